Source: an optimization exercise on an open RTL-to-GDS flow (aim: small area). Production flows keep margins and buffers that such runs may drop.
Where RTL was checked, it was by simulation tests only, not by an equivalence proof against the original.
The runs stand in the order in which they began. Some may have run side by side, so a run need not build on the results above it, and the first need not be the original design.
The series may have gaps, and a smaller design here may also do less where the tests do not look.
For runs 8 to 13, 17, 19, 20 and 28, only the layout was checked, not whether the RTL still works.
Power figures rest on the tool's default switching activity, not on a simulated workload.

## config.mk

```make
export PLATFORM = sky130hd
export DESIGN_NAME = vlt
export DESIGN_NICKNAME = vlt
export VERILOG_FILES = /design/flow/design.v
export SDC_FILE = /design/flow/constraint.sdc
export NUM_CORES = 4
export LEC_CHECK = 0
export CAP_MARGIN = 20
export CORE_MARGIN = 2
export CORE_UTILIZATION = 40
export PLACE_DENSITY = 0.6
export SLEW_MARGIN = 20
```

## constraint.sdc

```tcl
create_clock -name core_clock -period 9.0 [get_ports {clock}]
set_input_delay 1.8000 -clock core_clock [delete_from_list [all_inputs] [get_ports {clock}]]
set_output_delay 1.8000 -clock core_clock [all_outputs]
set_load 0.01 [all_outputs]
```

## design.v

```verilog
module vlt_IQ (
    input important_i
  , input [8:0] opcode_i
  , input [9:0] start_ts_i
  , input [9:0] end_ts_i
  , output reg [3:0] shift1_o
  , output reg [3:0] shift2_o
  , output reg shift1_v_o
  , output reg shift2_v_o
  , output reg [9:0] duration_o
  );
always @(*)
begin
  shift1_o = 0;
  shift1_v_o = 0;
  shift2_o = 0;
  shift2_v_o = 0;
  duration_o = end_ts_i - start_ts_i;
  case (opcode_i)
    46: begin
      if (important_i) begin  
        shift1_o = 5;
        shift1_v_o = 1;
        shift2_o = 4;
        shift2_v_o = 1;
      end
      else begin  
        shift1_o = 5;
        shift1_v_o = 1;
        shift2_o = 1;
        shift2_v_o = 1;
      end
    end
    98: begin
      if (important_i) begin  
        shift1_o = 7;
        shift1_v_o = 1;
        shift2_o = 5;
        shift2_v_o = 1;
      end
      else begin  
        shift1_o = 5;
        shift1_v_o = 1;
        shift2_o = 0;
        shift2_v_o = 0;
      end
    end
    137: begin
      if (important_i) begin  
        shift1_o = 6;
        shift1_v_o = 1;
        shift2_o = 0;
        shift2_v_o = 0;
      end
      else begin  
        shift1_o = 5;
        shift1_v_o = 1;
        shift2_o = 0;
        shift2_v_o = 1;
      end
    end
    67: begin
      if (important_i) begin  
        shift1_o = 5;
        shift1_v_o = 1;
        shift2_o = 4;
        shift2_v_o = 1;
      end
      else begin  
        shift1_o = 5;
        shift1_v_o = 1;
        shift2_o = 1;
        shift2_v_o = 1;
      end
    end
    139: begin
      if (important_i) begin  
        shift1_o = 6;
        shift1_v_o = 1;
        shift2_o = 0;
        shift2_v_o = 0;
      end
      else begin  
        shift1_o = 5;
        shift1_v_o = 1;
        shift2_o = 0;
        shift2_v_o = 1;
      end
    end
    47: begin
      if (important_i) begin  
        shift1_o = 5;
        shift1_v_o = 1;
        shift2_o = 4;
        shift2_v_o = 1;
      end
      else begin  
        shift1_o = 5;
        shift1_v_o = 1;
        shift2_o = 1;
        shift2_v_o = 1;
      end
    end
    115: begin
      if (important_i) begin  
        shift1_o = 7;
        shift1_v_o = 1;
        shift2_o = 6;
        shift2_v_o = 1;
      end
      else begin  
        shift1_o = 5;
        shift1_v_o = 1;
        shift2_o = 0;
        shift2_v_o = 0;
      end
    end
    81: begin
      if (important_i) begin  
        shift1_o = 5;
        shift1_v_o = 1;
        shift2_o = 3;
        shift2_v_o = 1;
      end
      else begin  
        shift1_o = 4;
        shift1_v_o = 1;
        shift2_o = 3;
        shift2_v_o = 1;
      end
    end
    1: begin
      if (important_i) begin  
        shift1_o = 6;
        shift1_v_o = 1;
        shift2_o = 0;
        shift2_v_o = 1;
      end
      else begin  
        shift1_o = 5;
        shift1_v_o = 1;
        shift2_o = 3;
        shift2_v_o = 1;
      end
    end
    14: begin
      if (important_i) begin  
        shift1_o = 6;
        shift1_v_o = 1;
        shift2_o = 3;
        shift2_v_o = 1;
      end
      else begin  
        shift1_o = 5;
        shift1_v_o = 1;
        shift2_o = 3;
        shift2_v_o = 1;
      end
    end
    119: begin
      if (important_i) begin  
        shift1_o = 4;
        shift1_v_o = 1;
        shift2_o = 3;
        shift2_v_o = 1;
      end
      else begin  
        shift1_o = 4;
        shift1_v_o = 1;
        shift2_o = 3;
        shift2_v_o = 1;
      end
    end
    89: begin
      if (important_i) begin  
        shift1_o = 5;
        shift1_v_o = 1;
        shift2_o = 4;
        shift2_v_o = 1;
      end
      else begin  
        shift1_o = 5;
        shift1_v_o = 1;
        shift2_o = 1;
        shift2_v_o = 1;
      end
    end
    92: begin
      if (important_i) begin  
        shift1_o = 5;
        shift1_v_o = 1;
        shift2_o = 4;
        shift2_v_o = 1;
      end
      else begin  
        shift1_o = 5;
        shift1_v_o = 1;
        shift2_o = 1;
        shift2_v_o = 1;
      end
    end
    86: begin
      if (important_i) begin  
        shift1_o = 5;
        shift1_v_o = 1;
        shift2_o = 4;
        shift2_v_o = 1;
      end
      else begin  
        shift1_o = 5;
        shift1_v_o = 1;
        shift2_o = 1;
        shift2_v_o = 1;
      end
    end
    73: begin
      if (important_i) begin  
        shift1_o = 5;
        shift1_v_o = 1;
        shift2_o = 4;
        shift2_v_o = 1;
      end
      else begin  
        shift1_o = 5;
        shift1_v_o = 1;
        shift2_o = 1;
        shift2_v_o = 1;
      end
    end
    122: begin
      if (important_i) begin  
        shift1_o = 5;
        shift1_v_o = 1;
        shift2_o = 3;
        shift2_v_o = 1;
      end
      else begin  
        shift1_o = 4;
        shift1_v_o = 1;
        shift2_o = 3;
        shift2_v_o = 1;
      end
    end
    133: begin
      if (important_i) begin  
        shift1_o = 6;
        shift1_v_o = 1;
        shift2_o = 1;
        shift2_v_o = 1;
      end
      else begin  
        shift1_o = 5;
        shift1_v_o = 1;
        shift2_o = 1;
        shift2_v_o = 1;
      end
    end
    127: begin
      if (important_i) begin  
        shift1_o = 5;
        shift1_v_o = 1;
        shift2_o = 4;
        shift2_v_o = 1;
      end
      else begin  
        shift1_o = 4;
        shift1_v_o = 1;
        shift2_o = 3;
        shift2_v_o = 1;
      end
    end
    3: begin
      if (important_i) begin  
        shift1_o = 6;
        shift1_v_o = 1;
        shift2_o = 0;
        shift2_v_o = 1;
      end
      else begin  
        shift1_o = 5;
        shift1_v_o = 1;
        shift2_o = 3;
        shift2_v_o = 1;
      end
    end
    136: begin
      if (important_i) begin  
        shift1_o = 4;
        shift1_v_o = 1;
        shift2_o = 3;
        shift2_v_o = 1;
      end
      else begin  
        shift1_o = 4;
        shift1_v_o = 1;
        shift2_o = 3;
        shift2_v_o = 1;
      end
    end
    68: begin
      if (important_i) begin  
        shift1_o = 5;
        shift1_v_o = 1;
        shift2_o = 4;
        shift2_v_o = 1;
      end
      else begin  
        shift1_o = 5;
        shift1_v_o = 1;
        shift2_o = 1;
        shift2_v_o = 1;
      end
    end
    71: begin
      if (important_i) begin  
        shift1_o = 5;
        shift1_v_o = 1;
        shift2_o = 4;
        shift2_v_o = 1;
      end
      else begin  
        shift1_o = 5;
        shift1_v_o = 1;
        shift2_o = 1;
        shift2_v_o = 1;
      end
    end
    101: begin
      if (important_i) begin  
        shift1_o = 7;
        shift1_v_o = 1;
        shift2_o = 6;
        shift2_v_o = 1;
      end
      else begin  
        shift1_o = 5;
        shift1_v_o = 1;
        shift2_o = 0;
        shift2_v_o = 0;
      end
    end
    36: begin
      if (important_i) begin  
        shift1_o = 5;
        shift1_v_o = 1;
        shift2_o = 4;
        shift2_v_o = 1;
      end
      else begin  
        shift1_o = 5;
        shift1_v_o = 1;
        shift2_o = 1;
        shift2_v_o = 1;
      end
    end
    126: begin
      if (important_i) begin  
        shift1_o = 5;
        shift1_v_o = 1;
        shift2_o = 4;
        shift2_v_o = 1;
      end
      else begin  
        shift1_o = 4;
        shift1_v_o = 1;
        shift2_o = 3;
        shift2_v_o = 1;
      end
    end
    62: begin
      if (important_i) begin  
        shift1_o = 6;
        shift1_v_o = 1;
        shift2_o = 0;
        shift2_v_o = 0;
      end
      else begin  
        shift1_o = 5;
        shift1_v_o = 1;
        shift2_o = 0;
        shift2_v_o = 1;
      end
    end
    22: begin
      if (important_i) begin  
        shift1_o = 5;
        shift1_v_o = 1;
        shift2_o = 3;
        shift2_v_o = 1;
      end
      else begin  
        shift1_o = 5;
        shift1_v_o = 1;
        shift2_o = 0;
        shift2_v_o = 1;
      end
    end
    21: begin
      if (important_i) begin  
        shift1_o = 6;
        shift1_v_o = 1;
        shift2_o = 1;
        shift2_v_o = 1;
      end
      else begin  
        shift1_o = 5;
        shift1_v_o = 1;
        shift2_o = 1;
        shift2_v_o = 1;
      end
    end
    65: begin
      if (important_i) begin  
        shift1_o = 6;
        shift1_v_o = 1;
        shift2_o = 0;
        shift2_v_o = 0;
      end
      else begin  
        shift1_o = 5;
        shift1_v_o = 1;
        shift2_o = 0;
        shift2_v_o = 1;
      end
    end
    54: begin
      if (important_i) begin  
        shift1_o = 5;
        shift1_v_o = 1;
        shift2_o = 4;
        shift2_v_o = 1;
      end
      else begin  
        shift1_o = 5;
        shift1_v_o = 1;
        shift2_o = 1;
        shift2_v_o = 1;
      end
    end
    30: begin
      if (important_i) begin  
        shift1_o = 6;
        shift1_v_o = 1;
        shift2_o = 0;
        shift2_v_o = 0;
      end
      else begin  
        shift1_o = 5;
        shift1_v_o = 1;
        shift2_o = 0;
        shift2_v_o = 1;
      end
    end
    128: begin
      if (important_i) begin  
        shift1_o = 5;
        shift1_v_o = 1;
        shift2_o = 4;
        shift2_v_o = 1;
      end
      else begin  
        shift1_o = 4;
        shift1_v_o = 1;
        shift2_o = 3;
        shift2_v_o = 1;
      end
    end
    41: begin
      if (important_i) begin  
        shift1_o = 5;
        shift1_v_o = 1;
        shift2_o = 4;
        shift2_v_o = 1;
      end
      else begin  
        shift1_o = 5;
        shift1_v_o = 1;
        shift2_o = 1;
        shift2_v_o = 1;
      end
    end
    131: begin
      if (important_i) begin  
        shift1_o = 5;
        shift1_v_o = 1;
        shift2_o = 4;
        shift2_v_o = 1;
      end
      else begin  
        shift1_o = 4;
        shift1_v_o = 1;
        shift2_o = 3;
        shift2_v_o = 1;
      end
    end
    39: begin
      if (important_i) begin  
        shift1_o = 5;
        shift1_v_o = 1;
        shift2_o = 4;
        shift2_v_o = 1;
      end
      else begin  
        shift1_o = 5;
        shift1_v_o = 1;
        shift2_o = 1;
        shift2_v_o = 1;
      end
    end
    25: begin
      if (important_i) begin  
        shift1_o = 6;
        shift1_v_o = 1;
        shift2_o = 0;
        shift2_v_o = 0;
      end
      else begin  
        shift1_o = 5;
        shift1_v_o = 1;
        shift2_o = 0;
        shift2_v_o = 1;
      end
    end
    106: begin
      if (important_i) begin  
        shift1_o = 7;
        shift1_v_o = 1;
        shift2_o = 6;
        shift2_v_o = 1;
      end
      else begin  
        shift1_o = 5;
        shift1_v_o = 1;
        shift2_o = 0;
        shift2_v_o = 0;
      end
    end
    129: begin
      if (important_i) begin  
        shift1_o = 5;
        shift1_v_o = 1;
        shift2_o = 4;
        shift2_v_o = 1;
      end
      else begin  
        shift1_o = 4;
        shift1_v_o = 1;
        shift2_o = 3;
        shift2_v_o = 1;
      end
    end
    78: begin
      if (important_i) begin  
        shift1_o = 5;
        shift1_v_o = 1;
        shift2_o = 3;
        shift2_v_o = 1;
      end
      else begin  
        shift1_o = 5;
        shift1_v_o = 1;
        shift2_o = 0;
        shift2_v_o = 1;
      end
    end
    116: begin
      if (important_i) begin  
        shift1_o = 4;
        shift1_v_o = 1;
        shift2_o = 3;
        shift2_v_o = 1;
      end
      else begin  
        shift1_o = 4;
        shift1_v_o = 1;
        shift2_o = 3;
        shift2_v_o = 1;
      end
    end
    361: begin
      if (important_i) begin  
        shift1_o = 5;
        shift1_v_o = 1;
        shift2_o = 4;
        shift2_v_o = 1;
      end
      else begin  
        shift1_o = 5;
        shift1_v_o = 1;
        shift2_o = 1;
        shift2_v_o = 1;
      end
    end
    360: begin
      if (important_i) begin  
        shift1_o = 5;
        shift1_v_o = 1;
        shift2_o = 4;
        shift2_v_o = 1;
      end
      else begin  
        shift1_o = 5;
        shift1_v_o = 1;
        shift2_o = 1;
        shift2_v_o = 1;
      end
    end
    111: begin
      if (important_i) begin  
        shift1_o = 7;
        shift1_v_o = 1;
        shift2_o = 6;
        shift2_v_o = 1;
      end
      else begin  
        shift1_o = 5;
        shift1_v_o = 1;
        shift2_o = 0;
        shift2_v_o = 0;
      end
    end
    23: begin
      if (important_i) begin  
        shift1_o = 6;
        shift1_v_o = 1;
        shift2_o = 1;
        shift2_v_o = 1;
      end
      else begin  
        shift1_o = 5;
        shift1_v_o = 1;
        shift2_o = 1;
        shift2_v_o = 1;
      end
    end
    24: begin
      if (important_i) begin  
        shift1_o = 5;
        shift1_v_o = 1;
        shift2_o = 3;
        shift2_v_o = 1;
      end
      else begin  
        shift1_o = 5;
        shift1_v_o = 1;
        shift2_o = 0;
        shift2_v_o = 1;
      end
    end
    63: begin
      if (important_i) begin  
        shift1_o = 6;
        shift1_v_o = 1;
        shift2_o = 0;
        shift2_v_o = 0;
      end
      else begin  
        shift1_o = 5;
        shift1_v_o = 1;
        shift2_o = 0;
        shift2_v_o = 1;
      end
    end
    74: begin
      if (important_i) begin  
        shift1_o = 5;
        shift1_v_o = 1;
        shift2_o = 4;
        shift2_v_o = 1;
      end
      else begin  
        shift1_o = 5;
        shift1_v_o = 1;
        shift2_o = 1;
        shift2_v_o = 1;
      end
    end
    100: begin
      if (important_i) begin  
        shift1_o = 7;
        shift1_v_o = 1;
        shift2_o = 6;
        shift2_v_o = 1;
      end
      else begin  
        shift1_o = 5;
        shift1_v_o = 1;
        shift2_o = 0;
        shift2_v_o = 0;
      end
    end
    80: begin
      if (important_i) begin  
        shift1_o = 5;
        shift1_v_o = 1;
        shift2_o = 3;
        shift2_v_o = 1;
      end
      else begin  
        shift1_o = 4;
        shift1_v_o = 1;
        shift2_o = 3;
        shift2_v_o = 1;
      end
    end
    48: begin
      if (important_i) begin  
        shift1_o = 5;
        shift1_v_o = 1;
        shift2_o = 4;
        shift2_v_o = 1;
      end
      else begin  
        shift1_o = 5;
        shift1_v_o = 1;
        shift2_o = 1;
        shift2_v_o = 1;
      end
    end
    130: begin
      if (important_i) begin  
        shift1_o = 5;
        shift1_v_o = 1;
        shift2_o = 4;
        shift2_v_o = 1;
      end
      else begin  
        shift1_o = 4;
        shift1_v_o = 1;
        shift2_o = 3;
        shift2_v_o = 1;
      end
    end
    76: begin
      if (important_i) begin  
        shift1_o = 5;
        shift1_v_o = 1;
        shift2_o = 3;
        shift2_v_o = 1;
      end
      else begin  
        shift1_o = 4;
        shift1_v_o = 1;
        shift2_o = 3;
        shift2_v_o = 1;
      end
    end
    88: begin
      if (important_i) begin  
        shift1_o = 5;
        shift1_v_o = 1;
        shift2_o = 4;
        shift2_v_o = 1;
      end
      else begin  
        shift1_o = 5;
        shift1_v_o = 1;
        shift2_o = 1;
        shift2_v_o = 1;
      end
    end
    40: begin
      if (important_i) begin  
        shift1_o = 5;
        shift1_v_o = 1;
        shift2_o = 4;
        shift2_v_o = 1;
      end
      else begin  
        shift1_o = 5;
        shift1_v_o = 1;
        shift2_o = 1;
        shift2_v_o = 1;
      end
    end
    13: begin
      if (important_i) begin  
        shift1_o = 6;
        shift1_v_o = 1;
        shift2_o = 3;
        shift2_v_o = 1;
      end
      else begin  
        shift1_o = 5;
        shift1_v_o = 1;
        shift2_o = 3;
        shift2_v_o = 1;
      end
    end
    97: begin
      if (important_i) begin  
        shift1_o = 7;
        shift1_v_o = 1;
        shift2_o = 5;
        shift2_v_o = 1;
      end
      else begin  
        shift1_o = 5;
        shift1_v_o = 1;
        shift2_o = 3;
        shift2_v_o = 1;
      end
    end
    52: begin
      if (important_i) begin  
        shift1_o = 5;
        shift1_v_o = 1;
        shift2_o = 4;
        shift2_v_o = 1;
      end
      else begin  
        shift1_o = 5;
        shift1_v_o = 1;
        shift2_o = 1;
        shift2_v_o = 1;
      end
    end
    20: begin
      if (important_i) begin  
        shift1_o = 6;
        shift1_v_o = 1;
        shift2_o = 0;
        shift2_v_o = 1;
      end
      else begin  
        shift1_o = 5;
        shift1_v_o = 1;
        shift2_o = 3;
        shift2_v_o = 1;
      end
    end
    43: begin
      if (important_i) begin  
        shift1_o = 5;
        shift1_v_o = 1;
        shift2_o = 4;
        shift2_v_o = 1;
      end
      else begin  
        shift1_o = 5;
        shift1_v_o = 1;
        shift2_o = 1;
        shift2_v_o = 1;
      end
    end
    114: begin
      if (important_i) begin  
        shift1_o = 7;
        shift1_v_o = 1;
        shift2_o = 6;
        shift2_v_o = 1;
      end
      else begin  
        shift1_o = 5;
        shift1_v_o = 1;
        shift2_o = 0;
        shift2_v_o = 0;
      end
    end
    113: begin
      if (important_i) begin  
        shift1_o = 7;
        shift1_v_o = 1;
        shift2_o = 6;
        shift2_v_o = 1;
      end
      else begin  
        shift1_o = 5;
        shift1_v_o = 1;
        shift2_o = 3;
        shift2_v_o = 1;
      end
    end
    147: begin
      if (important_i) begin  
        shift1_o = 5;
        shift1_v_o = 1;
        shift2_o = 3;
        shift2_v_o = 1;
      end
      else begin  
        shift1_o = 5;
        shift1_v_o = 1;
        shift2_o = 0;
        shift2_v_o = 1;
      end
    end
    37: begin
      if (important_i) begin  
        shift1_o = 5;
        shift1_v_o = 1;
        shift2_o = 4;
        shift2_v_o = 1;
      end
      else begin  
        shift1_o = 5;
        shift1_v_o = 1;
        shift2_o = 1;
        shift2_v_o = 1;
      end
    end
    53: begin
      if (important_i) begin  
        shift1_o = 6;
        shift1_v_o = 1;
        shift2_o = 0;
        shift2_v_o = 0;
      end
      else begin  
        shift1_o = 5;
        shift1_v_o = 1;
        shift2_o = 0;
        shift2_v_o = 1;
      end
    end
    99: begin
      if (important_i) begin  
        shift1_o = 7;
        shift1_v_o = 1;
        shift2_o = 5;
        shift2_v_o = 1;
      end
      else begin  
        shift1_o = 5;
        shift1_v_o = 1;
        shift2_o = 0;
        shift2_v_o = 0;
      end
    end
    61: begin
      if (important_i) begin  
        shift1_o = 5;
        shift1_v_o = 1;
        shift2_o = 4;
        shift2_v_o = 1;
      end
      else begin  
        shift1_o = 5;
        shift1_v_o = 1;
        shift2_o = 1;
        shift2_v_o = 1;
      end
    end
    138: begin
      if (important_i) begin  
        shift1_o = 6;
        shift1_v_o = 1;
        shift2_o = 1;
        shift2_v_o = 1;
      end
      else begin  
        shift1_o = 5;
        shift1_v_o = 1;
        shift2_o = 1;
        shift2_v_o = 1;
      end
    end
    153: begin
      if (important_i) begin  
        shift1_o = 5;
        shift1_v_o = 1;
        shift2_o = 4;
        shift2_v_o = 1;
      end
      else begin  
        shift1_o = 5;
        shift1_v_o = 1;
        shift2_o = 0;
        shift2_v_o = 0;
      end
    end
    83: begin
      if (important_i) begin  
        shift1_o = 5;
        shift1_v_o = 1;
        shift2_o = 3;
        shift2_v_o = 1;
      end
      else begin  
        shift1_o = 5;
        shift1_v_o = 1;
        shift2_o = 0;
        shift2_v_o = 1;
      end
    end
    59: begin
      if (important_i) begin  
        shift1_o = 6;
        shift1_v_o = 1;
        shift2_o = 0;
        shift2_v_o = 0;
      end
      else begin  
        shift1_o = 5;
        shift1_v_o = 1;
        shift2_o = 0;
        shift2_v_o = 1;
      end
    end
    134: begin
      if (important_i) begin  
        shift1_o = 4;
        shift1_v_o = 1;
        shift2_o = 3;
        shift2_v_o = 1;
      end
      else begin  
        shift1_o = 4;
        shift1_v_o = 1;
        shift2_o = 3;
        shift2_v_o = 1;
      end
    end
    38: begin
      if (important_i) begin  
        shift1_o = 5;
        shift1_v_o = 1;
        shift2_o = 4;
        shift2_v_o = 1;
      end
      else begin  
        shift1_o = 5;
        shift1_v_o = 1;
        shift2_o = 1;
        shift2_v_o = 1;
      end
    end
    42: begin
      if (important_i) begin  
        shift1_o = 5;
        shift1_v_o = 1;
        shift2_o = 4;
        shift2_v_o = 1;
      end
      else begin  
        shift1_o = 5;
        shift1_v_o = 1;
        shift2_o = 1;
        shift2_v_o = 1;
      end
    end
    105: begin
      if (important_i) begin  
        shift1_o = 7;
        shift1_v_o = 1;
        shift2_o = 6;
        shift2_v_o = 1;
      end
      else begin  
        shift1_o = 5;
        shift1_v_o = 1;
        shift2_o = 0;
        shift2_v_o = 0;
      end
    end
    110: begin
      if (important_i) begin  
        shift1_o = 7;
        shift1_v_o = 1;
        shift2_o = 6;
        shift2_v_o = 1;
      end
      else begin  
        shift1_o = 5;
        shift1_v_o = 1;
        shift2_o = 0;
        shift2_v_o = 0;
      end
    end
    84: begin
      if (important_i) begin  
        shift1_o = 5;
        shift1_v_o = 1;
        shift2_o = 4;
        shift2_v_o = 1;
      end
      else begin  
        shift1_o = 5;
        shift1_v_o = 1;
        shift2_o = 1;
        shift2_v_o = 1;
      end
    end
    60: begin
      if (important_i) begin  
        shift1_o = 6;
        shift1_v_o = 1;
        shift2_o = 0;
        shift2_v_o = 0;
      end
      else begin  
        shift1_o = 5;
        shift1_v_o = 1;
        shift2_o = 0;
        shift2_v_o = 1;
      end
    end
    77: begin
      if (important_i) begin  
        shift1_o = 5;
        shift1_v_o = 1;
        shift2_o = 3;
        shift2_v_o = 1;
      end
      else begin  
        shift1_o = 4;
        shift1_v_o = 1;
        shift2_o = 3;
        shift2_v_o = 1;
      end
    end
    27: begin
      if (important_i) begin  
        shift1_o = 6;
        shift1_v_o = 1;
        shift2_o = 0;
        shift2_v_o = 0;
      end
      else begin  
        shift1_o = 5;
        shift1_v_o = 1;
        shift2_o = 0;
        shift2_v_o = 1;
      end
    end
    91: begin
      if (important_i) begin  
        shift1_o = 5;
        shift1_v_o = 1;
        shift2_o = 4;
        shift2_v_o = 1;
      end
      else begin  
        shift1_o = 5;
        shift1_v_o = 1;
        shift2_o = 1;
        shift2_v_o = 1;
      end
    end
    64: begin
      if (important_i) begin  
        shift1_o = 5;
        shift1_v_o = 1;
        shift2_o = 4;
        shift2_v_o = 1;
      end
      else begin  
        shift1_o = 5;
        shift1_v_o = 1;
        shift2_o = 1;
        shift2_v_o = 1;
      end
    end
    90: begin
      if (important_i) begin  
        shift1_o = 5;
        shift1_v_o = 1;
        shift2_o = 4;
        shift2_v_o = 1;
      end
      else begin  
        shift1_o = 5;
        shift1_v_o = 1;
        shift2_o = 1;
        shift2_v_o = 1;
      end
    end
    85: begin
      if (important_i) begin  
        shift1_o = 5;
        shift1_v_o = 1;
        shift2_o = 4;
        shift2_v_o = 1;
      end
      else begin  
        shift1_o = 5;
        shift1_v_o = 1;
        shift2_o = 1;
        shift2_v_o = 1;
      end
    end
    120: begin
      if (important_i) begin  
        shift1_o = 5;
        shift1_v_o = 1;
        shift2_o = 3;
        shift2_v_o = 1;
      end
      else begin  
        shift1_o = 4;
        shift1_v_o = 1;
        shift2_o = 3;
        shift2_v_o = 1;
      end
    end
    368: begin
      if (important_i) begin  
        shift1_o = 5;
        shift1_v_o = 1;
        shift2_o = 4;
        shift2_v_o = 1;
      end
      else begin  
        shift1_o = 5;
        shift1_v_o = 1;
        shift2_o = 1;
        shift2_v_o = 1;
      end
    end
    367: begin
      if (important_i) begin  
        shift1_o = 5;
        shift1_v_o = 1;
        shift2_o = 4;
        shift2_v_o = 1;
      end
      else begin  
        shift1_o = 5;
        shift1_v_o = 1;
        shift2_o = 1;
        shift2_v_o = 1;
      end
    end
    145: begin
      if (important_i) begin  
        shift1_o = 5;
        shift1_v_o = 1;
        shift2_o = 3;
        shift2_v_o = 1;
      end
      else begin  
        shift1_o = 5;
        shift1_v_o = 1;
        shift2_o = 0;
        shift2_v_o = 1;
      end
    end
    70: begin
      if (important_i) begin  
        shift1_o = 5;
        shift1_v_o = 1;
        shift2_o = 4;
        shift2_v_o = 1;
      end
      else begin  
        shift1_o = 5;
        shift1_v_o = 1;
        shift2_o = 1;
        shift2_v_o = 1;
      end
    end
    55: begin
      if (important_i) begin  
        shift1_o = 6;
        shift1_v_o = 1;
        shift2_o = 0;
        shift2_v_o = 0;
      end
      else begin  
        shift1_o = 5;
        shift1_v_o = 1;
        shift2_o = 0;
        shift2_v_o = 1;
      end
    end
    123: begin
      if (important_i) begin  
        shift1_o = 5;
        shift1_v_o = 1;
        shift2_o = 3;
        shift2_v_o = 1;
      end
      else begin  
        shift1_o = 4;
        shift1_v_o = 1;
        shift2_o = 3;
        shift2_v_o = 1;
      end
    end
    33: begin
      if (important_i) begin  
        shift1_o = 6;
        shift1_v_o = 1;
        shift2_o = 0;
        shift2_v_o = 0;
      end
      else begin  
        shift1_o = 5;
        shift1_v_o = 1;
        shift2_o = 0;
        shift2_v_o = 1;
      end
    end
    57: begin
      if (important_i) begin  
        shift1_o = 6;
        shift1_v_o = 1;
        shift2_o = 0;
        shift2_v_o = 0;
      end
      else begin  
        shift1_o = 5;
        shift1_v_o = 1;
        shift2_o = 0;
        shift2_v_o = 1;
      end
    end
    35: begin
      if (important_i) begin  
        shift1_o = 5;
        shift1_v_o = 1;
        shift2_o = 4;
        shift2_v_o = 1;
      end
      else begin  
        shift1_o = 5;
        shift1_v_o = 1;
        shift2_o = 1;
        shift2_v_o = 1;
      end
    end
    69: begin
      if (important_i) begin  
        shift1_o = 5;
        shift1_v_o = 1;
        shift2_o = 4;
        shift2_v_o = 1;
      end
      else begin  
        shift1_o = 5;
        shift1_v_o = 1;
        shift2_o = 1;
        shift2_v_o = 1;
      end
    end
    50: begin
      if (important_i) begin  
        shift1_o = 5;
        shift1_v_o = 1;
        shift2_o = 3;
        shift2_v_o = 1;
      end
      else begin  
        shift1_o = 5;
        shift1_v_o = 1;
        shift2_o = 0;
        shift2_v_o = 1;
      end
    end
    34: begin
      if (important_i) begin  
        shift1_o = 6;
        shift1_v_o = 1;
        shift2_o = 0;
        shift2_v_o = 0;
      end
      else begin  
        shift1_o = 5;
        shift1_v_o = 1;
        shift2_o = 0;
        shift2_v_o = 1;
      end
    end
    32: begin
      if (important_i) begin  
        shift1_o = 6;
        shift1_v_o = 1;
        shift2_o = 0;
        shift2_v_o = 0;
      end
      else begin  
        shift1_o = 5;
        shift1_v_o = 1;
        shift2_o = 0;
        shift2_v_o = 1;
      end
    end
    72: begin
      if (important_i) begin  
        shift1_o = 5;
        shift1_v_o = 1;
        shift2_o = 4;
        shift2_v_o = 1;
      end
      else begin  
        shift1_o = 5;
        shift1_v_o = 1;
        shift2_o = 1;
        shift2_v_o = 1;
      end
    end
    109: begin
      if (important_i) begin  
        shift1_o = 7;
        shift1_v_o = 1;
        shift2_o = 6;
        shift2_v_o = 1;
      end
      else begin  
        shift1_o = 5;
        shift1_v_o = 1;
        shift2_o = 3;
        shift2_v_o = 1;
      end
    end
    96: begin
      if (important_i) begin  
        shift1_o = 7;
        shift1_v_o = 1;
        shift2_o = 5;
        shift2_v_o = 1;
      end
      else begin  
        shift1_o = 5;
        shift1_v_o = 1;
        shift2_o = 3;
        shift2_v_o = 1;
      end
    end
    31: begin
      if (important_i) begin  
        shift1_o = 6;
        shift1_v_o = 1;
        shift2_o = 0;
        shift2_v_o = 0;
      end
      else begin  
        shift1_o = 5;
        shift1_v_o = 1;
        shift2_o = 0;
        shift2_v_o = 1;
      end
    end
    132: begin
      if (important_i) begin  
        shift1_o = 6;
        shift1_v_o = 1;
        shift2_o = 1;
        shift2_v_o = 1;
      end
      else begin  
        shift1_o = 5;
        shift1_v_o = 1;
        shift2_o = 1;
        shift2_v_o = 1;
      end
    end
    8: begin
      if (important_i) begin  
        shift1_o = 6;
        shift1_v_o = 1;
        shift2_o = 1;
        shift2_v_o = 1;
      end
      else begin  
        shift1_o = 5;
        shift1_v_o = 1;
        shift2_o = 1;
        shift2_v_o = 1;
      end
    end
    95: begin
      if (important_i) begin  
        shift1_o = 6;
        shift1_v_o = 1;
        shift2_o = 5;
        shift2_v_o = 1;
      end
      else begin  
        shift1_o = 5;
        shift1_v_o = 1;
        shift2_o = 2;
        shift2_v_o = 1;
      end
    end
    118: begin
      if (important_i) begin  
        shift1_o = 4;
        shift1_v_o = 1;
        shift2_o = 3;
        shift2_v_o = 1;
      end
      else begin  
        shift1_o = 4;
        shift1_v_o = 1;
        shift2_o = 3;
        shift2_v_o = 1;
      end
    end
    7: begin
      if (important_i) begin  
        shift1_o = 6;
        shift1_v_o = 1;
        shift2_o = 1;
        shift2_v_o = 1;
      end
      else begin  
        shift1_o = 5;
        shift1_v_o = 1;
        shift2_o = 1;
        shift2_v_o = 1;
      end
    end
    58: begin
      if (important_i) begin  
        shift1_o = 5;
        shift1_v_o = 1;
        shift2_o = 4;
        shift2_v_o = 1;
      end
      else begin  
        shift1_o = 5;
        shift1_v_o = 1;
        shift2_o = 1;
        shift2_v_o = 1;
      end
    end
    29: begin
      if (important_i) begin  
        shift1_o = 6;
        shift1_v_o = 1;
        shift2_o = 0;
        shift2_v_o = 0;
      end
      else begin  
        shift1_o = 5;
        shift1_v_o = 1;
        shift2_o = 0;
        shift2_v_o = 1;
      end
    end
    6: begin
      if (important_i) begin  
        shift1_o = 6;
        shift1_v_o = 1;
        shift2_o = 1;
        shift2_v_o = 1;
      end
      else begin  
        shift1_o = 5;
        shift1_v_o = 1;
        shift2_o = 1;
        shift2_v_o = 1;
      end
    end
    146: begin
      if (important_i) begin  
        shift1_o = 5;
        shift1_v_o = 1;
        shift2_o = 3;
        shift2_v_o = 1;
      end
      else begin  
        shift1_o = 5;
        shift1_v_o = 1;
        shift2_o = 0;
        shift2_v_o = 1;
      end
    end
    10: begin
      if (important_i) begin  
        shift1_o = 6;
        shift1_v_o = 1;
        shift2_o = 1;
        shift2_v_o = 1;
      end
      else begin  
        shift1_o = 5;
        shift1_v_o = 1;
        shift2_o = 1;
        shift2_v_o = 1;
      end
    end
    108: begin
      if (important_i) begin  
        shift1_o = 7;
        shift1_v_o = 1;
        shift2_o = 6;
        shift2_v_o = 1;
      end
      else begin  
        shift1_o = 5;
        shift1_v_o = 1;
        shift2_o = 0;
        shift2_v_o = 0;
      end
    end
    15: begin
      if (important_i) begin  
        shift1_o = 6;
        shift1_v_o = 1;
        shift2_o = 1;
        shift2_v_o = 1;
      end
      else begin  
        shift1_o = 5;
        shift1_v_o = 1;
        shift2_o = 1;
        shift2_v_o = 1;
      end
    end
    79: begin
      if (important_i) begin  
        shift1_o = 5;
        shift1_v_o = 1;
        shift2_o = 3;
        shift2_v_o = 1;
      end
      else begin  
        shift1_o = 5;
        shift1_v_o = 1;
        shift2_o = 0;
        shift2_v_o = 1;
      end
    end
    12: begin
      if (important_i) begin  
        shift1_o = 6;
        shift1_v_o = 1;
        shift2_o = 3;
        shift2_v_o = 1;
      end
      else begin  
        shift1_o = 5;
        shift1_v_o = 1;
        shift2_o = 3;
        shift2_v_o = 1;
      end
    end
    28: begin
      if (important_i) begin  
        shift1_o = 5;
        shift1_v_o = 1;
        shift2_o = 4;
        shift2_v_o = 1;
      end
      else begin  
        shift1_o = 5;
        shift1_v_o = 1;
        shift2_o = 0;
        shift2_v_o = 0;
      end
    end
    5: begin
      if (important_i) begin  
        shift1_o = 6;
        shift1_v_o = 1;
        shift2_o = 0;
        shift2_v_o = 1;
      end
      else begin  
        shift1_o = 5;
        shift1_v_o = 1;
        shift2_o = 3;
        shift2_v_o = 1;
      end
    end
    75: begin
      if (important_i) begin  
        shift1_o = 5;
        shift1_v_o = 1;
        shift2_o = 4;
        shift2_v_o = 1;
      end
      else begin  
        shift1_o = 5;
        shift1_v_o = 1;
        shift2_o = 1;
        shift2_v_o = 1;
      end
    end
    56: begin
      if (important_i) begin  
        shift1_o = 5;
        shift1_v_o = 1;
        shift2_o = 4;
        shift2_v_o = 1;
      end
      else begin  
        shift1_o = 5;
        shift1_v_o = 1;
        shift2_o = 1;
        shift2_v_o = 1;
      end
    end
    49: begin
      if (important_i) begin  
        shift1_o = 5;
        shift1_v_o = 1;
        shift2_o = 3;
        shift2_v_o = 1;
      end
      else begin  
        shift1_o = 5;
        shift1_v_o = 1;
        shift2_o = 0;
        shift2_v_o = 1;
      end
    end
    11: begin
      if (important_i) begin  
        shift1_o = 6;
        shift1_v_o = 1;
        shift2_o = 3;
        shift2_v_o = 1;
      end
      else begin  
        shift1_o = 5;
        shift1_v_o = 1;
        shift2_o = 3;
        shift2_v_o = 1;
      end
    end
    117: begin
      if (important_i) begin  
        shift1_o = 5;
        shift1_v_o = 1;
        shift2_o = 4;
        shift2_v_o = 1;
      end
      else begin  
        shift1_o = 4;
        shift1_v_o = 1;
        shift2_o = 3;
        shift2_v_o = 1;
      end
    end
    16: begin
      if (important_i) begin  
        shift1_o = 6;
        shift1_v_o = 1;
        shift2_o = 1;
        shift2_v_o = 1;
      end
      else begin  
        shift1_o = 5;
        shift1_v_o = 1;
        shift2_o = 1;
        shift2_v_o = 1;
      end
    end
    9: begin
      if (important_i) begin  
        shift1_o = 6;
        shift1_v_o = 1;
        shift2_o = 0;
        shift2_v_o = 1;
      end
      else begin  
        shift1_o = 5;
        shift1_v_o = 1;
        shift2_o = 3;
        shift2_v_o = 1;
      end
    end
    0: begin
      if (important_i) begin  
        shift1_o = 6;
        shift1_v_o = 1;
        shift2_o = 0;
        shift2_v_o = 1;
      end
      else begin  
        shift1_o = 5;
        shift1_v_o = 1;
        shift2_o = 3;
        shift2_v_o = 1;
      end
    end
    112: begin
      if (important_i) begin  
        shift1_o = 7;
        shift1_v_o = 1;
        shift2_o = 6;
        shift2_v_o = 1;
      end
      else begin  
        shift1_o = 5;
        shift1_v_o = 1;
        shift2_o = 0;
        shift2_v_o = 0;
      end
    end
    19: begin
      if (important_i) begin  
        shift1_o = 6;
        shift1_v_o = 1;
        shift2_o = 0;
        shift2_v_o = 1;
      end
      else begin  
        shift1_o = 5;
        shift1_v_o = 1;
        shift2_o = 3;
        shift2_v_o = 1;
      end
    end
    51: begin
      if (important_i) begin  
        shift1_o = 6;
        shift1_v_o = 1;
        shift2_o = 0;
        shift2_v_o = 0;
      end
      else begin  
        shift1_o = 5;
        shift1_v_o = 1;
        shift2_o = 0;
        shift2_v_o = 1;
      end
    end
    66: begin
      if (important_i) begin  
        shift1_o = 6;
        shift1_v_o = 1;
        shift2_o = 0;
        shift2_v_o = 0;
      end
      else begin  
        shift1_o = 5;
        shift1_v_o = 1;
        shift2_o = 0;
        shift2_v_o = 1;
      end
    end
    2: begin
      if (important_i) begin  
        shift1_o = 6;
        shift1_v_o = 1;
        shift2_o = 0;
        shift2_v_o = 1;
      end
      else begin  
        shift1_o = 5;
        shift1_v_o = 1;
        shift2_o = 3;
        shift2_v_o = 1;
      end
    end
    124: begin
      if (important_i) begin  
        shift1_o = 5;
        shift1_v_o = 1;
        shift2_o = 3;
        shift2_v_o = 1;
      end
      else begin  
        shift1_o = 4;
        shift1_v_o = 1;
        shift2_o = 3;
        shift2_v_o = 1;
      end
    end
    4: begin
      if (important_i) begin  
        shift1_o = 6;
        shift1_v_o = 1;
        shift2_o = 0;
        shift2_v_o = 1;
      end
      else begin  
        shift1_o = 5;
        shift1_v_o = 1;
        shift2_o = 3;
        shift2_v_o = 1;
      end
    end
    142: begin
      if (important_i) begin  
        shift1_o = 6;
        shift1_v_o = 1;
        shift2_o = 1;
        shift2_v_o = 1;
      end
      else begin  
        shift1_o = 5;
        shift1_v_o = 1;
        shift2_o = 1;
        shift2_v_o = 1;
      end
    end
    87: begin
      if (important_i) begin  
        shift1_o = 5;
        shift1_v_o = 1;
        shift2_o = 4;
        shift2_v_o = 1;
      end
      else begin  
        shift1_o = 5;
        shift1_v_o = 1;
        shift2_o = 1;
        shift2_v_o = 1;
      end
    end
    121: begin
      if (important_i) begin  
        shift1_o = 5;
        shift1_v_o = 1;
        shift2_o = 3;
        shift2_v_o = 1;
      end
      else begin  
        shift1_o = 4;
        shift1_v_o = 1;
        shift2_o = 3;
        shift2_v_o = 1;
      end
    end
    26: begin
      if (important_i) begin  
        shift1_o = 6;
        shift1_v_o = 1;
        shift2_o = 0;
        shift2_v_o = 0;
      end
      else begin  
        shift1_o = 5;
        shift1_v_o = 1;
        shift2_o = 0;
        shift2_v_o = 1;
      end
    end
    103: begin
      if (important_i) begin  
        shift1_o = 7;
        shift1_v_o = 1;
        shift2_o = 6;
        shift2_v_o = 1;
      end
      else begin  
        shift1_o = 5;
        shift1_v_o = 1;
        shift2_o = 3;
        shift2_v_o = 1;
      end
    end
    93: begin
      if (important_i) begin  
        shift1_o = 6;
        shift1_v_o = 1;
        shift2_o = 5;
        shift2_v_o = 1;
      end
      else begin  
        shift1_o = 5;
        shift1_v_o = 1;
        shift2_o = 0;
        shift2_v_o = 0;
      end
    end
    44: begin
      if (important_i) begin  
        shift1_o = 5;
        shift1_v_o = 1;
        shift2_o = 4;
        shift2_v_o = 1;
      end
      else begin  
        shift1_o = 5;
        shift1_v_o = 1;
        shift2_o = 1;
        shift2_v_o = 1;
      end
    end
    141: begin
      if (important_i) begin  
        shift1_o = 6;
        shift1_v_o = 1;
        shift2_o = 0;
        shift2_v_o = 0;
      end
      else begin  
        shift1_o = 5;
        shift1_v_o = 1;
        shift2_o = 0;
        shift2_v_o = 1;
      end
    end
    135: begin
      if (important_i) begin  
        shift1_o = 4;
        shift1_v_o = 1;
        shift2_o = 3;
        shift2_v_o = 1;
      end
      else begin  
        shift1_o = 4;
        shift1_v_o = 1;
        shift2_o = 3;
        shift2_v_o = 1;
      end
    end
    102: begin
      if (important_i) begin  
        shift1_o = 7;
        shift1_v_o = 1;
        shift2_o = 6;
        shift2_v_o = 1;
      end
      else begin  
        shift1_o = 5;
        shift1_v_o = 1;
        shift2_o = 0;
        shift2_v_o = 0;
      end
    end
    125: begin
      if (important_i) begin  
        shift1_o = 5;
        shift1_v_o = 1;
        shift2_o = 3;
        shift2_v_o = 1;
      end
      else begin  
        shift1_o = 4;
        shift1_v_o = 1;
        shift2_o = 3;
        shift2_v_o = 1;
      end
    end
    17: begin
      if (important_i) begin  
        shift1_o = 6;
        shift1_v_o = 1;
        shift2_o = 1;
        shift2_v_o = 1;
      end
      else begin  
        shift1_o = 5;
        shift1_v_o = 1;
        shift2_o = 1;
        shift2_v_o = 1;
      end
    end
    140: begin
      if (important_i) begin  
        shift1_o = 6;
        shift1_v_o = 1;
        shift2_o = 0;
        shift2_v_o = 0;
      end
      else begin  
        shift1_o = 5;
        shift1_v_o = 1;
        shift2_o = 0;
        shift2_v_o = 1;
      end
    end
    144: begin
      if (important_i) begin  
        shift1_o = 6;
        shift1_v_o = 1;
        shift2_o = 1;
        shift2_v_o = 1;
      end
      else begin  
        shift1_o = 5;
        shift1_v_o = 1;
        shift2_o = 1;
        shift2_v_o = 1;
      end
    end
    18: begin
      if (important_i) begin  
        shift1_o = 6;
        shift1_v_o = 1;
        shift2_o = 1;
        shift2_v_o = 1;
      end
      else begin  
        shift1_o = 5;
        shift1_v_o = 1;
        shift2_o = 1;
        shift2_v_o = 1;
      end
    end
    45: begin
      if (important_i) begin  
        shift1_o = 5;
        shift1_v_o = 1;
        shift2_o = 4;
        shift2_v_o = 1;
      end
      else begin  
        shift1_o = 5;
        shift1_v_o = 1;
        shift2_o = 1;
        shift2_v_o = 1;
      end
    end
    94: begin
      if (important_i) begin  
        shift1_o = 6;
        shift1_v_o = 1;
        shift2_o = 5;
        shift2_v_o = 1;
      end
      else begin  
        shift1_o = 5;
        shift1_v_o = 1;
        shift2_o = 2;
        shift2_v_o = 1;
      end
    end
    104: begin
      if (important_i) begin  
        shift1_o = 7;
        shift1_v_o = 1;
        shift2_o = 6;
        shift2_v_o = 1;
      end
      else begin  
        shift1_o = 5;
        shift1_v_o = 1;
        shift2_o = 0;
        shift2_v_o = 0;
      end
    end
    143: begin
      if (important_i) begin  
        shift1_o = 6;
        shift1_v_o = 1;
        shift2_o = 1;
        shift2_v_o = 1;
      end
      else begin  
        shift1_o = 5;
        shift1_v_o = 1;
        shift2_o = 1;
        shift2_v_o = 1;
      end
    end
    107: begin
      if (important_i) begin  
        shift1_o = 7;
        shift1_v_o = 1;
        shift2_o = 6;
        shift2_v_o = 1;
      end
      else begin  
        shift1_o = 5;
        shift1_v_o = 1;
        shift2_o = 3;
        shift2_v_o = 1;
      end
    end
    82: begin
      if (important_i) begin  
        shift1_o = 5;
        shift1_v_o = 1;
        shift2_o = 3;
        shift2_v_o = 1;
      end
      else begin  
        shift1_o = 5;
        shift1_v_o = 1;
        shift2_o = 0;
        shift2_v_o = 1;
      end
    end
  endcase
end
endmodule
module vlt_ROB (
    input important_i
  , input [8:0] opcode_i
  , input [9:0] start_ts_i
  , input [9:0] end_ts_i
  , output reg [3:0] shift1_o
  , output reg [3:0] shift2_o
  , output reg shift1_v_o
  , output reg shift2_v_o
  , output reg [9:0] duration_o
  );
always @(*)
begin
  shift1_o = 0;
  shift1_v_o = 0;
  shift2_o = 0;
  shift2_v_o = 0;
  duration_o = end_ts_i - start_ts_i;
  case (opcode_i)
    46: begin
      if (important_i) begin  
        shift1_o = 5;
        shift1_v_o = 1;
        shift2_o = 0;
        shift2_v_o = 0;
      end
      else begin  
        shift1_o = 5;
        shift1_v_o = 1;
        shift2_o = 0;
        shift2_v_o = 0;
      end
    end
    98: begin
      if (important_i) begin  
        shift1_o = 6;
        shift1_v_o = 1;
        shift2_o = 4;
        shift2_v_o = 1;
      end
      else begin  
        shift1_o = 6;
        shift1_v_o = 1;
        shift2_o = 4;
        shift2_v_o = 1;
      end
    end
    137: begin
      if (important_i) begin  
        shift1_o = 5;
        shift1_v_o = 1;
        shift2_o = 0;
        shift2_v_o = 0;
      end
      else begin  
        shift1_o = 5;
        shift1_v_o = 1;
        shift2_o = 0;
        shift2_v_o = 0;
      end
    end
    67: begin
      if (important_i) begin  
        shift1_o = 5;
        shift1_v_o = 1;
        shift2_o = 0;
        shift2_v_o = 0;
      end
      else begin  
        shift1_o = 5;
        shift1_v_o = 1;
        shift2_o = 0;
        shift2_v_o = 0;
      end
    end
    139: begin
      if (important_i) begin  
        shift1_o = 5;
        shift1_v_o = 1;
        shift2_o = 0;
        shift2_v_o = 0;
      end
      else begin  
        shift1_o = 5;
        shift1_v_o = 1;
        shift2_o = 0;
        shift2_v_o = 0;
      end
    end
    47: begin
      if (important_i) begin  
        shift1_o = 5;
        shift1_v_o = 1;
        shift2_o = 0;
        shift2_v_o = 0;
      end
      else begin  
        shift1_o = 5;
        shift1_v_o = 1;
        shift2_o = 0;
        shift2_v_o = 0;
      end
    end
    115: begin
      if (important_i) begin  
        shift1_o = 6;
        shift1_v_o = 1;
        shift2_o = 4;
        shift2_v_o = 1;
      end
      else begin  
        shift1_o = 6;
        shift1_v_o = 1;
        shift2_o = 4;
        shift2_v_o = 1;
      end
    end
    81: begin
      if (important_i) begin  
        shift1_o = 4;
        shift1_v_o = 1;
        shift2_o = 0;
        shift2_v_o = 0;
      end
      else begin  
        shift1_o = 4;
        shift1_v_o = 1;
        shift2_o = 0;
        shift2_v_o = 0;
      end
    end
    1: begin
      if (important_i) begin  
        shift1_o = 6;
        shift1_v_o = 1;
        shift2_o = 5;
        shift2_v_o = 1;
      end
      else begin  
        shift1_o = 6;
        shift1_v_o = 1;
        shift2_o = 5;
        shift2_v_o = 1;
      end
    end
    14: begin
      if (important_i) begin  
        shift1_o = 6;
        shift1_v_o = 1;
        shift2_o = 5;
        shift2_v_o = 1;
      end
      else begin  
        shift1_o = 6;
        shift1_v_o = 1;
        shift2_o = 5;
        shift2_v_o = 1;
      end
    end
    119: begin
      if (important_i) begin  
        shift1_o = 6;
        shift1_v_o = 1;
        shift2_o = 4;
        shift2_v_o = 1;
      end
      else begin  
        shift1_o = 6;
        shift1_v_o = 1;
        shift2_o = 4;
        shift2_v_o = 1;
      end
    end
    89: begin
      if (important_i) begin  
        shift1_o = 5;
        shift1_v_o = 1;
        shift2_o = 0;
        shift2_v_o = 0;
      end
      else begin  
        shift1_o = 5;
        shift1_v_o = 1;
        shift2_o = 0;
        shift2_v_o = 0;
      end
    end
    92: begin
      if (important_i) begin  
        shift1_o = 5;
        shift1_v_o = 1;
        shift2_o = 0;
        shift2_v_o = 0;
      end
      else begin  
        shift1_o = 5;
        shift1_v_o = 1;
        shift2_o = 0;
        shift2_v_o = 0;
      end
    end
    86: begin
      if (important_i) begin  
        shift1_o = 5;
        shift1_v_o = 1;
        shift2_o = 0;
        shift2_v_o = 0;
      end
      else begin  
        shift1_o = 5;
        shift1_v_o = 1;
        shift2_o = 0;
        shift2_v_o = 0;
      end
    end
    73: begin
      if (important_i) begin  
        shift1_o = 5;
        shift1_v_o = 1;
        shift2_o = 0;
        shift2_v_o = 0;
      end
      else begin  
        shift1_o = 5;
        shift1_v_o = 1;
        shift2_o = 0;
        shift2_v_o = 0;
      end
    end
    122: begin
      if (important_i) begin  
        shift1_o = 6;
        shift1_v_o = 1;
        shift2_o = 4;
        shift2_v_o = 1;
      end
      else begin  
        shift1_o = 6;
        shift1_v_o = 1;
        shift2_o = 4;
        shift2_v_o = 1;
      end
    end
    133: begin
      if (important_i) begin  
        shift1_o = 4;
        shift1_v_o = 1;
        shift2_o = 0;
        shift2_v_o = 0;
      end
      else begin  
        shift1_o = 4;
        shift1_v_o = 1;
        shift2_o = 0;
        shift2_v_o = 0;
      end
    end
    127: begin
      if (important_i) begin  
        shift1_o = 6;
        shift1_v_o = 1;
        shift2_o = 4;
        shift2_v_o = 1;
      end
      else begin  
        shift1_o = 6;
        shift1_v_o = 1;
        shift2_o = 4;
        shift2_v_o = 1;
      end
    end
    3: begin
      if (important_i) begin  
        shift1_o = 6;
        shift1_v_o = 1;
        shift2_o = 5;
        shift2_v_o = 1;
      end
      else begin  
        shift1_o = 6;
        shift1_v_o = 1;
        shift2_o = 5;
        shift2_v_o = 1;
      end
    end
    136: begin
      if (important_i) begin  
        shift1_o = 5;
        shift1_v_o = 1;
        shift2_o = 0;
        shift2_v_o = 0;
      end
      else begin  
        shift1_o = 5;
        shift1_v_o = 1;
        shift2_o = 0;
        shift2_v_o = 0;
      end
    end
    68: begin
      if (important_i) begin  
        shift1_o = 5;
        shift1_v_o = 1;
        shift2_o = 0;
        shift2_v_o = 0;
      end
      else begin  
        shift1_o = 5;
        shift1_v_o = 1;
        shift2_o = 0;
        shift2_v_o = 0;
      end
    end
    71: begin
      if (important_i) begin  
        shift1_o = 5;
        shift1_v_o = 1;
        shift2_o = 0;
        shift2_v_o = 0;
      end
      else begin  
        shift1_o = 5;
        shift1_v_o = 1;
        shift2_o = 0;
        shift2_v_o = 0;
      end
    end
    101: begin
      if (important_i) begin  
        shift1_o = 6;
        shift1_v_o = 1;
        shift2_o = 4;
        shift2_v_o = 1;
      end
      else begin  
        shift1_o = 6;
        shift1_v_o = 1;
        shift2_o = 4;
        shift2_v_o = 1;
      end
    end
    36: begin
      if (important_i) begin  
        shift1_o = 5;
        shift1_v_o = 1;
        shift2_o = 0;
        shift2_v_o = 0;
      end
      else begin  
        shift1_o = 5;
        shift1_v_o = 1;
        shift2_o = 0;
        shift2_v_o = 0;
      end
    end
    126: begin
      if (important_i) begin  
        shift1_o = 6;
        shift1_v_o = 1;
        shift2_o = 4;
        shift2_v_o = 1;
      end
      else begin  
        shift1_o = 6;
        shift1_v_o = 1;
        shift2_o = 4;
        shift2_v_o = 1;
      end
    end
    62: begin
      if (important_i) begin  
        shift1_o = 5;
        shift1_v_o = 1;
        shift2_o = 0;
        shift2_v_o = 0;
      end
      else begin  
        shift1_o = 5;
        shift1_v_o = 1;
        shift2_o = 0;
        shift2_v_o = 0;
      end
    end
    22: begin
      if (important_i) begin  
        shift1_o = 6;
        shift1_v_o = 1;
        shift2_o = 5;
        shift2_v_o = 1;
      end
      else begin  
        shift1_o = 6;
        shift1_v_o = 1;
        shift2_o = 5;
        shift2_v_o = 1;
      end
    end
    21: begin
      if (important_i) begin  
        shift1_o = 6;
        shift1_v_o = 1;
        shift2_o = 4;
        shift2_v_o = 1;
      end
      else begin  
        shift1_o = 6;
        shift1_v_o = 1;
        shift2_o = 4;
        shift2_v_o = 1;
      end
    end
    65: begin
      if (important_i) begin  
        shift1_o = 5;
        shift1_v_o = 1;
        shift2_o = 0;
        shift2_v_o = 0;
      end
      else begin  
        shift1_o = 5;
        shift1_v_o = 1;
        shift2_o = 0;
        shift2_v_o = 0;
      end
    end
    54: begin
      if (important_i) begin  
        shift1_o = 5;
        shift1_v_o = 1;
        shift2_o = 0;
        shift2_v_o = 0;
      end
      else begin  
        shift1_o = 5;
        shift1_v_o = 1;
        shift2_o = 0;
        shift2_v_o = 0;
      end
    end
    30: begin
      if (important_i) begin  
        shift1_o = 5;
        shift1_v_o = 1;
        shift2_o = 0;
        shift2_v_o = 0;
      end
      else begin  
        shift1_o = 5;
        shift1_v_o = 1;
        shift2_o = 0;
        shift2_v_o = 0;
      end
    end
    128: begin
      if (important_i) begin  
        shift1_o = 6;
        shift1_v_o = 1;
        shift2_o = 4;
        shift2_v_o = 1;
      end
      else begin  
        shift1_o = 6;
        shift1_v_o = 1;
        shift2_o = 4;
        shift2_v_o = 1;
      end
    end
    41: begin
      if (important_i) begin  
        shift1_o = 5;
        shift1_v_o = 1;
        shift2_o = 0;
        shift2_v_o = 0;
      end
      else begin  
        shift1_o = 5;
        shift1_v_o = 1;
        shift2_o = 0;
        shift2_v_o = 0;
      end
    end
    131: begin
      if (important_i) begin  
        shift1_o = 6;
        shift1_v_o = 1;
        shift2_o = 4;
        shift2_v_o = 1;
      end
      else begin  
        shift1_o = 6;
        shift1_v_o = 1;
        shift2_o = 4;
        shift2_v_o = 1;
      end
    end
    39: begin
      if (important_i) begin  
        shift1_o = 5;
        shift1_v_o = 1;
        shift2_o = 0;
        shift2_v_o = 0;
      end
      else begin  
        shift1_o = 5;
        shift1_v_o = 1;
        shift2_o = 0;
        shift2_v_o = 0;
      end
    end
    25: begin
      if (important_i) begin  
        shift1_o = 6;
        shift1_v_o = 1;
        shift2_o = 5;
        shift2_v_o = 1;
      end
      else begin  
        shift1_o = 6;
        shift1_v_o = 1;
        shift2_o = 5;
        shift2_v_o = 1;
      end
    end
    106: begin
      if (important_i) begin  
        shift1_o = 6;
        shift1_v_o = 1;
        shift2_o = 4;
        shift2_v_o = 1;
      end
      else begin  
        shift1_o = 6;
        shift1_v_o = 1;
        shift2_o = 4;
        shift2_v_o = 1;
      end
    end
    129: begin
      if (important_i) begin  
        shift1_o = 6;
        shift1_v_o = 1;
        shift2_o = 4;
        shift2_v_o = 1;
      end
      else begin  
        shift1_o = 6;
        shift1_v_o = 1;
        shift2_o = 4;
        shift2_v_o = 1;
      end
    end
    78: begin
      if (important_i) begin  
        shift1_o = 5;
        shift1_v_o = 1;
        shift2_o = 0;
        shift2_v_o = 0;
      end
      else begin  
        shift1_o = 5;
        shift1_v_o = 1;
        shift2_o = 0;
        shift2_v_o = 0;
      end
    end
    116: begin
      if (important_i) begin  
        shift1_o = 4;
        shift1_v_o = 1;
        shift2_o = 0;
        shift2_v_o = 0;
      end
      else begin  
        shift1_o = 4;
        shift1_v_o = 1;
        shift2_o = 0;
        shift2_v_o = 0;
      end
    end
    361: begin
      if (important_i) begin  
        shift1_o = 5;
        shift1_v_o = 1;
        shift2_o = 0;
        shift2_v_o = 0;
      end
      else begin  
        shift1_o = 5;
        shift1_v_o = 1;
        shift2_o = 0;
        shift2_v_o = 0;
      end
    end
    360: begin
      if (important_i) begin  
        shift1_o = 5;
        shift1_v_o = 1;
        shift2_o = 0;
        shift2_v_o = 0;
      end
      else begin  
        shift1_o = 5;
        shift1_v_o = 1;
        shift2_o = 0;
        shift2_v_o = 0;
      end
    end
    111: begin
      if (important_i) begin  
        shift1_o = 6;
        shift1_v_o = 1;
        shift2_o = 4;
        shift2_v_o = 1;
      end
      else begin  
        shift1_o = 6;
        shift1_v_o = 1;
        shift2_o = 4;
        shift2_v_o = 1;
      end
    end
    23: begin
      if (important_i) begin  
        shift1_o = 6;
        shift1_v_o = 1;
        shift2_o = 4;
        shift2_v_o = 1;
      end
      else begin  
        shift1_o = 6;
        shift1_v_o = 1;
        shift2_o = 4;
        shift2_v_o = 1;
      end
    end
    24: begin
      if (important_i) begin  
        shift1_o = 6;
        shift1_v_o = 1;
        shift2_o = 5;
        shift2_v_o = 1;
      end
      else begin  
        shift1_o = 6;
        shift1_v_o = 1;
        shift2_o = 5;
        shift2_v_o = 1;
      end
    end
    63: begin
      if (important_i) begin  
        shift1_o = 5;
        shift1_v_o = 1;
        shift2_o = 0;
        shift2_v_o = 0;
      end
      else begin  
        shift1_o = 5;
        shift1_v_o = 1;
        shift2_o = 0;
        shift2_v_o = 0;
      end
    end
    74: begin
      if (important_i) begin  
        shift1_o = 5;
        shift1_v_o = 1;
        shift2_o = 0;
        shift2_v_o = 0;
      end
      else begin  
        shift1_o = 5;
        shift1_v_o = 1;
        shift2_o = 0;
        shift2_v_o = 0;
      end
    end
    100: begin
      if (important_i) begin  
        shift1_o = 6;
        shift1_v_o = 1;
        shift2_o = 4;
        shift2_v_o = 1;
      end
      else begin  
        shift1_o = 6;
        shift1_v_o = 1;
        shift2_o = 4;
        shift2_v_o = 1;
      end
    end
    80: begin
      if (important_i) begin  
        shift1_o = 4;
        shift1_v_o = 1;
        shift2_o = 0;
        shift2_v_o = 0;
      end
      else begin  
        shift1_o = 4;
        shift1_v_o = 1;
        shift2_o = 0;
        shift2_v_o = 0;
      end
    end
    48: begin
      if (important_i) begin  
        shift1_o = 5;
        shift1_v_o = 1;
        shift2_o = 0;
        shift2_v_o = 0;
      end
      else begin  
        shift1_o = 5;
        shift1_v_o = 1;
        shift2_o = 0;
        shift2_v_o = 0;
      end
    end
    130: begin
      if (important_i) begin  
        shift1_o = 6;
        shift1_v_o = 1;
        shift2_o = 4;
        shift2_v_o = 1;
      end
      else begin  
        shift1_o = 6;
        shift1_v_o = 1;
        shift2_o = 4;
        shift2_v_o = 1;
      end
    end
    76: begin
      if (important_i) begin  
        shift1_o = 4;
        shift1_v_o = 1;
        shift2_o = 0;
        shift2_v_o = 0;
      end
      else begin  
        shift1_o = 4;
        shift1_v_o = 1;
        shift2_o = 0;
        shift2_v_o = 0;
      end
    end
    88: begin
      if (important_i) begin  
        shift1_o = 5;
        shift1_v_o = 1;
        shift2_o = 0;
        shift2_v_o = 0;
      end
      else begin  
        shift1_o = 5;
        shift1_v_o = 1;
        shift2_o = 0;
        shift2_v_o = 0;
      end
    end
    40: begin
      if (important_i) begin  
        shift1_o = 5;
        shift1_v_o = 1;
        shift2_o = 0;
        shift2_v_o = 0;
      end
      else begin  
        shift1_o = 5;
        shift1_v_o = 1;
        shift2_o = 0;
        shift2_v_o = 0;
      end
    end
    13: begin
      if (important_i) begin  
        shift1_o = 6;
        shift1_v_o = 1;
        shift2_o = 5;
        shift2_v_o = 1;
      end
      else begin  
        shift1_o = 6;
        shift1_v_o = 1;
        shift2_o = 5;
        shift2_v_o = 1;
      end
    end
    97: begin
      if (important_i) begin  
        shift1_o = 6;
        shift1_v_o = 1;
        shift2_o = 5;
        shift2_v_o = 1;
      end
      else begin  
        shift1_o = 6;
        shift1_v_o = 1;
        shift2_o = 5;
        shift2_v_o = 1;
      end
    end
    52: begin
      if (important_i) begin  
        shift1_o = 5;
        shift1_v_o = 1;
        shift2_o = 0;
        shift2_v_o = 0;
      end
      else begin  
        shift1_o = 5;
        shift1_v_o = 1;
        shift2_o = 0;
        shift2_v_o = 0;
      end
    end
    20: begin
      if (important_i) begin  
        shift1_o = 6;
        shift1_v_o = 1;
        shift2_o = 5;
        shift2_v_o = 1;
      end
      else begin  
        shift1_o = 6;
        shift1_v_o = 1;
        shift2_o = 5;
        shift2_v_o = 1;
      end
    end
    43: begin
      if (important_i) begin  
        shift1_o = 5;
        shift1_v_o = 1;
        shift2_o = 0;
        shift2_v_o = 0;
      end
      else begin  
        shift1_o = 5;
        shift1_v_o = 1;
        shift2_o = 0;
        shift2_v_o = 0;
      end
    end
    114: begin
      if (important_i) begin  
        shift1_o = 6;
        shift1_v_o = 1;
        shift2_o = 4;
        shift2_v_o = 1;
      end
      else begin  
        shift1_o = 6;
        shift1_v_o = 1;
        shift2_o = 4;
        shift2_v_o = 1;
      end
    end
    113: begin
      if (important_i) begin  
        shift1_o = 6;
        shift1_v_o = 1;
        shift2_o = 5;
        shift2_v_o = 1;
      end
      else begin  
        shift1_o = 6;
        shift1_v_o = 1;
        shift2_o = 5;
        shift2_v_o = 1;
      end
    end
    147: begin
      if (important_i) begin  
        shift1_o = 5;
        shift1_v_o = 1;
        shift2_o = 0;
        shift2_v_o = 0;
      end
      else begin  
        shift1_o = 5;
        shift1_v_o = 1;
        shift2_o = 0;
        shift2_v_o = 0;
      end
    end
    37: begin
      if (important_i) begin  
        shift1_o = 5;
        shift1_v_o = 1;
        shift2_o = 0;
        shift2_v_o = 0;
      end
      else begin  
        shift1_o = 5;
        shift1_v_o = 1;
        shift2_o = 0;
        shift2_v_o = 0;
      end
    end
    53: begin
      if (important_i) begin  
        shift1_o = 5;
        shift1_v_o = 1;
        shift2_o = 0;
        shift2_v_o = 0;
      end
      else begin  
        shift1_o = 5;
        shift1_v_o = 1;
        shift2_o = 0;
        shift2_v_o = 0;
      end
    end
    99: begin
      if (important_i) begin  
        shift1_o = 6;
        shift1_v_o = 1;
        shift2_o = 4;
        shift2_v_o = 1;
      end
      else begin  
        shift1_o = 6;
        shift1_v_o = 1;
        shift2_o = 4;
        shift2_v_o = 1;
      end
    end
    61: begin
      if (important_i) begin  
        shift1_o = 5;
        shift1_v_o = 1;
        shift2_o = 0;
        shift2_v_o = 0;
      end
      else begin  
        shift1_o = 5;
        shift1_v_o = 1;
        shift2_o = 0;
        shift2_v_o = 0;
      end
    end
    138: begin
      if (important_i) begin  
        shift1_o = 5;
        shift1_v_o = 1;
        shift2_o = 0;
        shift2_v_o = 0;
      end
      else begin  
        shift1_o = 5;
        shift1_v_o = 1;
        shift2_o = 0;
        shift2_v_o = 0;
      end
    end
    153: begin
      if (important_i) begin  
        shift1_o = 5;
        shift1_v_o = 1;
        shift2_o = 0;
        shift2_v_o = 0;
      end
      else begin  
        shift1_o = 5;
        shift1_v_o = 1;
        shift2_o = 0;
        shift2_v_o = 0;
      end
    end
    83: begin
      if (important_i) begin  
        shift1_o = 5;
        shift1_v_o = 1;
        shift2_o = 0;
        shift2_v_o = 0;
      end
      else begin  
        shift1_o = 5;
        shift1_v_o = 1;
        shift2_o = 0;
        shift2_v_o = 0;
      end
    end
    59: begin
      if (important_i) begin  
        shift1_o = 5;
        shift1_v_o = 1;
        shift2_o = 0;
        shift2_v_o = 0;
      end
      else begin  
        shift1_o = 5;
        shift1_v_o = 1;
        shift2_o = 0;
        shift2_v_o = 0;
      end
    end
    134: begin
      if (important_i) begin  
        shift1_o = 4;
        shift1_v_o = 1;
        shift2_o = 0;
        shift2_v_o = 0;
      end
      else begin  
        shift1_o = 4;
        shift1_v_o = 1;
        shift2_o = 0;
        shift2_v_o = 0;
      end
    end
    38: begin
      if (important_i) begin  
        shift1_o = 5;
        shift1_v_o = 1;
        shift2_o = 0;
        shift2_v_o = 0;
      end
      else begin  
        shift1_o = 5;
        shift1_v_o = 1;
        shift2_o = 0;
        shift2_v_o = 0;
      end
    end
    42: begin
      if (important_i) begin  
        shift1_o = 6;
        shift1_v_o = 1;
        shift2_o = 5;
        shift2_v_o = 1;
      end
      else begin  
        shift1_o = 6;
        shift1_v_o = 1;
        shift2_o = 5;
        shift2_v_o = 1;
      end
    end
    105: begin
      if (important_i) begin  
        shift1_o = 6;
        shift1_v_o = 1;
        shift2_o = 4;
        shift2_v_o = 1;
      end
      else begin  
        shift1_o = 6;
        shift1_v_o = 1;
        shift2_o = 4;
        shift2_v_o = 1;
      end
    end
    110: begin
      if (important_i) begin  
        shift1_o = 6;
        shift1_v_o = 1;
        shift2_o = 4;
        shift2_v_o = 1;
      end
      else begin  
        shift1_o = 6;
        shift1_v_o = 1;
        shift2_o = 4;
        shift2_v_o = 1;
      end
    end
    84: begin
      if (important_i) begin  
        shift1_o = 5;
        shift1_v_o = 1;
        shift2_o = 0;
        shift2_v_o = 0;
      end
      else begin  
        shift1_o = 5;
        shift1_v_o = 1;
        shift2_o = 0;
        shift2_v_o = 0;
      end
    end
    60: begin
      if (important_i) begin  
        shift1_o = 5;
        shift1_v_o = 1;
        shift2_o = 0;
        shift2_v_o = 0;
      end
      else begin  
        shift1_o = 5;
        shift1_v_o = 1;
        shift2_o = 0;
        shift2_v_o = 0;
      end
    end
    77: begin
      if (important_i) begin  
        shift1_o = 4;
        shift1_v_o = 1;
        shift2_o = 0;
        shift2_v_o = 0;
      end
      else begin  
        shift1_o = 4;
        shift1_v_o = 1;
        shift2_o = 0;
        shift2_v_o = 0;
      end
    end
    27: begin
      if (important_i) begin  
        shift1_o = 5;
        shift1_v_o = 1;
        shift2_o = 0;
        shift2_v_o = 0;
      end
      else begin  
        shift1_o = 5;
        shift1_v_o = 1;
        shift2_o = 0;
        shift2_v_o = 0;
      end
    end
    91: begin
      if (important_i) begin  
        shift1_o = 5;
        shift1_v_o = 1;
        shift2_o = 0;
        shift2_v_o = 0;
      end
      else begin  
        shift1_o = 5;
        shift1_v_o = 1;
        shift2_o = 0;
        shift2_v_o = 0;
      end
    end
    64: begin
      if (important_i) begin  
        shift1_o = 5;
        shift1_v_o = 1;
        shift2_o = 0;
        shift2_v_o = 0;
      end
      else begin  
        shift1_o = 5;
        shift1_v_o = 1;
        shift2_o = 0;
        shift2_v_o = 0;
      end
    end
    90: begin
      if (important_i) begin  
        shift1_o = 5;
        shift1_v_o = 1;
        shift2_o = 0;
        shift2_v_o = 0;
      end
      else begin  
        shift1_o = 5;
        shift1_v_o = 1;
        shift2_o = 0;
        shift2_v_o = 0;
      end
    end
    85: begin
      if (important_i) begin  
        shift1_o = 5;
        shift1_v_o = 1;
        shift2_o = 0;
        shift2_v_o = 0;
      end
      else begin  
        shift1_o = 5;
        shift1_v_o = 1;
        shift2_o = 0;
        shift2_v_o = 0;
      end
    end
    120: begin
      if (important_i) begin  
        shift1_o = 6;
        shift1_v_o = 1;
        shift2_o = 4;
        shift2_v_o = 1;
      end
      else begin  
        shift1_o = 6;
        shift1_v_o = 1;
        shift2_o = 4;
        shift2_v_o = 1;
      end
    end
    368: begin
      if (important_i) begin  
        shift1_o = 5;
        shift1_v_o = 1;
        shift2_o = 0;
        shift2_v_o = 0;
      end
      else begin  
        shift1_o = 5;
        shift1_v_o = 1;
        shift2_o = 0;
        shift2_v_o = 0;
      end
    end
    367: begin
      if (important_i) begin  
        shift1_o = 5;
        shift1_v_o = 1;
        shift2_o = 0;
        shift2_v_o = 0;
      end
      else begin  
        shift1_o = 5;
        shift1_v_o = 1;
        shift2_o = 0;
        shift2_v_o = 0;
      end
    end
    145: begin
      if (important_i) begin  
        shift1_o = 5;
        shift1_v_o = 1;
        shift2_o = 0;
        shift2_v_o = 0;
      end
      else begin  
        shift1_o = 5;
        shift1_v_o = 1;
        shift2_o = 0;
        shift2_v_o = 0;
      end
    end
    70: begin
      if (important_i) begin  
        shift1_o = 5;
        shift1_v_o = 1;
        shift2_o = 0;
        shift2_v_o = 0;
      end
      else begin  
        shift1_o = 5;
        shift1_v_o = 1;
        shift2_o = 0;
        shift2_v_o = 0;
      end
    end
    55: begin
      if (important_i) begin  
        shift1_o = 5;
        shift1_v_o = 1;
        shift2_o = 0;
        shift2_v_o = 0;
      end
      else begin  
        shift1_o = 5;
        shift1_v_o = 1;
        shift2_o = 0;
        shift2_v_o = 0;
      end
    end
    123: begin
      if (important_i) begin  
        shift1_o = 6;
        shift1_v_o = 1;
        shift2_o = 4;
        shift2_v_o = 1;
      end
      else begin  
        shift1_o = 6;
        shift1_v_o = 1;
        shift2_o = 4;
        shift2_v_o = 1;
      end
    end
    33: begin
      if (important_i) begin  
        shift1_o = 6;
        shift1_v_o = 1;
        shift2_o = 5;
        shift2_v_o = 1;
      end
      else begin  
        shift1_o = 6;
        shift1_v_o = 1;
        shift2_o = 5;
        shift2_v_o = 1;
      end
    end
    57: begin
      if (important_i) begin  
        shift1_o = 5;
        shift1_v_o = 1;
        shift2_o = 0;
        shift2_v_o = 0;
      end
      else begin  
        shift1_o = 5;
        shift1_v_o = 1;
        shift2_o = 0;
        shift2_v_o = 0;
      end
    end
    35: begin
      if (important_i) begin  
        shift1_o = 6;
        shift1_v_o = 1;
        shift2_o = 5;
        shift2_v_o = 1;
      end
      else begin  
        shift1_o = 6;
        shift1_v_o = 1;
        shift2_o = 5;
        shift2_v_o = 1;
      end
    end
    69: begin
      if (important_i) begin  
        shift1_o = 5;
        shift1_v_o = 1;
        shift2_o = 0;
        shift2_v_o = 0;
      end
      else begin  
        shift1_o = 5;
        shift1_v_o = 1;
        shift2_o = 0;
        shift2_v_o = 0;
      end
    end
    50: begin
      if (important_i) begin  
        shift1_o = 5;
        shift1_v_o = 1;
        shift2_o = 0;
        shift2_v_o = 0;
      end
      else begin  
        shift1_o = 5;
        shift1_v_o = 1;
        shift2_o = 0;
        shift2_v_o = 0;
      end
    end
    34: begin
      if (important_i) begin  
        shift1_o = 5;
        shift1_v_o = 1;
        shift2_o = 0;
        shift2_v_o = 0;
      end
      else begin  
        shift1_o = 5;
        shift1_v_o = 1;
        shift2_o = 0;
        shift2_v_o = 0;
      end
    end
    32: begin
      if (important_i) begin  
        shift1_o = 5;
        shift1_v_o = 1;
        shift2_o = 0;
        shift2_v_o = 0;
      end
      else begin  
        shift1_o = 5;
        shift1_v_o = 1;
        shift2_o = 0;
        shift2_v_o = 0;
      end
    end
    72: begin
      if (important_i) begin  
        shift1_o = 5;
        shift1_v_o = 1;
        shift2_o = 0;
        shift2_v_o = 0;
      end
      else begin  
        shift1_o = 5;
        shift1_v_o = 1;
        shift2_o = 0;
        shift2_v_o = 0;
      end
    end
    109: begin
      if (important_i) begin  
        shift1_o = 6;
        shift1_v_o = 1;
        shift2_o = 5;
        shift2_v_o = 1;
      end
      else begin  
        shift1_o = 6;
        shift1_v_o = 1;
        shift2_o = 5;
        shift2_v_o = 1;
      end
    end
    96: begin
      if (important_i) begin  
        shift1_o = 6;
        shift1_v_o = 1;
        shift2_o = 5;
        shift2_v_o = 1;
      end
      else begin  
        shift1_o = 6;
        shift1_v_o = 1;
        shift2_o = 5;
        shift2_v_o = 1;
      end
    end
    31: begin
      if (important_i) begin  
        shift1_o = 5;
        shift1_v_o = 1;
        shift2_o = 0;
        shift2_v_o = 0;
      end
      else begin  
        shift1_o = 5;
        shift1_v_o = 1;
        shift2_o = 0;
        shift2_v_o = 0;
      end
    end
    132: begin
      if (important_i) begin  
        shift1_o = 4;
        shift1_v_o = 1;
        shift2_o = 0;
        shift2_v_o = 0;
      end
      else begin  
        shift1_o = 4;
        shift1_v_o = 1;
        shift2_o = 0;
        shift2_v_o = 0;
      end
    end
    8: begin
      if (important_i) begin  
        shift1_o = 6;
        shift1_v_o = 1;
        shift2_o = 4;
        shift2_v_o = 1;
      end
      else begin  
        shift1_o = 6;
        shift1_v_o = 1;
        shift2_o = 4;
        shift2_v_o = 1;
      end
    end
    95: begin
      if (important_i) begin  
        shift1_o = 5;
        shift1_v_o = 1;
        shift2_o = 0;
        shift2_v_o = 0;
      end
      else begin  
        shift1_o = 5;
        shift1_v_o = 1;
        shift2_o = 0;
        shift2_v_o = 0;
      end
    end
    118: begin
      if (important_i) begin  
        shift1_o = 6;
        shift1_v_o = 1;
        shift2_o = 4;
        shift2_v_o = 1;
      end
      else begin  
        shift1_o = 6;
        shift1_v_o = 1;
        shift2_o = 4;
        shift2_v_o = 1;
      end
    end
    7: begin
      if (important_i) begin  
        shift1_o = 6;
        shift1_v_o = 1;
        shift2_o = 4;
        shift2_v_o = 1;
      end
      else begin  
        shift1_o = 6;
        shift1_v_o = 1;
        shift2_o = 4;
        shift2_v_o = 1;
      end
    end
    58: begin
      if (important_i) begin  
        shift1_o = 5;
        shift1_v_o = 1;
        shift2_o = 0;
        shift2_v_o = 0;
      end
      else begin  
        shift1_o = 5;
        shift1_v_o = 1;
        shift2_o = 0;
        shift2_v_o = 0;
      end
    end
    29: begin
      if (important_i) begin  
        shift1_o = 5;
        shift1_v_o = 1;
        shift2_o = 0;
        shift2_v_o = 0;
      end
      else begin  
        shift1_o = 5;
        shift1_v_o = 1;
        shift2_o = 0;
        shift2_v_o = 0;
      end
    end
    6: begin
      if (important_i) begin  
        shift1_o = 6;
        shift1_v_o = 1;
        shift2_o = 4;
        shift2_v_o = 1;
      end
      else begin  
        shift1_o = 6;
        shift1_v_o = 1;
        shift2_o = 4;
        shift2_v_o = 1;
      end
    end
    146: begin
      if (important_i) begin  
        shift1_o = 5;
        shift1_v_o = 1;
        shift2_o = 0;
        shift2_v_o = 0;
      end
      else begin  
        shift1_o = 5;
        shift1_v_o = 1;
        shift2_o = 0;
        shift2_v_o = 0;
      end
    end
    10: begin
      if (important_i) begin  
        shift1_o = 6;
        shift1_v_o = 1;
        shift2_o = 4;
        shift2_v_o = 1;
      end
      else begin  
        shift1_o = 6;
        shift1_v_o = 1;
        shift2_o = 4;
        shift2_v_o = 1;
      end
    end
    108: begin
      if (important_i) begin  
        shift1_o = 6;
        shift1_v_o = 1;
        shift2_o = 4;
        shift2_v_o = 1;
      end
      else begin  
        shift1_o = 6;
        shift1_v_o = 1;
        shift2_o = 4;
        shift2_v_o = 1;
      end
    end
    15: begin
      if (important_i) begin  
        shift1_o = 6;
        shift1_v_o = 1;
        shift2_o = 4;
        shift2_v_o = 1;
      end
      else begin  
        shift1_o = 6;
        shift1_v_o = 1;
        shift2_o = 4;
        shift2_v_o = 1;
      end
    end
    79: begin
      if (important_i) begin  
        shift1_o = 5;
        shift1_v_o = 1;
        shift2_o = 0;
        shift2_v_o = 0;
      end
      else begin  
        shift1_o = 5;
        shift1_v_o = 1;
        shift2_o = 0;
        shift2_v_o = 0;
      end
    end
    12: begin
      if (important_i) begin  
        shift1_o = 6;
        shift1_v_o = 1;
        shift2_o = 5;
        shift2_v_o = 1;
      end
      else begin  
        shift1_o = 6;
        shift1_v_o = 1;
        shift2_o = 5;
        shift2_v_o = 1;
      end
    end
    28: begin
      if (important_i) begin  
        shift1_o = 5;
        shift1_v_o = 1;
        shift2_o = 0;
        shift2_v_o = 0;
      end
      else begin  
        shift1_o = 5;
        shift1_v_o = 1;
        shift2_o = 0;
        shift2_v_o = 0;
      end
    end
    5: begin
      if (important_i) begin  
        shift1_o = 6;
        shift1_v_o = 1;
        shift2_o = 5;
        shift2_v_o = 1;
      end
      else begin  
        shift1_o = 6;
        shift1_v_o = 1;
        shift2_o = 5;
        shift2_v_o = 1;
      end
    end
    75: begin
      if (important_i) begin  
        shift1_o = 5;
        shift1_v_o = 1;
        shift2_o = 0;
        shift2_v_o = 0;
      end
      else begin  
        shift1_o = 5;
        shift1_v_o = 1;
        shift2_o = 0;
        shift2_v_o = 0;
      end
    end
    56: begin
      if (important_i) begin  
        shift1_o = 5;
        shift1_v_o = 1;
        shift2_o = 0;
        shift2_v_o = 0;
      end
      else begin  
        shift1_o = 5;
        shift1_v_o = 1;
        shift2_o = 0;
        shift2_v_o = 0;
      end
    end
    49: begin
      if (important_i) begin  
        shift1_o = 5;
        shift1_v_o = 1;
        shift2_o = 0;
        shift2_v_o = 0;
      end
      else begin  
        shift1_o = 5;
        shift1_v_o = 1;
        shift2_o = 0;
        shift2_v_o = 0;
      end
    end
    11: begin
      if (important_i) begin  
        shift1_o = 6;
        shift1_v_o = 1;
        shift2_o = 5;
        shift2_v_o = 1;
      end
      else begin  
        shift1_o = 6;
        shift1_v_o = 1;
        shift2_o = 5;
        shift2_v_o = 1;
      end
    end
    117: begin
      if (important_i) begin  
        shift1_o = 4;
        shift1_v_o = 1;
        shift2_o = 0;
        shift2_v_o = 0;
      end
      else begin  
        shift1_o = 4;
        shift1_v_o = 1;
        shift2_o = 0;
        shift2_v_o = 0;
      end
    end
    16: begin
      if (important_i) begin  
        shift1_o = 6;
        shift1_v_o = 1;
        shift2_o = 4;
        shift2_v_o = 1;
      end
      else begin  
        shift1_o = 6;
        shift1_v_o = 1;
        shift2_o = 4;
        shift2_v_o = 1;
      end
    end
    9: begin
      if (important_i) begin  
        shift1_o = 6;
        shift1_v_o = 1;
        shift2_o = 5;
        shift2_v_o = 1;
      end
      else begin  
        shift1_o = 6;
        shift1_v_o = 1;
        shift2_o = 5;
        shift2_v_o = 1;
      end
    end
    0: begin
      if (important_i) begin  
        shift1_o = 6;
        shift1_v_o = 1;
        shift2_o = 5;
        shift2_v_o = 1;
      end
      else begin  
        shift1_o = 6;
        shift1_v_o = 1;
        shift2_o = 5;
        shift2_v_o = 1;
      end
    end
    112: begin
      if (important_i) begin  
        shift1_o = 6;
        shift1_v_o = 1;
        shift2_o = 4;
        shift2_v_o = 1;
      end
      else begin  
        shift1_o = 6;
        shift1_v_o = 1;
        shift2_o = 4;
        shift2_v_o = 1;
      end
    end
    19: begin
      if (important_i) begin  
        shift1_o = 6;
        shift1_v_o = 1;
        shift2_o = 5;
        shift2_v_o = 1;
      end
      else begin  
        shift1_o = 6;
        shift1_v_o = 1;
        shift2_o = 5;
        shift2_v_o = 1;
      end
    end
    51: begin
      if (important_i) begin  
        shift1_o = 5;
        shift1_v_o = 1;
        shift2_o = 0;
        shift2_v_o = 0;
      end
      else begin  
        shift1_o = 5;
        shift1_v_o = 1;
        shift2_o = 0;
        shift2_v_o = 0;
      end
    end
    66: begin
      if (important_i) begin  
        shift1_o = 5;
        shift1_v_o = 1;
        shift2_o = 0;
        shift2_v_o = 0;
      end
      else begin  
        shift1_o = 5;
        shift1_v_o = 1;
        shift2_o = 0;
        shift2_v_o = 0;
      end
    end
    2: begin
      if (important_i) begin  
        shift1_o = 6;
        shift1_v_o = 1;
        shift2_o = 5;
        shift2_v_o = 1;
      end
      else begin  
        shift1_o = 6;
        shift1_v_o = 1;
        shift2_o = 5;
        shift2_v_o = 1;
      end
    end
    124: begin
      if (important_i) begin  
        shift1_o = 6;
        shift1_v_o = 1;
        shift2_o = 4;
        shift2_v_o = 1;
      end
      else begin  
        shift1_o = 6;
        shift1_v_o = 1;
        shift2_o = 4;
        shift2_v_o = 1;
      end
    end
    4: begin
      if (important_i) begin  
        shift1_o = 6;
        shift1_v_o = 1;
        shift2_o = 5;
        shift2_v_o = 1;
      end
      else begin  
        shift1_o = 6;
        shift1_v_o = 1;
        shift2_o = 5;
        shift2_v_o = 1;
      end
    end
    142: begin
      if (important_i) begin  
        shift1_o = 5;
        shift1_v_o = 1;
        shift2_o = 0;
        shift2_v_o = 0;
      end
      else begin  
        shift1_o = 5;
        shift1_v_o = 1;
        shift2_o = 0;
        shift2_v_o = 0;
      end
    end
    87: begin
      if (important_i) begin  
        shift1_o = 5;
        shift1_v_o = 1;
        shift2_o = 0;
        shift2_v_o = 0;
      end
      else begin  
        shift1_o = 5;
        shift1_v_o = 1;
        shift2_o = 0;
        shift2_v_o = 0;
      end
    end
    121: begin
      if (important_i) begin  
        shift1_o = 6;
        shift1_v_o = 1;
        shift2_o = 4;
        shift2_v_o = 1;
      end
      else begin  
        shift1_o = 6;
        shift1_v_o = 1;
        shift2_o = 4;
        shift2_v_o = 1;
      end
    end
    26: begin
      if (important_i) begin  
        shift1_o = 5;
        shift1_v_o = 1;
        shift2_o = 0;
        shift2_v_o = 0;
      end
      else begin  
        shift1_o = 5;
        shift1_v_o = 1;
        shift2_o = 0;
        shift2_v_o = 0;
      end
    end
    103: begin
      if (important_i) begin  
        shift1_o = 6;
        shift1_v_o = 1;
        shift2_o = 5;
        shift2_v_o = 1;
      end
      else begin  
        shift1_o = 6;
        shift1_v_o = 1;
        shift2_o = 5;
        shift2_v_o = 1;
      end
    end
    93: begin
      if (important_i) begin  
        shift1_o = 4;
        shift1_v_o = 1;
        shift2_o = 0;
        shift2_v_o = 0;
      end
      else begin  
        shift1_o = 4;
        shift1_v_o = 1;
        shift2_o = 0;
        shift2_v_o = 0;
      end
    end
    44: begin
      if (important_i) begin  
        shift1_o = 5;
        shift1_v_o = 1;
        shift2_o = 0;
        shift2_v_o = 0;
      end
      else begin  
        shift1_o = 5;
        shift1_v_o = 1;
        shift2_o = 0;
        shift2_v_o = 0;
      end
    end
    141: begin
      if (important_i) begin  
        shift1_o = 5;
        shift1_v_o = 1;
        shift2_o = 0;
        shift2_v_o = 0;
      end
      else begin  
        shift1_o = 5;
        shift1_v_o = 1;
        shift2_o = 0;
        shift2_v_o = 0;
      end
    end
    135: begin
      if (important_i) begin  
        shift1_o = 4;
        shift1_v_o = 1;
        shift2_o = 0;
        shift2_v_o = 0;
      end
      else begin  
        shift1_o = 4;
        shift1_v_o = 1;
        shift2_o = 0;
        shift2_v_o = 0;
      end
    end
    102: begin
      if (important_i) begin  
        shift1_o = 6;
        shift1_v_o = 1;
        shift2_o = 4;
        shift2_v_o = 1;
      end
      else begin  
        shift1_o = 6;
        shift1_v_o = 1;
        shift2_o = 4;
        shift2_v_o = 1;
      end
    end
    125: begin
      if (important_i) begin  
        shift1_o = 6;
        shift1_v_o = 1;
        shift2_o = 4;
        shift2_v_o = 1;
      end
      else begin  
        shift1_o = 6;
        shift1_v_o = 1;
        shift2_o = 4;
        shift2_v_o = 1;
      end
    end
    17: begin
      if (important_i) begin  
        shift1_o = 6;
        shift1_v_o = 1;
        shift2_o = 4;
        shift2_v_o = 1;
      end
      else begin  
        shift1_o = 6;
        shift1_v_o = 1;
        shift2_o = 4;
        shift2_v_o = 1;
      end
    end
    140: begin
      if (important_i) begin  
        shift1_o = 5;
        shift1_v_o = 1;
        shift2_o = 0;
        shift2_v_o = 0;
      end
      else begin  
        shift1_o = 5;
        shift1_v_o = 1;
        shift2_o = 0;
        shift2_v_o = 0;
      end
    end
    144: begin
      if (important_i) begin  
        shift1_o = 5;
        shift1_v_o = 1;
        shift2_o = 0;
        shift2_v_o = 0;
      end
      else begin  
        shift1_o = 5;
        shift1_v_o = 1;
        shift2_o = 0;
        shift2_v_o = 0;
      end
    end
    18: begin
      if (important_i) begin  
        shift1_o = 6;
        shift1_v_o = 1;
        shift2_o = 4;
        shift2_v_o = 1;
      end
      else begin  
        shift1_o = 6;
        shift1_v_o = 1;
        shift2_o = 4;
        shift2_v_o = 1;
      end
    end
    45: begin
      if (important_i) begin  
        shift1_o = 5;
        shift1_v_o = 1;
        shift2_o = 0;
        shift2_v_o = 0;
      end
      else begin  
        shift1_o = 5;
        shift1_v_o = 1;
        shift2_o = 0;
        shift2_v_o = 0;
      end
    end
    94: begin
      if (important_i) begin  
        shift1_o = 5;
        shift1_v_o = 1;
        shift2_o = 0;
        shift2_v_o = 0;
      end
      else begin  
        shift1_o = 5;
        shift1_v_o = 1;
        shift2_o = 0;
        shift2_v_o = 0;
      end
    end
    104: begin
      if (important_i) begin  
        shift1_o = 6;
        shift1_v_o = 1;
        shift2_o = 4;
        shift2_v_o = 1;
      end
      else begin  
        shift1_o = 6;
        shift1_v_o = 1;
        shift2_o = 4;
        shift2_v_o = 1;
      end
    end
    143: begin
      if (important_i) begin  
        shift1_o = 5;
        shift1_v_o = 1;
        shift2_o = 0;
        shift2_v_o = 0;
      end
      else begin  
        shift1_o = 5;
        shift1_v_o = 1;
        shift2_o = 0;
        shift2_v_o = 0;
      end
    end
    107: begin
      if (important_i) begin  
        shift1_o = 6;
        shift1_v_o = 1;
        shift2_o = 5;
        shift2_v_o = 1;
      end
      else begin  
        shift1_o = 6;
        shift1_v_o = 1;
        shift2_o = 5;
        shift2_v_o = 1;
      end
    end
    82: begin
      if (important_i) begin  
        shift1_o = 5;
        shift1_v_o = 1;
        shift2_o = 0;
        shift2_v_o = 0;
      end
      else begin  
        shift1_o = 5;
        shift1_v_o = 1;
        shift2_o = 0;
        shift2_v_o = 0;
      end
    end
  endcase
end
endmodule
module vlt_LQ (
    input important_i
  , input [8:0] opcode_i
  , input [9:0] start_ts_i
  , input [9:0] end_ts_i
  , output reg [3:0] shift1_o
  , output reg [3:0] shift2_o
  , output reg shift1_v_o
  , output reg shift2_v_o
  , output reg [9:0] duration_o
  );
always @(*)
begin
  shift1_o = 0;
  shift1_v_o = 0;
  shift2_o = 0;
  shift2_v_o = 0;
  duration_o = end_ts_i - start_ts_i;
  case (opcode_i)
    9: begin
      if (important_i) begin  
        shift1_o = 6;
        shift1_v_o = 1;
        shift2_o = 5;
        shift2_v_o = 1;
      end
      else begin  
        shift1_o = 6;
        shift1_v_o = 1;
        shift2_o = 5;
        shift2_v_o = 1;
      end
    end
    1: begin
      if (important_i) begin  
        shift1_o = 6;
        shift1_v_o = 1;
        shift2_o = 5;
        shift2_v_o = 1;
      end
      else begin  
        shift1_o = 6;
        shift1_v_o = 1;
        shift2_o = 5;
        shift2_v_o = 1;
      end
    end
    4: begin
      if (important_i) begin  
        shift1_o = 6;
        shift1_v_o = 1;
        shift2_o = 5;
        shift2_v_o = 1;
      end
      else begin  
        shift1_o = 6;
        shift1_v_o = 1;
        shift2_o = 5;
        shift2_v_o = 1;
      end
    end
    12: begin
      if (important_i) begin  
        shift1_o = 7;
        shift1_v_o = 1;
        shift2_o = 5;
        shift2_v_o = 1;
      end
      else begin  
        shift1_o = 6;
        shift1_v_o = 1;
        shift2_o = 5;
        shift2_v_o = 1;
      end
    end
    19: begin
      if (important_i) begin  
        shift1_o = 6;
        shift1_v_o = 1;
        shift2_o = 5;
        shift2_v_o = 1;
      end
      else begin  
        shift1_o = 6;
        shift1_v_o = 1;
        shift2_o = 5;
        shift2_v_o = 1;
      end
    end
    132: begin
      if (important_i) begin  
        shift1_o = 4;
        shift1_v_o = 1;
        shift2_o = 2;
        shift2_v_o = 1;
      end
      else begin  
        shift1_o = 4;
        shift1_v_o = 1;
        shift2_o = 2;
        shift2_v_o = 1;
      end
    end
    2: begin
      if (important_i) begin  
        shift1_o = 6;
        shift1_v_o = 1;
        shift2_o = 5;
        shift2_v_o = 1;
      end
      else begin  
        shift1_o = 6;
        shift1_v_o = 1;
        shift2_o = 5;
        shift2_v_o = 1;
      end
    end
    5: begin
      if (important_i) begin  
        shift1_o = 6;
        shift1_v_o = 1;
        shift2_o = 5;
        shift2_v_o = 1;
      end
      else begin  
        shift1_o = 6;
        shift1_v_o = 1;
        shift2_o = 5;
        shift2_v_o = 1;
      end
    end
    133: begin
      if (important_i) begin  
        shift1_o = 4;
        shift1_v_o = 1;
        shift2_o = 2;
        shift2_v_o = 1;
      end
      else begin  
        shift1_o = 4;
        shift1_v_o = 1;
        shift2_o = 2;
        shift2_v_o = 1;
      end
    end
    14: begin
      if (important_i) begin  
        shift1_o = 7;
        shift1_v_o = 1;
        shift2_o = 5;
        shift2_v_o = 1;
      end
      else begin  
        shift1_o = 6;
        shift1_v_o = 1;
        shift2_o = 5;
        shift2_v_o = 1;
      end
    end
    3: begin
      if (important_i) begin  
        shift1_o = 6;
        shift1_v_o = 1;
        shift2_o = 5;
        shift2_v_o = 1;
      end
      else begin  
        shift1_o = 6;
        shift1_v_o = 1;
        shift2_o = 5;
        shift2_v_o = 1;
      end
    end
    11: begin
      if (important_i) begin  
        shift1_o = 7;
        shift1_v_o = 1;
        shift2_o = 5;
        shift2_v_o = 1;
      end
      else begin  
        shift1_o = 6;
        shift1_v_o = 1;
        shift2_o = 5;
        shift2_v_o = 1;
      end
    end
    0: begin
      if (important_i) begin  
        shift1_o = 6;
        shift1_v_o = 1;
        shift2_o = 5;
        shift2_v_o = 1;
      end
      else begin  
        shift1_o = 6;
        shift1_v_o = 1;
        shift2_o = 5;
        shift2_v_o = 1;
      end
    end
    13: begin
      if (important_i) begin  
        shift1_o = 7;
        shift1_v_o = 1;
        shift2_o = 5;
        shift2_v_o = 1;
      end
      else begin  
        shift1_o = 6;
        shift1_v_o = 1;
        shift2_o = 5;
        shift2_v_o = 1;
      end
    end
    20: begin
      if (important_i) begin  
        shift1_o = 6;
        shift1_v_o = 1;
        shift2_o = 5;
        shift2_v_o = 1;
      end
      else begin  
        shift1_o = 6;
        shift1_v_o = 1;
        shift2_o = 5;
        shift2_v_o = 1;
      end
    end
  endcase
end
endmodule
module vlt_SQ (
    input important_i
  , input [8:0] opcode_i
  , input [9:0] start_ts_i
  , input [9:0] end_ts_i
  , output reg [3:0] shift1_o
  , output reg [3:0] shift2_o
  , output reg shift1_v_o
  , output reg shift2_v_o
  , output reg [9:0] duration_o
  );
always @(*)
begin
  shift1_o = 0;
  shift1_v_o = 0;
  shift2_o = 0;
  shift2_v_o = 0;
  duration_o = end_ts_i - start_ts_i;
  case (opcode_i)
    15: begin
      if (important_i) begin  
        shift1_o = 6;
        shift1_v_o = 1;
        shift2_o = 5;
        shift2_v_o = 1;
      end
      else begin  
        shift1_o = 6;
        shift1_v_o = 1;
        shift2_o = 3;
        shift2_v_o = 1;
      end
    end
    18: begin
      if (important_i) begin  
        shift1_o = 7;
        shift1_v_o = 1;
        shift2_o = 4;
        shift2_v_o = 1;
      end
      else begin  
        shift1_o = 6;
        shift1_v_o = 1;
        shift2_o = 3;
        shift2_v_o = 1;
      end
    end
    21: begin
      if (important_i) begin  
        shift1_o = 7;
        shift1_v_o = 1;
        shift2_o = 4;
        shift2_v_o = 1;
      end
      else begin  
        shift1_o = 6;
        shift1_v_o = 1;
        shift2_o = 3;
        shift2_v_o = 1;
      end
    end
    8: begin
      if (important_i) begin  
        shift1_o = 6;
        shift1_v_o = 1;
        shift2_o = 5;
        shift2_v_o = 1;
      end
      else begin  
        shift1_o = 6;
        shift1_v_o = 1;
        shift2_o = 3;
        shift2_v_o = 1;
      end
    end
    7: begin
      if (important_i) begin  
        shift1_o = 6;
        shift1_v_o = 1;
        shift2_o = 5;
        shift2_v_o = 1;
      end
      else begin  
        shift1_o = 6;
        shift1_v_o = 1;
        shift2_o = 3;
        shift2_v_o = 1;
      end
    end
    23: begin
      if (important_i) begin  
        shift1_o = 7;
        shift1_v_o = 1;
        shift2_o = 4;
        shift2_v_o = 1;
      end
      else begin  
        shift1_o = 6;
        shift1_v_o = 1;
        shift2_o = 3;
        shift2_v_o = 1;
      end
    end
    17: begin
      if (important_i) begin  
        shift1_o = 7;
        shift1_v_o = 1;
        shift2_o = 4;
        shift2_v_o = 1;
      end
      else begin  
        shift1_o = 6;
        shift1_v_o = 1;
        shift2_o = 3;
        shift2_v_o = 1;
      end
    end
    6: begin
      if (important_i) begin  
        shift1_o = 6;
        shift1_v_o = 1;
        shift2_o = 4;
        shift2_v_o = 1;
      end
      else begin  
        shift1_o = 6;
        shift1_v_o = 1;
        shift2_o = 3;
        shift2_v_o = 1;
      end
    end
    16: begin
      if (important_i) begin  
        shift1_o = 6;
        shift1_v_o = 1;
        shift2_o = 5;
        shift2_v_o = 1;
      end
      else begin  
        shift1_o = 6;
        shift1_v_o = 1;
        shift2_o = 3;
        shift2_v_o = 1;
      end
    end
    10: begin
      if (important_i) begin  
        shift1_o = 7;
        shift1_v_o = 1;
        shift2_o = 4;
        shift2_v_o = 1;
      end
      else begin  
        shift1_o = 6;
        shift1_v_o = 1;
        shift2_o = 3;
        shift2_v_o = 1;
      end
    end
  endcase
end
endmodule
module vlt_InstBuff (
    input important_i
  , input [8:0] opcode_i
  , input [9:0] start_ts_i
  , input [9:0] end_ts_i
  , output reg [3:0] shift1_o
  , output reg [3:0] shift2_o
  , output reg shift1_v_o
  , output reg shift2_v_o
  , output reg [9:0] duration_o
  );
always @(*)
begin
  shift1_o = 0;
  shift1_v_o = 0;
  shift2_o = 0;
  shift2_v_o = 0;
  duration_o = end_ts_i - start_ts_i;
  case (opcode_i)
    46: begin
      if (important_i) begin  
        shift1_o = 5;
        shift1_v_o = 1;
        shift2_o = 3;
        shift2_v_o = 1;
      end
      else begin  
        shift1_o = 4;
        shift1_v_o = 1;
        shift2_o = 3;
        shift2_v_o = 1;
      end
    end
    98: begin
      if (important_i) begin  
        shift1_o = 6;
        shift1_v_o = 1;
        shift2_o = 5;
        shift2_v_o = 1;
      end
      else begin  
        shift1_o = 4;
        shift1_v_o = 1;
        shift2_o = 3;
        shift2_v_o = 1;
      end
    end
    137: begin
      if (important_i) begin  
        shift1_o = 5;
        shift1_v_o = 1;
        shift2_o = 4;
        shift2_v_o = 1;
      end
      else begin  
        shift1_o = 4;
        shift1_v_o = 1;
        shift2_o = 3;
        shift2_v_o = 1;
      end
    end
    67: begin
      if (important_i) begin  
        shift1_o = 5;
        shift1_v_o = 1;
        shift2_o = 3;
        shift2_v_o = 1;
      end
      else begin  
        shift1_o = 4;
        shift1_v_o = 1;
        shift2_o = 3;
        shift2_v_o = 1;
      end
    end
    139: begin
      if (important_i) begin  
        shift1_o = 5;
        shift1_v_o = 1;
        shift2_o = 4;
        shift2_v_o = 1;
      end
      else begin  
        shift1_o = 4;
        shift1_v_o = 1;
        shift2_o = 3;
        shift2_v_o = 1;
      end
    end
    47: begin
      if (important_i) begin  
        shift1_o = 5;
        shift1_v_o = 1;
        shift2_o = 3;
        shift2_v_o = 1;
      end
      else begin  
        shift1_o = 4;
        shift1_v_o = 1;
        shift2_o = 3;
        shift2_v_o = 1;
      end
    end
    115: begin
      if (important_i) begin  
        shift1_o = 7;
        shift1_v_o = 1;
        shift2_o = 0;
        shift2_v_o = 0;
      end
      else begin  
        shift1_o = 4;
        shift1_v_o = 1;
        shift2_o = 3;
        shift2_v_o = 1;
      end
    end
    81: begin
      if (important_i) begin  
        shift1_o = 5;
        shift1_v_o = 1;
        shift2_o = 0;
        shift2_v_o = 1;
      end
      else begin  
        shift1_o = 4;
        shift1_v_o = 1;
        shift2_o = 2;
        shift2_v_o = 1;
      end
    end
    1: begin
      if (important_i) begin  
        shift1_o = 7;
        shift1_v_o = 1;
        shift2_o = 0;
        shift2_v_o = 0;
      end
      else begin  
        shift1_o = 4;
        shift1_v_o = 1;
        shift2_o = 3;
        shift2_v_o = 1;
      end
    end
    14: begin
      if (important_i) begin  
        shift1_o = 7;
        shift1_v_o = 1;
        shift2_o = 0;
        shift2_v_o = 0;
      end
      else begin  
        shift1_o = 4;
        shift1_v_o = 1;
        shift2_o = 3;
        shift2_v_o = 1;
      end
    end
    119: begin
      if (important_i) begin  
        shift1_o = 6;
        shift1_v_o = 1;
        shift2_o = 4;
        shift2_v_o = 1;
      end
      else begin  
        shift1_o = 4;
        shift1_v_o = 1;
        shift2_o = 2;
        shift2_v_o = 1;
      end
    end
    89: begin
      if (important_i) begin  
        shift1_o = 5;
        shift1_v_o = 1;
        shift2_o = 3;
        shift2_v_o = 1;
      end
      else begin  
        shift1_o = 4;
        shift1_v_o = 1;
        shift2_o = 3;
        shift2_v_o = 1;
      end
    end
    92: begin
      if (important_i) begin  
        shift1_o = 5;
        shift1_v_o = 1;
        shift2_o = 3;
        shift2_v_o = 1;
      end
      else begin  
        shift1_o = 4;
        shift1_v_o = 1;
        shift2_o = 3;
        shift2_v_o = 1;
      end
    end
    86: begin
      if (important_i) begin  
        shift1_o = 5;
        shift1_v_o = 1;
        shift2_o = 3;
        shift2_v_o = 1;
      end
      else begin  
        shift1_o = 4;
        shift1_v_o = 1;
        shift2_o = 3;
        shift2_v_o = 1;
      end
    end
    73: begin
      if (important_i) begin  
        shift1_o = 5;
        shift1_v_o = 1;
        shift2_o = 3;
        shift2_v_o = 1;
      end
      else begin  
        shift1_o = 4;
        shift1_v_o = 1;
        shift2_o = 3;
        shift2_v_o = 1;
      end
    end
    122: begin
      if (important_i) begin  
        shift1_o = 6;
        shift1_v_o = 1;
        shift2_o = 5;
        shift2_v_o = 1;
      end
      else begin  
        shift1_o = 4;
        shift1_v_o = 1;
        shift2_o = 2;
        shift2_v_o = 1;
      end
    end
    133: begin
      if (important_i) begin  
        shift1_o = 5;
        shift1_v_o = 1;
        shift2_o = 4;
        shift2_v_o = 1;
      end
      else begin  
        shift1_o = 4;
        shift1_v_o = 1;
        shift2_o = 2;
        shift2_v_o = 1;
      end
    end
    127: begin
      if (important_i) begin  
        shift1_o = 6;
        shift1_v_o = 1;
        shift2_o = 5;
        shift2_v_o = 1;
      end
      else begin  
        shift1_o = 4;
        shift1_v_o = 1;
        shift2_o = 2;
        shift2_v_o = 1;
      end
    end
    3: begin
      if (important_i) begin  
        shift1_o = 7;
        shift1_v_o = 1;
        shift2_o = 0;
        shift2_v_o = 0;
      end
      else begin  
        shift1_o = 4;
        shift1_v_o = 1;
        shift2_o = 3;
        shift2_v_o = 1;
      end
    end
    136: begin
      if (important_i) begin  
        shift1_o = 4;
        shift1_v_o = 1;
        shift2_o = 2;
        shift2_v_o = 1;
      end
      else begin  
        shift1_o = 4;
        shift1_v_o = 1;
        shift2_o = 2;
        shift2_v_o = 1;
      end
    end
    68: begin
      if (important_i) begin  
        shift1_o = 5;
        shift1_v_o = 1;
        shift2_o = 3;
        shift2_v_o = 1;
      end
      else begin  
        shift1_o = 4;
        shift1_v_o = 1;
        shift2_o = 3;
        shift2_v_o = 1;
      end
    end
    71: begin
      if (important_i) begin  
        shift1_o = 5;
        shift1_v_o = 1;
        shift2_o = 3;
        shift2_v_o = 1;
      end
      else begin  
        shift1_o = 4;
        shift1_v_o = 1;
        shift2_o = 3;
        shift2_v_o = 1;
      end
    end
    101: begin
      if (important_i) begin  
        shift1_o = 7;
        shift1_v_o = 1;
        shift2_o = 0;
        shift2_v_o = 0;
      end
      else begin  
        shift1_o = 4;
        shift1_v_o = 1;
        shift2_o = 3;
        shift2_v_o = 1;
      end
    end
    36: begin
      if (important_i) begin  
        shift1_o = 5;
        shift1_v_o = 1;
        shift2_o = 3;
        shift2_v_o = 1;
      end
      else begin  
        shift1_o = 4;
        shift1_v_o = 1;
        shift2_o = 3;
        shift2_v_o = 1;
      end
    end
    126: begin
      if (important_i) begin  
        shift1_o = 6;
        shift1_v_o = 1;
        shift2_o = 5;
        shift2_v_o = 1;
      end
      else begin  
        shift1_o = 4;
        shift1_v_o = 1;
        shift2_o = 2;
        shift2_v_o = 1;
      end
    end
    62: begin
      if (important_i) begin  
        shift1_o = 5;
        shift1_v_o = 1;
        shift2_o = 4;
        shift2_v_o = 1;
      end
      else begin  
        shift1_o = 4;
        shift1_v_o = 1;
        shift2_o = 3;
        shift2_v_o = 1;
      end
    end
    22: begin
      if (important_i) begin  
        shift1_o = 6;
        shift1_v_o = 1;
        shift2_o = 5;
        shift2_v_o = 1;
      end
      else begin  
        shift1_o = 4;
        shift1_v_o = 1;
        shift2_o = 3;
        shift2_v_o = 1;
      end
    end
    21: begin
      if (important_i) begin  
        shift1_o = 7;
        shift1_v_o = 1;
        shift2_o = 0;
        shift2_v_o = 0;
      end
      else begin  
        shift1_o = 4;
        shift1_v_o = 1;
        shift2_o = 2;
        shift2_v_o = 1;
      end
    end
    65: begin
      if (important_i) begin  
        shift1_o = 5;
        shift1_v_o = 1;
        shift2_o = 4;
        shift2_v_o = 1;
      end
      else begin  
        shift1_o = 4;
        shift1_v_o = 1;
        shift2_o = 3;
        shift2_v_o = 1;
      end
    end
    54: begin
      if (important_i) begin  
        shift1_o = 5;
        shift1_v_o = 1;
        shift2_o = 3;
        shift2_v_o = 1;
      end
      else begin  
        shift1_o = 4;
        shift1_v_o = 1;
        shift2_o = 3;
        shift2_v_o = 1;
      end
    end
    30: begin
      if (important_i) begin  
        shift1_o = 5;
        shift1_v_o = 1;
        shift2_o = 4;
        shift2_v_o = 1;
      end
      else begin  
        shift1_o = 4;
        shift1_v_o = 1;
        shift2_o = 3;
        shift2_v_o = 1;
      end
    end
    128: begin
      if (important_i) begin  
        shift1_o = 6;
        shift1_v_o = 1;
        shift2_o = 5;
        shift2_v_o = 1;
      end
      else begin  
        shift1_o = 4;
        shift1_v_o = 1;
        shift2_o = 2;
        shift2_v_o = 1;
      end
    end
    41: begin
      if (important_i) begin  
        shift1_o = 5;
        shift1_v_o = 1;
        shift2_o = 3;
        shift2_v_o = 1;
      end
      else begin  
        shift1_o = 4;
        shift1_v_o = 1;
        shift2_o = 3;
        shift2_v_o = 1;
      end
    end
    131: begin
      if (important_i) begin  
        shift1_o = 6;
        shift1_v_o = 1;
        shift2_o = 5;
        shift2_v_o = 1;
      end
      else begin  
        shift1_o = 4;
        shift1_v_o = 1;
        shift2_o = 2;
        shift2_v_o = 1;
      end
    end
    39: begin
      if (important_i) begin  
        shift1_o = 5;
        shift1_v_o = 1;
        shift2_o = 3;
        shift2_v_o = 1;
      end
      else begin  
        shift1_o = 4;
        shift1_v_o = 1;
        shift2_o = 3;
        shift2_v_o = 1;
      end
    end
    25: begin
      if (important_i) begin  
        shift1_o = 7;
        shift1_v_o = 1;
        shift2_o = 0;
        shift2_v_o = 0;
      end
      else begin  
        shift1_o = 4;
        shift1_v_o = 1;
        shift2_o = 3;
        shift2_v_o = 1;
      end
    end
    106: begin
      if (important_i) begin  
        shift1_o = 7;
        shift1_v_o = 1;
        shift2_o = 0;
        shift2_v_o = 0;
      end
      else begin  
        shift1_o = 4;
        shift1_v_o = 1;
        shift2_o = 3;
        shift2_v_o = 1;
      end
    end
    129: begin
      if (important_i) begin  
        shift1_o = 6;
        shift1_v_o = 1;
        shift2_o = 5;
        shift2_v_o = 1;
      end
      else begin  
        shift1_o = 4;
        shift1_v_o = 1;
        shift2_o = 2;
        shift2_v_o = 1;
      end
    end
    78: begin
      if (important_i) begin  
        shift1_o = 5;
        shift1_v_o = 1;
        shift2_o = 0;
        shift2_v_o = 1;
      end
      else begin  
        shift1_o = 4;
        shift1_v_o = 1;
        shift2_o = 3;
        shift2_v_o = 1;
      end
    end
    116: begin
      if (important_i) begin  
        shift1_o = 4;
        shift1_v_o = 1;
        shift2_o = 2;
        shift2_v_o = 1;
      end
      else begin  
        shift1_o = 4;
        shift1_v_o = 1;
        shift2_o = 2;
        shift2_v_o = 1;
      end
    end
    361: begin
      if (important_i) begin  
        shift1_o = 5;
        shift1_v_o = 1;
        shift2_o = 3;
        shift2_v_o = 1;
      end
      else begin  
        shift1_o = 4;
        shift1_v_o = 1;
        shift2_o = 3;
        shift2_v_o = 1;
      end
    end
    360: begin
      if (important_i) begin  
        shift1_o = 5;
        shift1_v_o = 1;
        shift2_o = 3;
        shift2_v_o = 1;
      end
      else begin  
        shift1_o = 4;
        shift1_v_o = 1;
        shift2_o = 3;
        shift2_v_o = 1;
      end
    end
    111: begin
      if (important_i) begin  
        shift1_o = 7;
        shift1_v_o = 1;
        shift2_o = 0;
        shift2_v_o = 0;
      end
      else begin  
        shift1_o = 4;
        shift1_v_o = 1;
        shift2_o = 3;
        shift2_v_o = 1;
      end
    end
    23: begin
      if (important_i) begin  
        shift1_o = 7;
        shift1_v_o = 1;
        shift2_o = 0;
        shift2_v_o = 0;
      end
      else begin  
        shift1_o = 4;
        shift1_v_o = 1;
        shift2_o = 2;
        shift2_v_o = 1;
      end
    end
    24: begin
      if (important_i) begin  
        shift1_o = 6;
        shift1_v_o = 1;
        shift2_o = 5;
        shift2_v_o = 1;
      end
      else begin  
        shift1_o = 4;
        shift1_v_o = 1;
        shift2_o = 3;
        shift2_v_o = 1;
      end
    end
    63: begin
      if (important_i) begin  
        shift1_o = 5;
        shift1_v_o = 1;
        shift2_o = 4;
        shift2_v_o = 1;
      end
      else begin  
        shift1_o = 4;
        shift1_v_o = 1;
        shift2_o = 3;
        shift2_v_o = 1;
      end
    end
    74: begin
      if (important_i) begin  
        shift1_o = 5;
        shift1_v_o = 1;
        shift2_o = 3;
        shift2_v_o = 1;
      end
      else begin  
        shift1_o = 4;
        shift1_v_o = 1;
        shift2_o = 3;
        shift2_v_o = 1;
      end
    end
    100: begin
      if (important_i) begin  
        shift1_o = 7;
        shift1_v_o = 1;
        shift2_o = 0;
        shift2_v_o = 0;
      end
      else begin  
        shift1_o = 4;
        shift1_v_o = 1;
        shift2_o = 3;
        shift2_v_o = 1;
      end
    end
    80: begin
      if (important_i) begin  
        shift1_o = 5;
        shift1_v_o = 1;
        shift2_o = 0;
        shift2_v_o = 1;
      end
      else begin  
        shift1_o = 4;
        shift1_v_o = 1;
        shift2_o = 2;
        shift2_v_o = 1;
      end
    end
    48: begin
      if (important_i) begin  
        shift1_o = 5;
        shift1_v_o = 1;
        shift2_o = 3;
        shift2_v_o = 1;
      end
      else begin  
        shift1_o = 4;
        shift1_v_o = 1;
        shift2_o = 3;
        shift2_v_o = 1;
      end
    end
    130: begin
      if (important_i) begin  
        shift1_o = 6;
        shift1_v_o = 1;
        shift2_o = 5;
        shift2_v_o = 1;
      end
      else begin  
        shift1_o = 4;
        shift1_v_o = 1;
        shift2_o = 2;
        shift2_v_o = 1;
      end
    end
    76: begin
      if (important_i) begin  
        shift1_o = 5;
        shift1_v_o = 1;
        shift2_o = 0;
        shift2_v_o = 1;
      end
      else begin  
        shift1_o = 4;
        shift1_v_o = 1;
        shift2_o = 2;
        shift2_v_o = 1;
      end
    end
    88: begin
      if (important_i) begin  
        shift1_o = 5;
        shift1_v_o = 1;
        shift2_o = 3;
        shift2_v_o = 1;
      end
      else begin  
        shift1_o = 4;
        shift1_v_o = 1;
        shift2_o = 3;
        shift2_v_o = 1;
      end
    end
    40: begin
      if (important_i) begin  
        shift1_o = 5;
        shift1_v_o = 1;
        shift2_o = 3;
        shift2_v_o = 1;
      end
      else begin  
        shift1_o = 4;
        shift1_v_o = 1;
        shift2_o = 3;
        shift2_v_o = 1;
      end
    end
    13: begin
      if (important_i) begin  
        shift1_o = 7;
        shift1_v_o = 1;
        shift2_o = 0;
        shift2_v_o = 0;
      end
      else begin  
        shift1_o = 4;
        shift1_v_o = 1;
        shift2_o = 3;
        shift2_v_o = 1;
      end
    end
    97: begin
      if (important_i) begin  
        shift1_o = 6;
        shift1_v_o = 1;
        shift2_o = 5;
        shift2_v_o = 1;
      end
      else begin  
        shift1_o = 5;
        shift1_v_o = 1;
        shift2_o = 0;
        shift2_v_o = 1;
      end
    end
    52: begin
      if (important_i) begin  
        shift1_o = 5;
        shift1_v_o = 1;
        shift2_o = 3;
        shift2_v_o = 1;
      end
      else begin  
        shift1_o = 4;
        shift1_v_o = 1;
        shift2_o = 3;
        shift2_v_o = 1;
      end
    end
    20: begin
      if (important_i) begin  
        shift1_o = 7;
        shift1_v_o = 1;
        shift2_o = 0;
        shift2_v_o = 0;
      end
      else begin  
        shift1_o = 4;
        shift1_v_o = 1;
        shift2_o = 3;
        shift2_v_o = 1;
      end
    end
    43: begin
      if (important_i) begin  
        shift1_o = 5;
        shift1_v_o = 1;
        shift2_o = 3;
        shift2_v_o = 1;
      end
      else begin  
        shift1_o = 4;
        shift1_v_o = 1;
        shift2_o = 3;
        shift2_v_o = 1;
      end
    end
    114: begin
      if (important_i) begin  
        shift1_o = 7;
        shift1_v_o = 1;
        shift2_o = 0;
        shift2_v_o = 0;
      end
      else begin  
        shift1_o = 4;
        shift1_v_o = 1;
        shift2_o = 3;
        shift2_v_o = 1;
      end
    end
    113: begin
      if (important_i) begin  
        shift1_o = 7;
        shift1_v_o = 1;
        shift2_o = 0;
        shift2_v_o = 0;
      end
      else begin  
        shift1_o = 5;
        shift1_v_o = 1;
        shift2_o = 0;
        shift2_v_o = 1;
      end
    end
    147: begin
      if (important_i) begin  
        shift1_o = 5;
        shift1_v_o = 1;
        shift2_o = 0;
        shift2_v_o = 1;
      end
      else begin  
        shift1_o = 4;
        shift1_v_o = 1;
        shift2_o = 3;
        shift2_v_o = 1;
      end
    end
    37: begin
      if (important_i) begin  
        shift1_o = 5;
        shift1_v_o = 1;
        shift2_o = 3;
        shift2_v_o = 1;
      end
      else begin  
        shift1_o = 4;
        shift1_v_o = 1;
        shift2_o = 3;
        shift2_v_o = 1;
      end
    end
    53: begin
      if (important_i) begin  
        shift1_o = 5;
        shift1_v_o = 1;
        shift2_o = 4;
        shift2_v_o = 1;
      end
      else begin  
        shift1_o = 4;
        shift1_v_o = 1;
        shift2_o = 3;
        shift2_v_o = 1;
      end
    end
    99: begin
      if (important_i) begin  
        shift1_o = 6;
        shift1_v_o = 1;
        shift2_o = 5;
        shift2_v_o = 1;
      end
      else begin  
        shift1_o = 4;
        shift1_v_o = 1;
        shift2_o = 3;
        shift2_v_o = 1;
      end
    end
    61: begin
      if (important_i) begin  
        shift1_o = 5;
        shift1_v_o = 1;
        shift2_o = 3;
        shift2_v_o = 1;
      end
      else begin  
        shift1_o = 4;
        shift1_v_o = 1;
        shift2_o = 3;
        shift2_v_o = 1;
      end
    end
    138: begin
      if (important_i) begin  
        shift1_o = 5;
        shift1_v_o = 1;
        shift2_o = 4;
        shift2_v_o = 1;
      end
      else begin  
        shift1_o = 4;
        shift1_v_o = 1;
        shift2_o = 3;
        shift2_v_o = 1;
      end
    end
    153: begin
      if (important_i) begin  
        shift1_o = 5;
        shift1_v_o = 1;
        shift2_o = 3;
        shift2_v_o = 1;
      end
      else begin  
        shift1_o = 4;
        shift1_v_o = 1;
        shift2_o = 3;
        shift2_v_o = 1;
      end
    end
    83: begin
      if (important_i) begin  
        shift1_o = 5;
        shift1_v_o = 1;
        shift2_o = 0;
        shift2_v_o = 1;
      end
      else begin  
        shift1_o = 4;
        shift1_v_o = 1;
        shift2_o = 3;
        shift2_v_o = 1;
      end
    end
    59: begin
      if (important_i) begin  
        shift1_o = 5;
        shift1_v_o = 1;
        shift2_o = 4;
        shift2_v_o = 1;
      end
      else begin  
        shift1_o = 4;
        shift1_v_o = 1;
        shift2_o = 3;
        shift2_v_o = 1;
      end
    end
    134: begin
      if (important_i) begin  
        shift1_o = 4;
        shift1_v_o = 1;
        shift2_o = 2;
        shift2_v_o = 1;
      end
      else begin  
        shift1_o = 4;
        shift1_v_o = 1;
        shift2_o = 2;
        shift2_v_o = 1;
      end
    end
    38: begin
      if (important_i) begin  
        shift1_o = 5;
        shift1_v_o = 1;
        shift2_o = 3;
        shift2_v_o = 1;
      end
      else begin  
        shift1_o = 4;
        shift1_v_o = 1;
        shift2_o = 3;
        shift2_v_o = 1;
      end
    end
    42: begin
      if (important_i) begin  
        shift1_o = 6;
        shift1_v_o = 1;
        shift2_o = 5;
        shift2_v_o = 1;
      end
      else begin  
        shift1_o = 4;
        shift1_v_o = 1;
        shift2_o = 3;
        shift2_v_o = 1;
      end
    end
    105: begin
      if (important_i) begin  
        shift1_o = 7;
        shift1_v_o = 1;
        shift2_o = 0;
        shift2_v_o = 0;
      end
      else begin  
        shift1_o = 4;
        shift1_v_o = 1;
        shift2_o = 3;
        shift2_v_o = 1;
      end
    end
    110: begin
      if (important_i) begin  
        shift1_o = 7;
        shift1_v_o = 1;
        shift2_o = 0;
        shift2_v_o = 0;
      end
      else begin  
        shift1_o = 4;
        shift1_v_o = 1;
        shift2_o = 3;
        shift2_v_o = 1;
      end
    end
    84: begin
      if (important_i) begin  
        shift1_o = 5;
        shift1_v_o = 1;
        shift2_o = 3;
        shift2_v_o = 1;
      end
      else begin  
        shift1_o = 4;
        shift1_v_o = 1;
        shift2_o = 3;
        shift2_v_o = 1;
      end
    end
    60: begin
      if (important_i) begin  
        shift1_o = 5;
        shift1_v_o = 1;
        shift2_o = 4;
        shift2_v_o = 1;
      end
      else begin  
        shift1_o = 4;
        shift1_v_o = 1;
        shift2_o = 3;
        shift2_v_o = 1;
      end
    end
    77: begin
      if (important_i) begin  
        shift1_o = 5;
        shift1_v_o = 1;
        shift2_o = 0;
        shift2_v_o = 1;
      end
      else begin  
        shift1_o = 4;
        shift1_v_o = 1;
        shift2_o = 2;
        shift2_v_o = 1;
      end
    end
    27: begin
      if (important_i) begin  
        shift1_o = 5;
        shift1_v_o = 1;
        shift2_o = 4;
        shift2_v_o = 1;
      end
      else begin  
        shift1_o = 4;
        shift1_v_o = 1;
        shift2_o = 3;
        shift2_v_o = 1;
      end
    end
    91: begin
      if (important_i) begin  
        shift1_o = 5;
        shift1_v_o = 1;
        shift2_o = 3;
        shift2_v_o = 1;
      end
      else begin  
        shift1_o = 4;
        shift1_v_o = 1;
        shift2_o = 3;
        shift2_v_o = 1;
      end
    end
    64: begin
      if (important_i) begin  
        shift1_o = 5;
        shift1_v_o = 1;
        shift2_o = 3;
        shift2_v_o = 1;
      end
      else begin  
        shift1_o = 4;
        shift1_v_o = 1;
        shift2_o = 3;
        shift2_v_o = 1;
      end
    end
    90: begin
      if (important_i) begin  
        shift1_o = 5;
        shift1_v_o = 1;
        shift2_o = 3;
        shift2_v_o = 1;
      end
      else begin  
        shift1_o = 4;
        shift1_v_o = 1;
        shift2_o = 3;
        shift2_v_o = 1;
      end
    end
    85: begin
      if (important_i) begin  
        shift1_o = 5;
        shift1_v_o = 1;
        shift2_o = 3;
        shift2_v_o = 1;
      end
      else begin  
        shift1_o = 4;
        shift1_v_o = 1;
        shift2_o = 3;
        shift2_v_o = 1;
      end
    end
    120: begin
      if (important_i) begin  
        shift1_o = 6;
        shift1_v_o = 1;
        shift2_o = 5;
        shift2_v_o = 1;
      end
      else begin  
        shift1_o = 4;
        shift1_v_o = 1;
        shift2_o = 2;
        shift2_v_o = 1;
      end
    end
    368: begin
      if (important_i) begin  
        shift1_o = 5;
        shift1_v_o = 1;
        shift2_o = 3;
        shift2_v_o = 1;
      end
      else begin  
        shift1_o = 4;
        shift1_v_o = 1;
        shift2_o = 3;
        shift2_v_o = 1;
      end
    end
    367: begin
      if (important_i) begin  
        shift1_o = 5;
        shift1_v_o = 1;
        shift2_o = 3;
        shift2_v_o = 1;
      end
      else begin  
        shift1_o = 4;
        shift1_v_o = 1;
        shift2_o = 3;
        shift2_v_o = 1;
      end
    end
    145: begin
      if (important_i) begin  
        shift1_o = 5;
        shift1_v_o = 1;
        shift2_o = 0;
        shift2_v_o = 1;
      end
      else begin  
        shift1_o = 4;
        shift1_v_o = 1;
        shift2_o = 3;
        shift2_v_o = 1;
      end
    end
    70: begin
      if (important_i) begin  
        shift1_o = 5;
        shift1_v_o = 1;
        shift2_o = 3;
        shift2_v_o = 1;
      end
      else begin  
        shift1_o = 4;
        shift1_v_o = 1;
        shift2_o = 3;
        shift2_v_o = 1;
      end
    end
    55: begin
      if (important_i) begin  
        shift1_o = 5;
        shift1_v_o = 1;
        shift2_o = 4;
        shift2_v_o = 1;
      end
      else begin  
        shift1_o = 4;
        shift1_v_o = 1;
        shift2_o = 3;
        shift2_v_o = 1;
      end
    end
    123: begin
      if (important_i) begin  
        shift1_o = 6;
        shift1_v_o = 1;
        shift2_o = 5;
        shift2_v_o = 1;
      end
      else begin  
        shift1_o = 4;
        shift1_v_o = 1;
        shift2_o = 2;
        shift2_v_o = 1;
      end
    end
    33: begin
      if (important_i) begin  
        shift1_o = 7;
        shift1_v_o = 1;
        shift2_o = 0;
        shift2_v_o = 0;
      end
      else begin  
        shift1_o = 4;
        shift1_v_o = 1;
        shift2_o = 3;
        shift2_v_o = 1;
      end
    end
    57: begin
      if (important_i) begin  
        shift1_o = 5;
        shift1_v_o = 1;
        shift2_o = 4;
        shift2_v_o = 1;
      end
      else begin  
        shift1_o = 4;
        shift1_v_o = 1;
        shift2_o = 3;
        shift2_v_o = 1;
      end
    end
    35: begin
      if (important_i) begin  
        shift1_o = 6;
        shift1_v_o = 1;
        shift2_o = 5;
        shift2_v_o = 1;
      end
      else begin  
        shift1_o = 4;
        shift1_v_o = 1;
        shift2_o = 3;
        shift2_v_o = 1;
      end
    end
    69: begin
      if (important_i) begin  
        shift1_o = 5;
        shift1_v_o = 1;
        shift2_o = 3;
        shift2_v_o = 1;
      end
      else begin  
        shift1_o = 4;
        shift1_v_o = 1;
        shift2_o = 3;
        shift2_v_o = 1;
      end
    end
    50: begin
      if (important_i) begin  
        shift1_o = 5;
        shift1_v_o = 1;
        shift2_o = 0;
        shift2_v_o = 1;
      end
      else begin  
        shift1_o = 4;
        shift1_v_o = 1;
        shift2_o = 3;
        shift2_v_o = 1;
      end
    end
    34: begin
      if (important_i) begin  
        shift1_o = 5;
        shift1_v_o = 1;
        shift2_o = 4;
        shift2_v_o = 1;
      end
      else begin  
        shift1_o = 4;
        shift1_v_o = 1;
        shift2_o = 3;
        shift2_v_o = 1;
      end
    end
    32: begin
      if (important_i) begin  
        shift1_o = 5;
        shift1_v_o = 1;
        shift2_o = 4;
        shift2_v_o = 1;
      end
      else begin  
        shift1_o = 4;
        shift1_v_o = 1;
        shift2_o = 3;
        shift2_v_o = 1;
      end
    end
    72: begin
      if (important_i) begin  
        shift1_o = 5;
        shift1_v_o = 1;
        shift2_o = 3;
        shift2_v_o = 1;
      end
      else begin  
        shift1_o = 4;
        shift1_v_o = 1;
        shift2_o = 3;
        shift2_v_o = 1;
      end
    end
    109: begin
      if (important_i) begin  
        shift1_o = 7;
        shift1_v_o = 1;
        shift2_o = 0;
        shift2_v_o = 0;
      end
      else begin  
        shift1_o = 5;
        shift1_v_o = 1;
        shift2_o = 0;
        shift2_v_o = 1;
      end
    end
    96: begin
      if (important_i) begin  
        shift1_o = 6;
        shift1_v_o = 1;
        shift2_o = 5;
        shift2_v_o = 1;
      end
      else begin  
        shift1_o = 5;
        shift1_v_o = 1;
        shift2_o = 0;
        shift2_v_o = 1;
      end
    end
    31: begin
      if (important_i) begin  
        shift1_o = 5;
        shift1_v_o = 1;
        shift2_o = 4;
        shift2_v_o = 1;
      end
      else begin  
        shift1_o = 4;
        shift1_v_o = 1;
        shift2_o = 3;
        shift2_v_o = 1;
      end
    end
    132: begin
      if (important_i) begin  
        shift1_o = 5;
        shift1_v_o = 1;
        shift2_o = 4;
        shift2_v_o = 1;
      end
      else begin  
        shift1_o = 4;
        shift1_v_o = 1;
        shift2_o = 2;
        shift2_v_o = 1;
      end
    end
    8: begin
      if (important_i) begin  
        shift1_o = 7;
        shift1_v_o = 1;
        shift2_o = 0;
        shift2_v_o = 0;
      end
      else begin  
        shift1_o = 4;
        shift1_v_o = 1;
        shift2_o = 2;
        shift2_v_o = 1;
      end
    end
    95: begin
      if (important_i) begin  
        shift1_o = 5;
        shift1_v_o = 1;
        shift2_o = 0;
        shift2_v_o = 1;
      end
      else begin  
        shift1_o = 5;
        shift1_v_o = 1;
        shift2_o = 0;
        shift2_v_o = 1;
      end
    end
    118: begin
      if (important_i) begin  
        shift1_o = 6;
        shift1_v_o = 1;
        shift2_o = 4;
        shift2_v_o = 1;
      end
      else begin  
        shift1_o = 4;
        shift1_v_o = 1;
        shift2_o = 2;
        shift2_v_o = 1;
      end
    end
    7: begin
      if (important_i) begin  
        shift1_o = 7;
        shift1_v_o = 1;
        shift2_o = 0;
        shift2_v_o = 0;
      end
      else begin  
        shift1_o = 4;
        shift1_v_o = 1;
        shift2_o = 2;
        shift2_v_o = 1;
      end
    end
    58: begin
      if (important_i) begin  
        shift1_o = 5;
        shift1_v_o = 1;
        shift2_o = 3;
        shift2_v_o = 1;
      end
      else begin  
        shift1_o = 4;
        shift1_v_o = 1;
        shift2_o = 3;
        shift2_v_o = 1;
      end
    end
    29: begin
      if (important_i) begin  
        shift1_o = 5;
        shift1_v_o = 1;
        shift2_o = 4;
        shift2_v_o = 1;
      end
      else begin  
        shift1_o = 4;
        shift1_v_o = 1;
        shift2_o = 3;
        shift2_v_o = 1;
      end
    end
    6: begin
      if (important_i) begin  
        shift1_o = 7;
        shift1_v_o = 1;
        shift2_o = 0;
        shift2_v_o = 0;
      end
      else begin  
        shift1_o = 4;
        shift1_v_o = 1;
        shift2_o = 2;
        shift2_v_o = 1;
      end
    end
    146: begin
      if (important_i) begin  
        shift1_o = 5;
        shift1_v_o = 1;
        shift2_o = 0;
        shift2_v_o = 1;
      end
      else begin  
        shift1_o = 4;
        shift1_v_o = 1;
        shift2_o = 3;
        shift2_v_o = 1;
      end
    end
    10: begin
      if (important_i) begin  
        shift1_o = 7;
        shift1_v_o = 1;
        shift2_o = 0;
        shift2_v_o = 0;
      end
      else begin  
        shift1_o = 4;
        shift1_v_o = 1;
        shift2_o = 2;
        shift2_v_o = 1;
      end
    end
    108: begin
      if (important_i) begin  
        shift1_o = 7;
        shift1_v_o = 1;
        shift2_o = 0;
        shift2_v_o = 0;
      end
      else begin  
        shift1_o = 4;
        shift1_v_o = 1;
        shift2_o = 3;
        shift2_v_o = 1;
      end
    end
    15: begin
      if (important_i) begin  
        shift1_o = 7;
        shift1_v_o = 1;
        shift2_o = 0;
        shift2_v_o = 0;
      end
      else begin  
        shift1_o = 4;
        shift1_v_o = 1;
        shift2_o = 2;
        shift2_v_o = 1;
      end
    end
    79: begin
      if (important_i) begin  
        shift1_o = 5;
        shift1_v_o = 1;
        shift2_o = 0;
        shift2_v_o = 1;
      end
      else begin  
        shift1_o = 4;
        shift1_v_o = 1;
        shift2_o = 3;
        shift2_v_o = 1;
      end
    end
    12: begin
      if (important_i) begin  
        shift1_o = 7;
        shift1_v_o = 1;
        shift2_o = 0;
        shift2_v_o = 0;
      end
      else begin  
        shift1_o = 4;
        shift1_v_o = 1;
        shift2_o = 3;
        shift2_v_o = 1;
      end
    end
    28: begin
      if (important_i) begin  
        shift1_o = 5;
        shift1_v_o = 1;
        shift2_o = 3;
        shift2_v_o = 1;
      end
      else begin  
        shift1_o = 4;
        shift1_v_o = 1;
        shift2_o = 3;
        shift2_v_o = 1;
      end
    end
    5: begin
      if (important_i) begin  
        shift1_o = 7;
        shift1_v_o = 1;
        shift2_o = 0;
        shift2_v_o = 0;
      end
      else begin  
        shift1_o = 4;
        shift1_v_o = 1;
        shift2_o = 3;
        shift2_v_o = 1;
      end
    end
    75: begin
      if (important_i) begin  
        shift1_o = 5;
        shift1_v_o = 1;
        shift2_o = 3;
        shift2_v_o = 1;
      end
      else begin  
        shift1_o = 4;
        shift1_v_o = 1;
        shift2_o = 3;
        shift2_v_o = 1;
      end
    end
    56: begin
      if (important_i) begin  
        shift1_o = 5;
        shift1_v_o = 1;
        shift2_o = 3;
        shift2_v_o = 1;
      end
      else begin  
        shift1_o = 4;
        shift1_v_o = 1;
        shift2_o = 3;
        shift2_v_o = 1;
      end
    end
    49: begin
      if (important_i) begin  
        shift1_o = 5;
        shift1_v_o = 1;
        shift2_o = 0;
        shift2_v_o = 1;
      end
      else begin  
        shift1_o = 4;
        shift1_v_o = 1;
        shift2_o = 3;
        shift2_v_o = 1;
      end
    end
    11: begin
      if (important_i) begin  
        shift1_o = 7;
        shift1_v_o = 1;
        shift2_o = 0;
        shift2_v_o = 0;
      end
      else begin  
        shift1_o = 4;
        shift1_v_o = 1;
        shift2_o = 3;
        shift2_v_o = 1;
      end
    end
    117: begin
      if (important_i) begin  
        shift1_o = 5;
        shift1_v_o = 1;
        shift2_o = 3;
        shift2_v_o = 1;
      end
      else begin  
        shift1_o = 4;
        shift1_v_o = 1;
        shift2_o = 2;
        shift2_v_o = 1;
      end
    end
    16: begin
      if (important_i) begin  
        shift1_o = 7;
        shift1_v_o = 1;
        shift2_o = 0;
        shift2_v_o = 0;
      end
      else begin  
        shift1_o = 4;
        shift1_v_o = 1;
        shift2_o = 2;
        shift2_v_o = 1;
      end
    end
    9: begin
      if (important_i) begin  
        shift1_o = 7;
        shift1_v_o = 1;
        shift2_o = 0;
        shift2_v_o = 0;
      end
      else begin  
        shift1_o = 4;
        shift1_v_o = 1;
        shift2_o = 3;
        shift2_v_o = 1;
      end
    end
    0: begin
      if (important_i) begin  
        shift1_o = 7;
        shift1_v_o = 1;
        shift2_o = 0;
        shift2_v_o = 0;
      end
      else begin  
        shift1_o = 4;
        shift1_v_o = 1;
        shift2_o = 3;
        shift2_v_o = 1;
      end
    end
    112: begin
      if (important_i) begin  
        shift1_o = 7;
        shift1_v_o = 1;
        shift2_o = 0;
        shift2_v_o = 0;
      end
      else begin  
        shift1_o = 4;
        shift1_v_o = 1;
        shift2_o = 3;
        shift2_v_o = 1;
      end
    end
    19: begin
      if (important_i) begin  
        shift1_o = 7;
        shift1_v_o = 1;
        shift2_o = 0;
        shift2_v_o = 0;
      end
      else begin  
        shift1_o = 4;
        shift1_v_o = 1;
        shift2_o = 3;
        shift2_v_o = 1;
      end
    end
    51: begin
      if (important_i) begin  
        shift1_o = 5;
        shift1_v_o = 1;
        shift2_o = 4;
        shift2_v_o = 1;
      end
      else begin  
        shift1_o = 4;
        shift1_v_o = 1;
        shift2_o = 3;
        shift2_v_o = 1;
      end
    end
    66: begin
      if (important_i) begin  
        shift1_o = 5;
        shift1_v_o = 1;
        shift2_o = 4;
        shift2_v_o = 1;
      end
      else begin  
        shift1_o = 4;
        shift1_v_o = 1;
        shift2_o = 3;
        shift2_v_o = 1;
      end
    end
    2: begin
      if (important_i) begin  
        shift1_o = 7;
        shift1_v_o = 1;
        shift2_o = 0;
        shift2_v_o = 0;
      end
      else begin  
        shift1_o = 4;
        shift1_v_o = 1;
        shift2_o = 3;
        shift2_v_o = 1;
      end
    end
    124: begin
      if (important_i) begin  
        shift1_o = 6;
        shift1_v_o = 1;
        shift2_o = 5;
        shift2_v_o = 1;
      end
      else begin  
        shift1_o = 4;
        shift1_v_o = 1;
        shift2_o = 2;
        shift2_v_o = 1;
      end
    end
    4: begin
      if (important_i) begin  
        shift1_o = 7;
        shift1_v_o = 1;
        shift2_o = 0;
        shift2_v_o = 0;
      end
      else begin  
        shift1_o = 4;
        shift1_v_o = 1;
        shift2_o = 3;
        shift2_v_o = 1;
      end
    end
    142: begin
      if (important_i) begin  
        shift1_o = 5;
        shift1_v_o = 1;
        shift2_o = 4;
        shift2_v_o = 1;
      end
      else begin  
        shift1_o = 4;
        shift1_v_o = 1;
        shift2_o = 3;
        shift2_v_o = 1;
      end
    end
    87: begin
      if (important_i) begin  
        shift1_o = 5;
        shift1_v_o = 1;
        shift2_o = 3;
        shift2_v_o = 1;
      end
      else begin  
        shift1_o = 4;
        shift1_v_o = 1;
        shift2_o = 3;
        shift2_v_o = 1;
      end
    end
    121: begin
      if (important_i) begin  
        shift1_o = 6;
        shift1_v_o = 1;
        shift2_o = 5;
        shift2_v_o = 1;
      end
      else begin  
        shift1_o = 4;
        shift1_v_o = 1;
        shift2_o = 2;
        shift2_v_o = 1;
      end
    end
    26: begin
      if (important_i) begin  
        shift1_o = 5;
        shift1_v_o = 1;
        shift2_o = 4;
        shift2_v_o = 1;
      end
      else begin  
        shift1_o = 4;
        shift1_v_o = 1;
        shift2_o = 3;
        shift2_v_o = 1;
      end
    end
    103: begin
      if (important_i) begin  
        shift1_o = 7;
        shift1_v_o = 1;
        shift2_o = 0;
        shift2_v_o = 0;
      end
      else begin  
        shift1_o = 5;
        shift1_v_o = 1;
        shift2_o = 0;
        shift2_v_o = 1;
      end
    end
    93: begin
      if (important_i) begin  
        shift1_o = 4;
        shift1_v_o = 1;
        shift2_o = 3;
        shift2_v_o = 1;
      end
      else begin  
        shift1_o = 4;
        shift1_v_o = 1;
        shift2_o = 3;
        shift2_v_o = 1;
      end
    end
    44: begin
      if (important_i) begin  
        shift1_o = 5;
        shift1_v_o = 1;
        shift2_o = 3;
        shift2_v_o = 1;
      end
      else begin  
        shift1_o = 4;
        shift1_v_o = 1;
        shift2_o = 3;
        shift2_v_o = 1;
      end
    end
    141: begin
      if (important_i) begin  
        shift1_o = 5;
        shift1_v_o = 1;
        shift2_o = 4;
        shift2_v_o = 1;
      end
      else begin  
        shift1_o = 4;
        shift1_v_o = 1;
        shift2_o = 3;
        shift2_v_o = 1;
      end
    end
    135: begin
      if (important_i) begin  
        shift1_o = 4;
        shift1_v_o = 1;
        shift2_o = 2;
        shift2_v_o = 1;
      end
      else begin  
        shift1_o = 4;
        shift1_v_o = 1;
        shift2_o = 2;
        shift2_v_o = 1;
      end
    end
    102: begin
      if (important_i) begin  
        shift1_o = 7;
        shift1_v_o = 1;
        shift2_o = 0;
        shift2_v_o = 0;
      end
      else begin  
        shift1_o = 4;
        shift1_v_o = 1;
        shift2_o = 3;
        shift2_v_o = 1;
      end
    end
    125: begin
      if (important_i) begin  
        shift1_o = 6;
        shift1_v_o = 1;
        shift2_o = 5;
        shift2_v_o = 1;
      end
      else begin  
        shift1_o = 4;
        shift1_v_o = 1;
        shift2_o = 2;
        shift2_v_o = 1;
      end
    end
    17: begin
      if (important_i) begin  
        shift1_o = 7;
        shift1_v_o = 1;
        shift2_o = 0;
        shift2_v_o = 0;
      end
      else begin  
        shift1_o = 4;
        shift1_v_o = 1;
        shift2_o = 2;
        shift2_v_o = 1;
      end
    end
    140: begin
      if (important_i) begin  
        shift1_o = 5;
        shift1_v_o = 1;
        shift2_o = 4;
        shift2_v_o = 1;
      end
      else begin  
        shift1_o = 4;
        shift1_v_o = 1;
        shift2_o = 3;
        shift2_v_o = 1;
      end
    end
    144: begin
      if (important_i) begin  
        shift1_o = 5;
        shift1_v_o = 1;
        shift2_o = 4;
        shift2_v_o = 1;
      end
      else begin  
        shift1_o = 4;
        shift1_v_o = 1;
        shift2_o = 3;
        shift2_v_o = 1;
      end
    end
    18: begin
      if (important_i) begin  
        shift1_o = 7;
        shift1_v_o = 1;
        shift2_o = 0;
        shift2_v_o = 0;
      end
      else begin  
        shift1_o = 4;
        shift1_v_o = 1;
        shift2_o = 2;
        shift2_v_o = 1;
      end
    end
    45: begin
      if (important_i) begin  
        shift1_o = 5;
        shift1_v_o = 1;
        shift2_o = 3;
        shift2_v_o = 1;
      end
      else begin  
        shift1_o = 4;
        shift1_v_o = 1;
        shift2_o = 3;
        shift2_v_o = 1;
      end
    end
    94: begin
      if (important_i) begin  
        shift1_o = 5;
        shift1_v_o = 1;
        shift2_o = 0;
        shift2_v_o = 1;
      end
      else begin  
        shift1_o = 5;
        shift1_v_o = 1;
        shift2_o = 0;
        shift2_v_o = 1;
      end
    end
    104: begin
      if (important_i) begin  
        shift1_o = 7;
        shift1_v_o = 1;
        shift2_o = 0;
        shift2_v_o = 0;
      end
      else begin  
        shift1_o = 4;
        shift1_v_o = 1;
        shift2_o = 3;
        shift2_v_o = 1;
      end
    end
    143: begin
      if (important_i) begin  
        shift1_o = 5;
        shift1_v_o = 1;
        shift2_o = 4;
        shift2_v_o = 1;
      end
      else begin  
        shift1_o = 4;
        shift1_v_o = 1;
        shift2_o = 3;
        shift2_v_o = 1;
      end
    end
    107: begin
      if (important_i) begin  
        shift1_o = 7;
        shift1_v_o = 1;
        shift2_o = 0;
        shift2_v_o = 0;
      end
      else begin  
        shift1_o = 5;
        shift1_v_o = 1;
        shift2_o = 0;
        shift2_v_o = 1;
      end
    end
    82: begin
      if (important_i) begin  
        shift1_o = 5;
        shift1_v_o = 1;
        shift2_o = 0;
        shift2_v_o = 1;
      end
      else begin  
        shift1_o = 4;
        shift1_v_o = 1;
        shift2_o = 3;
        shift2_v_o = 1;
      end
    end
  endcase
end
endmodule
module addshift8x10 (
    input                                clk,
    input                                reset,
    input [11:0]                         in12_i,
    input  [9:0]                         in10_i,
    input  [3:0]                         shift1_i,
    input                                shift1_v_i,
    input  [3:0]                         shift2_i,
    input                                shift2_v_i,
    output reg [17:0]                    mul_o
    );
always @(posedge clk) begin
    if (reset)
        mul_o <= 0;
    else
        mul_o <= (shift1_v_i ? (in10_i << shift1_i) : 0) +
                 (shift2_v_i ? (in10_i << shift2_i) : 0) + in12_i;
end
endmodule
module counter10 (
    input clk,
    input reset,
    output reg [9:0] counter
    );
always @(posedge clk) begin
    if (reset)
        counter <= 0;
    else
        counter <= counter + 1;
end
endmodule  
module spu (
    input               clk,
    input               reset,
    input [11:0]        total_qvbits0_i,
    input [11:0]        total_qvbits1_i,
    input [11:0]        total_qvbits2_i,
    input [11:0]        total_qvbits3_i,
    input [9:0]         rf_vbits_adj_i,
    input               rf_vbits_adj_mode_i,
    input [11:0]        total_sq_vbits_i,
    input [31:0]        rf_live_vector_i,
    input [31:0]        rf_kill_vector_i,
    output reg [19:0]   total_svf_o
);
reg [31:0] reg_live_vector;
reg [12:0] reg_vbits;
always @(posedge clk) begin
    if (reset) begin
        total_svf_o <= 0;
    end
    else begin
        total_svf_o <= total_svf_o + total_qvbits0_i + total_qvbits1_i +
                       total_qvbits2_i + total_qvbits3_i + reg_vbits +
                       (rf_vbits_adj_mode_i ? rf_vbits_adj_i : (-rf_vbits_adj_i)) +
                       total_sq_vbits_i;
    end
end
always @(posedge clk) begin
    if (reset) begin
        reg_live_vector <= 31'h00000000;
    end
    else begin
        reg_live_vector <= (reg_live_vector & (~rf_kill_vector_i)) | rf_live_vector_i;
    end
end
always @(*) begin: REG_VBITS
    integer n;
    reg_vbits = 0;
    for (n=0; n<32; n=n+1) begin
        reg_vbits = reg_vbits + reg_live_vector[n];
    end
    reg_vbits = reg_vbits << 6;
end
endmodule
module vlt (
    input clock
  , input reset
  , input important
  , input [8:0] opcode
  , input [9:0] start_ts
  , input [9:0] end_ts
  , input [11:0] prev_vbits
  , output [3:0] iq_shift1
  , output [3:0] iq_shift2
  , output iq_shift1_v
  , output iq_shift2_v
  , output [17:0] iq_vbits
  , output [3:0] rob_shift1
  , output [3:0] rob_shift2
  , output rob_shift1_v
  , output rob_shift2_v
  , output [17:0] rob_vbits
  , output [3:0] lq_shift1
  , output [3:0] lq_shift2
  , output lq_shift1_v
  , output lq_shift2_v
  , output [17:0] lq_vbits
  , output [3:0] sq_shift1
  , output [3:0] sq_shift2
  , output sq_shift1_v
  , output sq_shift2_v
  , output [17:0] sq_vbits
  , output [3:0] instbuff_shift1
  , output [3:0] instbuff_shift2
  , output instbuff_shift1_v
  , output instbuff_shift2_v
  , output [17:0] instbuff_vbits
  , input [11:0] total_qvbits0
  , input [11:0] total_qvbits1
  , input [11:0] total_qvbits2
  , input [11:0] total_qvbits3
  , input [9:0] rf_vbits_adj
  , input rf_vbits_adj_mode
  , input [11:0] total_sq_vbits
  , input [31:0] rf_live_vector
  , input [31:0] rf_kill_vector
  , output [19:0] total_svf
  , output [9:0] counter_iq
  , output [9:0] counter_rob
  , output [9:0] counter_lq
  , output [9:0] counter_sq
  , output [9:0] counter_instbuff
  );
wire [9:0] iq_duration;
vlt_IQ u_vlt_iq (
  .important_i  (important),
  .opcode_i     (opcode),
  .start_ts_i   (start_ts),
  .end_ts_i     (end_ts),
  .shift1_o     (iq_shift1),
  .shift2_o     (iq_shift2),
  .shift1_v_o   (iq_shift1_v),
  .shift2_v_o   (iq_shift2_v),
  .duration_o   (iq_duration)
);
addshift8x10 u_mul_iq (
    .clk        (clock),
    .reset      (reset),
    .in12_i     (prev_vbits),
    .in10_i     (iq_duration),
    .shift1_i   (iq_shift1),
    .shift1_v_i (iq_shift1_v),
    .shift2_i   (iq_shift2),
    .shift2_v_i (iq_shift2_v),
    .mul_o      (iq_vbits)
);
counter10 u_ctr_iq (
  .clk    (clock),
  .reset  (reset),
  .counter(counter_iq)
);
wire [9:0] rob_duration;
vlt_ROB u_vlt_rob (
  .important_i  (important),
  .opcode_i     (opcode),
  .start_ts_i   (start_ts),
  .end_ts_i     (end_ts),
  .shift1_o     (rob_shift1),
  .shift2_o     (rob_shift2),
  .shift1_v_o   (rob_shift1_v),
  .shift2_v_o   (rob_shift2_v),
  .duration_o   (rob_duration)
);
addshift8x10 u_mul_rob (
    .clk        (clock),
    .reset      (reset),
    .in12_i     (prev_vbits),
    .in10_i     (rob_duration),
    .shift1_i   (rob_shift1),
    .shift1_v_i (rob_shift1_v),
    .shift2_i   (rob_shift2),
    .shift2_v_i (rob_shift2_v),
    .mul_o      (rob_vbits)
);
counter10 u_ctr_rob (
  .clk    (clock),
  .reset  (reset),
  .counter(counter_rob)
);
wire [9:0] lq_duration;
vlt_LQ u_vlt_lq (
  .important_i  (important),
  .opcode_i     (opcode),
  .start_ts_i   (start_ts),
  .end_ts_i     (end_ts),
  .shift1_o     (lq_shift1),
  .shift2_o     (lq_shift2),
  .shift1_v_o   (lq_shift1_v),
  .shift2_v_o   (lq_shift2_v),
  .duration_o   (lq_duration)
);
addshift8x10 u_mul_lq (
    .clk        (clock),
    .reset      (reset),
    .in12_i     (prev_vbits),
    .in10_i     (lq_duration),
    .shift1_i   (lq_shift1),
    .shift1_v_i (lq_shift1_v),
    .shift2_i   (lq_shift2),
    .shift2_v_i (lq_shift2_v),
    .mul_o      (lq_vbits)
);
counter10 u_ctr_lq (
  .clk    (clock),
  .reset  (reset),
  .counter(counter_lq)
);
wire [9:0] sq_duration;
vlt_SQ u_vlt_sq (
  .important_i  (important),
  .opcode_i     (opcode),
  .start_ts_i   (start_ts),
  .end_ts_i     (end_ts),
  .shift1_o     (sq_shift1),
  .shift2_o     (sq_shift2),
  .shift1_v_o   (sq_shift1_v),
  .shift2_v_o   (sq_shift2_v),
  .duration_o   (sq_duration)
);
addshift8x10 u_mul_sq (
    .clk        (clock),
    .reset      (reset),
    .in12_i     (prev_vbits),
    .in10_i     (sq_duration),
    .shift1_i   (sq_shift1),
    .shift1_v_i (sq_shift1_v),
    .shift2_i   (sq_shift2),
    .shift2_v_i (sq_shift2_v),
    .mul_o      (sq_vbits)
);
counter10 u_ctr_sq (
  .clk    (clock),
  .reset  (reset),
  .counter(counter_sq)
);
wire [9:0] instbuff_duration;
vlt_InstBuff u_vlt_instbuff (
  .important_i  (important),
  .opcode_i     (opcode),
  .start_ts_i   (start_ts),
  .end_ts_i     (end_ts),
  .shift1_o     (instbuff_shift1),
  .shift2_o     (instbuff_shift2),
  .shift1_v_o   (instbuff_shift1_v),
  .shift2_v_o   (instbuff_shift2_v),
  .duration_o   (instbuff_duration)
);
addshift8x10 u_mul_instbuff (
    .clk        (clock),
    .reset      (reset),
    .in12_i     (12'b0),
    .in10_i     (instbuff_duration),
    .shift1_i   (instbuff_shift1),
    .shift1_v_i (instbuff_shift1_v),
    .shift2_i   (instbuff_shift2),
    .shift2_v_i (instbuff_shift2_v),
    .mul_o      (instbuff_vbits)
);
counter10 u_ctr_instbuff (
  .clk    (clock),
  .reset  (reset),
  .counter(counter_instbuff)
);
spu u_spu (
    .clk                   (clock),
    .reset                 (reset),
    .total_qvbits0_i       (total_qvbits0),
    .total_qvbits1_i       (total_qvbits1),
    .total_qvbits2_i       (total_qvbits2),
    .total_qvbits3_i       (total_qvbits3),
    .rf_vbits_adj_i        (rf_vbits_adj),
    .rf_vbits_adj_mode_i   (rf_vbits_adj_mode),
    .total_sq_vbits_i      (total_sq_vbits),
    .rf_live_vector_i      (rf_live_vector),
    .rf_kill_vector_i      (rf_kill_vector),
    .total_svf_o           (total_svf)
);
endmodule
```

## run.sh

```bash
#!/bin/bash
# synth_recipe.tcl (not shown) runs the flow's synth.tcl, then flattens the netlist and writes it again
# the make line also repeats each setting of config.mk as NAME=value (left out here)
make -C /OpenROAD-flow-scripts/flow DESIGN_CONFIG=/design/flow/config.mk WORK_HOME=/design/flow/orfs CLKGATE_MAP_FILE= SYNTH_SCRIPT=/design/flow/synth_recipe.tcl finish
```

==> summary.txt, run 1 <==
outcome no timing/DRC/antenna violations; Post-Route WL 72,500 um; CTS tree done; Post-synth EDFFs 0; Final Non-Filler Cells 3,608; DRT antenna net count 0; Mapped Area 19,900 sq um; P_int 4070 uW; setup TNS 0 ps; WS Path Type flop to flop; worst hold path class flop to flop; unrepaired setup endpoints after global routing no; Final period util 94.0%; Largest delay share family, worst path adder cells; PortBufs 377; total gr overflow 0; DP Wirelength 59,300 um; worst clock skew 11.8 ps; first-pass GRT wire length 110,000 um; # DRC 0; clk root buf clkbuf_16; Total GRT Usage 28.1%; Die Area 51,400 sq um; IO Pins 389; Synth Area per Inst 8.00 sq um; Sink Count 192; Sw Pwr 3780 uW; synth unique cells 94; WP data required 9330 ps; minimum clock period 8460 ps; Seq/Total Area, Yosys 19.4%; width of the die 227 um; Post-Synth Adder-Cell Area 25.3%; Worst slew margin 23.5%; Core Util, Final 52.5%; CP endpoint kind flop; row count 81; Area Growth Syn to Fin 29.4%; initial antenna violation count 0; CP most frequent cell fa_1; core region area 49,000 sq um; DRT Pass-1 Iters 6; Via Count 19,300; ys async rst share 0%; multiplexer share of the synthesized area 2.71%; fmax 0.118 GHz; CTS max path bufs 2; CP max stage cell fa_1; XOR/XNOR Fraction of Synth Area 6.62%; Final Hold Fails 0; sw frac 48.2%; power share of the sequential group 13.7%; Fillers 4,759; Nets 3,425; pre-CTS setup slack 279 ps; Startpoint Class flop; CP Launch Point u_spu.reg_live_vector[0]$_SDFF_PP0_; number of global-route vias before repair 19,400; pwr dens 306 nW/um^2; reg2reg setup slack 540 ps; clock transition at the registers of the reported paths 90 ps; Critical R2R Capture u_spu.total_svf_o[19]$_SDFF_PP0_; Least-Margin Pin Slew 1130 ps; slowest stage delay, CP 590 ps; Crit path depth 27; Synth Area in Simple Gates 20.3%; Final Wtd Congestion 0.975; hold path cells 1; worst-skew pair later-pin latency 480 ps; hold_buf cts 0; Mapped Cells 2,482; Die H 227 um; Fin Hold WS 466 ps; placed cells 3,576; Initial Util 40.6%; CTS H-Tree Depth 4; largest family of logic cells by synthesized area adder cells; Routed wire per std cell 20.1 um; Inserted Diodes 0; Slew Viols, Final 0; compound-cell area share of the yosys netlist 15.9%; CP arrival 8790 ps; Worst Slack Setup Final 542 ps; Critical path buffers and inverters 3; clock buffer count from CTS 17; Iteration-0 DRC Markers 1,333; combinational power share 76.0%; layout cells sized above 1 7.57%; worst-path fanout max 4; # setup viols final 0; r2r startpoint u_spu.reg_live_vector[0]$_SDFF_PP0_; max cap viols 0; Clk network pwr share 10.4%; end of the critical path u_spu.total_svf_o[19]$_SDFF_PP0_; worst r2r path cells 27; vias per cell 5.34; Synth warnings 8; P_leak 0.0119 uW; largest net degree at the start of global routing 128; maximum VDD drop 0.000720 V; Top FF cell, synth dfxtp_1; Yosys reg bits 192
## layout by cell type (no fill, tap or decap), types with 105 or more instances in the layout
cell	synthesis	layout
buf_4	25	142
clkdlybuf4s50_1	0	376
a21oi_1	158	158
inv_1	324	324
ha_1	172	172
o21ai_0	106	105
nand2_1	150	150
nor2_1	270	270
fa_1	143	143
dfxtp_1	192	192
## flip-flops by register name (all words and copies together), names as in the netlist
name	count
u_spu.reg_live_vector	32
u_spu.total_svf_o	20
u_mul_instbuff.mul_o	18
u_mul_iq.mul_o	18
u_mul_lq.mul_o	18
u_mul_rob.mul_o	18
u_mul_sq.mul_o	18
u_ctr_instbuff.counter	10
u_ctr_iq.counter	10
u_ctr_lq.counter	10
u_ctr_rob.counter	10
u_ctr_sq.counter	10
## routing by layer
layer  GRT usage [%]  vias to the layer above  share of wire, %
li1                -                     9230                 -
met1            34.5                     9217                41
met5               0                        -                 0
met2            47.7                      675                48
met3            6.53                      149               7.3
met4            10.3                        0               3.6
## cells by family after synthesis
family / Yosys count
AOI/OAI and AO/OA: 497
xor gates and xnor gates: 150
adders and majority gates: 315
buffers and inverters: 470
DFF: 192
muxes: 53
other: 2
and+or+nand+nor: 803
## Yosys cell counts, drive strengths merged (12+ instances only)
library cell / count / area [sq um]
nand4: 12 / 75.1
buf: 73 / 458
a31oi: 21 / 131
or3: 19 / 119
inv: 328 / 1230
a21o: 28 / 210
ha: 172 / 2150
dfxtp: 192 / 3840
o21ai: 108 / 544
nand2: 151 / 569
nor3b: 15 / 113
nor2: 270 / 1010
mux2i: 50 / 500
nand2b: 19 / 119
a21oi: 158 / 791
fa: 143 / 2860
and2: 17 / 106
o211ai: 19 / 143
and3: 39 / 244
o22ai: 20 / 125
nand3: 85 / 425
xnor2: 81 / 709
nor3: 54 / 287
a211oi: 21 / 163
xor2: 69 / 604
nor4: 20 / 140
clkbuf: 66 / 248
a22oi: 12 / 90.1
o21a: 12 / 90.1
nor2b: 41 / 257
## per-stage QoR
stage	area [sq um]	total power [uW]
2_1_floorplan	20000	5480
4_1_cts	25700	7920
3_5_place_dp	25100	7010
3_3_place_gp	25100	6950
6_report	25700	7860
5_1_grt	25700	8780
## timing repair
action | CTS | global route
setup buffers | 0 | 0
gates resized for setup | 0 | 1
endpoints found under the setup margin | 0 | 1
## power by group through the flow
stage / Combinational, uW / Clock (uW) / Sequential (uW)
final: 5970 / 814 / 1080
after global routing: 6820 / 876 / 1090
after CTS: 6000 / 842 / 1080
after detailed placement: 5920 / 0 / 1100
after global placement: 5860 / 0 / 1090
after floorplan: 4330 / 0 / 1140
## final cells by class
class / count / area [sq um] / area share [%]
clock buffers: 17 / 425 / 1.66
clock inverters: 15 / 215 / 0.837
inverters: 331 / 1240 / 4.83
multi-input cells: 1869 / 14300 / 55.6
flip-flops and latches: 192 / 3840 / 15.0
well taps: 664 / 831 / 3.23
repair buffers: 520 / 4860 / 18.9
## worst min path at each step
| stage | startpoint | endpoint | slack (ps) |
|---|---|---|---|
| floorplan | u_spu.reg_live_vector[11]$_SDFF_PP0_ | u_spu.reg_live_vector[11]$_SDFF_PP0_ | 450 |
| global placement | u_ctr_iq.counter[0]$_SDFF_PP0_ | u_ctr_iq.counter[0]$_SDFF_PP0_ | 440 |
| detailed placement | u_ctr_iq.counter[0]$_SDFF_PP0_ | u_ctr_iq.counter[0]$_SDFF_PP0_ | 450 |
| CTS | u_ctr_iq.counter[0]$_SDFF_PP0_ | u_ctr_iq.counter[0]$_SDFF_PP0_ | 470 |
| global route | u_ctr_iq.counter[0]$_SDFF_PP0_ | u_ctr_iq.counter[0]$_SDFF_PP0_ | 490 |
| finish | u_ctr_iq.counter[0]$_SDFF_PP0_ | u_ctr_iq.counter[0]$_SDFF_PP0_ | 470 |
==> run 2, diff against run 1 <==
==> design.v (replaced) <==
module vlt (
    input clock
  , input reset
  , input important
  , input [8:0] opcode
  , input [9:0] start_ts
  , input [9:0] end_ts
  , input [11:0] prev_vbits
  , output [3:0] iq_shift1
  , output [3:0] iq_shift2
  , output iq_shift1_v
  , output iq_shift2_v
  , output [17:0] iq_vbits
  , output [3:0] rob_shift1
  , output [3:0] rob_shift2
  , output rob_shift1_v
  , output rob_shift2_v
  , output [17:0] rob_vbits
  , output [3:0] lq_shift1
  , output [3:0] lq_shift2
  , output lq_shift1_v
  , output lq_shift2_v
  , output [17:0] lq_vbits
  , output [3:0] sq_shift1
  , output [3:0] sq_shift2
  , output sq_shift1_v
  , output sq_shift2_v
  , output [17:0] sq_vbits
  , output [3:0] instbuff_shift1
  , output [3:0] instbuff_shift2
  , output instbuff_shift1_v
  , output instbuff_shift2_v
  , output [17:0] instbuff_vbits
  , input [11:0] total_qvbits0
  , input [11:0] total_qvbits1
  , input [11:0] total_qvbits2
  , input [11:0] total_qvbits3
  , input [9:0] rf_vbits_adj
  , input rf_vbits_adj_mode
  , input [11:0] total_sq_vbits
  , input [31:0] rf_live_vector
  , input [31:0] rf_kill_vector
  , output [19:0] total_svf
  , output [9:0] counter_iq
  , output [9:0] counter_rob
  , output [9:0] counter_lq
  , output [9:0] counter_sq
  , output [9:0] counter_instbuff
  );
reg [3:0] iq_c;
always @(*) begin
  case ({important, opcode})
    10'd0: iq_c = 4'd3;
    10'd1: iq_c = 4'd3;
    10'd2: iq_c = 4'd3;
    10'd3: iq_c = 4'd3;
    10'd4: iq_c = 4'd3;
    10'd5: iq_c = 4'd3;
    10'd6: iq_c = 4'd1;
    10'd7: iq_c = 4'd1;
    10'd8: iq_c = 4'd1;
    10'd9: iq_c = 4'd3;
    10'd10: iq_c = 4'd1;
    10'd11: iq_c = 4'd3;
    10'd12: iq_c = 4'd3;
    10'd13: iq_c = 4'd3;
    10'd14: iq_c = 4'd3;
    10'd15: iq_c = 4'd1;
    10'd16: iq_c = 4'd1;
    10'd17: iq_c = 4'd1;
    10'd18: iq_c = 4'd1;
    10'd19: iq_c = 4'd3;
    10'd20: iq_c = 4'd3;
    10'd21: iq_c = 4'd1;
    10'd22: iq_c = 4'd4;
    10'd23: iq_c = 4'd1;
    10'd24: iq_c = 4'd4;
    10'd25: iq_c = 4'd4;
    10'd26: iq_c = 4'd4;
    10'd27: iq_c = 4'd4;
    10'd28: iq_c = 4'd7;
    10'd29: iq_c = 4'd4;
    10'd30: iq_c = 4'd4;
    10'd31: iq_c = 4'd4;
    10'd32: iq_c = 4'd4;
    10'd33: iq_c = 4'd4;
    10'd34: iq_c = 4'd4;
    10'd35: iq_c = 4'd1;
    10'd36: iq_c = 4'd1;
    10'd37: iq_c = 4'd1;
    10'd38: iq_c = 4'd1;
    10'd39: iq_c = 4'd1;
    10'd40: iq_c = 4'd1;
    10'd41: iq_c = 4'd1;
    10'd42: iq_c = 4'd1;
    10'd43: iq_c = 4'd1;
    10'd44: iq_c = 4'd1;
    10'd45: iq_c = 4'd1;
    10'd46: iq_c = 4'd1;
    10'd47: iq_c = 4'd1;
    10'd48: iq_c = 4'd1;
    10'd49: iq_c = 4'd4;
    10'd50: iq_c = 4'd4;
    10'd51: iq_c = 4'd4;
    10'd52: iq_c = 4'd1;
    10'd53: iq_c = 4'd4;
    10'd54: iq_c = 4'd1;
    10'd55: iq_c = 4'd4;
    10'd56: iq_c = 4'd1;
    10'd57: iq_c = 4'd4;
    10'd58: iq_c = 4'd1;
    10'd59: iq_c = 4'd4;
    10'd60: iq_c = 4'd4;
    10'd61: iq_c = 4'd1;
    10'd62: iq_c = 4'd4;
    10'd63: iq_c = 4'd4;
    10'd64: iq_c = 4'd1;
    10'd65: iq_c = 4'd4;
    10'd66: iq_c = 4'd4;
    10'd67: iq_c = 4'd1;
    10'd68: iq_c = 4'd1;
    10'd69: iq_c = 4'd1;
    10'd70: iq_c = 4'd1;
    10'd71: iq_c = 4'd1;
    10'd72: iq_c = 4'd1;
    10'd73: iq_c = 4'd1;
    10'd74: iq_c = 4'd1;
    10'd75: iq_c = 4'd1;
    10'd76: iq_c = 4'd5;
    10'd77: iq_c = 4'd5;
    10'd78: iq_c = 4'd4;
    10'd79: iq_c = 4'd4;
    10'd80: iq_c = 4'd5;
    10'd81: iq_c = 4'd5;
    10'd82: iq_c = 4'd4;
    10'd83: iq_c = 4'd4;
    10'd84: iq_c = 4'd1;
    10'd85: iq_c = 4'd1;
    10'd86: iq_c = 4'd1;
    10'd87: iq_c = 4'd1;
    10'd88: iq_c = 4'd1;
    10'd89: iq_c = 4'd1;
    10'd90: iq_c = 4'd1;
    10'd91: iq_c = 4'd1;
    10'd92: iq_c = 4'd1;
    10'd93: iq_c = 4'd7;
    10'd94: iq_c = 4'd14;
    10'd95: iq_c = 4'd14;
    10'd96: iq_c = 4'd3;
    10'd97: iq_c = 4'd3;
    10'd98: iq_c = 4'd7;
    10'd99: iq_c = 4'd7;
    10'd100: iq_c = 4'd7;
    10'd101: iq_c = 4'd7;
    10'd102: iq_c = 4'd7;
    10'd103: iq_c = 4'd3;
    10'd104: iq_c = 4'd7;
    10'd105: iq_c = 4'd7;
    10'd106: iq_c = 4'd7;
    10'd107: iq_c = 4'd3;
    10'd108: iq_c = 4'd7;
    10'd109: iq_c = 4'd3;
    10'd110: iq_c = 4'd7;
    10'd111: iq_c = 4'd7;
    10'd112: iq_c = 4'd7;
    10'd113: iq_c = 4'd3;
    10'd114: iq_c = 4'd7;
    10'd115: iq_c = 4'd7;
    10'd116: iq_c = 4'd5;
    10'd117: iq_c = 4'd5;
    10'd118: iq_c = 4'd5;
    10'd119: iq_c = 4'd5;
    10'd120: iq_c = 4'd5;
    10'd121: iq_c = 4'd5;
    10'd122: iq_c = 4'd5;
    10'd123: iq_c = 4'd5;
    10'd124: iq_c = 4'd5;
    10'd125: iq_c = 4'd5;
    10'd126: iq_c = 4'd5;
    10'd127: iq_c = 4'd5;
    10'd128: iq_c = 4'd5;
    10'd129: iq_c = 4'd5;
    10'd130: iq_c = 4'd5;
    10'd131: iq_c = 4'd5;
    10'd132: iq_c = 4'd1;
    10'd133: iq_c = 4'd1;
    10'd134: iq_c = 4'd5;
    10'd135: iq_c = 4'd5;
    10'd136: iq_c = 4'd5;
    10'd137: iq_c = 4'd4;
    10'd138: iq_c = 4'd1;
    10'd139: iq_c = 4'd4;
    10'd140: iq_c = 4'd4;
    10'd141: iq_c = 4'd4;
    10'd142: iq_c = 4'd1;
    10'd143: iq_c = 4'd1;
    10'd144: iq_c = 4'd1;
    10'd145: iq_c = 4'd4;
    10'd146: iq_c = 4'd4;
    10'd147: iq_c = 4'd4;
    10'd153: iq_c = 4'd7;
    10'd360: iq_c = 4'd1;
    10'd361: iq_c = 4'd1;
    10'd367: iq_c = 4'd1;
    10'd368: iq_c = 4'd1;
    10'd512: iq_c = 4'd10;
    10'd513: iq_c = 4'd10;
    10'd514: iq_c = 4'd10;
    10'd515: iq_c = 4'd10;
    10'd516: iq_c = 4'd10;
    10'd517: iq_c = 4'd10;
    10'd518: iq_c = 4'd8;
    10'd519: iq_c = 4'd8;
    10'd520: iq_c = 4'd8;
    10'd521: iq_c = 4'd10;
    10'd522: iq_c = 4'd8;
    10'd523: iq_c = 4'd11;
    10'd524: iq_c = 4'd11;
    10'd525: iq_c = 4'd11;
    10'd526: iq_c = 4'd11;
    10'd527: iq_c = 4'd8;
    10'd528: iq_c = 4'd8;
    10'd529: iq_c = 4'd8;
    10'd530: iq_c = 4'd8;
    10'd531: iq_c = 4'd10;
    10'd532: iq_c = 4'd10;
    10'd533: iq_c = 4'd8;
    10'd534: iq_c = 4'd3;
    10'd535: iq_c = 4'd8;
    10'd536: iq_c = 4'd3;
    10'd537: iq_c = 4'd6;
    10'd538: iq_c = 4'd6;
    10'd539: iq_c = 4'd6;
    10'd540: iq_c = 4'd2;
    10'd541: iq_c = 4'd6;
    10'd542: iq_c = 4'd6;
    10'd543: iq_c = 4'd6;
    10'd544: iq_c = 4'd6;
    10'd545: iq_c = 4'd6;
    10'd546: iq_c = 4'd6;
    10'd547: iq_c = 4'd2;
    10'd548: iq_c = 4'd2;
    10'd549: iq_c = 4'd2;
    10'd550: iq_c = 4'd2;
    10'd551: iq_c = 4'd2;
    10'd552: iq_c = 4'd2;
    10'd553: iq_c = 4'd2;
    10'd554: iq_c = 4'd2;
    10'd555: iq_c = 4'd2;
    10'd556: iq_c = 4'd2;
    10'd557: iq_c = 4'd2;
    10'd558: iq_c = 4'd2;
    10'd559: iq_c = 4'd2;
    10'd560: iq_c = 4'd2;
    10'd561: iq_c = 4'd3;
    10'd562: iq_c = 4'd3;
    10'd563: iq_c = 4'd6;
    10'd564: iq_c = 4'd2;
    10'd565: iq_c = 4'd6;
    10'd566: iq_c = 4'd2;
    10'd567: iq_c = 4'd6;
    10'd568: iq_c = 4'd2;
    10'd569: iq_c = 4'd6;
    10'd570: iq_c = 4'd2;
    10'd571: iq_c = 4'd6;
    10'd572: iq_c = 4'd6;
    10'd573: iq_c = 4'd2;
    10'd574: iq_c = 4'd6;
    10'd575: iq_c = 4'd6;
    10'd576: iq_c = 4'd2;
    10'd577: iq_c = 4'd6;
    10'd578: iq_c = 4'd6;
    10'd579: iq_c = 4'd2;
    10'd580: iq_c = 4'd2;
    10'd581: iq_c = 4'd2;
    10'd582: iq_c = 4'd2;
    10'd583: iq_c = 4'd2;
    10'd584: iq_c = 4'd2;
    10'd585: iq_c = 4'd2;
    10'd586: iq_c = 4'd2;
    10'd587: iq_c = 4'd2;
    10'd588: iq_c = 4'd3;
    10'd589: iq_c = 4'd3;
    10'd590: iq_c = 4'd3;
    10'd591: iq_c = 4'd3;
    10'd592: iq_c = 4'd3;
    10'd593: iq_c = 4'd3;
    10'd594: iq_c = 4'd3;
    10'd595: iq_c = 4'd3;
    10'd596: iq_c = 4'd2;
    10'd597: iq_c = 4'd2;
    10'd598: iq_c = 4'd2;
    10'd599: iq_c = 4'd2;
    10'd600: iq_c = 4'd2;
    10'd601: iq_c = 4'd2;
    10'd602: iq_c = 4'd2;
    10'd603: iq_c = 4'd2;
    10'd604: iq_c = 4'd2;
    10'd605: iq_c = 4'd13;
    10'd606: iq_c = 4'd13;
    10'd607: iq_c = 4'd13;
    10'd608: iq_c = 4'd12;
    10'd609: iq_c = 4'd12;
    10'd610: iq_c = 4'd12;
    10'd611: iq_c = 4'd12;
    10'd612: iq_c = 4'd9;
    10'd613: iq_c = 4'd9;
    10'd614: iq_c = 4'd9;
    10'd615: iq_c = 4'd9;
    10'd616: iq_c = 4'd9;
    10'd617: iq_c = 4'd9;
    10'd618: iq_c = 4'd9;
    10'd619: iq_c = 4'd9;
    10'd620: iq_c = 4'd9;
    10'd621: iq_c = 4'd9;
    10'd622: iq_c = 4'd9;
    10'd623: iq_c = 4'd9;
    10'd624: iq_c = 4'd9;
    10'd625: iq_c = 4'd9;
    10'd626: iq_c = 4'd9;
    10'd627: iq_c = 4'd9;
    10'd628: iq_c = 4'd5;
    10'd629: iq_c = 4'd2;
    10'd630: iq_c = 4'd5;
    10'd631: iq_c = 4'd5;
    10'd632: iq_c = 4'd3;
    10'd633: iq_c = 4'd3;
    10'd634: iq_c = 4'd3;
    10'd635: iq_c = 4'd3;
    10'd636: iq_c = 4'd3;
    10'd637: iq_c = 4'd3;
    10'd638: iq_c = 4'd2;
    10'd639: iq_c = 4'd2;
    10'd640: iq_c = 4'd2;
    10'd641: iq_c = 4'd2;
    10'd642: iq_c = 4'd2;
    10'd643: iq_c = 4'd2;
    10'd644: iq_c = 4'd8;
    10'd645: iq_c = 4'd8;
    10'd646: iq_c = 4'd5;
    10'd647: iq_c = 4'd5;
    10'd648: iq_c = 4'd5;
    10'd649: iq_c = 4'd6;
    10'd650: iq_c = 4'd8;
    10'd651: iq_c = 4'd6;
    10'd652: iq_c = 4'd6;
    10'd653: iq_c = 4'd6;
    10'd654: iq_c = 4'd8;
    10'd655: iq_c = 4'd8;
    10'd656: iq_c = 4'd8;
    10'd657: iq_c = 4'd3;
    10'd658: iq_c = 4'd3;
    10'd659: iq_c = 4'd3;
    10'd665: iq_c = 4'd2;
    10'd872: iq_c = 4'd2;
    10'd873: iq_c = 4'd2;
    10'd879: iq_c = 4'd2;
    10'd880: iq_c = 4'd2;
    default: iq_c = 4'd0;
  endcase
end
reg [3:0] iq_cr;
reg [2:0] rob_c;
always @(*) begin
  case ({important, opcode})
    10'd0: rob_c = 3'd3;
    10'd1: rob_c = 3'd3;
    10'd2: rob_c = 3'd3;
    10'd3: rob_c = 3'd3;
    10'd4: rob_c = 3'd3;
    10'd5: rob_c = 3'd3;
    10'd6: rob_c = 3'd2;
    10'd7: rob_c = 3'd2;
    10'd8: rob_c = 3'd2;
    10'd9: rob_c = 3'd3;
    10'd10: rob_c = 3'd2;
    10'd11: rob_c = 3'd3;
    10'd12: rob_c = 3'd3;
    10'd13: rob_c = 3'd3;
    10'd14: rob_c = 3'd3;
    10'd15: rob_c = 3'd2;
    10'd16: rob_c = 3'd2;
    10'd17: rob_c = 3'd2;
    10'd18: rob_c = 3'd2;
    10'd19: rob_c = 3'd3;
    10'd20: rob_c = 3'd3;
    10'd21: rob_c = 3'd2;
    10'd22: rob_c = 3'd3;
    10'd23: rob_c = 3'd2;
    10'd24: rob_c = 3'd3;
    10'd25: rob_c = 3'd3;
    10'd26: rob_c = 3'd1;
    10'd27: rob_c = 3'd1;
    10'd28: rob_c = 3'd1;
    10'd29: rob_c = 3'd1;
    10'd30: rob_c = 3'd1;
    10'd31: rob_c = 3'd1;
    10'd32: rob_c = 3'd1;
    10'd33: rob_c = 3'd3;
    10'd34: rob_c = 3'd1;
    10'd35: rob_c = 3'd3;
    10'd36: rob_c = 3'd1;
    10'd37: rob_c = 3'd1;
    10'd38: rob_c = 3'd1;
    10'd39: rob_c = 3'd1;
    10'd40: rob_c = 3'd1;
    10'd41: rob_c = 3'd1;
    10'd42: rob_c = 3'd3;
    10'd43: rob_c = 3'd1;
    10'd44: rob_c = 3'd1;
    10'd45: rob_c = 3'd1;
    10'd46: rob_c = 3'd1;
    10'd47: rob_c = 3'd1;
    10'd48: rob_c = 3'd1;
    10'd49: rob_c = 3'd1;
    10'd50: rob_c = 3'd1;
    10'd51: rob_c = 3'd1;
    10'd52: rob_c = 3'd1;
    10'd53: rob_c = 3'd1;
    10'd54: rob_c = 3'd1;
    10'd55: rob_c = 3'd1;
    10'd56: rob_c = 3'd1;
    10'd57: rob_c = 3'd1;
    10'd58: rob_c = 3'd1;
    10'd59: rob_c = 3'd1;
    10'd60: rob_c = 3'd1;
    10'd61: rob_c = 3'd1;
    10'd62: rob_c = 3'd1;
    10'd63: rob_c = 3'd1;
    10'd64: rob_c = 3'd1;
    10'd65: rob_c = 3'd1;
    10'd66: rob_c = 3'd1;
    10'd67: rob_c = 3'd1;
    10'd68: rob_c = 3'd1;
    10'd69: rob_c = 3'd1;
    10'd70: rob_c = 3'd1;
    10'd71: rob_c = 3'd1;
    10'd72: rob_c = 3'd1;
    10'd73: rob_c = 3'd1;
    10'd74: rob_c = 3'd1;
    10'd75: rob_c = 3'd1;
    10'd76: rob_c = 3'd4;
    10'd77: rob_c = 3'd4;
    10'd78: rob_c = 3'd1;
    10'd79: rob_c = 3'd1;
    10'd80: rob_c = 3'd4;
    10'd81: rob_c = 3'd4;
    10'd82: rob_c = 3'd1;
    10'd83: rob_c = 3'd1;
    10'd84: rob_c = 3'd1;
    10'd85: rob_c = 3'd1;
    10'd86: rob_c = 3'd1;
    10'd87: rob_c = 3'd1;
    10'd88: rob_c = 3'd1;
    10'd89: rob_c = 3'd1;
    10'd90: rob_c = 3'd1;
    10'd91: rob_c = 3'd1;
    10'd92: rob_c = 3'd1;
    10'd93: rob_c = 3'd4;
    10'd94: rob_c = 3'd1;
    10'd95: rob_c = 3'd1;
    10'd96: rob_c = 3'd3;
    10'd97: rob_c = 3'd3;
    10'd98: rob_c = 3'd2;
    10'd99: rob_c = 3'd2;
    10'd100: rob_c = 3'd2;
    10'd101: rob_c = 3'd2;
    10'd102: rob_c = 3'd2;
    10'd103: rob_c = 3'd3;
    10'd104: rob_c = 3'd2;
    10'd105: rob_c = 3'd2;
    10'd106: rob_c = 3'd2;
    10'd107: rob_c = 3'd3;
    10'd108: rob_c = 3'd2;
    10'd109: rob_c = 3'd3;
    10'd110: rob_c = 3'd2;
    10'd111: rob_c = 3'd2;
    10'd112: rob_c = 3'd2;
    10'd113: rob_c = 3'd3;
    10'd114: rob_c = 3'd2;
    10'd115: rob_c = 3'd2;
    10'd116: rob_c = 3'd4;
    10'd117: rob_c = 3'd4;
    10'd118: rob_c = 3'd2;
    10'd119: rob_c = 3'd2;
    10'd120: rob_c = 3'd2;
    10'd121: rob_c = 3'd2;
    10'd122: rob_c = 3'd2;
    10'd123: rob_c = 3'd2;
    10'd124: rob_c = 3'd2;
    10'd125: rob_c = 3'd2;
    10'd126: rob_c = 3'd2;
    10'd127: rob_c = 3'd2;
    10'd128: rob_c = 3'd2;
    10'd129: rob_c = 3'd2;
    10'd130: rob_c = 3'd2;
    10'd131: rob_c = 3'd2;
    10'd132: rob_c = 3'd4;
    10'd133: rob_c = 3'd4;
    10'd134: rob_c = 3'd4;
    10'd135: rob_c = 3'd4;
    10'd136: rob_c = 3'd1;
    10'd137: rob_c = 3'd1;
    10'd138: rob_c = 3'd1;
    10'd139: rob_c = 3'd1;
    10'd140: rob_c = 3'd1;
    10'd141: rob_c = 3'd1;
    10'd142: rob_c = 3'd1;
    10'd143: rob_c = 3'd1;
    10'd144: rob_c = 3'd1;
    10'd145: rob_c = 3'd1;
    10'd146: rob_c = 3'd1;
    10'd147: rob_c = 3'd1;
    10'd153: rob_c = 3'd1;
    10'd360: rob_c = 3'd1;
    10'd361: rob_c = 3'd1;
    10'd367: rob_c = 3'd1;
    10'd368: rob_c = 3'd1;
    10'd512: rob_c = 3'd3;
    10'd513: rob_c = 3'd3;
    10'd514: rob_c = 3'd3;
    10'd515: rob_c = 3'd3;
    10'd516: rob_c = 3'd3;
    10'd517: rob_c = 3'd3;
    10'd518: rob_c = 3'd2;
    10'd519: rob_c = 3'd2;
    10'd520: rob_c = 3'd2;
    10'd521: rob_c = 3'd3;
    10'd522: rob_c = 3'd2;
    10'd523: rob_c = 3'd3;
    10'd524: rob_c = 3'd3;
    10'd525: rob_c = 3'd3;
    10'd526: rob_c = 3'd3;
    10'd527: rob_c = 3'd2;
    10'd528: rob_c = 3'd2;
    10'd529: rob_c = 3'd2;
    10'd530: rob_c = 3'd2;
    10'd531: rob_c = 3'd3;
    10'd532: rob_c = 3'd3;
    10'd533: rob_c = 3'd2;
    10'd534: rob_c = 3'd3;
    10'd535: rob_c = 3'd2;
    10'd536: rob_c = 3'd3;
    10'd537: rob_c = 3'd3;
    10'd538: rob_c = 3'd1;
    10'd539: rob_c = 3'd1;
    10'd540: rob_c = 3'd1;
    10'd541: rob_c = 3'd1;
    10'd542: rob_c = 3'd1;
    10'd543: rob_c = 3'd1;
    10'd544: rob_c = 3'd1;
    10'd545: rob_c = 3'd3;
    10'd546: rob_c = 3'd1;
    10'd547: rob_c = 3'd3;
    10'd548: rob_c = 3'd1;
    10'd549: rob_c = 3'd1;
    10'd550: rob_c = 3'd1;
    10'd551: rob_c = 3'd1;
    10'd552: rob_c = 3'd1;
    10'd553: rob_c = 3'd1;
    10'd554: rob_c = 3'd3;
    10'd555: rob_c = 3'd1;
    10'd556: rob_c = 3'd1;
    10'd557: rob_c = 3'd1;
    10'd558: rob_c = 3'd1;
    10'd559: rob_c = 3'd1;
    10'd560: rob_c = 3'd1;
    10'd561: rob_c = 3'd1;
    10'd562: rob_c = 3'd1;
    10'd563: rob_c = 3'd1;
    10'd564: rob_c = 3'd1;
    10'd565: rob_c = 3'd1;
    10'd566: rob_c = 3'd1;
    10'd567: rob_c = 3'd1;
    10'd568: rob_c = 3'd1;
    10'd569: rob_c = 3'd1;
    10'd570: rob_c = 3'd1;
    10'd571: rob_c = 3'd1;
    10'd572: rob_c = 3'd1;
    10'd573: rob_c = 3'd1;
    10'd574: rob_c = 3'd1;
    10'd575: rob_c = 3'd1;
    10'd576: rob_c = 3'd1;
    10'd577: rob_c = 3'd1;
    10'd578: rob_c = 3'd1;
    10'd579: rob_c = 3'd1;
    10'd580: rob_c = 3'd1;
    10'd581: rob_c = 3'd1;
    10'd582: rob_c = 3'd1;
    10'd583: rob_c = 3'd1;
    10'd584: rob_c = 3'd1;
    10'd585: rob_c = 3'd1;
    10'd586: rob_c = 3'd1;
    10'd587: rob_c = 3'd1;
    10'd588: rob_c = 3'd4;
    10'd589: rob_c = 3'd4;
    10'd590: rob_c = 3'd1;
    10'd591: rob_c = 3'd1;
    10'd592: rob_c = 3'd4;
    10'd593: rob_c = 3'd4;
    10'd594: rob_c = 3'd1;
    10'd595: rob_c = 3'd1;
    10'd596: rob_c = 3'd1;
    10'd597: rob_c = 3'd1;
    10'd598: rob_c = 3'd1;
    10'd599: rob_c = 3'd1;
    10'd600: rob_c = 3'd1;
    10'd601: rob_c = 3'd1;
    10'd602: rob_c = 3'd1;
    10'd603: rob_c = 3'd1;
    10'd604: rob_c = 3'd1;
    10'd605: rob_c = 3'd4;
    10'd606: rob_c = 3'd1;
    10'd607: rob_c = 3'd1;
    10'd608: rob_c = 3'd3;
    10'd609: rob_c = 3'd3;
    10'd610: rob_c = 3'd2;
    10'd611: rob_c = 3'd2;
    10'd612: rob_c = 3'd2;
    10'd613: rob_c = 3'd2;
    10'd614: rob_c = 3'd2;
    10'd615: rob_c = 3'd3;
    10'd616: rob_c = 3'd2;
    10'd617: rob_c = 3'd2;
    10'd618: rob_c = 3'd2;
    10'd619: rob_c = 3'd3;
    10'd620: rob_c = 3'd2;
    10'd621: rob_c = 3'd3;
    10'd622: rob_c = 3'd2;
    10'd623: rob_c = 3'd2;
    10'd624: rob_c = 3'd2;
    10'd625: rob_c = 3'd3;
    10'd626: rob_c = 3'd2;
    10'd627: rob_c = 3'd2;
    10'd628: rob_c = 3'd4;
    10'd629: rob_c = 3'd4;
    10'd630: rob_c = 3'd2;
    10'd631: rob_c = 3'd2;
    10'd632: rob_c = 3'd2;
    10'd633: rob_c = 3'd2;
    10'd634: rob_c = 3'd2;
    10'd635: rob_c = 3'd2;
    10'd636: rob_c = 3'd2;
    10'd637: rob_c = 3'd2;
    10'd638: rob_c = 3'd2;
    10'd639: rob_c = 3'd2;
    10'd640: rob_c = 3'd2;
    10'd641: rob_c = 3'd2;
    10'd642: rob_c = 3'd2;
    10'd643: rob_c = 3'd2;
    10'd644: rob_c = 3'd4;
    10'd645: rob_c = 3'd4;
    10'd646: rob_c = 3'd4;
    10'd647: rob_c = 3'd4;
    10'd648: rob_c = 3'd1;
    10'd649: rob_c = 3'd1;
    10'd650: rob_c = 3'd1;
    10'd651: rob_c = 3'd1;
    10'd652: rob_c = 3'd1;
    10'd653: rob_c = 3'd1;
    10'd654: rob_c = 3'd1;
    10'd655: rob_c = 3'd1;
    10'd656: rob_c = 3'd1;
    10'd657: rob_c = 3'd1;
    10'd658: rob_c = 3'd1;
    10'd659: rob_c = 3'd1;
    10'd665: rob_c = 3'd1;
    10'd872: rob_c = 3'd1;
    10'd873: rob_c = 3'd1;
    10'd879: rob_c = 3'd1;
    10'd880: rob_c = 3'd1;
    default: rob_c = 3'd0;
  endcase
end
reg [2:0] rob_cr;
reg [1:0] lq_c;
always @(*) begin
  case ({important, opcode})
    10'd0: lq_c = 2'd1;
    10'd1: lq_c = 2'd1;
    10'd2: lq_c = 2'd1;
    10'd3: lq_c = 2'd1;
    10'd4: lq_c = 2'd1;
    10'd5: lq_c = 2'd1;
    10'd9: lq_c = 2'd1;
    10'd11: lq_c = 2'd1;
    10'd12: lq_c = 2'd1;
    10'd13: lq_c = 2'd1;
    10'd14: lq_c = 2'd1;
    10'd19: lq_c = 2'd1;
    10'd20: lq_c = 2'd1;
    10'd132: lq_c = 2'd2;
    10'd133: lq_c = 2'd2;
    10'd512: lq_c = 2'd1;
    10'd513: lq_c = 2'd1;
    10'd514: lq_c = 2'd1;
    10'd515: lq_c = 2'd1;
    10'd516: lq_c = 2'd1;
    10'd517: lq_c = 2'd1;
    10'd521: lq_c = 2'd1;
    10'd523: lq_c = 2'd3;
    10'd524: lq_c = 2'd3;
    10'd525: lq_c = 2'd3;
    10'd526: lq_c = 2'd3;
    10'd531: lq_c = 2'd1;
    10'd532: lq_c = 2'd1;
    10'd644: lq_c = 2'd2;
    10'd645: lq_c = 2'd2;
    default: lq_c = 2'd0;
  endcase
end
reg [1:0] lq_cr;
reg [2:0] sq_c;
always @(*) begin
  case ({important, opcode})
    10'd6: sq_c = 3'd1;
    10'd7: sq_c = 3'd1;
    10'd8: sq_c = 3'd1;
    10'd10: sq_c = 3'd1;
    10'd15: sq_c = 3'd1;
    10'd16: sq_c = 3'd1;
    10'd17: sq_c = 3'd1;
    10'd18: sq_c = 3'd1;
    10'd21: sq_c = 3'd1;
    10'd23: sq_c = 3'd1;
    10'd518: sq_c = 3'd4;
    10'd519: sq_c = 3'd3;
    10'd520: sq_c = 3'd3;
    10'd522: sq_c = 3'd2;
    10'd527: sq_c = 3'd3;
    10'd528: sq_c = 3'd3;
    10'd529: sq_c = 3'd2;
    10'd530: sq_c = 3'd2;
    10'd533: sq_c = 3'd2;
    10'd535: sq_c = 3'd2;
    default: sq_c = 3'd0;
  endcase
end
reg [2:0] sq_cr;
reg [3:0] instbuff_c;
always @(*) begin
  case ({important, opcode})
    10'd0: instbuff_c = 4'd1;
    10'd1: instbuff_c = 4'd1;
    10'd2: instbuff_c = 4'd1;
    10'd3: instbuff_c = 4'd1;
    10'd4: instbuff_c = 4'd1;
    10'd5: instbuff_c = 4'd1;
    10'd6: instbuff_c = 4'd4;
    10'd7: instbuff_c = 4'd4;
    10'd8: instbuff_c = 4'd4;
    10'd9: instbuff_c = 4'd1;
    10'd10: instbuff_c = 4'd4;
    10'd11: instbuff_c = 4'd1;
    10'd12: instbuff_c = 4'd1;
    10'd13: instbuff_c = 4'd1;
    10'd14: instbuff_c = 4'd1;
    10'd15: instbuff_c = 4'd4;
    10'd16: instbuff_c = 4'd4;
    10'd17: instbuff_c = 4'd4;
    10'd18: instbuff_c = 4'd4;
    10'd19: instbuff_c = 4'd1;
    10'd20: instbuff_c = 4'd1;
    10'd21: instbuff_c = 4'd4;
    10'd22: instbuff_c = 4'd1;
    10'd23: instbuff_c = 4'd4;
    10'd24: instbuff_c = 4'd1;
    10'd25: instbuff_c = 4'd1;
    10'd26: instbuff_c = 4'd1;
    10'd27: instbuff_c = 4'd1;
    10'd28: instbuff_c = 4'd1;
    10'd29: instbuff_c = 4'd1;
    10'd30: instbuff_c = 4'd1;
    10'd31: instbuff_c = 4'd1;
    10'd32: instbuff_c = 4'd1;
    10'd33: instbuff_c = 4'd1;
    10'd34: instbuff_c = 4'd1;
    10'd35: instbuff_c = 4'd1;
    10'd36: instbuff_c = 4'd1;
    10'd37: instbuff_c = 4'd1;
    10'd38: instbuff_c = 4'd1;
    10'd39: instbuff_c = 4'd1;
    10'd40: instbuff_c = 4'd1;
    10'd41: instbuff_c = 4'd1;
    10'd42: instbuff_c = 4'd1;
    10'd43: instbuff_c = 4'd1;
    10'd44: instbuff_c = 4'd1;
    10'd45: instbuff_c = 4'd1;
    10'd46: instbuff_c = 4'd1;
    10'd47: instbuff_c = 4'd1;
    10'd48: instbuff_c = 4'd1;
    10'd49: instbuff_c = 4'd1;
    10'd50: instbuff_c = 4'd1;
    10'd51: instbuff_c = 4'd1;
    10'd52: instbuff_c = 4'd1;
    10'd53: instbuff_c = 4'd1;
    10'd54: instbuff_c = 4'd1;
    10'd55: instbuff_c = 4'd1;
    10'd56: instbuff_c = 4'd1;
    10'd57: instbuff_c = 4'd1;
    10'd58: instbuff_c = 4'd1;
    10'd59: instbuff_c = 4'd1;
    10'd60: instbuff_c = 4'd1;
    10'd61: instbuff_c = 4'd1;
    10'd62: instbuff_c = 4'd1;
    10'd63: instbuff_c = 4'd1;
    10'd64: instbuff_c = 4'd1;
    10'd65: instbuff_c = 4'd1;
    10'd66: instbuff_c = 4'd1;
    10'd67: instbuff_c = 4'd1;
    10'd68: instbuff_c = 4'd1;
    10'd69: instbuff_c = 4'd1;
    10'd70: instbuff_c = 4'd1;
    10'd71: instbuff_c = 4'd1;
    10'd72: instbuff_c = 4'd1;
    10'd73: instbuff_c = 4'd1;
    10'd74: instbuff_c = 4'd1;
    10'd75: instbuff_c = 4'd1;
    10'd76: instbuff_c = 4'd4;
    10'd77: instbuff_c = 4'd4;
    10'd78: instbuff_c = 4'd1;
    10'd79: instbuff_c = 4'd1;
    10'd80: instbuff_c = 4'd4;
    10'd81: instbuff_c = 4'd4;
    10'd82: instbuff_c = 4'd1;
    10'd83: instbuff_c = 4'd1;
    10'd84: instbuff_c = 4'd1;
    10'd85: instbuff_c = 4'd1;
    10'd86: instbuff_c = 4'd1;
    10'd87: instbuff_c = 4'd1;
    10'd88: instbuff_c = 4'd1;
    10'd89: instbuff_c = 4'd1;
    10'd90: instbuff_c = 4'd1;
    10'd91: instbuff_c = 4'd1;
    10'd92: instbuff_c = 4'd1;
    10'd93: instbuff_c = 4'd1;
    10'd94: instbuff_c = 4'd6;
    10'd95: instbuff_c = 4'd6;
    10'd96: instbuff_c = 4'd6;
    10'd97: instbuff_c = 4'd6;
    10'd98: instbuff_c = 4'd1;
    10'd99: instbuff_c = 4'd1;
    10'd100: instbuff_c = 4'd1;
    10'd101: instbuff_c = 4'd1;
    10'd102: instbuff_c = 4'd1;
    10'd103: instbuff_c = 4'd6;
    10'd104: instbuff_c = 4'd1;
    10'd105: instbuff_c = 4'd1;
    10'd106: instbuff_c = 4'd1;
    10'd107: instbuff_c = 4'd6;
    10'd108: instbuff_c = 4'd1;
    10'd109: instbuff_c = 4'd6;
    10'd110: instbuff_c = 4'd1;
    10'd111: instbuff_c = 4'd1;
    10'd112: instbuff_c = 4'd1;
    10'd113: instbuff_c = 4'd6;
    10'd114: instbuff_c = 4'd1;
    10'd115: instbuff_c = 4'd1;
    10'd116: instbuff_c = 4'd4;
    10'd117: instbuff_c = 4'd4;
    10'd118: instbuff_c = 4'd4;
    10'd119: instbuff_c = 4'd4;
    10'd120: instbuff_c = 4'd4;
    10'd121: instbuff_c = 4'd4;
    10'd122: instbuff_c = 4'd4;
    10'd123: instbuff_c = 4'd4;
    10'd124: instbuff_c = 4'd4;
    10'd125: instbuff_c = 4'd4;
    10'd126: instbuff_c = 4'd4;
    10'd127: instbuff_c = 4'd4;
    10'd128: instbuff_c = 4'd4;
    10'd129: instbuff_c = 4'd4;
    10'd130: instbuff_c = 4'd4;
    10'd131: instbuff_c = 4'd4;
    10'd132: instbuff_c = 4'd4;
    10'd133: instbuff_c = 4'd4;
    10'd134: instbuff_c = 4'd4;
    10'd135: instbuff_c = 4'd4;
    10'd136: instbuff_c = 4'd4;
    10'd137: instbuff_c = 4'd1;
    10'd138: instbuff_c = 4'd1;
    10'd139: instbuff_c = 4'd1;
    10'd140: instbuff_c = 4'd1;
    10'd141: instbuff_c = 4'd1;
    10'd142: instbuff_c = 4'd1;
    10'd143: instbuff_c = 4'd1;
    10'd144: instbuff_c = 4'd1;
    10'd145: instbuff_c = 4'd1;
    10'd146: instbuff_c = 4'd1;
    10'd147: instbuff_c = 4'd1;
    10'd153: instbuff_c = 4'd1;
    10'd360: instbuff_c = 4'd1;
    10'd361: instbuff_c = 4'd1;
    10'd367: instbuff_c = 4'd1;
    10'd368: instbuff_c = 4'd1;
    10'd512: instbuff_c = 4'd3;
    10'd513: instbuff_c = 4'd3;
    10'd514: instbuff_c = 4'd3;
    10'd515: instbuff_c = 4'd3;
    10'd516: instbuff_c = 4'd3;
    10'd517: instbuff_c = 4'd3;
    10'd518: instbuff_c = 4'd3;
    10'd519: instbuff_c = 4'd3;
    10'd520: instbuff_c = 4'd3;
    10'd521: instbuff_c = 4'd3;
    10'd522: instbuff_c = 4'd3;
    10'd523: instbuff_c = 4'd3;
    10'd524: instbuff_c = 4'd3;
    10'd525: instbuff_c = 4'd3;
    10'd526: instbuff_c = 4'd3;
    10'd527: instbuff_c = 4'd3;
    10'd528: instbuff_c = 4'd3;
    10'd529: instbuff_c = 4'd3;
    10'd530: instbuff_c = 4'd3;
    10'd531: instbuff_c = 4'd3;
    10'd532: instbuff_c = 4'd3;
    10'd533: instbuff_c = 4'd3;
    10'd534: instbuff_c = 4'd7;
    10'd535: instbuff_c = 4'd3;
    10'd536: instbuff_c = 4'd7;
    10'd537: instbuff_c = 4'd3;
    10'd538: instbuff_c = 4'd5;
    10'd539: instbuff_c = 4'd5;
    10'd540: instbuff_c = 4'd2;
    10'd541: instbuff_c = 4'd5;
    10'd542: instbuff_c = 4'd5;
    10'd543: instbuff_c = 4'd5;
    10'd544: instbuff_c = 4'd5;
    10'd545: instbuff_c = 4'd3;
    10'd546: instbuff_c = 4'd5;
    10'd547: instbuff_c = 4'd7;
    10'd548: instbuff_c = 4'd2;
    10'd549: instbuff_c = 4'd2;
    10'd550: instbuff_c = 4'd2;
    10'd551: instbuff_c = 4'd2;
    10'd552: instbuff_c = 4'd2;
    10'd553: instbuff_c = 4'd2;
    10'd554: instbuff_c = 4'd7;
    10'd555: instbuff_c = 4'd2;
    10'd556: instbuff_c = 4'd2;
    10'd557: instbuff_c = 4'd2;
    10'd558: instbuff_c = 4'd2;
    10'd559: instbuff_c = 4'd2;
    10'd560: instbuff_c = 4'd2;
    10'd561: instbuff_c = 4'd6;
    10'd562: instbuff_c = 4'd6;
    10'd563: instbuff_c = 4'd5;
    10'd564: instbuff_c = 4'd2;
    10'd565: instbuff_c = 4'd5;
    10'd566: instbuff_c = 4'd2;
    10'd567: instbuff_c = 4'd5;
    10'd568: instbuff_c = 4'd2;
    10'd569: instbuff_c = 4'd5;
    10'd570: instbuff_c = 4'd2;
    10'd571: instbuff_c = 4'd5;
    10'd572: instbuff_c = 4'd5;
    10'd573: instbuff_c = 4'd2;
    10'd574: instbuff_c = 4'd5;
    10'd575: instbuff_c = 4'd5;
    10'd576: instbuff_c = 4'd2;
    10'd577: instbuff_c = 4'd5;
    10'd578: instbuff_c = 4'd5;
    10'd579: instbuff_c = 4'd2;
    10'd580: instbuff_c = 4'd2;
    10'd581: instbuff_c = 4'd2;
    10'd582: instbuff_c = 4'd2;
    10'd583: instbuff_c = 4'd2;
    10'd584: instbuff_c = 4'd2;
    10'd585: instbuff_c = 4'd2;
    10'd586: instbuff_c = 4'd2;
    10'd587: instbuff_c = 4'd2;
    10'd588: instbuff_c = 4'd6;
    10'd589: instbuff_c = 4'd6;
    10'd590: instbuff_c = 4'd6;
    10'd591: instbuff_c = 4'd6;
    10'd592: instbuff_c = 4'd6;
    10'd593: instbuff_c = 4'd6;
    10'd594: instbuff_c = 4'd6;
    10'd595: instbuff_c = 4'd6;
    10'd596: instbuff_c = 4'd2;
    10'd597: instbuff_c = 4'd2;
    10'd598: instbuff_c = 4'd2;
    10'd599: instbuff_c = 4'd2;
    10'd600: instbuff_c = 4'd2;
    10'd601: instbuff_c = 4'd2;
    10'd602: instbuff_c = 4'd2;
    10'd603: instbuff_c = 4'd2;
    10'd604: instbuff_c = 4'd2;
    10'd605: instbuff_c = 4'd1;
    10'd606: instbuff_c = 4'd6;
    10'd607: instbuff_c = 4'd6;
    10'd608: instbuff_c = 4'd7;
    10'd609: instbuff_c = 4'd7;
    10'd610: instbuff_c = 4'd7;
    10'd611: instbuff_c = 4'd7;
    10'd612: instbuff_c = 4'd3;
    10'd613: instbuff_c = 4'd3;
    10'd614: instbuff_c = 4'd3;
    10'd615: instbuff_c = 4'd3;
    10'd616: instbuff_c = 4'd3;
    10'd617: instbuff_c = 4'd3;
    10'd618: instbuff_c = 4'd3;
    10'd619: instbuff_c = 4'd3;
    10'd620: instbuff_c = 4'd3;
    10'd621: instbuff_c = 4'd3;
    10'd622: instbuff_c = 4'd3;
    10'd623: instbuff_c = 4'd3;
    10'd624: instbuff_c = 4'd3;
    10'd625: instbuff_c = 4'd3;
    10'd626: instbuff_c = 4'd3;
    10'd627: instbuff_c = 4'd3;
    10'd628: instbuff_c = 4'd4;
    10'd629: instbuff_c = 4'd2;
    10'd630: instbuff_c = 4'd8;
    10'd631: instbuff_c = 4'd8;
    10'd632: instbuff_c = 4'd7;
    10'd633: instbuff_c = 4'd7;
    10'd634: instbuff_c = 4'd7;
    10'd635: instbuff_c = 4'd7;
    10'd636: instbuff_c = 4'd7;
    10'd637: instbuff_c = 4'd7;
    10'd638: instbuff_c = 4'd7;
    10'd639: instbuff_c = 4'd7;
    10'd640: instbuff_c = 4'd7;
    10'd641: instbuff_c = 4'd7;
    10'd642: instbuff_c = 4'd7;
    10'd643: instbuff_c = 4'd7;
    10'd644: instbuff_c = 4'd5;
    10'd645: instbuff_c = 4'd5;
    10'd646: instbuff_c = 4'd4;
    10'd647: instbuff_c = 4'd4;
    10'd648: instbuff_c = 4'd4;
    10'd649: instbuff_c = 4'd5;
    10'd650: instbuff_c = 4'd5;
    10'd651: instbuff_c = 4'd5;
    10'd652: instbuff_c = 4'd5;
    10'd653: instbuff_c = 4'd5;
    10'd654: instbuff_c = 4'd5;
    10'd655: instbuff_c = 4'd5;
    10'd656: instbuff_c = 4'd5;
    10'd657: instbuff_c = 4'd6;
    10'd658: instbuff_c = 4'd6;
    10'd659: instbuff_c = 4'd6;
    10'd665: instbuff_c = 4'd2;
    10'd872: instbuff_c = 4'd2;
    10'd873: instbuff_c = 4'd2;
    10'd879: instbuff_c = 4'd2;
    10'd880: instbuff_c = 4'd2;
    default: instbuff_c = 4'd0;
  endcase
end
reg [3:0] instbuff_cr;
reg [3:0] iq_s1, iq_s2; reg iq_v1, iq_v2;
always @(*) begin
  case (iq_c)
    4'd1: begin iq_s1 = 4'd5; iq_v1 = 1'b1; iq_s2 = 4'd1; iq_v2 = 1'b1; end
    4'd2: begin iq_s1 = 4'd5; iq_v1 = 1'b1; iq_s2 = 4'd4; iq_v2 = 1'b1; end
    4'd3: begin iq_s1 = 4'd5; iq_v1 = 1'b1; iq_s2 = 4'd3; iq_v2 = 1'b1; end
    4'd4: begin iq_s1 = 4'd5; iq_v1 = 1'b1; iq_s2 = 4'd0; iq_v2 = 1'b1; end
    4'd5: begin iq_s1 = 4'd4; iq_v1 = 1'b1; iq_s2 = 4'd3; iq_v2 = 1'b1; end
    4'd6: begin iq_s1 = 4'd6; iq_v1 = 1'b1; iq_s2 = 4'd0; iq_v2 = 1'b0; end
    4'd7: begin iq_s1 = 4'd5; iq_v1 = 1'b1; iq_s2 = 4'd0; iq_v2 = 1'b0; end
    4'd8: begin iq_s1 = 4'd6; iq_v1 = 1'b1; iq_s2 = 4'd1; iq_v2 = 1'b1; end
    4'd9: begin iq_s1 = 4'd7; iq_v1 = 1'b1; iq_s2 = 4'd6; iq_v2 = 1'b1; end
    4'd10: begin iq_s1 = 4'd6; iq_v1 = 1'b1; iq_s2 = 4'd0; iq_v2 = 1'b1; end
    4'd11: begin iq_s1 = 4'd6; iq_v1 = 1'b1; iq_s2 = 4'd3; iq_v2 = 1'b1; end
    4'd12: begin iq_s1 = 4'd7; iq_v1 = 1'b1; iq_s2 = 4'd5; iq_v2 = 1'b1; end
    4'd13: begin iq_s1 = 4'd6; iq_v1 = 1'b1; iq_s2 = 4'd5; iq_v2 = 1'b1; end
    4'd14: begin iq_s1 = 4'd5; iq_v1 = 1'b1; iq_s2 = 4'd2; iq_v2 = 1'b1; end
    default: begin iq_s1 = 4'd0; iq_v1 = 1'b0; iq_s2 = 4'd0; iq_v2 = 1'b0; end
  endcase
end
assign iq_shift1 = iq_s1; assign iq_shift1_v = iq_v1; assign iq_shift2 = iq_s2; assign iq_shift2_v = iq_v2;
reg [3:0] rob_s1, rob_s2; reg rob_v1, rob_v2;
always @(*) begin
  case (rob_c)
    3'd1: begin rob_s1 = 4'd5; rob_v1 = 1'b1; rob_s2 = 4'd0; rob_v2 = 1'b0; end
    3'd2: begin rob_s1 = 4'd6; rob_v1 = 1'b1; rob_s2 = 4'd4; rob_v2 = 1'b1; end
    3'd3: begin rob_s1 = 4'd6; rob_v1 = 1'b1; rob_s2 = 4'd5; rob_v2 = 1'b1; end
    3'd4: begin rob_s1 = 4'd4; rob_v1 = 1'b1; rob_s2 = 4'd0; rob_v2 = 1'b0; end
    default: begin rob_s1 = 4'd0; rob_v1 = 1'b0; rob_s2 = 4'd0; rob_v2 = 1'b0; end
  endcase
end
assign rob_shift1 = rob_s1; assign rob_shift1_v = rob_v1; assign rob_shift2 = rob_s2; assign rob_shift2_v = rob_v2;
reg [3:0] lq_s1, lq_s2; reg lq_v1, lq_v2;
always @(*) begin
  case (lq_c)
    2'd1: begin lq_s1 = 4'd6; lq_v1 = 1'b1; lq_s2 = 4'd5; lq_v2 = 1'b1; end
    2'd2: begin lq_s1 = 4'd4; lq_v1 = 1'b1; lq_s2 = 4'd2; lq_v2 = 1'b1; end
    2'd3: begin lq_s1 = 4'd7; lq_v1 = 1'b1; lq_s2 = 4'd5; lq_v2 = 1'b1; end
    default: begin lq_s1 = 4'd0; lq_v1 = 1'b0; lq_s2 = 4'd0; lq_v2 = 1'b0; end
  endcase
end
assign lq_shift1 = lq_s1; assign lq_shift1_v = lq_v1; assign lq_shift2 = lq_s2; assign lq_shift2_v = lq_v2;
reg [3:0] sq_s1, sq_s2; reg sq_v1, sq_v2;
always @(*) begin
  case (sq_c)
    3'd1: begin sq_s1 = 4'd6; sq_v1 = 1'b1; sq_s2 = 4'd3; sq_v2 = 1'b1; end
    3'd2: begin sq_s1 = 4'd7; sq_v1 = 1'b1; sq_s2 = 4'd4; sq_v2 = 1'b1; end
    3'd3: begin sq_s1 = 4'd6; sq_v1 = 1'b1; sq_s2 = 4'd5; sq_v2 = 1'b1; end
    3'd4: begin sq_s1 = 4'd6; sq_v1 = 1'b1; sq_s2 = 4'd4; sq_v2 = 1'b1; end
    default: begin sq_s1 = 4'd0; sq_v1 = 1'b0; sq_s2 = 4'd0; sq_v2 = 1'b0; end
  endcase
end
assign sq_shift1 = sq_s1; assign sq_shift1_v = sq_v1; assign sq_shift2 = sq_s2; assign sq_shift2_v = sq_v2;
reg [3:0] instbuff_s1, instbuff_s2; reg instbuff_v1, instbuff_v2;
always @(*) begin
  case (instbuff_c)
    4'd1: begin instbuff_s1 = 4'd4; instbuff_v1 = 1'b1; instbuff_s2 = 4'd3; instbuff_v2 = 1'b1; end
    4'd2: begin instbuff_s1 = 4'd5; instbuff_v1 = 1'b1; instbuff_s2 = 4'd3; instbuff_v2 = 1'b1; end
    4'd3: begin instbuff_s1 = 4'd7; instbuff_v1 = 1'b1; instbuff_s2 = 4'd0; instbuff_v2 = 1'b0; end
    4'd4: begin instbuff_s1 = 4'd4; instbuff_v1 = 1'b1; instbuff_s2 = 4'd2; instbuff_v2 = 1'b1; end
    4'd5: begin instbuff_s1 = 4'd5; instbuff_v1 = 1'b1; instbuff_s2 = 4'd4; instbuff_v2 = 1'b1; end
    4'd6: begin instbuff_s1 = 4'd5; instbuff_v1 = 1'b1; instbuff_s2 = 4'd0; instbuff_v2 = 1'b1; end
    4'd7: begin instbuff_s1 = 4'd6; instbuff_v1 = 1'b1; instbuff_s2 = 4'd5; instbuff_v2 = 1'b1; end
    4'd8: begin instbuff_s1 = 4'd6; instbuff_v1 = 1'b1; instbuff_s2 = 4'd4; instbuff_v2 = 1'b1; end
    default: begin instbuff_s1 = 4'd0; instbuff_v1 = 1'b0; instbuff_s2 = 4'd0; instbuff_v2 = 1'b0; end
  endcase
end
assign instbuff_shift1 = instbuff_s1; assign instbuff_shift1_v = instbuff_v1; assign instbuff_shift2 = instbuff_s2; assign instbuff_shift2_v = instbuff_v2;
reg [9:0] dur_r; reg [11:0] prev_r; reg [9:0] cnt;
always @(posedge clock) begin
  if (reset) begin
    dur_r <= 10'd0; prev_r <= 12'd0; cnt <= 10'd0;
    iq_cr <= 0;
    rob_cr <= 0;
    lq_cr <= 0;
    sq_cr <= 0;
    instbuff_cr <= 0;
  end else begin
    dur_r <= end_ts - start_ts; prev_r <= prev_vbits; cnt <= cnt + 10'd1;
    iq_cr <= iq_c;
    rob_cr <= rob_c;
    lq_cr <= lq_c;
    sq_cr <= sq_c;
    instbuff_cr <= instbuff_c;
  end
end
assign counter_iq = cnt;
assign counter_rob = cnt;
assign counter_lq = cnt;
assign counter_sq = cnt;
assign counter_instbuff = cnt;
reg iq_a16;
reg iq_a32;
reg iq_a64;
reg iq_a128;
reg iq_b1;
reg iq_b2;
reg iq_b4;
reg iq_b8;
reg iq_b16;
reg iq_b32;
reg iq_b64;
always @(*) begin
  iq_a16 = 1'b0;
  iq_a32 = 1'b0;
  iq_a64 = 1'b0;
  iq_a128 = 1'b0;
  iq_b1 = 1'b0;
  iq_b2 = 1'b0;
  iq_b4 = 1'b0;
  iq_b8 = 1'b0;
  iq_b16 = 1'b0;
  iq_b32 = 1'b0;
  iq_b64 = 1'b0;
  case (iq_cr)
    4'd1: begin iq_a32 = 1'b1; iq_b2 = 1'b1; end
    4'd2: begin iq_a32 = 1'b1; iq_b16 = 1'b1; end
    4'd3: begin iq_a32 = 1'b1; iq_b8 = 1'b1; end
    4'd4: begin iq_a32 = 1'b1; iq_b1 = 1'b1; end
    4'd5: begin iq_a16 = 1'b1; iq_b8 = 1'b1; end
    4'd6: begin iq_a32 = 1'b1; iq_b32 = 1'b1; end
    4'd7: begin iq_a16 = 1'b1; iq_b16 = 1'b1; end
    4'd8: begin iq_a64 = 1'b1; iq_b2 = 1'b1; end
    4'd9: begin iq_a128 = 1'b1; iq_b64 = 1'b1; end
    4'd10: begin iq_a64 = 1'b1; iq_b1 = 1'b1; end
    4'd11: begin iq_a64 = 1'b1; iq_b8 = 1'b1; end
    4'd12: begin iq_a128 = 1'b1; iq_b32 = 1'b1; end
    4'd13: begin iq_a64 = 1'b1; iq_b32 = 1'b1; end
    4'd14: begin iq_a32 = 1'b1; iq_b4 = 1'b1; end
    default: ;
  endcase
end
wire [17:0] iq_ta = ({18{iq_a16}} & ({8'd0, dur_r} << 4)) | ({18{iq_a32}} & ({8'd0, dur_r} << 5)) | ({18{iq_a64}} & ({8'd0, dur_r} << 6)) | ({18{iq_a128}} & ({8'd0, dur_r} << 7));
wire [17:0] iq_tb = ({18{iq_b1}} & ({8'd0, dur_r} << 0)) | ({18{iq_b2}} & ({8'd0, dur_r} << 1)) | ({18{iq_b4}} & ({8'd0, dur_r} << 2)) | ({18{iq_b8}} & ({8'd0, dur_r} << 3)) | ({18{iq_b16}} & ({8'd0, dur_r} << 4)) | ({18{iq_b32}} & ({8'd0, dur_r} << 5)) | ({18{iq_b64}} & ({8'd0, dur_r} << 6));
assign iq_vbits = iq_ta + iq_tb + {6'd0, prev_r};
reg rob_a16;
reg rob_a64;
reg rob_b16;
reg rob_b32;
always @(*) begin
  rob_a16 = 1'b0;
  rob_a64 = 1'b0;
  rob_b16 = 1'b0;
  rob_b32 = 1'b0;
  case (rob_cr)
    3'd1: begin rob_a16 = 1'b1; rob_b16 = 1'b1; end
    3'd2: begin rob_a64 = 1'b1; rob_b16 = 1'b1; end
    3'd3: begin rob_a64 = 1'b1; rob_b32 = 1'b1; end
    3'd4: begin rob_a16 = 1'b1; end
    default: ;
  endcase
end
wire [17:0] rob_ta = ({18{rob_a16}} & ({8'd0, dur_r} << 4)) | ({18{rob_a64}} & ({8'd0, dur_r} << 6));
wire [17:0] rob_tb = ({18{rob_b16}} & ({8'd0, dur_r} << 4)) | ({18{rob_b32}} & ({8'd0, dur_r} << 5));
assign rob_vbits = rob_ta + rob_tb + {6'd0, prev_r};
reg lq_a16;
reg lq_a64;
reg lq_a128;
reg lq_b4;
reg lq_b32;
always @(*) begin
  lq_a16 = 1'b0;
  lq_a64 = 1'b0;
  lq_a128 = 1'b0;
  lq_b4 = 1'b0;
  lq_b32 = 1'b0;
  case (lq_cr)
    2'd1: begin lq_a64 = 1'b1; lq_b32 = 1'b1; end
    2'd2: begin lq_a16 = 1'b1; lq_b4 = 1'b1; end
    2'd3: begin lq_a128 = 1'b1; lq_b32 = 1'b1; end
    default: ;
  endcase
end
wire [17:0] lq_ta = ({18{lq_a16}} & ({8'd0, dur_r} << 4)) | ({18{lq_a64}} & ({8'd0, dur_r} << 6)) | ({18{lq_a128}} & ({8'd0, dur_r} << 7));
wire [17:0] lq_tb = ({18{lq_b4}} & ({8'd0, dur_r} << 2)) | ({18{lq_b32}} & ({8'd0, dur_r} << 5));
assign lq_vbits = lq_ta + lq_tb + {6'd0, prev_r};
reg sq_a64;
reg sq_a128;
reg sq_b8;
reg sq_b16;
reg sq_b32;
always @(*) begin
  sq_a64 = 1'b0;
  sq_a128 = 1'b0;
  sq_b8 = 1'b0;
  sq_b16 = 1'b0;
  sq_b32 = 1'b0;
  case (sq_cr)
    3'd1: begin sq_a64 = 1'b1; sq_b8 = 1'b1; end
    3'd2: begin sq_a128 = 1'b1; sq_b16 = 1'b1; end
    3'd3: begin sq_a64 = 1'b1; sq_b32 = 1'b1; end
    3'd4: begin sq_a64 = 1'b1; sq_b16 = 1'b1; end
    default: ;
  endcase
end
wire [17:0] sq_ta = ({18{sq_a64}} & ({8'd0, dur_r} << 6)) | ({18{sq_a128}} & ({8'd0, dur_r} << 7));
wire [17:0] sq_tb = ({18{sq_b8}} & ({8'd0, dur_r} << 3)) | ({18{sq_b16}} & ({8'd0, dur_r} << 4)) | ({18{sq_b32}} & ({8'd0, dur_r} << 5));
assign sq_vbits = sq_ta + sq_tb + {6'd0, prev_r};
reg instbuff_a16;
reg instbuff_a32;
reg instbuff_a64;
reg instbuff_b1;
reg instbuff_b4;
reg instbuff_b8;
reg instbuff_b16;
reg instbuff_b32;
reg instbuff_b64;
always @(*) begin
  instbuff_a16 = 1'b0;
  instbuff_a32 = 1'b0;
  instbuff_a64 = 1'b0;
  instbuff_b1 = 1'b0;
  instbuff_b4 = 1'b0;
  instbuff_b8 = 1'b0;
  instbuff_b16 = 1'b0;
  instbuff_b32 = 1'b0;
  instbuff_b64 = 1'b0;
  case (instbuff_cr)
    4'd1: begin instbuff_a16 = 1'b1; instbuff_b8 = 1'b1; end
    4'd2: begin instbuff_a32 = 1'b1; instbuff_b8 = 1'b1; end
    4'd3: begin instbuff_a64 = 1'b1; instbuff_b64 = 1'b1; end
    4'd4: begin instbuff_a16 = 1'b1; instbuff_b4 = 1'b1; end
    4'd5: begin instbuff_a32 = 1'b1; instbuff_b16 = 1'b1; end
    4'd6: begin instbuff_a32 = 1'b1; instbuff_b1 = 1'b1; end
    4'd7: begin instbuff_a64 = 1'b1; instbuff_b32 = 1'b1; end
    4'd8: begin instbuff_a64 = 1'b1; instbuff_b16 = 1'b1; end
    default: ;
  endcase
end
wire [17:0] instbuff_ta = ({18{instbuff_a16}} & ({8'd0, dur_r} << 4)) | ({18{instbuff_a32}} & ({8'd0, dur_r} << 5)) | ({18{instbuff_a64}} & ({8'd0, dur_r} << 6));
wire [17:0] instbuff_tb = ({18{instbuff_b1}} & ({8'd0, dur_r} << 0)) | ({18{instbuff_b4}} & ({8'd0, dur_r} << 2)) | ({18{instbuff_b8}} & ({8'd0, dur_r} << 3)) | ({18{instbuff_b16}} & ({8'd0, dur_r} << 4)) | ({18{instbuff_b32}} & ({8'd0, dur_r} << 5)) | ({18{instbuff_b64}} & ({8'd0, dur_r} << 6));
assign instbuff_vbits = instbuff_ta + instbuff_tb;
reg [31:0] live; reg [19:0] svf;
wire [1:0] p1 [0:15]; wire [2:0] p2 [0:7]; wire [3:0] p3 [0:3]; wire [4:0] p4 [0:1]; wire [5:0] pop;
genvar gi;
generate for (gi=0; gi<16; gi=gi+1) begin : g1 assign p1[gi] = live[2*gi] + live[2*gi+1]; end endgenerate
generate for (gi=0; gi<8; gi=gi+1) begin : g2 assign p2[gi] = p1[2*gi] + p1[2*gi+1]; end endgenerate
generate for (gi=0; gi<4; gi=gi+1) begin : g3 assign p3[gi] = p2[2*gi] + p2[2*gi+1]; end endgenerate
generate for (gi=0; gi<2; gi=gi+1) begin : g4 assign p4[gi] = p3[2*gi] + p3[2*gi+1]; end endgenerate
assign pop = p4[0] + p4[1];
always @(posedge clock) begin
  if (reset) begin live <= 32'd0; svf <= 20'd0; end
  else begin
    live <= (live & ~rf_kill_vector) | rf_live_vector;
    svf <= svf + total_qvbits0 + total_qvbits1 + total_qvbits2 + total_qvbits3 + total_sq_vbits + {pop, 6'd0} + (rf_vbits_adj_mode ? {10'd0, rf_vbits_adj} : -{10'd0, rf_vbits_adj});
  end
end
assign total_svf = svf;
endmodule
==> summary.txt, run 2 <==
Synth Area per Inst 8.06 sq um; post-CTS sizing 0; CP most frequent cell fa_1; outcome no timing/DRC/antenna violations; CP arrival 8290 ps; CP max stage cell fa_1; core region area 39,500 sq um; Initial Util 40.3%; Setup Fix Bufs, Post-CTS 0; vias per cell 5.46; Top Usage Layer GRT met2; Mapped Cells 1,973; DRT antenna net count 0; CTS max path bufs 2; dominant cell type by area after synthesis fa_1; Final period util 89.1%; Largest delay share family, worst path adder cells; CP endpoint kind flop; P_leak 0.00912 uW; Inserted Diodes 0; GRT met2 Usage 39.1%; IO Pins 389; Startpoint Class flop; Seq/Total Area, Yosys 14.1%; worst hold path class flop to flop; DRT Pass-1 Iters 6; largest net degree at the start of global routing 78; ranking of synthesized cells by area fa_1 16%, dfxtp_1 14%, ha_1 13%, inv_1 5.9%, a21oi_1 4.4%; Die Area 41,400 sq um; CTS H-Tree Depth 3; Final Non-Filler Cells 2,735; placed cells 2,719; slowest stage delay, CP 600 ps; synth unique cells 86; Fillers 3,862; Clk network pwr share 6.4%; clk root buf clkbuf_16; Crit path depth 24; worst-skew pair later-pin latency 390 ps; most frequent cell after synthesis inv_1; ys async rst share 0%; Post-synth EDFFs 0; total gr overflow 0; Via Count 14,900; Routed wire per std cell 18.7 um; Sw Pwr 3720 uW; # setup viols final 0; Final Wtd Congestion 0.913; Mapped Area 15,900 sq um; WP data required 9270 ps; combinational power share 83.9%; clock transition at the registers of the reported paths 100 ps; commonest non-fill, non-tap cell in the layout clkdlybuf4s50_1; PortBufs 375; row count 73; Final Hold Fails 0; worst r2r path cells 24; initial antenna violation count 1; Largest register FFs 32; Top FF cell, synth dfxtp_1; Die H 203 um; unrepaired setup endpoints after global routing no; Total GRT Usage 24.2%; P_int 3300 uW; max cap viols 0; clock buffer count from CTS 9; layout cells sized above 1 4.21%; most instantiated cells after synthesis 250 x inv_1, 171 x ha_1, 146 x nor2_1; GR Layer Usage met3 3.24%; CTS tree done; setup TNS 0 ps; Least-Margin Pin Slew 874 ps; worst clock skew 11.5 ps; Synth warnings 1; Sink Count 112; DP Wirelength 41,000 um; WS Path Type flop to flop; hold path cells 2; Area Growth Syn to Fin 24.7%; Critical path buffers and inverters 3; width of the die 203 um; Top reg by flops live; # DRC 0; sw frac 53.0%; Post-Route WL 51,100 um; Slew Viols, Final 0; Iteration-0 DRC Markers 1,239; CP Cell Sequence inv_1, fa_1, fa_1, fa_1, fa_1, fa_1, fa_1, inv_1, ha_1, fa_1, a21o_1, a21oi_1, xor2_1, fa_1, fa_1, fa_1, inv_1, ha_1, nand3_1, a211oi_1, nor3_1, o31ai_1, a21oi_1, o311ai_0; commonest non-fill, non-tap cells in the layout 374 x clkdlybuf4s50_1, 250 x inv_1, 171 x ha_1, 146 x nor2_1, 140 x a21oi_1; hold_buf cts 0; number of global-route vias before repair 14,400; pwr dens 354 nW/um^2; maximum VDD drop 0.000892 V; first-pass GRT wire length 79,500 um; Nets 2,680; largest registers live: 32 flops, svf: 20 flops, prev_r: 12 flops; Yosys reg bits 112; share of the synthesized area in the top cell type 15.7%; minimum clock period 8020 ps; power share of the sequential group 9.7%; Worst slew margin 41.7%; GR Layer Usage met1 33.9%; fmax 0.125 GHz; worst-path fanout max 7
==> run 2: power groups by stage <==
stage / logic [uW] / registers (uW) / clock network, uW
5_1_grt: 6600 / 691 / 476
3_3_place_gp: 5750 / 694 / 0
6_report: 5890 / 682 / 447
4_1_cts: 5840 / 682 / 463
3_5_place_dp: 5770 / 690 / 0
2_1_floorplan: 4250 / 665 / 0
==> run 2: cell type report <==
cell class | count | area [sq um] | area share [%]
repair buffers | 405 | 3980 | 20.1
well taps | 525 | 657 | 3.31
clock buffers | 9 | 225 | 1.14
multi-input cells | 1426 | 11700 | 59.0
clock inverters | 7 | 88.8 | 0.448
flip-flops and latches | 112 | 2240 | 11.3
inverters | 251 | 942 | 4.75
==> run 2: logic make-up (layout without fill, tap and decap cells) <==
logic type / Yosys count / in the layout / share of synthesized area (%)
simple gates: 499 / 499 / 15.6
xor+xnor: 100 / 100 / 5.56
buf+inv: 447 / 672 / 12.6
fa+ha+maj: 296 / 296 / 29.2
flops: 112 / 112 / 14.1
mux: 28 / 28 / 1.87
other cells: 1 / 13 / 0.0236
compound gates: 490 / 490 / 21.0
==> run 2: through the flow <==
stage | instance area [sq um] | total power, uW | worst slack, ps | hold slack (ps) | utilization, %
3_3_place_gp | 19500 | 6450 | 1230 | 467 | 49.4
5_1_grt | 19800 | 7770 | 580 | 508 | 50.2
2_1_floorplan | 15900 | 4910 | 1440 | 451 | -
4_1_cts | 19800 | 6980 | 977 | 494 | 50.2
3_5_place_dp | 19500 | 6460 | 1080 | 472 | 49.4
6_report | 19800 | 7010 | 980 | 493 | 50.2
==> run 2: final timing paths <==
kind	startpoint	to	slack (ps)
min reg2reg	live[16]$_SDFF_PP0_	live[16]$_SDFF_PP0_	490
max reg2reg	live[0]$_SDFF_PP0_	svf[19]$_SDFF_PP0_	980
min	live[16]$_SDFF_PP0_	live[16]$_SDFF_PP0_	490
max	live[0]$_SDFF_PP0_	svf[19]$_SDFF_PP0_	980
==> run 2: worst reg2reg max path, delay by kind of cell, from the launching register on <==
family	cells	cell delay, ps
xor gates and xnor gates	1	220
and+or+nand+nor	2	250
DFF	1	340
buffers and inverters	3	150
AOI/OAI and AO/OA	6	1400
adders and majority gates	12	5540
==> run 2: metal layers <==
| metal | part of all wire [%] | vias to the layer above |
|---|---|---|
| met5 | 0.025 | - |
| met4 | 2.1 | 2 |
| li1 | - | 7137 |
| met3 | 5.6 | 64 |
| met1 | 46 | 7185 |
| met2 | 46 | 548 |
==> run 3, diff against run 2 <==
==> design.v (replaced) <==
module vlt_tab ( 
    x0, x1, x2, x3, x4, x5, x6, x7, x8, x9,
    f0, f1, f2, f3, f4, f5, f6, f7, f8, f9, f10, f11, f12, f13, f14, f15,
    f16, f17, f18, f19, f20, f21, f22, f23, f24, c_iq0, c_iq1, c_iq2,
    c_iq3, c_rob0, c_rob1, c_rob2, c_lq0, c_lq1, c_sq0, c_sq1, c_sq2,
    c_instbuff0, c_instbuff1, c_instbuff2, c_instbuff3  );
  input  x0, x1, x2, x3, x4, x5, x6, x7, x8, x9;
  output f0, f1, f2, f3, f4, f5, f6, f7, f8, f9, f10, f11, f12, f13, f14, f15,
    f16, f17, f18, f19, f20, f21, f22, f23, f24, c_iq0, c_iq1, c_iq2,
    c_iq3, c_rob0, c_rob1, c_rob2, c_lq0, c_lq1, c_sq0, c_sq1, c_sq2,
    c_instbuff0, c_instbuff1, c_instbuff2, c_instbuff3;
  wire new_n52, new_n53, new_n54, new_n55, new_n56, new_n57, new_n58,
    new_n59, new_n60, new_n61, new_n62, new_n63, new_n64, new_n65, new_n66,
    new_n67, new_n68, new_n69, new_n70, new_n71, new_n72, new_n73, new_n74,
    new_n75, new_n76, new_n77, new_n78, new_n79, new_n80, new_n81, new_n82,
    new_n83, new_n84, new_n85, new_n86, new_n87, new_n88, new_n89, new_n90,
    new_n91, new_n92, new_n93, new_n94, new_n95, new_n96, new_n97, new_n98,
    new_n99, new_n100, new_n101, new_n102, new_n103, new_n104, new_n105,
    new_n106, new_n107, new_n108, new_n109, new_n110, new_n111, new_n112,
    new_n113, new_n114, new_n115, new_n116, new_n117, new_n118, new_n119,
    new_n120, new_n122, new_n123, new_n125, new_n126, new_n127, new_n128,
    new_n129, new_n130, new_n132, new_n133, new_n134, new_n135, new_n136,
    new_n137, new_n138, new_n139, new_n140, new_n141, new_n142, new_n143,
    new_n144, new_n145, new_n146, new_n147, new_n148, new_n149, new_n150,
    new_n151, new_n152, new_n153, new_n154, new_n155, new_n156, new_n157,
    new_n158, new_n159, new_n160, new_n161, new_n162, new_n163, new_n164,
    new_n165, new_n166, new_n167, new_n168, new_n169, new_n170, new_n171,
    new_n172, new_n173, new_n174, new_n175, new_n176, new_n177, new_n178,
    new_n179, new_n180, new_n181, new_n182, new_n183, new_n184, new_n185,
    new_n186, new_n187, new_n188, new_n189, new_n190, new_n191, new_n192,
    new_n194, new_n195, new_n196, new_n197, new_n198, new_n199, new_n200,
    new_n201, new_n202, new_n203, new_n204, new_n205, new_n206, new_n207,
    new_n208, new_n209, new_n210, new_n211, new_n212, new_n214, new_n215,
    new_n216, new_n217, new_n218, new_n220, new_n221, new_n222, new_n223,
    new_n224, new_n226, new_n227, new_n228, new_n232, new_n233, new_n234,
    new_n235, new_n236, new_n237, new_n238, new_n239, new_n240, new_n241,
    new_n242, new_n243, new_n244, new_n245, new_n246, new_n247, new_n248,
    new_n249, new_n250, new_n251, new_n252, new_n253, new_n254, new_n255,
    new_n256, new_n257, new_n259, new_n261, new_n262, new_n263, new_n264,
    new_n265, new_n266, new_n267, new_n268, new_n269, new_n270, new_n271,
    new_n272, new_n273, new_n274, new_n275, new_n276, new_n277, new_n278,
    new_n279, new_n280, new_n281, new_n282, new_n284, new_n285, new_n286,
    new_n287, new_n288, new_n289, new_n290, new_n292, new_n294, new_n296,
    new_n297, new_n298, new_n299, new_n300, new_n306, new_n309, new_n310,
    new_n311, new_n312, new_n313, new_n314, new_n316, new_n317, new_n318,
    new_n319, new_n320, new_n322, new_n323, new_n324, new_n326, new_n327,
    new_n330, new_n331, new_n332, new_n333, new_n335, new_n336, new_n337,
    new_n338, new_n343, new_n345, new_n346, new_n347, new_n349, new_n351,
    new_n352, new_n353, new_n354;
  assign new_n52 = ~x3 & ~x4;
  assign new_n53 = ~x1 & new_n52;
  assign new_n54 = ~x7 & x9;
  assign new_n55 = ~x8 & new_n54;
  assign new_n56 = ~x8 & ~x9;
  assign new_n57 = ~x5 & ~new_n56;
  assign new_n58 = ~new_n55 & ~new_n57;
  assign new_n59 = x6 & ~new_n58;
  assign new_n60 = x7 & ~x8;
  assign new_n61 = ~x5 & new_n60;
  assign new_n62 = ~x6 & ~x7;
  assign new_n63 = x5 & new_n62;
  assign new_n64 = ~new_n61 & ~new_n63;
  assign new_n65 = ~new_n59 & new_n64;
  assign new_n66 = new_n53 & ~new_n65;
  assign new_n67 = ~x1 & ~x2;
  assign new_n68 = ~x3 & new_n67;
  assign new_n69 = x4 & ~x9;
  assign new_n70 = ~x7 & new_n69;
  assign new_n71 = new_n59 & new_n70;
  assign new_n72 = ~x5 & x9;
  assign new_n73 = new_n62 & new_n72;
  assign new_n74 = x7 & x8;
  assign new_n75 = x5 & ~x6;
  assign new_n76 = new_n74 & new_n75;
  assign new_n77 = x5 & x6;
  assign new_n78 = ~x8 & new_n77;
  assign new_n79 = ~new_n76 & ~new_n78;
  assign new_n80 = ~x4 & ~new_n79;
  assign new_n81 = x8 & x9;
  assign new_n82 = ~new_n60 & ~new_n81;
  assign new_n83 = new_n80 & new_n82;
  assign new_n84 = ~new_n73 & ~new_n83;
  assign new_n85 = ~new_n71 & new_n84;
  assign new_n86 = new_n68 & ~new_n85;
  assign new_n87 = new_n52 & new_n67;
  assign new_n88 = ~new_n77 & new_n87;
  assign new_n89 = ~new_n86 & ~new_n88;
  assign new_n90 = x5 & ~x8;
  assign new_n91 = x3 & new_n67;
  assign new_n92 = new_n90 & new_n91;
  assign new_n93 = x7 & new_n92;
  assign new_n94 = ~x6 & new_n93;
  assign new_n95 = x3 & x4;
  assign new_n96 = ~x2 & new_n95;
  assign new_n97 = ~x1 & new_n96;
  assign new_n98 = ~new_n94 & new_n97;
  assign new_n99 = new_n89 & ~new_n98;
  assign new_n100 = x6 & x7;
  assign new_n101 = ~new_n62 & ~new_n100;
  assign new_n102 = new_n81 & new_n101;
  assign new_n103 = x7 & ~x9;
  assign new_n104 = ~x8 & ~new_n103;
  assign new_n105 = ~new_n101 & new_n104;
  assign new_n106 = ~new_n102 & ~new_n105;
  assign new_n107 = new_n92 & ~new_n106;
  assign new_n108 = x6 & new_n61;
  assign new_n109 = ~x4 & ~new_n108;
  assign new_n110 = x5 & ~new_n62;
  assign new_n111 = x4 & ~new_n110;
  assign new_n112 = new_n91 & ~new_n111;
  assign new_n113 = ~new_n109 & new_n112;
  assign new_n114 = ~new_n107 & ~new_n113;
  assign new_n115 = new_n99 & ~new_n114;
  assign new_n116 = ~x4 & x6;
  assign new_n117 = x2 & ~x5;
  assign new_n118 = new_n53 & new_n117;
  assign new_n119 = ~new_n116 & new_n118;
  assign new_n120 = x7 & new_n119;
  assign c_rob2 = new_n115 | new_n120;
  assign new_n122 = ~x5 & new_n62;
  assign new_n123 = new_n53 & new_n122;
  assign f8 = ~new_n99 | new_n123;
  assign new_n125 = new_n67 & ~f8;
  assign new_n126 = ~c_rob2 & new_n125;
  assign new_n127 = ~new_n66 & ~new_n126;
  assign new_n128 = ~x0 & ~new_n127;
  assign new_n129 = ~x9 & new_n80;
  assign new_n130 = new_n67 & new_n129;
  assign f20 = x0 & f8;
  assign new_n132 = ~x6 & ~new_n56;
  assign new_n133 = new_n113 & ~new_n132;
  assign new_n134 = ~new_n119 & ~new_n133;
  assign new_n135 = f20 & ~new_n134;
  assign new_n136 = ~new_n130 & ~new_n135;
  assign new_n137 = ~x0 & new_n67;
  assign new_n138 = x4 & ~new_n56;
  assign new_n139 = new_n67 & ~new_n81;
  assign new_n140 = new_n138 & new_n139;
  assign new_n141 = new_n60 & ~new_n75;
  assign new_n142 = new_n140 & new_n141;
  assign new_n143 = ~new_n137 & ~new_n142;
  assign new_n144 = new_n97 & ~new_n110;
  assign new_n145 = ~new_n88 & ~new_n144;
  assign new_n146 = ~new_n129 & ~new_n145;
  assign new_n147 = new_n107 & new_n116;
  assign new_n148 = ~new_n146 & ~new_n147;
  assign new_n149 = x3 & new_n148;
  assign new_n150 = ~new_n143 & ~new_n149;
  assign new_n151 = x2 & x5;
  assign new_n152 = new_n66 & new_n151;
  assign new_n153 = ~new_n56 & new_n152;
  assign new_n154 = ~x3 & ~new_n69;
  assign new_n155 = new_n67 & ~new_n95;
  assign new_n156 = new_n101 & new_n155;
  assign new_n157 = ~new_n154 & new_n156;
  assign new_n158 = new_n63 & new_n140;
  assign new_n159 = x0 & new_n91;
  assign new_n160 = ~new_n110 & ~new_n122;
  assign new_n161 = new_n159 & new_n160;
  assign new_n162 = ~new_n158 & ~new_n161;
  assign new_n163 = ~new_n157 & new_n162;
  assign new_n164 = ~new_n153 & new_n163;
  assign new_n165 = ~new_n150 & new_n164;
  assign new_n166 = new_n136 & new_n165;
  assign new_n167 = ~new_n128 & new_n166;
  assign new_n168 = ~x6 & ~new_n81;
  assign new_n169 = ~x5 & ~new_n168;
  assign new_n170 = x4 & ~new_n75;
  assign new_n171 = new_n56 & ~new_n170;
  assign new_n172 = ~new_n169 & ~new_n171;
  assign new_n173 = x3 & x5;
  assign new_n174 = ~new_n116 & ~new_n173;
  assign new_n175 = new_n155 & new_n174;
  assign new_n176 = ~new_n172 & new_n175;
  assign new_n177 = ~new_n52 & new_n176;
  assign new_n178 = ~x5 & x7;
  assign new_n179 = ~new_n56 & ~new_n178;
  assign new_n180 = new_n60 & new_n179;
  assign new_n181 = ~new_n122 & ~new_n180;
  assign new_n182 = x0 & new_n97;
  assign new_n183 = ~new_n181 & new_n182;
  assign new_n184 = ~new_n177 & ~new_n183;
  assign new_n185 = new_n167 & new_n184;
  assign new_n186 = ~x6 & ~new_n90;
  assign new_n187 = ~new_n110 & ~new_n186;
  assign new_n188 = ~new_n74 & ~new_n82;
  assign new_n189 = ~new_n56 & ~new_n72;
  assign new_n190 = ~new_n188 & ~new_n189;
  assign new_n191 = new_n187 & new_n190;
  assign new_n192 = new_n96 & new_n191;
  assign f0 = ~new_n185 | new_n192;
  assign new_n194 = x0 & ~new_n166;
  assign new_n195 = ~new_n113 & ~new_n194;
  assign new_n196 = new_n74 & new_n77;
  assign new_n197 = ~new_n111 & ~new_n196;
  assign new_n198 = new_n91 & ~new_n197;
  assign new_n199 = x2 & x6;
  assign new_n200 = ~new_n167 & new_n199;
  assign new_n201 = new_n136 & new_n184;
  assign new_n202 = ~new_n93 & ~new_n142;
  assign new_n203 = ~new_n157 & new_n202;
  assign new_n204 = ~new_n192 & new_n203;
  assign new_n205 = ~new_n97 & ~new_n204;
  assign new_n206 = new_n201 & ~new_n205;
  assign new_n207 = ~new_n200 & new_n206;
  assign new_n208 = ~f8 & ~new_n207;
  assign new_n209 = ~new_n198 & ~new_n208;
  assign new_n210 = x0 & ~new_n209;
  assign new_n211 = x0 & ~x5;
  assign new_n212 = ~new_n201 & new_n211;
  assign f5 = new_n210 | new_n212;
  assign new_n214 = ~new_n195 & ~f5;
  assign new_n215 = x6 & new_n118;
  assign new_n216 = x1 & new_n192;
  assign new_n217 = ~new_n152 & ~new_n216;
  assign new_n218 = ~new_n126 & new_n217;
  assign f7 = new_n215 | ~new_n218;
  assign new_n220 = new_n103 & ~new_n132;
  assign new_n221 = ~new_n54 & ~new_n60;
  assign new_n222 = ~new_n122 & new_n221;
  assign new_n223 = ~new_n90 & ~new_n222;
  assign new_n224 = ~new_n220 & ~new_n223;
  assign f11 = new_n88 & ~new_n224;
  assign new_n226 = ~new_n106 & new_n144;
  assign new_n227 = ~new_n191 & new_n226;
  assign new_n228 = ~f11 & ~new_n227;
  assign f9 = new_n86 | ~new_n228;
  assign c_rob0 = f7 | f9;
  assign f15 = new_n68 & ~c_rob0;
  assign new_n232 = ~x7 & new_n115;
  assign new_n233 = new_n74 & new_n116;
  assign new_n234 = new_n159 & new_n233;
  assign new_n235 = ~new_n123 & ~f11;
  assign new_n236 = ~x4 & new_n198;
  assign new_n237 = ~new_n227 & ~new_n236;
  assign new_n238 = new_n235 & new_n237;
  assign new_n239 = ~x0 & ~new_n238;
  assign new_n240 = x4 & new_n239;
  assign new_n241 = ~new_n234 & ~new_n240;
  assign new_n242 = ~new_n232 & new_n241;
  assign new_n243 = ~new_n176 & new_n235;
  assign new_n244 = ~new_n205 & new_n243;
  assign new_n245 = ~x0 & ~new_n244;
  assign new_n246 = ~new_n183 & ~new_n245;
  assign new_n247 = new_n115 & new_n246;
  assign new_n248 = ~new_n115 & ~new_n246;
  assign new_n249 = x2 & ~new_n221;
  assign new_n250 = new_n53 & ~new_n55;
  assign new_n251 = ~new_n249 & new_n250;
  assign new_n252 = new_n187 & new_n251;
  assign new_n253 = ~new_n120 & ~new_n252;
  assign new_n254 = ~new_n248 & new_n253;
  assign new_n255 = ~new_n247 & new_n254;
  assign new_n256 = new_n242 & new_n255;
  assign new_n257 = ~f15 & new_n256;
  assign f3 = new_n214 | ~new_n257;
  assign new_n259 = x0 & f11;
  assign f10 = f3 & new_n259;
  assign new_n261 = x7 & ~new_n172;
  assign new_n262 = ~new_n187 & ~new_n261;
  assign new_n263 = new_n251 & ~new_n262;
  assign new_n264 = x6 & ~new_n151;
  assign new_n265 = ~x6 & new_n151;
  assign new_n266 = ~new_n264 & ~new_n265;
  assign new_n267 = new_n66 & new_n266;
  assign new_n268 = ~new_n263 & ~new_n267;
  assign new_n269 = new_n66 & ~new_n268;
  assign new_n270 = new_n67 & ~new_n146;
  assign new_n271 = ~new_n118 & ~new_n270;
  assign new_n272 = ~new_n269 & ~new_n271;
  assign new_n273 = ~new_n253 & new_n272;
  assign new_n274 = new_n161 & ~new_n205;
  assign new_n275 = ~new_n273 & ~new_n274;
  assign new_n276 = ~new_n214 & new_n275;
  assign new_n277 = ~f10 & new_n276;
  assign new_n278 = ~new_n107 & ~new_n234;
  assign new_n279 = new_n277 & new_n278;
  assign new_n280 = ~new_n97 & new_n268;
  assign new_n281 = ~f3 & new_n280;
  assign new_n282 = ~x0 & ~new_n281;
  assign c_iq0 = ~new_n279 | new_n282;
  assign new_n284 = ~f0 & new_n272;
  assign new_n285 = ~c_iq0 & new_n284;
  assign new_n286 = ~new_n54 & new_n269;
  assign new_n287 = new_n148 & ~new_n286;
  assign new_n288 = x0 & ~new_n287;
  assign new_n289 = ~new_n285 & ~new_n288;
  assign new_n290 = ~f0 & new_n210;
  assign f1 = ~new_n289 | new_n290;
  assign new_n292 = ~new_n118 & new_n218;
  assign f2 = new_n67 | ~new_n292;
  assign new_n294 = ~new_n232 & ~new_n239;
  assign f4 = ~new_n277 | ~new_n294;
  assign new_n296 = new_n89 & ~f0;
  assign new_n297 = ~c_iq0 & ~new_n296;
  assign new_n298 = ~f3 & ~new_n297;
  assign new_n299 = ~new_n285 & ~new_n298;
  assign new_n300 = x0 & ~new_n279;
  assign f6 = new_n299 | new_n300;
  assign f13 = new_n60 & new_n119;
  assign f12 = f11 | f13;
  assign f18 = x0 & f15;
  assign f14 = new_n179 & f18;
  assign new_n306 = x0 & new_n189;
  assign f16 = f15 & ~new_n306;
  assign f17 = ~x0 & f15;
  assign new_n309 = ~x0 & new_n237;
  assign new_n310 = ~new_n99 & ~new_n183;
  assign new_n311 = f1 & new_n310;
  assign new_n312 = ~f20 & f0;
  assign new_n313 = new_n127 & ~new_n312;
  assign new_n314 = ~new_n311 & new_n313;
  assign f19 = ~new_n309 & ~new_n314;
  assign new_n316 = ~c_rob0 & new_n299;
  assign new_n317 = new_n67 & new_n237;
  assign new_n318 = ~new_n316 & new_n317;
  assign new_n319 = ~new_n152 & ~new_n318;
  assign new_n320 = ~x0 & ~new_n319;
  assign f21 = ~new_n207 | new_n320;
  assign new_n322 = f2 & new_n309;
  assign new_n323 = ~new_n94 & ~new_n273;
  assign new_n324 = ~new_n322 & new_n323;
  assign f22 = new_n208 | ~new_n324;
  assign new_n326 = f20 & ~new_n311;
  assign new_n327 = ~new_n289 & ~new_n292;
  assign f23 = new_n326 | new_n327;
  assign f24 = f2 & ~new_n311;
  assign new_n330 = f2 & ~f6;
  assign new_n331 = ~new_n288 & ~new_n309;
  assign new_n332 = f0 & new_n331;
  assign new_n333 = ~f11 & ~new_n332;
  assign c_iq1 = new_n330 | ~new_n333;
  assign new_n335 = f0 & ~f3;
  assign new_n336 = f5 & new_n335;
  assign new_n337 = ~f5 & ~new_n284;
  assign new_n338 = ~new_n335 & new_n337;
  assign c_iq2 = ~new_n336 & ~new_n338;
  assign c_iq3 = new_n236 | new_n288;
  assign c_lq1 = f10 | f13;
  assign c_sq1 = ~new_n103 & f18;
  assign new_n343 = new_n103 & new_n185;
  assign c_sq2 = f15 & new_n343;
  assign new_n345 = ~x0 & f21;
  assign new_n346 = ~new_n201 & new_n326;
  assign new_n347 = new_n289 & ~new_n346;
  assign c_instbuff0 = new_n345 | ~new_n347;
  assign new_n349 = x0 & ~new_n296;
  assign c_instbuff1 = ~new_n237 | new_n349;
  assign new_n351 = ~new_n137 & ~f7;
  assign new_n352 = ~f21 & ~new_n351;
  assign new_n353 = new_n134 & new_n242;
  assign new_n354 = ~new_n346 & new_n353;
  assign c_instbuff2 = new_n352 | ~new_n354;
  assign c_instbuff3 = new_n76 & new_n182;
  assign c_rob1 = f8;
  assign c_lq0 = f11;
  assign c_sq0 = f16;
endmodule
module vlt (
    input clock
  , input reset
  , input important
  , input [8:0] opcode
  , input [9:0] start_ts
  , input [9:0] end_ts
  , input [11:0] prev_vbits
  , output [3:0] iq_shift1
  , output [3:0] iq_shift2
  , output iq_shift1_v
  , output iq_shift2_v
  , output [17:0] iq_vbits
  , output [3:0] rob_shift1
  , output [3:0] rob_shift2
  , output rob_shift1_v
  , output rob_shift2_v
  , output [17:0] rob_vbits
  , output [3:0] lq_shift1
  , output [3:0] lq_shift2
  , output lq_shift1_v
  , output lq_shift2_v
  , output [17:0] lq_vbits
  , output [3:0] sq_shift1
  , output [3:0] sq_shift2
  , output sq_shift1_v
  , output sq_shift2_v
  , output [17:0] sq_vbits
  , output [3:0] instbuff_shift1
  , output [3:0] instbuff_shift2
  , output instbuff_shift1_v
  , output instbuff_shift2_v
  , output [17:0] instbuff_vbits
  , input [11:0] total_qvbits0
  , input [11:0] total_qvbits1
  , input [11:0] total_qvbits2
  , input [11:0] total_qvbits3
  , input [9:0] rf_vbits_adj
  , input rf_vbits_adj_mode
  , input [11:0] total_sq_vbits
  , input [31:0] rf_live_vector
  , input [31:0] rf_kill_vector
  , output [19:0] total_svf
  , output [9:0] counter_iq
  , output [9:0] counter_rob
  , output [9:0] counter_lq
  , output [9:0] counter_sq
  , output [9:0] counter_instbuff
  );
wire [40:0] t;
vlt_tab u_tab (.x0(important), .x1(opcode[8]), .x2(opcode[7]), .x3(opcode[6]), .x4(opcode[5]), .x5(opcode[4]), .x6(opcode[3]), .x7(opcode[2]), .x8(opcode[1]), .x9(opcode[0]), .f0(t[0]), .f1(t[1]), .f2(t[2]), .f3(t[3]), .f4(t[4]), .f5(t[5]), .f6(t[6]), .f7(t[7]), .f8(t[8]), .f9(t[9]), .f10(t[10]), .f11(t[11]), .f12(t[12]), .f13(t[13]), .f14(t[14]), .f15(t[15]), .f16(t[16]), .f17(t[17]), .f18(t[18]), .f19(t[19]), .f20(t[20]), .f21(t[21]), .f22(t[22]), .f23(t[23]), .f24(t[24]), .c_iq0(t[25]), .c_iq1(t[26]), .c_iq2(t[27]), .c_iq3(t[28]), .c_rob0(t[29]), .c_rob1(t[30]), .c_rob2(t[31]), .c_lq0(t[32]), .c_lq1(t[33]), .c_sq0(t[34]), .c_sq1(t[35]), .c_sq2(t[36]), .c_instbuff0(t[37]), .c_instbuff1(t[38]), .c_instbuff2(t[39]), .c_instbuff3(t[40]));
assign iq_shift1 = {1'b0, t[2], t[1], t[0]};
assign iq_shift2 = {1'b0, t[5], t[4], t[3]};
assign iq_shift1_v = t[2];
assign iq_shift2_v = t[6];
assign rob_shift1 = {1'b0, t[2], t[8], t[7]};
assign rob_shift2 = {1'b0, t[8], 1'b0, t[9]};
assign rob_shift1_v = t[2];
assign rob_shift2_v = t[8];
assign lq_shift1 = {1'b0, t[12], t[11], t[10]};
assign lq_shift2 = {1'b0, t[11], t[13], t[11]};
assign lq_shift1_v = t[12];
assign lq_shift2_v = t[12];
assign sq_shift1 = {1'b0, t[15], t[15], t[14]};
assign sq_shift2 = {1'b0, t[18], t[17], t[16]};
assign sq_shift1_v = t[15];
assign sq_shift2_v = t[15];
assign instbuff_shift1 = {1'b0, t[2], t[20], t[19]};
assign instbuff_shift2 = {1'b0, t[23], t[22], t[21]};
assign instbuff_shift1_v = t[2];
assign instbuff_shift2_v = t[24];
wire [3:0] iq_c = t[28:25];
reg [3:0] iq_cr;
wire [2:0] rob_c = t[31:29];
reg [2:0] rob_cr;
wire [1:0] lq_c = t[33:32];
reg [1:0] lq_cr;
wire [2:0] sq_c = t[36:34];
reg [2:0] sq_cr;
wire [3:0] instbuff_c = t[40:37];
reg [3:0] instbuff_cr;
reg [9:0] dur_r; reg [11:0] prev_r; reg [9:0] cnt;
always @(posedge clock) begin
  if (reset) begin
    dur_r <= 10'd0; prev_r <= 12'd0; cnt <= 10'd0;
    iq_cr <= 4'd0;
    rob_cr <= 3'd0;
    lq_cr <= 2'd0;
    sq_cr <= 3'd0;
    instbuff_cr <= 4'd0;
  end else begin
    dur_r <= end_ts - start_ts; prev_r <= prev_vbits; cnt <= cnt + 10'd1;
    iq_cr <= iq_c;
    rob_cr <= rob_c;
    lq_cr <= lq_c;
    sq_cr <= sq_c;
    instbuff_cr <= instbuff_c;
  end
end
assign counter_iq = cnt;
assign counter_rob = cnt;
assign counter_lq = cnt;
assign counter_sq = cnt;
assign counter_instbuff = cnt;
wire iq_a16 = (iq_cr == 4'd5) | (iq_cr == 4'd7);
wire iq_a32 = (iq_cr == 4'd1) | (iq_cr == 4'd2) | (iq_cr == 4'd3) | (iq_cr == 4'd4) | (iq_cr == 4'd6) | (iq_cr == 4'd14);
wire iq_a64 = (iq_cr == 4'd8) | (iq_cr == 4'd10) | (iq_cr == 4'd11) | (iq_cr == 4'd13);
wire iq_a128 = (iq_cr == 4'd9) | (iq_cr == 4'd12);
wire iq_b1 = (iq_cr == 4'd4) | (iq_cr == 4'd10);
wire iq_b2 = (iq_cr == 4'd1) | (iq_cr == 4'd8);
wire iq_b4 = (iq_cr == 4'd14);
wire iq_b8 = (iq_cr == 4'd3) | (iq_cr == 4'd5) | (iq_cr == 4'd11);
wire iq_b16 = (iq_cr == 4'd2) | (iq_cr == 4'd7);
wire iq_b32 = (iq_cr == 4'd6) | (iq_cr == 4'd12) | (iq_cr == 4'd13);
wire iq_b64 = (iq_cr == 4'd9);
wire [17:0] iq_ta = ({18{iq_a16}} & ({8'd0, dur_r} << 4)) | ({18{iq_a32}} & ({8'd0, dur_r} << 5)) | ({18{iq_a64}} & ({8'd0, dur_r} << 6)) | ({18{iq_a128}} & ({8'd0, dur_r} << 7));
wire [17:0] iq_tb = ({18{iq_b1}} & ({8'd0, dur_r} << 0)) | ({18{iq_b2}} & ({8'd0, dur_r} << 1)) | ({18{iq_b4}} & ({8'd0, dur_r} << 2)) | ({18{iq_b8}} & ({8'd0, dur_r} << 3)) | ({18{iq_b16}} & ({8'd0, dur_r} << 4)) | ({18{iq_b32}} & ({8'd0, dur_r} << 5)) | ({18{iq_b64}} & ({8'd0, dur_r} << 6));
assign iq_vbits = iq_ta + iq_tb + {6'd0, prev_r};
wire rob_a16 = (rob_cr == 3'd1) | (rob_cr == 3'd4);
wire rob_a64 = (rob_cr == 3'd2) | (rob_cr == 3'd3);
wire rob_b16 = (rob_cr == 3'd1) | (rob_cr == 3'd2);
wire rob_b32 = (rob_cr == 3'd3);
wire [17:0] rob_ta = ({18{rob_a16}} & ({8'd0, dur_r} << 4)) | ({18{rob_a64}} & ({8'd0, dur_r} << 6));
wire [17:0] rob_tb = ({18{rob_b16}} & ({8'd0, dur_r} << 4)) | ({18{rob_b32}} & ({8'd0, dur_r} << 5));
assign rob_vbits = rob_ta + rob_tb + {6'd0, prev_r};
wire lq_a16 = (lq_cr == 2'd2);
wire lq_a64 = (lq_cr == 2'd1);
wire lq_a128 = (lq_cr == 2'd3);
wire lq_b4 = (lq_cr == 2'd2);
wire lq_b32 = (lq_cr == 2'd1) | (lq_cr == 2'd3);
wire [17:0] lq_ta = ({18{lq_a16}} & ({8'd0, dur_r} << 4)) | ({18{lq_a64}} & ({8'd0, dur_r} << 6)) | ({18{lq_a128}} & ({8'd0, dur_r} << 7));
wire [17:0] lq_tb = ({18{lq_b4}} & ({8'd0, dur_r} << 2)) | ({18{lq_b32}} & ({8'd0, dur_r} << 5));
assign lq_vbits = lq_ta + lq_tb + {6'd0, prev_r};
wire sq_a64 = (sq_cr == 3'd1) | (sq_cr == 3'd3) | (sq_cr == 3'd4);
wire sq_a128 = (sq_cr == 3'd2);
wire sq_b8 = (sq_cr == 3'd1);
wire sq_b16 = (sq_cr == 3'd2) | (sq_cr == 3'd4);
wire sq_b32 = (sq_cr == 3'd3);
wire [17:0] sq_ta = ({18{sq_a64}} & ({8'd0, dur_r} << 6)) | ({18{sq_a128}} & ({8'd0, dur_r} << 7));
wire [17:0] sq_tb = ({18{sq_b8}} & ({8'd0, dur_r} << 3)) | ({18{sq_b16}} & ({8'd0, dur_r} << 4)) | ({18{sq_b32}} & ({8'd0, dur_r} << 5));
assign sq_vbits = sq_ta + sq_tb + {6'd0, prev_r};
wire instbuff_a16 = (instbuff_cr == 4'd1) | (instbuff_cr == 4'd4);
wire instbuff_a32 = (instbuff_cr == 4'd2) | (instbuff_cr == 4'd5) | (instbuff_cr == 4'd6);
wire instbuff_a64 = (instbuff_cr == 4'd3) | (instbuff_cr == 4'd7) | (instbuff_cr == 4'd8);
wire instbuff_b1 = (instbuff_cr == 4'd6);
wire instbuff_b4 = (instbuff_cr == 4'd4);
wire instbuff_b8 = (instbuff_cr == 4'd1) | (instbuff_cr == 4'd2);
wire instbuff_b16 = (instbuff_cr == 4'd5) | (instbuff_cr == 4'd8);
wire instbuff_b32 = (instbuff_cr == 4'd7);
wire instbuff_b64 = (instbuff_cr == 4'd3);
wire [17:0] instbuff_ta = ({18{instbuff_a16}} & ({8'd0, dur_r} << 4)) | ({18{instbuff_a32}} & ({8'd0, dur_r} << 5)) | ({18{instbuff_a64}} & ({8'd0, dur_r} << 6));
wire [17:0] instbuff_tb = ({18{instbuff_b1}} & ({8'd0, dur_r} << 0)) | ({18{instbuff_b4}} & ({8'd0, dur_r} << 2)) | ({18{instbuff_b8}} & ({8'd0, dur_r} << 3)) | ({18{instbuff_b16}} & ({8'd0, dur_r} << 4)) | ({18{instbuff_b32}} & ({8'd0, dur_r} << 5)) | ({18{instbuff_b64}} & ({8'd0, dur_r} << 6));
assign instbuff_vbits = instbuff_ta + instbuff_tb;
reg [31:0] live; reg [19:0] svf;
wire [1:0] p1 [0:15]; wire [2:0] p2 [0:7]; wire [3:0] p3 [0:3]; wire [4:0] p4 [0:1]; wire [5:0] pop;
genvar gi;
generate for (gi=0; gi<16; gi=gi+1) begin : g1 assign p1[gi] = live[2*gi] + live[2*gi+1]; end endgenerate
generate for (gi=0; gi<8; gi=gi+1) begin : g2 assign p2[gi] = p1[2*gi] + p1[2*gi+1]; end endgenerate
generate for (gi=0; gi<4; gi=gi+1) begin : g3 assign p3[gi] = p2[2*gi] + p2[2*gi+1]; end endgenerate
generate for (gi=0; gi<2; gi=gi+1) begin : g4 assign p4[gi] = p3[2*gi] + p3[2*gi+1]; end endgenerate
assign pop = p4[0] + p4[1];
always @(posedge clock) begin
  if (reset) begin live <= 32'd0; svf <= 20'd0; end
  else begin
    live <= (live & ~rf_kill_vector) | rf_live_vector;
    svf <= svf + total_qvbits0 + total_qvbits1 + total_qvbits2 + total_qvbits3 + total_sq_vbits + {pop, 6'd0} + (rf_vbits_adj_mode ? {10'd0, rf_vbits_adj} : -{10'd0, rf_vbits_adj});
  end
end
assign total_svf = svf;
endmodule
--- a/config.mk
+++ b/config.mk
@@ -5,6 +5,7 @@
 export SDC_FILE = /design/flow/constraint.sdc
 export NUM_CORES = 4
 export LEC_CHECK = 0
+export ABC_AREA = 1
 export CAP_MARGIN = 20
 export CORE_MARGIN = 2
 export CORE_UTILIZATION = 40
==> summary.txt, run 3 <==
outcome no timing/DRC/antenna violations; worst clock skew 13.2 ps; minimum clock period 8170 ps; most frequent cell after synthesis inv_1; # setup viols final 0; Iteration-0 DRC Markers 842; clk root buf clkbuf_16; DRT antenna net count 0; dominant cell type by area after synthesis fa_1; worst hold path class flop to flop; most instantiated cells after synthesis 396 x inv_1, 226 x nor2_1, 191 x nand2_1; Yosys reg bits 100; vias per cell 5.11; hold_buf cts 0; IO Pins 389; # DRC 0; row count 69; fmax 0.122 GHz; unrepaired setup endpoints after global routing no; Inserted Diodes 0; width of the die 193 um; commonest non-fill, non-tap cells in the layout 396 x inv_1, 374 x clkdlybuf4s50_1, 226 x nor2_1, 191 x nand2_1, 158 x ha_1; Fillers 3,527; Synth Area per Inst 7.34 sq um; Final Hold Fails 0; largest net degree at the start of global routing 60; Via Count 13,700; Least-Margin Pin Slew 953 ps; WS Path Type flop to flop; Startpoint Class flop; initial antenna violation count 1; ranking of synthesized cells by area fa_1 17%, dfxtp_1 14%, ha_1 14%, inv_1 10%, nor2_1 5.9%; number of global-route vias before repair 14,200; Area Growth Syn to Fin 26.7%; PortBufs 375; clock transition at the registers of the reported paths 80 ps; Total GRT Usage 25.0%; setup TNS 0 ps; Routed wire per std cell 17.5 um; Mapped Cells 1,955; Mapped Area 14,300 sq um; largest registers live: 32 flops, svf: 20 flops, prev_r: 12 flops; DP Wirelength 39,100 um; Initial Util 40.5%; Setup Fix Bufs, Post-CTS 0; CTS tree done; Post-Route WL 46,900 um; Largest register FFs 32; DRT Pass-1 Iters 6; worst-path fanout max 5; synth unique cells 56; CP arrival 8420 ps; slowest stage delay, CP 540 ps; Die H 193 um; Worst Slack Setup Final 830 ps; Post-synth EDFFs 0; Seq/Total Area, Yosys 14.0%; share of the synthesized area in the top cell type 17.4%; Post-Place Cell Area 17,900 sq um; ys async rst share 0%; WP data required 9250 ps; CP max stage cell fa_1; CTS H-Tree Depth 3; Fin Hold WS 523 ps; Synth warnings 1; CTS max path bufs 2; pwr dens 316 nW/um^2; core region area 35,400 sq um; Worst slew margin 36.4%; fin area 18,200 sq um; Final period util 90.8%; Sink Count 100; total gr overflow 0; commonest non-fill, non-tap cell in the layout inv_1; Nets 2,679; CP endpoint kind flop; clock buffer count from CTS 9; first-pass GRT wire length 75,200 um; Top reg by flops live; P_leak 0.00891 uW; layout cells sized above 1 3.29%; Slew Viols, Final 0; Final Wtd Congestion 0.938; worst-skew pair later-pin latency 360 ps; post-CTS sizing 0; Top FF cell, synth dfxtp_1; Die Area 37,400 sq um; max cap viols 0; pre-CTS setup slack 870 ps; maximum VDD drop 0.000713 V
-- run 3: critical path, delay by kind of cell (launching register included) --
family | cells | cell delay [ps]
adder cells (fa/ha/maj) | 12 | 5270
flip-flops | 1 | 340
XOR/XNOR | 1 | 160
buffers and inverters | 10 | 520
AO/OA/AOI/OAI | 6 | 790
AND/OR/NAND/NOR | 13 | 980
-- run 3: worst paths after layout --
| check | from | end | slack, ps | depth (start not counted) |
|---|---|---|---|---|
| max | live[17]$_SDFF_PP0_ | svf[19]$_SDFF_PP0_ | 830 | 42 |
| min | live[31]$_SDFF_PP0_ | live[31]$_SDFF_PP0_ | 520 | 2 |
| max reg2reg | live[17]$_SDFF_PP0_ | svf[19]$_SDFF_PP0_ | 830 | 42 |
| min reg2reg | live[31]$_SDFF_PP0_ | live[31]$_SDFF_PP0_ | 520 | 2 |
-- run 3: kinds of logic (layout without fill, tap and decap cells) --
logic type	Yosys count	count (layout)	synth area share (%)
buffers and inverters	561	816	17.3
and+or+nand+nor	525	525	15.8
AOI/OAI and AO/OA	409	409	17.1
adders and majority gates	283	283	31.2
DFF	100	100	14.0
xor gates and xnor gates	76	76	4.64
other	1	13	0.0261
-- run 3: area by class of cell --
cell class / instances / area [sq um] / share of cell area, %
well taps: 461 / 577 / 3.17
flip-flops and latches: 100 / 2000 / 11.0
repair buffers: 385 / 3820 / 21.0
inverters: 415 / 1560 / 8.59
clock buffers: 10 / 229 / 1.26
clock inverters: 6 / 72.6 / 0.399
multi-input cells: 1306 / 9910 / 54.5
-- run 3: power breakdown --
part | total [uW] | internal, uW | leakage [uW] | switching [uW]
Combinational | 4710 | 1930 | 0.00794 | 2780
Sequential | 617 | 542 | 0.000830 | 75.1
Clock | 412 | 219 | 0.000137 | 193
Total | 5740 | 2690 | 0.00891 | 3050
-- run 3: routing by layer --
layer / GRT usage [%] / vias to the layer above / wire length [um]
met1: 30.5 / 6385 / 19600
met4: 6.90 / 0 / 1110
met2: 45.2 / 542 / 23200
met5: 0 / - / 0
li1: - / 6722 / -
met3: 4.20 / 66 / 3030
-- run 3: stage by stage --
stage               instances  total power, uW  util, %
floorplan                1967             4060        -
global placement         2667             5230     50.5
detailed placement       2667             5290     50.5
CTS                      2683             5740     51.3
global route             2683             6590     51.3
finish                   2683             5740     51.3
## Run 4: large edit since run 3, in outline
design.v: 528 -> 842 lines; modules unchanged: 1
  vlt: edited, 170 -> 482 lines, not shown
  vfa: new, 1 line
  vha: new, 1 line
==> module vfa as of run 4 <==
module vfa(input a, input b, input c, output s, output co); assign {co, s} = a + b + c; endmodule
==> module vha as of run 4 <==
module vha(input a, input b, output s, output co); assign {co, s} = a + b; endmodule
--- a/config.mk
+++ b/config.mk
@@ -11,3 +11,5 @@
 export CORE_UTILIZATION = 40
 export PLACE_DENSITY = 0.6
 export SLEW_MARGIN = 20
+export SYNTH_HIERARCHICAL = 1
+export SYNTH_MINIMUM_KEEP_SIZE = 0
==> summary.txt, run 4 <==
outcome no timing/DRC/antenna violations; Post-Place Cell Area 17,000 sq um; Iteration-0 DRC Markers 838; # setup viols final 0; Final Hold Fails 0; IO Pins 389; WS Path Type flop to output pin; clk root buf clkbuf_16; worst hold path class flop to flop; Top reg by flops live; Synth Area per Inst 7.81 sq um; minimum clock period 8910 ps; largest net degree at the start of global routing 66; fmax 0.112 GHz; hold_buf cts 0; commonest non-fill, non-tap cells in the layout 367 x clkdlybuf4s50_1, 260 x nand2_1, 232 x inv_1, 191 x nor2_1, 162 x fa_1; Least-Margin Pin Slew 848 ps; DRT antenna net count 0; CP most frequent cell fa_2; CP max stage cell fa_1; maximum VDD drop 0.000457 V; CTS tree done; largest registers live: 32 flops, svf: 20 flops, prev_r: 12 flops; setup TNS 0 ps; Largest register FFs 32; CP Cell Sequence inv_2, nand2_2, nor2_2, nor2_4, nor2_2, ha_2, fa_2, fa_2, fa_2, fa_2, fa_2, fa_2, fa_2, fa_2, fa_2, fa_2, fa_2, fa_2, fa_2, fa_2, fa_2, fa_1, buf_2; total power 4890 uW; Yosys reg bits 100; most instantiated cells after synthesis 264 x nand2_1, 234 x inv_1, 193 x nor2_1; Seq/Total Area, Yosys 14.8%; pwr dens 282 nW/um^2; Initial Util 40.6%; Core Util, Final 51.8%; Via Count 12,200; Die Area 35,400 sq um; DP Wirelength 37,500 um; share of the synthesized area in the top cell type 26.4%; CP endpoint kind output pin; Synth warnings 7; initial antenna violation count 4; core region area 33,400 sq um; Routed wire per std cell 18.1 um; fin area 17,300 sq um; clock transition at the registers of the reported paths 70 ps; width of the die 188 um; Slew Viols, Final 0; PortBufs 375; Worst slew margin 43.1%; CTS H-Tree Depth 3; max cap viols 0; WP data required 7200 ps; Top FF cell, synth dfxtp_1; Mapped Area 13,600 sq um; row count 67; most frequent cell after synthesis nand2_1; Post-synth EDFFs 0; synth unique cells 51; worst-skew pair later-pin latency 370 ps; slowest stage delay, CP 480 ps; Final period util 99.0%; CTS max path bufs 2; ranking of synthesized cells by area fa_1 26%, dfxtp_1 15%, buf_4 9.2%, nand2_1 7.3%, ha_1 6.5%; layout cells sized above 1 9.69%; dominant cell type by area after synthesis fa_1; Startpoint Class flop; Mapped Cells 1,736; ys async rst share 0%; number of global-route vias before repair 12,300; pre-CTS setup slack -684 ps; commonest non-fill, non-tap cell in the layout clkdlybuf4s50_1; Sink Count 100; Area Growth Syn to Fin 27.8%; Final Wtd Congestion 0.888; Total GRT Usage 25.0%; first-pass GRT wire length 69,200 um; Nets 2,416; total gr overflow 0; worst clock skew 5.84 ps; P_leak 0.00800 uW; Die H 188 um; CP arrival 7110 ps; Worst Slack Setup Final 93.2 ps; vias per cell 5.01; unrepaired setup endpoints after global routing yes; DRT Pass-1 Iters 5; Post-Route WL 44,200 um; # DRC 0; worst-path fanout max 3; clock buffer count from CTS 9
==> run 4: stage by stage <==
stage | cells | hold slack, ps
floorplan | 1748 | 459
global placement | 2421 | 491
detailed placement | 2421 | 494
CTS | 2438 | 511
global route | 2439 | 544
finish | 2441 | 511
==> run 4: worst max-delay path, delay by kind of cell, from the launching register on <==
family	cells	cell delay, ps
adder cells (fa/ha/maj)	17	5840
flip-flops	1	360
AND/OR/NAND/NOR	4	350
buffers and inverters	2	170
==> run 4: repair_timing <==
action / CTS / global route
setup buffers: 2 / 1
gates resized for setup: 31 / 13
setup endpoints to repair: 6 / 6
pin swaps: 4 / 3
hold endpoints to repair: 0 / 0
==> run 4: kinds of logic (layout without fill, tap and decap cells) <==
logic type / count (synthesis) / count (layout) / synth area share, %
buf+inv: 468 / 711 / 17.7
xor+xnor: 14 / 14 / 0.904
fa+ha+maj: 250 / 250 / 33.0
other cells: 1 / 15 / 0.0276
compound gates: 319 / 319 / 14.6
simple gates: 584 / 584 / 19.0
flops: 100 / 100 / 14.8
==> run 4: cell type report <==
cell class,instances,area [sq um]
fillers,3186,16100
repair buffers,441,4240
inverters,255,960
well taps,448,561
diodes,2,5.00
clock buffers,10,229
flip-flops and latches,100,2010
clock inverters,5,37.5
multi-input cells,1180,9290
==> run 4: per-module statistics from Yosys, one instance, submodules excluded <==
module	cell area, sq um	flops+latches	copies in the design	cells
vfa	20.0	0	177	1
vlt	8080	100	1	1229
vha	12.5	0	33	1
vlt_tab	1530	0	1	297
==> run 4: metal layers <==
metal  vias up  global-route usage, %  part of all wire (%)
met1      5808                   33.9                    45
met4         0                   6.06                   1.9
met2       441                   41.6                    47
met5         -                      0                     0
li1       5928                      -                     -
met3        48                   4.25                   6.2
==> run 4: worst paths after layout <==
kind	to	cells past startpoint	from	slack, ps
max	iq_vbits[16]	23	iq_cr[3]$_SDFF_PP0_	90
min	live[23]$_SDFF_PP0_	2	live[23]$_SDFF_PP0_	510
max reg2reg	svf[14]$_SDFF_PP0_	15	svf[6]$_SDFF_PP0_	4060
min reg2reg	live[23]$_SDFF_PP0_	2	live[23]$_SDFF_PP0_	510
==> run 4: report_power, final <==
group / internal [uW] / switching, uW
sequential: 527 / 68.2
combinational: 1530 / 2390
clock: 187 / 188
total: 2240 / 2640
==> run 5, diff against run 4 <==
==> flow/run.sh (new file) <==
#!/bin/bash
# The standard layout (standard.sh, unchanged synthesis and steps), except that
# buffer_ports puts a sky130_fd_sc_hd__buf_1 on each input and output port instead of the
# cell it would pick itself. Each tool's output goes to the ORFS logs under orfs/logs/ and
# make's own output to standard.log.
set -euo pipefail
export BUFFER_PORTS_ARGS="-buffer_cell sky130_fd_sc_hd__buf_1"
bash standard.sh > standard.log 2>&1
==> standard.sh (new file) <==
#!/bin/bash
# synth_recipe.tcl (not shown) runs the flow's synth.tcl, then flattens the netlist and writes it again
# the make line also repeats each setting of config.mk as NAME=value (left out here)
make -C /OpenROAD-flow-scripts/flow DESIGN_CONFIG=/design/flow/config.mk WORK_HOME=/design/flow/orfs CLKGATE_MAP_FILE= SYNTH_SCRIPT=/design/flow/synth_recipe.tcl "${@:-finish}"
removed: run.sh
==> summary.txt, run 5 <==
CTS tree done; width of the die 188 um; Critical R2R Capture svf[18]$_SDFF_PP0_; setup TNS 0 ps; Sink Count 100; commonest non-fill, non-tap cells in the layout 372 x buf_1, 262 x nand2_1, 232 x inv_1, 190 x nor2_1, 164 x fa_1; Initial Util 40.6%; largest net degree at the start of global routing 73; Synth warnings 7; unrepaired setup endpoints after global routing yes; first-pass GRT wire length 64,600 um; Top reg by flops live; Mapped Cells 1,736; DP Wirelength 34,900 um; Largest register FFs 32; total power 4700 uW; clk root buf clkbuf_16; Final period util 99.2%; worst r2r path cells 16; largest registers live: 32 flops, svf: 20 flops, prev_r: 12 flops; # DRC 0; P_int 2060 uW; Iteration-0 DRC Markers 703; Sw Pwr 2630 uW; CP endpoint kind output pin; worst-skew pair later-pin latency 360 ps; CP most frequent cell fa_2; HP Start live[8]$_SDFF_PP0_; reg2reg setup slack 4060 ps; pwr dens 318 nW/um^2; max cap viols 0; WP data required 7200 ps; Seq/Total Area, Yosys 14.8%; WS Path Type flop to output pin; worst clock skew 9.74 ps; worst hold path class flop to flop; Inserted Diodes 0; most frequent cell after synthesis nand2_1; minimum clock period 8920 ps; synth unique cells 51; power share of the sequential group 12.8%; r2r startpoint svf[6]$_SDFF_PP0_; Die H 188 um; Startpoint Class flop; CTS max path bufs 2; Worst slew margin 43.4%; Via Count 12,200; Post-synth EDFFs 0; sw frac 56.1%; clock buffer count from CTS 9; IO Pins 389; CTS H-Tree Depth 3; Final Wtd Congestion 0.932; fmax 0.112 GHz; Post-Route WL 41,300 um; Nets 2,390; Setup Fix Bufs, Post-CTS 0; layout cells sized above 1 8.39%; commonest non-fill, non-tap cell in the layout buf_1; share of the synthesized area in the top cell type 26.4%; dominant cell type by area after synthesis fa_1; Mapped Area 13,600 sq um; Clk network pwr share 8.7%; Hold Path End live[8]$_SDFF_PP0_; row count 67; outcome no timing/DRC/antenna violations; Least-Margin Pin Slew 844 ps; # setup viols final 0; DRT Pass-1 Iters 5; P_leak 0.00688 uW; core region area 33,400 sq um; Area Growth Syn to Fin 9.08%; Final Hold Fails 0; Slew Viols, Final 0; Die Area 35,400 sq um; vias per cell 5.05; initial antenna violation count 2; CP max stage cell fa_1; Synth Area per Inst 7.81 sq um; combinational power share 78.5%; Yosys reg bits 100; number of global-route vias before repair 11,800; Total GRT Usage 23.2%; clock transition at the registers of the reported paths 70 ps; total gr overflow 0; CP Cell Sequence inv_2, nand2_2, nor2_2, nor2_4, nor2_2, ha_2, fa_2, fa_2, fa_2, fa_2, fa_2, fa_2, fa_2, fa_2, fa_2, fa_2, fa_2, fa_2, fa_2, fa_2, fa_2, fa_1, buf_2; ranking of synthesized cells by area fa_1 26%, dfxtp_1 15%, buf_4 9.2%, nand2_1 7.3%, ha_1 6.5%; most instantiated cells after synthesis 264 x nand2_1, 234 x inv_1, 193 x nor2_1; hold path cells 2; worst-path fanout max 3; Top FF cell, synth dfxtp_1; Routed wire per std cell 17.1 um; CP arrival 7120 ps; ys async rst share 0%; PortBufs 375; slowest stage delay, CP 480 ps; maximum VDD drop 0.000495 V; DRT antenna net count 0
-- run 5: cell counts after synthesis --
Identical to the previous run, type by type.
-- run 5: worst max path at each step --
stage / from / end / slack (ps) / cells after the start
global route: iq_cr[2]$_SDFF_PP0_ / iq_vbits[16] / -140 / 24
global placement: iq_cr[2]$_SDFF_PP0_ / iq_vbits[16] / -250 / 23
detailed placement: iq_cr[3]$_SDFF_PP0_ / iq_vbits[16] / -320 / 23
finish: iq_cr[3]$_SDFF_PP0_ / iq_vbits[16] / 80 / 23
CTS: iq_cr[2]$_SDFF_PP0_ / iq_vbits[16] / -40 / 23
floorplan: iq_cr[0]$_SDFF_PP0_ / iq_vbits[16] / 2 / 23
-- run 5: what timing repair did --
| item | 4_1_cts | 5_1_grt |
|---|---|---|
| pin swaps | 2 | 2 |
| setup endpoints to repair | 3 | 5 |
| gates resized for setup | 17 | 11 |
| hold buffers | 0 | 0 |
-- run 5: critical path: cells and delay by family (launching register included) --
kind	cells	cell delay (ps)
buffers and inverters	2	180
adders and majority gates	17	5840
DFF	1	360
and+or+nand+nor	4	330
-- run 5: cell families (layout without fill, tap and decap cells) --
family	after synthesis	count (layout)	synth area share, %
and+or+nand+nor	584	584	19.0
buffers and inverters	468	686	17.7
AOI/OAI and AO/OA	319	319	14.6
adders and majority gates	250	250	33.0
DFF	100	100	14.8
xor gates and xnor gates	14	14	0.904
other	1	13	0.0276
-- run 5: area by class of cell --
cell class,count,area [sq um]
Timing Repair Buffer,415,1710
Inverter,255,960
Clock inverter,6,65.1
Tap cell,448,561
Sequential cell,100,2010
Multi-Input combinational cell,1180,9260
Fill cell,3490,18700
Clock buffer,10,229
-- run 5: stage by stage --
step	instances	area [sq um]	setup WS [ps]	util [%]	hold slack [ps]
6_report	2414	14800	75.6	44.2	507
4_1_cts	2414	14800	-40.4	44.2	514
3_3_place_gp	2398	14400	-247	43.2	490
3_5_place_dp	2398	14400	-324	43.2	495
5_1_grt	2414	14800	-140	44.2	531
2_1_floorplan	1748	13600	2.37	-	459
-- run 5: per-layer routing --
metal / wire, um / track usage [%] / up-vias
li1: - / - / 5879
met1: 18800 / 32.6 / 5848
met2: 19300 / 37.5 / 418
met3: 2480 / 3.61 / 41
met4: 687 / 5.33 / 2
met5: 13 / 0 / -
-- run 5: per-module statistics from Yosys (local to each module, per instance) --
module / flops+latches / cells inside / area, sq um
vha: 0 / 1 / 12.5
vfa: 0 / 1 / 20.0
vlt: 100 / 1229 / 8080
vlt_tab: 0 / 297 / 1530
-- run 5: power groups by stage --
stage	Sequential, uW	Combinational [uW]	Clock [uW]
4_1_cts	603	3700	423
5_1_grt	611	4260	439
3_3_place_gp	611	3640	0
3_5_place_dp	611	3670	0
6_report	601	3690	410
2_1_floorplan	597	2830	0
==> run 6, diff against run 5 <==
--- a/config.mk
+++ b/config.mk
@@ -9,6 +9,7 @@
 export CAP_MARGIN = 20
 export CORE_MARGIN = 2
 export CORE_UTILIZATION = 40
+export GPL_TIMING_DRIVEN = 0
 export PLACE_DENSITY = 0.6
 export SLEW_MARGIN = 20
 export SYNTH_HIERARCHICAL = 1
==> summary.txt, run 6 <==
outcome complete, but fails checks; Layout Check Fails negative setup slack; Least-Margin Pin Slew 780 ps; Largest register FFs 32; Final Wtd Congestion 0.915; most instantiated cells after synthesis 264 x nand2_1, 234 x inv_1, 193 x nor2_1; width of the die 188 um; Final period util 101%; worst-path fanout max 4; commonest non-fill, non-tap cell in the layout buf_1; slowest stage delay, CP 560 ps; Synth Area per Inst 7.81 sq um; ranking of synthesized cells by area fa_1 26%, dfxtp_1 15%, buf_4 9.2%, nand2_1 7.3%, ha_1 6.5%; worst hold path class flop to flop; Routed wire per std cell 16.7 um; pwr dens 300 nW/um^2; Post-synth EDFFs 0; clock buffer count from CTS 9; vias per cell 4.97; Mapped Area 13,600 sq um; initial antenna violation count 2; total gr overflow 0; CP arrival 7250 ps; Yosys reg bits 100; HP Start live[23]$_SDFF_PP0_; CTS H-Tree Depth 3; Mapped Cells 1,736; largest registers live: 32 flops, svf: 20 flops, prev_r: 12 flops; Critical path buffers and inverters 3; Startpoint Class flop; maximum VDD drop 0.000482 V; core region area 33,400 sq um; Hold Path End live[23]$_SDFF_PP0_; r2r startpoint svf[6]$_SDFF_PP0_; Largest delay share family, worst path adder cells; CTS max path bufs 2; Worst Slack Setup Final -51.5 ps; CP max stage cell fa_2; Critical R2R Capture svf[10]$_SDFF_PP0_; fmax 0.110 GHz; Seq/Total Area, Yosys 14.8%; setup TNS -51.5 ps; Nets 2,565; IO Pins 389; minimum clock period 9050 ps; DRT antenna net count 0; row count 67; Synth warnings 7; Iteration-0 DRC Markers 1,025; Slew Viols, Final 0; layout cells sized above 1 15.0%; ys async rst share 0%; P_leak 0.00771 uW; first-pass GRT wire length 67,000 um; Via Count 12,900; largest net degree at the start of global routing 16; DP Wirelength 36,900 um; # setup viols final 1; worst clock skew 7.77 ps; Initial Util 40.6%; Final Hold Fails 0; Sink Count 100; CP endpoint kind output pin; number of global-route vias before repair 12,300; Die Area 35,400 sq um; Top reg by flops live; WP data required 7200 ps; Core Util, Final 48.0%; CP Cell Sequence inv_2, nand2_4, nor2_2, nor2_4, nor2_2, ha_2, fa_2, fa_2, fa_2, fa_2, fa_2, fa_2, fa_2, fa_2, fa_2, fa_2, fa_2, fa_2, fa_2, fa_2, fa_2, fa_2, buf_6, buf_4; synth unique cells 51; DRT Pass-1 Iters 8; PortBufs 373; CP most frequent cell fa_2; WS Path Type flop to output pin; most frequent cell after synthesis nand2_1; total power 4820 uW; reg2reg setup slack 4050 ps; Total GRT Usage 24.1%; max cap viols 0; CTS tree done; dominant cell type by area after synthesis fa_1; Top FF cell, synth dfxtp_1; Die H 188 um; Area Growth Syn to Fin 18.5%; hold path cells 2; share of the synthesized area in the top cell type 26.4%; Post-Route WL 43,300 um; worst r2r path cells 14; unrepaired setup endpoints after global routing yes; # DRC 0; commonest non-fill, non-tap cells in the layout 378 x buf_1, 261 x nand2_1, 231 x inv_1, 190 x nor2_1, 171 x buf_4; worst-skew pair later-pin latency 360 ps; Fillers 3,437; clock transition at the registers of the reported paths 70 ps; clk root buf clkbuf_16; Worst slew margin 48.0%
==> run 6: cell count changes in the layout (fill, tap and decap cells not counted), moves of 4 or more <==
cell	delta
buf_4	+131
clkbuf_1	+21
buf_2	+11
buf_1	+6
buf_6	+4
clkbuf_8	+4
==> run 6: report_power, final <==
part | internal [uW] | switching (uW) | total, uW
clock | 204 | 186 | 390
sequential | 527 | 69.4 | 597
combinational | 1410 | 2420 | 3830
==> run 6: how the worst max path moves through the flow <==
stage	startpoint	end	slack, ps	cells after the start
after floorplan	iq_cr[0]$_SDFF_PP0_	iq_vbits[16]	2	23
after global placement	dur_r[0]$_SDFF_PP0_	iq_vbits[16]	-650	22
after detailed placement	dur_r[0]$_SDFF_PP0_	iq_vbits[16]	-690	22
after CTS	iq_cr[2]$_SDFF_PP0_	iq_vbits[16]	-130	24
after global routing	iq_cr[2]$_SDFF_PP0_	iq_vbits[16]	-270	25
final	iq_cr[2]$_SDFF_PP0_	iq_vbits[16]	-50	24
==> run 6: per-layer routing <==
metal | global-route usage [%] | wire length (um)
met3 | 3.78 | 3010
met2 | 39.7 | 20400
met5 | 0 | 0
met4 | 6.12 | 901
met1 | 33.0 | 19000
==> run 6: cell families (layout without fill, tap and decap cells) <==
logic type	Yosys count	after routing	synth area share [%]
AOI/OAI and AO/OA	319	319	14.6
xor gates and xnor gates	14	14	0.904
adders and majority gates	250	250	33.0
buffers and inverters	468	861	17.7
DFF	100	100	14.8
other	1	15	0.0276
and+or+nand+nor	584	584	19.0
==> run 6: per-module statistics from Yosys, one instance, submodules excluded <==
module	area, sq um	copies in the design	cells inside	flip-flops and latches
vha	12.5	33	1	0
vlt	8080	1	1229	100
vlt_tab	1530	1	297	0
vfa	20.0	177	1	0
==> run 6: what timing repair did <==
action	in CTS	in global routing
setup endpoints to repair	7	5
setup buffers	5	1
pin swaps	3	3
hold buffers	0	0
gates resized for setup	49	14
==> run 6: layout make-up <==
type,instances,area (sq um),share of cell area (%)
diodes,2,5.00,0.0311
plain buffers,211,1470,9.17
clock buffers,13,260,1.62
clock inverters,3,18.8,0.117
inverters,255,973,6.06
multi-input cells,1180,9300,57.9
flip-flops and latches,100,2020,12.6
well taps,448,561,3.49
repair buffers,379,1460,9.06
==> run 6: per-stage QoR <==
| step | setup WS (ps) | hold WS (ps) | cell area, sq um | cells |
|---|---|---|---|---|
| final | -51.5 | 507 | 16100 | 2591 |
| after global routing | -265 | 527 | 16100 | 2590 |
| after CTS | -132 | 512 | 16000 | 2589 |
| after detailed placement | -688 | 494 | 15600 | 2569 |
| after global placement | -646 | 485 | 15600 | 2569 |
| after floorplan | 2.37 | 459 | 13600 | 1748 |
==> run 6: worst register-to-register path: stages (launching register included) <==
cell and delay, ps:
dfxtp_1 350, fa_1 520, fa_1 430, fa_1 390, fa_1 470, fa_1 430, fa_1 530, fa_1 410
ha_1 360, nand2_1 170, nor2_1 170, nand3_1 100, nand3_1 200, o21ai_0 110, a21oi_1 220
==> run 7, diff against run 6 <==
==> flow/run.sh (replaced) <==
#!/bin/bash
# Own layout flow: the standard synthesis (standard.sh, unchanged), then the
# combinational cells between the standard synthesis's registers and adder cells are
# re-mapped by ABC for area (remap.tcl), then the standard layout steps.
# Port buffers use sky130_fd_sc_hd__buf_1.
# Logs: synth.log (standard synthesis), remap.log (yosys/ABC re-map), standard.log (the
# layout steps); each ORFS step also keeps its own log under orfs/logs/.
set -euo pipefail
HERE=$(pwd)
R=$HERE/orfs/results/sky130hd/vlt/base
export BUFFER_PORTS_ARGS="-buffer_cell sky130_fd_sc_hd__buf_1"
bash standard.sh $R/1_2_yosys.v > synth.log 2>&1
cp $R/1_2_yosys.v std_1_2_yosys.v
YOSYS=$FLOW_HOME/../tools/install/yosys/bin/yosys
[ -x "$YOSYS" ] || YOSYS=yosys
LIB=$FLOW_HOME/platforms/sky130hd/lib/sky130_fd_sc_hd__tt_025C_1v80.lib
DU=$(grep -o -- "-dont_use [^ ]*" $HERE/orfs/logs/sky130hd/vlt/base/1_2_yosys.log | sort -u | tr '\n' ' ')
printf 'strash\ndch -f\nmap -a\namap\ntopo\n' > area.abc
cat > remap.ys <<Y
read_liberty -ignore_miss_func $LIB
read_verilog std_1_2_yosys.v
hierarchy -top $FLOW_TOP
select -module $FLOW_TOP -list
Y
KEEP=$(grep -o "sky130_fd_sc_hd__[a-z0-9_]*" std_1_2_yosys.v | sort -u | grep -E "__(fa|ha|df|sdf|edf|dl|conb)" | tr '\n' ' ')
cat > remap.ys <<Y
read_liberty -ignore_miss_func $LIB
read_verilog std_1_2_yosys.v
hierarchy -top $FLOW_TOP
setattr -mod -set keep_hierarchy 1 $KEEP
flatten
blackbox $KEEP
delete t:\$scopeinfo
opt_clean -purge
tee -o remap_before.txt stat -liberty $LIB
abc -script area.abc -liberty $LIB $DU
opt_clean -purge
splitnets
opt_clean -purge
hilomap -singleton -hicell sky130_fd_sc_hd__conb_1 HI -locell sky130_fd_sc_hd__conb_1 LO
insbuf -buf sky130_fd_sc_hd__buf_4 A X
opt_clean -purge
tee -o remap_after.txt stat -liberty $LIB
write_verilog -noattr -nohex -nodec -noexpr remap_1_2_yosys.v
Y
$YOSYS -l remap.log -q remap.ys > /dev/null 2>&1
grep -q "^module $FLOW_TOP" remap_1_2_yosys.v
cp remap_1_2_yosys.v $R/1_2_yosys.v
touch $R/1_2_yosys.v
bash standard.sh > standard.log 2>&1
--- a/config.mk
+++ b/config.mk
@@ -9,7 +9,6 @@
 export CAP_MARGIN = 20
 export CORE_MARGIN = 2
 export CORE_UTILIZATION = 40
-export GPL_TIMING_DRIVEN = 0
 export PLACE_DENSITY = 0.6
 export SLEW_MARGIN = 20
 export SYNTH_HIERARCHICAL = 1
==> summary.txt, run 7 <==
outcome complete, but fails checks; Layout Check Fails negative setup slack; Worst Slack Setup Final -18.4 ps; initial antenna violation count 0; Final Wtd Congestion 0.933; Synth warnings 7; setup TNS -18.4 ps; clock transition at the registers of the reported paths 80 ps; Inserted Diodes 0; Slew Viols, Final 0; commonest non-fill, non-tap cells in the layout 370 x buf_1, 208 x clkinv_1, 185 x nor2_1, 164 x fa_1, 129 x buf_4; Die Area 32,200 sq um; worst-skew pair later-pin latency 370 ps; CP endpoint kind output pin; CTS max path bufs 2; storage element area 2010 sq um; first-pass GRT wire length 59,800 um; fmax 0.111 GHz; unrepaired setup endpoints after global routing yes; layout cells sized above 1 10.7%; vias per cell 5.21; pwr dens 252 nW/um^2; Final period util 100%; DRT Pass-1 Iters 10; clk root buf clkbuf_16; CP arrival 7220 ps; WP data required 7200 ps; Via Count 11,200; pre-CTS setup slack -320 ps; DRT antenna net count 0; Post-Route WL 37,100 um; Area Growth Syn to Fin 16.3%; worst clock skew 8.51 ps; width of the die 179 um; clock buffer count from CTS 9; total gr overflow 0; Mapped Area 12,300 sq um; Final Hold Fails 0; core region area 30,400 sq um; # DRC 0; Least-Margin Pin Slew 996 ps; minimum clock period 9020 ps; CTS H-Tree Depth 3; Initial Util 40.5%; maximum VDD drop 0.000335 V; Startpoint Class flop; Largest register FFs 32; P_leak 0.00587 uW; commonest non-fill, non-tap cell in the layout buf_1; Fillers 3,060; IO Pins 389; Sink Count 100; worst hold path class flop to flop; Routed wire per std cell 17.3 um; # setup viols final 1; fin area 14,300 sq um; Post-Place Cell Area 13,900 sq um; worst-path fanout max 4; CTS tree done; max cap viols 0; WS Path Type flop to output pin; Mapped Cells 1,397; Nets 2,173; largest registers live: 32 flops, svf: 20 flops, prev_r: 12 flops; DP Wirelength 31,000 um; Synth Area per Inst 8.82 sq um; Total GRT Usage 23.0%; largest net degree at the start of global routing 81; Top reg by flops live; Iteration-0 DRC Markers 959; Worst slew margin 33.6%; Multi-input gate area 8320 sq um; Die H 179 um; number of global-route vias before repair 11,200; PortBufs 375; row count 64
run 7: changes by cell type in the layout (fill, tap and decap cells not counted), moves of 12 or more:
cell,delta
inv_1,-231
nand2_2,-20
nand2_1,-213
a21oi_1,-41
clkinv_1,+202
nand3_1,-38
buf_2,-12
nor2b_1,+20
buf_4,-42
clkbuf_1,-22
a222oi_1,+52
run 7: repair_timing:
item | in CTS | in global routing
hold buffers | 0 | 0
setup endpoints to repair | 4 | 8
setup buffers | 1 | 2
pin swaps | 2 | 4
resized for setup | 17 | 27
run 7: final cells by class:
type                    instances  share of cell area (%)
clock inverters                 7                   0.515
repair buffers                505                    16.7
clock buffers                   9                    1.57
flip-flops and latches        100                    14.0
inverters                     213                    5.64
multi-input cells             915                    58.1
well taps                     396                    3.46
run 7: worst paths after layout:
check | cells after the start | start | to | slack [ps]
max | 22 | iq_cr[2]$_SDFF_PP0_ | iq_vbits[16] | -20
min | 2 | live[22]$_SDFF_PP0_ | live[22]$_SDFF_PP0_ | 520
max reg2reg | 21 | svf[6]$_SDFF_PP0_ | svf[18]$_SDFF_PP0_ | 3160
min reg2reg | 2 | live[22]$_SDFF_PP0_ | live[22]$_SDFF_PP0_ | 520
run 7: where the power goes:
| group | internal [uW] | total, uW | switching, uW |
|---|---|---|---|
| sequential | 526 | 591 | 64.6 |
| combinational | 1100 | 2620 | 1520 |
| clock | 198 | 406 | 208 |
| total | 1820 | 3610 | 1790 |
run 7: through the flow:
step | total power (uW) | utilization (%) | std cells | hold slack, ps
after floorplan | 2640 | - | 1409 | 455
after global placement | 3140 | 45.7 | 2126 | 488
after detailed placement | 3180 | 45.7 | 2126 | 493
after CTS | 3620 | 46.8 | 2143 | 515
after global routing | 4070 | 47.1 | 2145 | 542
final | 3610 | 47.1 | 2145 | 516
run 7: per-layer routing:
layer	vias up	routed length (um)	share of wire [%]	global-route usage, %
met5	-	0	0	0
met4	0	764	2.1	5.76
met3	46	2220	6.0	2.94
met2	506	17600	48	38.4
met1	5294	16500	44	31.6
li1	5337	-	-	-
run 7: worst max-delay path: stages (launching register included):
cell and delay, ps:
dfxtp_4 370, inv_4 60, nor2_4 40, o221ai_4 260, nor2_2 70, ha_2 200, fa_2 330, fa_2 340
fa_2 340, fa_2 340, fa_2 340, fa_2 350, fa_2 350, fa_2 350, fa_2 340, fa_2 350
fa_2 360, fa_2 350, fa_2 350, fa_2 380, fa_2 350, fa_1 490, buf_2 120
==> run 8: too many edits to list; what changed since run 7 <==
design.v: 842 -> 902 lines; modules unchanged: 3
  vlt: edited, 482 -> 542 lines, not shown
==> summary.txt, run 8 <==
Inserted Diodes 0; power share of the sequential group 16.5%; DP Wirelength 32,800 um; Mapped Area 12,300 sq um; # setup viols final 0; Clk network pwr share 12.0%; Synth Area per Inst 9.12 sq um; CTS tree done; Sw Pwr 1840 uW; CTS max path bufs 2; clock transition at the registers of the reported paths 90 ps; initial antenna violation count 0; outcome no timing/DRC/antenna violations; Routed wire per std cell 19.4 um; P_leak 0.00575 uW; Critical R2R Capture svf[19]$_SDFF_PP0_; HP Start live[23]$_SDFF_PP0_; Mapped Cells 1,352; hold path cells 2; layout cells sized above 1 6.48%; Top reg by flops live; clock buffer count from CTS 9; PortBufs 375; worst-path fanout max 10; Largest register FFs 32; Post-Route WL 39,700 um; first-pass GRT wire length 62,200 um; Synth warnings 7; commonest non-fill, non-tap cells in the layout 373 x buf_1, 195 x clkinv_1, 186 x fa_1, 159 x nor2_1, 99 x dfxtp_1; clk root buf clkbuf_16; Slew Viols, Final 0; Iteration-0 DRC Markers 1,167; total gr overflow 0; worst hold path class flop to flop; minimum clock period 8780 ps; fmax 0.114 GHz; largest net degree at the start of global routing 65; r2r startpoint svf[6]$_SDFF_PP0_; # DRC 0; Final period util 97.6%; Startpoint Class flop; worst clock skew 18.5 ps; Final Hold Fails 0; pre-CTS setup slack 56.2 ps; P_int 1840 uW; Hold Path End live[23]$_SDFF_PP0_; Initial Util 40.4%; Die H 180 um; vias per cell 5.38; Via Count 11,000; CP arrival 6980 ps; worst-skew pair later-pin latency 390 ps; WS Path Type flop to output pin; Worst Slack Setup Final 219 ps; fin area 13,900 sq um; Core Util, Final 45.6%; worst r2r path cells 23; Total GRT Usage 24.7%; reg2reg setup slack 3000 ps; pwr dens 264 nW/um^2; total power 3680 uW; hold_buf cts 0; Least-Margin Pin Slew 1040 ps; width of the die 180 um; combinational power share 71.5%; core region area 30,500 sq um; Fillers 3,084; largest registers live: 32 flops, svf: 20 flops, prev_r: 12 flops; CTS H-Tree Depth 3; Die Area 32,300 sq um; Area Growth Syn to Fin 12.8%; Nets 2,099; sw frac 49.9%; IO Pins 389; CP endpoint kind output pin; max cap viols 0; WP data required 7200 ps; Sink Count 100; commonest non-fill, non-tap cell in the layout buf_1; number of global-route vias before repair 11,000; row count 64; maximum VDD drop 0.000317 V; DRT Pass-1 Iters 10; Final Wtd Congestion 1.01; Worst slew margin 30.1%; DRT antenna net count 0; Post-Place Cell Area 13,500 sq um
==> run 8: what timing repair did <==
item                                    4_1_cts  5_1_grt
endpoints found under the setup margin        2       13
gates resized for setup                       2       26
setup buffers                                 0        1
pin swaps                                     0        1
==> run 8: area by class of cell <==
class / count / area [sq um] / share of cell area (%)
Clock buffer: 9 / 225 / 1.62
Clock inverter: 7 / 92.6 / 0.666
Inverter: 199 / 749 / 5.39
Multi-Input combinational cell: 892 / 8420 / 60.5
Sequential cell: 100 / 2000 / 14.4
Tap cell: 396 / 495 / 3.56
Timing Repair Buffer: 444 / 1930 / 13.9
==> run 8: stage by stage <==
stage / TNS, ps / std cells / hold WS, ps
6_report: 0 / 2047 / 500
5_1_grt: -24.7 / 2047 / 534
4_1_cts: 0 / 2046 / 504
3_5_place_dp: 0 / 2030 / 484
3_3_place_gp: 0 / 2030 / 480
2_1_floorplan: 0 / 1364 / 449
==> run 8: metal layers <==
layer | GRT usage [%] | wire (um)
met5 | 0 | 0
met4 | 8.88 | 1390
met3 | 5.06 | 3070
met2 | 40.5 | 18800
met1 | 32.5 | 16500
==> run 8: worst max path at each step <==
| stage | startpoint | endpoint | slack, ps | cells after the start |
|---|---|---|---|---|
| after CTS | opcode[0] | instbuff_shift2[0] | 30 | 32 |
| after floorplan | opcode[8] | instbuff_shift2[0] | 710 | 26 |
| after global routing | rob_cr[0]$_SDFF_PP0_ | rob_vbits[15] | -20 | 17 |
| after global placement | opcode[0] | instbuff_shift2[2] | 250 | 28 |
| final | rob_cr[0]$_SDFF_PP0_ | rob_vbits[15] | 220 | 17 |
| after detailed placement | opcode[0] | instbuff_shift2[0] | 60 | 32 |
==> run 8: power groups by stage <==
| stage | logic (uW) | registers (uW) | clock network (uW) |
|---|---|---|---|
| floorplan | 2050 | 602 | 0 |
| global placement | 2560 | 619 | 0 |
| detailed placement | 2600 | 619 | 0 |
| CTS | 2620 | 610 | 459 |
| global route | 3000 | 618 | 474 |
| finish | 2630 | 607 | 442 |
==> run 8: worst max-delay path, cell delays in order (launching register included) <==
cell and delay [ps]:
dfxtp_1 450, clkinv_1 170, nor3_1 380, a31oi_2 210, nor2_1 230, fa_1 440, fa_1 440, fa_1 410
fa_1 400, fa_1 420, fa_1 430, fa_1 400, fa_1 400, fa_1 400, fa_1 400, fa_1 400
fa_1 480, buf_1 140
## Run 9: large edit since run 8, in outline
design.v: 902 -> 930 lines; modules unchanged: 3
  vlt: edited, 542 -> 570 lines, shown in part
==> module vlt, changes in run 9, first 35 of 518 lines <==
@@ -258,20 +258,27 @@
 assign rob_sum[8] = rob_n156;
 wire rob_n158, rob_n159; vfa u_rob_n158 (rob_n135, rob_n136, rob_n157, rob_n158, rob_n159);
 assign rob_sum[9] = rob_n158;
-wire rob_n160, rob_n161; vfa u_rob_n160 (rob_n137, rob_n138, rob_n159, rob_n160, rob_n161);
-assign rob_sum[10] = rob_n160;
+wire rob_n160, rob_n161; vha u_rob_n160 (rob_n137, rob_n138, rob_n160, rob_n161);
 wire rob_n162, rob_n163; vfa u_rob_n162 (rob_n139, rob_n140, rob_n161, rob_n162, rob_n163);
-assign rob_sum[11] = rob_n162;
 wire rob_n164, rob_n165; vfa u_rob_n164 (rob_n141, rob_n142, rob_n163, rob_n164, rob_n165);
-assign rob_sum[12] = rob_n164;
 wire rob_n166, rob_n167; vfa u_rob_n166 (rob_n143, rob_n144, rob_n165, rob_n166, rob_n167);
-assign rob_sum[13] = rob_n166;
 wire rob_n168, rob_n169; vfa u_rob_n168 (rob_n145, rob_n146, rob_n167, rob_n168, rob_n169);
-assign rob_sum[14] = rob_n168;
 wire rob_n170, rob_n171; vfa u_rob_n170 (rob_ta[15], rob_n147, rob_n169, rob_n170, rob_n171);
-assign rob_sum[15] = rob_n170;
-assign rob_sum[16] = rob_n171;
-assign rob_sum[17] = 1'b0;
+assign rob_sum[10] = rob_n160 ^ rob_n159;
+wire rob_n172 = rob_n159 & rob_n160;
+assign rob_sum[11] = rob_n162 ^ rob_n172;
+wire rob_n173 = rob_n172 & rob_n162;
+assign rob_sum[12] = rob_n164 ^ rob_n173;
+wire rob_n174 = rob_n173 & rob_n164;
+assign rob_sum[13] = rob_n166 ^ rob_n174;
+wire rob_n175 = rob_n174 & rob_n166;
+assign rob_sum[14] = rob_n168 ^ rob_n175;
+wire rob_n176 = rob_n175 & rob_n168;
+assign rob_sum[15] = rob_n170 ^ rob_n176;
+wire rob_n177 = rob_n176 & rob_n170;
+assign rob_sum[16] = rob_n171 ^ rob_n177;
+wire rob_n178 = rob_n177 & rob_n171;
+assign rob_sum[17] = 1'b0 ^ rob_n178;
 assign rob_vbits = rob_sum;
==> summary.txt, run 9 <==
CP arrival 6840 ps; Iteration-0 DRC Markers 986; commonest non-fill, non-tap cell in the layout buf_1; Area Growth Syn to Fin 13.9%; # setup viols final 0; initial antenna violation count 0; worst r2r path cells 22; worst hold path class flop to flop; CP Cell Sequence or2_0, o22ai_1, clkinv_1, o22ai_1, fa_1, fa_1, fa_1, fa_1, fa_1, fa_1, fa_1, fa_1, fa_1, ha_1, ha_1, ha_1, ha_1, ha_1, ha_1, ha_1, xor2_1, buf_1; first-pass GRT wire length 60,300 um; clock transition at the registers of the reported paths 70 ps; largest net degree at the start of global routing 54; # DRC 0; Die Area 32,600 sq um; Inserted Diodes 0; Fillers 3,051; DRT Pass-1 Iters 11; core region area 30,700 sq um; width of the die 181 um; CTS max path bufs 2; clock buffer count from CTS 9; max cap viols 0; WS Path Type flop to output pin; CTS H-Tree Depth 3; worst-path fanout max 6; storage element area 2000 sq um; CTS tree done; P_leak 0.00607 uW; CP most frequent cell fa_1; clk root buf clkbuf_16; Least-Margin Pin Slew 1050 ps; Final Hold Fails 0; Hold Path End cnt[0]$_SDFF_PP0_; Largest delay share family, worst path adder cells; maximum VDD drop 0.000364 V; worst clock skew 9.47 ps; hold_buf cts 0; Sink Count 100; Critical path buffers and inverters 2; Total GRT Usage 23.5%; Critical R2R Capture svf[19]$_SDFF_PP0_; Mapped Cells 1,359; Synth warnings 7; Mapped Area 12,500 sq um; commonest non-fill, non-tap cells in the layout 373 x buf_1, 206 x clkinv_1, 182 x fa_1, 162 x nor2_1, 120 x ha_1; fmax 0.116 GHz; DRT antenna net count 0; HP Start cnt[0]$_SDFF_PP0_; total power 3650 uW; Startpoint Class flop; total gr overflow 0; CP endpoint kind output pin; IO Pins 389; Worst Slack Setup Final 365 ps; largest registers live: 32 flops, svf: 20 flops, prev_r: 12 flops; Core Util, Final 46.4%; PortBufs 377; worst-skew pair later-pin latency 370 ps; number of global-route vias before repair 11,300; Final Wtd Congestion 0.917; minimum clock period 8640 ps; Via Count 11,100; Multi-input gate area 8720 sq um; Die H 181 um; Initial Util 40.7%; hold path cells 1; slowest stage delay, CP 460 ps; Worst slew margin 29.2%; pwr dens 257 nW/um^2; row count 64; Final period util 95.9%; DP Wirelength 31,900 um; Synth Area per Inst 9.18 sq um; vias per cell 5.33; layout cells sized above 1 5.66%; Slew Viols, Final 0; Largest register FFs 32; Nets 2,155; Routed wire per std cell 18.4 um; WP data required 7200 ps; Final Non-Filler Cells 2,075; Top reg by flops live; r2r startpoint live[2]$_SDFF_PP0_; placed cells 2,057; CP max stage cell fa_1; pre-CTS setup slack -35.7 ps; Post-Route WL 38,200 um; reg2reg setup slack 3080 ps; outcome no timing/DRC/antenna violations
-- run 9: cell types whose count changed in the layout (fill, tap and decap cells not counted), sizes merged, moves of 5 or more --
cell,change
ha,+32
clkinv,+12
buf,-9
a21oi,-5
-- run 9: worst max-delay path by stage --
stage                     slack (ps)                 from  cells after the start            endpoint
after floorplan                  590            opcode[7]                     25  instbuff_shift2[0]
after global placement           230            opcode[3]                     21  instbuff_shift2[0]
after detailed placement         -40            opcode[2]                     30  instbuff_shift2[0]
after CTS                         40            opcode[0]                     29  instbuff_shift2[0]
after global routing            -110            opcode[1]                     34  instbuff_shift2[2]
final                            360  iq_cr[1]$_SDFF_PP0_                     22        iq_vbits[17]
-- run 9: timing repair --
| action | CTS | global route |
|---|---|---|
| setup endpoints to repair | 1 | 7 |
| setup buffers | 0 | 2 |
| gates resized for setup | 1 | 26 |
| pin swaps | 1 | 3 |
-- run 9: worst register-to-register path: cells and delay by family (launching register included) --
kind / cells / cell delay [ps]
AOI/OAI and AO/OA: 7 / 1380
adders and majority gates: 7 / 3200
buffers and inverters: 2 / 210
DFF: 1 / 340
and+or+nand+nor: 6 / 700
-- run 9: metal layers --
| metal | vias up | track usage (%) | part of all wire [%] |
|---|---|---|---|
| li1 | 5214 | - | - |
| met1 | 5293 | 29.2 | 41 |
| met2 | 487 | 40.8 | 49 |
| met3 | 62 | 4.93 | 7.0 |
| met4 | 0 | 7.39 | 2.6 |
| met5 | - | 0 | 0 |
-- run 9: layout make-up --
type,count,area share (%)
Clock inverter,7,0.845
Multi-Input combinational cell,917,61.3
Clock buffer,9,1.58
Timing Repair Buffer,437,13.2
Sequential cell,100,14.1
Tap cell,396,3.48
Inverter,209,5.52
-- run 9: where the power goes --
part | switching, uW | internal (uW) | total [uW]
Sequential | 89.0 | 528 | 617
Clock | 207 | 252 | 459
Combinational | 1510 | 1060 | 2570
Total | 1810 | 1840 | 3650
-- run 9: through the flow --
step           area (sq um)  setup TNS (ps)  hold slack (ps)
2_1_floorplan         12500               0              449
3_3_place_gp          13800               0              473
3_5_place_dp          13800           -35.7              491
4_1_cts               14100               0              507
5_1_grt               14200            -165              540
6_report              14200               0              502
==> run 10: too many edits to list; what changed since run 9 <==
design.v: 930 -> 908 lines; modules unchanged: 2
  vlt_tab: edited, 358 -> 359 lines, not shown
  vlt: edited, 570 -> 547 lines, shown in part
==> module vlt as of run 10, first 50 of 547 lines <==
module vlt (
    input clock
  , input reset
  , input important
  , input [8:0] opcode
  , input [9:0] start_ts
  , input [9:0] end_ts
  , input [11:0] prev_vbits
  , output [3:0] iq_shift1
  , output [3:0] iq_shift2
  , output iq_shift1_v
  , output iq_shift2_v
  , output [17:0] iq_vbits
  , output [3:0] rob_shift1
  , output [3:0] rob_shift2
  , output rob_shift1_v
  , output rob_shift2_v
  , output [17:0] rob_vbits
  , output [3:0] lq_shift1
  , output [3:0] lq_shift2
  , output lq_shift1_v
  , output lq_shift2_v
  , output [17:0] lq_vbits
  , output [3:0] sq_shift1
  , output [3:0] sq_shift2
  , output sq_shift1_v
  , output sq_shift2_v
  , output [17:0] sq_vbits
  , output [3:0] instbuff_shift1
  , output [3:0] instbuff_shift2
  , output instbuff_shift1_v
  , output instbuff_shift2_v
  , output [17:0] instbuff_vbits
  , input [11:0] total_qvbits0
  , input [11:0] total_qvbits1
  , input [11:0] total_qvbits2
  , input [11:0] total_qvbits3
  , input [9:0] rf_vbits_adj
  , input rf_vbits_adj_mode
  , input [11:0] total_sq_vbits
  , input [31:0] rf_live_vector
  , input [31:0] rf_kill_vector
  , output [19:0] total_svf
  , output [9:0] counter_iq
  , output [9:0] counter_rob
  , output [9:0] counter_lq
  , output [9:0] counter_sq
  , output [9:0] counter_instbuff
  );
wire [38:0] t;
==> summary.txt, run 10 <==
outcome no timing/DRC/antenna violations; commonest non-fill, non-tap cells in the layout 370 x buf_1, 187 x clkinv_1, 180 x fa_1, 159 x nor2_1, 108 x buf_4; Mapped Cells 1,273; initial antenna violation count 1; Synth Area per Inst 9.25 sq um; row count 62; first-pass GRT wire length 58,200 um; DP Wirelength 32,200 um; Final Non-Filler Cells 2,028; layout cells sized above 1 9.01%; pwr dens 253 nW/um^2; CP arrival 6940 ps; maximum VDD drop 0.000287 V; Final Wtd Congestion 0.960; Via Count 10,600; largest net degree at the start of global routing 52; total gr overflow 0; slowest stage delay, CP 410 ps; Synth warnings 7; Sink Count 98; Total GRT Usage 24.6%; CTS H-Tree Depth 3; P_leak 0.00573 uW; number of global-route vias before repair 10,600; Area Growth Syn to Fin 17.5%; hold_buf cts 0; Worst slew margin 28.1%; clock buffer count from CTS 9; commonest non-fill, non-tap cell in the layout buf_1; r2r startpoint svf[6]$_SDFF_PP0_; DRT antenna net count 0; core region area 28,900 sq um; width of the die 176 um; # setup viols final 0; worst-skew pair later-pin latency 360 ps; worst hold path class flop to flop; clock transition at the registers of the reported paths 80 ps; CP max stage cell fa_1; DRT Pass-1 Iters 7; vias per cell 5.24; Least-Margin Pin Slew 1070 ps; CTS tree done; minimum clock period 8740 ps; Die Area 30,800 sq um; worst clock skew 11.0 ps; Top reg by flops live; placed cells 2,010; Nets 2,087; Largest register FFs 32; HP Start cnt[0]$_SDFF_PP0_; Startpoint Class flop; Critical path buffers and inverters 2; CP most frequent cell fa_1; Iteration-0 DRC Markers 925; Routed wire per std cell 18.7 um; CP endpoint kind output pin; IO Pins 389; fmax 0.114 GHz; PortBufs 375; largest registers live: 32 flops, svf: 20 flops, prev_r: 12 flops; Post-Route WL 37,900 um; clk root buf clkbuf_16; Fillers 2,909; Largest delay share family, worst path adder cells; worst-path fanout max 5; Final Hold Fails 0; Die H 176 um; Final period util 97.1%; Slew Viols, Final 0; CP Launch Point lsq_cr[1]$_SDFF_PP0_; max cap viols 0; CTS max path bufs 2; Initial Util 40.8%; CP Cell Sequence nor2_1, nand2_2, o221ai_1, ha_1, fa_1, fa_1, fa_1, fa_1, fa_1, fa_1, fa_1, fa_1, fa_2, fa_2, fa_2, fa_1, ha_1, clkinv_1, nor2_1, clkbuf_2; Fin Hold WS 503 ps; # DRC 0; Mapped Area 11,800 sq um; WP data required 7200 ps; WS Path Type flop to output pin
-- run 10: cell count changes in the layout (fill, tap and decap cells not counted), sizes merged, moves of 5 or more --
cell	change
buf	+45
o21bai	-5
nor2b	+18
a22o	+11
ha	-35
o22ai	-19
o22a	+10
clkinv	-18
o221ai	+5
-- run 10: final cells by class --
cell class,instances,area (sq um),area share (%)
flip-flops and latches,98,1960,14.2
diodes,1,2.50,0.0181
repair buffers,483,2230,16.1
clock inverters,7,76.3,0.552
clock buffers,9,225,1.63
well taps,384,480,3.47
multi-input cells,857,8150,58.9
inverters,189,709,5.13
-- run 10: stage by stage --
stage | util, % | cell area, sq um | power (uW) | setup TNS, ps | setup WS [ps]
after floorplan | - | 11800 | 2500 | 0 | 293
after global placement | 46.6 | 13500 | 3080 | -508 | -239
after detailed placement | 46.6 | 13500 | 3150 | -803 | -329
after CTS | 47.7 | 13800 | 3560 | 0 | 26.3
after global routing | 47.9 | 13800 | 3940 | -15.1 | -15.1
final | 47.9 | 13800 | 3500 | 0 | 259
-- run 10: per-layer routing --
metal,up-vias,global-route usage (%),part of all wire [%]
met2,499,43.8,51
li1,4941,-,-
met3,74,4.35,7.2
met5,-,0,0
met4,0,8.71,3.3
met1,5111,29.9,39
-- run 10: worst paths after layout --
path         cells past startpoint                 end  slack, ps
max                             20        lq_vbits[16]        260
min reg2reg                      1   cnt[0]$_SDFF_PP0_        500
min                              1   cnt[0]$_SDFF_PP0_        500
max reg2reg                     21  svf[18]$_SDFF_PP0_       1520
-- run 10: timing repair --
item | 4_1_cts | 5_1_grt
setup buffers | 0 | 1
hold endpoints to repair | 0 | 0
endpoints found under the setup margin | 2 | 16
resized for setup | 1 | 28
pin swaps | 0 | 5
-- run 10: worst register-to-register path, stage by stage, from the launching register on --
cell and delay, ps:
dfxtp_1 370, fa_1 520, fa_1 410, fa_1 480, fa_1 570, fa_1 430, fa_1 440, ha_1 200
fa_1 370, fa_1 390, fa_1 390, fa_1 390, fa_1 390, fa_1 440, ha_1 200, or2_0 230
ha_1 190, ha_1 180, ha_1 180, ha_1 180, ha_1 260, nor2b_1 120
-- run 10: power by group --
part / total [uW] / switching [uW] / internal [uW]
Clock: 403 / 205 / 198
Sequential: 611 / 84.2 / 527
Combinational: 2480 / 1270 / 1210
Total: 3500 / 1560 / 1940
==> run 11: too many edits to list; what changed since run 10 <==
design.v: 908 -> 931 lines; modules unchanged: 3
  vlt_tab: edited, 359 -> 382 lines, shown in part
==> module vlt_tab, changes in run 11, first 23 of 707 lines <==
@@ -13,347 +13,370 @@
     new_n57, new_n58, new_n59, new_n60, new_n61, new_n62, new_n63, new_n64,
     new_n65, new_n66, new_n67, new_n68, new_n69, new_n70, new_n71, new_n72,
     new_n73, new_n74, new_n75, new_n76, new_n77, new_n78, new_n79, new_n80,
-    new_n81, new_n82, new_n83, new_n84, new_n85, new_n87, new_n88, new_n89,
-    new_n90, new_n91, new_n92, new_n93, new_n94, new_n95, new_n96, new_n97,
-    new_n98, new_n99, new_n100, new_n101, new_n102, new_n103, new_n104,
-    new_n105, new_n106, new_n107, new_n108, new_n109, new_n110, new_n111,
+    new_n81, new_n82, new_n83, new_n84, new_n85, new_n86, new_n87, new_n88,
+    new_n89, new_n90, new_n91, new_n92, new_n93, new_n94, new_n95, new_n96,
+    new_n97, new_n98, new_n99, new_n100, new_n101, new_n102, new_n103,
+    new_n104, new_n105, new_n106, new_n107, new_n108, new_n109, new_n110,
     new_n112, new_n113, new_n114, new_n115, new_n116, new_n117, new_n118,
     new_n119, new_n120, new_n121, new_n122, new_n123, new_n124, new_n125,
-    new_n126, new_n128, new_n129, new_n130, new_n131, new_n132, new_n133,
+    new_n126, new_n127, new_n129, new_n130, new_n131, new_n132, new_n133,
     new_n134, new_n135, new_n136, new_n137, new_n138, new_n139, new_n140,
-    new_n141, new_n142, new_n143, new_n144, new_n145, new_n146, new_n147,
-    new_n148, new_n149, new_n150, new_n151, new_n152, new_n153, new_n154,
-    new_n155, new_n156, new_n157, new_n158, new_n159, new_n160, new_n161,
-    new_n162, new_n163, new_n164, new_n165, new_n166, new_n167, new_n168,
-    new_n169, new_n170, new_n172, new_n173, new_n174, new_n175, new_n176,
-    new_n177, new_n178, new_n179, new_n180, new_n181, new_n182, new_n183,
==> summary.txt, run 11 <==
outcome complete, but fails checks; Layout Check Fails negative setup slack; DRT antenna net count 0; total power 3530 uW; reg2reg setup slack 1480 ps; worst-path fanout max 3; Least-Margin Pin Slew 995 ps; placed cells 2,033; core region area 28,900 sq um; worst r2r path cells 21; HP Start cnt[0]$_SDFF_PP0_; Final Hold Fails 0; hold_buf cts 0; # DRC 0; vias per cell 5.33; Largest register FFs 32; CP arrival 7450 ps; DP Wirelength 32,800 um; Top reg by flops live; Final Non-Filler Cells 2,088; worst-skew pair later-pin latency 360 ps; Hold Path End cnt[0]$_SDFF_PP0_; commonest non-fill, non-tap cells in the layout 365 x buf_1, 183 x fa_1, 174 x buf_4, 163 x clkinv_1, 144 x nor2_1; Iteration-0 DRC Markers 1,213; slowest stage delay, CP 380 ps; commonest non-fill, non-tap cell in the layout buf_1; Routed wire per std cell 19.0 um; largest registers live: 32 flops, svf: 20 flops, prev_r: 12 flops; worst hold path class flop to flop; Initial Util 40.8%; Core Util, Final 50.5%; Mapped Area 11,800 sq um; CP endpoint kind output pin; pwr dens 242 nW/um^2; max cap viols 0; DRT Pass-1 Iters 10; Area Growth Syn to Fin 23.9%; Via Count 11,100; clk root buf clkbuf_16; unrepaired setup endpoints after global routing yes; pre-CTS setup slack -383 ps; clock buffer count from CTS 9; CTS tree done; WP data required 7200 ps; Die Area 30,800 sq um; fmax 0.108 GHz; largest net degree at the start of global routing 83; Nets 2,143; Startpoint Class primary input; hold path cells 1; CTS H-Tree Depth 3; Slew Viols, Final 0; P_leak 0.00615 uW; row count 62; worst clock skew 9.88 ps; Mapped Cells 1,264; CP max stage cell or3_4; WS Path Type primary input to output pin; Die H 175 um; width of the die 175 um; CTS max path bufs 2; minimum clock period 9250 ps; Synth warnings 7; Critical R2R Capture svf[18]$_SDFF_PP0_; total gr overflow 0; Sink Count 98; Worst Slack Setup Final -255 ps; Total GRT Usage 25.5%; Worst slew margin 32.9%; initial antenna violation count 1; PortBufs 375; # setup viols final 5; first-pass GRT wire length 60,500 um; Final period util 103%; layout cells sized above 1 15.4%; Final Wtd Congestion 0.968; Fin Hold WS 506 ps; Post-Route WL 39,700 um; number of global-route vias before repair 11,000; Synth Area per Inst 9.30 sq um; maximum VDD drop 0.000391 V; IO Pins 389; r2r startpoint svf[6]$_SDFF_PP0_; clock transition at the registers of the reported paths 80 ps
## run 11: report_power, final
group	total [uW]	internal, uW	leakage (uW)	switching, uW
sequential	605	526	0.000814	79.4
clock	388	194	0.000144	194
combinational	2540	1240	0.00519	1300
## run 11: layer usage
| layer | track usage [%] | part of all wire [%] | up-vias |
|---|---|---|---|
| met1 | 32.2 | 39 | 5380 |
| met2 | 45.0 | 51 | 580 |
| met3 | 4.13 | 7.7 | 66 |
| li1 | - | - | 5098 |
| met5 | 0 | 0 | - |
| met4 | 7.13 | 2.4 | 0 |
## run 11: final cells by class
cell class	instances	area, sq um
diodes	1	2.50
clock buffers	9	225
clock inverters	7	62.6
fillers	2798	14300
inverters	176	688
multi-input cells	861	8350
flip-flops and latches	98	1970
well taps	384	480
repair buffers	552	2800
## run 11: how the worst max path moves through the flow
stage	endpoint	depth (start not counted)	startpoint	slack, ps
6_report	instbuff_shift2_v	37	opcode[3]	-250
5_1_grt	instbuff_shift2_v	37	opcode[5]	-570
4_1_cts	instbuff_shift2_v	37	opcode[6]	-20
3_5_place_dp	instbuff_shift2_v	34	opcode[2]	-380
3_3_place_gp	instbuff_shift2_v	34	opcode[2]	-280
2_1_floorplan	instbuff_shift2_v	35	opcode[5]	0.5
## run 11: critical path, delay by kind of cell
family          cells  cell delay [ps]
compound gates     16             2840
fa+ha+maj           1              140
simple gates       11             1850
buf+inv             9              810
## run 11: per-stage QoR
step	cell area (sq um)	setup TNS, ps
floorplan	11900	0
global placement	13800	-809
detailed placement	13800	-1330
CTS	14400	-19.8
global route	14600	-2480
finish	14600	-667
## run 11: timing repair
item	in CTS	in global routing
setup endpoints to repair	6	15
resized for setup	20	51
buffers inserted	31	8
pin swaps	17	16
==> run 12, diff against run 11 <==
==> design.v: back to that of run 10 <==
--- a/flow/run.sh
+++ b/flow/run.sh
@@ -15,7 +15,7 @@
 [ -x "$YOSYS" ] || YOSYS=yosys
 LIB=$FLOW_HOME/platforms/sky130hd/lib/sky130_fd_sc_hd__tt_025C_1v80.lib
 DU=$(grep -o -- "-dont_use [^ ]*" $HERE/orfs/logs/sky130hd/vlt/base/1_2_yosys.log | sort -u | tr '\n' ' ')
-printf 'strash\ndch -f\nmap -a\namap\ntopo\n' > area.abc
+printf 'strash\ndch -f\nmap -a\namap\ntopo\nbuffer -c\nupsize -c\ndnsize -c\n' > area.abc
 cat > remap.ys <<Y
 read_liberty -ignore_miss_func $LIB
 read_verilog std_1_2_yosys.v
@@ -33,7 +33,7 @@
 delete t:\$scopeinfo
 opt_clean -purge
 tee -o remap_before.txt stat -liberty $LIB
-abc -script area.abc -liberty $LIB $DU
+abc -script area.abc -liberty $LIB $DU -constr $HERE/orfs/objects/sky130hd/vlt/base/abc.constr -D 9000
 opt_clean -purge
 splitnets
 opt_clean -purge
==> summary.txt, run 12 <==
Via Count 10,400; number of global-route vias before repair 10,100; Final Non-Filler Cells 1,967; CTS max path bufs 2; IO Pins 389; Final period util 97.5%; Top reg by flops live; vias per cell 5.28; worst clock skew 9.50 ps; DRT antenna net count 0; DRT Pass-1 Iters 12; total gr overflow 0; DP Wirelength 29,900 um; total power 3520 uW; unrepaired setup endpoints after global routing no; CTS H-Tree Depth 3; Total GRT Usage 22.3%; reg2reg setup slack 1480 ps; first-pass GRT wire length 54,500 um; worst-skew pair later-pin latency 350 ps; Hold Path End live[23]$_SDFF_PP0_; Startpoint Class flop; Nets 2,021; WS Path Type flop to output pin; CTS tree done; clock buffer count from CTS 9; CP arrival 6980 ps; max cap viols 0; Slew Viols, Final 0; # setup viols final 0; Post-Place Cell Area 13,100 sq um; fmax 0.114 GHz; Largest register FFs 32; Critical R2R Capture svf[18]$_SDFF_PP0_; minimum clock period 8780 ps; largest registers live: 32 flops, svf: 20 flops, prev_r: 12 flops; placed cells 1,951; layout cells sized above 1 8.05%; Die Area 31,700 sq um; worst r2r path cells 21; commonest non-fill, non-tap cell in the layout buf_1; row count 63; pre-CTS setup slack -289 ps; outcome no timing/DRC/antenna violations; HP Start live[23]$_SDFF_PP0_; Iteration-0 DRC Markers 1,056; Post-Route WL 35,500 um; worst-path fanout max 4; Final Wtd Congestion 0.957; P_int 1950 uW; initial antenna violation count 3; Synth Area per Inst 9.17 sq um; Final Hold Fails 0; clock transition at the registers of the reported paths 80 ps; WP data required 7200 ps; combinational power share 71.6%; sw frac 44.6%; Initial Util 40.8%; maximum VDD drop 0.000442 V; Least-Margin Pin Slew 1050 ps; Sink Count 98; clk root buf clkbuf_16; Area Growth Syn to Fin 11.0%; Sw Pwr 1570 uW; commonest non-fill, non-tap cells in the layout 371 x buf_1, 182 x fa_1, 162 x inv_1, 150 x nor2_1, 96 x dfxtp_1; hold path cells 2; # DRC 0; Mapped Area 12,100 sq um; core region area 29,700 sq um; fin area 13,500 sq um; Worst slew margin 29.8%; largest net degree at the start of global routing 99; PortBufs 375; Setup Fix Bufs, Post-CTS 0; post-CTS sizing 0; P_leak 0.00604 uW; Die H 178 um; power share of the sequential group 17.2%; Synth warnings 7; pwr dens 261 nW/um^2; hold_buf cts 0; Routed wire per std cell 18.1 um; Fillers 2,983; Inserted Diodes 0; width of the die 178 um; Clk network pwr share 11.3%; Mapped Cells 1,323; r2r startpoint svf[6]$_SDFF_PP0_; worst hold path class flop to flop; Worst Slack Setup Final 224 ps; CP endpoint kind output pin
run 12: changes by cell type in the layout (fill, tap and decap cells not counted), moves of 6 or more:
| cell | previous run | this run |
|---|---|---|
| inv_1 | 0 | 162 |
| clkinv_1 | 163 | 9 |
| nor2_1 | 144 | 150 |
| inv_2 | 3 | 17 |
| buf_4 | 174 | 42 |
| o21ai_1 | 4 | 10 |
| a31oi_1 | 12 | 6 |
| buf_1 | 365 | 371 |
| ha_1 | 78 | 85 |
run 12: area by class of cell:
class	count	area, sq um	share of cell area (%)
Multi-Input combinational cell	857	8270	61.4
Sequential cell	98	1960	14.6
Timing Repair Buffer	417	1730	12.9
Inverter	189	712	5.29
Tap cell	390	488	3.63
Clock buffer	10	239	1.78
Clock inverter	6	57.6	0.428
run 12: metrics by stage:
| step | setup TNS, ps | utilization [%] | hold WS [ps] |
|---|---|---|---|
| finish | 0 | 45.3 | 496 |
| floorplan | 0 | - | 450 |
| CTS | 0 | 45.2 | 501 |
| global placement | -308 | 44.2 | 477 |
| detailed placement | -643 | 44.2 | 483 |
| global route | 0 | 45.3 | 520 |
run 12: worst max-delay path by stage:
| stage | startpoint | end | slack [ps] | depth (start not counted) |
|---|---|---|---|---|
| final | lsq_cr[0]$_SDFF_PP0_ | lq_vbits[16] | 220 | 20 |
| after global routing | lsq_cr[0]$_SDFF_PP0_ | sq_vbits[16] | 20 | 21 |
| after CTS | lsq_cr[1]$_SDFF_PP0_ | sq_vbits[16] | 60 | 21 |
| after detailed placement | rf_vbits_adj_mode | svf[18]$_SDFF_PP0_ | -290 | 22 |
| after global placement | rf_vbits_adj_mode | svf[18]$_SDFF_PP0_ | -170 | 22 |
| after floorplan | rf_vbits_adj_mode | svf[18]$_SDFF_PP0_ | 8 | 23 |
run 12: metal layers:
metal | part of all wire, % | global-route usage, % | vias to the layer above
met2 | 47 | 36.3 | 515
met1 | 43 | 30.4 | 5007
met5 | 0.12 | 0 | -
met3 | 8.1 | 4.58 | 56
li1 | - | - | 4804
met4 | 1.9 | 5.33 | 6
run 12: power by group through the flow:
stage	logic [uW]	clock network (uW)	registers, uW
global placement	2510	0	615
finish	2520	396	604
floorplan	1950	0	579
global route	2950	428	615
detailed placement	2560	0	613
CTS	2590	413	605
run 12: worst max-delay path, stage by stage, from the launching register on:
cell	delay, ps
dfxtp_1	330
nor2_2	210
nand2_1	180
o221ai_1	280
ha_1	310
fa_1	420
fa_1	380
fa_1	390
fa_1	390
fa_1	380
fa_1	390
fa_1	390
fa_1	400
fa_1	390
fa_1	420
fa_2	370
fa_1	390
ha_1	300
inv_1	50
nor2_1	90
clkbuf_2	160
==> run 13, diff against run 12 <==
==> flow/run.sh (replaced) <==
#!/bin/bash
# The standard layout (standard.sh, unchanged synthesis and steps), except that
# buffer_ports puts a sky130_fd_sc_hd__buf_1 on each input and output port instead of the
# cell it would pick itself. Each tool's output goes to the ORFS logs under orfs/logs/ and
# make's own output to standard.log.
set -euo pipefail
export BUFFER_PORTS_ARGS="-buffer_cell sky130_fd_sc_hd__buf_1"
bash standard.sh > standard.log 2>&1
==> summary.txt, run 13 <==
outcome no timing/DRC/antenna violations; fmax 0.114 GHz; vias per cell 4.92; WP data required 9230 ps; Area Growth Syn to Fin 10.4%; power share of the sequential group 16.7%; GRT met2 Usage 40.5%; Post-Route WL 39,200 um; Sink Count 98; Synth warnings 7; Critical R2R Capture svf[19]$_SDFF_PP0_; GR Layer Usage met3 3.65%; Top FF cell, synth dfxtp_1; Die H 183 um; post-CTS sizing 3; total power 3740 uW; CP Cell Sequence clkbuf_2, xnor2_1, fa_1, fa_1, fa_1, fa_1, fa_1, fa_1, fa_1, fa_1, fa_2, fa_1, fa_1, fa_1, ha_1, or2_2, ha_1, ha_1, ha_1, ha_1, ha_1, xnor2_1, nor2_1; Core Util, Final 44.7%; commonest non-fill, non-tap cells in the layout 372 x buf_1, 323 x nand2_1, 238 x inv_1, 191 x nor2_1, 178 x fa_1; CTS H-Tree Depth 3; DP Wirelength 33,500 um; Iteration-0 DRC Markers 655; most frequent cell after synthesis nand2_1; CP arrival 8980 ps; CP most frequent cell fa_1; Routed wire per std cell 17.2 um; GR Layer Usage met1 30.0%; largest net degree at the start of global routing 56; worst-path fanout max 2; core region area 31,500 sq um; setup TNS 0 ps; Slew Viols, Final 0; DRT Pass-1 Iters 7; Top Usage Layer GRT met2; most instantiated cells after synthesis 324 x nand2_1, 238 x inv_1, 191 x nor2_1; Mapped Cells 1,627; clk root buf clkbuf_16; Clk network pwr share 11.3%; hold_buf cts 0; minimum clock period 8750 ps; share of the synthesized area in the top cell type 29.0%; Least-Margin Pin Slew 988 ps; WS Path Type primary input to flop; width of the die 183 um; IO Pins 389; Setup Fix Bufs, Post-CTS 0; Final Hold Fails 0; r2r startpoint svf[6]$_SDFF_PP0_; unrepaired setup endpoints after global routing no; pwr dens 266 nW/um^2; maximum VDD drop 0.000393 V; Sw Pwr 1820 uW; Seq/Total Area, Yosys 15.4%; ranking of synthesized cells by area fa_1 29%, dfxtp_1 15%, nand2_1 9.5%, ha_1 8.3%, buf_4 7.2%; synth unique cells 45; Synth Area per Inst 7.84 sq um; CP endpoint kind flop; CTS max path bufs 2; Via Count 11,200; Top reg by flops live; layout cells sized above 1 6.22%; Total GRT Usage 23.6%; Final Non-Filler Cells 2,283; sw frac 48.6%; # setup viols final 0; P_leak 0.00675 uW; end of the critical path svf[19]$_SDFF_PP0_; initial antenna violation count 2; Mapped Area 12,800 sq um; P_int 1920 uW; Post-synth EDFFs 0; PortBufs 375; worst hold path class flop to flop; first-pass GRT wire length 61,100 um; commonest non-fill, non-tap cell in the layout buf_1; max cap viols 0; row count 65; ys async rst share 0%; CP max stage cell fa_1; Initial Util 40.5%; combinational power share 72.0%; Die Area 33,300 sq um; slowest stage delay, CP 530 ps; Yosys reg bits 98; DRT antenna net count 0; Final period util 97.2%; CP Launch Point rf_vbits_adj_mode; dominant cell type by area after synthesis fa_1; worst clock skew 11.2 ps; worst r2r path cells 22; total gr overflow 0; CTS tree done; worst-skew pair later-pin latency 360 ps; placed cells 2,266; Startpoint Class primary input; number of global-route vias before repair 11,300; reg2reg setup slack 1420 ps; # DRC 0; largest registers live: 32 flops, svf: 20 flops, prev_r: 12 flops; Largest register FFs 32; Nets 2,324; Final Wtd Congestion 0.944; Worst slew margin 34.1%; clock transition at the registers of the reported paths 80 ps; clock buffer count from CTS 9
==> run 13: cell families after synthesis <==
family / Yosys count / share of synthesized area [%]
simple gates: 649 / 22.0
buf+inv: 422 / 16.3
fa+ha+maj: 270 / 37.4
compound gates: 174 / 8.05
flops: 98 / 15.4
xor+xnor: 13 / 0.892
other cells: 1 / 0.0294
==> run 13: area by class of cell <==
cell class	instances	area (sq um)
Antenna cell	1	2.50
Clock buffer	9	225
Clock inverter	7	93.8
Fill cell	3205	17400
Inverter	254	953
Multi-Input combinational cell	1119	8790
Sequential cell	98	1960
Tap cell	402	503
Timing Repair Buffer	393	1550
==> run 13: how the worst min path moves through the flow <==
stage,start,to,slack [ps],depth (start not counted)
2_1_floorplan,live[23]$_SDFF_PP0_,live[23]$_SDFF_PP0_,460,2
3_3_place_gp,live[23]$_SDFF_PP0_,live[23]$_SDFF_PP0_,490,2
3_5_place_dp,live[9]$_SDFF_PP0_,live[9]$_SDFF_PP0_,500,2
4_1_cts,live[9]$_SDFF_PP0_,live[9]$_SDFF_PP0_,520,2
5_1_grt,live[23]$_SDFF_PP0_,live[23]$_SDFF_PP0_,540,2
6_report,live[9]$_SDFF_PP0_,live[9]$_SDFF_PP0_,510,2
==> run 13: per-module statistics from Yosys, one instance, submodules excluded <==
module   cell area [sq um]  cells inside  flops+latches
vfa                   20.0             1              0
vha                   12.5             1              0
vlt                   6890          1101             98
vlt_tab               1540           291              0
==> run 13: power groups by stage <==
stage	clock network, uW	registers (uW)	logic [uW]
global route	454	635	3170
finish	422	626	2690
detailed placement	0	632	2730
CTS	436	624	2750
floorplan	0	598	2060
global placement	0	635	2660
==> run 13: routing by layer <==
| metal | vias up | wire length, um | share of wire [%] |
|---|---|---|---|
| li1 | 5423 | - | - |
| met1 | 5342 | 16600 | 42 |
| met2 | 404 | 19100 | 49 |
| met3 | 68 | 2160 | 5.5 |
| met4 | 2 | 1400 | 3.6 |
| met5 | - | 13 | 0.033 |
==> run 13: stage by stage <==
| step | instance area, sq um | setup slack, ps | hold slack [ps] |
|---|---|---|---|
| floorplan | 12800 | 11.1 | 459 |
| global placement | 13700 | -143 | 489 |
| detailed placement | 13700 | -271 | 495 |
| CTS | 14100 | 30.5 | 516 |
| global route | 14100 | 13.2 | 536 |
| finish | 14100 | 252 | 511 |
==> run 13: critical path: cells and delay by family <==
family / cells / cell delay, ps
fa+ha+maj: 18 / 6410
simple gates: 2 / 330
xor+xnor: 2 / 310
buf+inv: 1 / 110
--- run 14: outline of the changes from run 13 ---
design.v: 908 -> 902 lines; modules unchanged: 3
  vlt: edited, 547 -> 541 lines, not shown
==> flow/run.sh (replaced) <==
#!/bin/bash
# Own layout flow: the standard synthesis (standard.sh, unchanged), then the
# combinational cells between the standard synthesis's registers and adder cells are
# re-mapped by ABC for area (remap.tcl), then the standard layout steps.
# Port buffers use sky130_fd_sc_hd__buf_1.
# Logs: synth.log (standard synthesis), remap.log (yosys/ABC re-map), standard.log (the
# layout steps); each ORFS step also keeps its own log under orfs/logs/.
set -euo pipefail
HERE=$(pwd)
R=$HERE/orfs/results/sky130hd/vlt/base
export BUFFER_PORTS_ARGS="-buffer_cell sky130_fd_sc_hd__buf_1"
bash standard.sh $R/1_2_yosys.v > synth.log 2>&1
cp $R/1_2_yosys.v std_1_2_yosys.v
YOSYS=$FLOW_HOME/../tools/install/yosys/bin/yosys
[ -x "$YOSYS" ] || YOSYS=yosys
LIB=$FLOW_HOME/platforms/sky130hd/lib/sky130_fd_sc_hd__tt_025C_1v80.lib
DU=$(grep -o -- "-dont_use [^ ]*" $HERE/orfs/logs/sky130hd/vlt/base/1_2_yosys.log | sort -u | tr '\n' ' ')
printf 'strash\ndch -f\nmap -a\namap\ntopo\nbuffer -c\nupsize -c\ndnsize -c\n' > area.abc
cat > remap.ys <<Y
read_liberty -ignore_miss_func $LIB
read_verilog std_1_2_yosys.v
hierarchy -top $FLOW_TOP
select -module $FLOW_TOP -list
Y
KEEP=$(grep -o "sky130_fd_sc_hd__[a-z0-9_]*" std_1_2_yosys.v | sort -u | grep -E "__(fa|ha|df|sdf|edf|dl|conb)" | tr '\n' ' ')
cat > remap.ys <<Y
read_liberty -ignore_miss_func $LIB
read_verilog std_1_2_yosys.v
hierarchy -top $FLOW_TOP
setattr -mod -set keep_hierarchy 1 $KEEP
flatten
blackbox $KEEP
delete t:\$scopeinfo
opt_clean -purge
tee -o remap_before.txt stat -liberty $LIB
abc -script area.abc -liberty $LIB $DU -constr $HERE/orfs/objects/sky130hd/vlt/base/abc.constr -D 9000
opt_clean -purge
splitnets
opt_clean -purge
hilomap -singleton -hicell sky130_fd_sc_hd__conb_1 HI -locell sky130_fd_sc_hd__conb_1 LO
insbuf -buf sky130_fd_sc_hd__buf_4 A X
opt_clean -purge
tee -o remap_after.txt stat -liberty $LIB
write_verilog -noattr -nohex -nodec -noexpr remap_1_2_yosys.v
Y
$YOSYS -l remap.log -q remap.ys > /dev/null 2>&1
grep -q "^module $FLOW_TOP" remap_1_2_yosys.v
cp remap_1_2_yosys.v $R/1_2_yosys.v
touch $R/1_2_yosys.v
bash standard.sh > standard.log 2>&1
==> summary.txt, run 14 <==
minimum clock period 8800 ps; Synth warnings 7; Area Growth Syn to Fin 11.6%; Final Wtd Congestion 0.952; storage element area 1970 sq um; slowest stage delay, CP 460 ps; largest registers live: 32 flops, svf: 20 flops, prev_r: 12 flops; core region area 29,500 sq um; CTS tree done; Final Hold Fails 0; P_leak 0.00602 uW; CTS max path bufs 2; worst-skew pair later-pin latency 360 ps; DP Wirelength 30,100 um; initial antenna violation count 1; DRT antenna net count 0; Synth Area per Inst 9.24 sq um; CP arrival 7000 ps; maximum VDD drop 0.000293 V; CP Cell Sequence inv_1, nor2_2, nand2_2, o21ai_2, inv_1, o22ai_2, fa_1, fa_1, fa_1, fa_1, fa_1, fa_1, fa_1, fa_2, fa_2, fa_2, fa_2, fa_2, fa_1, ha_1, inv_1, nor2_1, buf_1; reg2reg setup slack 1380 ps; Die H 176 um; IO Pins 389; fmax 0.114 GHz; Least-Margin Pin Slew 1070 ps; Slew Viols, Final 0; CP most frequent cell fa_1; clock transition at the registers of the reported paths 80 ps; width of the die 176 um; first-pass GRT wire length 53,800 um; r2r startpoint svf[6]$_SDFF_PP0_; CP max stage cell fa_1; Hold Path End cnt[0]$_SDFF_PP0_; Die Area 31,100 sq um; # setup viols final 0; clk root buf clkbuf_16; Routed wire per std cell 18.4 um; worst hold path class flop to flop; Top reg by flops live; WS Path Type flop to output pin; Nets 1,989; pre-CTS setup slack -312 ps; hold path cells 1; clock buffer count from CTS 9; Largest register FFs 32; CP endpoint kind output pin; Worst Slack Setup Final 204 ps; Total GRT Usage 22.5%; Inserted Diodes 0; Final period util 97.7%; # DRC 0; Worst slew margin 28.8%; vias per cell 5.11; largest net degree at the start of global routing 99; PortBufs 375; Mapped Area 11,900 sq um; WP data required 7200 ps; worst clock skew 13.7 ps; worst-path fanout max 6; pwr dens 259 nW/um^2; max cap viols 0; hold_buf cts 0; Initial Util 40.3%; number of global-route vias before repair 9,825; row count 63; Critical R2R Capture svf[18]$_SDFF_PP0_; total gr overflow 0; worst r2r path cells 21; CTS H-Tree Depth 3; Mapped Cells 1,287; unrepaired setup endpoints after global routing no; Via Count 9,900; Post-Place Cell Area 12,900 sq um; Iteration-0 DRC Markers 1,031; outcome no timing/DRC/antenna violations; Post-Route WL 35,600 um; Multi-input gate area 8070 sq um; fin area 13,300 sq um; HP Start cnt[0]$_SDFF_PP0_; Startpoint Class flop; commonest non-fill, non-tap cell in the layout buf_1; Sink Count 98; commonest non-fill, non-tap cells in the layout 372 x buf_1, 177 x fa_1, 171 x inv_1, 158 x nor2_1, 95 x dfxtp_1; Fillers 2,960; DRT Pass-1 Iters 10; Fin Hold WS 506 ps; layout cells sized above 1 8.41%
-- run 14: changes by cell type in the layout (fill, tap and decap cells not counted), sizes merged, moves of 23 or more --
cell and delta:
nand2 -312, inv -62, nor2b +51, nand3 -48
a222oi +43, nor2 -34, nand4 -23
-- run 14: routing by layer --
| metal | vias to the layer above | global-route usage [%] | share of wire (%) |
|---|---|---|---|
| li1 | 4623 | - | - |
| met1 | 4765 | 29.0 | 42 |
| met2 | 469 | 38.6 | 50 |
| met3 | 43 | 3.19 | 6.0 |
| met4 | 0 | 7.61 | 2.5 |
| met5 | - | 0 | 0 |
-- run 14: critical path: cells and delay by family (launching register included) --
kind            cells  cell delay, ps
fa+ha+maj          14            5320
simple gates        3             380
buf+inv             4             360
flops               1             350
compound gates      2             220
-- run 14: timing repair --
| item | in CTS | in global routing |
|---|---|---|
| hold endpoints to repair | 0 | 0 |
| setup buffers | 0 | 2 |
| cloned | 0 | 0 |
| pin swaps | 0 | 5 |
| endpoints found under the setup margin | 2 | 8 |
| resized for setup | 8 | 15 |
-- run 14: per-stage QoR --
stage	TNS (ps)	total power (uW)	cells	util (%)
after floorplan	0	2500	1299	-
after global placement	-514	3040	1918	43.7
after detailed placement	-669	3100	1918	43.7
after CTS	0	3520	1934	44.9
after global routing	0	3890	1936	45.0
final	0	3430	1936	45.0
-- run 14: how the worst max path moves through the flow --
stage,end,slack [ps],startpoint,cells past startpoint
detailed placement,svf[18]$_SDFF_PP0_,-310,rf_vbits_adj_mode,22
global placement,svf[18]$_SDFF_PP0_,-240,rf_vbits_adj_mode,22
CTS,sq_vbits[16],10,lsq_cr[2]$_SDFF_PP0_,23
floorplan,svf[18]$_SDFF_PP0_,8,rf_vbits_adj_mode,23
finish,sq_vbits[16],200,lsq_cr[2]$_SDFF_PP0_,23
global route,iq_vbits[17],2,iq_cr[2]$_SDFF_PP0_,23
-- run 14: final cells by class --
type | count | share of cell area (%)
multi-input combinational | 824 | 60.8
clock inverter | 7 | 0.613
clock buffer | 9 | 1.70
sequential | 98 | 14.8
inverter | 194 | 5.51
timing repair buffer | 414 | 12.9
tap | 390 | 3.68
-- run 14: report_power, final --
group          internal [uW]  switching [uW]  total, uW
registers                527            85.5        613
clock network            199             201        400
logic                   1180            1240       2420
==> run 15, diff against run 14 <==
--- a/config.mk
+++ b/config.mk
@@ -8,8 +8,8 @@
 export ABC_AREA = 1
 export CAP_MARGIN = 20
 export CORE_MARGIN = 2
-export CORE_UTILIZATION = 40
-export PLACE_DENSITY = 0.6
+export CORE_UTILIZATION = 55
+export PLACE_DENSITY = 0.7
 export SLEW_MARGIN = 20
 export SYNTH_HIERARCHICAL = 1
 export SYNTH_MINIMUM_KEEP_SIZE = 0
==> summary.txt, run 15 <==
worst r2r path cells 21; clock transition at the registers of the reported paths 80 ps; Routed wire per std cell 19.6 um; Slew Viols, Final 0; pwr dens 271 nW/um^2; worst hold path class flop to flop; CP Launch Point rf_vbits_adj_mode; width of the die 151 um; Final Wtd Congestion 1.02; outcome no timing/DRC/antenna violations; Total GRT Usage 31.0%; first-pass GRT wire length 53,400 um; commonest non-fill, non-tap cell in the layout buf_1; CTS H-Tree Depth 3; max cap viols 0; Largest delay share family, worst path adder cells; CP most frequent cell fa_1; Crit path depth 23; CP arrival 8990 ps; Worst slew margin 35.4%; PortBufs 375; Synth Area per Inst 9.24 sq um; Area Growth Syn to Fin 10.7%; clock buffer count from CTS 9; Iteration-0 DRC Markers 833; CP max stage cell fa_1; reg2reg setup slack 1480 ps; # DRC 0; # setup viols final 0; WP data required 9210 ps; Mapped Cells 1,287; Largest register FFs 32; worst clock skew 15.3 ps; Post-Route WL 35,800 um; minimum clock period 8770 ps; DRT antenna net count 0; worst-path fanout max 3; Startpoint Class primary input; fmax 0.114 GHz; largest registers live: 32 flops, svf: 20 flops, prev_r: 12 flops; Nets 1,989; DRT Pass-1 Iters 10; layout cells sized above 1 8.60%; Setup Fix Bufs, Post-CTS 0; total gr overflow 0; vias per cell 5.61; Die Area 22,800 sq um; row count 53; maximum VDD drop 0.000372 V; CP endpoint kind flop; CP Cell Sequence buf_1, nand2_1, o21ai_1, fa_1, fa_1, fa_1, fa_1, fa_1, fa_1, fa_2, fa_1, fa_2, fa_1, fa_1, fa_1, ha_1, or2_2, ha_1, ha_1, ha_1, ha_1, ha_1, nor2b_1; Critical R2R Capture svf[18]$_SDFF_PP0_; slowest stage delay, CP 530 ps; r2r startpoint svf[6]$_SDFF_PP0_; Mapped Area 11,900 sq um; hold_buf cts 0; DP Wirelength 30,200 um; IO Pins 389; P_leak 0.00603 uW; Final Hold Fails 0; largest net degree at the start of global routing 74; Sink Count 98; Critical path buffers and inverters 1; Initial Util 56.2%; unrepaired setup endpoints after global routing no; core region area 21,200 sq um; Die H 151 um; CTS tree done; commonest non-fill, non-tap cells in the layout 372 x buf_1, 174 x fa_1, 170 x inv_1, 157 x nor2_1, 95 x dfxtp_1; Via Count 10,300; clk root buf clkbuf_16; setup TNS 0 ps; worst-skew pair later-pin latency 360 ps; Synth warnings 7; Worst Slack Setup Final 227 ps; Least-Margin Pin Slew 968 ps; Fillers 1,952; WS Path Type primary input to flop; number of global-route vias before repair 10,100; end of the critical path svf[18]$_SDFF_PP0_; Final period util 97.5%; pre-CTS setup slack -274 ps; Top reg by flops live; initial antenna violation count 4; CTS max path bufs 2
run 15: changes by cell type in the layout (fill, tap and decap cells not counted), moves of 2 or more:
cell / change
fa_2: +3
o21ai_1: +3
inv_6: +2
fa_1: -3
o21ai_2: -2
diode_2: +5
run 15: metrics by stage:
stage	util (%)	total power, uW	cell area [sq um]	hold slack (ps)	std cells
final	62.2	3570	13200	518	1826
after global placement	60.3	2990	12800	482	1805
after detailed placement	60.3	3120	12800	495	1805
after global routing	62.2	3980	13200	546	1824
after CTS	62.0	3560	13100	518	1821
after floorplan	-	2500	11900	450	1299
run 15: repair_timing:
item	in CTS	in global routing
endpoints found under the setup margin	6	9
gates resized for setup	10	17
pin swaps	1	3
endpoints found under the hold margin	0	0
run 15: tightest hold or removal path: stages (launching register included):
cell and delay (ps):
dfxtp_1 350, a21oi_1 70, nor2_1 70
run 15: per-layer routing:
metal	track usage [%]	routed length, um
met5	0	0
met2	54.1	18000
met4	16.7	2100
met3	4.04	2490
met1	37.4	13200
run 15: layout make-up:
type                       instances  area, sq um  share of cell area [%]
inverter                         194          731                    5.55
antenna                            5         12.5                  0.0951
tap                              275          344                    2.61
clock inverter                     7         92.6                   0.703
timing repair buffer             414         1710                    13.0
multi-input combinational        824         8080                    61.4
clock buffer                       9          225                    1.71
sequential                        98         1970                    15.0
run 15: how the worst min path moves through the flow:
stage,to,from,depth (start not counted)
2_1_floorplan,cnt[0]$_SDFF_PP0_,cnt[0]$_SDFF_PP0_,1
3_3_place_gp,live[8]$_SDFF_PP0_,live[8]$_SDFF_PP0_,2
3_5_place_dp,live[8]$_SDFF_PP0_,live[8]$_SDFF_PP0_,2
4_1_cts,live[9]$_SDFF_PP0_,live[9]$_SDFF_PP0_,2
5_1_grt,live[4]$_SDFF_PP0_,live[4]$_SDFF_PP0_,2
6_report,live[21]$_SDFF_PP0_,live[21]$_SDFF_PP0_,2
run 15: power breakdown:
group | internal [uW] | switching, uW
Combinational | 1230 | 1320
Sequential | 527 | 77.7
Clock | 224 | 192
==> run 16, diff against run 15 <==
--- a/config.mk
+++ b/config.mk
@@ -8,8 +8,9 @@
 export ABC_AREA = 1
 export CAP_MARGIN = 20
 export CORE_MARGIN = 2
-export CORE_UTILIZATION = 55
-export PLACE_DENSITY = 0.7
+export CORE_UTILIZATION = 40
+export CTS_BUF_LIST = sky130_fd_sc_hd__clkbuf_8
+export PLACE_DENSITY = 0.6
 export SLEW_MARGIN = 20
 export SYNTH_HIERARCHICAL = 1
 export SYNTH_MINIMUM_KEEP_SIZE = 0
==> summary.txt, run 16 <==
outcome no timing/DRC/antenna violations; Nets 1,990; first-pass GRT wire length 53,900 um; Worst slew margin 29.0%; CTS max path bufs 2; CTS tree done; clk root buf clkbuf_8; WP data required 9240 ps; r2r startpoint svf[6]$_SDFF_PP0_; Final Non-Filler Cells 1,937; Routed wire per std cell 18.4 um; fmax 0.114 GHz; layout cells sized above 1 8.86%; WS Path Type primary input to flop; largest net degree at the start of global routing 99; row count 63; setup TNS 0 ps; CP most frequent cell fa_1; Die Area 31,100 sq um; Slew Viols, Final 0; Iteration-0 DRC Markers 1,126; Largest register FFs 32; maximum VDD drop 0.000289 V; Via Count 9,970; clock transition at the registers of the reported paths 120 ps; DRT antenna net count 0; fin area 13,200 sq um; CTS H-Tree Depth 3; Total GRT Usage 22.5%; Post-Place Cell Area 12,900 sq um; CP endpoint kind flop; unrepaired setup endpoints after global routing no; worst clock skew 19.1 ps; Synth Area per Inst 9.24 sq um; total gr overflow 0; pwr dens 252 nW/um^2; CP Cell Sequence buf_1, nand2_1, o21ai_2, fa_2, fa_1, fa_1, fa_1, fa_1, fa_1, fa_1, fa_1, fa_1, fa_1, fa_1, fa_1, ha_1, or2_2, ha_1, ha_1, ha_1, ha_1, ha_1, nor2b_1; minimum clock period 8740 ps; pre-CTS setup slack -312 ps; max cap viols 0; number of global-route vias before repair 9,843; Startpoint Class primary input; width of the die 176 um; Post-Route WL 35,600 um; DP Wirelength 30,100 um; Mapped Cells 1,287; largest registers live: 32 flops, svf: 20 flops, prev_r: 12 flops; clock buffer count from CTS 9; commonest non-fill, non-tap cell in the layout buf_1; Fillers 2,970; PortBufs 375; Initial Util 40.3%; # setup viols final 0; hold_buf cts 0; slowest stage delay, CP 530 ps; Synth warnings 7; Critical R2R Capture svf[18]$_SDFF_PP0_; Final Hold Fails 0; placed cells 1,918; worst hold path class flop to flop; Final Wtd Congestion 0.952; reg2reg setup slack 1390 ps; CP max stage cell fa_1; CP arrival 8990 ps; Inserted Diodes 0; Top reg by flops live; worst-path fanout max 3; Worst Slack Setup Final 259 ps; worst-skew pair later-pin latency 390 ps; core region area 29,500 sq um; Area Growth Syn to Fin 10.9%; CP Launch Point rf_vbits_adj_mode; IO Pins 389; # DRC 0; Die H 176 um; vias per cell 5.15; Final period util 97.1%; initial antenna violation count 1; P_leak 0.00597 uW; end of the critical path svf[18]$_SDFF_PP0_; worst r2r path cells 21; Mapped Area 11,900 sq um; DRT Pass-1 Iters 13; Fin Hold WS 515 ps; commonest non-fill, non-tap cells in the layout 372 x buf_1, 175 x fa_1, 168 x inv_1, 157 x nor2_1, 95 x dfxtp_1; Sink Count 98; Least-Margin Pin Slew 1070 ps
==> run 16: worst min-delay path by stage <==
stage / start / end / slack [ps] / cells past startpoint
after floorplan: cnt[0]$_SDFF_PP0_ / cnt[0]$_SDFF_PP0_ / 450 / 1
after global placement: live[23]$_SDFF_PP0_ / live[23]$_SDFF_PP0_ / 480 / 2
after detailed placement: cnt[0]$_SDFF_PP0_ / cnt[0]$_SDFF_PP0_ / 480 / 1
after CTS: cnt[0]$_SDFF_PP0_ / cnt[0]$_SDFF_PP0_ / 510 / 1
after global routing: live[22]$_SDFF_PP0_ / live[22]$_SDFF_PP0_ / 550 / 2
final: cnt[0]$_SDFF_PP0_ / cnt[0]$_SDFF_PP0_ / 520 / 1
==> run 16: through the flow <==
stage,total power [uW],utilization [%]
after floorplan,2500,-
after global placement,3040,43.7
after detailed placement,3100,43.7
after CTS,3420,44.5
after global routing,3800,44.7
final,3330,44.7
==> run 16: critical path, delay by kind of cell <==
kind	cells	cell delay (ps)
adders and majority gates	18	6420
and+or+nand+nor	3	480
buffers and inverters	1	170
AOI/OAI and AO/OA	1	90
==> run 16: layout make-up <==
cell class                 instances  area [sq um]  share of cell area, %
clock buffer                       9           124                  0.939
clock inverter                     7          81.3                  0.617
inverter                         194           731                   5.54
multi-input combinational        824          8080                   61.3
sequential                        98          1970                   14.9
tap                              390           488                   3.70
timing repair buffer             415          1710                   13.0
==> run 16: power breakdown <==
part | internal, uW | total (uW) | leakage [uW] | switching (uW)
combinational | 1180 | 2420 | 0.00506 | 1240
clock | 111 | 300 | 0.000103 | 189
sequential | 527 | 612 | 0.000815 | 85.1
==> run 16: routing by layer <==
| layer | global-route usage (%) | up-vias | wire (um) |
|---|---|---|---|
| met5 | 0 | - | 0 |
| met4 | 8.02 | 0 | 1030 |
| met3 | 3.38 | 54 | 2050 |
| met2 | 38.5 | 477 | 17600 |
| met1 | 29.1 | 4814 | 14900 |
| li1 | - | 4625 | - |
==> run 16: timing repair <==
item | 4_1_cts | 5_1_grt
endpoints found under the hold margin | 0 | 0
gates resized for setup | 12 | 20
pin swaps | 1 | 7
setup endpoints to repair | 6 | 9
setup buffers | 0 | 3
==> run 17: too many edits to list; what changed since run 16 <==
design.v: 902 -> 886 lines; modules unchanged: 3
  vlt_tab: edited, 359 -> 343 lines, shown in part
==> module vlt_tab as of run 17, first 22 of 343 lines <==
module vlt_tab ( 
    x0, x1, x2, x3, x4, x5, x6, x7, x8, x9,
    f0, f1, f2, f3, f4, f5, f6, f7, f8, f9, f10, f11, f12, f13, f14, f15,
    f16, f17, f18, f19, f20, f21, f22, f23, f24, c_iq0, c_iq1, c_iq2,
    c_iq3, c_rob0, c_rob1, c_rob2, c_lsq0, c_lsq1, c_lsq2, c_instbuff0,
    c_instbuff1, c_instbuff2, c_instbuff3  );
  input  x0, x1, x2, x3, x4, x5, x6, x7, x8, x9;
  output f0, f1, f2, f3, f4, f5, f6, f7, f8, f9, f10, f11, f12, f13, f14, f15,
    f16, f17, f18, f19, f20, f21, f22, f23, f24, c_iq0, c_iq1, c_iq2,
    c_iq3, c_rob0, c_rob1, c_rob2, c_lsq0, c_lsq1, c_lsq2, c_instbuff0,
    c_instbuff1, c_instbuff2, c_instbuff3;
  wire new_n50, new_n51, new_n52, new_n53, new_n54, new_n55, new_n56,
    new_n57, new_n58, new_n59, new_n60, new_n61, new_n62, new_n63, new_n64,
    new_n65, new_n66, new_n67, new_n68, new_n69, new_n70, new_n71, new_n72,
    new_n73, new_n74, new_n75, new_n76, new_n77, new_n78, new_n79, new_n80,
    new_n81, new_n82, new_n83, new_n84, new_n85, new_n86, new_n87, new_n88,
    new_n89, new_n90, new_n91, new_n92, new_n93, new_n94, new_n95, new_n96,
    new_n97, new_n98, new_n99, new_n100, new_n101, new_n102, new_n103,
    new_n104, new_n105, new_n106, new_n107, new_n108, new_n109, new_n110,
    new_n111, new_n112, new_n113, new_n114, new_n115, new_n116, new_n117,
    new_n118, new_n119, new_n120, new_n121, new_n122, new_n123, new_n124,
    new_n125, new_n126, new_n127, new_n128, new_n129, new_n130, new_n131,
--- a/config.mk
+++ b/config.mk
@@ -9,7 +9,6 @@
 export CAP_MARGIN = 20
 export CORE_MARGIN = 2
 export CORE_UTILIZATION = 40
-export CTS_BUF_LIST = sky130_fd_sc_hd__clkbuf_8
 export PLACE_DENSITY = 0.6
 export SLEW_MARGIN = 20
 export SYNTH_HIERARCHICAL = 1
==> summary.txt, run 17 <==
outcome complete, but fails checks; Layout Check Fails negative setup slack; IO Pins 389; Sink Count 98; worst-path fanout max 3; total power 3700 uW; WP data required 7200 ps; storage element area 1970 sq um; Largest register FFs 32; largest registers live: 32 flops, svf: 20 flops, prev_r: 12 flops; worst clock skew 20.6 ps; fmax 0.110 GHz; vias per cell 5.06; Area Growth Syn to Fin 21.6%; DRT Pass-1 Iters 11; Final period util 101%; Initial Util 40.7%; slowest stage delay, CP 360 ps; minimum clock period 9050 ps; clock buffer count from CTS 9; Die H 175 um; Slew Viols, Final 0; Top reg by flops live; PortBufs 375; maximum VDD drop 0.000448 V; Critical path buffers and inverters 10; layout cells sized above 1 17.1%; Crit path depth 42; worst r2r path cells 21; CP max stage cell a2111oi_4; CP most frequent cell nor2_2; Total GRT Usage 23.3%; max cap viols 0; # DRC 0; initial antenna violation count 0; Multi-input gate area 8060 sq um; clock transition at the registers of the reported paths 70 ps; width of the die 175 um; unrepaired setup endpoints after global routing yes; clk root buf clkbuf_16; Fillers 2,804; Routed wire per std cell 17.3 um; Least-Margin Pin Slew 856 ps; hold path cells 2; Final Non-Filler Cells 2,032; placed cells 1,989; WS Path Type primary input to output pin; # setup viols final 1; Nets 2,082; largest net degree at the start of global routing 99; core region area 28,800 sq um; Mapped Cells 1,268; CP arrival 7250 ps; Synth warnings 7; reg2reg setup slack 1420 ps; Largest delay share family, worst path compound AO/OA/AOI/OAI gates; DRT antenna net count 0; CP endpoint kind output pin; commonest non-fill, non-tap cell in the layout buf_1; Inserted Diodes 0; Synth Area per Inst 9.24 sq um; Final Wtd Congestion 0.888; Via Count 10,300; Worst Slack Setup Final -51.0 ps; Final Hold Fails 0; CTS H-Tree Depth 3; worst hold path class flop to flop; Die Area 30,700 sq um; pwr dens 260 nW/um^2; commonest non-fill, non-tap cells in the layout 363 x buf_1, 178 x fa_1, 166 x inv_1, 154 x buf_4, 139 x nor2_1; first-pass GRT wire length 56,000 um; worst-skew pair later-pin latency 370 ps; Startpoint Class primary input; DP Wirelength 29,300 um; setup TNS -51.0 ps; CTS tree done; Mapped Area 11,700 sq um; CTS max path bufs 2; number of global-route vias before repair 10,500; Post-Route WL 35,200 um; total gr overflow 0; Iteration-0 DRC Markers 655; row count 62; Worst slew margin 43.0%; P_leak 0.00661 uW
[run 17: layout make-up]
| type | count | area share [%] |
|---|---|---|
| clock buffers | 10 | 1.68 |
| clock inverters | 6 | 0.588 |
| inverters | 194 | 5.20 |
| multi-input cells | 806 | 56.5 |
| flip-flops and latches | 98 | 13.8 |
| well taps | 384 | 3.37 |
| repair buffers | 534 | 18.8 |
[run 17: report_power, final]
part           leakage (uW)  switching [uW]  total (uW)  internal, uW
Combinational       0.00564            1360        2660          1300
Sequential         0.000815            81.0         608           527
Clock              0.000158             203         433           230
Total               0.00661            1640        3700          2060
[run 17: worst min-delay path, cell delays in order (launching register included)]
cell	delay, ps
dfxtp_1	350
a21oi_1	70
nor2_1	60
[run 17: path summary, 6_finish.rpt]
kind / startpoint / to
worst max-delay path: opcode[2] / iq_shift1[1]
worst min-delay path: live[22]$_SDFF_PP0_ / live[22]$_SDFF_PP0_
worst max register to register: svf[6]$_SDFF_PP0_ / svf[18]$_SDFF_PP0_
worst min register to register: live[22]$_SDFF_PP0_ / live[22]$_SDFF_PP0_
[run 17: metal layers]
metal	track usage, %	share of wire [%]	up-vias
met5	0	0	-
met4	7.22	2.8	0
met3	3.29	5.4	55
met2	40.9	50	431
met1	29.6	42	4982
li1	-	-	4816
[run 17: repair_timing]
| item | 4_1_cts | 5_1_grt |
|---|---|---|
| buffers inserted | 0 | 28 |
| cloned | 0 | 0 |
| setup endpoints to repair | 4 | 12 |
| resized for setup | 9 | 75 |
| hold buffers | 0 | 0 |
| pin swaps | 0 | 36 |
[run 17: metrics by stage]
| step | cell area (sq um) | setup slack, ps | util [%] | hold WS [ps] |
|---|---|---|---|---|
| global route | 14300 | -397 | 49.5 | 552 |
| global placement | 13400 | -296 | 46.7 | 479 |
| detailed placement | 13400 | -455 | 46.7 | 491 |
| finish | 14300 | -51.0 | 49.5 | 508 |
| floorplan | 11800 | 8.03 | - | 450 |
| CTS | 13800 | 7.31 | 47.9 | 511 |
==> run 18, diff against run 17 <==
==> design.v: back to that of run 14 <==
--- a/config.mk
+++ b/config.mk
@@ -9,6 +9,7 @@
 export CAP_MARGIN = 20
 export CORE_MARGIN = 2
 export CORE_UTILIZATION = 40
+export CTS_CLUSTER_SIZE = 25
 export PLACE_DENSITY = 0.6
 export SLEW_MARGIN = 20
 export SYNTH_HIERARCHICAL = 1
==> summary.txt, run 18 <==
Routed wire per std cell 18.4 um; Worst slew margin 28.8%; Top reg by flops live; Sink Count 98; clock buffer count from CTS 9; Synth warnings 7; WP data required 7200 ps; DP Wirelength 30,100 um; total gr overflow 0; Fillers 2,960; Post-Route WL 35,600 um; largest net degree at the start of global routing 99; Initial Util 40.3%; WS Path Type flop to output pin; combinational power share 70.5%; width of the die 176 um; # setup viols final 0; Final Wtd Congestion 0.952; Largest register FFs 32; worst hold path class flop to flop; power share of the sequential group 17.8%; PortBufs 375; first-pass GRT wire length 53,800 um; CP arrival 7000 ps; IO Pins 389; CP Cell Sequence inv_1, nor2_2, nand2_2, o21ai_2, inv_1, o22ai_2, fa_1, fa_1, fa_1, fa_1, fa_1, fa_1, fa_1, fa_2, fa_2, fa_2, fa_2, fa_2, fa_1, ha_1, inv_1, nor2_1, buf_1; DRT antenna net count 0; CTS H-Tree Depth 3; sw frac 44.5%; P_leak 0.00602 uW; core region area 29,500 sq um; P_int 1900 uW; Inserted Diodes 0; Clk network pwr share 11.7%; worst-skew pair later-pin latency 360 ps; Core Util, Final 45.0%; CP max stage cell fa_1; layout cells sized above 1 8.41%; worst-path fanout max 6; worst clock skew 13.7 ps; clk root buf clkbuf_16; # DRC 0; largest registers live: 32 flops, svf: 20 flops, prev_r: 12 flops; max cap viols 0; Mapped Cells 1,287; Startpoint Class flop; fmax 0.114 GHz; DRT Pass-1 Iters 10; CTS tree done; Multi-input gate area 8070 sq um; outcome no timing/DRC/antenna violations; pwr dens 259 nW/um^2; Via Count 9,900; Total GRT Usage 22.5%; Final period util 97.7%; CTS max path bufs 2; slowest stage delay, CP 460 ps; Mapped Area 11,900 sq um; Die Area 31,100 sq um; hold_buf cts 0; maximum VDD drop 0.000293 V; Area Growth Syn to Fin 11.6%; Nets 1,989; Worst Slack Setup Final 204 ps; storage element area 1970 sq um; commonest non-fill, non-tap cells in the layout 372 x buf_1, 177 x fa_1, 171 x inv_1, 158 x nor2_1, 95 x dfxtp_1; row count 63; Final Hold Fails 0; worst r2r path cells 21; Slew Viols, Final 0; CP most frequent cell fa_1; Synth Area per Inst 9.24 sq um; initial antenna violation count 1; hold path cells 1; number of global-route vias before repair 9,825; Least-Margin Pin Slew 1070 ps; Iteration-0 DRC Markers 1,031; vias per cell 5.11; Die H 176 um; pre-CTS setup slack -312 ps; commonest non-fill, non-tap cell in the layout buf_1; Sw Pwr 1530 uW; CP endpoint kind output pin; clock transition at the registers of the reported paths 80 ps; unrepaired setup endpoints after global routing no; minimum clock period 8800 ps
-- run 18: cell count changes in the layout (fill, tap and decap cells not counted), sizes merged, moves of 3 or more --
cell	before	now
nor2	161	171
buf	530	412
o21ai	43	40
nand3	3	7
nand2	35	39
or3	4	1
clkbuf	14	11
ha	76	85
a31o	3	0
inv	186	190
-- run 18: cell type report --
cell class	count	area share [%]
clock buffers	9	1.70
repair buffers	414	12.9
clock inverters	7	0.613
well taps	390	3.68
multi-input cells	824	60.8
inverters	194	5.51
flip-flops and latches	98	14.8
-- run 18: layer usage --
layer | part of all wire [%] | up-vias | track usage, %
met5 | 0 | - | 0
met4 | 2.5 | 0 | 7.61
met3 | 6.0 | 43 | 3.19
met2 | 50 | 469 | 38.6
met1 | 42 | 4765 | 29.0
li1 | - | 4623 | -
-- run 18: power by group through the flow --
stage / logic (uW) / clock network (uW) / registers, uW
4_1_cts: 2490 / 416 / 613
3_5_place_dp: 2480 / 0 / 621
6_report: 2420 / 400 / 613
2_1_floorplan: 1910 / 0 / 581
3_3_place_gp: 2420 / 0 / 622
5_1_grt: 2840 / 430 / 622
-- run 18: worst paths after layout --
path | startpoint | to | slack (ps)
setup / recovery | lsq_cr[2]$_SDFF_PP0_ | sq_vbits[16] | 200
hold / removal | cnt[0]$_SDFF_PP0_ | cnt[0]$_SDFF_PP0_ | 510
setup reg to reg | svf[6]$_SDFF_PP0_ | svf[18]$_SDFF_PP0_ | 1380
hold reg to reg | cnt[0]$_SDFF_PP0_ | cnt[0]$_SDFF_PP0_ | 510
-- run 18: metrics by stage --
stage / hold WS, ps / total power [uW] / std cells / TNS (ps) / cell area [sq um]
2_1_floorplan: 450 / 2500 / 1299 / 0 / 11900
5_1_grt: 540 / 3890 / 1936 / 0 / 13300
6_report: 506 / 3430 / 1936 / 0 / 13300
3_5_place_dp: 482 / 3100 / 1918 / -669 / 12900
4_1_cts: 503 / 3520 / 1934 / 0 / 13200
3_3_place_gp: 478 / 3040 / 1918 / -514 / 12900
-- run 18: worst max-delay path: cells and delay by family, from the launching register on --
kind / cells / cell delay (ps)
buffers and inverters: 4 / 360
flip-flops: 1 / 350
AND/OR/NAND/NOR: 3 / 380
adder cells (fa/ha/maj): 14 / 5320
AO/OA/AOI/OAI: 2 / 220
-- run 18: timing repair --
item / 4_1_cts / 5_1_grt
setup endpoints to repair: 2 / 8
setup buffers: 0 / 2
resized for setup: 8 / 15
pin swaps: 0 / 5
--- run 19: outline of the changes from run 18 ---
design.v: 902 -> 889 lines; modules unchanged: 3
  vlt_tab: edited, 359 -> 346 lines, shown in part
==> module vlt_tab, changes in run 19, first 20 of 660 lines <==
@@ -13,347 +13,334 @@
     new_n57, new_n58, new_n59, new_n60, new_n61, new_n62, new_n63, new_n64,
     new_n65, new_n66, new_n67, new_n68, new_n69, new_n70, new_n71, new_n72,
     new_n73, new_n74, new_n75, new_n76, new_n77, new_n78, new_n79, new_n80,
-    new_n81, new_n82, new_n83, new_n84, new_n85, new_n87, new_n88, new_n89,
+    new_n81, new_n82, new_n83, new_n84, new_n85, new_n86, new_n87, new_n89,
     new_n90, new_n91, new_n92, new_n93, new_n94, new_n95, new_n96, new_n97,
     new_n98, new_n99, new_n100, new_n101, new_n102, new_n103, new_n104,
     new_n105, new_n106, new_n107, new_n108, new_n109, new_n110, new_n111,
     new_n112, new_n113, new_n114, new_n115, new_n116, new_n117, new_n118,
-    new_n119, new_n120, new_n121, new_n122, new_n123, new_n124, new_n125,
-    new_n126, new_n128, new_n129, new_n130, new_n131, new_n132, new_n133,
+    new_n119, new_n120, new_n121, new_n122, new_n123, new_n124, new_n126,
+    new_n127, new_n128, new_n129, new_n130, new_n131, new_n132, new_n133,
     new_n134, new_n135, new_n136, new_n137, new_n138, new_n139, new_n140,
     new_n141, new_n142, new_n143, new_n144, new_n145, new_n146, new_n147,
     new_n148, new_n149, new_n150, new_n151, new_n152, new_n153, new_n154,
     new_n155, new_n156, new_n157, new_n158, new_n159, new_n160, new_n161,
     new_n162, new_n163, new_n164, new_n165, new_n166, new_n167, new_n168,
-    new_n169, new_n170, new_n172, new_n173, new_n174, new_n175, new_n176,
--- a/config.mk
+++ b/config.mk
@@ -9,7 +9,6 @@
 export CAP_MARGIN = 20
 export CORE_MARGIN = 2
 export CORE_UTILIZATION = 40
-export CTS_CLUSTER_SIZE = 25
 export PLACE_DENSITY = 0.6
 export SLEW_MARGIN = 20
 export SYNTH_HIERARCHICAL = 1
==> summary.txt, run 19 <==
outcome no timing/DRC/antenna violations; Post-Route WL 36,600 um; clk root buf clkbuf_16; DRT antenna net count 0; Largest register FFs 32; commonest non-fill, non-tap cell in the layout buf_1; fmax 0.114 GHz; sw frac 44.3%; Area Growth Syn to Fin 17.7%; minimum clock period 8760 ps; row count 62; CTS H-Tree Depth 3; Slew Viols, Final 0; total gr overflow 0; IO Pins 389; core region area 28,800 sq um; largest net degree at the start of global routing 97; Die Area 30,700 sq um; CP arrival 6960 ps; combinational power share 71.2%; vias per cell 5.17; Synth Area per Inst 9.20 sq um; worst hold path class flop to flop; Mapped Area 11,700 sq um; maximum VDD drop 0.000416 V; layout cells sized above 1 13.5%; max cap viols 0; width of the die 175 um; Startpoint Class flop; Worst slew margin 28.4%; Mapped Cells 1,274; CTS tree done; Synth warnings 7; Routed wire per std cell 18.3 um; Sw Pwr 1550 uW; worst-path fanout max 5; Via Count 10,300; commonest non-fill, non-tap cells in the layout 367 x buf_1, 176 x fa_1, 167 x inv_1, 150 x nor2_1, 117 x buf_4; # setup viols final 0; WS Path Type flop to output pin; Fin Hold WS 499 ps; DRT Pass-1 Iters 13; Top reg by flops live; worst clock skew 15.4 ps; clock buffer count from CTS 9; Fillers 2,894; initial antenna violation count 0; CP endpoint kind output pin; Initial Util 40.7%; DP Wirelength 30,100 um; CP max stage cell fa_1; Clk network pwr share 11.3%; Iteration-0 DRC Markers 935; Die H 175 um; P_leak 0.00639 uW; # DRC 0; slowest stage delay, CP 450 ps; Final period util 97.3%; Inserted Diodes 0; Nets 2,049; pwr dens 253 nW/um^2; number of global-route vias before repair 10,400; Final Wtd Congestion 0.978; PortBufs 375; Sink Count 98; setup TNS 0 ps; CP most frequent cell fa_1; Least-Margin Pin Slew 1070 ps; clock transition at the registers of the reported paths 80 ps; CP Cell Sequence inv_1, nor2_2, nand2_2, o21ai_2, inv_1, o22ai_2, fa_1, fa_2, fa_1, fa_1, fa_1, fa_2, fa_1, fa_2, fa_2, fa_2, fa_2, fa_1, fa_1, ha_1, inv_1, nor2_1, buf_2; Total GRT Usage 24.0%; P_int 1950 uW; worst-skew pair later-pin latency 350 ps; CTS max path bufs 2; first-pass GRT wire length 57,100 um; WP data required 7200 ps; power share of the sequential group 17.4%; Final Hold Fails 0; largest registers live: 32 flops, svf: 20 flops, prev_r: 12 flops
run 19: repair_timing:
item,4_1_cts,5_1_grt
gates resized for setup,11,46
hold buffers,0,0
hold endpoints to repair,0,0
pin swaps,1,11
buffers inserted,0,5
endpoints found under the setup margin,5,20
run 19: per-layer routing:
metal	routed length, um	GRT usage [%]	up-vias	share of wire (%)
met2	17300	39.8	548	47
li1	-	-	4757	-
met1	15600	32.5	4936	43
met4	830	6.63	0	2.3
met5	0	0	-	0
met3	2830	3.72	67	7.7
run 19: cell type report:
cell class / count / area, sq um / share of cell area (%)
tap: 384 / 480 / 3.48
inverter: 190 / 718 / 5.21
timing repair buffer: 492 / 2300 / 16.7
sequential: 98 / 1970 / 14.2
multi-input combinational: 814 / 8040 / 58.3
clock inverter: 7 / 70.1 / 0.508
clock buffer: 9 / 225 / 1.63
run 19: power by group through the flow:
stage | registers [uW] | clock network, uW | logic (uW)
finish | 610 | 397 | 2490
global route | 620 | 433 | 2920
CTS | 610 | 420 | 2550
detailed placement | 619 | 0 | 2510
floorplan | 580 | 0 | 1920
global placement | 620 | 0 | 2480
run 19: critical path: cells and delay by family, from the launching register on:
kind	cells	cell delay [ps]
adders and majority gates	14	5220
buffers and inverters	4	380
DFF	1	370
and+or+nand+nor	3	370
AOI/OAI and AO/OA	2	270
run 19: stage by stage:
step	setup WS, ps	std cells	instance area (sq um)	utilization, %	total power (uW)
after floorplan	8.01	1286	11800	-	2500
after global placement	-234	1973	13300	46.1	3100
after detailed placement	-366	1973	13300	46.1	3130
after CTS	10.8	1989	13600	47.3	3580
after global routing	-32.4	1994	13800	47.9	3970
final	239	1994	13800	47.9	3500
run 19: path summary, 6_finish.rpt:
path | start | endpoint | slack (ps) | cells past startpoint
setup / recovery | lsq_cr[2]$_SDFF_PP0_ | lq_vbits[16] | 240 | 23
setup reg to reg | svf[6]$_SDFF_PP0_ | svf[18]$_SDFF_PP0_ | 1390 | 21
hold reg to reg | live[23]$_SDFF_PP0_ | live[23]$_SDFF_PP0_ | 500 | 2
hold / removal | live[23]$_SDFF_PP0_ | live[23]$_SDFF_PP0_ | 500 | 2
## Run 20: large edit since run 19, in outline
design.v: 889 -> 914 lines; modules unchanged: 2
  vlt_tab: edited, 346 -> 359 lines, not shown
  vlt: edited, 541 -> 553 lines, not shown
==> summary.txt, run 20 <==
outcome no timing/DRC/antenna violations; Core Util, Final 45.1%; WP data required 9210 ps; reg2reg setup slack 1690 ps; DRT antenna net count 0; Largest register FFs 32; Least-Margin Pin Slew 909 ps; core region area 29,400 sq um; P_leak 0.00621 uW; CP endpoint kind flop; Post-Place Cell Area 12,900 sq um; Mapped Area 11,900 sq um; initial antenna violation count 1; unrepaired setup endpoints after global routing no; Fin Hold WS 500 ps; placed cells 1,933; Final Hold Fails 0; Die H 176 um; CP most frequent cell ha_1; clock buffer count from CTS 9; Synth warnings 7; Largest delay share family, worst path adder cells; minimum clock period 8720 ps; DP Wirelength 29,900 um; number of global-route vias before repair 10,100; Initial Util 40.3%; Startpoint Class primary input; r2r startpoint svf[6]$_SDFF_PP0_; CTS max path bufs 2; worst-skew pair later-pin latency 350 ps; Crit path depth 26; row count 63; Worst slew margin 38.9%; Via Count 10,200; Iteration-0 DRC Markers 940; Top reg by flops live; worst hold path class flop to flop; Critical path buffers and inverters 2; clock transition at the registers of the reported paths 80 ps; CTS tree done; commonest non-fill, non-tap cell in the layout buf_1; slowest stage delay, CP 550 ps; layout cells sized above 1 6.74%; Mapped Cells 1,290; Area Growth Syn to Fin 11.9%; Final period util 96.8%; Critical R2R Capture svf[18]$_SDFF_PP0_; PortBufs 375; max cap viols 0; end of the critical path svf[18]$_SDFF_PP0_; Final Wtd Congestion 0.966; worst clock skew 12.0 ps; Final Non-Filler Cells 1,950; CP Launch Point rf_vbits_adj[6]; Die Area 31,000 sq um; Total GRT Usage 23.2%; worst-path fanout max 2; largest net degree at the start of global routing 73; CP arrival 8930 ps; fin area 13,300 sq um; largest registers live: 32 flops, svf: 20 flops, prev_r: 12 flops; maximum VDD drop 0.000325 V; # DRC 0; Routed wire per std cell 18.4 um; Nets 2,011; WS Path Type primary input to flop; clk root buf clkbuf_16; first-pass GRT wire length 55,600 um; IO Pins 389; DRT Pass-1 Iters 9; Slew Viols, Final 0; width of the die 176 um; Post-Route WL 35,900 um; Synth Area per Inst 9.19 sq um; Sink Count 98; pwr dens 288 nW/um^2; CTS H-Tree Depth 3; worst r2r path cells 22; total gr overflow 0; CP max stage cell fa_1; vias per cell 5.25; # setup viols final 0; commonest non-fill, non-tap cells in the layout 373 x buf_1, 182 x fa_1, 177 x inv_1, 162 x nor2_1, 98 x dfxtp_1; fmax 0.115 GHz
## run 20: timing repair
| item | CTS | global route |
|---|---|---|
| gates resized for setup | 0 | 1 |
| setup buffers | 0 | 0 |
| hold buffers | 0 | 0 |
| setup endpoints to repair | 0 | 2 |
## run 20: metrics by stage
| step | setup WS, ps | TNS (ps) | power [uW] |
|---|---|---|---|
| floorplan | 226 | 0 | 2720 |
| global placement | -31.1 | -31.1 | 3350 |
| detailed placement | -108 | -203 | 3420 |
| CTS | 266 | 0 | 3880 |
| global route | 36.1 | 0 | 4350 |
| finish | 284 | 0 | 3820 |
## run 20: worst min-delay path by stage
| stage | startpoint | slack, ps | cells after the start | endpoint |
|---|---|---|---|---|
| 2_1_floorplan | cnt[0]$_SDFF_PP0_ | 450 | 1 | cnt[0]$_SDFF_PP0_ |
| 3_3_place_gp | live[22]$_SDFF_PP0_ | 480 | 2 | live[22]$_SDFF_PP0_ |
| 3_5_place_dp | live[8]$_SDFF_PP0_ | 480 | 2 | live[8]$_SDFF_PP0_ |
| 4_1_cts | live[8]$_SDFF_PP0_ | 500 | 2 | live[8]$_SDFF_PP0_ |
| 5_1_grt | live[9]$_SDFF_PP0_ | 540 | 2 | live[9]$_SDFF_PP0_ |
| 6_report | live[8]$_SDFF_PP0_ | 500 | 2 | live[8]$_SDFF_PP0_ |
## run 20: layout make-up
type	instances	area, sq um
well taps	390	488
repair buffers	423	1770
diodes	1	2.50
clock inverters	6	88.8
clock buffers	10	229
inverters	193	727
fillers	2929	16100
multi-input cells	829	8000
flip-flops and latches	98	1960
## run 20: power breakdown
part           internal [uW]  switching (uW)
Combinational           1310            1450
Sequential               532            99.3
Clock                    245             180
Total                   2090            1730
## run 20: worst reg2reg max path: cells and delay by family (launching register included)
family,cells,cell delay (ps)
adders and majority gates,19,6110
and+or+nand+nor,3,700
DFF,1,360
## run 20: per-layer routing
metal,wire length [um],GRT usage [%],up-vias
met4,808,6.58,0
li1,-,-,4671
met1,15400,32.1,4940
met3,2780,3.66,62
met2,16800,37.8,558
met5,0,0,-
--- run 21: outline of the changes from run 20 ---
design.v: 914 -> 903 lines; modules unchanged: 3
  vlt: edited, 553 -> 542 lines, not shown
removed: flow/run.sh
removed: standard.sh
==> run.sh (new file) <==
#!/bin/bash
# synth_recipe.tcl (not shown) runs the flow's synth.tcl, then flattens the netlist and writes it again
# the make line also repeats each setting of config.mk as NAME=value (left out here)
make -C /OpenROAD-flow-scripts/flow DESIGN_CONFIG=/design/flow/config.mk WORK_HOME=/design/flow/orfs CLKGATE_MAP_FILE= SYNTH_SCRIPT=/design/flow/synth_recipe.tcl finish
==> summary.txt, run 21 <==
Mapped Area 12,400 sq um; Total GRT Usage 24.4%; most instantiated cells after synthesis 303 x nand2_1, 225 x inv_1, 194 x nor2_1; Final Non-Filler Cells 2,213; largest net degree at the start of global routing 89; Least-Margin Pin Slew 1040 ps; vias per cell 4.87; Area Growth Syn to Fin 30.4%; Critical R2R Capture svf[19]$_SDFF_PP0_; unrepaired setup endpoints after global routing yes; CTS H-Tree Depth 3; Top FF cell, synth dfxtp_1; IO Pins 389; ys async rst share 0%; Fillers 2,936; Yosys reg bits 98; Slew Viols, Final 0; Iteration-0 DRC Markers 757; pwr dens 265 nW/um^2; layout cells sized above 1 7.82%; max cap viols 0; row count 64; Hold Path End live[8]$_SDFF_PP0_; most frequent cell after synthesis nand2_1; DRT antenna net count 0; Final Wtd Congestion 0.914; Max Used Layer met4; Routed wire per std cell 17.7 um; # DRC 0; outcome no timing/DRC/antenna violations; first-pass GRT wire length 61,600 um; DRT Pass-1 Iters 6; synth unique cells 45; HP Start live[8]$_SDFF_PP0_; Worst slew margin 31.0%; reg2reg setup slack 1760 ps; Final Hold Fails 0; clock transition at the registers of the reported paths 80 ps; Synth warnings 7; Seq/Total Area, Yosys 15.9%; Fin Hold WS 505 ps; Post-Route WL 39,100 um; worst r2r path cells 22; Metal-1 WL 16,400 um; Sink Count 98; commonest non-fill, non-tap cell in the layout clkdlybuf4s50_1; fmax 0.114 GHz; clock buffer count from CTS 9; PortBufs 375; total gr overflow 0; setup TNS 0 ps; DR WL met3 2580 um; Post-Place Cell Area 15,700 sq um; Startpoint Class flop; Die Area 32,300 sq um; core region area 30,500 sq um; placed cells 2,194; DP Wirelength 33,200 um; minimum clock period 8740 ps; largest registers live: 32 flops, svf: 20 flops, prev_r: 12 flops; Mapped Cells 1,551; # setup viols final 0; WS Path Type flop to output pin; worst clock skew 13.9 ps; number of global-route vias before repair 11,000; Largest register FFs 32; Via Count 10,800; Initial Util 40.5%; Top reg by flops live; r2r startpoint svf[6]$_SDFF_PP0_; worst hold path class flop to flop; CTS tree done; worst-path fanout max 3; clk root buf clkbuf_16; worst-skew pair later-pin latency 370 ps; CP arrival 6940 ps; fin area 16,100 sq um; Multi-input gate area 8520 sq um; P_leak 0.00771 uW; initial antenna violation count 1; Die H 180 um; WP data required 7200 ps; hold path cells 2; width of the die 180 um; Post-synth EDFFs 0; storage element area 1960 sq um; Nets 2,259; commonest non-fill, non-tap cells in the layout 364 x clkdlybuf4s50_1, 301 x nand2_1, 225 x inv_1, 188 x nor2_1, 170 x fa_1; Synth Area per Inst 7.97 sq um; Final period util 97.1%; CP endpoint kind output pin; share of the synthesized area in the top cell type 29.8%; dominant cell type by area after synthesis fa_1; CTS max path bufs 2; ranking of synthesized cells by area fa_1 30%, dfxtp_1 16%, nand2_1 9.2%, ha_1 8.6%, buf_4 7.4%; maximum VDD drop 0.000437 V; DR WL met2 19,000 um
-- run 21: changes by cell type in the layout (fill, tap and decap cells not counted), moves of 26 or more --
cell,change
nand2_1,+256
nor2_1,+26
inv_1,+48
nand2_2,+28
nand3_1,+39
buf_1,-373
a222oi_1,-42
clkdlybuf4s50_1,+364
nor2b_1,-42
-- run 21: power breakdown --
part           switching, uW  leakage, uW  internal [uW]
registers               85.9     0.000815            534
logic                   1700      0.00674           1540
clock network            207     0.000152            206
total                   1990      0.00771           2280
-- run 21: worst max-delay path by stage --
stage / slack [ps] / startpoint / end
2_1_floorplan: 10 / rf_vbits_adj_mode / svf[19]$_SDFF_PP0_
3_3_place_gp: -470 / rf_vbits_adj[6] / svf[19]$_SDFF_PP0_
3_5_place_dp: -520 / rf_vbits_adj[6] / svf[19]$_SDFF_PP0_
4_1_cts: 9 / lsq_cr[1]$_SDFF_PP0_ / sq_vbits[15]
5_1_grt: -40 / lsq_cr[1]$_SDFF_PP0_ / sq_vbits[16]
6_report: 260 / lsq_cr[1]$_SDFF_PP0_ / sq_vbits[15]
-- run 21: what timing repair did --
| item | CTS | global route |
|---|---|---|
| pin swaps | 6 | 7 |
| gates resized for setup | 20 | 19 |
| setup endpoints to repair | 9 | 14 |
| hold buffers | 0 | 0 |
| buffers inserted | 0 | 2 |
-- run 21: final cells by class --
| cell class | instances | area share (%) |
|---|---|---|
| antenna | 1 | 0.0155 |
| clock buffer | 10 | 1.48 |
| clock inverter | 6 | 0.435 |
| inverter | 238 | 5.54 |
| multi-input combinational | 1064 | 52.8 |
| sequential | 98 | 12.2 |
| tap | 396 | 3.07 |
| timing repair buffer | 400 | 24.4 |
-- run 21: critical path: stages, from the launching register on --
cell	delay (ps)
dfxtp_1	320
buf_4	140
nor2_2	130
nand2_2	110
nor2_2	100
ha_1	250
fa_1	410
fa_1	390
fa_1	390
fa_2	350
fa_2	340
fa_1	380
fa_1	380
fa_1	390
fa_2	340
fa_1	380
fa_2	350
fa_2	340
fa_2	520
inv_1	80
nor2_2	170
dlygate4sd2_1	290
-- run 21: cells by family (layout without fill, tap and decap cells) --
group                    Yosys count  after routing  synth area share (%)
AO/OA/AOI/OAI                    143            143                  6.72
XOR/XNOR                          14             14                 0.992
adder cells (fa/ha/maj)          269            269                  38.4
buffers and inverters            401            654                  16.1
flip-flops                        98             98                  15.9
other                              1             14                0.0303
AND/OR/NAND/NOR                  625            625                  21.9
-- run 21: stage by stage --
step | setup slack [ps] | total power (uW) | util [%]
after CTS | 9.28 | 4320 | 52.6
final | 263 | 4270 | 52.9
after global placement | -469 | 3840 | 51.6
after detailed placement | -519 | 3870 | 51.6
after global routing | -40.3 | 4880 | 52.9
after floorplan | 11.1 | 2840 | -
-- run 21: layer usage --
metal  up-vias  global-route usage (%)
met4         0                    7.32
met2       430                    41.7
met3        63                    4.44
met1      5118                    31.5
met5         -                       0
li1       5162                       -
-- run 21: Yosys stat by module, one instance, submodules excluded --
module	cells inside	flops+latches
vlt_tab	291	0
vha	1	0
vfa	1	0
vlt	1026	98
==> run 22, diff against run 21 <==
==> flow/run.sh (new file) <==
#!/bin/bash
# Own layout flow: the standard synthesis (standard.sh, unchanged), then the
# combinational cells between the standard synthesis's registers and adder cells are
# re-mapped by ABC for area (remap.tcl), then the standard layout steps.
# Port buffers use sky130_fd_sc_hd__buf_1.
# Logs: synth.log (standard synthesis), remap.log (yosys/ABC re-map), standard.log (the
# layout steps); each ORFS step also keeps its own log under orfs/logs/.
set -euo pipefail
HERE=$(pwd)
R=$HERE/orfs/results/sky130hd/vlt/base
export BUFFER_PORTS_ARGS="-buffer_cell sky130_fd_sc_hd__buf_1"
bash standard.sh $R/1_2_yosys.v > synth.log 2>&1
cp $R/1_2_yosys.v std_1_2_yosys.v
YOSYS=$FLOW_HOME/../tools/install/yosys/bin/yosys
[ -x "$YOSYS" ] || YOSYS=yosys
LIB=$FLOW_HOME/platforms/sky130hd/lib/sky130_fd_sc_hd__tt_025C_1v80.lib
DU=$(grep -o -- "-dont_use [^ ]*" $HERE/orfs/logs/sky130hd/vlt/base/1_2_yosys.log | sort -u | tr '\n' ' ')
printf 'strash\ndch -f\nmap -a\namap\ntopo\nupsize -c\ndnsize -c\n' > area.abc
cat > remap.ys <<Y
read_liberty -ignore_miss_func $LIB
read_verilog std_1_2_yosys.v
hierarchy -top $FLOW_TOP
select -module $FLOW_TOP -list
Y
KEEP=$(grep -o "sky130_fd_sc_hd__[a-z0-9_]*" std_1_2_yosys.v | sort -u | grep -E "__(fa|ha|df|sdf|edf|dl|conb)" | tr '\n' ' ')
cat > remap.ys <<Y
read_liberty -ignore_miss_func $LIB
read_verilog std_1_2_yosys.v
hierarchy -top $FLOW_TOP
setattr -mod -set keep_hierarchy 1 $KEEP
flatten
blackbox $KEEP
delete t:\$scopeinfo
opt_clean -purge
tee -o remap_before.txt stat -liberty $LIB
abc -script area.abc -liberty $LIB $DU -constr $HERE/orfs/objects/sky130hd/vlt/base/abc.constr -D 9000
opt_clean -purge
splitnets
opt_clean -purge
hilomap -singleton -hicell sky130_fd_sc_hd__conb_1 HI -locell sky130_fd_sc_hd__conb_1 LO
insbuf -buf sky130_fd_sc_hd__buf_4 A X
opt_clean -purge
tee -o remap_after.txt stat -liberty $LIB
write_verilog -noattr -nohex -nodec -noexpr remap_1_2_yosys.v
Y
$YOSYS -l remap.log -q remap.ys > /dev/null 2>&1
grep -q "^module $FLOW_TOP" remap_1_2_yosys.v
cp remap_1_2_yosys.v $R/1_2_yosys.v
touch $R/1_2_yosys.v
bash standard.sh > standard.log 2>&1
==> standard.sh (new file) <==
#!/bin/bash
# synth_recipe.tcl (not shown) runs the flow's synth.tcl, then flattens the netlist and writes it again
# the make line also repeats each setting of config.mk as NAME=value (left out here)
make -C /OpenROAD-flow-scripts/flow DESIGN_CONFIG=/design/flow/config.mk WORK_HOME=/design/flow/orfs CLKGATE_MAP_FILE= SYNTH_SCRIPT=/design/flow/synth_recipe.tcl "${@:-finish}"
removed: run.sh
==> summary.txt, run 22 <==
total gr overflow 0; CP most frequent cell fa_2; Setup Fix Bufs, Post-CTS 0; Critical R2R Capture svf[19]$_SDFF_PP0_; # DRC 0; Synth Area per Inst 9.40 sq um; Die Area 30,500 sq um; commonest non-fill, non-tap cell in the layout buf_1; Startpoint Class flop; IO Pins 389; clock buffer count from CTS 9; vias per cell 5.15; unrepaired setup endpoints after global routing no; Post-Place Cell Area 12,900 sq um; pwr dens 280 nW/um^2; Initial Util 40.5%; number of global-route vias before repair 9,934; fmax 0.115 GHz; Fillers 2,857; worst hold path class flop to flop; Sink Count 98; Synth warnings 7; Final Wtd Congestion 0.934; reg2reg setup slack 1580 ps; WP data required 7200 ps; slowest stage delay, CP 390 ps; Worst Slack Setup Final 325 ps; Die H 175 um; Mapped Area 11,600 sq um; Routed wire per std cell 17.8 um; Final Hold Fails 0; fin area 13,300 sq um; clock transition at the registers of the reported paths 70 ps; clk root buf clkbuf_16; PortBufs 375; initial antenna violation count 0; Inserted Diodes 0; width of the die 175 um; CP Cell Sequence inv_2, nor2_2, nand2_1, buf_4, nor2_1, ha_1, fa_2, fa_1, fa_1, fa_2, fa_2, fa_2, fa_1, fa_2, fa_2, fa_2, fa_1, fa_1, fa_1, ha_1, clkinv_2, nor2_4, buf_6; CP Launch Point lsq_cr[2]$_SDFF_PP0_; Post-Route WL 34,400 um; Largest register FFs 32; Nets 1,999; Worst slew margin 32.2%; Fin Hold WS 507 ps; P_leak 0.00548 uW; CP max stage cell fa_1; end of the critical path lq_vbits[16]; r2r startpoint svf[6]$_SDFF_PP0_; Top reg by flops live; DRT antenna net count 0; largest net degree at the start of global routing 61; Slew Viols, Final 0; hold_buf cts 0; row count 62; minimum clock period 8680 ps; # setup viols final 0; CTS tree done; pre-CTS setup slack -179 ps; worst clock skew 7.35 ps; CP endpoint kind output pin; CP arrival 6880 ps; outcome no timing/DRC/antenna violations; Via Count 9,991; Mapped Cells 1,237; worst-path fanout max 6; Iteration-0 DRC Markers 842; Multi-input gate area 7960 sq um; core region area 28,700 sq um; storage element area 1960 sq um; layout cells sized above 1 8.42%; worst-skew pair later-pin latency 360 ps; Final period util 96.4%; WS Path Type flop to output pin; max cap viols 0; first-pass GRT wire length 54,500 um; worst r2r path cells 21; CTS max path bufs 2; maximum VDD drop 0.000311 V; DRT Pass-1 Iters 9; Least-Margin Pin Slew 1020 ps; CTS H-Tree Depth 3; largest registers live: 32 flops, svf: 20 flops, prev_r: 12 flops; commonest non-fill, non-tap cells in the layout 372 x buf_1, 183 x clkinv_1, 177 x fa_1, 148 x nor2_1, 96 x dfxtp_1; Total GRT Usage 22.9%; DP Wirelength 29,100 um; Area Growth Syn to Fin 14.4%
## run 22: cell count changes in the layout (fill, tap and decap cells not counted), moves of 12 or more
cell             delta
buf_4              +31
clkinv_1          +182
inv_1             -225
clkdlybuf4s50_1   -364
nand2_1           -254
nand2_2            -27
xnor2_1            -12
o22a_1             +21
buf_1             +372
nor2b_1            +42
nor2_1             -40
nand3_1            -38
a222oi_1           +42
## run 22: layout make-up
class                   count  share of cell area [%]
multi-input cells         813                    59.8
clock buffers              10                    1.80
inverters                 197                    5.58
repair buffers            432                    13.9
flip-flops and latches     98                    14.8
well taps                 384                    3.61
clock inverters             6                   0.555
## run 22: worst min-delay path by stage
stage	slack, ps	to	depth (start not counted)	start
floorplan	450	cnt[0]$_SDFF_PP0_	1	cnt[0]$_SDFF_PP0_
global placement	480	live[9]$_SDFF_PP0_	2	live[9]$_SDFF_PP0_
detailed placement	490	live[9]$_SDFF_PP0_	2	live[9]$_SDFF_PP0_
CTS	510	live[9]$_SDFF_PP0_	2	live[9]$_SDFF_PP0_
global route	530	live[23]$_SDFF_PP0_	2	live[23]$_SDFF_PP0_
finish	510	live[9]$_SDFF_PP0_	2	live[9]$_SDFF_PP0_
## run 22: what timing repair did
item,in CTS,in global routing
setup endpoints to repair,5,9
resized for setup,13,12
pin swaps,2,3
## run 22: where the power goes
group | switching [uW] | internal (uW)
Combinational | 1400 | 1280
Sequential | 88.6 | 533
Clock | 194 | 228
Total | 1680 | 2040
## run 22: critical path, delay by kind of cell (launching register included)
kind | cells | cell delay [ps]
buffers and inverters | 4 | 440
adders and majority gates | 15 | 5270
DFF | 1 | 360
and+or+nand+nor | 4 | 420
## run 22: routing by layer
metal	vias to the layer above	track usage, %	wire length, um
li1	4656	-	-
met1	4781	31.0	14800
met2	494	38.0	16400
met3	60	3.83	2440
met4	0	6.67	767
met5	-	0	0
## run 22: metrics by stage
step	TNS [ps]	power [uW]	std cells	utilization, %
detailed placement	-352	3340	1924	45.1
global placement	-108	3280	1924	45.1
floorplan	0	2750	1249	-
CTS	0	3800	1940	46.3
global route	0	4280	1940	46.4
finish	0	3720	1940	46.4
==> run 23, diff against run 22 <==
--- a/flow/run.sh
+++ b/flow/run.sh
@@ -15,7 +15,7 @@
 [ -x "$YOSYS" ] || YOSYS=yosys
 LIB=$FLOW_HOME/platforms/sky130hd/lib/sky130_fd_sc_hd__tt_025C_1v80.lib
 DU=$(grep -o -- "-dont_use [^ ]*" $HERE/orfs/logs/sky130hd/vlt/base/1_2_yosys.log | sort -u | tr '\n' ' ')
-printf 'strash\ndch -f\nmap -a\namap\ntopo\nupsize -c\ndnsize -c\n' > area.abc
+printf 'strash\ndch -f\nmap -a\namap\ntopo\nbuffer -c\nupsize -c\ndnsize -c\n' > area.abc
 cat > remap.ys <<Y
 read_liberty -ignore_miss_func $LIB
 read_verilog std_1_2_yosys.v
==> summary.txt, run 23 <==
Iteration-0 DRC Markers 955; DP Wirelength 29,800 um; maximum VDD drop 0.000251 V; Total GRT Usage 23.6%; Via Count 10,100; worst-path fanout max 1; minimum clock period 8760 ps; Nets 1,991; clock transition at the registers of the reported paths 80 ps; worst hold path class flop to flop; CP arrival 8990 ps; PortBufs 375; Synth warnings 7; Post-Route WL 35,700 um; row count 62; Sw Pwr 1690 uW; r2r startpoint svf[6]$_SDFF_PP0_; Startpoint Class primary input; # DRC 0; Sink Count 98; commonest non-fill, non-tap cell in the layout buf_1; WS Path Type primary input to flop; CTS tree done; commonest non-fill, non-tap cells in the layout 371 x buf_1, 180 x inv_1, 176 x fa_1, 151 x nor2_1, 95 x dfxtp_1; DRT antenna net count 0; fmax 0.114 GHz; layout cells sized above 1 7.95%; Inserted Diodes 0; unrepaired setup endpoints after global routing no; IO Pins 389; CP Launch Point total_qvbits0[6]; Final Wtd Congestion 1.01; Area Growth Syn to Fin 12.3%; core region area 28,900 sq um; Initial Util 40.7%; Largest register FFs 32; sw frac 45.7%; largest net degree at the start of global routing 62; Final period util 97.3%; Die Area 30,800 sq um; P_leak 0.00607 uW; Routed wire per std cell 18.5 um; P_int 2010 uW; width of the die 175 um; worst-skew pair later-pin latency 360 ps; CTS H-Tree Depth 3; largest registers live: 32 flops, svf: 20 flops, prev_r: 12 flops; hold_buf cts 0; Die H 175 um; total power 3710 uW; power share of the sequential group 17.2%; pre-CTS setup slack -271 ps; total gr overflow 0; CTS max path bufs 2; Synth Area per Inst 9.20 sq um; first-pass GRT wire length 56,600 um; Mapped Cells 1,278; clock buffer count from CTS 9; number of global-route vias before repair 10,300; setup TNS 0 ps; Least-Margin Pin Slew 1000 ps; pwr dens 281 nW/um^2; Core Util, Final 45.8%; Clk network pwr share 10.5%; CP endpoint kind flop; combinational power share 72.3%; worst clock skew 10.7 ps; max cap viols 0; WP data required 9230 ps; # setup viols final 0; Mapped Area 11,800 sq um; vias per cell 5.25; placed cells 1,914; Top reg by flops live; outcome no timing/DRC/antenna violations; Final Hold Fails 0; initial antenna violation count 0; DRT Pass-1 Iters 10; Final Non-Filler Cells 1,932; Worst slew margin 33.1%; Slew Viols, Final 0; HP Start live[26]$_SDFF_PP0_; clk root buf clkbuf_16; Worst Slack Setup Final 242 ps
==> run 23: cell count changes in the layout (fill, tap and decap cells not counted), sizes merged <==
| cell | before | now |
|---|---|---|
| buf | 431 | 423 |
| clkbuf | 11 | 10 |
| clkinv | 186 | 10 |
| inv | 15 | 193 |
| bufinv | 1 | 0 |
==> run 23: layout make-up <==
cell class / instances / area, sq um
fillers: 2942 / 15700
multi-input cells: 813 / 7950
flip-flops and latches: 98 / 1970
repair buffers: 424 / 1780
inverters: 197 / 742
well taps: 384 / 480
clock buffers: 9 / 225
clock inverters: 7 / 61.3
==> run 23: worst max-delay path: stages <==
cell     delay, ps
buf_1           90
fa_1           490
fa_1           420
fa_1           480
fa_1           580
fa_1           430
fa_1           440
ha_1           220
fa_1           400
fa_1           400
fa_1           390
fa_1           400
fa_1           390
fa_1           440
ha_1           210
or2_2          280
ha_1           190
ha_1           180
ha_1           180
ha_1           180
ha_1           260
nor2b_1        120
==> run 23: timing repair <==
| item | in CTS | in global routing |
|---|---|---|
| setup buffers | 2 | 0 |
| resized for setup | 12 | 13 |
| endpoints found under the hold margin | 0 | 0 |
| pin swaps | 2 | 0 |
| endpoints found under the setup margin | 6 | 9 |
==> run 23: power groups by stage <==
stage	sequential (uW)	clock, uW	combinational (uW)
floorplan	586	0	2170
global placement	648	0	2640
detailed placement	647	0	2720
CTS	639	405	2750
global route	649	422	3160
finish	638	387	2680
==> run 23: metrics by stage <==
stage          cell area, sq um  hold WS [ps]
3_3_place_gp              12800           490
6_report                  13200           510
5_1_grt                   13200           541
3_5_place_dp              12800           496
4_1_cts                   13200           516
2_1_floorplan             11800           450
==> run 23: final timing paths <==
path / to / slack [ps] / depth (start not counted)
worst max-delay path: svf[18]$_SDFF_PP0_ / 240 / 22
worst min-delay path: live[26]$_SDFF_PP0_ / 510 / 2
worst max register to register: svf[18]$_SDFF_PP0_ / 1370 / 21
worst min register to register: live[26]$_SDFF_PP0_ / 510 / 2
==> run 23: routing by layer <==
metal / global-route usage [%] / wire length, um / vias up
met4: 8.75 / 1200 / 0
met1: 31.7 / 15200 / 4939
met5: 0 / 0 / -
li1: - / - / 4618
met2: 38.9 / 16800 / 520
met3: 3.05 / 2500 / 70
==> run 24, diff against run 23 <==
--- a/config.mk
+++ b/config.mk
@@ -6,10 +6,10 @@
 export NUM_CORES = 4
 export LEC_CHECK = 0
 export ABC_AREA = 1
-export CAP_MARGIN = 20
+export CAP_MARGIN = 5
 export CORE_MARGIN = 2
 export CORE_UTILIZATION = 40
 export PLACE_DENSITY = 0.6
-export SLEW_MARGIN = 20
+export SLEW_MARGIN = 5
 export SYNTH_HIERARCHICAL = 1
 export SYNTH_MINIMUM_KEEP_SIZE = 0
==> summary.txt, run 24 <==
outcome no timing/DRC/antenna violations; first-pass GRT wire length 56,600 um; CTS H-Tree Depth 3; row count 62; Synth warnings 7; WS Path Type primary input to flop; worst-skew pair later-pin latency 360 ps; DRT antenna net count 0; total gr overflow 0; DP Wirelength 29,800 um; initial antenna violation count 0; clock transition at the registers of the reported paths 80 ps; Critical R2R Capture svf[18]$_SDFF_PP0_; commonest non-fill, non-tap cell in the layout buf_1; # DRC 0; Post-Route WL 35,700 um; storage element area 1970 sq um; Largest register FFs 32; Startpoint Class primary input; r2r startpoint svf[6]$_SDFF_PP0_; hold path cells 2; Least-Margin Pin Slew 1000 ps; Die H 175 um; Total GRT Usage 23.6%; Area Growth Syn to Fin 12.3%; CP max stage cell fa_1; worst clock skew 10.7 ps; # setup viols final 0; Final period util 97.3%; Via Count 10,100; PortBufs 375; Inserted Diodes 0; number of global-route vias before repair 10,300; Iteration-0 DRC Markers 955; max cap viols 0; Multi-input gate area 7950 sq um; maximum VDD drop 0.000251 V; Fillers 2,942; CP arrival 8990 ps; CP endpoint kind flop; Nets 1,991; largest net degree at the start of global routing 62; CTS tree done; Fin Hold WS 510 ps; Sink Count 98; unrepaired setup endpoints after global routing no; P_leak 0.00607 uW; Routed wire per std cell 18.5 um; Initial Util 40.7%; setup TNS 0 ps; Slew Viols, Final 0; worst r2r path cells 21; Die Area 30,800 sq um; Final Wtd Congestion 1.01; minimum clock period 8760 ps; Mapped Cells 1,278; CP Cell Sequence buf_1, fa_1, fa_1, fa_1, fa_1, fa_1, fa_1, ha_1, fa_1, fa_1, fa_1, fa_1, fa_1, fa_1, ha_1, or2_2, ha_1, ha_1, ha_1, ha_1, ha_1, nor2b_1; Worst slew margin 33.1%; Mapped Area 11,800 sq um; core region area 28,900 sq um; slowest stage delay, CP 580 ps; largest registers live: 32 flops, svf: 20 flops, prev_r: 12 flops; fmax 0.114 GHz; pwr dens 281 nW/um^2; CTS max path bufs 2; HP Start live[26]$_SDFF_PP0_; reg2reg setup slack 1370 ps; width of the die 175 um; Synth Area per Inst 9.20 sq um; commonest non-fill, non-tap cells in the layout 371 x buf_1, 180 x inv_1, 176 x fa_1, 151 x nor2_1, 95 x dfxtp_1; pre-CTS setup slack -271 ps; CP most frequent cell fa_1; WP data required 9230 ps; Final Hold Fails 0; Worst Slack Setup Final 242 ps; clock buffer count from CTS 9; clk root buf clkbuf_16; Top reg by flops live; worst-path fanout max 1; worst hold path class flop to flop; DRT Pass-1 Iters 10; layout cells sized above 1 7.95%; vias per cell 5.25; Hold Path End live[26]$_SDFF_PP0_; IO Pins 389
run 24: how the worst max path moves through the flow:
stage / from / endpoint / slack, ps / cells past startpoint
finish: total_qvbits0[6] / svf[18]$_SDFF_PP0_ / 240 / 22
global route: iq_cr[1]$_SDFF_PP0_ / iq_vbits[17] / 20 / 24
CTS: lsq_cr[2]$_SDFF_PP0_ / lq_vbits[16] / 10 / 23
detailed placement: rf_vbits_adj_mode / svf[18]$_SDFF_PP0_ / -270 / 22
global placement: rf_vbits_adj_mode / svf[18]$_SDFF_PP0_ / -190 / 22
floorplan: rf_vbits_adj_mode / svf[18]$_SDFF_PP0_ / 8 / 23
run 24: stage by stage:
stage | instances | utilization, % | cell area, sq um | power, uW
floorplan | 1290 | - | 11800 | 2750
global placement | 1914 | 44.5 | 12800 | 3290
detailed placement | 1914 | 44.5 | 12800 | 3360
CTS | 1932 | 45.6 | 13200 | 3790
global route | 1932 | 45.8 | 13200 | 4240
finish | 1932 | 45.8 | 13200 | 3710
run 24: layer usage:
metal	routed length, um	share of wire [%]	GRT usage (%)
met1	15200	43	31.7
met2	16800	47	38.9
met3	2500	7.0	3.05
met4	1200	3.4	8.75
met5	0	0	0
run 24: what timing repair did:
action,4_1_cts,5_1_grt
buffers inserted,2,0
pin swaps,2,0
setup endpoints to repair,6,9
hold buffers,0,0
cloned,0,0
resized for setup,12,13
run 24: cell type report:
cell class                 count  area share (%)
clock inverter                 7           0.464
tap                          384            3.64
multi-input combinational    813            60.2
inverter                     197            5.62
sequential                    98            14.9
timing repair buffer         424            13.5
clock buffer                   9            1.71
run 24: report_power, final:
group	internal, uW	switching [uW]	total, uW	leakage, uW
Sequential	533	105	638	0.000816
Clock	193	194	387	0.000140
Combinational	1290	1400	2680	0.00512
run 24: worst max-delay path: cells and delay by family:
family / cells / cell delay [ps]
AND/OR/NAND/NOR: 2 / 400
adder cells (fa/ha/maj): 19 / 6680
buffers and inverters: 1 / 90
==> run 25, diff against run 24 <==
--- a/flow/run.sh
+++ b/flow/run.sh
@@ -9,6 +9,7 @@
 HERE=$(pwd)
 R=$HERE/orfs/results/sky130hd/vlt/base
 export BUFFER_PORTS_ARGS="-buffer_cell sky130_fd_sc_hd__buf_1"
+export GPL_KEEP_OVERFLOW=0
 bash standard.sh $R/1_2_yosys.v > synth.log 2>&1
 cp $R/1_2_yosys.v std_1_2_yosys.v
 YOSYS=$FLOW_HOME/../tools/install/yosys/bin/yosys
--- a/config.mk
+++ b/config.mk
@@ -6,10 +6,10 @@
 export NUM_CORES = 4
 export LEC_CHECK = 0
 export ABC_AREA = 1
-export CAP_MARGIN = 5
+export CAP_MARGIN = 20
 export CORE_MARGIN = 2
 export CORE_UTILIZATION = 40
 export PLACE_DENSITY = 0.6
-export SLEW_MARGIN = 5
+export SLEW_MARGIN = 20
 export SYNTH_HIERARCHICAL = 1
 export SYNTH_MINIMUM_KEEP_SIZE = 0
==> summary.txt, run 25 <==
placed cells 1,869; CTS H-Tree Depth 3; commonest non-fill, non-tap cell in the layout buf_1; PortBufs 375; CTS max path bufs 2; fmax 0.114 GHz; max cap viols 0; # DRC 0; Slew Viols, Final 0; hold_buf cts 0; total gr overflow 0; Via Count 10,000; outcome no timing/DRC/antenna violations; r2r startpoint svf[6]$_SDFF_PP0_; Synth warnings 7; commonest non-fill, non-tap cells in the layout 367 x buf_1, 177 x fa_1, 176 x inv_1, 146 x nor2_1, 90 x dfxtp_1; Die Area 30,800 sq um; Mapped Cells 1,278; clock transition at the registers of the reported paths 80 ps; row count 62; DP Wirelength 28,700 um; worst hold path class flop to flop; Top reg by flops live; width of the die 175 um; Sink Count 98; Iteration-0 DRC Markers 916; largest registers live: 32 flops, svf: 20 flops, prev_r: 12 flops; Final Wtd Congestion 0.964; vias per cell 5.29; CP endpoint kind output pin; slowest stage delay, CP 490 ps; Total GRT Usage 22.9%; minimum clock period 8750 ps; WS Path Type flop to output pin; Largest register FFs 32; largest net degree at the start of global routing 36; CP most frequent cell fa_1; CP max stage cell dfxtp_4; pwr dens 283 nW/um^2; worst clock skew 15.4 ps; DRT antenna net count 0; core region area 28,900 sq um; CTS tree done; Mapped Area 11,800 sq um; total power 3680 uW; Post-Route WL 34,900 um; worst-path fanout max 15; clk root buf clkbuf_16; IO Pins 389; Die H 175 um; Initial Util 40.7%; Least-Margin Pin Slew 1070 ps; worst-skew pair later-pin latency 360 ps; Startpoint Class flop; clock buffer count from CTS 9; Area Growth Syn to Fin 10.5%; WP data required 7200 ps; Inserted Diodes 0; Worst slew margin 28.4%; Nets 1,949; # setup viols final 0; Final Non-Filler Cells 1,890; Final Hold Fails 0; DRT Pass-1 Iters 9; number of global-route vias before repair 10,100; Synth Area per Inst 9.20 sq um; CP arrival 6950 ps; first-pass GRT wire length 54,800 um; HP Start cnt[0]$_SDFF_PP0_; Fin Hold WS 518 ps; setup TNS 0 ps; maximum VDD drop 0.000272 V; initial antenna violation count 0; P_leak 0.00590 uW; Routed wire per std cell 18.4 um; CP Cell Sequence clkinvlp_4, nor2_2, ha_1, fa_1, fa_2, fa_2, fa_1, fa_2, fa_1, fa_2, fa_1, fa_1, fa_1, fa_2, fa_1, fa_1, ha_1, inv_2, nor2_1, buf_2; layout cells sized above 1 6.91%; Final period util 97.2%; CP Launch Point dur_r[1]$_DFF_P_
[run 25: cell count changes in the layout (fill, tap and decap cells not counted), moves of 3 or more]
cell      change
clkbuf_2      +3
o21ai_2       +3
nor2_2        +5
dfxtp_1       -5
buf_4        -44
inv_1         -4
o21ai_0       -3
buf_1         -4
dfxtp_4       +5
nor2_1        -5
inv_6         +3
[run 25: path summary, 6_finish.rpt]
kind,cells past startpoint,slack [ps],to
min,1,520,cnt[0]$_SDFF_PP0_
min reg2reg,1,520,cnt[0]$_SDFF_PP0_
max,20,250,lq_vbits[16]
max reg2reg,21,1470,svf[19]$_SDFF_PP0_
[run 25: power by group]
group / internal (uW) / switching, uW
combinational: 1260 / 1360
sequential: 534 / 135
clock: 202 / 196
total: 2000 / 1690
[run 25: repair_timing]
item,4_1_cts,5_1_grt
buffers inserted,5,0
pin swaps,1,3
setup endpoints to repair,12,14
resized for setup,27,32
[run 25: cell type report]
cell class / instances / area (sq um)
flip-flops and latches: 98 / 1980
multi-input cells: 813 / 7990
inverters: 197 / 752
well taps: 384 / 480
repair buffers: 382 / 1500
clock inverters: 6 / 55.1
fillers: 2869 / 15900
clock buffers: 10 / 239
[run 25: metal layers]
layer / part of all wire (%) / vias to the layer above / GRT usage (%)
li1: - / 4546 / -
met1: 42 / 4811 / 31.0
met2: 47 / 566 / 37.3
met3: 8.2 / 79 / 3.40
met4: 3.4 / 0 / 8.13
met5: 0 / - / 0
[run 25: through the flow]
stage	util, %	setup slack [ps]	area (sq um)
after detailed placement	43.4	-816	12500
after global routing	45.0	-0.863	13000
after global placement	43.2	-819	12500
after floorplan	-	8.03	11800
final	45.0	249	13000
after CTS	44.8	36.1	12900
[run 25: critical path: cells and delay by family (launching register included)]
| kind | cells | cell delay (ps) |
|---|---|---|
| flops | 1 | 490 |
| buf+inv | 3 | 440 |
| simple gates | 2 | 230 |
| fa+ha+maj | 15 | 5430 |
==> run 26, diff against run 25 <==
--- a/flow/run.sh
+++ b/flow/run.sh
@@ -2,7 +2,9 @@
 # Own layout flow: the standard synthesis (standard.sh, unchanged), then the
 # combinational cells between the standard synthesis's registers and adder cells are
 # re-mapped by ABC for area (remap.tcl), then the standard layout steps.
-# Port buffers use sky130_fd_sc_hd__buf_1.
+# Port buffers use sky130_fd_sc_hd__buf_1. Timing-driven global placement only uses the
+# resizer virtually (GPL_KEEP_OVERFLOW=0): its buffers and resizes are not kept; the later
+# standard repair steps fix timing.
 # Logs: synth.log (standard synthesis), remap.log (yosys/ABC re-map), standard.log (the
 # layout steps); each ORFS step also keeps its own log under orfs/logs/.
 set -euo pipefail
==> summary.txt, run 26 <==
Critical R2R Capture svf[19]$_SDFF_PP0_; CP Cell Sequence clkinvlp_4, nor2_2, ha_1, fa_1, fa_2, fa_2, fa_1, fa_2, fa_1, fa_2, fa_1, fa_1, fa_1, fa_2, fa_1, fa_1, ha_1, inv_2, nor2_1, buf_2; largest registers live: 32 flops, svf: 20 flops, prev_r: 12 flops; width of the die 175 um; r2r startpoint svf[6]$_SDFF_PP0_; Mapped Area 11,800 sq um; Fin Hold WS 518 ps; outcome no timing/DRC/antenna violations; clk root buf clkbuf_16; row count 62; CTS H-Tree Depth 3; Nets 1,949; Post-Route WL 34,900 um; Synth Area per Inst 9.20 sq um; Slew Viols, Final 0; Critical path buffers and inverters 3; worst-path fanout max 15; Inserted Diodes 0; commonest non-fill, non-tap cell in the layout buf_1; Final Hold Fails 0; maximum VDD drop 0.000272 V; commonest non-fill, non-tap cells in the layout 367 x buf_1, 177 x fa_1, 176 x inv_1, 146 x nor2_1, 90 x dfxtp_1; Initial Util 40.7%; clock buffer count from CTS 9; Mapped Cells 1,278; worst clock skew 15.4 ps; Worst slew margin 28.4%; Top reg by flops live; Die H 175 um; Via Count 10,000; P_leak 0.00590 uW; layout cells sized above 1 6.91%; WS Path Type flop to output pin; # setup viols final 0; DRT Pass-1 Iters 9; setup TNS 0 ps; total gr overflow 0; Synth warnings 7; hold path cells 1; largest net degree at the start of global routing 36; Crit path depth 20; fmax 0.114 GHz; Die Area 30,800 sq um; vias per cell 5.29; # DRC 0; CP arrival 6950 ps; Area Growth Syn to Fin 10.5%; Largest delay share family, worst path adder cells; CP most frequent cell fa_1; worst hold path class flop to flop; CTS max path bufs 2; CP max stage cell dfxtp_4; Total GRT Usage 22.9%; DRT antenna net count 0; Least-Margin Pin Slew 1070 ps; IO Pins 389; slowest stage delay, CP 490 ps; CTS tree done; CP endpoint kind output pin; Iteration-0 DRC Markers 916; DP Wirelength 28,700 um; core region area 28,900 sq um; pwr dens 283 nW/um^2; Routed wire per std cell 18.4 um; CP Launch Point dur_r[1]$_DFF_P_; number of global-route vias before repair 10,100; reg2reg setup slack 1470 ps; minimum clock period 8750 ps; initial antenna violation count 0; worst r2r path cells 21; end of the critical path lq_vbits[16]; hold_buf cts 0; Startpoint Class flop; Final Wtd Congestion 0.964; max cap viols 0; Final period util 97.2%; first-pass GRT wire length 54,800 um; worst-skew pair later-pin latency 360 ps; WP data required 7200 ps; PortBufs 375; clock transition at the registers of the reported paths 80 ps; Sink Count 98; Largest register FFs 32
run 26: where the power goes:
part / internal [uW] / switching, uW
Clock: 202 / 196
Sequential: 534 / 135
Combinational: 1260 / 1360
Total: 2000 / 1690
run 26: worst min path at each step:
stage / from / to / slack [ps]
after floorplan: cnt[0]$_SDFF_PP0_ / cnt[0]$_SDFF_PP0_ / 450
after global placement: live[21]$_SDFF_PP0_ / live[21]$_SDFF_PP0_ / 490
after detailed placement: live[21]$_SDFF_PP0_ / live[21]$_SDFF_PP0_ / 500
after CTS: live[21]$_SDFF_PP0_ / live[21]$_SDFF_PP0_ / 520
after global routing: live[21]$_SDFF_PP0_ / live[21]$_SDFF_PP0_ / 550
final: cnt[0]$_SDFF_PP0_ / cnt[0]$_SDFF_PP0_ / 520
run 26: area by class of cell:
cell class	count	area [sq um]
well taps	384	480
fillers	2869	15900
flip-flops and latches	98	1980
inverters	197	752
clock buffers	10	239
multi-input cells	813	7990
repair buffers	382	1500
clock inverters	6	55.1
run 26: per-stage QoR:
step	util (%)	std cells	setup WS, ps	total power [uW]	area (sq um)
4_1_cts	44.8	1890	36.1	3770	12900
3_5_place_dp	43.4	1869	-816	3340	12500
3_3_place_gp	43.2	1867	-819	3260	12500
6_report	45.0	1890	249	3680	13000
5_1_grt	45.0	1890	-0.863	4240	13000
2_1_floorplan	-	1290	8.03	2750	11800
run 26: timing repair:
item,CTS,global route
setup endpoints to repair,12,14
pin swaps,1,3
resized for setup,27,32
buffers inserted,5,0
run 26: layer usage:
metal / wire [um] / GRT usage, % / vias to the layer above
met5: 0 / 0 / -
met4: 1180 / 8.13 / 0
met3: 2850 / 3.40 / 79
met2: 16300 / 37.3 / 566
met1: 14600 / 31.0 / 4811
li1: - / - / 4546
==> run 27, diff against run 26 <==
--- a/flow/run.sh
+++ b/flow/run.sh
@@ -1,7 +1,7 @@
 #!/bin/bash
 # Own layout flow: the standard synthesis (standard.sh, unchanged), then the
 # combinational cells between the standard synthesis's registers and adder cells are
-# re-mapped by ABC for area (remap.tcl), then the standard layout steps.
+# re-mapped by ABC for area (remap.ys), then the standard layout steps.
 # Port buffers use sky130_fd_sc_hd__buf_1. Timing-driven global placement only uses the
 # resizer virtually (GPL_KEEP_OVERFLOW=0): its buffers and resizes are not kept; the later
 # standard repair steps fix timing.
--- a/config.mk
+++ b/config.mk
@@ -9,6 +9,7 @@
 export CAP_MARGIN = 20
 export CORE_MARGIN = 2
 export CORE_UTILIZATION = 40
+export GPL_TIMING_DRIVEN = 0
 export PLACE_DENSITY = 0.6
 export SLEW_MARGIN = 20
 export SYNTH_HIERARCHICAL = 1
==> summary.txt, run 27 <==
Critical path buffers and inverters 2; Final Hold Fails 0; minimum clock period 8770 ps; WS Path Type primary input to flop; # setup viols final 0; Metal-1 WL 15,900 um; Nets 2,126; CP arrival 8980 ps; P_leak 0.00669 uW; DR WL met2 18,200 um; width of the die 175 um; largest net degree at the start of global routing 19; Routed wire per std cell 18.5 um; Max Used Layer met4; CP endpoint kind flop; Initial Util 40.7%; first-pass GRT wire length 58,800 um; unrepaired setup endpoints after global routing no; Final period util 97.4%; CP max stage cell fa_1; Die H 175 um; fmax 0.114 GHz; Worst slew margin 37.7%; clock buffer count from CTS 9; Total GRT Usage 24.8%; Startpoint Class primary input; commonest non-fill, non-tap cells in the layout 369 x buf_1, 174 x fa_1, 173 x inv_1, 148 x buf_4, 147 x nor2_1; Area Growth Syn to Fin 20.9%; Largest register FFs 32; Mapped Cells 1,278; setup TNS 0 ps; Mapped Area 11,800 sq um; Post-Place Cell Area 13,700 sq um; Synth Area per Inst 9.20 sq um; core region area 28,900 sq um; Final Wtd Congestion 0.971; worst-path fanout max 10; total gr overflow 0; CTS max path bufs 2; Top reg by flops live; WP data required 9210 ps; largest registers live: 32 flops, svf: 20 flops, prev_r: 12 flops; vias per cell 5.08; fin area 14,200 sq um; layout cells sized above 1 15.0%; outcome no timing/DRC/antenna violations; Slew Viols, Final 0; clock transition at the registers of the reported paths 90 ps; Synth warnings 7; Least-Margin Pin Slew 928 ps; CP most frequent cell fa_1; CTS H-Tree Depth 3; max cap viols 0; worst-skew pair later-pin latency 360 ps; Core Util, Final 49.3%; worst hold path class flop to flop; slowest stage delay, CP 570 ps; pre-CTS setup slack -668 ps; # DRC 0; pwr dens 277 nW/um^2; DP Wirelength 32,100 um; IO Pins 389; PortBufs 373; DR WL met3 2930 um; initial antenna violation count 0; Post-Route WL 38,200 um; clk root buf clkbuf_16; row count 62; Iteration-0 DRC Markers 858; Die Area 30,800 sq um; maximum VDD drop 0.000335 V; total power 3940 uW; number of global-route vias before repair 10,700; worst clock skew 17.3 ps; Largest delay share family, worst path adder cells; Via Count 10,500; DRT antenna net count 0; CTS tree done; Sink Count 98; Worst Slack Setup Final 231 ps; DRT Pass-1 Iters 9; commonest non-fill, non-tap cell in the layout buf_1
==> run 27: worst paths after layout <==
check | depth (start not counted) | endpoint | slack, ps | from
worst max-delay path | 25 | svf[19]$_SDFF_PP0_ | 230 | rf_vbits_adj_mode
worst min-delay path | 2 | live[21]$_SDFF_PP0_ | 510 | live[21]$_SDFF_PP0_
worst max register to register | 22 | svf[19]$_SDFF_PP0_ | 1490 | svf[6]$_SDFF_PP0_
worst min register to register | 2 | live[21]$_SDFF_PP0_ | 510 | live[21]$_SDFF_PP0_
==> run 27: final cells by class <==
type	instances	area (sq um)
Antenna cell	1	2.50
Buffer	180	1230
Timing Repair Buffer	379	1450
Clock inverter	6	58.8
Inverter	197	748
Sequential cell	98	1970
Clock buffer	10	239
Tap cell	384	480
Fill cell	2851	14600
Multi-Input combinational cell	813	8030
==> run 27: where the power goes <==
group | internal, uW | leakage [uW] | switching, uW
Clock | 202 | 0.000143 | 195
Sequential | 533 | 0.000816 | 77.7
Combinational | 1450 | 0.00573 | 1480
==> run 27: layer usage <==
metal,vias up,track usage [%]
met5,-,0
met4,0,8.51
met3,65,4.18
met2,505,41.7
met1,5027,32.4
li1,4900,-
==> run 27: through the flow <==
stage	hold slack, ps	std cells
after CTS	516	2066
after global routing	535	2067
after global placement	493	2047
after detailed placement	498	2047
after floorplan	450	1290
final	512	2068
==> run 27: worst register-to-register path: stages, from the launching register on <==
cell	delay (ps)
dfxtp_1	440
fa_1	470
fa_1	420
fa_1	480
fa_1	560
fa_1	420
fa_1	440
ha_1	200
fa_1	380
fa_2	350
fa_2	350
fa_1	390
fa_1	390
fa_1	450
ha_1	210
or2_2	280
ha_1	190
ha_1	180
ha_1	180
ha_1	180
ha_1	220
nor2_2	130
a211oi_2	40
==> run 27: what timing repair did <==
item,in CTS,in global routing
setup endpoints to repair,12,14
pin swaps,3,4
gates resized for setup,31,41
hold buffers,0,0
setup buffers,5,1
--- run 28: outline of the changes from run 27 ---
design.v: 903 -> 895 lines; modules unchanged: 3
  vlt: edited, 542 -> 534 lines, not shown
--- a/config.mk
+++ b/config.mk
@@ -9,7 +9,6 @@
 export CAP_MARGIN = 20
 export CORE_MARGIN = 2
 export CORE_UTILIZATION = 40
-export GPL_TIMING_DRIVEN = 0
 export PLACE_DENSITY = 0.6
 export SLEW_MARGIN = 20
 export SYNTH_HIERARCHICAL = 1
==> summary.txt, run 28 <==
Worst Slack Setup Final -79.8 ps; P_int 2020 uW; worst-skew pair later-pin latency 370 ps; Nets 1,947; CP Cell Sequence buf_4, nand4_1, o21ai_0, a311oi_1, inv_1, a222oi_1, inv_1, fa_1, fa_2, fa_2, fa_2, fa_2, fa_2, fa_2, fa_2, fa_2, fa_2, fa_2, fa_1, buf_2; # DRC 0; CP endpoint kind output pin; slowest stage delay, CP 680 ps; Die Area 30,700 sq um; Synth Area per Inst 9.18 sq um; Startpoint Class flop; Clk network pwr share 10.8%; IO Pins 389; max cap viols 0; commonest non-fill, non-tap cell in the layout buf_1; # setup viols final 1; Die H 175 um; CTS H-Tree Depth 3; number of global-route vias before repair 10,000; Largest register FFs 32; pwr dens 285 nW/um^2; Total GRT Usage 23.1%; pre-CTS setup slack -732 ps; combinational power share 71.6%; PortBufs 375; CP arrival 7280 ps; Sink Count 98; Final Wtd Congestion 0.949; CTS tree done; first-pass GRT wire length 54,700 um; Core Util, Final 45.6%; Post-Route WL 35,500 um; commonest non-fill, non-tap cells in the layout 366 x buf_1, 171 x inv_1, 163 x fa_1, 147 x nor2_1, 88 x dfxtp_1; initial antenna violation count 1; Top reg by flops live; outcome complete, but fails checks; vias per cell 5.22; WS Path Type flop to output pin; Layout Check Fails negative setup slack; Area Growth Syn to Fin 11.9%; fmax 0.110 GHz; Iteration-0 DRC Markers 780; worst clock skew 15.1 ps; clock buffer count from CTS 9; Worst slew margin 29.8%; width of the die 175 um; Final period util 101%; row count 62; sw frac 46.1%; Synth warnings 7; clock transition at the registers of the reported paths 80 ps; power share of the sequential group 17.6%; CP max stage cell a311oi_1; layout cells sized above 1 9.66%; CTS max path bufs 2; worst hold path class flop to flop; unrepaired setup endpoints after global routing yes; maximum VDD drop 0.000280 V; Slew Viols, Final 0; largest net degree at the start of global routing 40; DRT antenna net count 0; largest registers live: 32 flops, svf: 20 flops, prev_r: 12 flops; DP Wirelength 29,300 um; Mapped Area 11,700 sq um; Least-Margin Pin Slew 1050 ps; Mapped Cells 1,278; hold_buf cts 0; Final Hold Fails 0; minimum clock period 9080 ps; P_leak 0.00588 uW; worst-path fanout max 8; Via Count 9,906; Fillers 2,846; Sw Pwr 1730 uW; core region area 28,800 sq um; DRT Pass-1 Iters 15; CP most frequent cell fa_2; total gr overflow 0; clk root buf clkbuf_16; WP data required 7200 ps; Routed wire per std cell 18.7 um; Multi-input gate area 8000 sq um; Initial Util 40.8%; storage element area 1990 sq um
run 28: per-layer routing:
metal	vias up	share of wire [%]	global-route usage (%)
met5	-	0	0
met4	0	2.3	7.15
met3	52	7.2	4.11
met2	511	50	40.2
met1	4791	40	29.1
li1	4552	-	-
run 28: layout make-up:
type                    count  area share, %
flip-flops and latches     98           15.1
diodes                      1         0.0191
repair buffers            395           12.3
well taps                 384           3.66
clock inverters             7          0.581
clock buffers               9           1.71
multi-input cells         805           60.9
inverters                 197           5.74
run 28: worst paths after layout:
path                             end  slack [ps]  cells after the start           startpoint
setup reg to reg  svf[18]$_SDFF_PP0_        1480                     21    svf[6]$_SDFF_PP0_
setup / recovery        iq_vbits[16]         -80                     20  iq_cr[0]$_SDFF_PP0_
hold / removal     cnt[0]$_SDFF_PP0_         510                      1    cnt[0]$_SDFF_PP0_
hold reg to reg    cnt[0]$_SDFF_PP0_         510                      1    cnt[0]$_SDFF_PP0_
run 28: power groups by stage:
stage               Combinational (uW)  Sequential, uW  Clock (uW)
global route                      3190             672         441
detailed placement                2660             665           0
CTS                               2720             658         425
finish                            2680             659         405
global placement                  2590             669           0
floorplan                         2190             587           0
run 28: worst max-delay path, delay by kind of cell (launching register included):
kind            cells  cell delay, ps
buf+inv             4             690
fa+ha+maj          12            4530
simple gates        1             160
flops               1             340
compound gates      3            1220
run 28: per-stage QoR:
| step | total power (uW) | cell area (sq um) | hold WS (ps) | cells | setup TNS, ps |
|---|---|---|---|---|---|
| after floorplan | 2780 | 11800 | 450 | 1290 | -15.4 |
| after detailed placement | 3330 | 12500 | 487 | 1861 | -4700 |
| after global routing | 4300 | 13100 | 544 | 1896 | -324 |
| after global placement | 3260 | 12400 | 479 | 1859 | -4470 |
| after CTS | 3800 | 13000 | 510 | 1891 | -33.8 |
| final | 3750 | 13100 | 509 | 1896 | -79.8 |
run 28: timing repair:
action / CTS / global route
setup endpoints to repair: 15 / 15
buffers inserted: 14 / 4
resized for setup: 47 / 35
pin swaps: 7 / 6

==> what the ideal ports hide <==
Ports are ideal in the flow. The routed layouts listed here were re-timed in OpenROAD. Step 1 (the two cells are an assumption about what drives the block):
set clk [get_ports {clock}]
set_driving_cell -lib_cell sky130_fd_sc_hd__clkbuf_16 $clk
set_driving_cell -lib_cell sky130_fd_sc_hd__buf_2 [delete_from_list [all_inputs] $clk]
Step 2 times the ports against the registers' clock, not the clock port: input delays grow and output delays shrink by t, the midpoint of the rising clock arrivals with the driver on. Slacks: ideal / step 1 / step 2; pairs: ideal / step 1.
run | t (ns) | setup WS [ns] | hold slack, ns
run 1 | 0.536 | 0.542 / 0.542 / 0.140 | 0.466 / 0.466 / 0.466
run 2 | 0.442 | 0.980 / 0.980 / 0.980 | 0.493 / 0.493 / 0.493
run 3 | 0.407 | 0.830 / 0.830 / 0.830 | 0.523 / 0.523 / 0.523
run 4 | 0.414 | 0.093 / 0.041 / 0.455 | 0.511 / 0.511 / 0.511
run 5 | 0.411 | 0.076 / 0.024 / 0.435 | 0.507 / 0.507 / 0.507
run 6 | 0.409 | -0.052 / -0.105 / 0.305 | 0.507 / 0.507 / 0.507
run 7 | 0.413 | -0.018 / -0.070 / 0.344 | 0.516 / 0.516 / 0.516
run 8 | 0.431 | 0.219 / 0.169 / 0.377 | 0.500 / 0.500 / 0.500
run 9 | 0.411 | 0.365 / 0.313 / 0.431 | 0.502 / 0.502 / 0.502
run 10 | 0.403 | 0.259 / 0.213 / -0.098 | 0.503 / 0.503 / 0.503
run 11 | 0.402 | -0.255 / -0.291 / -0.291 | 0.506 / 0.506 / 0.506
run 12 | 0.396 | 0.224 / 0.175 / -0.042 | 0.496 / 0.496 / 0.496
run 13 | 0.403 | 0.252 / 0.243 / -0.127 | 0.511 / 0.511 / 0.511
run 14 | 0.396 | 0.204 / 0.159 / -0.127 | 0.506 / 0.506 / 0.506
run 15 | 0.398 | 0.227 / 0.223 / -0.145 | 0.518 / 0.518 / 0.518
run 16 | 0.418 | 0.259 / 0.236 / -0.139 | 0.515 / 0.515 / 0.515
run 17 | 0.401 | -0.051 / -0.095 / -0.108 | 0.508 / 0.508 / 0.508
run 18 | 0.396 | 0.204 / 0.159 / -0.127 | 0.506 / 0.506 / 0.506
run 19 | 0.394 | 0.239 / 0.190 / -0.111 | 0.499 / 0.499 / 0.499
run 20 | 0.390 | 0.284 / 0.270 / -0.099 | 0.500 / 0.500 / 0.500
run 21 | 0.412 | 0.263 / 0.213 / -0.120 | 0.505 / 0.505 / 0.505
run 22 | 0.408 | 0.325 / 0.278 / -0.015 | 0.507 / 0.507 / 0.507
run 23 | 0.399 | 0.242 / 0.269 / -0.130 | 0.510 / 0.510 / 0.510
run 24 | 0.399 | 0.242 / 0.269 / -0.130 | 0.510 / 0.510 / 0.510
run 25 | 0.393 | 0.249 / 0.202 / -0.085 | 0.518 / 0.518 / 0.518
run 26 | 0.393 | 0.249 / 0.202 / -0.085 | 0.518 / 0.518 / 0.518
run 27 | 0.398 | 0.231 / 0.224 / -0.139 | 0.512 / 0.512 / 0.512
run 28 | 0.409 | -0.080 / -0.129 / -0.094 | 0.509 / 0.509 / 0.509
With both steps, setup timing fails in 16 of these runs, where it was met with ideal ports. For run 1, which loses most, drivers alone change the setup slack by 0.000 ns; drivers and shift together by -0.402 ns.
